Source: an optimization exercise on an open RTL-to-GDS flow (aim: small area and a short achievable clock period). Production flows keep margins and buffers that such runs may drop.
Where RTL was checked, it was by simulation tests only, not by an equivalence proof against the original.
The runs stand in the order in which they began. Some may have run side by side, so a run need not build on the results above it, and the first need not be the original design.
The series may have gaps, and a smaller design here may also do less where the tests do not look.
Function not checked in runs 1 to 6, 22, 25, 26, 29, 30 and 34: the RTL went through the layout flow alone.

File: flow/design.v
`timescale 1ns/1ps
module mul_pipe_single #(
  parameter XLEN    = 32,
  parameter RD_BITS = 5,
  parameter TAG_W   = 4   
) (
  input  wire                 clk,
  input  wire                 rst,
  input  wire                 EX_mul,
  input  wire [XLEN-1:0]      EX_mul_a,
  input  wire [XLEN-1:0]      EX_mul_b,
  input  wire [RD_BITS-1:0]   EX_mul_rd,
  input  wire [TAG_W-1:0]     EX_mul_tag,     
  input  wire                 MEM_we,     
  input  wire                 MEM_jlx,    
  output wire                 mul_result_valid,
  output wire [XLEN-1:0]      mul_result,
  output wire [RD_BITS-1:0]   mul_rd,           
  output wire [TAG_W-1:0]     mul_result_tag,   
  output wire                 mul_busy,
  output wire [RD_BITS-1:0]   mul_busy_rd,
  output wire [TAG_W-1:0]     mul_busy_tag,    
  output wire                 mul_wb_conflict_stall,
  output wire                 mul_issue_stall
);
  reg v1, v2, v3, v4, v5;
  reg [XLEN-1:0] p1, p2, p3, p4, p5;
  reg [RD_BITS-1:0] rd1, rd2, rd3, rd4, rd5;
  reg [TAG_W-1:0]   t1,  t2,  t3,  t4,  t5;
  assign mul_busy    = v1 | v2 | v3 | v4 | v5;
  assign mul_busy_rd = rd5;         
  assign mul_busy_tag= t5;
  assign mul_result_valid = v5;
  assign mul_result       = p5;
  assign mul_rd           = rd5;
  assign mul_result_tag   = t5;
  assign mul_wb_conflict_stall = v5 && (MEM_we || MEM_jlx);
  assign mul_issue_stall = EX_mul && mul_busy;
  wire accept_new = EX_mul && !mul_busy;
  always @(posedge clk) begin
    if (rst) begin
      v1 <= 1'b0; v2 <= 1'b0; v3 <= 1'b0; v4 <= 1'b0; v5 <= 1'b0;
      p1 <= {XLEN{1'b0}}; p2 <= {XLEN{1'b0}};
      p3 <= {XLEN{1'b0}}; p4 <= {XLEN{1'b0}}; p5 <= {XLEN{1'b0}};
      rd1 <= {RD_BITS{1'b0}}; rd2 <= {RD_BITS{1'b0}}; rd3 <= {RD_BITS{1'b0}};
      rd4 <= {RD_BITS{1'b0}}; rd5 <= {RD_BITS{1'b0}};
      t1  <= {TAG_W{1'b0}}; t2  <= {TAG_W{1'b0}}; t3  <= {TAG_W{1'b0}};
      t4  <= {TAG_W{1'b0}}; t5  <= {TAG_W{1'b0}};
    end else begin
      v5 <= v4;  p5 <= p4;  rd5 <= rd4;  t5 <= t4;
      v4 <= v3;  p4 <= p3;  rd4 <= rd3;  t4 <= t3;
      v3 <= v2;  p3 <= p2;  rd3 <= rd2;  t3 <= t2;
      v2 <= v1;  p2 <= p1;  rd2 <= rd1;  t2 <= t1;
      if (accept_new) begin
        v1  <= 1'b1;
        p1  <= EX_mul_a * EX_mul_b;
        rd1 <= EX_mul_rd;
        t1  <= EX_mul_tag;
      end else begin
        v1  <= 1'b0;
        p1  <= {XLEN{1'b0}};
        rd1 <= {RD_BITS{1'b0}};
        t1  <= {TAG_W{1'b0}};
      end
    end
  end
endmodule
File: flow/constraint.sdc
create_clock -name core_clock -period 10.0 [get_ports {clk}]
set_input_delay 2.0000 -clock core_clock [delete_from_list [all_inputs] [get_ports {clk}]]
set_output_delay 2.0000 -clock core_clock [all_outputs]
set_load 0.01 [all_outputs]
File: flow/run.sh
#!/bin/bash
# synth_recipe.tcl (not shown) runs the flow's synth.tcl, then flattens the netlist and writes it again
# the make line also repeats each setting of config.mk as NAME=value (left out here)
make -C /OpenROAD-flow-scripts/flow DESIGN_CONFIG=/design/flow/config.mk WORK_HOME=/design/flow/orfs CLKGATE_MAP_FILE= SYNTH_SCRIPT=/design/flow/synth_recipe.tcl finish
File: flow/config.mk
export PLATFORM = sky130hd
export DESIGN_NAME = mul_pipe_single
export DESIGN_NICKNAME = mul_pipe_single
export VERILOG_FILES = /design/flow/design.v
export SDC_FILE = /design/flow/constraint.sdc
export NUM_CORES = 4
export LEC_CHECK = 0
export CAP_MARGIN = 20
export CORE_MARGIN = 2
export CORE_UTILIZATION = 40
export SLEW_MARGIN = 20
==> summary.md, run 1 <==
| Metric | Value |
|---|---|
| CTS hold repair buffers | `0` |
| Vias per cell | `approximately 4.7` |
| Gr usage total | `between 10% and 20%` |
| Share of layout cells above drive strength 1 | `4.01%` |
| H-tree depth | `1` |
| Initial antenna violation count | `1` |
| First-pass GRT wire length | `81500 um` |
| Post-DP HPWL | `about 40000 um` |
| Final period util | `around nine tenths` |
| Worst Path Max Fanout | `14` |
| Iteration-0 DRC Markers | `around 670` |
| Core area | `0.0527 mm^2` |
| Port Buf Inserts | `approximately 130` |
| Area Overhead vs Synth | `12.6%` |
| Critical setup path kind | `in -> reg` |
| Largest net degree at the start of global routing | `91` |
| Detailed Route WL | `49900 um` |
| Startpoint types | `input port` |
| Status | `complete, no violations` |
| Drc violations | `0` |
| Multi-input gate area | `0.0153 mm^2` |
| First-pass DRT Iterations | `5` |
| Die ar. | `between 0.05 and 0.06 mm^2` |
| Max Cap Violations | `0` |
| Synthesis Warnings | `1` |
| Setup violators final | `0` |
| Min-Delay Path Class | `reg -> reg` |
| RSZ-0062 raised after global routing | `false` |
| Worst Path Arrival | `9510 ps` |
| Pre-CTS setup slack | `approximately 370 ps` |
| Synth Register Bits | `210` |
| Register area share after synthesis | `19.7%` |
| Top FF cell, synth | `dfxtp_1` |
| Mapped Area | `0.0213 mm^2` |
| Final setup TNS | `0 ps` |
| Postcts setup bufs | `0` |
| Ports | `132` |
| Final Hold Violating Endpoints | `0` |
| FF+latch area | `0.00420 mm^2` |
| # rows | `84` |
| Clk latency of the worst-skew pair | `470 ps` |
| Synthesized Nets | `roughly 2800` |
| Overflow after GRT | `0` |
| Worst setup EP type | `register` |
| CTS Buffer Depth | `3` |
| Final clock skew | `14.4 ps` |
| Post-DRT Antenna Nets | `0` |
| Routability congestion estimate | `slightly below 0.9` |
| Post-synth EDFFs | `0` |
| Vias in the first global route | `15000` |
| Worst Slack Setup Final | `846 ps` |
| CTS tree | `built` |
| Library cells used by synthesis | `42` |
| Clock sink count | `210` |
| Mapped Cells | `2146` |
| Clock Pin Slew Worst Setup and Hold Paths | `70 ps` |
| Fraction of registers with async set/reset | `0%` |
| Post-CTS Resized | `0` |
| Most frequent cells in the layout | `fa_1, and2_1, inv_1, dfxtp_1, nand2_1` |
| Final Util | `between 40% and 50%` |
| Commonest non-fill, non-tap cell in the layout | `fa_1` |
| Max Slew Vio Count | `0` |
| Slew @ Worst Pin | `991 ps` |
| Fillers | `4940` |
| WL/cell | `about 17 um` |
| Nets | `2843` |
| Total CTS buffers | `19` |
| Die Y | `approximately 230 um` |
| Post-synth top area cell | `fa_1` |
| Worst endpoint required time | `between 10000 and 15000 ps` |
| Relative slew slack | `33.7%` |
| Crit path time final | `9150 ps` |
| Starting Density | `40.5%` |
| Die X | `235 um` |
| Mean Syn Cell Area | `slightly below 10 um^2` |
| Clk root buf | `clkbuf_16` |
| Top cell type's share of synthesized area | `38.3%` |
| FMAX | `109 MHz` |
| Routed vias | `around 14000` |
| Area contributors post-synth | `fa_1, dfxtp_1, and2_1` |
metal layers:
layer | GRT usage [%] | wire length [um]
met1 | 25.3 | 22100
met2 | 30.7 | 23200
met3 | 3.31 | 3590
met4 | 4.10 | 1020
met5 | 0 | 0
logic make-up (layout without fill, tap and decap cells):
family | count (synthesis) | in the layout | share of synthesized area, %
AOI/OAI and AO/OA | 70 | 70 | 2.49
xor gates and xnor gates | 83 | 83 | 3.41
adders and majority gates | 531 | 531 | 45.5
buffers and inverters | 468 | 569 | 8.40
DFF | 210 | 210 | 19.7
other | 0 | 1 | 0
and+or+nand+nor | 784 | 784 | 20.5
path summary, 6_finish.rpt:
path	from	endpoint	slack, ps	cells past startpoint
worst max-delay path	EX_mul_b[8]	p1[29]$_SDFF_PP0_	850	24
worst min-delay path	p1[21]$_SDFF_PP0_	p2[21]$_SDFF_PP0_	420	1
worst max register to register	v2$_SDFF_PP0_	p1[0]$_SDFF_PP0_	8180	5
worst min register to register	p1[21]$_SDFF_PP0_	p2[21]$_SDFF_PP0_	420	1
sequential cells by signal (all words and copies together), names as in the netlist, 5 cells and up:
signal  count
p5         32
rd2         5
p3         32
p1         32
rd1         5
p2         32
rd4         5
rd3         5
rd5         5
p4         32
Yosys cell counts (all sizes together) (2+ instances only):
library cell,number
nand2,173
o21ai,15
nor2b,169
a211oi,6
a21o,10
nand3,3
clkbuf,100
o21a,5
inv,358
a21oi,17
o21bai,4
nand2b,2
xnor2,60
o31ai,3
nor3,9
buf,10
xor2,23
nand4,4
and3,2
dfxtp,210
and2,380
fa,408
ha,123
nor2,40
worst max-delay path, stage by stage:
cell,delay [ps]
clkdlybuf4s50_1,810
buf_4,410
and2_1,180
fa_1,540
inv_1,60
fa_1,550
fa_1,580
inv_1,70
fa_1,500
inv_1,50
fa_1,540
inv_1,60
fa_1,450
fa_1,520
fa_1,420
ha_1,350
a21oi_1,270
a21boi_0,250
o21ai_0,160
nor3_1,190
a211o_1,220
o21ai_1,110
xnor2_1,140
nor2_1,50
metrics by stage:
step	cell area, um^2	hold slack [ps]	cells
after floorplan	21300	414	2146
final	24000	421	2936
after detailed placement	23400	420	2901
after global placement	23400	416	2901
after CTS	24000	422	2935
after global routing	24000	439	2935
area by class of cell:
class / instances / area share [%]
diodes: 1 / 0.0104
well taps: 688 / 3.59
multi-input cells: 1468 / 63.8
repair buffers: 177 / 6.89
inverters: 358 / 5.60
clock inverters: 6 / 0.193
flip-flops and latches: 210 / 17.5
clock buffers: 28 / 2.37
Power of run 1 is left out: the tool's default activity adds up to more than one toggle a clock period on the data nets, which glitch-free logic cannot reach.
==> run 2, diff against run 1 <==
==> flow/design.v (replaced) <==
`timescale 1ns/1ps
module mul_pipe_single #(
  parameter XLEN    = 32,
  parameter RD_BITS = 5,
  parameter TAG_W   = 4
) (
  input  wire                 clk,
  input  wire                 rst,
  input  wire                 EX_mul,
  input  wire [XLEN-1:0]      EX_mul_a,
  input  wire [XLEN-1:0]      EX_mul_b,
  input  wire [RD_BITS-1:0]   EX_mul_rd,
  input  wire [TAG_W-1:0]     EX_mul_tag,
  input  wire                 MEM_we,     
  input  wire                 MEM_jlx,    
  output wire                 mul_result_valid,
  output wire [XLEN-1:0]      mul_result,
  output wire [RD_BITS-1:0]   mul_rd,           
  output wire [TAG_W-1:0]     mul_result_tag,   
  output wire                 mul_busy,
  output wire [RD_BITS-1:0]   mul_busy_rd,
  output wire [TAG_W-1:0]     mul_busy_tag,
  output wire                 mul_wb_conflict_stall,
  output wire                 mul_issue_stall
);
  reg  [2:0]         cnt;
  reg  [31:0]        a;
  reg  [31:0]        pb;      
  reg                bprev;   
  reg  [23:0]        acc;
  reg  [RD_BITS-1:0] rd;
  reg  [TAG_W-1:0]   tag;
  wire idle  = (cnt == 3'd0);
  wire valid = (cnt == 3'd5);
  assign mul_busy         = !idle;
  assign mul_result_valid = valid;
  assign mul_result       = valid ? pb  : 32'd0;
  assign mul_rd           = valid ? rd  : {RD_BITS{1'b0}};
  assign mul_result_tag   = valid ? tag : {TAG_W{1'b0}};
  assign mul_busy_rd      = mul_rd;
  assign mul_busy_tag     = mul_result_tag;
  assign mul_wb_conflict_stall = valid && (MEM_we || MEM_jlx);
  assign mul_issue_stall       = EX_mul && !idle;
  wire [8:0]  bw = {pb[7:0], bprev};
  wire [31:0] sa, sb, x;
  wire one1;
  wire two2;
  wire neg3;
  wire one4;
  wire two5;
  wire neg6;
  wire one7;
  wire two8;
  wire neg9;
  wire one10;
  wire two11;
  wire neg12;
  wire pp13;
  wire pp14;
  wire pp15;
  wire pp16;
  wire pp17;
  wire pp18;
  wire pp19;
  wire pp20;
  wire pp21;
  wire pp22;
  wire pp23;
  wire pp24;
  wire pp25;
  wire pp26;
  wire pp27;
  wire pp28;
  wire pp29;
  wire pp30;
  wire pp31;
  wire pp32;
  wire pp33;
  wire pp34;
  wire pp35;
  wire pp36;
  wire pp37;
  wire pp38;
  wire pp39;
  wire pp40;
  wire pp41;
  wire pp42;
  wire pp43;
  wire pp44;
  wire pp45;
  wire pp46;
  wire pp47;
  wire pp48;
  wire pp49;
  wire pp50;
  wire pp51;
  wire pp52;
  wire pp53;
  wire pp54;
  wire pp55;
  wire pp56;
  wire pp57;
  wire pp58;
  wire pp59;
  wire pp60;
  wire pp61;
  wire pp62;
  wire pp63;
  wire pp64;
  wire pp65;
  wire pp66;
  wire pp67;
  wire pp68;
  wire pp69;
  wire pp70;
  wire pp71;
  wire pp72;
  wire pp73;
  wire pp74;
  wire pp75;
  wire pp76;
  wire pp77;
  wire pp78;
  wire pp79;
  wire pp80;
  wire pp81;
  wire pp82;
  wire pp83;
  wire pp84;
  wire pp85;
  wire pp86;
  wire pp87;
  wire pp88;
  wire pp89;
  wire pp90;
  wire pp91;
  wire pp92;
  wire pp93;
  wire pp94;
  wire pp95;
  wire pp96;
  wire pp97;
  wire pp98;
  wire pp99;
  wire pp100;
  wire pp101;
  wire pp102;
  wire pp103;
  wire pp104;
  wire pp105;
  wire pp106;
  wire pp107;
  wire pp108;
  wire pp109;
  wire pp110;
  wire pp111;
  wire pp112;
  wire pp113;
  wire pp114;
  wire pp115;
  wire pp116;
  wire pp117;
  wire pp118;
  wire pp119;
  wire pp120;
  wire pp121;
  wire pp122;
  wire pp123;
  wire pp124;
  wire pp125;
  wire pp126;
  wire pp127;
  wire pp128;
  wire s129;
  wire c130;
  wire s131;
  wire c132;
  wire s133;
  wire c134;
  wire s135;
  wire c136;
  wire s137;
  wire c138;
  wire s139;
  wire c140;
  wire s141;
  wire c142;
  wire s143;
  wire c144;
  wire s145;
  wire c146;
  wire s147;
  wire c148;
  wire s149;
  wire c150;
  wire s151;
  wire c152;
  wire s153;
  wire c154;
  wire s155;
  wire c156;
  wire s157;
  wire c158;
  wire s159;
  wire c160;
  wire s161;
  wire c162;
  wire s163;
  wire c164;
  wire s165;
  wire c166;
  wire s167;
  wire c168;
  wire s169;
  wire c170;
  wire s171;
  wire c172;
  wire s173;
  wire c174;
  wire s175;
  wire c176;
  wire s177;
  wire c178;
  wire s179;
  wire c180;
  wire s181;
  wire c182;
  wire s183;
  wire c184;
  wire s185;
  wire c186;
  wire s187;
  wire c188;
  wire s189;
  wire c190;
  wire s191;
  wire c192;
  wire s193;
  wire c194;
  wire s195;
  wire c196;
  wire s197;
  wire c198;
  wire s199;
  wire c200;
  wire s201;
  wire c202;
  wire s203;
  wire c204;
  wire s205;
  wire c206;
  wire s207;
  wire c208;
  wire s209;
  wire c210;
  wire s211;
  wire c212;
  wire s213;
  wire c214;
  wire s215;
  wire c216;
  wire s217;
  wire c218;
  wire s219;
  wire c220;
  wire s221;
  wire c222;
  wire s223;
  wire c224;
  wire s225;
  wire c226;
  wire s227;
  wire c228;
  wire s229;
  wire c230;
  wire s231;
  wire c232;
  wire s233;
  wire c234;
  wire s235;
  wire c236;
  wire s237;
  wire c238;
  wire s239;
  wire c240;
  wire s241;
  wire c242;
  wire s243;
  wire c244;
  wire s245;
  wire c246;
  wire s247;
  wire c248;
  wire s249;
  wire c250;
  wire s251;
  wire c252;
  wire s253;
  wire c254;
  wire s255;
  wire c256;
  wire s257;
  wire c258;
  wire s259;
  wire c260;
  wire s261;
  wire c262;
  wire s263;
  wire c264;
  wire s265;
  wire c266;
  wire s267;
  wire c268;
  wire s269;
  wire c270;
  wire s271;
  wire c272;
  wire s273;
  wire c274;
  wire s275;
  wire c276;
  wire s277;
  wire c278;
  wire s279;
  wire c280;
  wire s281;
  wire c282;
  wire s283;
  wire c284;
  wire s285;
  wire c286;
  wire s287;
  wire c288;
  wire s289;
  wire c290;
  wire s291;
  wire c292;
  wire s293;
  wire c294;
  wire s295;
  wire c296;
  wire s297;
  wire c298;
  wire s299;
  wire c300;
  wire s301;
  wire c302;
  wire s303;
  wire c304;
  wire s305;
  wire c306;
  wire s307;
  wire c308;
  wire s309;
  wire c310;
  wire s311;
  wire c312;
  wire s313;
  wire c314;
  wire s315;
  wire c316;
  wire s317;
  wire c318;
  wire s319;
  wire c320;
  wire s321;
  wire c322;
  wire s323;
  wire c324;
  wire s325;
  wire c326;
  wire s327;
  wire c328;
  wire s329;
  wire c330;
  wire s331;
  wire c332;
  wire s333;
  wire c334;
  wire s335;
  wire c336;
  wire s337;
  wire c338;
  wire s339;
  wire c340;
  wire s341;
  wire c342;
  wire s343;
  wire c344;
  wire g345;
  wire p346;
  wire g347;
  wire p348;
  wire g349;
  wire p350;
  wire g351;
  wire p352;
  wire g353;
  wire p354;
  wire g355;
  wire p356;
  wire g357;
  wire p358;
  wire g359;
  wire p360;
  wire g361;
  wire p362;
  wire g363;
  wire p364;
  wire g365;
  wire p366;
  wire g367;
  wire p368;
  wire g369;
  wire p370;
  wire g371;
  wire p372;
  wire g373;
  wire p374;
  wire g375;
  wire p376;
  wire g377;
  wire p378;
  wire g379;
  wire p380;
  wire g381;
  wire p382;
  wire g383;
  wire p384;
  wire g385;
  wire p386;
  wire g387;
  wire p388;
  wire g389;
  wire p390;
  wire g391;
  wire p392;
  wire g393;
  wire p394;
  wire g395;
  wire p396;
  wire g397;
  wire p398;
  wire g399;
  wire p400;
  wire g401;
  wire p402;
  wire g403;
  wire p404;
  wire g405;
  wire p406;
  wire g407;
  wire p408;
  wire g409;
  wire p410;
  wire g411;
  wire p412;
  wire g413;
  wire p414;
  wire g415;
  wire p416;
  wire g417;
  wire p418;
  wire g419;
  wire p420;
  wire g421;
  wire p422;
  wire g423;
  wire p424;
  wire g425;
  wire p426;
  wire g427;
  wire p428;
  wire g429;
  wire p430;
  wire g431;
  wire p432;
  wire g433;
  wire p434;
  wire g435;
  wire p436;
  wire g437;
  wire p438;
  wire g439;
  wire p440;
  wire g441;
  wire p442;
  wire g443;
  wire p444;
  wire g445;
  wire p446;
  wire g447;
  wire p448;
  wire g449;
  wire p450;
  wire g451;
  wire p452;
  wire g453;
  wire p454;
  wire g455;
  wire p456;
  wire g457;
  wire p458;
  wire g459;
  wire p460;
  wire g461;
  wire p462;
  wire g463;
  wire p464;
  wire g465;
  wire p466;
  wire g467;
  wire p468;
  wire g469;
  wire p470;
  wire g471;
  wire p472;
  wire g473;
  wire p474;
  wire g475;
  wire p476;
  wire g477;
  wire p478;
  wire g479;
  wire p480;
  wire g481;
  wire p482;
  wire g483;
  wire p484;
  wire g485;
  wire p486;
  wire g487;
  wire p488;
  wire g489;
  wire p490;
  wire g491;
  wire p492;
  wire g493;
  wire p494;
  wire g495;
  wire p496;
  wire g497;
  wire p498;
  wire g499;
  wire p500;
  wire g501;
  wire p502;
  wire g503;
  wire p504;
  wire g505;
  wire p506;
  wire g507;
  wire p508;
  wire g509;
  wire p510;
  wire g511;
  wire p512;
  wire g513;
  wire p514;
  wire g515;
  wire p516;
  wire g517;
  wire p518;
  wire g519;
  wire p520;
  wire g521;
  wire p522;
  wire g523;
  wire p524;
  wire g525;
  wire p526;
  wire g527;
  wire p528;
  wire g529;
  wire p530;
  wire g531;
  wire p532;
  wire g533;
  wire p534;
  wire g535;
  wire p536;
  wire g537;
  wire p538;
  wire g539;
  wire p540;
  wire g541;
  wire p542;
  wire g543;
  wire p544;
  wire g545;
  wire p546;
  wire g547;
  wire p548;
  wire g549;
  wire p550;
  wire g551;
  wire p552;
  wire g553;
  wire p554;
  wire g555;
  wire p556;
  wire g557;
  wire p558;
  wire g559;
  wire p560;
  wire g561;
  wire p562;
  wire g563;
  wire p564;
  wire g565;
  wire p566;
  wire g567;
  wire p568;
  assign one1 = bw[0] ^ bw[1];
  assign two2 = (bw[2] & ~bw[1] & ~bw[0]) | (~bw[2] & bw[1] & bw[0]);
  assign neg3 = bw[2];
  assign one4 = bw[2] ^ bw[3];
  assign two5 = (bw[4] & ~bw[3] & ~bw[2]) | (~bw[4] & bw[3] & bw[2]);
  assign neg6 = bw[4];
  assign one7 = bw[4] ^ bw[5];
  assign two8 = (bw[6] & ~bw[5] & ~bw[4]) | (~bw[6] & bw[5] & bw[4]);
  assign neg9 = bw[6];
  assign one10 = bw[6] ^ bw[7];
  assign two11 = (bw[8] & ~bw[7] & ~bw[6]) | (~bw[8] & bw[7] & bw[6]);
  assign neg12 = bw[8];
  assign pp13 = (one1 & a[0]) ^ neg3;
  assign pp14 = ((one1 & a[1]) | (two2 & a[0])) ^ neg3;
  assign pp15 = ((one1 & a[2]) | (two2 & a[1])) ^ neg3;
  assign pp16 = ((one1 & a[3]) | (two2 & a[2])) ^ neg3;
  assign pp17 = ((one1 & a[4]) | (two2 & a[3])) ^ neg3;
  assign pp18 = ((one1 & a[5]) | (two2 & a[4])) ^ neg3;
  assign pp19 = ((one1 & a[6]) | (two2 & a[5])) ^ neg3;
  assign pp20 = ((one1 & a[7]) | (two2 & a[6])) ^ neg3;
  assign pp21 = ((one1 & a[8]) | (two2 & a[7])) ^ neg3;
  assign pp22 = ((one1 & a[9]) | (two2 & a[8])) ^ neg3;
  assign pp23 = ((one1 & a[10]) | (two2 & a[9])) ^ neg3;
  assign pp24 = ((one1 & a[11]) | (two2 & a[10])) ^ neg3;
  assign pp25 = ((one1 & a[12]) | (two2 & a[11])) ^ neg3;
  assign pp26 = ((one1 & a[13]) | (two2 & a[12])) ^ neg3;
  assign pp27 = ((one1 & a[14]) | (two2 & a[13])) ^ neg3;
  assign pp28 = ((one1 & a[15]) | (two2 & a[14])) ^ neg3;
  assign pp29 = ((one1 & a[16]) | (two2 & a[15])) ^ neg3;
  assign pp30 = ((one1 & a[17]) | (two2 & a[16])) ^ neg3;
  assign pp31 = ((one1 & a[18]) | (two2 & a[17])) ^ neg3;
  assign pp32 = ((one1 & a[19]) | (two2 & a[18])) ^ neg3;
  assign pp33 = ((one1 & a[20]) | (two2 & a[19])) ^ neg3;
  assign pp34 = ((one1 & a[21]) | (two2 & a[20])) ^ neg3;
  assign pp35 = ((one1 & a[22]) | (two2 & a[21])) ^ neg3;
  assign pp36 = ((one1 & a[23]) | (two2 & a[22])) ^ neg3;
  assign pp37 = ((one1 & a[24]) | (two2 & a[23])) ^ neg3;
  assign pp38 = ((one1 & a[25]) | (two2 & a[24])) ^ neg3;
  assign pp39 = ((one1 & a[26]) | (two2 & a[25])) ^ neg3;
  assign pp40 = ((one1 & a[27]) | (two2 & a[26])) ^ neg3;
  assign pp41 = ((one1 & a[28]) | (two2 & a[27])) ^ neg3;
  assign pp42 = ((one1 & a[29]) | (two2 & a[28])) ^ neg3;
  assign pp43 = ((one1 & a[30]) | (two2 & a[29])) ^ neg3;
  assign pp44 = ((one1 & a[31]) | (two2 & a[30])) ^ neg3;
  assign pp45 = (one4 & a[0]) ^ neg6;
  assign pp46 = ((one4 & a[1]) | (two5 & a[0])) ^ neg6;
  assign pp47 = ((one4 & a[2]) | (two5 & a[1])) ^ neg6;
  assign pp48 = ((one4 & a[3]) | (two5 & a[2])) ^ neg6;
  assign pp49 = ((one4 & a[4]) | (two5 & a[3])) ^ neg6;
  assign pp50 = ((one4 & a[5]) | (two5 & a[4])) ^ neg6;
  assign pp51 = ((one4 & a[6]) | (two5 & a[5])) ^ neg6;
  assign pp52 = ((one4 & a[7]) | (two5 & a[6])) ^ neg6;
  assign pp53 = ((one4 & a[8]) | (two5 & a[7])) ^ neg6;
  assign pp54 = ((one4 & a[9]) | (two5 & a[8])) ^ neg6;
  assign pp55 = ((one4 & a[10]) | (two5 & a[9])) ^ neg6;
  assign pp56 = ((one4 & a[11]) | (two5 & a[10])) ^ neg6;
  assign pp57 = ((one4 & a[12]) | (two5 & a[11])) ^ neg6;
  assign pp58 = ((one4 & a[13]) | (two5 & a[12])) ^ neg6;
  assign pp59 = ((one4 & a[14]) | (two5 & a[13])) ^ neg6;
  assign pp60 = ((one4 & a[15]) | (two5 & a[14])) ^ neg6;
  assign pp61 = ((one4 & a[16]) | (two5 & a[15])) ^ neg6;
  assign pp62 = ((one4 & a[17]) | (two5 & a[16])) ^ neg6;
  assign pp63 = ((one4 & a[18]) | (two5 & a[17])) ^ neg6;
  assign pp64 = ((one4 & a[19]) | (two5 & a[18])) ^ neg6;
  assign pp65 = ((one4 & a[20]) | (two5 & a[19])) ^ neg6;
  assign pp66 = ((one4 & a[21]) | (two5 & a[20])) ^ neg6;
  assign pp67 = ((one4 & a[22]) | (two5 & a[21])) ^ neg6;
  assign pp68 = ((one4 & a[23]) | (two5 & a[22])) ^ neg6;
  assign pp69 = ((one4 & a[24]) | (two5 & a[23])) ^ neg6;
  assign pp70 = ((one4 & a[25]) | (two5 & a[24])) ^ neg6;
  assign pp71 = ((one4 & a[26]) | (two5 & a[25])) ^ neg6;
  assign pp72 = ((one4 & a[27]) | (two5 & a[26])) ^ neg6;
  assign pp73 = ((one4 & a[28]) | (two5 & a[27])) ^ neg6;
  assign pp74 = ((one4 & a[29]) | (two5 & a[28])) ^ neg6;
  assign pp75 = (one7 & a[0]) ^ neg9;
  assign pp76 = ((one7 & a[1]) | (two8 & a[0])) ^ neg9;
  assign pp77 = ((one7 & a[2]) | (two8 & a[1])) ^ neg9;
  assign pp78 = ((one7 & a[3]) | (two8 & a[2])) ^ neg9;
  assign pp79 = ((one7 & a[4]) | (two8 & a[3])) ^ neg9;
  assign pp80 = ((one7 & a[5]) | (two8 & a[4])) ^ neg9;
  assign pp81 = ((one7 & a[6]) | (two8 & a[5])) ^ neg9;
  assign pp82 = ((one7 & a[7]) | (two8 & a[6])) ^ neg9;
  assign pp83 = ((one7 & a[8]) | (two8 & a[7])) ^ neg9;
  assign pp84 = ((one7 & a[9]) | (two8 & a[8])) ^ neg9;
  assign pp85 = ((one7 & a[10]) | (two8 & a[9])) ^ neg9;
  assign pp86 = ((one7 & a[11]) | (two8 & a[10])) ^ neg9;
  assign pp87 = ((one7 & a[12]) | (two8 & a[11])) ^ neg9;
  assign pp88 = ((one7 & a[13]) | (two8 & a[12])) ^ neg9;
  assign pp89 = ((one7 & a[14]) | (two8 & a[13])) ^ neg9;
  assign pp90 = ((one7 & a[15]) | (two8 & a[14])) ^ neg9;
  assign pp91 = ((one7 & a[16]) | (two8 & a[15])) ^ neg9;
  assign pp92 = ((one7 & a[17]) | (two8 & a[16])) ^ neg9;
  assign pp93 = ((one7 & a[18]) | (two8 & a[17])) ^ neg9;
  assign pp94 = ((one7 & a[19]) | (two8 & a[18])) ^ neg9;
  assign pp95 = ((one7 & a[20]) | (two8 & a[19])) ^ neg9;
  assign pp96 = ((one7 & a[21]) | (two8 & a[20])) ^ neg9;
  assign pp97 = ((one7 & a[22]) | (two8 & a[21])) ^ neg9;
  assign pp98 = ((one7 & a[23]) | (two8 & a[22])) ^ neg9;
  assign pp99 = ((one7 & a[24]) | (two8 & a[23])) ^ neg9;
  assign pp100 = ((one7 & a[25]) | (two8 & a[24])) ^ neg9;
  assign pp101 = ((one7 & a[26]) | (two8 & a[25])) ^ neg9;
  assign pp102 = ((one7 & a[27]) | (two8 & a[26])) ^ neg9;
  assign pp103 = (one10 & a[0]) ^ neg12;
  assign pp104 = ((one10 & a[1]) | (two11 & a[0])) ^ neg12;
  assign pp105 = ((one10 & a[2]) | (two11 & a[1])) ^ neg12;
  assign pp106 = ((one10 & a[3]) | (two11 & a[2])) ^ neg12;
  assign pp107 = ((one10 & a[4]) | (two11 & a[3])) ^ neg12;
  assign pp108 = ((one10 & a[5]) | (two11 & a[4])) ^ neg12;
  assign pp109 = ((one10 & a[6]) | (two11 & a[5])) ^ neg12;
  assign pp110 = ((one10 & a[7]) | (two11 & a[6])) ^ neg12;
  assign pp111 = ((one10 & a[8]) | (two11 & a[7])) ^ neg12;
  assign pp112 = ((one10 & a[9]) | (two11 & a[8])) ^ neg12;
  assign pp113 = ((one10 & a[10]) | (two11 & a[9])) ^ neg12;
  assign pp114 = ((one10 & a[11]) | (two11 & a[10])) ^ neg12;
  assign pp115 = ((one10 & a[12]) | (two11 & a[11])) ^ neg12;
  assign pp116 = ((one10 & a[13]) | (two11 & a[12])) ^ neg12;
  assign pp117 = ((one10 & a[14]) | (two11 & a[13])) ^ neg12;
  assign pp118 = ((one10 & a[15]) | (two11 & a[14])) ^ neg12;
  assign pp119 = ((one10 & a[16]) | (two11 & a[15])) ^ neg12;
  assign pp120 = ((one10 & a[17]) | (two11 & a[16])) ^ neg12;
  assign pp121 = ((one10 & a[18]) | (two11 & a[17])) ^ neg12;
  assign pp122 = ((one10 & a[19]) | (two11 & a[18])) ^ neg12;
  assign pp123 = ((one10 & a[20]) | (two11 & a[19])) ^ neg12;
  assign pp124 = ((one10 & a[21]) | (two11 & a[20])) ^ neg12;
  assign pp125 = ((one10 & a[22]) | (two11 & a[21])) ^ neg12;
  assign pp126 = ((one10 & a[23]) | (two11 & a[22])) ^ neg12;
  assign pp127 = ((one10 & a[24]) | (two11 & a[23])) ^ neg12;
  assign pp128 = ((one10 & a[25]) | (two11 & a[24])) ^ neg12;
  assign s129 = acc[4] ^ pp17;
  assign c130 = acc[4] & pp17;
  assign s131 = acc[5] ^ pp18;
  assign c132 = acc[5] & pp18;
  assign s133 = acc[6] ^ pp19 ^ pp49;
  assign c134 = (acc[6] & pp19) | (acc[6] & pp49) | (pp19 & pp49);
  assign s135 = pp77 ^ pp103;
  assign c136 = pp77 & pp103;
  assign s137 = acc[7] ^ pp20 ^ pp50;
  assign c138 = (acc[7] & pp20) | (acc[7] & pp50) | (pp20 & pp50);
  assign s139 = pp78 ^ pp104;
  assign c140 = pp78 & pp104;
  assign s141 = acc[8] ^ pp21 ^ pp51;
  assign c142 = (acc[8] & pp21) | (acc[8] & pp51) | (pp21 & pp51);
  assign s143 = pp79 ^ pp105;
  assign c144 = pp79 & pp105;
  assign s145 = acc[9] ^ pp22 ^ pp52;
  assign c146 = (acc[9] & pp22) | (acc[9] & pp52) | (pp22 & pp52);
  assign s147 = pp80 ^ pp106;
  assign c148 = pp80 & pp106;
  assign s149 = acc[10] ^ pp23 ^ pp53;
  assign c150 = (acc[10] & pp23) | (acc[10] & pp53) | (pp23 & pp53);
  assign s151 = pp81 ^ pp107;
  assign c152 = pp81 & pp107;
  assign s153 = acc[11] ^ pp24 ^ pp54;
  assign c154 = (acc[11] & pp24) | (acc[11] & pp54) | (pp24 & pp54);
  assign s155 = pp82 ^ pp108;
  assign c156 = pp82 & pp108;
  assign s157 = acc[12] ^ pp25 ^ pp55;
  assign c158 = (acc[12] & pp25) | (acc[12] & pp55) | (pp25 & pp55);
  assign s159 = pp83 ^ pp109;
  assign c160 = pp83 & pp109;
  assign s161 = acc[13] ^ pp26 ^ pp56;
  assign c162 = (acc[13] & pp26) | (acc[13] & pp56) | (pp26 & pp56);
  assign s163 = pp84 ^ pp110;
  assign c164 = pp84 & pp110;
  assign s165 = acc[14] ^ pp27 ^ pp57;
  assign c166 = (acc[14] & pp27) | (acc[14] & pp57) | (pp27 & pp57);
  assign s167 = pp85 ^ pp111;
  assign c168 = pp85 & pp111;
  assign s169 = acc[15] ^ pp28 ^ pp58;
  assign c170 = (acc[15] & pp28) | (acc[15] & pp58) | (pp28 & pp58);
  assign s171 = pp86 ^ pp112;
  assign c172 = pp86 & pp112;
  assign s173 = acc[16] ^ pp29 ^ pp59;
  assign c174 = (acc[16] & pp29) | (acc[16] & pp59) | (pp29 & pp59);
  assign s175 = pp87 ^ pp113;
  assign c176 = pp87 & pp113;
  assign s177 = acc[17] ^ pp30 ^ pp60;
  assign c178 = (acc[17] & pp30) | (acc[17] & pp60) | (pp30 & pp60);
  assign s179 = pp88 ^ pp114;
  assign c180 = pp88 & pp114;
  assign s181 = acc[18] ^ pp31 ^ pp61;
  assign c182 = (acc[18] & pp31) | (acc[18] & pp61) | (pp31 & pp61);
  assign s183 = pp89 ^ pp115;
  assign c184 = pp89 & pp115;
  assign s185 = acc[19] ^ pp32 ^ pp62;
  assign c186 = (acc[19] & pp32) | (acc[19] & pp62) | (pp32 & pp62);
  assign s187 = pp90 ^ pp116;
  assign c188 = pp90 & pp116;
  assign s189 = acc[20] ^ pp33 ^ pp63;
  assign c190 = (acc[20] & pp33) | (acc[20] & pp63) | (pp33 & pp63);
  assign s191 = pp91 ^ pp117;
  assign c192 = pp91 & pp117;
  assign s193 = acc[21] ^ pp34 ^ pp64;
  assign c194 = (acc[21] & pp34) | (acc[21] & pp64) | (pp34 & pp64);
  assign s195 = pp92 ^ pp118;
  assign c196 = pp92 & pp118;
  assign s197 = acc[22] ^ pp35 ^ pp65;
  assign c198 = (acc[22] & pp35) | (acc[22] & pp65) | (pp35 & pp65);
  assign s199 = pp93 ^ pp119;
  assign c200 = pp93 & pp119;
  assign s201 = acc[23] ^ pp36 ^ pp66;
  assign c202 = (acc[23] & pp36) | (acc[23] & pp66) | (pp36 & pp66);
  assign s203 = pp94 ^ pp120;
  assign c204 = pp94 & pp120;
  assign s205 = pp37 ^ pp67 ^ pp95;
  assign c206 = (pp37 & pp67) | (pp37 & pp95) | (pp67 & pp95);
  assign s207 = pp38 ^ pp68;
  assign c208 = pp38 & pp68;
  assign s209 = pp39 ^ pp69;
  assign c210 = pp39 & pp69;
  assign s211 = pp40 ^ pp70;
  assign c212 = pp40 & pp70;
  assign s213 = pp41 ^ pp71;
  assign c214 = pp41 & pp71;
  assign s215 = pp42 ^ pp72;
  assign c216 = pp42 & pp72;
  assign s217 = pp43 ^ pp73;
  assign c218 = pp43 & pp73;
  assign s219 = pp44 ^ pp74;
  assign c220 = pp44 & pp74;
  assign s221 = acc[2] ^ pp15;
  assign c222 = acc[2] & pp15;
  assign s223 = acc[3] ^ pp16;
  assign c224 = acc[3] & pp16;
  assign s225 = pp47 ^ pp75 ^ neg9;
  assign c226 = (pp47 & pp75) | (pp47 & neg9) | (pp75 & neg9);
  assign s227 = pp48 ^ pp76 ^ s131;
  assign c228 = (pp48 & pp76) | (pp48 & s131) | (pp76 & s131);
  assign s229 = neg12 ^ s133 ^ s135;
  assign c230 = (neg12 & s133) | (neg12 & s135) | (s133 & s135);
  assign s231 = s137 ^ s139 ^ c134;
  assign c232 = (s137 & s139) | (s137 & c134) | (s139 & c134);
  assign s233 = s141 ^ s143 ^ c138;
  assign c234 = (s141 & s143) | (s141 & c138) | (s143 & c138);
  assign s235 = s145 ^ s147 ^ c142;
  assign c236 = (s145 & s147) | (s145 & c142) | (s147 & c142);
  assign s237 = s149 ^ s151 ^ c146;
  assign c238 = (s149 & s151) | (s149 & c146) | (s151 & c146);
  assign s239 = s153 ^ s155 ^ c150;
  assign c240 = (s153 & s155) | (s153 & c150) | (s155 & c150);
  assign s241 = s157 ^ s159 ^ c154;
  assign c242 = (s157 & s159) | (s157 & c154) | (s159 & c154);
  assign s243 = s161 ^ s163 ^ c158;
  assign c244 = (s161 & s163) | (s161 & c158) | (s163 & c158);
  assign s245 = s165 ^ s167 ^ c162;
  assign c246 = (s165 & s167) | (s165 & c162) | (s167 & c162);
  assign s247 = s169 ^ s171 ^ c166;
  assign c248 = (s169 & s171) | (s169 & c166) | (s171 & c166);
  assign s249 = s173 ^ s175 ^ c170;
  assign c250 = (s173 & s175) | (s173 & c170) | (s175 & c170);
  assign s251 = s177 ^ s179 ^ c174;
  assign c252 = (s177 & s179) | (s177 & c174) | (s179 & c174);
  assign s253 = s181 ^ s183 ^ c178;
  assign c254 = (s181 & s183) | (s181 & c178) | (s183 & c178);
  assign s255 = s185 ^ s187 ^ c182;
  assign c256 = (s185 & s187) | (s185 & c182) | (s187 & c182);
  assign s257 = s189 ^ s191 ^ c186;
  assign c258 = (s189 & s191) | (s189 & c186) | (s191 & c186);
  assign s259 = s193 ^ s195 ^ c190;
  assign c260 = (s193 & s195) | (s193 & c190) | (s195 & c190);
  assign s261 = s197 ^ s199 ^ c194;
  assign c262 = (s197 & s199) | (s197 & c194) | (s199 & c194);
  assign s263 = s201 ^ s203 ^ c198;
  assign c264 = (s201 & s203) | (s201 & c198) | (s203 & c198);
  assign s265 = pp121 ^ s205 ^ c202;
  assign c266 = (pp121 & s205) | (pp121 & c202) | (s205 & c202);
  assign s267 = pp96 ^ pp122 ^ s207;
  assign c268 = (pp96 & pp122) | (pp96 & s207) | (pp122 & s207);
  assign s269 = pp97 ^ pp123 ^ s209;
  assign c270 = (pp97 & pp123) | (pp97 & s209) | (pp123 & s209);
  assign s271 = pp98 ^ pp124 ^ s211;
  assign c272 = (pp98 & pp124) | (pp98 & s211) | (pp124 & s211);
  assign s273 = pp99 ^ pp125 ^ s213;
  assign c274 = (pp99 & pp125) | (pp99 & s213) | (pp125 & s213);
  assign s275 = pp100 ^ pp126 ^ s215;
  assign c276 = (pp100 & pp126) | (pp100 & s215) | (pp126 & s215);
  assign s277 = pp101 ^ pp127 ^ s217;
  assign c278 = (pp101 & pp127) | (pp101 & s217) | (pp127 & s217);
  assign s279 = pp102 ^ pp128 ^ s219;
  assign c280 = (pp102 & pp128) | (pp102 & s219) | (pp128 & s219);
  assign s281 = acc[0] ^ pp13;
  assign c282 = acc[0] & pp13;
  assign s283 = acc[1] ^ pp14;
  assign c284 = acc[1] & pp14;
  assign s285 = pp45 ^ neg6 ^ s221;
  assign c286 = (pp45 & neg6) | (pp45 & s221) | (neg6 & s221);
  assign s287 = pp46 ^ s223 ^ c222;
  assign c288 = (pp46 & s223) | (pp46 & c222) | (s223 & c222);
  assign s289 = s129 ^ s225 ^ c224;
  assign c290 = (s129 & s225) | (s129 & c224) | (s225 & c224);
  assign s291 = c130 ^ s227 ^ c226;
  assign c292 = (c130 & s227) | (c130 & c226) | (s227 & c226);
  assign s293 = c132 ^ s229 ^ c228;
  assign c294 = (c132 & s229) | (c132 & c228) | (s229 & c228);
  assign s295 = c136 ^ s231 ^ c230;
  assign c296 = (c136 & s231) | (c136 & c230) | (s231 & c230);
  assign s297 = c140 ^ s233 ^ c232;
  assign c298 = (c140 & s233) | (c140 & c232) | (s233 & c232);
  assign s299 = c144 ^ s235 ^ c234;
  assign c300 = (c144 & s235) | (c144 & c234) | (s235 & c234);
  assign s301 = c148 ^ s237 ^ c236;
  assign c302 = (c148 & s237) | (c148 & c236) | (s237 & c236);
  assign s303 = c152 ^ s239 ^ c238;
  assign c304 = (c152 & s239) | (c152 & c238) | (s239 & c238);
  assign s305 = c156 ^ s241 ^ c240;
  assign c306 = (c156 & s241) | (c156 & c240) | (s241 & c240);
  assign s307 = c160 ^ s243 ^ c242;
  assign c308 = (c160 & s243) | (c160 & c242) | (s243 & c242);
  assign s309 = c164 ^ s245 ^ c244;
  assign c310 = (c164 & s245) | (c164 & c244) | (s245 & c244);
  assign s311 = c168 ^ s247 ^ c246;
  assign c312 = (c168 & s247) | (c168 & c246) | (s247 & c246);
  assign s313 = c172 ^ s249 ^ c248;
  assign c314 = (c172 & s249) | (c172 & c248) | (s249 & c248);
  assign s315 = c176 ^ s251 ^ c250;
  assign c316 = (c176 & s251) | (c176 & c250) | (s251 & c250);
  assign s317 = c180 ^ s253 ^ c252;
  assign c318 = (c180 & s253) | (c180 & c252) | (s253 & c252);
  assign s319 = c184 ^ s255 ^ c254;
  assign c320 = (c184 & s255) | (c184 & c254) | (s255 & c254);
  assign s321 = c188 ^ s257 ^ c256;
  assign c322 = (c188 & s257) | (c188 & c256) | (s257 & c256);
  assign s323 = c192 ^ s259 ^ c258;
  assign c324 = (c192 & s259) | (c192 & c258) | (s259 & c258);
  assign s325 = c196 ^ s261 ^ c260;
  assign c326 = (c196 & s261) | (c196 & c260) | (s261 & c260);
  assign s327 = c200 ^ s263 ^ c262;
  assign c328 = (c200 & s263) | (c200 & c262) | (s263 & c262);
  assign s329 = c204 ^ s265 ^ c264;
  assign c330 = (c204 & s265) | (c204 & c264) | (s265 & c264);
  assign s331 = c206 ^ s267 ^ c266;
  assign c332 = (c206 & s267) | (c206 & c266) | (s267 & c266);
  assign s333 = c208 ^ s269 ^ c268;
  assign c334 = (c208 & s269) | (c208 & c268) | (s269 & c268);
  assign s335 = c210 ^ s271 ^ c270;
  assign c336 = (c210 & s271) | (c210 & c270) | (s271 & c270);
  assign s337 = c212 ^ s273 ^ c272;
  assign c338 = (c212 & s273) | (c212 & c272) | (s273 & c272);
  assign s339 = c214 ^ s275 ^ c274;
  assign c340 = (c214 & s275) | (c214 & c274) | (s275 & c274);
  assign s341 = c216 ^ s277 ^ c276;
  assign c342 = (c216 & s277) | (c216 & c276) | (s277 & c276);
  assign s343 = c218 ^ s279 ^ c278;
  assign c344 = (c218 & s279) | (c218 & c278) | (s279 & c278);
  assign sa = {s343, s341, s339, s337, s335, s333, s331, s329, s327, s325, s323, s321, s319, s317, s315, s313, s311, s309, s307, s305, s303, s301, s299, s297, s295, s293, s291, s289, s287, s285, s283, neg3};
  assign sb = {c342, c340, c338, c336, c334, c332, c330, c328, c326, c324, c322, c320, c318, c316, c314, c312, c310, c308, c306, c304, c302, c300, c298, c296, c294, c292, c290, c288, c286, c284, c282, s281};
  assign g345 = (sa[0] & sb[0]);
  assign p346 = (sa[0] ^ sb[0]);
  assign g347 = (sa[1] & sb[1]);
  assign p348 = (sa[1] ^ sb[1]);
  assign g349 = (sa[2] & sb[2]);
  assign p350 = (sa[2] ^ sb[2]);
  assign g351 = (sa[3] & sb[3]);
  assign p352 = (sa[3] ^ sb[3]);
  assign g353 = (sa[4] & sb[4]);
  assign p354 = (sa[4] ^ sb[4]);
  assign g355 = (sa[5] & sb[5]);
  assign p356 = (sa[5] ^ sb[5]);
  assign g357 = (sa[6] & sb[6]);
  assign p358 = (sa[6] ^ sb[6]);
  assign g359 = (sa[7] & sb[7]);
  assign p360 = (sa[7] ^ sb[7]);
  assign g361 = (sa[8] & sb[8]);
  assign p362 = (sa[8] ^ sb[8]);
  assign g363 = (sa[9] & sb[9]);
  assign p364 = (sa[9] ^ sb[9]);
  assign g365 = (sa[10] & sb[10]);
  assign p366 = (sa[10] ^ sb[10]);
  assign g367 = (sa[11] & sb[11]);
  assign p368 = (sa[11] ^ sb[11]);
  assign g369 = (sa[12] & sb[12]);
  assign p370 = (sa[12] ^ sb[12]);
  assign g371 = (sa[13] & sb[13]);
  assign p372 = (sa[13] ^ sb[13]);
  assign g373 = (sa[14] & sb[14]);
  assign p374 = (sa[14] ^ sb[14]);
  assign g375 = (sa[15] & sb[15]);
  assign p376 = (sa[15] ^ sb[15]);
  assign g377 = (sa[16] & sb[16]);
  assign p378 = (sa[16] ^ sb[16]);
  assign g379 = (sa[17] & sb[17]);
  assign p380 = (sa[17] ^ sb[17]);
  assign g381 = (sa[18] & sb[18]);
  assign p382 = (sa[18] ^ sb[18]);
  assign g383 = (sa[19] & sb[19]);
  assign p384 = (sa[19] ^ sb[19]);
  assign g385 = (sa[20] & sb[20]);
  assign p386 = (sa[20] ^ sb[20]);
  assign g387 = (sa[21] & sb[21]);
  assign p388 = (sa[21] ^ sb[21]);
  assign g389 = (sa[22] & sb[22]);
  assign p390 = (sa[22] ^ sb[22]);
  assign g391 = (sa[23] & sb[23]);
  assign p392 = (sa[23] ^ sb[23]);
  assign g393 = (sa[24] & sb[24]);
  assign p394 = (sa[24] ^ sb[24]);
  assign g395 = (sa[25] & sb[25]);
  assign p396 = (sa[25] ^ sb[25]);
  assign g397 = (sa[26] & sb[26]);
  assign p398 = (sa[26] ^ sb[26]);
  assign g399 = (sa[27] & sb[27]);
  assign p400 = (sa[27] ^ sb[27]);
  assign g401 = (sa[28] & sb[28]);
  assign p402 = (sa[28] ^ sb[28]);
  assign g403 = (sa[29] & sb[29]);
  assign p404 = (sa[29] ^ sb[29]);
  assign g405 = (sa[30] & sb[30]);
  assign p406 = (sa[30] ^ sb[30]);
  assign g407 = (sa[31] & sb[31]);
  assign p408 = (sa[31] ^ sb[31]);
  assign g409 = g347 | (p348 & g345);
  assign p410 = p348 & p346;
  assign g411 = g351 | (p352 & g349);
  assign p412 = p352 & p350;
  assign g413 = g355 | (p356 & g353);
  assign p414 = p356 & p354;
  assign g415 = g359 | (p360 & g357);
  assign p416 = p360 & p358;
  assign g417 = g363 | (p364 & g361);
  assign p418 = p364 & p362;
  assign g419 = g367 | (p368 & g365);
  assign p420 = p368 & p366;
  assign g421 = g371 | (p372 & g369);
  assign p422 = p372 & p370;
  assign g423 = g375 | (p376 & g373);
  assign p424 = p376 & p374;
  assign g425 = g379 | (p380 & g377);
  assign p426 = p380 & p378;
  assign g427 = g383 | (p384 & g381);
  assign p428 = p384 & p382;
  assign g429 = g387 | (p388 & g385);
  assign p430 = p388 & p386;
  assign g431 = g391 | (p392 & g389);
  assign p432 = p392 & p390;
  assign g433 = g395 | (p396 & g393);
  assign p434 = p396 & p394;
  assign g435 = g399 | (p400 & g397);
  assign p436 = p400 & p398;
  assign g437 = g403 | (p404 & g401);
  assign p438 = p404 & p402;
  assign g439 = g407 | (p408 & g405);
  assign p440 = p408 & p406;
  assign g441 = g349 | (p350 & g409);
  assign p442 = p350 & p410;
  assign g443 = g411 | (p412 & g409);
  assign p444 = p412 & p410;
  assign g445 = g357 | (p358 & g413);
  assign p446 = p358 & p414;
  assign g447 = g415 | (p416 & g413);
  assign p448 = p416 & p414;
  assign g449 = g365 | (p366 & g417);
  assign p450 = p366 & p418;
  assign g451 = g419 | (p420 & g417);
  assign p452 = p420 & p418;
  assign g453 = g373 | (p374 & g421);
  assign p454 = p374 & p422;
  assign g455 = g423 | (p424 & g421);
  assign p456 = p424 & p422;
  assign g457 = g381 | (p382 & g425);
  assign p458 = p382 & p426;
  assign g459 = g427 | (p428 & g425);
  assign p460 = p428 & p426;
  assign g461 = g389 | (p390 & g429);
  assign p462 = p390 & p430;
  assign g463 = g431 | (p432 & g429);
  assign p464 = p432 & p430;
  assign g465 = g397 | (p398 & g433);
  assign p466 = p398 & p434;
  assign g467 = g435 | (p436 & g433);
  assign p468 = p436 & p434;
  assign g469 = g405 | (p406 & g437);
  assign p470 = p406 & p438;
  assign g471 = g439 | (p440 & g437);
  assign p472 = p440 & p438;
  assign g473 = g353 | (p354 & g443);
  assign p474 = p354 & p444;
  assign g475 = g413 | (p414 & g443);
  assign p476 = p414 & p444;
  assign g477 = g445 | (p446 & g443);
  assign p478 = p446 & p444;
  assign g479 = g447 | (p448 & g443);
  assign p480 = p448 & p444;
  assign g481 = g369 | (p370 & g451);
  assign p482 = p370 & p452;
  assign g483 = g421 | (p422 & g451);
  assign p484 = p422 & p452;
  assign g485 = g453 | (p454 & g451);
  assign p486 = p454 & p452;
  assign g487 = g455 | (p456 & g451);
  assign p488 = p456 & p452;
  assign g489 = g385 | (p386 & g459);
  assign p490 = p386 & p460;
  assign g491 = g429 | (p430 & g459);
  assign p492 = p430 & p460;
  assign g493 = g461 | (p462 & g459);
  assign p494 = p462 & p460;
  assign g495 = g463 | (p464 & g459);
  assign p496 = p464 & p460;
  assign g497 = g401 | (p402 & g467);
  assign p498 = p402 & p468;
  assign g499 = g437 | (p438 & g467);
  assign p500 = p438 & p468;
  assign g501 = g469 | (p470 & g467);
  assign p502 = p470 & p468;
  assign g503 = g471 | (p472 & g467);
  assign p504 = p472 & p468;
  assign g505 = g361 | (p362 & g479);
  assign p506 = p362 & p480;
  assign g507 = g417 | (p418 & g479);
  assign p508 = p418 & p480;
  assign g509 = g449 | (p450 & g479);
  assign p510 = p450 & p480;
  assign g511 = g451 | (p452 & g479);
  assign p512 = p452 & p480;
  assign g513 = g481 | (p482 & g479);
  assign p514 = p482 & p480;
  assign g515 = g483 | (p484 & g479);
  assign p516 = p484 & p480;
  assign g517 = g485 | (p486 & g479);
  assign p518 = p486 & p480;
  assign g519 = g487 | (p488 & g479);
  assign p520 = p488 & p480;
  assign g521 = g393 | (p394 & g495);
  assign p522 = p394 & p496;
  assign g523 = g433 | (p434 & g495);
  assign p524 = p434 & p496;
  assign g525 = g465 | (p466 & g495);
  assign p526 = p466 & p496;
  assign g527 = g467 | (p468 & g495);
  assign p528 = p468 & p496;
  assign g529 = g497 | (p498 & g495);
  assign p530 = p498 & p496;
  assign g531 = g499 | (p500 & g495);
  assign p532 = p500 & p496;
  assign g533 = g501 | (p502 & g495);
  assign p534 = p502 & p496;
  assign g535 = g503 | (p504 & g495);
  assign p536 = p504 & p496;
  assign g537 = g377 | (p378 & g519);
  assign p538 = p378 & p520;
  assign g539 = g425 | (p426 & g519);
  assign p540 = p426 & p520;
  assign g541 = g457 | (p458 & g519);
  assign p542 = p458 & p520;
  assign g543 = g459 | (p460 & g519);
  assign p544 = p460 & p520;
  assign g545 = g489 | (p490 & g519);
  assign p546 = p490 & p520;
  assign g547 = g491 | (p492 & g519);
  assign p548 = p492 & p520;
  assign g549 = g493 | (p494 & g519);
  assign p550 = p494 & p520;
  assign g551 = g495 | (p496 & g519);
  assign p552 = p496 & p520;
  assign g553 = g521 | (p522 & g519);
  assign p554 = p522 & p520;
  assign g555 = g523 | (p524 & g519);
  assign p556 = p524 & p520;
  assign g557 = g525 | (p526 & g519);
  assign p558 = p526 & p520;
  assign g559 = g527 | (p528 & g519);
  assign p560 = p528 & p520;
  assign g561 = g529 | (p530 & g519);
  assign p562 = p530 & p520;
  assign g563 = g531 | (p532 & g519);
  assign p564 = p532 & p520;
  assign g565 = g533 | (p534 & g519);
  assign p566 = p534 & p520;
  assign g567 = g535 | (p536 & g519);
  assign p568 = p536 & p520;
  assign x[0] = p346 ^ 1'b0;
  assign x[1] = p348 ^ g345;
  assign x[2] = p350 ^ g409;
  assign x[3] = p352 ^ g441;
  assign x[4] = p354 ^ g443;
  assign x[5] = p356 ^ g473;
  assign x[6] = p358 ^ g475;
  assign x[7] = p360 ^ g477;
  assign x[8] = p362 ^ g479;
  assign x[9] = p364 ^ g505;
  assign x[10] = p366 ^ g507;
  assign x[11] = p368 ^ g509;
  assign x[12] = p370 ^ g511;
  assign x[13] = p372 ^ g513;
  assign x[14] = p374 ^ g515;
  assign x[15] = p376 ^ g517;
  assign x[16] = p378 ^ g519;
  assign x[17] = p380 ^ g537;
  assign x[18] = p382 ^ g539;
  assign x[19] = p384 ^ g541;
  assign x[20] = p386 ^ g543;
  assign x[21] = p388 ^ g545;
  assign x[22] = p390 ^ g547;
  assign x[23] = p392 ^ g549;
  assign x[24] = p394 ^ g551;
  assign x[25] = p396 ^ g553;
  assign x[26] = p398 ^ g555;
  assign x[27] = p400 ^ g557;
  assign x[28] = p402 ^ g559;
  assign x[29] = p404 ^ g561;
  assign x[30] = p406 ^ g563;
  assign x[31] = p408 ^ g565;
  always @(posedge clk) begin
    if (rst) cnt <= 3'd0;
    else if (idle) cnt <= EX_mul ? 3'd1 : 3'd0;
    else if (valid) cnt <= 3'd0;
    else cnt <= cnt + 3'd1;
    if (idle) begin
      a     <= EX_mul_a;
      pb    <= EX_mul_b;
      rd    <= EX_mul_rd;
      tag   <= EX_mul_tag;
      bprev <= 1'b0;
      acc   <= 24'd0;
    end else begin
      pb    <= {x[7:0], pb[31:8]};
      bprev <= pb[7];
      acc   <= x[31:8];
    end
  end
endmodule
==> run 2 against run 1 <==
Compared with the run above: routed wire length fell by 30%; global-route usage rose by 4.2 points; non-clock buffer count fell by 26; synthesized cell count fell by 28%; first-iteration DRC count rose by 31%; flip-flop and latch count fell by 109; design area fell by 45%; die area fell by 44%; clock skew rose by 3.4 ps; utilization rose by 0.65 points; critical path type is now reg -> reg; largest cell class unchanged; highest routed layer unchanged.
==> summary.md, run 2 <==
| Metric | Value |
|---|---|
| Status | `complete, no violations` |
| Die Y | `175 um (-25%)` |
| Nets | `1747 (-39%)` |
| Min-Delay Path Class | `reg -> reg` |
| Hold Startpoint | `pb[26]$_DFF_P_` |
| Overflow after GRT | `0 (unchanged)` |
| Starting Density | `40.8% (+0.31 points)` |
| Max Cap Violations | `0 (unchanged)` |
| WL/cell | `18.1 um (+6.6%)` |
| Synthesized Nets | `1765 (-36%)` |
| Fraction of registers with async set/reset | `0% (unchanged)` |
| Gr usage total | `22.7% (+4.2 points)` |
| Clock sink count | `101 (-52%)` |
| CTS hold repair buffers | `0 (unchanged)` |
| Terminus of the critical flop-to-flop path | `acc[23]$_SDFF_PP0_` |
| Mapped Cells | `1546 (-28%)` |
| Most common cell in the synthesized netlist | `nand2_1` |
| Synth top cells by count | `nand2_1, a21oi_1, clkbuf_1, inv_1, nor2_1` |
| Drc violations | `0 (unchanged)` |
| Iteration-0 DRC Markers | `877 (+31%)` |
| Die ar. | `0.0307 mm^2 (-44%)` |
| Clk root buf | `clkbuf_16` |
| Slew @ Worst Pin | `1050 ps (+57.2 ps)` |
| Critical setup path kind | `reg -> reg` |
| Ports | `132 (unchanged)` |
| Detailed Route WL | `34700 um (-30%)` |
| Total CTS buffers | `9 (-10)` |
| Post-Route M1 WL | `15900 um (-28%)` |
| Final setup TNS | `0 ps (unchanged)` |
| Worst Path Arrival | `6410 ps (-3100 ps)` |
| Area contributors post-synth | `fa_1, edfxtp_1, dfxtp_1` |
| Area Overhead vs Synth | `13.3%` |
| Worst setup EP type | `register` |
| Post-synth top area cell | `fa_1` |
| CTS tree | `built` |
| Most frequent cells in the layout | `nand2_1, a21oi_1, inv_1, clkdlybuf4s50_1, nor2_1` |
| Top flop regs | `a (32), pb (32), acc (24)` |
| Startpoint types | `register` |
| RSZ-0062 raised after global routing | `false` |
| Relative slew slack | `30.0% (-3.8 points)` |
| Routability congestion estimate | `0.878 (-1.4%)` |
| Share of layout cells above drive strength 1 | `3.26% (-0.74 points)` |
| Worst Path Max Fanout | `72 (+58)` |
| Clock Pin Slew Worst Setup and Hold Paths | `90 ps (+20 ps)` |
| Pre-CTS setup slack | `4020 ps (+3640 ps)` |
| Postcts setup bufs | `0 (unchanged)` |
| Routed vias | `11000 (-21%)` |
| Max Slew Vio Count | `0 (unchanged)` |
| Synth Register Bits | `101 (-52%)` |
| Mapped Area | `0.0117 mm^2 (-45%)` |
| Final period util | `61.4% (-30 points)` |
| CTS Buffer Depth | `2 (-1)` |
| Crit path time final | `6140 ps (-3020 ps)` |
| Max layer used | `met4` |
| Commonest non-fill, non-tap cell in the layout | `nand2_1` |
| Core area | `0.0288 mm^2 (-45%)` |
| Met2 WL | `15600 um (-33%)` |
| Diode count | `0 (-1)` |
| Worst endpoint required time | `10270 ps (-90 ps)` |
| Post-DP HPWL | `23600 um (-42%)` |
| Register area share after synthesis | `20.7% (+0.99 points)` |
| Initial antenna violation count | `0 (-1)` |
| Met3 routed WL | `2510 um (-30%)` |
| Top FF cell, synth | `dfxtp_1` |
| Hold endpoint | `pb[18]$_DFF_P_` |
| Post-DRT Antenna Nets | `0 (unchanged)` |
| Post-synth EDFFs | `41 (+41)` |
| Vias in the first global route | `10300 (-32%)` |
| Mean Syn Cell Area | `7.60 um^2 (-24%)` |
| Largest net degree at the start of global routing | `77 (-15%)` |
| # rows | `62 (-26%)` |
| First-pass DRT Iterations | `5 (unchanged)` |
| Post-CTS Resized | `0 (unchanged)` |
| Register-to-Register Path Depth | `17 (+12)` |
| Crit path from | `pb[1]$_DFF_P_` |
| Clk latency of the worst-skew pair | `380 ps (-90 ps)` |
| Hold depth | `2 (+1)` |
| H-tree depth | `3 (+2)` |
| Final Hold Violating Endpoints | `0 (unchanged)` |
| R2R Setup Slk | `3860 ps (-4320 ps)` |
| Vias per cell | `5.75 (+21%)` |
| First-pass GRT wire length | `56300 um (-31%)` |
| RR Startpoint | `pb[1]$_DFF_P_` |
| FMAX | `163 MHz (+49%)` |
| Synthesis Warnings | `1 (unchanged)` |
| Setup violators final | `0 (unchanged)` |
| Die X | `175 um (-25%)` |
| Library cells used by synthesis | `60 (+43%)` |
| Worst Slack Setup Final | `3860 ps (+3020 ps)` |
| Port Buf Inserts | `131 (unchanged)` |
| Top cell type's share of synthesized area | `13.3% (-25 points)` |
| Final clock skew | `17.8 ps (+3.44 ps)` |
-- run 2: cell types whose count changed in the layout (fill, tap and decap cells not counted), moves of 54 or more --
| cell | previous run | this run |
|---|---|---|
| o22ai_1 | 1 | 77 |
| nor2_1 | 39 | 124 |
| dfxtp_1 | 210 | 55 |
| nor2b_1 | 169 | 45 |
| a21oi_1 | 17 | 147 |
| and2_1 | 380 | 12 |
| inv_1 | 358 | 133 |
| fa_1 | 408 | 78 |
| ha_1 | 123 | 63 |
| a221oi_1 | 0 | 54 |
-- run 2: how the worst max path moves through the flow --
| stage | cells past startpoint | slack (ps) | endpoint |
|---|---|---|---|
| 2_1_floorplan | 18 | 4940 | acc[23]$_SDFF_PP0_ |
| 5_1_grt | 17 | 3480 | acc[23]$_SDFF_PP0_ |
| 6_report | 17 | 3860 | acc[23]$_SDFF_PP0_ |
| 3_3_place_gp | 17 | 4080 | acc[23]$_SDFF_PP0_ |
| 4_1_cts | 17 | 3960 | acc[23]$_SDFF_PP0_ |
| 3_5_place_dp | 17 | 4020 | acc[23]$_SDFF_PP0_ |
-- run 2: area by class of cell --
| class | count | area, um^2 |
|---|---|---|
| clock buffer | 9 | 225 |
| clock inverter | 7 | 81.3 |
| fill | 2879 | 15500 |
| inverter | 134 | 505 |
| multi-input combinational | 1131 | 8110 |
| sequential | 101 | 2450 |
| tap | 384 | 480 |
| timing repair buffer | 151 | 1460 |
-- run 2: logic make-up after synthesis --
logic type / synth area share [%]
AND/OR/NAND/NOR: 18.2
AO/OA/AOI/OAI: 24.1
buffers and inverters: 10.4
adder cells (fa/ha/maj): 23.9
flip-flops: 20.7
XOR/XNOR: 2.34
multiplexers: 0.362
-- run 2: metrics by stage --
stage	hold WS (ps)	cell area, um^2	cells	util [%]
after global routing	443	13300	1917	46.2
after floorplan	414	11700	1546	-
after detailed placement	429	13000	1901	45.2
final	436	13300	1917	46.2
after global placement	427	13000	1901	45.2
after CTS	440	13300	1917	46.2
-- run 2: layer usage --
metal	global-route usage, %	up-vias
li1	-	5332
met1	31.7	5221
met2	35.9	420
met3	4.37	43
met4	6.15	0
met5	0	-
-- run 2: critical path, cell delays in order, from the launching register on --
cell and delay [ps]:
dfxtp_4 830, buf_4 560, and2_1 200, buf_4 340, a221oi_1 180, fa_1 530
inv_1 50, fa_1 480, inv_1 50, fa_1 480, ha_1 370, a21o_1 210
a21oi_1 240, o211ai_1 390, a21o_1 320, nor3_1 360, nor4b_1 120, nor4_2 280
Power of run 2 is not shown: the default activity estimate is doubtful for this run.
==> run 3, diff against run 2 <==
--- a/flow/config.mk
+++ b/flow/config.mk
@@ -8,4 +8,5 @@
 export CAP_MARGIN = 20
 export CORE_MARGIN = 2
 export CORE_UTILIZATION = 40
+export SETUP_SLACK_MARGIN = 5
 export SLEW_MARGIN = 20
==> run 3 against run 2 <==
Compared with the run above: die area unchanged; register-to-register slack gained 1300 ps; clock skew is 0.58 ps higher; sequential share of layout area down 1.8 points; area after synthesis did not move; first-iteration DRC count is 30% higher.
==> summary.md, run 3 <==
| Metric | Value |
|---|---|
| Status | `complete, no violations` |
| Ports | `132 (unchanged)` |
| Synthesis Warnings | `1 (unchanged)` |
| Mapped Cells | `1546 (unchanged)` |
| Most frequent cells in the layout | `nand2_1, a21oi_1, inv_1, clkdlybuf4s50_1, nor2_1` |
| Multi-input gate area | `0.00851 mm^2 (+5.0%)` |
| Post-synth top area cell | `fa_1` |
| Worst endpoint required time | `8000 ps (-2270 ps)` |
| CP max stage cell | `clkdlybuf4s50_1` |
| Top FF cell, synth | `dfxtp_1` |
| Max Slew Vio Count | `0 (unchanged)` |
| FMAX | `205 MHz (+26%)` |
| Worst Setup EP | `mul_issue_stall` |
| Top cell type's share of synthesized area | `13.3% (unchanged)` |
| Hold Startpoint | `pb[11]$_DFF_P_` |
| Clk latency of the worst-skew pair | `380 ps (about the same)` |
| CTS hold repair buffers | `0 (unchanged)` |
| Port Buf Inserts | `131 (unchanged)` |
| Final Hold Violating Endpoints | `0 (unchanged)` |
| Mapped Area | `0.0117 mm^2 (unchanged)` |
| Fraction of registers with async set/reset | `0% (unchanged)` |
| Commonest non-fill, non-tap cell in the layout | `nand2_1` |
| Largest family of logic cells by synthesized area | `compound AO/OA/AOI/OAI gates` |
| Simple-Gate Fraction of Synth Area | `18.2% (unchanged)` |
| Most common cell in the synthesized netlist | `nand2_1` |
| Worst Path Arrival | `2880 ps (-3530 ps)` |
| Fillers | `2691 (-6.5%)` |
| Overflow after GRT | `0 (unchanged)` |
| Min-Delay Path Class | `reg -> reg` |
| Final setup TNS | `0 ps (unchanged)` |
| Die X | `175 um (unchanged)` |
| Starting Density | `40.8% (unchanged)` |
| Mux contribution to synthesized area | `0.362% (unchanged)` |
| Startpoint types | `input port` |
| Post-synth EDFFs | `41 (unchanged)` |
| Initial antenna violation count | `0 (unchanged)` |
| Post-DP Area | `0.0130 mm^2 (unchanged)` |
| Diode count | `0 (unchanged)` |
| Clock Pin Slew Worst Setup and Hold Paths | `80 ps (about the same)` |
| Design area | `0.0149 mm^2 (+12%)` |
| Clk root buf | `clkbuf_16` |
| Worst setup EP type | `primary output` |
| Routed vias | `11700 (+6.4%)` |
| Largest net degree at the start of global routing | `94 (+22%)` |
| CTS Buffer Depth | `2 (unchanged)` |
| Post-synthesis compound-gate area fraction | `24.1% (unchanged)` |
| Clock sink count | `101 (unchanged)` |
| Iteration-0 DRC Markers | `1141 (+30%)` |
| Terminus of the critical flop-to-flop path | `acc[9]$_SDFF_PP0_` |
| Final period util | `48.8% (-13 points)` |
| Post-DRT Antenna Nets | `0 (unchanged)` |
| RSZ-0062 raised after global routing | `true` |
| CP peak stage delay | `470 ps (-360 ps)` |
| Fin Hold WS | `435 ps (-1.23 ps)` |
| Adder-cell area share of the yosys netlist | `23.9% (unchanged)` |
| Die Y | `175 um (unchanged)` |
| Total CTS buffers | `9 (unchanged)` |
| Buffers plus inverters on the worst setup path | `2 (-2)` |
| Register area share after synthesis | `20.7% (unchanged)` |
| # rows | `62 (unchanged)` |
| Relative slew slack | `41.8% (+12 points)` |
| Max Cap Violations | `0 (unchanged)` |
| Area contributors post-synth | `fa_1, edfxtp_1, dfxtp_1` |
| RR Startpoint | `bprev$_SDFF_PP0_` |
| Share of layout cells above drive strength 1 | `12.3% (+9.0 points)` |
| Family with the most delay on the worst path | `buffers and inverters` |
| Register-to-Register Path Depth | `19 (+2)` |
| Crit path cell chain | `clkdlybuf4s50_1 > and2_1 > dlygate4sd2_1` |
| Drc violations | `0 (unchanged)` |
| Synth Register Bits | `101 (unchanged)` |
| Synthesized Nets | `1765 (unchanged)` |
| Post-DP HPWL | `23700 um (+0.33%)` |
| FF+latch area | `0.00246 mm^2 (+0.41%)` |
| Final Util | `51.6% (+5.4 points)` |
| Detailed Route WL | `39800 um (+15%)` |
| Synth top cells by count | `nand2_1, a21oi_1, clkbuf_1, inv_1, nor2_1` |
| Critical setup path kind | `in -> out` |
| Routability congestion estimate | `0.877 (-0.11%)` |
| Vias in the first global route | `10600 (+3.5%)` |
| Mean Syn Cell Area | `7.60 um^2 (unchanged)` |
| Gr usage total | `24.4% (+1.7 points)` |
| Worst Path Max Fanout | `2 (-97%)` |
| Core area | `0.0288 mm^2 (unchanged)` |
| H-tree depth | `3 (unchanged)` |
| Nets | `1836 (+5.1%)` |
| Die ar. | `0.0307 mm^2 (unchanged)` |
| Slew @ Worst Pin | `873 ps (-175 ps)` |
| Crit path from | `EX_mul` |
| Area Overhead vs Synth | `26.5%` |
| Setup violators final | `0 (unchanged)` |
| Top flop regs | `a (32), pb (32), acc (24)` |
| Final clock skew | `18.4 ps (+0.576 ps)` |
| First-pass DRT Iterations | `6 (+1)` |
| First-pass GRT wire length | `58900 um (+4.7%)` |
| Cell count along the critical path | `3 (-14)` |
| XOR/XNOR share of the synthesized area | `2.34% (unchanged)` |
| WL/cell | `19.8 um (+9.6%)` |
| CTS tree | `built` |
| Library cells used by synthesis | `60 (unchanged)` |
| Vias per cell | `5.84 (+1.7%)` |
| R2R Setup Slk | `5140 ps (+1280 ps)` |
| Crit path time final | `4880 ps (-1260 ps)` |
-- run 3: cell counts after synthesis --
Identical to the previous run, type by type.
-- run 3: cell type report --
type	count	share of cell area (%)
Sequential cell	101	16.6
Tap cell	384	3.23
Clock buffer	10	1.68
Multi-Input combinational cell	1135	57.3
Clock inverter	6	0.430
Timing Repair Buffer	236	17.4
Inverter	134	3.42
-- run 3: worst min-delay path by stage --
| stage | to | slack, ps | cells after the start |
|---|---|---|---|
| 2_1_floorplan | pb[0]$_DFF_P_ | 410 | 2 |
| 3_3_place_gp | pb[1]$_DFF_P_ | 420 | 2 |
| 3_5_place_dp | pb[1]$_DFF_P_ | 420 | 2 |
| 4_1_cts | pb[3]$_DFF_P_ | 440 | 2 |
| 5_1_grt | pb[9]$_DFF_P_ | 460 | 2 |
| 6_report | pb[3]$_DFF_P_ | 430 | 2 |
-- run 3: worst reg2reg max path, cell delays in order (launching register included) --
cell      delay (ps)
dfxtp_4          380
buf_12           160
xor2_4           190
and2_4           190
buf_4            170
a221oi_2         260
fa_1             460
inv_1             80
fa_1             430
fa_1             510
inv_1             40
ha_1             330
nand4_1          180
buf_4            190
o22ai_4          170
o21ai_1          140
and3_1           200
fa_1             430
xor2_1           150
nor2_1            50
-- run 3: metal layers --
layer  part of all wire (%)  GRT usage (%)
met5                      0              0
met1                     43           33.1
met4                    1.8           6.94
met3                     10           5.95
met2                     45           38.6
-- run 3: cell families after synthesis --
group | after synthesis
multiplexers | 4
flip-flops | 101
adder cells (fa/ha/maj) | 187
buffers and inverters | 314
XOR/XNOR | 29
AO/OA/AOI/OAI | 444
AND/OR/NAND/NOR | 467
-- run 3: metrics by stage --
step | worst slack (ps) | instances
6_report | 5120 | 2006
3_5_place_dp | 3690 | 1901
2_1_floorplan | 5020 | 1546
4_1_cts | 4980 | 1951
5_1_grt | 4960 | 2006
3_3_place_gp | 3810 | 1901
-- run 3: what timing repair did --
action                     4_1_cts  5_1_grt
pin swaps                        4       13
setup endpoints to repair       28       20
buffers inserted                30       49
cloned                           4        6
gates resized for setup         53       68
Power of run 3 is not shown: the default activity estimate is doubtful for this run.
## Run 4: large edit since run 3, in outline
flow/design.v: 1234 -> 1220 lines; modules unchanged: 0
  mul_pipe_single: edited, 1233 -> 1219 lines, shown in part
==> module mul_pipe_single, changes in run 4, first 89 of 1323 lines <==
@@ -25,7 +25,7 @@
   reg  [2:0]         cnt;
   reg  [31:0]        a;
   reg  [31:0]        pb;      
-  reg                bprev;   
+  reg  [3:0]         bo, bt, bn;   
   reg  [23:0]        acc;
   reg  [RD_BITS-1:0] rd;
   reg  [TAG_W-1:0]   tag;
@@ -40,20 +40,29 @@
   assign mul_busy_tag     = mul_result_tag;
   assign mul_wb_conflict_stall = valid && (MEM_we || MEM_jlx);
   assign mul_issue_stall       = EX_mul && !idle;
-  wire [8:0]  bw = {pb[7:0], bprev};
+  wire [8:0] nw = idle ? {EX_mul_b[7:0], 1'b0} : pb[15:7];
+  wire [3:0] no, nt, nn;
+  genvar gj;
+  generate
+    for (gj = 0; gj < 4; gj = gj + 1) begin : g_booth
+      assign no[gj] = nw[2*gj] ^ nw[2*gj+1];
+      assign nt[gj] = (nw[2*gj+2] & ~nw[2*gj+1] & ~nw[2*gj]) | (~nw[2*gj+2] & nw[2*gj+1] & nw[2*gj]);
+      assign nn[gj] = nw[2*gj+2];
+    end
+  endgenerate
   wire [31:0] sa, sb, x;
-  wire one1;
-  wire two2;
-  wire neg3;
-  wire one4;
-  wire two5;
-  wire neg6;
-  wire one7;
-  wire two8;
-  wire neg9;
-  wire one10;
-  wire two11;
-  wire neg12;
+  wire pp1;
+  wire pp2;
+  wire pp3;
+  wire pp4;
+  wire pp5;
+  wire pp6;
+  wire pp7;
+  wire pp8;
+  wire pp9;
+  wire pp10;
+  wire pp11;
+  wire pp12;
   wire pp13;
   wire pp14;
   wire pp15;
@@ -158,18 +167,18 @@
   wire pp114;
   wire pp115;
   wire pp116;
-  wire pp117;
-  wire pp118;
-  wire pp119;
-  wire pp120;
-  wire pp121;
-  wire pp122;
-  wire pp123;
-  wire pp124;
-  wire pp125;
-  wire pp126;
-  wire pp127;
-  wire pp128;
+  wire s117;
+  wire c118;
+  wire s119;
+  wire c120;
+  wire s121;
+  wire c122;
+  wire s123;
+  wire c124;
+  wire s125;
+  wire c126;
+  wire s127;
+  wire c128;
   wire s129;
   wire c130;
   wire s131;
@@ -374,18 +383,18 @@
   wire c330;
   wire s331;
   wire c332;
-  wire s333;
-  wire c334;
removed: flow/run.sh
==> flow/flow/run.sh (new file) <==
#!/bin/bash
# Layout flow: the standard ORFS flow (standard.sh, unchanged synthesis), with
#  - port buffers made of plain buffers instead of the delay cells buffer_ports picks by default
set -euo pipefail
cd "$(dirname "$0")/.."
source flow/params.sh
export BUFFER_PORTS_ARGS
export SETUP_SLACK_MARGIN
bash standard.sh > standard.log 2>&1
==> flow/flow/params.sh (new file) <==
BUFFER_PORTS_ARGS="-buffer_cell sky130_fd_sc_hd__buf_2"
SETUP_SLACK_MARGIN=5.6
==> flow/standard.sh (new file) <==
#!/bin/bash
# synth_recipe.tcl (not shown) runs the flow's synth.tcl, then flattens the netlist and writes it again
# the make line also repeats each setting of config.mk as NAME=value (left out here)
make -C /OpenROAD-flow-scripts/flow DESIGN_CONFIG=/design/flow/config.mk WORK_HOME=/design/flow/orfs CLKGATE_MAP_FILE= SYNTH_SCRIPT=/design/flow/synth_recipe.tcl "${@:-finish}"
--- a/flow/config.mk
+++ b/flow/config.mk
@@ -8,5 +8,4 @@
 export CAP_MARGIN = 20
 export CORE_MARGIN = 2
 export CORE_UTILIZATION = 40
-export SETUP_SLACK_MARGIN = 5
 export SLEW_MARGIN = 20
==> run 4 against run 3 <==
Compared with the run above: clock skew down 10 ps; hold slack gained 2.3 ps; synthesized cell count down 35%; first-iteration DRC count down 59%; clock-buffer cell count is 2 higher; design area fell by 25%.
==> summary.md, run 4 <==
| Metric | Value |
|---|---|
| Status | `complete, no violations` |
| Worst Path Arrival | `4930 ps (+2050 ps)` |
| Iteration-0 DRC Markers | `464 (-59%)` |
| Clock Pin Slew Worst Setup and Hold Paths | `80 ps (about the same)` |
| Max Cap Violations | `0 (unchanged)` |
| Hold depth | `2 (unchanged)` |
| # rows | `56 (-9.7%)` |
| R2R Setup Slk | `5290 ps (+150 ps)` |
| Die Y | `158 um (-10%)` |
| First-pass GRT wire length | `39400 um (-33%)` |
| Detailed Route WL | `25100 um (-37%)` |
| Top FF cell, synth | `dfxtp_1` |
| CTS Buffer Depth | `2 (unchanged)` |
| Critical setup path kind | `reg -> reg` |
| Clk root buf | `clkbuf_16` |
| Vias in the first global route | `7441 (-30%)` |
| Share of layout cells above drive strength 1 | `23.2% (+11 points)` |
| Top cell type's share of synthesized area | `16.6% (+3.3 points)` |
| Top flop regs | `a (32), pb (32), acc (24)` |
| Post-DP HPWL | `17800 um (-25%)` |
| Worst endpoint required time | `10220 ps (+2220 ps)` |
| Die X | `158 um (-10%)` |
| Synthesis Warnings | `1 (unchanged)` |
| Core area | `0.0233 mm^2 (-19%)` |
| CTS hold repair buffers | `0 (unchanged)` |
| Startpoint types | `register` |
| Most frequent cells in the layout | `buf_2, inv_1, xnor2_1, a22oi_1, nand2_1` |
| Crit path time final | `4710 ps (-162 ps)` |
| Mapped Cells | `1011 (-35%)` |
| Ports | `132 (unchanged)` |
| CTS tree | `built` |
| Slew @ Worst Pin | `860 ps (-13.2 ps)` |
| Vias per cell | `5.21 (-11%)` |
| Routed vias | `7471 (-36%)` |
| RSZ-0062 raised after global routing | `true` |
| Final clock skew | `8.32 ps (-10.1 ps)` |
| Final setup TNS | `0 ps (unchanged)` |
| FF+latch area | `0.00261 mm^2 (+6.2%)` |
| Library cells used by synthesis | `49 (-18%)` |
| Synthesized Nets | `1230 (-30%)` |
| Fillers | `2213 (-18%)` |
| Clk latency of the worst-skew pair | `360 ps (-20 ps)` |
| Area Overhead vs Synth | `18.6%` |
| Hold Startpoint | `pb[16]$_DFF_P_` |
| Register area share after synthesis | `27.3% (+6.6 points)` |
| Total CTS buffers | `9 (unchanged)` |
| Most common cell in the synthesized netlist | `inv_1` |
| Port Buf Inserts | `131 (unchanged)` |
| Area contributors post-synth | `fa_1, dfxtp_1, edfxtp_1` |
| Commonest non-fill, non-tap cell in the layout | `buf_2` |
| Final Hold Violating Endpoints | `0 (unchanged)` |
| Mapped Area | `0.00943 mm^2 (-20%)` |
| Pre-CTS setup slack | `4760 ps (+1070 ps)` |
| Synth Register Bits | `108 (+6.9%)` |
| Largest net degree at the start of global routing | `68 (-28%)` |
| Post-synth top area cell | `fa_1` |
| Relative slew slack | `42.7% (+0.88 points)` |
| WL/cell | `17.5 um (-12%)` |
| Worst setup EP type | `register` |
| Fraction of registers with async set/reset | `0% (unchanged)` |
| RR Startpoint | `a[7]$_DFFE_PP_` |
| First-pass DRT Iterations | `5 (-1)` |
| Drc violations | `0 (unchanged)` |
| Post-synth EDFFs | `41 (unchanged)` |
| Final period util | `47.1% (-1.6 points)` |
| H-tree depth | `3 (unchanged)` |
| Routability congestion estimate | `0.836 (-4.6%)` |
| Initial antenna violation count | `0 (unchanged)` |
| Diode count | `0 (unchanged)` |
| Final Util | `48.0% (-3.7 points)` |
| Hold endpoint | `pb[8]$_DFF_P_` |
| Setup violators final | `0 (unchanged)` |
| Multi-input gate area | `0.00626 mm^2 (-27%)` |
| Synth top cells by count | `inv_1, a22oi_1, xnor2_1, nand2_1, fa_1` |
| Max Slew Vio Count | `0 (unchanged)` |
| Starting Density | `40.4% (-0.39 points)` |
| Register-to-Register Path Depth | `16 (-3)` |
| FMAX | `212 MHz (+3.4%)` |
| Min-Delay Path Class | `reg -> reg` |
| Post-DRT Antenna Nets | `0 (unchanged)` |
| Nets | `1329 (-28%)` |
| Die ar. | `0.0248 mm^2 (-19%)` |
| Worst Path Max Fanout | `4 (+2)` |
| Overflow after GRT | `0 (unchanged)` |
| Gr usage total | `20.3% (-4.1 points)` |
| Worst Slack Setup Final | `5290 ps (+162 ps)` |
| Clock sink count | `108 (+6.9%)` |
| Mean Syn Cell Area | `9.33 um^2 (+23%)` |
| Terminus of the critical flop-to-flop path | `acc[18]$_SDFF_PP0_` |
## run 4: cell count changes in the layout (fill, tap and decap cells not counted), sizes merged, moves of 18 or more
cell           previous run  this run
a22oi                    11       112
nor2b                    45         0
xnor2                    13       107
a21oi                   147        17
buf                      98       177
clkdlybuf4s50           129         0
nor2                    127        32
o31ai                    22         4
o21ai                    43        11
a221oi                   54         1
a31oi                    26         3
maj3                     46         0
o22ai                    77         0
nand2                   181        90
## run 4: metrics by stage
| stage | cell area (um^2) | std cells | hold slack [ps] |
|---|---|---|---|
| 6_report | 11200 | 1434 | 437 |
| 5_1_grt | 11200 | 1434 | 473 |
| 4_1_cts | 10900 | 1417 | 437 |
| 3_5_place_dp | 10300 | 1384 | 424 |
| 3_3_place_gp | 10300 | 1384 | 427 |
| 2_1_floorplan | 9580 | 1011 | 414 |
## run 4: routing by layer
| metal | routed length, um | global-route usage, % | part of all wire, % | up-vias |
|---|---|---|---|---|
| met4 | 295 | 5.15 | 1.2 | 0 |
| met2 | 11800 | 33.4 | 47 | 273 |
| met1 | 11400 | 27.7 | 45 | 3632 |
| met3 | 1610 | 3.36 | 6.4 | 20 |
| li1 | - | - | - | 3546 |
| met5 | 0 | 0 | 0 | - |
## run 4: layout make-up
cell class                      instances  area share (%)
Multi-Input combinational cell        681            55.9
Tap cell                              319            3.57
Inverter                              132            4.44
Clock inverter                          4           0.481
Sequential cell                       108            23.3
Timing Repair Buffer                  178            9.87
Clock buffer                           12            2.39
## run 4: kinds of logic (layout without fill, tap and decap cells)
kind of cell | after synthesis | after routing | synth area share, %
buffers and inverters | 222 | 326 | 9.43
and+or+nand+nor | 210 | 210 | 10.5
AOI/OAI and AO/OA | 188 | 188 | 14.6
adders and majority gates | 141 | 141 | 24.9
xor gates and xnor gates | 135 | 135 | 12.5
DFF | 108 | 108 | 27.3
muxes | 7 | 7 | 0.756
## run 4: worst max path at each step
stage,cells after the start,end,start,slack (ps)
5_1_grt,18,acc[18]$_SDFF_PP0_,a[7]$_DFFE_PP_,5180
3_5_place_dp,14,acc[19]$_SDFF_PP0_,pb[3]$_DFF_P_,4760
6_report,16,acc[18]$_SDFF_PP0_,a[7]$_DFFE_PP_,5290
2_1_floorplan,17,acc[21]$_SDFF_PP0_,bt[1]$_DFF_P_,5550
3_3_place_gp,14,acc[20]$_SDFF_PP0_,pb[3]$_DFF_P_,4800
4_1_cts,15,acc[21]$_SDFF_PP0_,a[7]$_DFFE_PP_,5280
## run 4: critical path: stages, from the launching register on
cell and delay (ps):
edfxtp_1 510, a22oi_2 280, xnor2_2 110, fa_1 550, inv_1 50, fa_1 500, inv_2 40, fa_1 480
ha_4 280, a2111oi_4 280, o21ai_1 130, a311o_1 350, or4_4 490, buf_4 170, a31oi_2 140, xor2_1 160
nor2_1 50
## run 4: repair_timing
action	CTS	global route
resized for setup	42	40
setup endpoints to repair	27	24
pin swaps	8	21
cloned	0	1
buffers inserted	17	16
Power of run 4 is not shown: default switching activity piles up to over one toggle a cycle in this logic, so the estimate is an artifact.
==> run 5, diff against run 4 <==
==> flow/run.sh (new file) <==
#!/bin/bash
# synth_recipe.tcl (not shown) runs the flow's synth.tcl, then flattens the netlist and writes it again
# the make line also repeats each setting of config.mk as NAME=value (left out here)
make -C /OpenROAD-flow-scripts/flow DESIGN_CONFIG=/design/flow/config.mk WORK_HOME=/design/flow/orfs CLKGATE_MAP_FILE= SYNTH_SCRIPT=/design/flow/synth_recipe.tcl finish
--- a/flow/config.mk
+++ b/flow/config.mk
@@ -8,4 +8,5 @@
 export CAP_MARGIN = 20
 export CORE_MARGIN = 2
 export CORE_UTILIZATION = 40
+export SETUP_SLACK_MARGIN = 5
 export SLEW_MARGIN = 20
removed: flow/flow/run.sh
removed: flow/flow/params.sh
removed: flow/standard.sh
==> run 5 against run 4 <==
Compared with the run above: area after synthesis unchanged; clock-buffer cell count down 3; cell count down 0.84%; clock skew up 4.0 ps; flip-flop and latch count unchanged.
==> summary.md, run 5 <==
| Metric | Value |
|---|---|
| Commonest non-fill, non-tap cell in the layout | `inv_1` |
| Die Y | `158 um (unchanged)` |
| Slew @ Worst Pin | `920 ps (+60.1 ps)` |
| CP max stage cell | `clkdlybuf4s50_1` |
| Critical setup path kind | `in -> out` |
| Met2 WL | `11500 um (-2.4%)` |
| Share of layout cells above drive strength 1 | `6.62% (-17 points)` |
| Nets | `1317 (-0.90%)` |
| Area contributors post-synth | `fa_1, dfxtp_1, edfxtp_1` |
| Relative slew slack | `38.7% (-4.0 points)` |
| Post-DP HPWL | `17900 um (+0.86%)` |
| Buffers plus inverters on the worst setup path | `2 (-1)` |
| Most common cell in the synthesized netlist | `inv_1` |
| Final period util | `48.8% (+1.7 points)` |
| Mapped Area | `0.00943 mm^2 (unchanged)` |
| First-pass GRT wire length | `39100 um (-0.73%)` |
| Final clock skew | `12.4 ps (+4.05 ps)` |
| Post-synth top area cell | `fa_1` |
| Die ar. | `0.0248 mm^2 (unchanged)` |
| Synthesized Nets | `1230 (unchanged)` |
| Overflow after GRT | `0 (unchanged)` |
| Vias in the first global route | `7364 (-1.0%)` |
| Clk latency of the worst-skew pair | `370 ps (about the same)` |
| Synth Register Bits | `108 (unchanged)` |
| Min-Delay Path Class | `reg -> reg` |
| Most frequent cells in the layout | `inv_1, clkdlybuf4s50_1, a22oi_1, xnor2_1, nand2_1` |
| Final Hold Violating Endpoints | `0 (unchanged)` |
| Register area share after synthesis | `27.3% (unchanged)` |
| Crit path time final | `4880 ps (+170 ps)` |
| # rows | `56 (unchanged)` |
| Post-synth EDFFs | `41 (unchanged)` |
| WL/cell | `17.2 um (-1.5%)` |
| Clk root buf | `clkbuf_16` |
| Area Overhead vs Synth | `21.5%` |
| CTS hold repair buffers | `0 (unchanged)` |
| Library cells used by synthesis | `49 (unchanged)` |
| First-pass DRT Iterations | `5 (unchanged)` |
| RSZ-0062 raised after global routing | `false` |
| Iteration-0 DRC Markers | `412 (-11%)` |
| Largest net degree at the start of global routing | `54 (-21%)` |
| CP peak stage delay | `490 ps (-60 ps)` |
| Clock Pin Slew Worst Setup and Hold Paths | `80 ps (about the same)` |
| Max Slew Vio Count | `0 (unchanged)` |
| Total CTS buffers | `9 (unchanged)` |
| Die X | `158 um (unchanged)` |
| Starting Density | `40.4% (unchanged)` |
| Top FF cell, synth | `dfxtp_1` |
| Post-Route M1 WL | `11200 um (-1.1%)` |
| Post-DRT Antenna Nets | `0 (unchanged)` |
| Diode count | `0 (unchanged)` |
| Routed vias | `7315 (-2.1%)` |
| Met3 routed WL | `1460 um (-9.1%)` |
| Top cell type's share of synthesized area | `16.6% (unchanged)` |
| Fraction of registers with async set/reset | `0% (unchanged)` |
| CTS tree | `built` |
| Routability congestion estimate | `0.836 (about the same)` |
| Max layer used | `met4` |
| Core area | `0.0233 mm^2 (unchanged)` |
| CTS Buffer Depth | `2 (unchanged)` |
| Worst Path Max Fanout | `2 (-2)` |
| Gr usage total | `20.4% (+0.10 points)` |
| Worst endpoint required time | `8000 ps (-2220 ps)` |
| Synthesis Warnings | `1 (unchanged)` |
| Ports | `132 (unchanged)` |
| Synth top cells by count | `inv_1, a22oi_1, xnor2_1, nand2_1, fa_1` |
| Worst setup EP type | `primary output` |
| Max Cap Violations | `0 (unchanged)` |
| Mapped Cells | `1011 (unchanged)` |
| Startpoint types | `input port` |
| Status | `complete, no violations` |
| Final setup TNS | `0 ps (unchanged)` |
| Top flop regs | `a (32), pb (32), acc (24)` |
| Detailed Route WL | `24500 um (-2.3%)` |
| H-tree depth | `3 (unchanged)` |
| Clock sink count | `108 (unchanged)` |
| Setup violators final | `0 (unchanged)` |
| Port Buf Inserts | `131 (unchanged)` |
| Drc violations | `0 (unchanged)` |
| Mean Syn Cell Area | `9.33 um^2 (unchanged)` |
| FMAX | `205 MHz (-3.5%)` |
| Vias per cell | `5.14 (-1.3%)` |
| Family with the most delay on the worst path | `buffers and inverters` |
| Crit path cell chain | `clkdlybuf4s50_1 > and2_1 > dlygate4sd2_1` |
| Initial antenna violation count | `0 (unchanged)` |
| Worst Path Arrival | `2880 ps (-2050 ps)` |
## run 5: cell counts after synthesis
No cell type changed its count.
## run 5: tightest hold or removal path, delay by kind of cell, from the launching register on
family,cells,cell delay (ps)
flip-flops,1,310
AND/OR/NAND/NOR,2,100
## run 5: worst paths after layout
kind,endpoint,from,slack (ps),cells past startpoint
setup / recovery,mul_issue_stall,EX_mul,5120,3
hold / removal,pb[9]$_DFF_P_,pb[17]$_DFF_P_,450,2
setup reg to reg,acc[21]$_SDFF_PP0_,a[5]$_DFFE_PP_,5190,16
hold reg to reg,pb[9]$_DFF_P_,pb[17]$_DFF_P_,450,2
## run 5: cell families (layout without fill, tap and decap cells)
group,Yosys count,in the layout,share of synthesized area (%)
compound gates,188,188,14.6
fa+ha+maj,141,141,24.9
mux,7,7,0.756
buf+inv,222,314,9.43
simple gates,210,210,10.5
xor+xnor,135,135,12.5
flops,108,108,27.3
## run 5: timing repair
action	CTS	global route
cloned	0	1
buffers inserted	0	18
resized for setup	10	24
pin swaps	0	3
setup endpoints to repair	20	14
## run 5: metrics by stage
stage          setup WS, ps  util, %  instances  hold slack, ps  area [um^2]
2_1_floorplan          5030        -       1011             414         9430
3_3_place_gp           4790     46.6       1387             433        10900
3_5_place_dp           4690     46.6       1387             434        10900
4_1_cts                5020     47.9       1403             450        11200
5_1_grt                4980     49.1       1422             471        11500
6_report               5120     49.1       1422             447        11500
## run 5: per-layer routing
layer | track usage [%] | vias to the layer above
met5 | 0 | -
met4 | 5.89 | 0
met3 | 4.32 | 18
met2 | 33.4 | 210
met1 | 27.2 | 3561
li1 | - | 3526
## run 5: final cells by class
class / count / area, um^2
timing repair buffer: 166 / 1650
inverter: 132 / 497
tap: 319 / 399
clock inverter: 7 / 65.1
sequential: 108 / 2590
multi-input combinational: 681 / 6030
clock buffer: 9 / 225
fill: 2201 / 11900
Power of run 5 is left out for the same reason.
==> run 6, diff against run 5 <==
==> flow/design.v (replaced) <==
`timescale 1ns/1ps
module mul_pipe_single #(
  parameter XLEN    = 32,
  parameter RD_BITS = 5,
  parameter TAG_W   = 4
) (
  input  wire                 clk,
  input  wire                 rst,
  input  wire                 EX_mul,
  input  wire [XLEN-1:0]      EX_mul_a,
  input  wire [XLEN-1:0]      EX_mul_b,
  input  wire [RD_BITS-1:0]   EX_mul_rd,
  input  wire [TAG_W-1:0]     EX_mul_tag,
  input  wire                 MEM_we,     
  input  wire                 MEM_jlx,    
  output wire                 mul_result_valid,
  output wire [XLEN-1:0]      mul_result,
  output wire [RD_BITS-1:0]   mul_rd,           
  output wire [TAG_W-1:0]     mul_result_tag,   
  output wire                 mul_busy,
  output wire [RD_BITS-1:0]   mul_busy_rd,
  output wire [TAG_W-1:0]     mul_busy_tag,
  output wire                 mul_wb_conflict_stall,
  output wire                 mul_issue_stall
);
  reg  [2:0]         cnt;
  reg  [31:0]        a;
  reg  [31:0]        pb;      
  reg  [3:0]         bo, bt, bn;   
  reg  [23:0]        acc;
  reg  [RD_BITS-1:0] rd;
  reg  [TAG_W-1:0]   tag;
  wire idle  = (cnt == 3'd0);
  wire valid = (cnt == 3'd5);
  assign mul_busy         = !idle;
  assign mul_result_valid = valid;
  assign mul_result       = valid ? pb  : 32'd0;
  assign mul_rd           = valid ? rd  : {RD_BITS{1'b0}};
  assign mul_result_tag   = valid ? tag : {TAG_W{1'b0}};
  assign mul_busy_rd      = mul_rd;
  assign mul_busy_tag     = mul_result_tag;
  assign mul_wb_conflict_stall = valid && (MEM_we || MEM_jlx);
  assign mul_issue_stall       = EX_mul && !idle;
  wire [8:0] nw = idle ? {EX_mul_b[7:0], 1'b0} : pb[15:7];
  wire [3:0] no, nt, nn;
  genvar gj;
  generate
    for (gj = 0; gj < 4; gj = gj + 1) begin : g_booth
      assign no[gj] = nw[2*gj] ^ nw[2*gj+1];
      assign nt[gj] = (nw[2*gj+2] & ~nw[2*gj+1] & ~nw[2*gj]) | (~nw[2*gj+2] & nw[2*gj+1] & nw[2*gj]);
      assign nn[gj] = nw[2*gj+2];
    end
  endgenerate
  wire [31:0] sa, sb, x;
  wire pp1;
  wire pp2;
  wire pp3;
  wire pp4;
  wire pp5;
  wire pp6;
  wire pp7;
  wire pp8;
  wire pp9;
  wire pp10;
  wire pp11;
  wire pp12;
  wire pp13;
  wire pp14;
  wire pp15;
  wire pp16;
  wire pp17;
  wire pp18;
  wire pp19;
  wire pp20;
  wire pp21;
  wire pp22;
  wire pp23;
  wire pp24;
  wire pp25;
  wire pp26;
  wire pp27;
  wire pp28;
  wire pp29;
  wire pp30;
  wire pp31;
  wire pp32;
  wire pp33;
  wire pp34;
  wire pp35;
  wire pp36;
  wire pp37;
  wire pp38;
  wire pp39;
  wire pp40;
  wire pp41;
  wire pp42;
  wire pp43;
  wire pp44;
  wire pp45;
  wire pp46;
  wire pp47;
  wire pp48;
  wire pp49;
  wire pp50;
  wire pp51;
  wire pp52;
  wire pp53;
  wire pp54;
  wire pp55;
  wire pp56;
  wire pp57;
  wire pp58;
  wire pp59;
  wire pp60;
  wire pp61;
  wire pp62;
  wire pp63;
  wire pp64;
  wire pp65;
  wire pp66;
  wire pp67;
  wire pp68;
  wire pp69;
  wire pp70;
  wire pp71;
  wire pp72;
  wire pp73;
  wire pp74;
  wire pp75;
  wire pp76;
  wire pp77;
  wire pp78;
  wire pp79;
  wire pp80;
  wire pp81;
  wire pp82;
  wire pp83;
  wire pp84;
  wire pp85;
  wire pp86;
  wire pp87;
  wire pp88;
  wire pp89;
  wire pp90;
  wire pp91;
  wire pp92;
  wire pp93;
  wire pp94;
  wire pp95;
  wire pp96;
  wire pp97;
  wire pp98;
  wire pp99;
  wire pp100;
  wire pp101;
  wire pp102;
  wire pp103;
  wire pp104;
  wire pp105;
  wire pp106;
  wire pp107;
  wire pp108;
  wire pp109;
  wire pp110;
  wire pp111;
  wire pp112;
  wire pp113;
  wire pp114;
  wire pp115;
  wire pp116;
  wire s117;
  wire c118;
  wire s119;
  wire c120;
  wire s121;
  wire c122;
  wire s123;
  wire c124;
  wire s125;
  wire c126;
  wire s127;
  wire c128;
  wire s129;
  wire c130;
  wire s131;
  wire c132;
  wire s133;
  wire c134;
  wire s135;
  wire c136;
  wire s137;
  wire c138;
  wire s139;
  wire c140;
  wire s141;
  wire c142;
  wire s143;
  wire c144;
  wire s145;
  wire c146;
  wire s147;
  wire c148;
  wire s149;
  wire c150;
  wire s151;
  wire c152;
  wire s153;
  wire c154;
  wire s155;
  wire c156;
  wire s157;
  wire c158;
  wire s159;
  wire c160;
  wire s161;
  wire c162;
  wire s163;
  wire c164;
  wire s165;
  wire c166;
  wire s167;
  wire c168;
  wire s169;
  wire c170;
  wire s171;
  wire c172;
  wire s173;
  wire c174;
  wire s175;
  wire c176;
  wire s177;
  wire c178;
  wire s179;
  wire c180;
  wire s181;
  wire c182;
  wire s183;
  wire c184;
  wire s185;
  wire c186;
  wire s187;
  wire c188;
  wire s189;
  wire c190;
  wire s191;
  wire c192;
  wire s193;
  wire c194;
  wire s195;
  wire c196;
  wire s197;
  wire c198;
  wire s199;
  wire c200;
  wire s201;
  wire c202;
  wire s203;
  wire c204;
  wire s205;
  wire c206;
  wire s207;
  wire c208;
  wire s209;
  wire c210;
  wire s211;
  wire c212;
  wire s213;
  wire c214;
  wire s215;
  wire c216;
  wire s217;
  wire c218;
  wire s219;
  wire c220;
  wire s221;
  wire c222;
  wire s223;
  wire c224;
  wire s225;
  wire c226;
  wire s227;
  wire c228;
  wire s229;
  wire c230;
  wire s231;
  wire c232;
  wire s233;
  wire c234;
  wire s235;
  wire c236;
  wire s237;
  wire c238;
  wire s239;
  wire c240;
  wire s241;
  wire c242;
  wire s243;
  wire c244;
  wire s245;
  wire c246;
  wire s247;
  wire c248;
  wire s249;
  wire c250;
  wire s251;
  wire c252;
  wire s253;
  wire c254;
  wire s255;
  wire c256;
  wire s257;
  wire c258;
  wire s259;
  wire c260;
  wire s261;
  wire c262;
  wire s263;
  wire c264;
  wire s265;
  wire c266;
  wire s267;
  wire c268;
  wire s269;
  wire c270;
  wire s271;
  wire c272;
  wire s273;
  wire c274;
  wire s275;
  wire c276;
  wire s277;
  wire c278;
  wire s279;
  wire c280;
  wire s281;
  wire c282;
  wire s283;
  wire c284;
  wire g285;
  wire p286;
  wire g287;
  wire p288;
  wire g289;
  wire p290;
  wire g291;
  wire p292;
  wire g293;
  wire p294;
  wire g295;
  wire p296;
  wire g297;
  wire p298;
  wire g299;
  wire p300;
  wire g301;
  wire p302;
  wire g303;
  wire p304;
  wire g305;
  wire p306;
  wire g307;
  wire p308;
  wire g309;
  wire p310;
  wire g311;
  wire p312;
  wire g313;
  wire p314;
  wire g315;
  wire p316;
  wire g317;
  wire p318;
  wire g319;
  wire p320;
  wire g321;
  wire p322;
  wire g323;
  wire p324;
  wire g325;
  wire p326;
  wire g327;
  wire p328;
  wire g329;
  wire p330;
  wire g331;
  wire p332;
  wire g333;
  wire p334;
  wire g335;
  wire p336;
  wire g337;
  wire p338;
  wire g339;
  wire p340;
  wire g341;
  wire p342;
  wire g343;
  wire p344;
  wire g345;
  wire p346;
  wire g347;
  wire p348;
  wire g349;
  wire g350;
  wire p351;
  wire g352;
  wire p353;
  wire g354;
  wire p355;
  wire g356;
  wire p357;
  wire g358;
  wire p359;
  wire g360;
  wire p361;
  wire g362;
  wire p363;
  wire g364;
  wire p365;
  wire g366;
  wire p367;
  wire g368;
  wire p369;
  wire g370;
  wire p371;
  wire g372;
  wire p373;
  wire g374;
  wire p375;
  wire g376;
  wire p377;
  wire g378;
  wire p379;
  wire g380;
  wire p381;
  wire g382;
  wire p383;
  wire g384;
  wire p385;
  wire g386;
  wire p387;
  wire g388;
  wire p389;
  wire g390;
  wire p391;
  wire g392;
  wire p393;
  wire g394;
  wire p395;
  wire g396;
  wire p397;
  wire g398;
  wire p399;
  wire g400;
  wire p401;
  wire g402;
  wire p403;
  wire g404;
  wire p405;
  wire g406;
  wire p407;
  wire g408;
  wire p409;
  wire g410;
  wire p411;
  wire g412;
  wire p413;
  wire g414;
  wire p415;
  wire g416;
  wire p417;
  wire g418;
  wire p419;
  wire g420;
  wire p421;
  wire g422;
  wire p423;
  wire g424;
  wire p425;
  wire g426;
  wire p427;
  wire g428;
  wire p429;
  wire g430;
  wire p431;
  wire g432;
  wire p433;
  wire g434;
  wire p435;
  wire g436;
  wire p437;
  wire g438;
  wire p439;
  wire g440;
  wire p441;
  wire g442;
  wire p443;
  wire g444;
  wire p445;
  wire g446;
  wire p447;
  wire g448;
  wire p449;
  wire g450;
  wire p451;
  wire g452;
  wire p453;
  wire g454;
  wire p455;
  wire g456;
  wire p457;
  wire g458;
  wire p459;
  wire g460;
  wire p461;
  wire g462;
  wire p463;
  assign pp1 = (bo[0] & a[0]) ^ bn[0];
  assign pp2 = ((bo[0] & a[1]) | (bt[0] & a[0])) ^ bn[0];
  assign pp3 = ((bo[0] & a[2]) | (bt[0] & a[1])) ^ bn[0];
  assign pp4 = ((bo[0] & a[3]) | (bt[0] & a[2])) ^ bn[0];
  assign pp5 = ((bo[0] & a[4]) | (bt[0] & a[3])) ^ bn[0];
  assign pp6 = ((bo[0] & a[5]) | (bt[0] & a[4])) ^ bn[0];
  assign pp7 = ((bo[0] & a[6]) | (bt[0] & a[5])) ^ bn[0];
  assign pp8 = ((bo[0] & a[7]) | (bt[0] & a[6])) ^ bn[0];
  assign pp9 = ((bo[0] & a[8]) | (bt[0] & a[7])) ^ bn[0];
  assign pp10 = ((bo[0] & a[9]) | (bt[0] & a[8])) ^ bn[0];
  assign pp11 = ((bo[0] & a[10]) | (bt[0] & a[9])) ^ bn[0];
  assign pp12 = ((bo[0] & a[11]) | (bt[0] & a[10])) ^ bn[0];
  assign pp13 = ((bo[0] & a[12]) | (bt[0] & a[11])) ^ bn[0];
  assign pp14 = ((bo[0] & a[13]) | (bt[0] & a[12])) ^ bn[0];
  assign pp15 = ((bo[0] & a[14]) | (bt[0] & a[13])) ^ bn[0];
  assign pp16 = ((bo[0] & a[15]) | (bt[0] & a[14])) ^ bn[0];
  assign pp17 = ((bo[0] & a[16]) | (bt[0] & a[15])) ^ bn[0];
  assign pp18 = ((bo[0] & a[17]) | (bt[0] & a[16])) ^ bn[0];
  assign pp19 = ((bo[0] & a[18]) | (bt[0] & a[17])) ^ bn[0];
  assign pp20 = ((bo[0] & a[19]) | (bt[0] & a[18])) ^ bn[0];
  assign pp21 = ((bo[0] & a[20]) | (bt[0] & a[19])) ^ bn[0];
  assign pp22 = ((bo[0] & a[21]) | (bt[0] & a[20])) ^ bn[0];
  assign pp23 = ((bo[0] & a[22]) | (bt[0] & a[21])) ^ bn[0];
  assign pp24 = ((bo[0] & a[23]) | (bt[0] & a[22])) ^ bn[0];
  assign pp25 = ((bo[0] & a[24]) | (bt[0] & a[23])) ^ bn[0];
  assign pp26 = ((bo[0] & a[25]) | (bt[0] & a[24])) ^ bn[0];
  assign pp27 = ((bo[0] & a[26]) | (bt[0] & a[25])) ^ bn[0];
  assign pp28 = ((bo[0] & a[27]) | (bt[0] & a[26])) ^ bn[0];
  assign pp29 = ((bo[0] & a[28]) | (bt[0] & a[27])) ^ bn[0];
  assign pp30 = ((bo[0] & a[29]) | (bt[0] & a[28])) ^ bn[0];
  assign pp31 = ((bo[0] & a[30]) | (bt[0] & a[29])) ^ bn[0];
  assign pp32 = ((bo[0] & a[31]) | (bt[0] & a[30])) ^ bn[0];
  assign pp33 = (bo[1] & a[0]) ^ bn[1];
  assign pp34 = ((bo[1] & a[1]) | (bt[1] & a[0])) ^ bn[1];
  assign pp35 = ((bo[1] & a[2]) | (bt[1] & a[1])) ^ bn[1];
  assign pp36 = ((bo[1] & a[3]) | (bt[1] & a[2])) ^ bn[1];
  assign pp37 = ((bo[1] & a[4]) | (bt[1] & a[3])) ^ bn[1];
  assign pp38 = ((bo[1] & a[5]) | (bt[1] & a[4])) ^ bn[1];
  assign pp39 = ((bo[1] & a[6]) | (bt[1] & a[5])) ^ bn[1];
  assign pp40 = ((bo[1] & a[7]) | (bt[1] & a[6])) ^ bn[1];
  assign pp41 = ((bo[1] & a[8]) | (bt[1] & a[7])) ^ bn[1];
  assign pp42 = ((bo[1] & a[9]) | (bt[1] & a[8])) ^ bn[1];
  assign pp43 = ((bo[1] & a[10]) | (bt[1] & a[9])) ^ bn[1];
  assign pp44 = ((bo[1] & a[11]) | (bt[1] & a[10])) ^ bn[1];
  assign pp45 = ((bo[1] & a[12]) | (bt[1] & a[11])) ^ bn[1];
  assign pp46 = ((bo[1] & a[13]) | (bt[1] & a[12])) ^ bn[1];
  assign pp47 = ((bo[1] & a[14]) | (bt[1] & a[13])) ^ bn[1];
  assign pp48 = ((bo[1] & a[15]) | (bt[1] & a[14])) ^ bn[1];
  assign pp49 = ((bo[1] & a[16]) | (bt[1] & a[15])) ^ bn[1];
  assign pp50 = ((bo[1] & a[17]) | (bt[1] & a[16])) ^ bn[1];
  assign pp51 = ((bo[1] & a[18]) | (bt[1] & a[17])) ^ bn[1];
  assign pp52 = ((bo[1] & a[19]) | (bt[1] & a[18])) ^ bn[1];
  assign pp53 = ((bo[1] & a[20]) | (bt[1] & a[19])) ^ bn[1];
  assign pp54 = ((bo[1] & a[21]) | (bt[1] & a[20])) ^ bn[1];
  assign pp55 = ((bo[1] & a[22]) | (bt[1] & a[21])) ^ bn[1];
  assign pp56 = ((bo[1] & a[23]) | (bt[1] & a[22])) ^ bn[1];
  assign pp57 = ((bo[1] & a[24]) | (bt[1] & a[23])) ^ bn[1];
  assign pp58 = ((bo[1] & a[25]) | (bt[1] & a[24])) ^ bn[1];
  assign pp59 = ((bo[1] & a[26]) | (bt[1] & a[25])) ^ bn[1];
  assign pp60 = ((bo[1] & a[27]) | (bt[1] & a[26])) ^ bn[1];
  assign pp61 = ((bo[1] & a[28]) | (bt[1] & a[27])) ^ bn[1];
  assign pp62 = ((bo[1] & a[29]) | (bt[1] & a[28])) ^ bn[1];
  assign pp63 = (bo[2] & a[0]) ^ bn[2];
  assign pp64 = ((bo[2] & a[1]) | (bt[2] & a[0])) ^ bn[2];
  assign pp65 = ((bo[2] & a[2]) | (bt[2] & a[1])) ^ bn[2];
  assign pp66 = ((bo[2] & a[3]) | (bt[2] & a[2])) ^ bn[2];
  assign pp67 = ((bo[2] & a[4]) | (bt[2] & a[3])) ^ bn[2];
  assign pp68 = ((bo[2] & a[5]) | (bt[2] & a[4])) ^ bn[2];
  assign pp69 = ((bo[2] & a[6]) | (bt[2] & a[5])) ^ bn[2];
  assign pp70 = ((bo[2] & a[7]) | (bt[2] & a[6])) ^ bn[2];
  assign pp71 = ((bo[2] & a[8]) | (bt[2] & a[7])) ^ bn[2];
  assign pp72 = ((bo[2] & a[9]) | (bt[2] & a[8])) ^ bn[2];
  assign pp73 = ((bo[2] & a[10]) | (bt[2] & a[9])) ^ bn[2];
  assign pp74 = ((bo[2] & a[11]) | (bt[2] & a[10])) ^ bn[2];
  assign pp75 = ((bo[2] & a[12]) | (bt[2] & a[11])) ^ bn[2];
  assign pp76 = ((bo[2] & a[13]) | (bt[2] & a[12])) ^ bn[2];
  assign pp77 = ((bo[2] & a[14]) | (bt[2] & a[13])) ^ bn[2];
  assign pp78 = ((bo[2] & a[15]) | (bt[2] & a[14])) ^ bn[2];
  assign pp79 = ((bo[2] & a[16]) | (bt[2] & a[15])) ^ bn[2];
  assign pp80 = ((bo[2] & a[17]) | (bt[2] & a[16])) ^ bn[2];
  assign pp81 = ((bo[2] & a[18]) | (bt[2] & a[17])) ^ bn[2];
  assign pp82 = ((bo[2] & a[19]) | (bt[2] & a[18])) ^ bn[2];
  assign pp83 = ((bo[2] & a[20]) | (bt[2] & a[19])) ^ bn[2];
  assign pp84 = ((bo[2] & a[21]) | (bt[2] & a[20])) ^ bn[2];
  assign pp85 = ((bo[2] & a[22]) | (bt[2] & a[21])) ^ bn[2];
  assign pp86 = ((bo[2] & a[23]) | (bt[2] & a[22])) ^ bn[2];
  assign pp87 = ((bo[2] & a[24]) | (bt[2] & a[23])) ^ bn[2];
  assign pp88 = ((bo[2] & a[25]) | (bt[2] & a[24])) ^ bn[2];
  assign pp89 = ((bo[2] & a[26]) | (bt[2] & a[25])) ^ bn[2];
  assign pp90 = ((bo[2] & a[27]) | (bt[2] & a[26])) ^ bn[2];
  assign pp91 = (bo[3] & a[0]) ^ bn[3];
  assign pp92 = ((bo[3] & a[1]) | (bt[3] & a[0])) ^ bn[3];
  assign pp93 = ((bo[3] & a[2]) | (bt[3] & a[1])) ^ bn[3];
  assign pp94 = ((bo[3] & a[3]) | (bt[3] & a[2])) ^ bn[3];
  assign pp95 = ((bo[3] & a[4]) | (bt[3] & a[3])) ^ bn[3];
  assign pp96 = ((bo[3] & a[5]) | (bt[3] & a[4])) ^ bn[3];
  assign pp97 = ((bo[3] & a[6]) | (bt[3] & a[5])) ^ bn[3];
  assign pp98 = ((bo[3] & a[7]) | (bt[3] & a[6])) ^ bn[3];
  assign pp99 = ((bo[3] & a[8]) | (bt[3] & a[7])) ^ bn[3];
  assign pp100 = ((bo[3] & a[9]) | (bt[3] & a[8])) ^ bn[3];
  assign pp101 = ((bo[3] & a[10]) | (bt[3] & a[9])) ^ bn[3];
  assign pp102 = ((bo[3] & a[11]) | (bt[3] & a[10])) ^ bn[3];
  assign pp103 = ((bo[3] & a[12]) | (bt[3] & a[11])) ^ bn[3];
  assign pp104 = ((bo[3] & a[13]) | (bt[3] & a[12])) ^ bn[3];
  assign pp105 = ((bo[3] & a[14]) | (bt[3] & a[13])) ^ bn[3];
  assign pp106 = ((bo[3] & a[15]) | (bt[3] & a[14])) ^ bn[3];
  assign pp107 = ((bo[3] & a[16]) | (bt[3] & a[15])) ^ bn[3];
  assign pp108 = ((bo[3] & a[17]) | (bt[3] & a[16])) ^ bn[3];
  assign pp109 = ((bo[3] & a[18]) | (bt[3] & a[17])) ^ bn[3];
  assign pp110 = ((bo[3] & a[19]) | (bt[3] & a[18])) ^ bn[3];
  assign pp111 = ((bo[3] & a[20]) | (bt[3] & a[19])) ^ bn[3];
  assign pp112 = ((bo[3] & a[21]) | (bt[3] & a[20])) ^ bn[3];
  assign pp113 = ((bo[3] & a[22]) | (bt[3] & a[21])) ^ bn[3];
  assign pp114 = ((bo[3] & a[23]) | (bt[3] & a[22])) ^ bn[3];
  assign pp115 = ((bo[3] & a[24]) | (bt[3] & a[23])) ^ bn[3];
  assign pp116 = ((bo[3] & a[25]) | (bt[3] & a[24])) ^ bn[3];
  assign s117 = acc[4] ^ pp5 ^ pp35;
  assign c118 = (acc[4] & pp5) | (acc[4] & pp35) | (pp5 & pp35);
  assign s119 = acc[5] ^ pp6 ^ pp36;
  assign c120 = (acc[5] & pp6) | (acc[5] & pp36) | (pp6 & pp36);
  assign s121 = acc[6] ^ pp7 ^ pp37;
  assign c122 = (acc[6] & pp7) | (acc[6] & pp37) | (pp7 & pp37);
  assign s123 = pp65 ^ pp91 ^ bn[3];
  assign c124 = (pp65 & pp91) | (pp65 & bn[3]) | (pp91 & bn[3]);
  assign s125 = acc[7] ^ pp8 ^ pp38;
  assign c126 = (acc[7] & pp8) | (acc[7] & pp38) | (pp8 & pp38);
  assign s127 = pp66 ^ pp92 ^ s125;
  assign c128 = (pp66 & pp92) | (pp66 & s125) | (pp92 & s125);
  assign s129 = acc[8] ^ pp9 ^ pp39;
  assign c130 = (acc[8] & pp9) | (acc[8] & pp39) | (pp9 & pp39);
  assign s131 = pp67 ^ pp93 ^ s129;
  assign c132 = (pp67 & pp93) | (pp67 & s129) | (pp93 & s129);
  assign s133 = acc[9] ^ pp10 ^ pp40;
  assign c134 = (acc[9] & pp10) | (acc[9] & pp40) | (pp10 & pp40);
  assign s135 = pp68 ^ pp94 ^ s133;
  assign c136 = (pp68 & pp94) | (pp68 & s133) | (pp94 & s133);
  assign s137 = acc[10] ^ pp11 ^ pp41;
  assign c138 = (acc[10] & pp11) | (acc[10] & pp41) | (pp11 & pp41);
  assign s139 = pp69 ^ pp95 ^ s137;
  assign c140 = (pp69 & pp95) | (pp69 & s137) | (pp95 & s137);
  assign s141 = acc[11] ^ pp12 ^ pp42;
  assign c142 = (acc[11] & pp12) | (acc[11] & pp42) | (pp12 & pp42);
  assign s143 = pp70 ^ pp96 ^ s141;
  assign c144 = (pp70 & pp96) | (pp70 & s141) | (pp96 & s141);
  assign s145 = acc[12] ^ pp13 ^ pp43;
  assign c146 = (acc[12] & pp13) | (acc[12] & pp43) | (pp13 & pp43);
  assign s147 = pp71 ^ pp97 ^ s145;
  assign c148 = (pp71 & pp97) | (pp71 & s145) | (pp97 & s145);
  assign s149 = acc[13] ^ pp14 ^ pp44;
  assign c150 = (acc[13] & pp14) | (acc[13] & pp44) | (pp14 & pp44);
  assign s151 = pp72 ^ pp98 ^ s149;
  assign c152 = (pp72 & pp98) | (pp72 & s149) | (pp98 & s149);
  assign s153 = acc[14] ^ pp15 ^ pp45;
  assign c154 = (acc[14] & pp15) | (acc[14] & pp45) | (pp15 & pp45);
  assign s155 = pp73 ^ pp99 ^ s153;
  assign c156 = (pp73 & pp99) | (pp73 & s153) | (pp99 & s153);
  assign s157 = acc[15] ^ pp16 ^ pp46;
  assign c158 = (acc[15] & pp16) | (acc[15] & pp46) | (pp16 & pp46);
  assign s159 = pp74 ^ pp100 ^ s157;
  assign c160 = (pp74 & pp100) | (pp74 & s157) | (pp100 & s157);
  assign s161 = acc[16] ^ pp17 ^ pp47;
  assign c162 = (acc[16] & pp17) | (acc[16] & pp47) | (pp17 & pp47);
  assign s163 = pp75 ^ pp101 ^ s161;
  assign c164 = (pp75 & pp101) | (pp75 & s161) | (pp101 & s161);
  assign s165 = acc[17] ^ pp18 ^ pp48;
  assign c166 = (acc[17] & pp18) | (acc[17] & pp48) | (pp18 & pp48);
  assign s167 = pp76 ^ pp102 ^ s165;
  assign c168 = (pp76 & pp102) | (pp76 & s165) | (pp102 & s165);
  assign s169 = acc[18] ^ pp19 ^ pp49;
  assign c170 = (acc[18] & pp19) | (acc[18] & pp49) | (pp19 & pp49);
  assign s171 = pp77 ^ pp103 ^ s169;
  assign c172 = (pp77 & pp103) | (pp77 & s169) | (pp103 & s169);
  assign s173 = acc[19] ^ pp20 ^ pp50;
  assign c174 = (acc[19] & pp20) | (acc[19] & pp50) | (pp20 & pp50);
  assign s175 = pp78 ^ pp104 ^ s173;
  assign c176 = (pp78 & pp104) | (pp78 & s173) | (pp104 & s173);
  assign s177 = acc[20] ^ pp21 ^ pp51;
  assign c178 = (acc[20] & pp21) | (acc[20] & pp51) | (pp21 & pp51);
  assign s179 = pp79 ^ pp105 ^ s177;
  assign c180 = (pp79 & pp105) | (pp79 & s177) | (pp105 & s177);
  assign s181 = acc[21] ^ pp22 ^ pp52;
  assign c182 = (acc[21] & pp22) | (acc[21] & pp52) | (pp22 & pp52);
  assign s183 = pp80 ^ pp106 ^ s181;
  assign c184 = (pp80 & pp106) | (pp80 & s181) | (pp106 & s181);
  assign s185 = acc[22] ^ pp23 ^ pp53;
  assign c186 = (acc[22] & pp23) | (acc[22] & pp53) | (pp23 & pp53);
  assign s187 = pp81 ^ pp107 ^ s185;
  assign c188 = (pp81 & pp107) | (pp81 & s185) | (pp107 & s185);
  assign s189 = acc[23] ^ pp24 ^ pp54;
  assign c190 = (acc[23] & pp24) | (acc[23] & pp54) | (pp24 & pp54);
  assign s191 = pp82 ^ pp108 ^ s189;
  assign c192 = (pp82 & pp108) | (pp82 & s189) | (pp108 & s189);
  assign s193 = pp25 ^ pp55 ^ pp83;
  assign c194 = (pp25 & pp55) | (pp25 & pp83) | (pp55 & pp83);
  assign s195 = pp26 ^ pp56 ^ pp84;
  assign c196 = (pp26 & pp56) | (pp26 & pp84) | (pp56 & pp84);
  assign s197 = pp27 ^ pp57 ^ pp85;
  assign c198 = (pp27 & pp57) | (pp27 & pp85) | (pp57 & pp85);
  assign s199 = pp28 ^ pp58 ^ pp86;
  assign c200 = (pp28 & pp58) | (pp28 & pp86) | (pp58 & pp86);
  assign s201 = pp29 ^ pp59 ^ pp87;
  assign c202 = (pp29 & pp59) | (pp29 & pp87) | (pp59 & pp87);
  assign s203 = pp30 ^ pp60 ^ pp88;
  assign c204 = (pp30 & pp60) | (pp30 & pp88) | (pp60 & pp88);
  assign s205 = pp31 ^ pp61 ^ pp89;
  assign c206 = (pp31 & pp61) | (pp31 & pp89) | (pp61 & pp89);
  assign s207 = pp32 ^ pp62 ^ pp90;
  assign c208 = (pp32 & pp62) | (pp32 & pp90) | (pp62 & pp90);
  assign s209 = acc[2] ^ pp3 ^ pp33;
  assign c210 = (acc[2] & pp3) | (acc[2] & pp33) | (pp3 & pp33);
  assign s211 = acc[3] ^ pp4 ^ pp34;
  assign c212 = (acc[3] & pp4) | (acc[3] & pp34) | (pp4 & pp34);
  assign s213 = pp63 ^ bn[2] ^ s117;
  assign c214 = (pp63 & bn[2]) | (pp63 & s117) | (bn[2] & s117);
  assign s215 = pp64 ^ s119 ^ c118;
  assign c216 = (pp64 & s119) | (pp64 & c118) | (s119 & c118);
  assign s217 = s121 ^ s123 ^ c120;
  assign c218 = (s121 & s123) | (s121 & c120) | (s123 & c120);
  assign s219 = s127 ^ c122 ^ c124;
  assign c220 = (s127 & c122) | (s127 & c124) | (c122 & c124);
  assign s221 = s131 ^ c126 ^ c128;
  assign c222 = (s131 & c126) | (s131 & c128) | (c126 & c128);
  assign s223 = s135 ^ c130 ^ c132;
  assign c224 = (s135 & c130) | (s135 & c132) | (c130 & c132);
  assign s225 = s139 ^ c134 ^ c136;
  assign c226 = (s139 & c134) | (s139 & c136) | (c134 & c136);
  assign s227 = s143 ^ c138 ^ c140;
  assign c228 = (s143 & c138) | (s143 & c140) | (c138 & c140);
  assign s229 = s147 ^ c142 ^ c144;
  assign c230 = (s147 & c142) | (s147 & c144) | (c142 & c144);
  assign s231 = s151 ^ c146 ^ c148;
  assign c232 = (s151 & c146) | (s151 & c148) | (c146 & c148);
  assign s233 = s155 ^ c150 ^ c152;
  assign c234 = (s155 & c150) | (s155 & c152) | (c150 & c152);
  assign s235 = s159 ^ c154 ^ c156;
  assign c236 = (s159 & c154) | (s159 & c156) | (c154 & c156);
  assign s237 = s163 ^ c158 ^ c160;
  assign c238 = (s163 & c158) | (s163 & c160) | (c158 & c160);
  assign s239 = s167 ^ c162 ^ c164;
  assign c240 = (s167 & c162) | (s167 & c164) | (c162 & c164);
  assign s241 = s171 ^ c166 ^ c168;
  assign c242 = (s171 & c166) | (s171 & c168) | (c166 & c168);
  assign s243 = s175 ^ c170 ^ c172;
  assign c244 = (s175 & c170) | (s175 & c172) | (c170 & c172);
  assign s245 = s179 ^ c174 ^ c176;
  assign c246 = (s179 & c174) | (s179 & c176) | (c174 & c176);
  assign s247 = s183 ^ c178 ^ c180;
  assign c248 = (s183 & c178) | (s183 & c180) | (c178 & c180);
  assign s249 = s187 ^ c182 ^ c184;
  assign c250 = (s187 & c182) | (s187 & c184) | (c182 & c184);
  assign s251 = s191 ^ c186 ^ c188;
  assign c252 = (s191 & c186) | (s191 & c188) | (c186 & c188);
  assign s253 = pp109 ^ s193 ^ c190;
  assign c254 = (pp109 & s193) | (pp109 & c190) | (s193 & c190);
  assign s255 = pp110 ^ s195 ^ c194;
  assign c256 = (pp110 & s195) | (pp110 & c194) | (s195 & c194);
  assign s257 = pp111 ^ s197 ^ c196;
  assign c258 = (pp111 & s197) | (pp111 & c196) | (s197 & c196);
  assign s259 = pp112 ^ s199 ^ c198;
  assign c260 = (pp112 & s199) | (pp112 & c198) | (s199 & c198);
  assign s261 = pp113 ^ s201 ^ c200;
  assign c262 = (pp113 & s201) | (pp113 & c200) | (s201 & c200);
  assign s263 = pp114 ^ s203 ^ c202;
  assign c264 = (pp114 & s203) | (pp114 & c202) | (s203 & c202);
  assign s265 = pp115 ^ s205 ^ c204;
  assign c266 = (pp115 & s205) | (pp115 & c204) | (s205 & c204);
  assign s267 = pp116 ^ s207 ^ c206;
  assign c268 = (pp116 & s207) | (pp116 & c206) | (s207 & c206);
  assign s269 = c192 ^ s253 ^ c252;
  assign c270 = (c192 & s253) | (c192 & c252) | (s253 & c252);
  assign s271 = s255 ^ c254;
  assign c272 = s255 & c254;
  assign s273 = s257 ^ c256;
  assign c274 = s257 & c256;
  assign s275 = s259 ^ c258;
  assign c276 = s259 & c258;
  assign s277 = s261 ^ c260;
  assign c278 = s261 & c260;
  assign s279 = s263 ^ c262;
  assign c280 = s263 & c262;
  assign s281 = s265 ^ c264;
  assign c282 = s265 & c264;
  assign s283 = s267 ^ c266;
  assign c284 = s267 & c266;
  assign sa = {s283, s281, s279, s277, s275, s273, s271, s269, s251, s249, s247, s245, s243, s241, s239, s237, s235, s233, s231, s229, s227, s225, s223, s221, s219, s217, s215, s213, s211, bn[1], acc[1], acc[0]};
  assign sb = {c282, c280, c278, c276, c274, c272, c270, 1'b0, c250, c248, c246, c244, c242, c240, c238, c236, c234, c232, c230, c228, c226, c224, c222, c220, c218, c216, c214, c212, c210, s209, pp2, pp1};
  assign g285 = (sa[0] & sb[0]);
  assign p286 = (sa[0] ^ sb[0]);
  assign g287 = (sa[1] & sb[1]);
  assign p288 = (sa[1] ^ sb[1]);
  assign g289 = (sa[2] & sb[2]);
  assign p290 = (sa[2] ^ sb[2]);
  assign g291 = (sa[3] & sb[3]);
  assign p292 = (sa[3] ^ sb[3]);
  assign g293 = (sa[4] & sb[4]);
  assign p294 = (sa[4] ^ sb[4]);
  assign g295 = (sa[5] & sb[5]);
  assign p296 = (sa[5] ^ sb[5]);
  assign g297 = (sa[6] & sb[6]);
  assign p298 = (sa[6] ^ sb[6]);
  assign g299 = (sa[7] & sb[7]);
  assign p300 = (sa[7] ^ sb[7]);
  assign g301 = (sa[8] & sb[8]);
  assign p302 = (sa[8] ^ sb[8]);
  assign g303 = (sa[9] & sb[9]);
  assign p304 = (sa[9] ^ sb[9]);
  assign g305 = (sa[10] & sb[10]);
  assign p306 = (sa[10] ^ sb[10]);
  assign g307 = (sa[11] & sb[11]);
  assign p308 = (sa[11] ^ sb[11]);
  assign g309 = (sa[12] & sb[12]);
  assign p310 = (sa[12] ^ sb[12]);
  assign g311 = (sa[13] & sb[13]);
  assign p312 = (sa[13] ^ sb[13]);
  assign g313 = (sa[14] & sb[14]);
  assign p314 = (sa[14] ^ sb[14]);
  assign g315 = (sa[15] & sb[15]);
  assign p316 = (sa[15] ^ sb[15]);
  assign g317 = (sa[16] & sb[16]);
  assign p318 = (sa[16] ^ sb[16]);
  assign g319 = (sa[17] & sb[17]);
  assign p320 = (sa[17] ^ sb[17]);
  assign g321 = (sa[18] & sb[18]);
  assign p322 = (sa[18] ^ sb[18]);
  assign g323 = (sa[19] & sb[19]);
  assign p324 = (sa[19] ^ sb[19]);
  assign g325 = (sa[20] & sb[20]);
  assign p326 = (sa[20] ^ sb[20]);
  assign g327 = (sa[21] & sb[21]);
  assign p328 = (sa[21] ^ sb[21]);
  assign g329 = (sa[22] & sb[22]);
  assign p330 = (sa[22] ^ sb[22]);
  assign g331 = (sa[23] & sb[23]);
  assign p332 = (sa[23] ^ sb[23]);
  assign g333 = (sa[24] & sb[24]);
  assign p334 = (sa[24] ^ sb[24]);
  assign g335 = (sa[25] & sb[25]);
  assign p336 = (sa[25] ^ sb[25]);
  assign g337 = (sa[26] & sb[26]);
  assign p338 = (sa[26] ^ sb[26]);
  assign g339 = (sa[27] & sb[27]);
  assign p340 = (sa[27] ^ sb[27]);
  assign g341 = (sa[28] & sb[28]);
  assign p342 = (sa[28] ^ sb[28]);
  assign g343 = (sa[29] & sb[29]);
  assign p344 = (sa[29] ^ sb[29]);
  assign g345 = (sa[30] & sb[30]);
  assign p346 = (sa[30] ^ sb[30]);
  assign g347 = (sa[31] & sb[31]);
  assign p348 = (sa[31] ^ sb[31]);
  assign g349 = g285 | (p286 & bn[0]);
  assign g350 = g287 | (p288 & g349);
  assign p351 = p288 & p286;
  assign g352 = g291 | (p292 & g289);
  assign p353 = p292 & p290;
  assign g354 = g295 | (p296 & g293);
  assign p355 = p296 & p294;
  assign g356 = g299 | (p300 & g297);
  assign p357 = p300 & p298;
  assign g358 = g303 | (p304 & g301);
  assign p359 = p304 & p302;
  assign g360 = g307 | (p308 & g305);
  assign p361 = p308 & p306;
  assign g362 = g311 | (p312 & g309);
  assign p363 = p312 & p310;
  assign g364 = g315 | (p316 & g313);
  assign p365 = p316 & p314;
  assign g366 = g319 | (p320 & g317);
  assign p367 = p320 & p318;
  assign g368 = g323 | (p324 & g321);
  assign p369 = p324 & p322;
  assign g370 = g327 | (p328 & g325);
  assign p371 = p328 & p326;
  assign g372 = g331 | (p332 & g329);
  assign p373 = p332 & p330;
  assign g374 = g335 | (p336 & g333);
  assign p375 = p336 & p334;
  assign g376 = g339 | (p340 & g337);
  assign p377 = p340 & p338;
  assign g378 = g343 | (p344 & g341);
  assign p379 = p344 & p342;
  assign g380 = g347 | (p348 & g345);
  assign p381 = p348 & p346;
  assign g382 = g352 | (p353 & g350);
  assign p383 = p353 & p351;
  assign g384 = g356 | (p357 & g354);
  assign p385 = p357 & p355;
  assign g386 = g360 | (p361 & g358);
  assign p387 = p361 & p359;
  assign g388 = g364 | (p365 & g362);
  assign p389 = p365 & p363;
  assign g390 = g368 | (p369 & g366);
  assign p391 = p369 & p367;
  assign g392 = g372 | (p373 & g370);
  assign p393 = p373 & p371;
  assign g394 = g376 | (p377 & g374);
  assign p395 = p377 & p375;
  assign g396 = g380 | (p381 & g378);
  assign p397 = p381 & p379;
  assign g398 = g384 | (p385 & g382);
  assign p399 = p385 & p383;
  assign g400 = g388 | (p389 & g386);
  assign p401 = p389 & p387;
  assign g402 = g392 | (p393 & g390);
  assign p403 = p393 & p391;
  assign g404 = g396 | (p397 & g394);
  assign p405 = p397 & p395;
  assign g406 = g400 | (p401 & g398);
  assign p407 = p401 & p399;
  assign g408 = g404 | (p405 & g402);
  assign p409 = p405 & p403;
  assign g410 = g408 | (p409 & g406);
  assign p411 = p409 & p407;
  assign g412 = g402 | (p403 & g406);
  assign p413 = p403 & p407;
  assign g414 = g386 | (p387 & g398);
  assign p415 = p387 & p399;
  assign g416 = g390 | (p391 & g406);
  assign p417 = p391 & p407;
  assign g418 = g394 | (p395 & g412);
  assign p419 = p395 & p413;
  assign g420 = g354 | (p355 & g382);
  assign p421 = p355 & p383;
  assign g422 = g358 | (p359 & g398);
  assign p423 = p359 & p399;
  assign g424 = g362 | (p363 & g414);
  assign p425 = p363 & p415;
  assign g426 = g366 | (p367 & g406);
  assign p427 = p367 & p407;
  assign g428 = g370 | (p371 & g416);
  assign p429 = p371 & p417;
  assign g430 = g374 | (p375 & g412);
  assign p431 = p375 & p413;
  assign g432 = g378 | (p379 & g418);
  assign p433 = p379 & p419;
  assign g434 = g289 | (p290 & g350);
  assign p435 = p290 & p351;
  assign g436 = g293 | (p294 & g382);
  assign p437 = p294 & p383;
  assign g438 = g297 | (p298 & g420);
  assign p439 = p298 & p421;
  assign g440 = g301 | (p302 & g398);
  assign p441 = p302 & p399;
  assign g442 = g305 | (p306 & g422);
  assign p443 = p306 & p423;
  assign g444 = g309 | (p310 & g414);
  assign p445 = p310 & p415;
  assign g446 = g313 | (p314 & g424);
  assign p447 = p314 & p425;
  assign g448 = g317 | (p318 & g406);
  assign p449 = p318 & p407;
  assign g450 = g321 | (p322 & g426);
  assign p451 = p322 & p427;
  assign g452 = g325 | (p326 & g416);
  assign p453 = p326 & p417;
  assign g454 = g329 | (p330 & g428);
  assign p455 = p330 & p429;
  assign g456 = g333 | (p334 & g412);
  assign p457 = p334 & p413;
  assign g458 = g337 | (p338 & g430);
  assign p459 = p338 & p431;
  assign g460 = g341 | (p342 & g418);
  assign p461 = p342 & p419;
  assign g462 = g345 | (p346 & g432);
  assign p463 = p346 & p433;
  assign x[0] = p286 ^ bn[0];
  assign x[1] = p288 ^ g349;
  assign x[2] = p290 ^ g350;
  assign x[3] = p292 ^ g434;
  assign x[4] = p294 ^ g382;
  assign x[5] = p296 ^ g436;
  assign x[6] = p298 ^ g420;
  assign x[7] = p300 ^ g438;
  assign x[8] = p302 ^ g398;
  assign x[9] = p304 ^ g440;
  assign x[10] = p306 ^ g422;
  assign x[11] = p308 ^ g442;
  assign x[12] = p310 ^ g414;
  assign x[13] = p312 ^ g444;
  assign x[14] = p314 ^ g424;
  assign x[15] = p316 ^ g446;
  assign x[16] = p318 ^ g406;
  assign x[17] = p320 ^ g448;
  assign x[18] = p322 ^ g426;
  assign x[19] = p324 ^ g450;
  assign x[20] = p326 ^ g416;
  assign x[21] = p328 ^ g452;
  assign x[22] = p330 ^ g428;
  assign x[23] = p332 ^ g454;
  assign x[24] = p334 ^ g412;
  assign x[25] = p336 ^ g456;
  assign x[26] = p338 ^ g430;
  assign x[27] = p340 ^ g458;
  assign x[28] = p342 ^ g418;
  assign x[29] = p344 ^ g460;
  assign x[30] = p346 ^ g432;
  assign x[31] = p348 ^ g462;
  always @(posedge clk) begin
    if (rst) cnt <= 3'd0;
    else if (idle) cnt <= EX_mul ? 3'd1 : 3'd0;
    else if (valid) cnt <= 3'd0;
    else cnt <= cnt + 3'd1;
    bo <= no;
    bt <= nt;
    bn <= nn;
    if (idle) begin
      a     <= EX_mul_a;
      pb    <= EX_mul_b;
      rd    <= EX_mul_rd;
      tag   <= EX_mul_tag;
      acc   <= 24'd0;
    end else begin
      pb    <= {x[7:0], pb[31:8]};
      acc   <= x[31:8];
    end
  end
endmodule
==> flow/flow/run.sh (new file) <==
#!/bin/bash
# Layout flow: the standard ORFS flow (standard.sh, unchanged synthesis), with
#  - port buffers made of plain buffers instead of the delay cells buffer_ports picks by default
set -euo pipefail
cd "$(dirname "$0")/.."
source flow/params.sh
export BUFFER_PORTS_ARGS
export SETUP_SLACK_MARGIN
bash standard.sh > standard.log 2>&1
==> flow/flow/params.sh (new file) <==
BUFFER_PORTS_ARGS="-buffer_cell sky130_fd_sc_hd__buf_2"
SETUP_SLACK_MARGIN=5.6
==> flow/standard.sh (new file) <==
#!/bin/bash
# synth_recipe.tcl (not shown) runs the flow's synth.tcl, then flattens the netlist and writes it again
# the make line also repeats each setting of config.mk as NAME=value (left out here)
make -C /OpenROAD-flow-scripts/flow DESIGN_CONFIG=/design/flow/config.mk WORK_HOME=/design/flow/orfs CLKGATE_MAP_FILE= SYNTH_SCRIPT=/design/flow/synth_recipe.tcl "${@:-finish}"
--- a/flow/config.mk
+++ b/flow/config.mk
@@ -8,5 +8,4 @@
 export CAP_MARGIN = 20
 export CORE_MARGIN = 2
 export CORE_UTILIZATION = 40
-export SETUP_SLACK_MARGIN = 5
 export SLEW_MARGIN = 20
removed: flow/run.sh
==> run 6 against run 5 <==
Compared with the run above: flip-flop and latch count is the same; still clean on timing, DRC and antenna; fmax shrank 7.5%; global-route usage shrank 0.31 points; design area shrank 8.7%; area after synthesis shrank 5.5%; largest cell class unchanged; critical endpoint is now acc[23]$_SDFF_PP0_; cell count shrank 8.2%; worst setup slack lost 390 ps; routed wire length shrank 4.7%; clock skew is essentially flat; clock-buffer cell count is the same; sequential share of layout area grew 2.1 points; utilization shrank 1.2 points.
==> summary.md, run 6 <==
| Metric | Value |
|---|---|
| Status | `complete, no violations` |
| Synthesized Nets | `1128 (-8.3%)` |
| Clock sink count | `108 (unchanged)` |
| Starting Density | `40.8% (+0.42 points)` |
| Library cells used by synthesis | `42 (-14%)` |
| Die ar. | `0.0235 mm^2 (-5.4%)` |
| Total CTS buffers | `9 (unchanged)` |
| Mean Syn Cell Area | `9.63 um^2 (+3.3%)` |
| Buffers plus inverters on the worst setup path | `2 (unchanged)` |
| Nets | `1223 (-7.1%)` |
| Family with the most delay on the worst path | `adder cells` |
| Share of layout cells above drive strength 1 | `22.6% (+16 points)` |
| Most common cell in the synthesized netlist | `a22oi_1` |
| Worst endpoint required time | `10250 ps (+2250 ps)` |
| H-tree depth | `3 (unchanged)` |
| Clk latency of the worst-skew pair | `370 ps (about the same)` |
| CTS tree | `built` |
| Final clock skew | `12.0 ps (-0.341 ps)` |
| Die Y | `153 um (-2.7%)` |
| Register area share after synthesis | `28.9% (+1.6 points)` |
| Gr usage total | `20.1% (-0.31 points)` |
| Post-synth top area cell | `fa_1` |
| Min-Delay Path Class | `reg -> reg` |
| Port Buf Inserts | `131 (unchanged)` |
| Max Cap Violations | `0 (unchanged)` |
| Most frequent cells in the layout | `buf_2, inv_1, a22oi_1, fa_1, nand2_1` |
| Final period util | `52.8% (+3.9 points)` |
| CP max stage cell | `fa_1` |
| Top cell type's share of synthesized area | `19.8% (+3.2 points)` |
| Synth top cells by count | `a22oi_1, inv_1, fa_1, nand2_1, xnor2_1` |
| Final Hold Violating Endpoints | `0 (unchanged)` |
| Core area | `0.0218 mm^2 (-6.5%)` |
| Setup violators final | `0 (unchanged)` |
| Die X | `153 um (-2.7%)` |
| First-pass DRT Iterations | `4 (-1)` |
| Drc violations | `0 (unchanged)` |
| Synth Register Bits | `108 (unchanged)` |
| RSZ-0062 raised after global routing | `true` |
| FMAX | `189 MHz (-7.5%)` |
| Post-synth EDFFs | `41 (unchanged)` |
| CTS Buffer Depth | `2 (unchanged)` |
| CP peak stage delay | `530 ps (+40 ps)` |
| Fin Hold WS | `444 ps (-2.89 ps)` |
| Synthesis Warnings | `1 (unchanged)` |
| Startpoint types | `register` |
| Max Slew Vio Count | `0 (unchanged)` |
| Vias in the first global route | `6855 (-6.9%)` |
| Overflow after GRT | `0 (unchanged)` |
| Routed vias | `6810 (-6.9%)` |
| Slew @ Worst Pin | `825 ps (-94.4 ps)` |
| Area Overhead vs Synth | `17.3%` |
| Routability congestion estimate | `0.827 (-1.0%)` |
| RR Startpoint | `a[5]$_DFFE_PP_` |
| WL/cell | `17.9 um (+3.7%)` |
| Area contributors post-synth | `fa_1, dfxtp_1, edfxtp_1` |
| # rows | `54 (-3.6%)` |
| Post-DP HPWL | `16400 um (-8.2%)` |
| Worst Path Arrival | `5520 ps (+2640 ps)` |
| Crit path time final | `5280 ps (+395 ps)` |
| Relative slew slack | `45.0% (+6.3 points)` |
| Initial antenna violation count | `1 (+1)` |
| Mapped Area | `0.00891 mm^2 (-5.5%)` |
| Crit path from | `a[5]$_DFFE_PP_` |
| Post-DRT Antenna Nets | `0 (unchanged)` |
| Final setup TNS | `0 ps (unchanged)` |
| First-pass GRT wire length | `37300 um (-4.5%)` |
| Top flop regs | `a (32), pb (32), acc (24)` |
| Crit path cell chain | `a22oi_2 > xnor2_2 > fa_1 > inv_1 > fa_1 > fa_1 > inv_2 > ha_4 > a21o_1 > or3b_4 > a31o_4 > a211o_4 > a41o_1 > o41ai_4 > fa_2 > xnor2_2 > xnor2_1 > xnor2_1 > xnor2_1 > nor2_1` |
| Clock Pin Slew Worst Setup and Hold Paths | `90 ps (about the same)` |
| Mapped Cells | `925 (-8.5%)` |
| Critical setup path kind | `reg -> reg` |
| Ports | `132 (unchanged)` |
| Iteration-0 DRC Markers | `330 (-20%)` |
| Fraction of registers with async set/reset | `0% (unchanged)` |
| Commonest non-fill, non-tap cell in the layout | `buf_2` |
| Worst setup EP type | `register` |
| Top FF cell, synth | `dfxtp_1` |
| Clk root buf | `clkbuf_16` |
| Fillers | `2090 (-5.0%)` |
| Detailed Route WL | `23300 um (-4.7%)` |
| Vias per cell | `5.21 (+1.4%)` |
| Hold Startpoint | `pb[20]$_DFF_P_` |
| Largest net degree at the start of global routing | `52 (-3.7%)` |
| Worst Path Max Fanout | `4 (+2)` |
==> run 6: changes by cell type after synthesis, sizes merged, moves of 6 or more <==
cell,change
a21o,-6
buf,-8
clkbuf,+7
fa,+10
ha,-26
inv,-23
nand2,-10
nor3,-13
o21a,-9
xnor2,-33
xor2,+39
==> run 6: metrics by stage <==
stage / cell area, um^2 / util (%) / instances / setup WS (ps)
detailed placement: 9660 / 44.3 / 1259 / 3950
CTS: 10200 / 46.7 / 1290 / 4750
floorplan: 9000 / - / 925 / 4850
global placement: 9660 / 44.3 / 1259 / 4040
global route: 10500 / 47.9 / 1305 / 4510
finish: 10500 / 47.9 / 1306 / 4720
==> run 6: area by class of cell <==
class	count	area (um^2)	share of cell area [%]
Clock inverter	7	83.8	0.802
Multi-Input combinational cell	619	5750	55.0
Antenna cell	1	2.50	0.0239
Clock buffer	9	225	2.15
Timing Repair Buffer	173	1040	9.97
Inverter	109	415	3.97
Sequential cell	108	2590	24.7
Tap cell	280	350	3.35
==> run 6: worst paths after layout <==
kind | endpoint | slack [ps] | depth (start not counted)
worst max-delay path | acc[23]$_SDFF_PP0_ | 4720 | 20
worst min-delay path | pb[12]$_DFF_P_ | 440 | 2
worst max register to register | acc[23]$_SDFF_PP0_ | 4720 | 20
worst min register to register | pb[12]$_DFF_P_ | 440 | 2
==> run 6: cell families (layout without fill, tap and decap cells) <==
family	count (synthesis)	count (layout)	synth area share (%)
other	0	1	0
buffers and inverters	198	298	8.91
flip-flops	108	108	28.9
AND/OR/NAND/NOR	184	184	9.69
multiplexers	6	6	0.674
AO/OA/AOI/OAI	163	163	13.0
XOR/XNOR	141	141	13.9
adder cells (fa/ha/maj)	125	125	25.0
==> run 6: worst min-delay path, delay by kind of cell, from the launching register on <==
kind,cells,cell delay [ps]
DFF,1,310
and+or+nand+nor,2,90
==> run 6: routing by layer <==
layer,up-vias,wire length (um),global-route usage (%)
met3,19,1490,4.34
met4,0,264,4.67
li1,3211,-,-
met5,-,0,0
met2,228,11100,31.9
met1,3352,10500,28.1
==> run 6: repair_timing <==
| item | CTS | global route |
|---|---|---|
| endpoints found under the hold margin | 0 | 0 |
| hold buffers | 0 | 0 |
| setup endpoints to repair | 23 | 20 |
| buffers inserted | 15 | 15 |
| pin swaps | 5 | 9 |
| gates resized for setup | 22 | 30 |
Power of run 6 is left out for the same reason.
==> run 7, diff against run 6 <==
--- a/flow/design.v
+++ b/flow/design.v
@@ -515,6 +515,52 @@
   wire p461;
   wire g462;
   wire p463;
+  wire g464;
+  wire p465;
+  wire g466;
+  wire p467;
+  wire g468;
+  wire p469;
+  wire g470;
+  wire p471;
+  wire g472;
+  wire p473;
+  wire g474;
+  wire p475;
+  wire g476;
+  wire p477;
+  wire g478;
+  wire p479;
+  wire g480;
+  wire p481;
+  wire g482;
+  wire p483;
+  wire g484;
+  wire p485;
+  wire g486;
+  wire p487;
+  wire g488;
+  wire p489;
+  wire g490;
+  wire p491;
+  wire g492;
+  wire p493;
+  wire g494;
+  wire p495;
+  wire g496;
+  wire p497;
+  wire g498;
+  wire p499;
+  wire g500;
+  wire p501;
+  wire g502;
+  wire p503;
+  wire g504;
+  wire p505;
+  wire g506;
+  wire p507;
+  wire g508;
+  wire p509;
   assign pp1 = (bo[0] & a[0]) ^ bn[0];
   assign pp2 = ((bo[0] & a[1]) | (bt[0] & a[0])) ^ bn[0];
   assign pp3 = ((bo[0] & a[2]) | (bt[0] & a[1])) ^ bn[0];
@@ -898,120 +944,166 @@
   assign p379 = p344 & p342;
   assign g380 = g347 | (p348 & g345);
   assign p381 = p348 & p346;
-  assign g382 = g352 | (p353 & g350);
-  assign p383 = p353 & p351;
-  assign g384 = g356 | (p357 & g354);
-  assign p385 = p357 & p355;
-  assign g386 = g360 | (p361 & g358);
-  assign p387 = p361 & p359;
-  assign g388 = g364 | (p365 & g362);
-  assign p389 = p365 & p363;
-  assign g390 = g368 | (p369 & g366);
-  assign p391 = p369 & p367;
-  assign g392 = g372 | (p373 & g370);
-  assign p393 = p373 & p371;
-  assign g394 = g376 | (p377 & g374);
-  assign p395 = p377 & p375;
-  assign g396 = g380 | (p381 & g378);
-  assign p397 = p381 & p379;
-  assign g398 = g384 | (p385 & g382);
-  assign p399 = p385 & p383;
-  assign g400 = g388 | (p389 & g386);
-  assign p401 = p389 & p387;
-  assign g402 = g392 | (p393 & g390);
-  assign p403 = p393 & p391;
-  assign g404 = g396 | (p397 & g394);
-  assign p405 = p397 & p395;
-  assign g406 = g400 | (p401 & g398);
-  assign p407 = p401 & p399;
-  assign g408 = g404 | (p405 & g402);
-  assign p409 = p405 & p403;
-  assign g410 = g408 | (p409 & g406);
-  assign p411 = p409 & p407;
-  assign g412 = g402 | (p403 & g406);
-  assign p413 = p403 & p407;
-  assign g414 = g386 | (p387 & g398);
-  assign p415 = p387 & p399;
-  assign g416 = g390 | (p391 & g406);
-  assign p417 = p391 & p407;
-  assign g418 = g394 | (p395 & g412);
-  assign p419 = p395 & p413;
-  assign g420 = g354 | (p355 & g382);
-  assign p421 = p355 & p383;
-  assign g422 = g358 | (p359 & g398);
-  assign p423 = p359 & p399;
-  assign g424 = g362 | (p363 & g414);
-  assign p425 = p363 & p415;
-  assign g426 = g366 | (p367 & g406);
-  assign p427 = p367 & p407;
-  assign g428 = g370 | (p371 & g416);
-  assign p429 = p371 & p417;
-  assign g430 = g374 | (p375 & g412);
-  assign p431 = p375 & p413;
-  assign g432 = g378 | (p379 & g418);
-  assign p433 = p379 & p419;
-  assign g434 = g289 | (p290 & g350);
-  assign p435 = p290 & p351;
-  assign g436 = g293 | (p294 & g382);
-  assign p437 = p294 & p383;
-  assign g438 = g297 | (p298 & g420);
-  assign p439 = p298 & p421;
-  assign g440 = g301 | (p302 & g398);
-  assign p441 = p302 & p399;
-  assign g442 = g305 | (p306 & g422);
-  assign p443 = p306 & p423;
-  assign g444 = g309 | (p310 & g414);
-  assign p445 = p310 & p415;
-  assign g446 = g313 | (p314 & g424);
-  assign p447 = p314 & p425;
-  assign g448 = g317 | (p318 & g406);
-  assign p449 = p318 & p407;
-  assign g450 = g321 | (p322 & g426);
-  assign p451 = p322 & p427;
-  assign g452 = g325 | (p326 & g416);
-  assign p453 = p326 & p417;
-  assign g454 = g329 | (p330 & g428);
-  assign p455 = p330 & p429;
-  assign g456 = g333 | (p334 & g412);
-  assign p457 = p334 & p413;
-  assign g458 = g337 | (p338 & g430);
-  assign p459 = p338 & p431;
-  assign g460 = g341 | (p342 & g418);
-  assign p461 = p342 & p419;
-  assign g462 = g345 | (p346 & g432);
-  assign p463 = p346 & p433;
+  assign g382 = g289 | (p290 & g350);
+  assign p383 = p290 & p351;
+  assign g384 = g352 | (p353 & g350);
+  assign p385 = p353 & p351;
+  assign g386 = g297 | (p298 & g354);
+  assign p387 = p298 & p355;
+  assign g388 = g356 | (p357 & g354);
+  assign p389 = p357 & p355;
+  assign g390 = g305 | (p306 & g358);
+  assign p391 = p306 & p359;
+  assign g392 = g360 | (p361 & g358);
+  assign p393 = p361 & p359;
+  assign g394 = g313 | (p314 & g362);
+  assign p395 = p314 & p363;
+  assign g396 = g364 | (p365 & g362);
+  assign p397 = p365 & p363;
+  assign g398 = g321 | (p322 & g366);
+  assign p399 = p322 & p367;
+  assign g400 = g368 | (p369 & g366);
+  assign p401 = p369 & p367;
+  assign g402 = g329 | (p330 & g370);
+  assign p403 = p330 & p371;
+  assign g404 = g372 | (p373 & g370);
+  assign p405 = p373 & p371;
+  assign g406 = g337 | (p338 & g374);
+  assign p407 = p338 & p375;
+  assign g408 = g376 | (p377 & g374);
+  assign p409 = p377 & p375;
+  assign g410 = g345 | (p346 & g378);
+  assign p411 = p346 & p379;
+  assign g412 = g380 | (p381 & g378);
+  assign p413 = p381 & p379;
+  assign g414 = g293 | (p294 & g384);
+  assign p415 = p294 & p385;
+  assign g416 = g354 | (p355 & g384);
+  assign p417 = p355 & p385;
+  assign g418 = g386 | (p387 & g384);
+  assign p419 = p387 & p385;
+  assign g420 = g388 | (p389 & g384);
+  assign p421 = p389 & p385;
+  assign g422 = g309 | (p310 & g392);
+  assign p423 = p310 & p393;
+  assign g424 = g362 | (p363 & g392);
+  assign p425 = p363 & p393;
+  assign g426 = g394 | (p395 & g392);
+  assign p427 = p395 & p393;
+  assign g428 = g396 | (p397 & g392);
+  assign p429 = p397 & p393;
+  assign g430 = g325 | (p326 & g400);
+  assign p431 = p326 & p401;
+  assign g432 = g370 | (p371 & g400);
+  assign p433 = p371 & p401;
+  assign g434 = g402 | (p403 & g400);
+  assign p435 = p403 & p401;
+  assign g436 = g404 | (p405 & g400);
+  assign p437 = p405 & p401;
+  assign g438 = g341 | (p342 & g408);
+  assign p439 = p342 & p409;
+  assign g440 = g378 | (p379 & g408);
+  assign p441 = p379 & p409;
+  assign g442 = g410 | (p411 & g408);
+  assign p443 = p411 & p409;
+  assign g444 = g412 | (p413 & g408);
+  assign p445 = p413 & p409;
+  assign g446 = g301 | (p302 & g420);
+  assign p447 = p302 & p421;
+  assign g448 = g358 | (p359 & g420);
+  assign p449 = p359 & p421;
+  assign g450 = g390 | (p391 & g420);
+  assign p451 = p391 & p421;
+  assign g452 = g392 | (p393 & g420);
+  assign p453 = p393 & p421;
+  assign g454 = g422 | (p423 & g420);
+  assign p455 = p423 & p421;
+  assign g456 = g424 | (p425 & g420);
+  assign p457 = p425 & p421;
+  assign g458 = g426 | (p427 & g420);
+  assign p459 = p427 & p421;
+  assign g460 = g428 | (p429 & g420);
+  assign p461 = p429 & p421;
+  assign g462 = g333 | (p334 & g436);
+  assign p463 = p334 & p437;
+  assign g464 = g374 | (p375 & g436);
+  assign p465 = p375 & p437;
+  assign g466 = g406 | (p407 & g436);
+  assign p467 = p407 & p437;
+  assign g468 = g408 | (p409 & g436);
+  assign p469 = p409 & p437;
+  assign g470 = g438 | (p439 & g436);
+  assign p471 = p439 & p437;
+  assign g472 = g440 | (p441 & g436);
+  assign p473 = p441 & p437;
+  assign g474 = g442 | (p443 & g436);
+  assign p475 = p443 & p437;
+  assign g476 = g444 | (p445 & g436);
+  assign p477 = p445 & p437;
+  assign g478 = g317 | (p318 & g460);
+  assign p479 = p318 & p461;
+  assign g480 = g366 | (p367 & g460);
+  assign p481 = p367 & p461;
+  assign g482 = g398 | (p399 & g460);
+  assign p483 = p399 & p461;
+  assign g484 = g400 | (p401 & g460);
+  assign p485 = p401 & p461;
+  assign g486 = g430 | (p431 & g460);
+  assign p487 = p431 & p461;
+  assign g488 = g432 | (p433 & g460);
+  assign p489 = p433 & p461;
+  assign g490 = g434 | (p435 & g460);
+  assign p491 = p435 & p461;
+  assign g492 = g436 | (p437 & g460);
+  assign p493 = p437 & p461;
+  assign g494 = g462 | (p463 & g460);
+  assign p495 = p463 & p461;
+  assign g496 = g464 | (p465 & g460);
+  assign p497 = p465 & p461;
+  assign g498 = g466 | (p467 & g460);
+  assign p499 = p467 & p461;
+  assign g500 = g468 | (p469 & g460);
+  assign p501 = p469 & p461;
+  assign g502 = g470 | (p471 & g460);
+  assign p503 = p471 & p461;
+  assign g504 = g472 | (p473 & g460);
+  assign p505 = p473 & p461;
+  assign g506 = g474 | (p475 & g460);
+  assign p507 = p475 & p461;
+  assign g508 = g476 | (p477 & g460);
+  assign p509 = p477 & p461;
   assign x[0] = p286 ^ bn[0];
   assign x[1] = p288 ^ g349;
   assign x[2] = p290 ^ g350;
-  assign x[3] = p292 ^ g434;
-  assign x[4] = p294 ^ g382;
-  assign x[5] = p296 ^ g436;
-  assign x[6] = p298 ^ g420;
-  assign x[7] = p300 ^ g438;
-  assign x[8] = p302 ^ g398;
-  assign x[9] = p304 ^ g440;
-  assign x[10] = p306 ^ g422;
-  assign x[11] = p308 ^ g442;
-  assign x[12] = p310 ^ g414;
-  assign x[13] = p312 ^ g444;
-  assign x[14] = p314 ^ g424;
-  assign x[15] = p316 ^ g446;
-  assign x[16] = p318 ^ g406;
-  assign x[17] = p320 ^ g448;
-  assign x[18] = p322 ^ g426;
-  assign x[19] = p324 ^ g450;
-  assign x[20] = p326 ^ g416;
-  assign x[21] = p328 ^ g452;
-  assign x[22] = p330 ^ g428;
-  assign x[23] = p332 ^ g454;
-  assign x[24] = p334 ^ g412;
-  assign x[25] = p336 ^ g456;
-  assign x[26] = p338 ^ g430;
-  assign x[27] = p340 ^ g458;
-  assign x[28] = p342 ^ g418;
-  assign x[29] = p344 ^ g460;
-  assign x[30] = p346 ^ g432;
-  assign x[31] = p348 ^ g462;
+  assign x[3] = p292 ^ g382;
+  assign x[4] = p294 ^ g384;
+  assign x[5] = p296 ^ g414;
+  assign x[6] = p298 ^ g416;
+  assign x[7] = p300 ^ g418;
+  assign x[8] = p302 ^ g420;
+  assign x[9] = p304 ^ g446;
+  assign x[10] = p306 ^ g448;
+  assign x[11] = p308 ^ g450;
+  assign x[12] = p310 ^ g452;
+  assign x[13] = p312 ^ g454;
+  assign x[14] = p314 ^ g456;
+  assign x[15] = p316 ^ g458;
+  assign x[16] = p318 ^ g460;
+  assign x[17] = p320 ^ g478;
+  assign x[18] = p322 ^ g480;
+  assign x[19] = p324 ^ g482;
+  assign x[20] = p326 ^ g484;
+  assign x[21] = p328 ^ g486;
+  assign x[22] = p330 ^ g488;
+  assign x[23] = p332 ^ g490;
+  assign x[24] = p334 ^ g492;
+  assign x[25] = p336 ^ g494;
+  assign x[26] = p338 ^ g496;
+  assign x[27] = p340 ^ g498;
+  assign x[28] = p342 ^ g500;
+  assign x[29] = p344 ^ g502;
+  assign x[30] = p346 ^ g504;
+  assign x[31] = p348 ^ g506;
   always @(posedge clk) begin
     if (rst) cnt <= 3'd0;
     else if (idle) cnt <= EX_mul ? 3'd1 : 3'd0;
==> run 7 against run 6 <==
Compared with the run above: design area increased by 5.5%; register-to-register slack improved by 700 ps; global-route usage is 0.82 points higher; non-clock buffer count increased by 33; clock-buffer cell count increased by 1; via count grew 5.2%; fmax is 15% higher; area after synthesis shrank 0.17%; hold slack lost 8.3 ps; flip-flop and latch count unchanged; clock skew barely moved; highest routed layer unchanged.
==> summary.md, run 7 <==
| Metric | Value |
|---|---|
| Clock Pin Slew Worst Setup and Hold Paths | `80 ps (about the same)` |
| CTS tree | `built` |
| Fraction of registers with async set/reset | `0% (unchanged)` |
| Pre-CTS setup slack | `5150 ps (+1200 ps)` |
| Slew @ Worst Pin | `716 ps (-110 ps)` |
| Worst endpoint required time | `10230 ps (-20 ps)` |
| FMAX | `218 MHz (+15%)` |
| Die Y | `153 um (about the same)` |
| CP max stage cell | `fa_2` |
| Clock sink count | `108 (unchanged)` |
| H-tree depth | `3 (unchanged)` |
| Most frequent cells in the layout | `buf_2, a22oi_1, inv_1, nand2_1, fa_1` |
| Diode count | `0 (-1)` |
| Drc violations | `0 (unchanged)` |
| Final setup TNS | `0 ps (unchanged)` |
| Routed vias | `7166 (+5.2%)` |
| Clk latency of the worst-skew pair | `370 ps (about the same)` |
| CP peak stage delay | `530 ps (about the same)` |
| Initial antenna violation count | `0 (-1)` |
| Die X | `153 um (about the same)` |
| Share of layout cells above drive strength 1 | `28.5% (+5.9 points)` |
| Iteration-0 DRC Markers | `575 (+74%)` |
| Core area | `0.0218 mm^2 (unchanged)` |
| Worst setup EP type | `register` |
| Startpoint types | `register` |
| Setup violators final | `0 (unchanged)` |
| Final period util | `45.8% (-7.0 points)` |
| CTS hold repair buffers | `0 (unchanged)` |
| Mapped Area | `0.00890 mm^2 (-0.17%)` |
| Post-DP HPWL | `16100 um (-2.2%)` |
| # rows | `54 (unchanged)` |
| Worst Path Arrival | `4810 ps (-710 ps)` |
| Clk root buf | `clkbuf_16` |
| WL/cell | `18.4 um (+2.8%)` |
| Starting Density | `40.8% (-0.069 points)` |
| Buffers plus inverters on the worst setup path | `6 (+4)` |
| Post-DRT Antenna Nets | `0 (unchanged)` |
| Worst path most repeated cell | `buf_4` |
| Synth Register Bits | `108 (unchanged)` |
| Area contributors post-synth | `fa_1, dfxtp_1, edfxtp_1` |
| First-pass DRT Iterations | `5 (+1)` |
| Commonest non-fill, non-tap cell in the layout | `buf_2` |
| Mapped Cells | `938 (+1.4%)` |
| Relative slew slack | `52.3% (+7.3 points)` |
| Max Cap Violations | `0 (unchanged)` |
| Top FF cell, synth | `dfxtp_1` |
| Crit path cell chain | `buf_4 > a22oi_2 > xnor2_2 > fa_1 > fa_1 > inv_2 > fa_2 > inv_2 > ha_4 > nand4_1 > buf_4 > nor4_4 > o211ai_2 > nand3_4 > buf_4 > buf_6 > a21bo_4 > a21oi_2 > xnor2_2 > nor2_1` |
| Synthesized Nets | `1131 (+0.27%)` |
| Top flop regs | `a (32), pb (32), acc (24)` |
| Final clock skew | `12.1 ps (+0.119 ps)` |
| Largest net degree at the start of global routing | `54 (+3.8%)` |
| Port Buf Inserts | `131 (unchanged)` |
| Die ar. | `0.0235 mm^2 (-0.16%)` |
| Most common cell in the synthesized netlist | `a22oi_1` |
| Total CTS buffers | `9 (unchanged)` |
| Worst Slack Setup Final | `5420 ps (+695 ps)` |
| Max Slew Vio Count | `0 (unchanged)` |
| Gr usage total | `20.9% (+0.82 points)` |
| Library cells used by synthesis | `48 (+14%)` |
| Family with the most delay on the worst path | `adder cells` |
| Min-Delay Path Class | `reg -> reg` |
| Status | `complete, no violations` |
| Detailed Route WL | `24800 um (+6.2%)` |
| Post-synth EDFFs | `41 (unchanged)` |
| Synth top cells by count | `a22oi_1, inv_1, xnor2_1, fa_1, nand2_1` |
| Area Overhead vs Synth | `24.0%` |
| Overflow after GRT | `0 (unchanged)` |
| Ports | `132 (unchanged)` |
| Vias per cell | `5.31 (+1.8%)` |
| Top cell type's share of synthesized area | `17.6% (-2.2 points)` |
| CTS Buffer Depth | `2 (unchanged)` |
| RSZ-0062 raised after global routing | `true` |
| Worst Path Max Fanout | `6 (+2)` |
| Mean Syn Cell Area | `9.49 um^2 (-1.6%)` |
| Crit path time final | `4580 ps (-695 ps)` |
| Critical setup path kind | `reg -> reg` |
| First-pass GRT wire length | `38800 um (+3.9%)` |
| Final Hold Violating Endpoints | `0 (unchanged)` |
| Vias in the first global route | `7103 (+3.6%)` |
| Register area share after synthesis | `28.9% (+0.049 points)` |
| Nets | `1258 (+2.9%)` |
| Synthesis Warnings | `1 (unchanged)` |
| Routability congestion estimate | `0.826 (-0.22%)` |
| Post-synth top area cell | `fa_1` |
==> run 7: cell count changes after synthesis, moves of 4 or more <==
| cell | before | now |
|---|---|---|
| inv_1 | 108 | 104 |
| nand3_1 | 0 | 7 |
| o21ai_0 | 11 | 7 |
| fa_1 | 88 | 78 |
| buf_1 | 15 | 22 |
| a21oi_1 | 21 | 25 |
| nand2_1 | 80 | 76 |
| and2_1 | 7 | 2 |
| clkbuf_1 | 51 | 45 |
| xnor2_1 | 74 | 79 |
==> run 7: timing repair <==
item	4_1_cts	5_1_grt
gates cloned	3	1
endpoints found under the setup margin	15	17
resized for setup	70	26
setup buffers	49	8
pin swaps	48	25
==> run 7: routing by layer <==
| layer | global-route usage (%) | part of all wire (%) |
|---|---|---|
| met2 | 34.6 | 48 |
| met1 | 27.8 | 44 |
| met3 | 3.54 | 5.9 |
| met5 | 0 | 0 |
| met4 | 7.01 | 2.8 |
==> run 7: final cells by class <==
class                   instances  area [um^2]
fillers                      2036        10800
clock buffers                  10          250
multi-input cells             636         5970
well taps                     280          350
flip-flops and latches        108         2590
clock inverters                 6         70.1
repair buffers                206         1410
inverters                     104          395
==> run 7: path summary, 6_finish.rpt <==
kind | from | endpoint | slack, ps | cells after the start
setup / recovery | a[12]$_DFFE_PP_ | acc[16]$_SDFF_PP0_ | 5420 | 20
hold / removal | pb[25]$_DFF_P_ | pb[17]$_DFF_P_ | 440 | 2
setup reg to reg | a[12]$_DFFE_PP_ | acc[16]$_SDFF_PP0_ | 5420 | 20
hold reg to reg | pb[25]$_DFF_P_ | pb[17]$_DFF_P_ | 440 | 2
==> run 7: logic make-up after synthesis <==
kind of cell | after synthesis | share of synthesized area (%)
and+or+nand+nor | 192 | 10.2
buffers and inverters | 194 | 8.76
adders and majority gates | 115 | 22.8
DFF | 108 | 28.9
xor gates and xnor gates | 146 | 14.4
AOI/OAI and AO/OA | 176 | 14.2
muxes | 7 | 0.802
==> run 7: tightest hold or removal path: stages, from the launching register on <==
cell	delay, ps
dfxtp_1	310
nand2_1	50
nand2_1	40
==> run 7: stage by stage <==
| step | cells | area [um^2] | hold WS, ps | util [%] |
|---|---|---|---|---|
| after global routing | 1350 | 11000 | 447 | 50.6 |
| after CTS | 1341 | 10800 | 440 | 49.5 |
| final | 1350 | 11000 | 435 | 50.6 |
| after detailed placement | 1273 | 9680 | 428 | 44.4 |
| after floorplan | 938 | 8990 | 414 | - |
| after global placement | 1273 | 9680 | 422 | 44.3 |
Power of run 7 is left out for the same reason.
==> run 8, diff against run 7 <==
==> flow/flow/run.sh (replaced) <==
#!/bin/bash
# Layout flow: the standard ORFS flow (standard.sh, unchanged synthesis), with
#  - after synthesis, flow/polarity.py flips full-adder cells (FA(~a,~b,~c) = ~FA(a,b,c))
#    so that fewer inverters are needed around them; registers are untouched
#  - port buffers made of plain buffers instead of the delay cells buffer_ports picks
set -euo pipefail
cd "$(dirname "$0")/.."
source flow/params.sh
export BUFFER_PORTS_ARGS
export SETUP_SLACK_MARGIN
R=orfs/results/sky130hd/mul_pipe_single/base
bash standard.sh synth > synth.log 2>&1
if [[ "${POLARITY:-1}" == 1 ]]; then
  cp $R/1_2_yosys.v $R/1_2_yosys.std.v
  python3 flow/polarity.py $R/1_2_yosys.std.v $R/1_2_yosys.v > polarity.log 2>&1
  rm -f $R/1_synth.odb
fi
bash standard.sh > standard.log 2>&1
==> flow/flow/params.sh (replaced) <==
BUFFER_PORTS_ARGS="-buffer_cell sky130_fd_sc_hd__buf_1"
SETUP_SLACK_MARGIN=5.6
POLARITY=1
==> flow/flow/polarity.py (new file) <==
#!/usr/bin/env python3
"""Remove inverters around full adders in a flat gate-level netlist.

A full adder is self-dual: FA(~a, ~b, ~c) = (~cout, ~sum). So a full-adder cell can be
"flipped" (fed the complements of its inputs, its outputs then carry the complements of
their old values) without changing the circuit's function. This script chooses which
full adders to flip so that as few inverters as possible are needed, then rewrites the
netlist: inverters that only feed cell pins are removed and re-created where needed.
Registers, ports and all other cells are untouched.

usage: polarity.py IN.v OUT.v
"""
import re
import sys
from collections import defaultdict

INV = re.compile(r'sky130_fd_sc_hd__(clk)?inv_\d+$')
FA = re.compile(r'sky130_fd_sc_hd__fa_\d+$')
OUTPINS = {'X', 'Y', 'Q', 'Q_N', 'SUM', 'COUT', 'HI', 'LO'}

src = open(sys.argv[1]).read()
m = re.search(r'\bmodule\b.*?;', src, re.S)
endm = src.rindex('endmodule')
body = src[m.end():endm]

# statements of the module body
stmts = [s for s in re.split(r';', body)]
cells = []    # dict(type, name, pins: [(pin, net)], idx)
other = []    # (idx, text)
ports = set()
for i, s in enumerate(stmts):
    t = s.strip()
    if not t:
        continue
    cm = re.match(r'(sky130_fd_sc_hd__\w+)\s+(\S+)\s*\((.*)\)\s*$', t, re.S)
    if cm:
        pins = [(p, n.strip()) for p, n in re.findall(r'\.(\w+)\(([^()]*)\)', cm.group(3))]
        cells.append({'type': cm.group(1), 'name': cm.group(2), 'pins': pins})
        continue
    pm = re.match(r'(input|output|inout)\s+(\[[^\]]*\]\s*)?(\S+)', t)
    if pm:
        ports.add(pm.group(3))
    other.append(t)

def base_name(net):
    return re.sub(r'\s*\[\d+\]$', '', net.strip())

driver = {}
loads = defaultdict(list)   # net -> [(cell index, pin index)]
for ci, c in enumerate(cells):
    for pi, (p, n) in enumerate(c['pins']):
        if p in OUTPINS:
            driver[n] = ci
        else:
            loads[n].append((ci, pi))
# nets read by assign statements or ports count as fixed loads
assign_rhs = set()
for t in other:
    am = re.match(r'assign\s+(.*?)\s*=\s*(.*)$', t, re.S)
    if am:
        for tok in re.findall(r'\\\S+|[A-Za-z_][\w$]*(?:\s*\[\d+\])?', am.group(2)):
            assign_rhs.add(tok.strip())

def is_port_net(n):
    return base_name(n) in ports

# removable inverters: output feeds only cell input pins, is no port, no assign source
removable = set()
for ci, c in enumerate(cells):
    if INV.match(c['type']):
        y = dict(c['pins'])['Y']
        if not is_port_net(y) and y not in assign_rhs and y in loads:
            removable.add(ci)

def resolve(net):
    """logical source of a net: (base net, polarity) through removable inverters"""
    pol = 0
    seen = 0
    while net in driver and driver[net] in removable and seen < 100:
        net = dict(cells[driver[net]]['pins'])['A']
        pol ^= 1
        seen += 1
    return net, pol

fas = [ci for ci, c in enumerate(cells) if FA.match(c['type'])]
flip = defaultdict(int)

# load requirements: list of (cell index, pin index, base, pol)
reqs = []
for ci, c in enumerate(cells):
    if ci in removable:
        continue
    for pi, (p, n) in enumerate(c['pins']):
        if p in OUTPINS:
            continue
        b, pol = resolve(n)
        reqs.append((ci, pi, b, pol))
by_base = defaultdict(list)
by_cell = defaultdict(list)
for r in reqs:
    by_base[r[2]].append(r)
    by_cell[r[0]].append(r)

def phys(b):
    d = driver.get(b)
    return flip[d] if d is not None and FA.match(cells[d]['type']) else 0

def need(r):
    ci, pi, b, pol = r
    want = pol ^ (flip[ci] if FA.match(cells[ci]['type']) else 0)
    return want ^ phys(b)

def base_cost(b):
    return 1 if any(need(r) for r in by_base[b]) else 0

def fa_bases(ci):
    bs = {r[2] for r in by_cell[ci]}
    for p, n in cells[ci]['pins']:
        if p in OUTPINS:
            bs.add(n)
    return bs

total0 = sum(base_cost(b) for b in by_base)
improved = True
passes = 0
while improved and passes < 50:
    improved = False
    passes += 1
    for ci in fas:
        bs = fa_bases(ci)
        before = sum(base_cost(b) for b in bs)
        flip[ci] ^= 1
        after = sum(base_cost(b) for b in bs)
        if after < before:
            improved = True
        else:
            flip[ci] ^= 1
total1 = sum(base_cost(b) for b in by_base)

# rewrite
def esc(n):
    return n + ' ' if n.startswith('\\') else n

comp = {}
newcells = []
k = 0
for b in by_base:
    if base_cost(b):
        k += 1
        nn = f'polinv_n{k}'
        comp[b] = nn
        newcells.append(f'  sky130_fd_sc_hd__inv_1 polinv_{k} (\n    .A({esc(b)}),\n    .Y({nn})\n  );')
for r in reqs:
    ci, pi, b, pol = r
    p, _ = cells[ci]['pins'][pi]
    cells[ci]['pins'][pi] = (p, comp[b] if need(r) else b)

out = [src[:m.end()], '\n']
for t in other:
    out.append('  ' + t + ' ;\n')
for nn in comp.values():
    out.append(f'  wire {nn};\n')
for ci, c in enumerate(cells):
    if ci in removable:
        continue
    pins = ',\n'.join(f'    .{p}({esc(n)})' for p, n in c['pins'])
    out.append(f'  {c["type"]} {c["name"]} (\n{pins}\n  );\n')
out.append('\n'.join(newcells) + '\n')
out.append(src[endm:])
open(sys.argv[2], 'w').write(''.join(out))
print(f'polarity: {len(fas)} full adders, {sum(flip[c] for c in fas)} flipped, '
      f'inverters {len(removable)} removable -> {len(comp)} needed '
      f'(cost before {total0}, after {total1})', file=sys.stderr)
==> run 8 against run 7 <==
Compared with the run above: first-iteration DRC count is 19% lower; hold slack better by 3.4 ps; fmax is 1.4% lower; clock-buffer cell count is 1 lower; design area is 4.1% lower; highest routed layer unchanged.
==> summary.md, run 8 <==
| Metric | Value |
|---|---|
| Min-Delay Path Class | `reg -> reg` |
| Final Hold Violating Endpoints | `0 (unchanged)` |
| Share of layout cells above drive strength 1 | `15.2% (-13 points)` |
| Clk root buf | `clkbuf_16` |
| Worst endpoint required time | `10310 ps (+80 ps)` |
| Relative slew slack | `48.6% (-3.7 points)` |
| FMAX | `215 MHz (-1.4%)` |
| Routability congestion estimate | `0.821 (-0.53%)` |
| Terminus of the critical flop-to-flop path | `acc[8]$_SDFF_PP0_` |
| Crit path from | `a[5]$_DFFE_PP_` |
| Setup violators final | `0 (unchanged)` |
| Final setup TNS | `0 ps (unchanged)` |
| Routed vias | `6923 (-3.4%)` |
| Core area | `0.0217 mm^2 (-0.62%)` |
| Register-to-Register Path Depth | `16 (-20%)` |
| Synthesis Warnings | `1 (unchanged)` |
| First-pass DRT Iterations | `5 (unchanged)` |
| RR Startpoint | `a[5]$_DFFE_PP_` |
| Vias per cell | `5.26 (-0.82%)` |
| Worst Setup EP | `acc[8]$_SDFF_PP0_` |
| CTS tree | `built` |
| Critical setup path kind | `reg -> reg` |
| Port Buf Inserts | `131 (unchanged)` |
| WL/cell | `18.3 um (-0.43%)` |
| Fillers | `2046 (+0.49%)` |
| Slew @ Worst Pin | `770 ps (+54.0 ps)` |
| Final clock skew | `7.89 ps (-4.25 ps)` |
| Nets | `1223 (-2.8%)` |
| Die X | `152 um (-0.64%)` |
| Worst path most repeated cell | `fa_1` |
| Detailed Route WL | `24000 um (-3.0%)` |
| Largest net degree at the start of global routing | `51 (-5.6%)` |
| Max Cap Violations | `0 (unchanged)` |
| Status | `complete, no violations` |
| Diode count | `0 (unchanged)` |
| R2R Setup Slk | `5350 ps (-70 ps)` |
| # rows | `54 (unchanged)` |
| Clock Pin Slew Worst Setup and Hold Paths | `80 ps (about the same)` |
| Most frequent cells in the layout | `buf_1, a22oi_1, fa_1, nand2_1, xnor2_1` |
| Mean Syn Cell Area | `9.68 um^2 (+2.1%)` |
| Iteration-0 DRC Markers | `467 (-19%)` |
| Gr usage total | `20.2% (-0.65 points)` |
| Ports | `132 (unchanged)` |
| Top flop regs | `a (32), pb (32), acc (24)` |
| CTS Buffer Depth | `2 (unchanged)` |
| Max Slew Vio Count | `0 (unchanged)` |
| CTS hold repair buffers | `0 (unchanged)` |
| Final period util | `46.5% (+0.66 points)` |
| Total CTS buffers | `9 (unchanged)` |
| Area Overhead vs Synth | `20.5%` |
| Vias in the first global route | `6814 (-4.1%)` |
| Post-DP HPWL | `15800 um (-1.7%)` |
| Worst Path Max Fanout | `3 (-3)` |
| Clock sink count | `108 (unchanged)` |
| RSZ-0062 raised after global routing | `true` |
| Commonest non-fill, non-tap cell in the layout | `buf_1` |
| Fin Hold WS | `439 ps (+3.35 ps)` |
| Worst setup EP type | `register` |
| Synthesized Nets | `1100 (-2.7%)` |
| Clk latency of the worst-skew pair | `380 ps (about the same)` |
| Crit path cell chain | `a22oi_2 > xnor2_1 > fa_1 > inv_1 > fa_1 > inv_2 > fa_1 > ha_2 > a2111o_1 > o211ai_1 > a31oi_4 > or2_1 > a21o_1 > a21oi_2 > fa_1 > nor2_1` |
| Crit path time final | `4650 ps (+65.9 ps)` |
| Die Y | `152 um (-0.64%)` |
| CP max stage cell | `fa_1` |
| Worst Path Arrival | `4960 ps (+150 ps)` |
| Overflow after GRT | `0 (unchanged)` |
| CP peak stage delay | `510 ps (-20 ps)` |
| Initial antenna violation count | `0 (unchanged)` |
| Post-DRT Antenna Nets | `0 (unchanged)` |
| Mapped Area | `0.00878 mm^2 (-1.3%)` |
| Starting Density | `40.5% (-0.28 points)` |
| First-pass GRT wire length | `37300 um (-3.9%)` |
| Mapped Cells | `907 (-3.3%)` |
| Drc violations | `0 (unchanged)` |
| Die ar. | `0.0232 mm^2 (-1.3%)` |
| Startpoint types | `register` |
| H-tree depth | `3 (unchanged)` |
## run 8: worst min path at each step
stage                   startpoint              to  depth (start not counted)
floorplan           pb[18]$_DFF_P_  pb[10]$_DFF_P_                          2
global placement    pb[30]$_DFF_P_  pb[22]$_DFF_P_                          2
detailed placement  pb[24]$_DFF_P_  pb[16]$_DFF_P_                          2
CTS                 pb[24]$_DFF_P_  pb[16]$_DFF_P_                          2
global route        pb[27]$_DFF_P_  pb[19]$_DFF_P_                          2
finish              pb[27]$_DFF_P_  pb[19]$_DFF_P_                          2
## run 8: metrics by stage
step	worst slack [ps]	std cells	util [%]	cell area (um^2)
6_report	5350	1315	48.8	10600
5_1_grt	5210	1315	48.8	10600
4_1_cts	5500	1299	47.1	10200
3_5_place_dp	5010	1242	43.2	9380
3_3_place_gp	5090	1242	43.2	9380
2_1_floorplan	5530	907	-	8840
## run 8: repair_timing
action | CTS | global route
resized for setup | 40 | 38
setup endpoints to repair | 20 | 20
hold endpoints to repair | 0 | 0
setup buffers | 39 | 15
cloned | 2 | 1
pin swaps | 35 | 32
## run 8: per-layer routing
layer	GRT usage (%)	vias to the layer above	routed length (um)	share of wire, %
met1	27.8	3378	11000	46
met4	4.67	0	378	1.6
met5	0	-	0	0
li1	-	3297	-	-
met2	33.2	221	11500	48
met3	4.07	27	1210	5.0
## run 8: final cells by class
class	count	area, um^2	share of cell area, %
flip-flops and latches	108	2590	24.4
repair buffers	202	1170	11.1
well taps	280	350	3.31
inverters	73	279	2.64
multi-input cells	636	5880	55.6
clock inverters	7	82.6	0.781
clock buffers	9	225	2.13
## run 8: worst max-delay path, delay by kind of cell (launching register included)
kind                       cells  cell delay [ps]
buffers and inverters          2               90
xor gates and xnor gates       1              120
AOI/OAI and AO/OA              6             1480
adders and majority gates      5             2050
and+or+nand+nor                2              360
DFF                            1              470
Power of run 8 is left out for the same reason.
==> run 9, diff against run 8 <==
==> flow/flow/params.sh (replaced) <==
BUFFER_PORTS_ARGS="-buffer_cell sky130_fd_sc_hd__buf_1"
SETUP_SLACK_MARGIN=6.0
POLARITY=1
==> run 9 against run 8 <==
Compared with the run above: via count hardly changed; design area increased by 0.72%; sequential share of layout area is 0.20 points lower; utilization is 0.35 points higher; cell count down 0.23%; hold slack is essentially flat; fmax rose by 1.4%; register-to-register slack better by 70 ps; synthesized cell count did not move; critical path depth increased by 1; clock skew rose by 4.9 ps; flip-flop and latch count is the same; critical path type unchanged.
==> summary.md, run 9 <==
| Metric | Value |
|---|---|
| Status | `complete, no violations` |
| CTS tree | `built` |
| Worst Path Arrival | `4880 ps (-80 ps)` |
| Vias in the first global route | `7026 (+3.1%)` |
| Vias per cell | `5.28 (+0.20%)` |
| Synthesis Warnings | `1 (unchanged)` |
| Ports | `132 (unchanged)` |
| Met3 routed WL | `1430 um (+19%)` |
| Drc violations | `0 (unchanged)` |
| Met2 WL | `11500 um (about the same)` |
| Final period util | `45.8% (-0.66 points)` |
| # rows | `54 (unchanged)` |
| Commonest non-fill, non-tap cell in the layout | `buf_1` |
| Top flop regs | `a (32), pb (32), acc (24)` |
| Clock sink count | `108 (unchanged)` |
| Final Hold Violating Endpoints | `0 (unchanged)` |
| Share of layout cells above drive strength 1 | `16.0% (+0.82 points)` |
| Worst endpoint required time | `10290 ps (-20 ps)` |
| Max layer used | `met4` |
| Die Y | `152 um (unchanged)` |
| Post-DRT Antenna Nets | `0 (unchanged)` |
| Routed vias | `6921 (-0.029%)` |
| Final setup TNS | `0 ps (unchanged)` |
| First-pass DRT Iterations | `5 (unchanged)` |
| Fillers | `2046 (unchanged)` |
| FF+latch area | `0.00258 mm^2 (about the same)` |
| Gr usage total | `20.2% (-0.043 points)` |
| Post-Route M1 WL | `10400 um (-5.5%)` |
| Crit path cell chain | `buf_12 > a22oi_2 > xnor2_2 > fa_1 > inv_1 > fa_1 > inv_1 > fa_1 > ha_2 > a2111o_1 > o211ai_1 > a31oi_2 > or2_1 > a21o_1 > a21oi_2 > fa_1 > nor2_1` |
| Port Buf Inserts | `131 (unchanged)` |
| Mapped Cells | `907 (unchanged)` |
| Final clock skew | `12.8 ps (+4.88 ps)` |
| Crit path time final | `4580 ps (-66.2 ps)` |
| Area Overhead vs Synth | `21.4%` |
| Worst Path Max Fanout | `11 (+8)` |
| Post-DP HPWL | `15700 um (-0.56%)` |
| Diode count | `0 (unchanged)` |
| Total CTS buffers | `9 (unchanged)` |
| Placed cell count | `1242 (unchanged)` |
| Worst setup EP type | `register` |
| CP max stage cell | `fa_1` |
| Startpoint types | `register` |
| Clock Pin Slew Worst Setup and Hold Paths | `80 ps (about the same)` |
| Critical setup path kind | `reg -> reg` |
| Overflow after GRT | `0 (unchanged)` |
| Final non-filler cell total | `1312 (-0.23%)` |
| Mapped Area | `0.00878 mm^2 (unchanged)` |
| Slew @ Worst Pin | `785 ps (+15.1 ps)` |
| H-tree depth | `3 (unchanged)` |
| Core area | `0.0217 mm^2 (unchanged)` |
| Max Slew Vio Count | `0 (unchanged)` |
| Clk root buf | `clkbuf_16` |
| Detailed Route WL | `23800 um (-1.2%)` |
| Largest net degree at the start of global routing | `64 (+25%)` |
| Die X | `152 um (unchanged)` |
| CP peak stage delay | `520 ps (about the same)` |
| CTS hold repair buffers | `0 (unchanged)` |
| Most frequent cells in the layout | `buf_1, a22oi_1, nand2_1, fa_1` |
| First-pass GRT wire length | `37400 um (+0.35%)` |
| Mean Syn Cell Area | `9.68 um^2 (unchanged)` |
| Starting Density | `40.5% (unchanged)` |
| CTS Buffer Depth | `2 (unchanged)` |
| Iteration-0 DRC Markers | `456 (-2.4%)` |
| Min-Delay Path Class | `reg -> reg` |
| Routability congestion estimate | `0.830 (+1.0%)` |
| Nets | `1220 (-0.25%)` |
| Worst path most repeated cell | `fa_1` |
| Multi-input gate area | `0.00596 mm^2 (+1.4%)` |
| FMAX | `218 MHz (+1.4%)` |
| Max Cap Violations | `0 (unchanged)` |
| WL/cell | `18.1 um (-0.97%)` |
| RSZ-0062 raised after global routing | `true` |
| Setup violators final | `0 (unchanged)` |
| Clk latency of the worst-skew pair | `360 ps (-20 ps)` |
| Synthesized Nets | `1100 (unchanged)` |
| Initial antenna violation count | `0 (unchanged)` |
| Relative slew slack | `47.7% (-0.95 points)` |
| Die ar. | `0.0232 mm^2 (unchanged)` |
-- run 9: worst max-delay path, delay by kind of cell, from the launching register on --
kind | cells | cell delay (ps)
DFF | 1 | 370
xor gates and xnor gates | 1 | 100
buffers and inverters | 3 | 260
and+or+nand+nor | 2 | 360
AOI/OAI and AO/OA | 6 | 1330
adders and majority gates | 5 | 2110
-- run 9: repair_timing --
action                                  in CTS  in global routing
endpoints found under the setup margin      24                 27
pin swaps                                   34                 18
setup buffers                               34                 17
resized for setup                           60                 25
gates cloned                                 2                  1
-- run 9: cell type report --
type	instances	area share (%)
flip-flops and latches	108	24.2
well taps	280	3.29
multi-input cells	636	55.9
repair buffers	199	11.0
inverters	73	2.63
clock buffers	9	2.11
clock inverters	7	0.740
-- run 9: through the flow --
| step | util [%] | setup WS, ps | area (um^2) | hold WS [ps] |
|---|---|---|---|---|
| after global placement | 43.6 | 5290 | 9460 | 424 |
| final | 49.1 | 5420 | 10700 | 438 |
| after CTS | 48.0 | 5500 | 10400 | 443 |
| after detailed placement | 43.6 | 5210 | 9460 | 435 |
| after floorplan | - | 5620 | 8940 | 414 |
| after global routing | 49.1 | 5260 | 10700 | 476 |
-- run 9: path summary, 6_finish.rpt --
kind | from | endpoint | slack, ps | depth (start not counted)
worst max-delay path | bo[1]$_DFF_P_ | acc[8]$_SDFF_PP0_ | 5420 | 17
worst min-delay path | pb[25]$_DFF_P_ | pb[17]$_DFF_P_ | 440 | 2
worst max register to register | bo[1]$_DFF_P_ | acc[8]$_SDFF_PP0_ | 5420 | 17
worst min register to register | pb[25]$_DFF_P_ | pb[17]$_DFF_P_ | 440 | 2
-- run 9: layer usage --
metal,vias up,global-route usage (%)
met3,42,3.87
li1,3282,-
met1,3327,27.0
met5,-,0
met2,270,33.0
met4,0,6.99
Power of run 9 is left out for the same reason.
==> run 10, diff against run 9 <==
--- a/flow/flow/polarity.py
+++ b/flow/flow/polarity.py
@@ -1,7 +1,7 @@
 #!/usr/bin/env python3
 """Remove inverters around full adders in a flat gate-level netlist.
 
-A full adder is self-dual: FA(~a, ~b, ~c) = (~cout, ~sum). So a full-adder cell can be
+An xor2/xnor2 cell can be swapped for the other to invert its output. A full adder is self-dual: FA(~a, ~b, ~c) = (~cout, ~sum). So a full-adder cell can be
 "flipped" (fed the complements of its inputs, its outputs then carry the complements of
 their old values) without changing the circuit's function. This script chooses which
 full adders to flip so that as few inverters as possible are needed, then rewrites the
@@ -10,12 +10,14 @@
 
 usage: polarity.py IN.v OUT.v
 """
+import random
 import re
 import sys
 from collections import defaultdict
 
 INV = re.compile(r'sky130_fd_sc_hd__(clk)?inv_\d+$')
 FA = re.compile(r'sky130_fd_sc_hd__fa_\d+$')
+XO = re.compile(r'sky130_fd_sc_hd__x(n?)or2_(\d+)$')
 OUTPINS = {'X', 'Y', 'Q', 'Q_N', 'SUM', 'COUT', 'HI', 'LO'}
 
 src = open(sys.argv[1]).read()
@@ -83,6 +85,7 @@
     return net, pol
 
 fas = [ci for ci, c in enumerate(cells) if FA.match(c['type'])]
+xos = [ci for ci, c in enumerate(cells) if XO.match(c['type'])]
 flip = defaultdict(int)
 
 # load requirements: list of (cell index, pin index, base, pol)
@@ -103,7 +106,7 @@
 
 def phys(b):
     d = driver.get(b)
-    return flip[d] if d is not None and FA.match(cells[d]['type']) else 0
+    return flip[d] if d is not None and (FA.match(cells[d]['type']) or XO.match(cells[d]['type'])) else 0
 
 def need(r):
     ci, pi, b, pol = r
@@ -121,20 +124,38 @@
     return bs
 
 total0 = sum(base_cost(b) for b in by_base)
-improved = True
-passes = 0
-while improved and passes < 50:
-    improved = False
-    passes += 1
-    for ci in fas:
-        bs = fa_bases(ci)
-        before = sum(base_cost(b) for b in bs)
-        flip[ci] ^= 1
-        after = sum(base_cost(b) for b in bs)
-        if after < before:
-            improved = True
-        else:
+movable = fas + xos
+rng = random.Random(1)
+best = None
+for trial in range(30):
+    if trial:
+        for ci in movable:
+            flip[ci] = best[ci]
+        # perturb the best solution a little, then descend again
+        for ci in rng.sample(movable, max(1, len(movable) // 10)):
             flip[ci] ^= 1
+    for sweep in range(200):
+        changed = False
+        order = list(movable)
+        rng.shuffle(order)
+        for ci in order:
+            bs = fa_bases(ci)
+            before = sum(base_cost(b) for b in bs)
+            flip[ci] ^= 1
+            after = sum(base_cost(b) for b in bs)
+            if after < before:
+                changed = True
+            elif after == before and rng.random() < 0.3 and sweep < 150:
+                pass
+            else:
+                flip[ci] ^= 1
+        if not changed and sweep >= 150:
+            break
+    cost = sum(base_cost(b) for b in by_base)
+    if best is None or cost < best_cost:
+        best, best_cost = {ci: flip[ci] for ci in movable}, cost
+for ci in movable:
+    flip[ci] = best[ci]
 total1 = sum(base_cost(b) for b in by_base)
 
 # rewrite
@@ -163,11 +184,16 @@
 for ci, c in enumerate(cells):
     if ci in removable:
         continue
+    xm = XO.match(c['type'])
+    if xm and flip[ci]:
+        c['type'] = f"sky130_fd_sc_hd__{'xor2' if xm.group(1) else 'xnor2'}_{xm.group(2)}"
+        # xor2 drives X, xnor2 drives Y
+        c['pins'] = [({'X': 'Y', 'Y': 'X'}.get(p, p), n) for p, n in c['pins']]
     pins = ',\n'.join(f'    .{p}({esc(n)})' for p, n in c['pins'])
     out.append(f'  {c["type"]} {c["name"]} (\n{pins}\n  );\n')
 out.append('\n'.join(newcells) + '\n')
 out.append(src[endm:])
 open(sys.argv[2], 'w').write(''.join(out))
 print(f'polarity: {len(fas)} full adders, {sum(flip[c] for c in fas)} flipped, '
-      f'inverters {len(removable)} removable -> {len(comp)} needed '
+      f'{sum(flip[c] for c in xos)} of {len(xos)} xor/xnor swapped, inverters {len(removable)} removable -> {len(comp)} needed '
       f'(cost before {total0}, after {total1})', file=sys.stderr)
--- a/flow/config.mk
+++ b/flow/config.mk
@@ -7,5 +7,6 @@
 export LEC_CHECK = 0
 export CAP_MARGIN = 20
 export CORE_MARGIN = 2
-export CORE_UTILIZATION = 40
+export CORE_UTILIZATION = 60
+export CTS_BUF_LIST = sky130_fd_sc_hd__clkbuf_4 sky130_fd_sc_hd__clkbuf_8
 export SLEW_MARGIN = 20
==> run 10 against run 9 <==
Compared with the run above: still clean; clock skew grew 7.5 ps; sequential share of layout area grew 0.52 points; clock-buffer cell count stayed put; area after synthesis down 1.8%; highest routed layer unchanged.
==> summary.md, run 10 <==
| Metric | Value |
|---|---|
| Status | `complete, no violations` |
| Clk latency of the worst-skew pair | `400 ps (+40 ps)` |
| Terminus of the critical flop-to-flop path | `acc[9]$_SDFF_PP0_` |
| Final clock skew | `20.3 ps (+7.54 ps)` |
| First-pass DRT Iterations | `5 (unchanged)` |
| Die ar. | `0.0153 mm^2 (-34%)` |
| Routability congestion estimate | `0.860 (+3.6%)` |
| R2R Setup Slk | `5370 ps (-40 ps)` |
| Mapped Cells | `865 (-4.6%)` |
| Worst Path Arrival | `4890 ps (about the same)` |
| Max Cap Violations | `0 (unchanged)` |
| Final period util | `46.3% (+0.44 points)` |
| Setup violators final | `0 (unchanged)` |
| Max Slew Vio Count | `0 (unchanged)` |
| Clk root buf | `clkbuf_8` |
| Initial antenna violation count | `0 (unchanged)` |
| Hold endpoint | `pb[17]$_DFF_P_` |
| Total CTS buffers | `9 (unchanged)` |
| Mapped Area | `0.00862 mm^2 (-1.8%)` |
| Fillers | `1006 (-51%)` |
| Vias in the first global route | `6983 (-0.61%)` |
| Gr usage total | `32.0% (+12 points)` |
| Port Buf Inserts | `131 (unchanged)` |
| Clock sink count | `108 (unchanged)` |
| Slew @ Worst Pin | `818 ps (+33.3 ps)` |
| Vias per cell | `6.05 (+15%)` |
| Die X | `124 um (-19%)` |
| Critical setup path kind | `reg -> reg` |
| Ports | `132 (unchanged)` |
| Register-to-Register Path Depth | `16 (-1)` |
| Synthesized Nets | `1058 (-3.8%)` |
| Worst endpoint required time | `10270 ps (-20 ps)` |
| Share of layout cells above drive strength 1 | `19.4% (+3.4 points)` |
| Mean Syn Cell Area | `9.97 um^2 (+3.0%)` |
| Worst setup EP type | `register` |
| Crit path time final | `4630 ps (+44.1 ps)` |
| Startpoint types | `register` |
| Nets | `1183 (-3.0%)` |
| CTS Buffer Depth | `2 (unchanged)` |
| Overflow after GRT | `0 (unchanged)` |
| Routed vias | `7103 (+2.6%)` |
| CTS tree | `built` |
| Iteration-0 DRC Markers | `557 (+22%)` |
| Post-DRT Antenna Nets | `0 (unchanged)` |
| # rows | `43 (-20%)` |
| Synthesis Warnings | `1 (unchanged)` |
| Final Hold Violating Endpoints | `0 (unchanged)` |
| RR Startpoint | `a[7]$_DFFE_PP_` |
| Core area | `0.0139 mm^2 (-36%)` |
| First-pass GRT wire length | `37200 um (-0.70%)` |
| Commonest non-fill, non-tap cell in the layout | `buf_1` |
| H-tree depth | `3 (unchanged)` |
| Multi-input gate area | `0.00611 mm^2 (+2.4%)` |
| Diode count | `0 (unchanged)` |
| Drc violations | `0 (unchanged)` |
| Hold depth | `2 (unchanged)` |
| Hold Startpoint | `pb[25]$_DFF_P_` |
| Starting Density | `61.9% (+21 points)` |
| Top flop regs | `a (32), pb (32), acc (24)` |
| Worst Path Max Fanout | `5 (-6)` |
| Most frequent cells in the layout | `buf_1, xnor2_1, a22oi_1, nand2_1, fa_1` |
| RSZ-0062 raised after global routing | `true` |
| Largest net degree at the start of global routing | `67 (+4.7%)` |
| Die Y | `124 um (-19%)` |
| Detailed Route WL | `24300 um (+2.1%)` |
| FF+latch area | `0.00259 mm^2 (+0.24%)` |
| Min-Delay Path Class | `reg -> reg` |
| Final setup TNS | `0 ps (unchanged)` |
| CTS hold repair buffers | `0 (unchanged)` |
| FMAX | `216 MHz (-0.95%)` |
| Clock Pin Slew Worst Setup and Hold Paths | `110 ps (+30 ps)` |
| Area Overhead vs Synth | `21.3% (about the same)` |
| Post-DP HPWL | `15900 um (+1.1%)` |
| WL/cell | `20.6 um (+14%)` |
| Relative slew slack | `45.5% (-2.2 points)` |
[run 10: stage by stage]
| stage | cells | hold WS, ps | setup WS [ps] | area [um^2] | utilization (%) |
|---|---|---|---|---|---|
| 2_1_floorplan | 865 | 414 | 5730 | 8850 | - |
| 3_3_place_gp | 1097 | 437 | 5190 | 9210 | 66.1 |
| 3_5_place_dp | 1098 | 431 | 5050 | 9220 | 66.2 |
| 4_1_cts | 1167 | 452 | 5590 | 10200 | 73.3 |
| 5_1_grt | 1175 | 468 | 5290 | 10500 | 75.1 |
| 6_report | 1175 | 452 | 5370 | 10500 | 75.1 |
[run 10: final cells by class]
| cell class | count | share of cell area (%) |
|---|---|---|
| timing repair buffer | 204 | 11.9 |
| tap | 180 | 2.15 |
| inverter | 31 | 1.16 |
| clock inverter | 7 | 0.478 |
| clock buffer | 9 | 1.18 |
| multi-input combinational | 636 | 58.4 |
| sequential | 108 | 24.8 |
[run 10: critical path, cell delays in order, from the launching register on]
cell      delay [ps]
edfxtp_1         560
a22oi_2          300
xnor2_2          150
fa_1             470
fa_2             560
fa_2             470
ha_4             340
a21oi_2           70
o21ai_2          210
nand2_2          130
a31oi_2          220
or2_1            170
a21o_1           150
a21oi_2           70
fa_1             380
xor2_1           180
nor2_1            60
[run 10: repair_timing]
action / 4_1_cts / 5_1_grt
gates cloned: 3 / 1
resized for setup: 72 / 32
pin swaps: 41 / 14
hold endpoints to repair: 0 / 0
buffers inserted: 50 / 7
setup endpoints to repair: 77 / 35
[run 10: per-layer routing]
metal	track usage (%)	vias up	routed length [um]
met4	8.10	0	432
met1	44.9	3502	10200
met2	51.8	360	11700
met5	0	-	0
met3	5.27	35	1890
li1	-	3206	-
[run 10: worst max-delay path by stage]
stage / start / slack (ps) / to
2_1_floorplan: bt[1]$_DFF_P_ / 5730 / acc[8]$_SDFF_PP0_
3_3_place_gp: pb[1]$_DFF_P_ / 5190 / acc[9]$_SDFF_PP0_
3_5_place_dp: pb[1]$_DFF_P_ / 5050 / acc[9]$_SDFF_PP0_
4_1_cts: a[5]$_DFFE_PP_ / 5590 / acc[8]$_SDFF_PP0_
5_1_grt: a[7]$_DFFE_PP_ / 5290 / acc[9]$_SDFF_PP0_
6_report: a[7]$_DFFE_PP_ / 5370 / acc[9]$_SDFF_PP0_
Power of run 10 is left out for the same reason.
==> run 11, diff against run 10 <==
--- a/flow/config.mk
+++ b/flow/config.mk
@@ -7,6 +7,5 @@
 export LEC_CHECK = 0
 export CAP_MARGIN = 20
 export CORE_MARGIN = 2
-export CORE_UTILIZATION = 60
-export CTS_BUF_LIST = sky130_fd_sc_hd__clkbuf_4 sky130_fd_sc_hd__clkbuf_8
+export CORE_UTILIZATION = 40
 export SLEW_MARGIN = 20
==> run 11 against run 10 <==
Compared with the run above: design area rose by 0.48%; cell count rose by 6.9%; hold slack got worse by 16 ps; fmax rose by 3.6%; area after synthesis did not move; utilization fell by 25 points; synthesized cell count did not move; largest cell class unchanged; clock-buffer cell count rose by 1; critical endpoint is now acc[8]$_SDFF_PP0_; first-iteration DRC count fell by 34%; still clean.
==> summary.md, run 11 <==
| Metric | Value |
|---|---|
| Crit path cell chain | `a22oi_2 > xnor2_2 > fa_1 > fa_1 > fa_1 > ha_2 > a2111o_1 > o211ai_1 > a31oi_2 > or2_1 > a21o_1 > a21oi_2 > fa_1 > nor2_1` |
| Mean Syn Cell Area | `9.97 um^2 (unchanged)` |
| Final Hold Violating Endpoints | `0 (unchanged)` |
| Diode count | `0 (unchanged)` |
| Worst Path Max Fanout | `4 (-1)` |
| Clock Pin Slew Worst Setup and Hold Paths | `80 ps (-30 ps)` |
| Routed vias | `6790 (-4.4%)` |
| CP peak stage delay | `560 ps (about the same)` |
| Setup violators final | `0 (unchanged)` |
| # rows | `53 (+23%)` |
| RSZ-0062 raised after global routing | `true` |
| Die X | `151 um (+22%)` |
| Largest net degree at the start of global routing | `64 (-4.5%)` |
| Crit path time final | `4470 ps (-159 ps)` |
| Clk root buf | `clkbuf_16` |
| Mapped Cells | `865 (unchanged)` |
| Share of layout cells above drive strength 1 | `17.6% (-1.8 points)` |
| Core area | `0.0211 mm^2 (+51%)` |
| Routability congestion estimate | `0.885 (+3.0%)` |
| Overflow after GRT | `0 (unchanged)` |
| H-tree depth | `3 (unchanged)` |
| Vias in the first global route | `6791 (-2.7%)` |
| Final clock skew | `10.0 ps (-10.3 ps)` |
| Worst endpoint required time | `10290 ps (+20 ps)` |
| Top flop regs | `a (32), pb (32), acc (24)` |
| Slew @ Worst Pin | `765 ps (-53.0 ps)` |
| Post-DP HPWL | `15500 um (-2.6%)` |
| Status | `complete, no violations` |
| Final setup TNS | `0 ps (unchanged)` |
| Min-Delay Path Class | `reg -> reg` |
| Most frequent cells in the layout | `buf_1, xnor2_1, a22oi_1, nand2_1, fa_1` |
| Iteration-0 DRC Markers | `369 (-34%)` |
| Worst setup EP type | `register` |
| Final period util | `44.7% (-1.6 points)` |
| Worst Path Arrival | `4760 ps (-130 ps)` |
| Max Slew Vio Count | `0 (unchanged)` |
| Die ar. | `0.0227 mm^2 (+48%)` |
| Clock sink count | `108 (unchanged)` |
| Clk latency of the worst-skew pair | `360 ps (-40 ps)` |
| Total CTS buffers | `9 (unchanged)` |
| Fillers | `1987 (+98%)` |
| Startpoint types | `register` |
| First-pass GRT wire length | `37200 um (about the same)` |
| Area Overhead vs Synth | `21.9%` |
| Starting Density | `40.9% (-21 points)` |
| First-pass DRT Iterations | `5 (unchanged)` |
| Worst path most repeated cell | `fa_1` |
| Max Cap Violations | `0 (unchanged)` |
| Commonest non-fill, non-tap cell in the layout | `buf_1` |
| Ports | `132 (unchanged)` |
| Post-DRT Antenna Nets | `0 (unchanged)` |
| Critical setup path kind | `reg -> reg` |
| Nets | `1169 (-1.2%)` |
| Detailed Route WL | `23300 um (-3.8%)` |
| Synthesis Warnings | `1 (unchanged)` |
| FMAX | `224 MHz (+3.6%)` |
| CTS Buffer Depth | `2 (unchanged)` |
| R2R Setup Slk | `5530 ps (+160 ps)` |
| Gr usage total | `21.1% (-11 points)` |
| Port Buf Inserts | `131 (unchanged)` |
| Initial antenna violation count | `0 (unchanged)` |
| WL/cell | `18.6 um (-10%)` |
| CP max stage cell | `fa_1` |
| Relative slew slack | `49.0% (+3.5 points)` |
| Drc violations | `0 (unchanged)` |
| Synthesized Nets | `1058 (unchanged)` |
| Mapped Area | `0.00862 mm^2 (unchanged)` |
| CTS tree | `built` |
| CTS hold repair buffers | `0 (unchanged)` |
| Die Y | `151 um (+22%)` |
| Vias per cell | `5.41 (-11%)` |
==> run 11: changes by cell type in the layout (fill, tap and decap cells not counted), sizes merged <==
cell	change
bufinv	+1
inv	-1
buf	-12
clkinv	-1
clkbuf	-1
==> run 11: repair_timing <==
action                                  in CTS  in global routing
cloned                                       3                  0
pin swaps                                   43                 24
resized for setup                           65                 22
buffers inserted                            40                  8
endpoints found under the setup margin      79                 24
==> run 11: final timing paths <==
| kind | cells after the start | startpoint | to |
|---|---|---|---|
| min reg2reg | 2 | pb[26]$_DFF_P_ | pb[18]$_DFF_P_ |
| max reg2reg | 14 | a[5]$_DFFE_PP_ | acc[8]$_SDFF_PP0_ |
| min | 2 | pb[26]$_DFF_P_ | pb[18]$_DFF_P_ |
| max | 14 | a[5]$_DFFE_PP_ | acc[8]$_SDFF_PP0_ |
==> run 11: cell type report <==
type | instances | area (um^2) | area share, %
Sequential cell | 108 | 2590 | 24.7
Multi-Input combinational cell | 636 | 6050 | 57.5
Clock buffer | 10 | 229 | 2.18
Inverter | 31 | 121 | 1.15
Timing Repair Buffer | 190 | 1100 | 10.5
Clock inverter | 6 | 73.8 | 0.702
Tap cell | 275 | 344 | 3.27
==> run 11: worst max-delay path: cells and delay by family (launching register included) <==
kind / cells / cell delay [ps]
fa+ha+maj: 5 / 2060
compound gates: 6 / 1340
flops: 1 / 520
simple gates: 2 / 350
xor+xnor: 1 / 110
==> run 11: per-stage QoR <==
stage	worst slack [ps]	hold WS [ps]	utilization (%)	cell area (um^2)	instances
detailed placement	4810	431	44.1	9300	1189
global placement	4960	426	44.1	9300	1189
finish	5530	435	49.8	10500	1256
CTS	5550	443	48.9	10300	1248
floorplan	5730	414	-	8850	865
global route	5330	467	49.8	10500	1256
==> run 11: metal layers <==
| metal | vias to the layer above | GRT usage [%] | wire, um |
|---|---|---|---|
| met5 | - | 0 | 0 |
| met4 | 0 | 6.59 | 478 |
| met3 | 29 | 3.31 | 1620 |
| met2 | 281 | 35.6 | 11200 |
| met1 | 3295 | 27.9 | 10000 |
| li1 | 3185 | - | - |
Power of run 11 is left out for the same reason.
==> run 12, diff against run 11 <==
--- a/flow/config.mk
+++ b/flow/config.mk
@@ -8,4 +8,5 @@
 export CAP_MARGIN = 20
 export CORE_MARGIN = 2
 export CORE_UTILIZATION = 40
+export CTS_BUF_LIST = sky130_fd_sc_hd__clkbuf_4 sky130_fd_sc_hd__clkbuf_8
 export SLEW_MARGIN = 20
==> run 12 against run 11 <==
Compared with the run above: still clean on timing, DRC and antenna; clock-buffer cell count did not move; largest cell class unchanged; cell count is 0.16% higher; design area is 1.6% lower; critical endpoint unchanged.
==> summary.md, run 12 <==
| Metric | Value |
|---|---|
| Die ar. | `0.0227 mm^2 (unchanged)` |
| Setup violators final | `0 (unchanged)` |
| Startpoint types | `register` |
| Routability congestion estimate | `0.885 (unchanged)` |
| Multi-input gate area | `0.00598 mm^2 (-1.2%)` |
| Crit path time final | `4480 ps (+8.27 ps)` |
| Synthesized Nets | `1058 (unchanged)` |
| Clk root buf | `clkbuf_8` |
| Total CTS buffers | `9 (unchanged)` |
| Worst Path Max Fanout | `4 (unchanged)` |
| Post-DP HPWL | `15500 um (unchanged)` |
| Port Buf Inserts | `131 (unchanged)` |
| Gr usage total | `20.7% (-0.35 points)` |
| Vias in the first global route | `6643 (-2.2%)` |
| Final setup TNS | `0 ps (unchanged)` |
| Slew @ Worst Pin | `765 ps (-0.448 ps)` |
| Starting Density | `40.9% (unchanged)` |
| Detailed Route WL | `23100 um (-1.0%)` |
| Largest net degree at the start of global routing | `64 (unchanged)` |
| Status | `complete, no violations` |
| Clock sink count | `108 (unchanged)` |
| # rows | `53 (unchanged)` |
| WL/cell | `18.4 um (-1.2%)` |
| Mapped Area | `0.00862 mm^2 (unchanged)` |
| Diode count | `0 (unchanged)` |
| H-tree depth | `3 (unchanged)` |
| CTS Buffer Depth | `2 (unchanged)` |
| Worst Path Arrival | `4810 ps (+50 ps)` |
| Clk latency of the worst-skew pair | `400 ps (+40 ps)` |
| Worst setup EP type | `register` |
| Iteration-0 DRC Markers | `394 (+6.8%)` |
| First-pass GRT wire length | `36400 um (-2.1%)` |
| RSZ-0062 raised after global routing | `true` |
| Top flop regs | `a (32), pb (32), acc (24)` |
| Clock Pin Slew Worst Setup and Hold Paths | `110 ps (+30 ps)` |
| Final Hold Violating Endpoints | `0 (unchanged)` |
| Worst endpoint required time | `10340 ps (+50 ps)` |
| Final period util | `44.8% (+0.083 points)` |
| Synthesis Warnings | `1 (unchanged)` |
| Initial antenna violation count | `0 (unchanged)` |
| Mapped Cells | `865 (unchanged)` |
| Vias per cell | `5.38 (-0.51%)` |
| Share of layout cells above drive strength 1 | `16.6% (-1.1 points)` |
| FF+latch area | `0.00259 mm^2 (unchanged)` |
| First-pass DRT Iterations | `5 (unchanged)` |
| Min-Delay Path Class | `reg -> reg` |
| Die Y | `151 um (unchanged)` |
| Post-DP Area | `0.00930 mm^2 (unchanged)` |
| CTS tree | `built` |
| Final clock skew | `17.2 ps (+7.21 ps)` |
| Mean Syn Cell Area | `9.97 um^2 (unchanged)` |
| Routed vias | `6766 (-0.35%)` |
| Commonest non-fill, non-tap cell in the layout | `buf_1` |
| Most frequent cells in the layout | `buf_1, xnor2_1, a22oi_1, nand2_1, fa_1` |
| Overflow after GRT | `0 (unchanged)` |
| Die X | `151 um (unchanged)` |
| FMAX | `223 MHz (-0.18%)` |
| Max Cap Violations | `0 (unchanged)` |
| Nets | `1171 (+0.17%)` |
| CTS hold repair buffers | `0 (unchanged)` |
| Post-DRT Antenna Nets | `0 (unchanged)` |
| Fillers | `2001 (+0.70%)` |
| Relative slew slack | `49.0% (about the same)` |
| Critical setup path kind | `reg -> reg` |
| Core area | `0.0211 mm^2 (unchanged)` |
| Area Overhead vs Synth | `19.9%` |
| Max Slew Vio Count | `0 (unchanged)` |
| Design area | `0.0103 mm^2 (-1.6%)` |
| Drc violations | `0 (unchanged)` |
| Ports | `132 (unchanged)` |
-- run 12: critical path, stage by stage (launching register included) --
cell      delay [ps]
edfxtp_1         540
a22oi_2          270
xnor2_2          110
fa_1             560
fa_1             440
fa_1             450
ha_2             190
a2111o_1         330
o211ai_1         290
a31oi_2          140
or2_1            250
a21o_1           180
a21oi_2          130
fa_1             420
nor2_1           100
-- run 12: worst paths after layout --
check | slack [ps] | to | cells after the start | from
min reg2reg | 440 | pb[21]$_DFF_P_ | 2 | pb[29]$_DFF_P_
max reg2reg | 5520 | acc[8]$_SDFF_PP0_ | 14 | a[5]$_DFFE_PP_
max | 5520 | acc[8]$_SDFF_PP0_ | 14 | a[5]$_DFFE_PP_
min | 440 | pb[21]$_DFF_P_ | 2 | pb[29]$_DFF_P_
-- run 12: layout make-up --
class                           instances  area share, %
Tap cell                              275           3.33
Inverter                               31           1.17
Clock inverter                          6          0.714
Multi-Input combinational cell        636           57.8
Clock buffer                           10           1.27
Timing Repair Buffer                  192           10.6
Sequential cell                       108           25.1
-- run 12: layer usage --
metal | GRT usage [%] | share of wire, % | vias to the layer above | wire length [um]
met5 | 0 | 0 | - | 0
met4 | 6.45 | 1.8 | 0 | 424
met3 | 2.62 | 6.2 | 27 | 1430
met2 | 34.8 | 48 | 241 | 11200
met1 | 28.0 | 44 | 3320 | 10100
li1 | - | - | 3178 | -
-- run 12: stage by stage --
step	utilization (%)	instances	setup slack [ps]	hold WS, ps
2_1_floorplan	-	865	5730	414
3_3_place_gp	44.1	1189	4960	426
3_5_place_dp	44.1	1189	4810	431
4_1_cts	48.1	1246	5510	442
5_1_grt	49.0	1258	5340	471
6_report	49.0	1258	5520	438
-- run 12: repair_timing --
item,4_1_cts,5_1_grt
gates cloned,2,0
setup endpoints to repair,79,29
pin swaps,39,11
resized for setup,58,15
setup buffers,39,12
Power of run 12 is left out for the same reason.
==> run 13, diff against run 12 <==
--- a/flow/config.mk
+++ b/flow/config.mk
@@ -7,6 +7,5 @@
 export LEC_CHECK = 0
 export CAP_MARGIN = 20
 export CORE_MARGIN = 2
-export CORE_UTILIZATION = 40
-export CTS_BUF_LIST = sky130_fd_sc_hd__clkbuf_4 sky130_fd_sc_hd__clkbuf_8
+export CORE_UTILIZATION = 50
 export SLEW_MARGIN = 20
==> run 13 against run 12 <==
Compared with the run above: largest cell class unchanged; non-clock buffer count stayed put; clock skew is 4.0 ps lower; area after synthesis stayed put; die area is 19% lower; synthesized cell count stayed put; global-route usage is 6.1 points higher; sequential share of layout area is 0.12 points lower; first-iteration DRC count is 20% higher; fmax is 0.75% lower; design area is 0.44% higher; register-to-register slack worse by 30 ps; utilization is 12 points higher.
==> summary.md, run 13 <==
| Metric | Value |
|---|---|
| Status | `complete, no violations` |
| Synthesized Nets | `1058 (unchanged)` |
| Most frequent cells in the layout | `buf_1, xnor2_1, a22oi_1, nand2_1, fa_1` |
| Top flop regs | `a (32), pb (32), acc (24)` |
| Die ar. | `0.0183 mm^2 (-19%)` |
| Register-to-Register Path Depth | `14 (unchanged)` |
| Mapped Cells | `865 (unchanged)` |
| Die X | `135 um (-10%)` |
| Ports | `132 (unchanged)` |
| Min-Delay Path Class | `reg -> reg` |
| Core area | `0.0171 mm^2 (-19%)` |
| Clock sink count | `108 (unchanged)` |
| WL/cell | `19.9 um (+8.2%)` |
| Max Cap Violations | `0 (unchanged)` |
| Largest net degree at the start of global routing | `54 (-16%)` |
| Clock Pin Slew Worst Setup and Hold Paths | `80 ps (-30 ps)` |
| Gr usage total | `26.9% (+6.1 points)` |
| Multi-input gate area | `0.00595 mm^2 (-0.54%)` |
| Share of layout cells above drive strength 1 | `16.5% (-0.10 points)` |
| Worst endpoint required time | `10300 ps (-40 ps)` |
| Max Slew Vio Count | `0 (unchanged)` |
| Starting Density | `50.6% (+9.7 points)` |
| Commonest non-fill, non-tap cell in the layout | `buf_1` |
| Crit path time final | `4510 ps (+33.6 ps)` |
| Hold endpoint | `pb[19]$_DFF_P_` |
| Post-DRT Antenna Nets | `0 (unchanged)` |
| Mean Syn Cell Area | `9.97 um^2 (unchanged)` |
| CTS Buffer Depth | `2 (unchanged)` |
| Startpoint types | `register` |
| Worst Path Max Fanout | `4 (unchanged)` |
| Busiest grt layer | `met2` |
| M1 GR Usage | `34.4% (+6.4 points)` |
| Routed vias | `6921 (+2.3%)` |
| Port Buf Inserts | `131 (unchanged)` |
| Nets | `1171 (unchanged)` |
| Placed cell count | `1143 (-3.9%)` |
| Met3 GRT Util | `4.75% (+2.1 points)` |
| Hold Startpoint | `pb[27]$_DFF_P_` |
| Die Y | `135 um (-10%)` |
| Clk latency of the worst-skew pair | `380 ps (-20 ps)` |
| Final setup TNS | `0 ps (unchanged)` |
| FF+latch area | `0.00259 mm^2 (about the same)` |
| Final period util | `45.1% (+0.34 points)` |
| R2R Setup Slk | `5490 ps (-30 ps)` |
| Worst setup EP type | `register` |
| RR Startpoint | `a[4]$_DFFE_PP_` |
| Vias in the first global route | `7042 (+6.0%)` |
| Relative slew slack | `51.8% (+2.7 points)` |
| Clk root buf | `clkbuf_16` |
| Synthesis Warnings | `1 (unchanged)` |
| Setup violators final | `0 (unchanged)` |
| Detailed Route WL | `24000 um (+3.9%)` |
| Overflow after GRT | `0 (unchanged)` |
| Routability congestion estimate | `0.932 (+5.2%)` |
| Worst Path Arrival | `4810 ps (about the same)` |
| H-tree depth | `3 (unchanged)` |
| Fillers | `1446 (-28%)` |
| First-pass DRT Iterations | `5 (unchanged)` |
| First-pass GRT wire length | `37900 um (+4.2%)` |
| Diode count | `0 (unchanged)` |
| Total CTS buffers | `9 (unchanged)` |
| Final clock skew | `13.2 ps (-4.03 ps)` |
| Final Hold Violating Endpoints | `0 (unchanged)` |
| Final non-filler cell total | `1208 (-4.0%)` |
| Hold depth | `2 (unchanged)` |
| FMAX | `222 MHz (-0.75%)` |
| CTS tree | `built` |
| Post-DP HPWL | `15900 um (+2.5%)` |
| Area Overhead vs Synth | `20.4%` |
| Critical setup path kind | `reg -> reg` |
| Drc violations | `0 (unchanged)` |
| Met2 Track Usage GR | `45.5% (+11 points)` |
| Slew @ Worst Pin | `724 ps (-41.1 ps)` |
| Terminus of the critical flop-to-flop path | `acc[8]$_SDFF_PP0_` |
| RSZ-0062 raised after global routing | `true` |
| Iteration-0 DRC Markers | `472 (+20%)` |
| # rows | `48 (-9.4%)` |
| Initial antenna violation count | `0 (unchanged)` |
| Vias per cell | `5.73 (+6.5%)` |
| Mapped Area | `0.00862 mm^2 (unchanged)` |
[run 13: worst max-delay path by stage]
| stage | startpoint | end | cells past startpoint | slack [ps] |
|---|---|---|---|---|
| global route | bo[1]$_DFF_P_ | acc[8]$_SDFF_PP0_ | 15 | 5340 |
| CTS | a[6]$_DFFE_PP_ | acc[9]$_SDFF_PP0_ | 15 | 5480 |
| detailed placement | bt[3]$_DFF_P_ | acc[9]$_SDFF_PP0_ | 15 | 5060 |
| finish | a[4]$_DFFE_PP_ | acc[8]$_SDFF_PP0_ | 14 | 5490 |
| floorplan | bt[1]$_DFF_P_ | acc[8]$_SDFF_PP0_ | 16 | 5730 |
| global placement | bt[2]$_DFF_P_ | acc[9]$_SDFF_PP0_ | 15 | 5100 |
[run 13: what timing repair did]
action	in CTS	in global routing
gates cloned	3	1
gates resized for setup	61	14
endpoints found under the setup margin	78	27
hold buffers	0	0
buffers inserted	41	4
pin swaps	31	15
[run 13: per-stage QoR]
step	setup slack, ps	instance area, um^2	utilization [%]	hold WS [ps]
after floorplan	5730	8850	-	414
after global placement	5100	9270	54.4	434
after detailed placement	5060	9270	54.4	432
after CTS	5480	10300	60.2	442
after global routing	5340	10400	60.9	459
final	5490	10400	60.9	441
[run 13: worst max-delay path, stage by stage (launching register included)]
cell and delay, ps:
edfxtp_1 520, buf_4 210, a22oi_1 210, xnor2_1 200, fa_1 480, fa_1 470, ha_1 350, a2111o_1 430
o211ai_1 270, a31oi_2 160, or2_1 240, a21o_1 180, a21oi_2 160, fa_2 440, nor2_1 120
[run 13: final cells by class]
class | instances | share of cell area (%)
Clock buffer | 9 | 2.17
Clock inverter | 7 | 0.771
Inverter | 31 | 1.18
Multi-Input combinational cell | 636 | 57.3
Sequential cell | 108 | 24.9
Tap cell | 225 | 2.71
Timing Repair Buffer | 192 | 11.0
[run 13: layer usage]
metal / wire, um / vias up / part of all wire, %
met3: 1790 / 53 / 7.4
met2: 11600 / 343 / 48
met1: 9800 / 3335 / 41
met4: 786 / 0 / 3.3
li1: - / 3190 / -
met5: 0 / - / 0
Power of run 13 is left out for the same reason.
==> run 14, diff against run 13 <==
--- a/flow/design.v
+++ b/flow/design.v
@@ -25,8 +25,8 @@
 );
   reg  [2:0]         cnt;
   reg  [31:0]        a;
-  reg  [31:0]        pb;      
-  reg  [3:0]         bo, bt, bn;   
+  reg  [31:0]        pbn;     
+  reg  [3:0]         bo, bt;   
   reg  [23:0]        acc;
   reg  [RD_BITS-1:0] rd;
   reg  [TAG_W-1:0]   tag;
@@ -34,21 +34,21 @@
   wire valid = (cnt == 3'd5);
   assign mul_busy         = !idle;
   assign mul_result_valid = valid;
-  assign mul_result       = valid ? pb  : 32'd0;
+  assign mul_result       = valid ? ~pbn : 32'd0;
   assign mul_rd           = valid ? rd  : {RD_BITS{1'b0}};
   assign mul_result_tag   = valid ? tag : {TAG_W{1'b0}};
   assign mul_busy_rd      = mul_rd;
   assign mul_busy_tag     = mul_result_tag;
   assign mul_wb_conflict_stall = valid && (MEM_we || MEM_jlx);
   assign mul_issue_stall       = EX_mul && !idle;
-  wire [8:0] nw = idle ? {EX_mul_b[7:0], 1'b0} : pb[15:7];
-  wire [3:0] no, nt, nn;
+  wire [8:0] nw = idle ? {EX_mul_b[7:0], 1'b0} : ~pbn[15:7];
+  wire [3:0] no, nt;
+  wire [3:0] bn = ~{pbn[7], pbn[5], pbn[3], pbn[1]};
   genvar gj;
   generate
     for (gj = 0; gj < 4; gj = gj + 1) begin : g_booth
       assign no[gj] = nw[2*gj] ^ nw[2*gj+1];
       assign nt[gj] = (nw[2*gj+2] & ~nw[2*gj+1] & ~nw[2*gj]) | (~nw[2*gj+2] & nw[2*gj+1] & nw[2*gj]);
-      assign nn[gj] = nw[2*gj+2];
     end
   endgenerate
   wire [31:0] sa, sb, x;
@@ -1111,15 +1111,14 @@
     else cnt <= cnt + 3'd1;
     bo <= no;
     bt <= nt;
-    bn <= nn;
     if (idle) begin
       a     <= EX_mul_a;
-      pb    <= EX_mul_b;
+      pbn   <= ~EX_mul_b;
       rd    <= EX_mul_rd;
       tag   <= EX_mul_tag;
       acc   <= 24'd0;
     end else begin
-      pb    <= {x[7:0], pb[31:8]};
+      pbn   <= {~x[7:0], pbn[31:8]};
       acc   <= x[31:8];
     end
   end
--- a/flow/config.mk
+++ b/flow/config.mk
@@ -7,5 +7,6 @@
 export LEC_CHECK = 0
 export CAP_MARGIN = 20
 export CORE_MARGIN = 2
-export CORE_UTILIZATION = 50
+export CORE_UTILIZATION = 40
+export CTS_BUF_LIST = sky130_fd_sc_hd__clkbuf_4 sky130_fd_sc_hd__clkbuf_8
 export SLEW_MARGIN = 20
==> run 14 against run 13 <==
Compared with the run above: hold slack gained 36 ps; routed wire length fell by 7.3%; sequential share of layout area up 0.14 points; critical path depth is the same; via count shrank 4.5%; highest routed layer unchanged.
==> summary.md, run 14 <==
| Metric | Value |
|---|---|
| Status | `complete, no violations` |
| Vias per cell | `5.32 (-7.2%)` |
| Final Hold Violating Endpoints | `0 (unchanged)` |
| R2R Setup Slk | `5490 ps (about the same)` |
| Overflow after GRT | `0 (unchanged)` |
| Routed vias | `6612 (-4.5%)` |
| RSZ-0062 raised after global routing | `true` |
| Total CTS buffers | `9 (unchanged)` |
| Final period util | `45.1% (about the same)` |
| Clk latency of the worst-skew pair | `400 ps (+20 ps)` |
| Hold Startpoint | `pbn[25]$_DFF_P_` |
| Worst Path Arrival | `4760 ps (-50 ps)` |
| Final clock skew | `18.2 ps (+5.04 ps)` |
| Mean Syn Cell Area | `10.1 um^2 (+1.5%)` |
| Iteration-0 DRC Markers | `624 (+32%)` |
| Max Slew Vio Count | `0 (unchanged)` |
| Post-DP HPWL | `14900 um (-5.7%)` |
| Vias in the first global route | `6409 (-9.0%)` |
| Terminus of the critical flop-to-flop path | `acc[21]$_SDFF_PP0_` |
| Diode count | `0 (unchanged)` |
| CTS hold repair buffers | `0 (unchanged)` |
| Worst endpoint required time | `10250 ps (-50 ps)` |
| Fillers | `1995 (+38%)` |
| Detailed Route WL | `22200 um (-7.3%)` |
| Starting Density | `40.7% (-9.8 points)` |
| Clock sink count | `108 (unchanged)` |
| Max Cap Violations | `0 (unchanged)` |
| Die Y | `150 um (+11%)` |
| Mapped Cells | `844 (-2.4%)` |
| Die X | `150 um (+11%)` |
| Initial antenna violation count | `0 (unchanged)` |
| Routability congestion estimate | `0.834 (-10%)` |
| Drc violations | `0 (unchanged)` |
| Clock Pin Slew Worst Setup and Hold Paths | `120 ps (+40 ps)` |
| Synthesis Warnings | `1 (unchanged)` |
| Die ar. | `0.0225 mm^2 (+23%)` |
| Gr usage total | `19.9% (-7.0 points)` |
| Hold depth | `2 (unchanged)` |
| Nets | `1157 (-1.2%)` |
| H-tree depth | `3 (unchanged)` |
| Hold endpoint | `pbn[17]$_DFF_P_` |
| CTS tree | `built` |
| CTS Buffer Depth | `2 (unchanged)` |
| Slew @ Worst Pin | `855 ps (+132 ps)` |
| CP peak stage delay | `560 ps (+40 ps)` |
| Worst path most repeated cell | `fa_1` |
| RR Startpoint | `a[14]$_DFFE_PP_` |
| Setup violators final | `0 (unchanged)` |
| CP max stage cell | `edfxtp_1` |
| Core area | `0.0210 mm^2 (+23%)` |
| Crit path time final | `4510 ps (-1.68 ps)` |
| Top flop regs | `a (32), pbn (32), acc (24)` |
| Area Overhead vs Synth | `20.6%` |
| Share of layout cells above drive strength 1 | `17.8% (+1.3 points)` |
| Ports | `132 (unchanged)` |
| WL/cell | `17.9 um (-10%)` |
| Register-to-Register Path Depth | `14 (unchanged)` |
| First-pass GRT wire length | `34700 um (-8.5%)` |
| Mapped Area | `0.00854 mm^2 (-0.99%)` |
| Post-DRT Antenna Nets | `0 (unchanged)` |
| Critical setup path kind | `reg -> reg` |
| Relative slew slack | `43.0% (-8.8 points)` |
| # rows | `53 (+10%)` |
| Port Buf Inserts | `131 (unchanged)` |
| First-pass DRT Iterations | `5 (unchanged)` |
| Final setup TNS | `0 ps (unchanged)` |
| Most frequent cells in the layout | `buf_1, xor2_1, a22oi_1, fa_1, dfxtp_1` |
| Startpoint types | `register` |
| Crit path cell chain | `a22oi_1 > xor2_1 > fa_1 > fa_1 > fa_1 > ha_2 > a21o_1 > a31oi_2 > o22ai_4 > a2111oi_4 > buf_4 > o31ai_4 > a211oi_2 > nor3_1` |
| Worst setup EP type | `register` |
| Commonest non-fill, non-tap cell in the layout | `buf_1` |
| Min-Delay Path Class | `reg -> reg` |
| Clk root buf | `clkbuf_8` |
| Worst Path Max Fanout | `8 (+4)` |
| Synthesized Nets | `1037 (-2.0%)` |
| FMAX | `222 MHz (about the same)` |
| Largest net degree at the start of global routing | `78 (+44%)` |
[run 14: final cells by class]
type | instances | area, um^2 | area share (%)
sequential | 108 | 2580 | 25.1
inverter | 26 | 101 | 0.984
multi-input combinational | 623 | 5970 | 58.0
timing repair buffer | 196 | 1090 | 10.6
clock buffer | 10 | 138 | 1.34
clock inverter | 6 | 67.6 | 0.656
tap | 275 | 344 | 3.34
[run 14: worst max-delay path by stage]
stage / start / to / cells after the start
final: a[14]$_DFFE_PP_ / acc[21]$_SDFF_PP0_ / 14
after global routing: pbn[3]$_DFF_P_ / acc[21]$_SDFF_PP0_ / 15
after CTS: a[7]$_DFFE_PP_ / acc[21]$_SDFF_PP0_ / 14
after detailed placement: pbn[3]$_DFF_P_ / acc[22]$_SDFF_PP0_ / 14
after global placement: pbn[3]$_DFF_P_ / acc[22]$_SDFF_PP0_ / 14
after floorplan: bo[1]$_DFF_P_ / acc[22]$_SDFF_PP0_ / 15
[run 14: per-layer routing]
metal  wire length (um)  part of all wire, %  global-route usage (%)
met5                  0                    0                       0
met4                316                  1.4                    4.43
met3               1040                  4.7                    2.64
met2              10900                   49                    33.5
met1              10000                   45                    27.5
[run 14: through the flow]
stage	setup slack (ps)	hold slack, ps	instance area (um^2)	utilization, %	std cells
finish	5490	477	10300	49.1	1244
global route	5330	504	10300	49.1	1244
CTS	5400	483	9800	46.8	1223
detailed placement	4840	452	9210	44.0	1176
global placement	4890	447	9210	44.0	1176
floorplan	5680	426	8720	-	844
[run 14: worst max-delay path, delay by kind of cell (launching register included)]
kind / cells / cell delay (ps)
compound gates: 7 / 1430
xor+xnor: 1 / 230
fa+ha+maj: 4 / 1870
buf+inv: 1 / 200
flops: 1 / 560
simple gates: 1 / 70
[run 14: what timing repair did]
item,CTS,global route
setup buffers,31,21
pin swaps,25,33
resized for setup,32,58
gates cloned,0,0
endpoints found under the setup margin,58,33
Power of run 14 is left out for the same reason.
==> run 15, diff against run 14 <==
--- a/flow/config.mk
+++ b/flow/config.mk
@@ -5,6 +5,7 @@
 export SDC_FILE = /design/flow/constraint.sdc
 export NUM_CORES = 4
 export LEC_CHECK = 0
+export ABC_CLOCK_PERIOD_IN_PS = 4000
 export CAP_MARGIN = 20
 export CORE_MARGIN = 2
 export CORE_UTILIZATION = 40
==> run 15 against run 14 <==
Compared with the run above: still clean on timing, DRC and antenna; flip-flop and latch count is the same; first-iteration DRC count is the same; largest cell class unchanged; highest routed layer unchanged; synthesized cell count unchanged; critical endpoint unchanged; worst setup slack did not move; utilization unchanged.
==> summary.md, run 15 <==
| Metric | Value |
|---|---|
| Status | `complete, no violations` |
| Synthesis Warnings | `1 (unchanged)` |
| Crit path time final | `4510 ps (unchanged)` |
| Share of layout cells above drive strength 1 | `17.8% (unchanged)` |
| FF+latch area | `0.00258 mm^2 (unchanged)` |
| Final period util | `45.1% (unchanged)` |
| Max Cap Violations | `0 (unchanged)` |
| Post-DRT Antenna Nets | `0 (unchanged)` |
| Nets | `1157 (unchanged)` |
| Iteration-0 DRC Markers | `624 (unchanged)` |
| Die ar. | `0.0225 mm^2 (unchanged)` |
| Post-DP Area | `0.00921 mm^2 (unchanged)` |
| Routed vias | `6612 (unchanged)` |
| Gr usage total | `19.9% (unchanged)` |
| Mapped Cells | `844 (unchanged)` |
| Synthesized Nets | `1037 (unchanged)` |
| FMAX | `222 MHz (unchanged)` |
| Detailed Route WL | `22200 um (unchanged)` |
| Mean Syn Cell Area | `10.1 um^2 (unchanged)` |
| Worst Slack Setup Final | `5490 ps (unchanged)` |
| Diode count | `0 (unchanged)` |
| Max Slew Vio Count | `0 (unchanged)` |
| Commonest non-fill, non-tap cell in the layout | `buf_1` |
| WL/cell | `17.9 um (unchanged)` |
| Core area | `0.0210 mm^2 (unchanged)` |
| Worst endpoint required time | `10250 ps (about the same)` |
| Slew @ Worst Pin | `855 ps (unchanged)` |
| # rows | `53 (unchanged)` |
| Setup violators final | `0 (unchanged)` |
| Vias per cell | `5.32 (unchanged)` |
| Largest net degree at the start of global routing | `78 (unchanged)` |
| Ports | `132 (unchanged)` |
| Area Overhead vs Synth | `20.6% (unchanged)` |
| Most frequent cells in the layout | `buf_1, xor2_1, a22oi_1, fa_1, dfxtp_1` |
| CTS tree | `built` |
| Top flop regs | `a (32), pbn (32), acc (24)` |
| Final clock skew | `18.2 ps (unchanged)` |
| First-pass GRT wire length | `34700 um (unchanged)` |
| Starting Density | `40.7% (unchanged)` |
| Overflow after GRT | `0 (unchanged)` |
| H-tree depth | `3 (unchanged)` |
| Design area | `0.0103 mm^2 (unchanged)` |
| Drc violations | `0 (unchanged)` |
| Die X | `150 um (unchanged)` |
| Final setup TNS | `0 ps (unchanged)` |
| Clock Pin Slew Worst Setup and Hold Paths | `120 ps (about the same)` |
| Startpoint types | `register` |
| Fillers | `1995 (unchanged)` |
| First-pass DRT Iterations | `5 (unchanged)` |
| Critical setup path kind | `reg -> reg` |
| Clk latency of the worst-skew pair | `400 ps (about the same)` |
| Mapped Area | `0.00854 mm^2 (unchanged)` |
| Die Y | `150 um (unchanged)` |
| Total CTS buffers | `9 (unchanged)` |
| Post-DP HPWL | `14900 um (unchanged)` |
| Routability congestion estimate | `0.834 (unchanged)` |
| Port Buf Inserts | `131 (unchanged)` |
| Min-Delay Path Class | `reg -> reg` |
| Clk root buf | `clkbuf_8` |
| Pre-CTS setup slack | `4840 ps (unchanged)` |
| CTS Buffer Depth | `2 (unchanged)` |
| Clock sink count | `108 (unchanged)` |
| RSZ-0062 raised after global routing | `true` |
| Relative slew slack | `43.0% (unchanged)` |
| Initial antenna violation count | `0 (unchanged)` |
| Worst setup EP type | `register` |
| Worst Path Arrival | `4760 ps (about the same)` |
| Final Hold Violating Endpoints | `0 (unchanged)` |
| Worst Path Max Fanout | `8 (unchanged)` |
| Multi-input gate area | `0.00597 mm^2 (unchanged)` |
| Vias in the first global route | `6409 (unchanged)` |
| CTS hold repair buffers | `0 (unchanged)` |
run 15: per-stage QoR:
step           hold WS, ps  utilization (%)  std cells
6_report               477             49.1       1244
3_5_place_dp           452             44.0       1176
3_3_place_gp           447             44.0       1176
4_1_cts                483             46.8       1223
5_1_grt                504             49.1       1244
2_1_floorplan          426                -        844
run 15: critical path: stages, from the launching register on:
cell       delay [ps]
edfxtp_1          560
a22oi_1           280
xor2_1            230
fa_1              470
fa_1              510
fa_1              550
ha_2              340
a21o_1            190
a31oi_2           250
o22ai_4           130
a2111oi_4         310
buf_4             200
o31ai_4            80
a211oi_2          190
nor3_1             70
run 15: cell type report:
| cell class | instances | share of cell area (%) |
|---|---|---|
| Tap cell | 275 | 3.34 |
| Timing Repair Buffer | 196 | 10.6 |
| Sequential cell | 108 | 25.1 |
| Inverter | 26 | 0.984 |
| Clock inverter | 6 | 0.656 |
| Multi-Input combinational cell | 623 | 58.0 |
| Clock buffer | 10 | 1.34 |
run 15: worst paths after layout:
check	startpoint	to	slack, ps	cells after the start
max reg2reg	a[14]$_DFFE_PP_	acc[21]$_SDFF_PP0_	5490	14
max	a[14]$_DFFE_PP_	acc[21]$_SDFF_PP0_	5490	14
min reg2reg	pbn[25]$_DFF_P_	pbn[17]$_DFF_P_	480	2
min	pbn[25]$_DFF_P_	pbn[17]$_DFF_P_	480	2
run 15: timing repair:
action,in CTS,in global routing
cloned,0,0
resized for setup,32,58
endpoints found under the setup margin,58,33
buffers inserted,31,21
pin swaps,25,33
run 15: metal layers:
metal	GRT usage, %	routed length [um]	share of wire [%]
met1	27.5	10000	45
met2	33.5	10900	49
met3	2.64	1040	4.7
met4	4.43	316	1.4
met5	0	0	0
Power of run 15 is left out for the same reason.
==> run 16, diff against run 15 <==
==> flow/config.mk (replaced) <==
export PLATFORM = sky130hd
export DESIGN_NAME = mul_pipe_single
export DESIGN_NICKNAME = mul_pipe_single
export VERILOG_FILES = /design/flow/design.v
export SDC_FILE = /design/flow/constraint.sdc
export NUM_CORES = 4
export LEC_CHECK = 0
export CAP_MARGIN = 20
export CORE_MARGIN = 2
export CORE_UTILIZATION = 40
export SLEW_MARGIN = 20
==> run 16 against run 15 <==
Compared with the run above: design area rose by 0.56%; hold slack worse by 9.4 ps; still clean on timing, DRC and antenna; synthesized cell count stayed put; global-route usage increased by 0.16 points; clock-buffer cell count is the same; flip-flop and latch count stayed put; die area stayed put; sequential share of layout area is 0.14 points lower; clock skew fell by 7.3 ps; fmax down 0.57%.
==> summary.md, run 16 <==
| Metric | Value |
|---|---|
| Diode count | `0 (unchanged)` |
| Clock sink count | `108 (unchanged)` |
| Final period util | `45.3% (+0.26 points)` |
| H-tree depth | `3 (unchanged)` |
| Gr usage total | `20.1% (+0.16 points)` |
| Top flop regs | `a (32), pbn (32), acc (24)` |
| Routability congestion estimate | `0.834 (unchanged)` |
| RSZ-0062 raised after global routing | `true` |
| First-pass GRT wire length | `34900 um (+0.44%)` |
| FMAX | `221 MHz (-0.57%)` |
| Max Slew Vio Count | `0 (unchanged)` |
| Detailed Route WL | `22400 um (+0.85%)` |
| Slew @ Worst Pin | `861 ps (+5.22 ps)` |
| Routed vias | `6631 (+0.29%)` |
| Drc violations | `0 (unchanged)` |
| Overflow after GRT | `0 (unchanged)` |
| # rows | `53 (unchanged)` |
| Clock Pin Slew Worst Setup and Hold Paths | `80 ps (-40 ps)` |
| Placed cell count | `1176 (unchanged)` |
| Worst setup EP type | `register` |
| Vias in the first global route | `6476 (+1.0%)` |
| Nets | `1157 (unchanged)` |
| Commonest non-fill, non-tap cell in the layout | `buf_1` |
| Final setup TNS | `0 ps (unchanged)` |
| Buffers plus inverters on the worst setup path | `1 (unchanged)` |
| Min-Delay Path Class | `reg -> reg` |
| Relative slew slack | `42.6% (-0.35 points)` |
| Critical setup path kind | `reg -> reg` |
| Mapped Cells | `844 (unchanged)` |
| Worst endpoint required time | `10220 ps (-30 ps)` |
| CTS Buffer Depth | `2 (unchanged)` |
| Post-DRT Antenna Nets | `0 (unchanged)` |
| Initial antenna violation count | `0 (unchanged)` |
| Crit path cell chain | `a22oi_2 > xor2_1 > fa_1 > fa_1 > fa_1 > ha_4 > and2_1 > a221o_1 > a22o_4 > a2111oi_4 > buf_4 > o31ai_4 > a211oi_2 > nor3_1` |
| Die X | `150 um (unchanged)` |
| Share of layout cells above drive strength 1 | `16.9% (-0.83 points)` |
| Ports | `132 (unchanged)` |
| Port Buf Inserts | `131 (unchanged)` |
| Iteration-0 DRC Markers | `590 (-5.4%)` |
| Area Overhead vs Synth | `21.2%` |
| Largest net degree at the start of global routing | `78 (unchanged)` |
| Most frequent cells in the layout | `buf_1, xor2_1, a22oi_1, fa_1, dfxtp_1` |
| First-pass DRT Iterations | `6 (+1)` |
| Die Y | `150 um (unchanged)` |
| Total CTS buffers | `9 (unchanged)` |
| Final clock skew | `10.9 ps (-7.31 ps)` |
| Status | `complete, no violations` |
| Mean Syn Cell Area | `10.1 um^2 (unchanged)` |
| Max Cap Violations | `0 (unchanged)` |
| CP max stage cell | `fa_1` |
| Starting Density | `40.7% (unchanged)` |
| Vias per cell | `5.33 (+0.29%)` |
| Post-DP HPWL | `14900 um (unchanged)` |
| CP peak stage delay | `600 ps (+40 ps)` |
| Die ar. | `0.0225 mm^2 (unchanged)` |
| Synthesis Warnings | `1 (unchanged)` |
| Fillers | `1993 (-0.10%)` |
| Synthesized Nets | `1037 (unchanged)` |
| Setup violators final | `0 (unchanged)` |
| Worst Path Max Fanout | `6 (-2)` |
| Clk latency of the worst-skew pair | `370 ps (-30 ps)` |
| Core area | `0.0210 mm^2 (unchanged)` |
| Startpoint types | `register` |
| WL/cell | `18.0 um (+0.85%)` |
| Clk root buf | `clkbuf_16` |
| Final non-filler cell total | `1244 (unchanged)` |
| Worst Path Arrival | `4750 ps (about the same)` |
| Multi-input gate area | `0.00593 mm^2 (-0.73%)` |
| Final Hold Violating Endpoints | `0 (unchanged)` |
| FF+latch area | `0.00258 mm^2 (unchanged)` |
| Worst path most repeated cell | `fa_1` |
| CTS hold repair buffers | `0 (unchanged)` |
| CTS tree | `built` |
| Crit path time final | `4530 ps (+25.9 ps)` |
| Family with the most delay on the worst path | `adder cells` |
| Mapped Area | `0.00854 mm^2 (unchanged)` |
==> run 16: cell types whose count changed in the layout (fill, tap and decap cells not counted), moves of 2 or more <==
cell and change:
ha_2 -2, a22oi_1 +2, a22oi_2 -2, xnor2_1 +3, ha_1 +3, clkbuf_16 +9
xnor2_2 -3, clkbuf_8 -9
==> run 16: per-stage QoR <==
step	setup WS (ps)	utilization, %	hold WS, ps	instance area (um^2)
5_1_grt	5330	49.4	496	10400
6_report	5470	49.4	468	10400
3_5_place_dp	4840	44.0	452	9210
2_1_floorplan	5680	-	426	8720
4_1_cts	5410	47.3	473	9920
3_3_place_gp	4890	44.0	447	9210
==> run 16: path summary, 6_finish.rpt <==
path              depth (start not counted)                 end  slack (ps)             from
hold / removal                            2     pbn[17]$_DFF_P_         470  pbn[25]$_DFF_P_
setup reg to reg                         14  acc[21]$_SDFF_PP0_        5470  a[10]$_DFFE_PP_
hold reg to reg                           2     pbn[17]$_DFF_P_         470  pbn[25]$_DFF_P_
setup / recovery                         14  acc[21]$_SDFF_PP0_        5470  a[10]$_DFFE_PP_
==> run 16: final cells by class <==
type                    instances  area share, %
multi-input cells             623           57.3
flip-flops and latches        108           24.9
repair buffers                196           10.5
well taps                     275           3.32
clock buffers                  10           2.31
inverters                      26          0.979
clock inverters                 6          0.653
==> run 16: timing repair <==
action	CTS	global route
gates resized for setup	32	50
pin swaps	25	24
setup endpoints to repair	58	25
cloned	0	0
buffers inserted	33	19
==> run 16: worst reg2reg max path: stages (launching register included) <==
cell	delay [ps]
edfxtp_1	530
a22oi_2	250
xor2_1	190
fa_1	460
fa_1	470
fa_1	600
ha_4	240
and2_1	150
a221o_1	330
a22o_4	300
a2111oi_4	300
buf_4	210
o31ai_4	90
a211oi_2	190
nor3_1	70
==> run 16: per-layer routing <==
layer	wire, um	GRT usage (%)
met2	11000	33.8
met5	0	0
met3	1180	3.09
met1	9910	27.3
met4	304	4.76
Power of run 16 is left out for the same reason.
==> run 17, diff against run 16 <==
--- a/flow/config.mk
+++ b/flow/config.mk
@@ -8,4 +8,5 @@
 export CAP_MARGIN = 20
 export CORE_MARGIN = 2
 export CORE_UTILIZATION = 40
+export CTS_BUF_LIST = sky130_fd_sc_hd__clkbuf_8
 export SLEW_MARGIN = 20
==> run 17 against run 16 <==
Compared with the run above: flip-flop and latch count unchanged; fmax increased by 0.57%; synthesized cell count unchanged; critical path depth unchanged; hold slack improved by 9.4 ps; global-route usage decreased by 0.16 points; clock skew increased by 7.3 ps; register-to-register slack improved by 30 ps; cell count unchanged; clock-buffer cell count unchanged; still clean on timing, DRC and antenna; utilization decreased by 0.27 points.
==> summary.md, run 17 <==
| Metric | Value |
|---|---|
| Status | `complete, no violations` |
| Worst Path Arrival | `4760 ps (about the same)` |
| Clock sink count | `108 (unchanged)` |
| FF+latch area | `0.00258 mm^2 (unchanged)` |
| Core area | `0.0210 mm^2 (unchanged)` |
| Initial antenna violation count | `0 (unchanged)` |
| Area Overhead vs Synth | `20.6%` |
| R2R Setup Slk | `5490 ps (+30 ps)` |
| Mapped Area | `0.00854 mm^2 (unchanged)` |
| Clk latency of the worst-skew pair | `400 ps (+30 ps)` |
| Ports | `132 (unchanged)` |
| First-pass GRT wire length | `34700 um (-0.43%)` |
| Synthesis Warnings | `1 (unchanged)` |
| Die X | `150 um (unchanged)` |
| Starting Density | `40.7% (unchanged)` |
| Routed vias | `6612 (-0.29%)` |
| Top flop regs | `a (32), pbn (32), acc (24)` |
| Final setup TNS | `0 ps (unchanged)` |
| Port Buf Inserts | `131 (unchanged)` |
| Fillers | `1995 (+0.10%)` |
| Post-DP Area | `0.00921 mm^2 (unchanged)` |
| Worst endpoint required time | `10250 ps (+30 ps)` |
| Post-DP HPWL | `14900 um (unchanged)` |
| Crit path from | `a[14]$_DFFE_PP_` |
| Mapped Cells | `844 (unchanged)` |
| Most frequent cells in the layout | `buf_1, xor2_1, a22oi_1, fa_1, dfxtp_1` |
| Post-DRT Antenna Nets | `0 (unchanged)` |
| Clock Pin Slew Worst Setup and Hold Paths | `120 ps (+40 ps)` |
| Crit path cell chain | `a22oi_1 > xor2_1 > fa_1 > fa_1 > fa_1 > ha_2 > a21o_1 > a31oi_2 > o22ai_4 > a2111oi_4 > buf_4 > o31ai_4 > a211oi_2 > nor3_1` |
| WL/cell | `17.9 um (-0.84%)` |
| CTS hold repair buffers | `0 (unchanged)` |
| Max Cap Violations | `0 (unchanged)` |
| Nets | `1157 (unchanged)` |
| Family with the most delay on the worst path | `adder cells` |
| First-pass DRT Iterations | `5 (-1)` |
| FMAX | `222 MHz (+0.57%)` |
| Share of layout cells above drive strength 1 | `17.8% (+0.83 points)` |
| Clk root buf | `clkbuf_8` |
| Multi-input gate area | `0.00597 mm^2 (+0.74%)` |
| # rows | `53 (unchanged)` |
| Worst setup EP type | `register` |
| Register-to-Register Path Depth | `14 (unchanged)` |
| Relative slew slack | `43.0% (+0.35 points)` |
| Total CTS buffers | `9 (unchanged)` |
| Diode count | `0 (unchanged)` |
| Critical setup path kind | `reg -> reg` |
| Terminus of the critical flop-to-flop path | `acc[21]$_SDFF_PP0_` |
| Mean Syn Cell Area | `10.1 um^2 (unchanged)` |
| Worst path most repeated cell | `fa_1` |
| Pre-CTS setup slack | `4840 ps (unchanged)` |
| Die ar. | `0.0225 mm^2 (unchanged)` |
| Gr usage total | `19.9% (-0.16 points)` |
| CP peak stage delay | `560 ps (-40 ps)` |
| Min-Delay Path Class | `reg -> reg` |
| Routability congestion estimate | `0.834 (unchanged)` |
| Detailed Route WL | `22200 um (-0.84%)` |
| CP max stage cell | `edfxtp_1` |
| Commonest non-fill, non-tap cell in the layout | `buf_1` |
| Crit path time final | `4510 ps (-25.9 ps)` |
| Drc violations | `0 (unchanged)` |
| Vias in the first global route | `6409 (-1.0%)` |
| RR Startpoint | `a[14]$_DFFE_PP_` |
| CTS tree | `built` |
| Startpoint types | `register` |
| Final Util | `49.1% (-0.27 points)` |
| Worst Path Max Fanout | `8 (+2)` |
| Worst Setup EP | `acc[21]$_SDFF_PP0_` |
| Cell count along the critical path | `14 (unchanged)` |
| Worst Slack Setup Final | `5490 ps (+25.9 ps)` |
| CTS Buffer Depth | `2 (unchanged)` |
| Buffers plus inverters on the worst setup path | `1 (unchanged)` |
| RSZ-0062 raised after global routing | `true` |
| Overflow after GRT | `0 (unchanged)` |
| Design area | `0.0103 mm^2 (-0.56%)` |
| Iteration-0 DRC Markers | `624 (+5.8%)` |
| Final clock skew | `18.2 ps (+7.31 ps)` |
| H-tree depth | `3 (unchanged)` |
| Synthesized Nets | `1037 (unchanged)` |
| Largest net degree at the start of global routing | `78 (unchanged)` |
| Setup violators final | `0 (unchanged)` |
| Final period util | `45.1% (-0.26 points)` |
| Die Y | `150 um (unchanged)` |
| Final Hold Violating Endpoints | `0 (unchanged)` |
| Slew @ Worst Pin | `855 ps (-5.22 ps)` |
| Vias per cell | `5.32 (-0.29%)` |
| Max Slew Vio Count | `0 (unchanged)` |
[run 17: metrics by stage]
step                      hold slack [ps]  cells
after CTS                             483   1223
after floorplan                       426    844
after detailed placement              452   1176
after global placement                447   1176
after global routing                  504   1244
final                                 477   1244
[run 17: worst min path at each step]
| stage | to | startpoint | slack [ps] | cells past startpoint |
|---|---|---|---|---|
| 6_report | pbn[17]$_DFF_P_ | pbn[25]$_DFF_P_ | 480 | 2 |
| 5_1_grt | pbn[17]$_DFF_P_ | pbn[25]$_DFF_P_ | 500 | 2 |
| 4_1_cts | pbn[17]$_DFF_P_ | pbn[25]$_DFF_P_ | 480 | 2 |
| 3_5_place_dp | pbn[17]$_DFF_P_ | pbn[25]$_DFF_P_ | 450 | 2 |
| 3_3_place_gp | pbn[22]$_DFF_P_ | pbn[30]$_DFF_P_ | 450 | 2 |
| 2_1_floorplan | pbn[10]$_DFF_P_ | pbn[18]$_DFF_P_ | 430 | 2 |
[run 17: cell type report]
type | instances | area share [%]
Tap cell | 275 | 3.34
Multi-Input combinational cell | 623 | 58.0
Sequential cell | 108 | 25.1
Clock buffer | 10 | 1.34
Clock inverter | 6 | 0.656
Timing Repair Buffer | 196 | 10.6
Inverter | 26 | 0.984
[run 17: worst reg2reg max path, cell delays in order, from the launching register on]
cell and delay [ps]:
edfxtp_1 560, a22oi_1 290, xor2_1 230, fa_1 470, fa_1 510, fa_1 550, ha_2 340, a21o_1 190
a31oi_2 250, o22ai_4 130, a2111oi_4 310, buf_4 200, o31ai_4 90, a211oi_2 190, nor3_1 70
[run 17: repair_timing]
action | 4_1_cts | 5_1_grt
resized for setup | 32 | 58
endpoints found under the setup margin | 58 | 33
buffers inserted | 31 | 21
pin swaps | 25 | 33
[run 17: per-layer routing]
metal	GRT usage [%]	share of wire, %	up-vias
met1	27.5	45	3255
met4	4.43	1.4	0
met5	0	0	-
met3	2.64	4.7	28
li1	-	-	3146
met2	33.5	49	183
Power of run 17 is left out for the same reason.
==> run 18, diff against run 17 <==
==> flow/flow/params.sh (replaced) <==
BUFFER_PORTS_ARGS="-buffer_cell sky130_fd_sc_hd__buf_1"
SETUP_SLACK_MARGIN=7.0
POLARITY=1
--- a/flow/config.mk
+++ b/flow/config.mk
@@ -8,5 +8,4 @@
 export CAP_MARGIN = 20
 export CORE_MARGIN = 2
 export CORE_UTILIZATION = 40
-export CTS_BUF_LIST = sky130_fd_sc_hd__clkbuf_8
 export SLEW_MARGIN = 20
==> run 18 against run 17 <==
Compared with the run above: still clean; fmax grew 0.84%; critical path depth grew 1; worst setup slack gained 37 ps; via count grew 5.3%; flip-flop and latch count is the same; utilization grew 5.4 points; register-to-register slack gained 40 ps; die area is the same; synthesized cell count is the same; area after synthesis is the same; design area grew 11%; critical path type unchanged; critical endpoint is now acc[18]$_SDFF_PP0_.
==> summary.md, run 18 <==
| Metric | Value |
|---|---|
| Status | `complete, no violations` |
| Clock Pin Slew Worst Setup and Hold Paths | `80 ps (-40 ps)` |
| Area Overhead vs Synth | `33.8%` |
| Mean Syn Cell Area | `10.1 um^2 (unchanged)` |
| Max Cap Violations | `0 (unchanged)` |
| Critical setup path kind | `reg -> reg` |
| Overflow after GRT | `0 (unchanged)` |
| Nets | `1185 (+2.4%)` |
| Vias per cell | `5.47 (+3.0%)` |
| Commonest non-fill, non-tap cell in the layout | `xor2_1` |
| Die ar. | `0.0225 mm^2 (unchanged)` |
| Gr usage total | `23.1% (+3.1 points)` |
| Port Buf Inserts | `131 (unchanged)` |
| First-pass DRT Iterations | `7 (+2)` |
| Relative slew slack | `44.7% (+1.7 points)` |
| Ports | `132 (unchanged)` |
| First-pass GRT wire length | `39400 um (+13%)` |
| Final clock skew | `9.31 ps (-8.91 ps)` |
| Placed cell count | `1175 (-0.085%)` |
| Family with the most delay on the worst path | `adder cells` |
| Iteration-0 DRC Markers | `654 (+4.8%)` |
| Fin Hold WS | `484 ps (+7.07 ps)` |
| Worst endpoint required time | `10240 ps (about the same)` |
| Slew @ Worst Pin | `829 ps (-26.1 ps)` |
| Crit path cell chain | `a22oi_2 > xnor2_2 > fa_1 > fa_2 > fa_1 > ha_1 > and2_1 > a221o_1 > a22o_4 > buf_4 > buf_6 > a211oi_4 > o31ai_2 > xnor2_1 > nor2_1` |
| Buffers plus inverters on the worst setup path | `2 (+1)` |
| RSZ-0062 raised after global routing | `true` |
| Final period util | `44.7% (-0.37 points)` |
| Share of layout cells above drive strength 1 | `30.3% (+13 points)` |
| Core area | `0.0210 mm^2 (unchanged)` |
| Final Util | `54.5% (+5.4 points)` |
| H-tree depth | `3 (unchanged)` |
| Startpoint types | `register` |
| Crit path time final | `4470 ps (-37.5 ps)` |
| Clk root buf | `clkbuf_16` |
| Most frequent cells in the layout | `xor2_1, a22oi_1, buf_1, fa_1, buf_4` |
| Worst path most repeated cell | `fa_1` |
| Largest net degree at the start of global routing | `41 (-47%)` |
| FMAX | `224 MHz (+0.84%)` |
| Total CTS buffers | `9 (unchanged)` |
| Post-DP HPWL | `15200 um (+1.6%)` |
| Final Hold Violating Endpoints | `0 (unchanged)` |
| Starting Density | `40.7% (unchanged)` |
| Setup violators final | `0 (unchanged)` |
| Final setup TNS | `0 ps (unchanged)` |
| Clk latency of the worst-skew pair | `360 ps (-40 ps)` |
| Mapped Area | `0.00854 mm^2 (unchanged)` |
| Die X | `150 um (unchanged)` |
| Detailed Route WL | `25600 um (+15%)` |
| CP peak stage delay | `540 ps (-20 ps)` |
| CTS tree | `built` |
| Post-DRT Antenna Nets | `0 (unchanged)` |
| Diode count | `0 (unchanged)` |
| Synthesis Warnings | `1 (unchanged)` |
| # rows | `53 (unchanged)` |
| Drc violations | `0 (unchanged)` |
| Min-Delay Path Class | `reg -> reg` |
| Synthesized Nets | `1037 (unchanged)` |
| Final non-filler cell total | `1272 (+2.3%)` |
| Routability congestion estimate | `0.810 (-2.9%)` |
| Initial antenna violation count | `0 (unchanged)` |
| WL/cell | `20.2 um (+13%)` |
| CP max stage cell | `fa_2` |
| CTS hold repair buffers | `0 (unchanged)` |
| Top flop regs | `a (32), pbn (32), acc (24)` |
| R2R Setup Slk | `5530 ps (+40 ps)` |
| Max Slew Vio Count | `0 (unchanged)` |
| Routed vias | `6961 (+5.3%)` |
| Mapped Cells | `844 (unchanged)` |
| Die Y | `150 um (unchanged)` |
| Worst Path Arrival | `4710 ps (-50 ps)` |
| Worst Path Max Fanout | `6 (-2)` |
| Clock sink count | `108 (unchanged)` |
| Worst setup EP type | `register` |
| CTS Buffer Depth | `2 (unchanged)` |
| Vias in the first global route | `7052 (+10%)` |
[run 18: cell types whose count changed in the layout (fill, tap and decap cells not counted), sizes merged]
cell	change
clkdlybuf4s18	+1
nand2b	+3
nand2	+5
clkinvlp	-1
inv	+3
clkbuf	+3
buf	+17
clkinv	-3
[run 18: timing repair]
| action | 4_1_cts | 5_1_grt |
|---|---|---|
| buffers inserted | 56 | 15 |
| gates resized for setup | 159 | 91 |
| gates cloned | 8 | 2 |
| setup endpoints to repair | 82 | 82 |
| pin swaps | 42 | 44 |
| hold endpoints to repair | 0 | 0 |
[run 18: worst paths after layout]
kind	end	start	depth (start not counted)
worst min register to register	pbn[16]$_DFF_P_	pbn[24]$_DFF_P_	2
worst min-delay path	pbn[16]$_DFF_P_	pbn[24]$_DFF_P_	2
worst max register to register	acc[18]$_SDFF_PP0_	a[8]$_DFFE_PP_	15
worst max-delay path	acc[18]$_SDFF_PP0_	a[8]$_DFFE_PP_	15
[run 18: worst reg2reg max path, stage by stage, from the launching register on]
cell and delay [ps]:
edfxtp_1 530, a22oi_2 270, xnor2_2 100, fa_1 510, fa_2 540, fa_1 410
ha_1 340, and2_1 160, a221o_1 330, a22o_4 300, buf_4 150, buf_6 110
a211oi_4 300, o31ai_2 100, xnor2_1 150, nor2_1 50
[run 18: routing by layer]
layer / routed length (um) / share of wire, % / global-route usage (%) / vias to the layer above
met5: 0 / 0 / 0 / -
met4: 1010 / 3.9 / 10.0 / 0
met2: 12400 / 48 / 36.9 / 251
met3: 1340 / 5.2 / 3.18 / 63
met1: 10900 / 42 / 31.3 / 3431
li1: - / - / - / 3216
[run 18: cell type report]
| class | count | area [um^2] |
|---|---|---|
| clock buffers | 11 | 275 |
| clock inverters | 5 | 43.8 |
| fillers | 1848 | 9530 |
| inverters | 26 | 100 |
| multi-input cells | 631 | 6410 |
| flip-flops and latches | 108 | 2590 |
| well taps | 275 | 344 |
| repair buffers | 216 | 1650 |
[run 18: through the flow]
step / cell area [um^2] / setup slack, ps
after floorplan: 8870 / 5690
after global placement: 9300 / 5180
after detailed placement: 9300 / 5120
after CTS: 10900 / 5530
after global routing: 11400 / 5340
final: 11400 / 5530
Power of run 18 is left out for the same reason.
==> run 19, diff against run 18 <==
==> flow/flow/params.sh (replaced) <==
BUFFER_PORTS_ARGS="-buffer_cell sky130_fd_sc_hd__buf_1"
SETUP_SLACK_MARGIN=4.5
POLARITY=1
==> run 19 against run 18 <==
Compared with the run above: first-iteration DRC count decreased by 31%; area after synthesis stayed put; critical path depth down 2; non-clock buffer count fell by 72; sequential share of layout area increased by 4.6 points; global-route usage fell by 3.3 points; hold slack worse by 19 ps; register-to-register slack lost 590 ps; utilization shrank 9.6 points; design area is 18% lower; routed wire length is 16% lower; via count shrank 7.7%.
==> summary.md, run 19 <==
| Metric | Value |
|---|---|
| Postcts setup bufs | `0 (-100%)` |
| # rows | `53 (unchanged)` |
| Nets | `1105 (-6.8%)` |
| First-pass DRT Iterations | `6 (-1)` |
| Final clock skew | `16.3 ps (+7.00 ps)` |
| Status | `complete, no violations` |
| Synthesized Nets | `1037 (unchanged)` |
| Synthesis Warnings | `1 (unchanged)` |
| R2R Setup Slk | `4940 ps (-590 ps)` |
| Iteration-0 DRC Markers | `451 (-31%)` |
| Ports | `132 (unchanged)` |
| Cell count along the critical path | `13 (-2)` |
| Total CTS buffers | `9 (unchanged)` |
| Clock Pin Slew Worst Setup and Hold Paths | `90 ps (about the same)` |
| Mean Syn Cell Area | `10.1 um^2 (unchanged)` |
| Worst path most repeated cell | `fa_1` |
| Die Y | `150 um (unchanged)` |
| Worst endpoint required time | `10240 ps (about the same)` |
| Largest net degree at the start of global routing | `64 (+56%)` |
| Vias per cell | `5.39 (-1.6%)` |
| CTS hold repair buffers | `0 (unchanged)` |
| Fillers | `2083 (+13%)` |
| Relative slew slack | `51.3% (+6.5 points)` |
| Clk root buf | `clkbuf_16` |
| H-tree depth | `3 (unchanged)` |
| CTS Buffer Depth | `2 (unchanged)` |
| Post-CTS Resized | `0 (-100%)` |
| Mapped Area | `0.00854 mm^2 (unchanged)` |
| CTS tree | `built` |
| Terminus of the critical flop-to-flop path | `acc[21]$_SDFF_PP0_` |
| Post-Route M1 WL | `9750 um (-11%)` |
| Drc violations | `0 (unchanged)` |
| Crit path from | `pbn[3]$_DFF_P_` |
| Mapped Cells | `844 (unchanged)` |
| Share of layout cells above drive strength 1 | `4.80% (-25 points)` |
| CP max stage cell | `dfxtp_2` |
| Commonest non-fill, non-tap cell in the layout | `buf_1` |
| Met2 WL | `10500 um (-15%)` |
| Diode count | `0 (unchanged)` |
| Initial antenna violation count | `0 (unchanged)` |
| Post-DRT Antenna Nets | `0 (unchanged)` |
| Met3 routed WL | `932 um (-30%)` |
| Clock sink count | `108 (unchanged)` |
| Worst Slack Setup Final | `4940 ps (-590 ps)` |
| Max Cap Violations | `0 (unchanged)` |
| Crit path cell chain | `inv_2 > xnor2_1 > fa_1 > fa_1 > fa_1 > ha_1 > a21o_1 > a221o_1 > a22o_4 > a2111oi_4 > o31ai_1 > a211oi_1 > nor3_1` |
| FMAX | `198 MHz (-12%)` |
| Startpoint types | `register` |
| Worst Setup EP | `acc[21]$_SDFF_PP0_` |
| Pre-CTS setup slack | `4610 ps (-504 ps)` |
| Buffers plus inverters on the worst setup path | `1 (-1)` |
| Worst setup EP type | `register` |
| Vias in the first global route | `6455 (-8.5%)` |
| Die ar. | `0.0225 mm^2 (unchanged)` |
| Routed vias | `6422 (-7.7%)` |
| Max layer used | `met4` |
| Slew @ Worst Pin | `730 ps (-99.1 ps)` |
| RSZ-0062 raised after global routing | `false` |
| First-pass GRT wire length | `34700 um (-12%)` |
| CP peak stage delay | `600 ps (+60 ps)` |
| Routability congestion estimate | `0.799 (-1.3%)` |
| Gr usage total | `19.8% (-3.3 points)` |
| Setup violators final | `0 (unchanged)` |
| Critical setup path kind | `reg -> reg` |
| Top flop regs | `a (32), pbn (32), acc (24)` |
| RR Startpoint | `pbn[3]$_DFF_P_` |
| Overflow after GRT | `0 (unchanged)` |
| Core area | `0.0210 mm^2 (unchanged)` |
| Worst Path Max Fanout | `20 (+14)` |
| Final setup TNS | `0 ps (unchanged)` |
| Detailed Route WL | `21500 um (-16%)` |
| Max Slew Vio Count | `0 (unchanged)` |
| Area Overhead vs Synth | `10.3%` |
| Clk latency of the worst-skew pair | `370 ps (about the same)` |
| Port Buf Inserts | `131 (unchanged)` |
| Post-DP HPWL | `15200 um (+0.38%)` |
| Family with the most delay on the worst path | `adder cells` |
| Final period util | `50.6% (+5.9 points)` |
| Register-to-Register Path Depth | `13 (-2)` |
| Starting Density | `40.7% (unchanged)` |
| Crit path time final | `5060 ps (+590 ps)` |
| Min-Delay Path Class | `reg -> reg` |
| Die X | `150 um (unchanged)` |
| Most frequent cells in the layout | `buf_1, a22oi_1, xor2_1, fa_1, dfxtp_1` |
| Worst Path Arrival | `5300 ps (+590 ps)` |
| WL/cell | `18.0 um (-11%)` |
| Final Hold Violating Endpoints | `0 (unchanged)` |
-- run 19: changes by cell type in the layout (fill, tap and decap cells not counted), sizes merged --
cell           change
nand2b             -3
buf               -69
nand2              -5
clkinv             +1
clkbuf             -4
inv                +1
clkdlybuf4s18      -1
-- run 19: per-stage QoR --
| stage | hold slack (ps) | utilization [%] | area, um^2 | instances |
|---|---|---|---|---|
| final | 465 | 44.9 | 9420 | 1192 |
| after global routing | 507 | 44.9 | 9420 | 1192 |
| after CTS | 471 | 44.9 | 9410 | 1192 |
| after detailed placement | 447 | 43.4 | 9090 | 1176 |
| after global placement | 441 | 43.4 | 9090 | 1176 |
| after floorplan | 426 | - | 8540 | 844 |
-- run 19: worst min path at each step --
stage / start / endpoint / depth (start not counted)
global placement: pbn[24]$_DFF_P_ / pbn[16]$_DFF_P_ / 2
global route: pbn[24]$_DFF_P_ / pbn[16]$_DFF_P_ / 2
detailed placement: pbn[24]$_DFF_P_ / pbn[16]$_DFF_P_ / 2
finish: pbn[26]$_DFF_P_ / pbn[18]$_DFF_P_ / 2
CTS: pbn[26]$_DFF_P_ / pbn[18]$_DFF_P_ / 2
floorplan: pbn[18]$_DFF_P_ / pbn[10]$_DFF_P_ / 2
-- run 19: metal layers --
metal | global-route usage [%] | vias up
li1 | - | 3041
met5 | 0 | -
met3 | 3.03 | 20
met2 | 32.9 | 181
met1 | 27.0 | 3180
met4 | 5.28 | 0
-- run 19: final cells by class --
| class | count | area, um^2 | share of cell area [%] |
|---|---|---|---|
| clock inverters | 7 | 96.3 | 1.02 |
| inverters | 26 | 97.6 | 1.04 |
| flip-flops and latches | 108 | 2570 | 27.3 |
| repair buffers | 144 | 589 | 6.26 |
| well taps | 275 | 344 | 3.65 |
| clock buffers | 9 | 225 | 2.39 |
| multi-input cells | 623 | 5490 | 58.3 |
-- run 19: worst reg2reg max path: cells and delay by family, from the launching register on --
family                     cells  cell delay, ps
and+or+nand+nor                1              70
xor gates and xnor gates       1             350
AOI/OAI and AO/OA              6            1720
buffers and inverters          1             400
DFF                            1             600
adders and majority gates      4            1800
Power of run 19 is left out for the same reason.
==> run 20, diff against run 19 <==
==> flow/flow/params.sh (replaced) <==
BUFFER_PORTS_ARGS="-buffer_cell sky130_fd_sc_hd__buf_1"
SETUP_SLACK_MARGIN=4.0
POLARITY=1
==> run 20 against run 19 <==
Compared with the run above: first-iteration DRC count is the same; area after synthesis unchanged; utilization about the same; design area is essentially flat; worst setup slack lost 380 ps; synthesized cell count stayed put; clock-buffer cell count unchanged; clock skew is essentially flat; flip-flop and latch count unchanged; hold slack did not move.
==> summary.md, run 20 <==
| Metric | Value |
|---|---|
| Status | `complete, no violations` |
| CP max stage cell | `dfxtp_1` |
| Max Cap Violations | `0 (unchanged)` |
| Top flop regs | `a (32), pbn (32), acc (24)` |
| Ports | `132 (unchanged)` |
| Detailed Route WL | `21500 um (unchanged)` |
| Max Slew Vio Count | `0 (unchanged)` |
| Nets | `1105 (unchanged)` |
| Synthesis Warnings | `1 (unchanged)` |
| Clock Pin Slew Worst Setup and Hold Paths | `90 ps (about the same)` |
| WL/cell | `18.0 um (unchanged)` |
| Largest net degree at the start of global routing | `64 (unchanged)` |
| Post-DP HPWL | `15200 um (unchanged)` |
| Routed vias | `6419 (-0.047%)` |
| Placed cell count | `1176 (unchanged)` |
| Die ar. | `0.0225 mm^2 (unchanged)` |
| Worst Path Max Fanout | `20 (unchanged)` |
| Routability congestion estimate | `0.799 (unchanged)` |
| Post-DRT Antenna Nets | `0 (unchanged)` |
| RSZ-0062 raised after global routing | `false` |
| Post-CTS Resized | `0 (unchanged)` |
| Vias in the first global route | `6455 (unchanged)` |
| Min-Delay Path Class | `reg -> reg` |
| Die Y | `150 um (unchanged)` |
| CTS tree | `built` |
| Vias per cell | `5.39 (about the same)` |
| CTS Buffer Depth | `2 (unchanged)` |
| Setup violators final | `0 (unchanged)` |
| Synthesized Nets | `1037 (unchanged)` |
| First-pass GRT wire length | `34700 um (unchanged)` |
| Final setup TNS | `0 ps (unchanged)` |
| FMAX | `184 MHz (-7.0%)` |
| Drc violations | `0 (unchanged)` |
| Overflow after GRT | `0 (unchanged)` |
| Starting Density | `40.7% (unchanged)` |
| H-tree depth | `3 (unchanged)` |
| Fin Hold WS | `465 ps (unchanged)` |
| # rows | `53 (unchanged)` |
| First-pass DRT Iterations | `5 (-1)` |
| Die X | `150 um (unchanged)` |
| Worst Path Arrival | `5680 ps (+380 ps)` |
| Most frequent cells in the layout | `buf_1, a22oi_1, xor2_1, fa_1, dfxtp_1` |
| Core area | `0.0210 mm^2 (unchanged)` |
| Worst setup EP type | `register` |
| Final clock skew | `16.3 ps (+0.000100 ps)` |
| Crit path cell chain | `inv_2 > xnor2_1 > fa_1 > fa_1 > fa_1 > ha_1 > a21o_1 > a221o_1 > a22o_4 > a2111oi_4 > o31ai_1 > a211oi_1 > nor3_1` |
| Total CTS buffers | `9 (unchanged)` |
| Mapped Cells | `844 (unchanged)` |
| Startpoint types | `register` |
| Initial antenna violation count | `0 (unchanged)` |
| Clk latency of the worst-skew pair | `370 ps (about the same)` |
| Clock sink count | `108 (unchanged)` |
| CP peak stage delay | `850 ps (+250 ps)` |
| CTS hold repair buffers | `0 (unchanged)` |
| Iteration-0 DRC Markers | `451 (unchanged)` |
| Final period util | `54.4% (+3.8 points)` |
| Worst endpoint required time | `10240 ps (about the same)` |
| R2R Setup Slk | `4560 ps (-380 ps)` |
| Family with the most delay on the worst path | `adder cells` |
| Critical setup path kind | `reg -> reg` |
| Relative slew slack | `46.3% (-5.0 points)` |
| Mapped Area | `0.00854 mm^2 (unchanged)` |
| Area Overhead vs Synth | `10.3% (about the same)` |
| Crit path time final | `5440 ps (+384 ps)` |
| Final Hold Violating Endpoints | `0 (unchanged)` |
| Postcts setup bufs | `0 (unchanged)` |
| Diode count | `0 (unchanged)` |
| Port Buf Inserts | `131 (unchanged)` |
| Gr usage total | `19.8% (unchanged)` |
| Worst path most repeated cell | `fa_1` |
| Mean Syn Cell Area | `10.1 um^2 (unchanged)` |
| Commonest non-fill, non-tap cell in the layout | `buf_1` |
| Share of layout cells above drive strength 1 | `4.69% (-0.11 points)` |
| Clk root buf | `clkbuf_16` |
| Slew @ Worst Pin | `804 ps (+74.4 ps)` |
| Buffers plus inverters on the worst setup path | `1 (unchanged)` |
| Final non-filler cell total | `1192 (unchanged)` |
[run 20: tightest hold or removal path: cells and delay by family (launching register included)]
kind,cells,cell delay [ps]
compound gates,1,50
flops,1,340
simple gates,1,40
[run 20: area by class of cell]
type / count / area, um^2
clock buffer: 9 / 225
clock inverter: 7 / 96.3
fill: 2084 / 11500
inverter: 26 / 97.6
multi-input combinational: 623 / 5490
sequential: 108 / 2570
tap: 275 / 344
timing repair buffer: 144 / 589
[run 20: metrics by stage]
stage | area [um^2] | utilization, % | worst slack (ps)
floorplan | 8540 | - | 5320
global placement | 9090 | 43.4 | 4360
detailed placement | 9090 | 43.4 | 4610
CTS | 9410 | 44.9 | 4560
global route | 9420 | 44.9 | 4250
finish | 9420 | 44.9 | 4560
[run 20: worst paths after layout]
check | from | end | cells past startpoint
worst min-delay path | pbn[26]$_DFF_P_ | pbn[18]$_DFF_P_ | 2
worst min register to register | pbn[26]$_DFF_P_ | pbn[18]$_DFF_P_ | 2
worst max-delay path | pbn[3]$_DFF_P_ | acc[21]$_SDFF_PP0_ | 13
worst max register to register | pbn[3]$_DFF_P_ | acc[21]$_SDFF_PP0_ | 13
[run 20: per-layer routing]
layer  up-vias  share of wire [%]  track usage, %  wire length (um)
li1       3041                  -               -                 -
met1      3175                 45            27.0              9750
met2       183                 49            32.9             10500
met3        20                4.3            3.03               934
met4         0                1.4            5.28               292
met5         -                  0               0                 0
Power of run 20 is left out for the same reason.
==> run 21, diff against run 20 <==
==> flow/flow/params.sh (replaced) <==
BUFFER_PORTS_ARGS="-buffer_cell sky130_fd_sc_hd__buf_1"
SETUP_SLACK_MARGIN=5.0
POLARITY=1
--- a/flow/config.mk
+++ b/flow/config.mk
@@ -5,6 +5,7 @@
 export SDC_FILE = /design/flow/constraint.sdc
 export NUM_CORES = 4
 export LEC_CHECK = 0
+export ABC_AREA = 1
 export CAP_MARGIN = 20
 export CORE_MARGIN = 2
 export CORE_UTILIZATION = 40
==> run 21 against run 20 <==
Compared with the run above: critical path type unchanged; sequential share of layout area decreased by 1.3 points; worst setup slack improved by 700 ps; clock-buffer cell count unchanged.
==> summary.md, run 21 <==
| Metric | Value |
|---|---|
| Drc violations | `0 (unchanged)` |
| Synthesized Nets | `1227 (+18%)` |
| Overflow after GRT | `0 (unchanged)` |
| Final setup TNS | `0 ps (unchanged)` |
| Fillers | `2179 (+4.6%)` |
| Commonest non-fill, non-tap cell in the layout | `nand2_1` |
| Mapped Cells | `1034 (+23%)` |
| Worst Path Max Fanout | `16 (-20%)` |
| Routed vias | `7307 (+14%)` |
| Core area | `0.0218 mm^2 (+4.1%)` |
| CTS hold repair buffers | `0 (unchanged)` |
| H-tree depth | `3 (unchanged)` |
| Max Cap Violations | `0 (unchanged)` |
| Min-Delay Path Class | `reg -> reg` |
| Worst Path Arrival | `4990 ps (-690 ps)` |
| CTS tree | `built` |
| Placed cell count | `1396 (+19%)` |
| R2R Setup Slk | `5250 ps (+700 ps)` |
| Post-DRT Antenna Nets | `0 (unchanged)` |
| Critical setup path kind | `reg -> reg` |
| Slew @ Worst Pin | `934 ps (+129 ps)` |
| Clk root buf | `clkbuf_16` |
| Diode count | `0 (unchanged)` |
| Crit path time final | `4750 ps (-699 ps)` |
| Clock Pin Slew Worst Setup and Hold Paths | `90 ps (about the same)` |
| # rows | `54 (+1.9%)` |
| Crit path cell chain | `clkinvlp_4 > xor2_1 > fa_1 > fa_1 > fa_1 > ha_1 > nand2_1 > nand2_1 > nand2_1 > nand2_1 > a21oi_2 > nand2_4 > fa_1 > inv_1 > xor2_1 > nor2_1` |
| FMAX | `211 MHz (+15%)` |
| Final clock skew | `17.8 ps (+1.50 ps)` |
| WL/cell | `17.0 um (-5.6%)` |
| Top flop regs | `a (32), pbn (32), acc (24)` |
| Ports | `132 (unchanged)` |
| Port Buf Inserts | `131 (unchanged)` |
| Status | `complete, no violations` |
| Most frequent cells in the layout | `nand2_1, buf_1, inv_1, o22ai_1, nor2_1` |
| RSZ-0062 raised after global routing | `true` |
| Total CTS buffers | `9 (unchanged)` |
| Clock sink count | `108 (unchanged)` |
| Share of layout cells above drive strength 1 | `5.96% (+1.3 points)` |
| Largest net degree at the start of global routing | `63 (-1.6%)` |
| Starting Density | `40.8% (+0.059 points)` |
| First-pass DRT Iterations | `7 (+2)` |
| Die ar. | `0.0235 mm^2 (+4.2%)` |
| Clk latency of the worst-skew pair | `370 ps (about the same)` |
| CTS Buffer Depth | `2 (unchanged)` |
| Final non-filler cell total | `1420 (+19%)` |
| First-pass GRT wire length | `38200 um (+10%)` |
| Worst endpoint required time | `10240 ps (about the same)` |
| CP max stage cell | `dfxtp_2` |
| Mapped Area | `0.00890 mm^2 (+4.3%)` |
| Initial antenna violation count | `0 (unchanged)` |
| Vias in the first global route | `7166 (+11%)` |
| Synthesis Warnings | `1 (unchanged)` |
| Final period util | `47.5% (-7.0 points)` |
| Post-DP HPWL | `17800 um (+17%)` |
| Setup violators final | `0 (unchanged)` |
| Mean Syn Cell Area | `8.61 um^2 (-15%)` |
| Final Util | `45.3% (+0.32 points)` |
| Worst setup EP type | `register` |
| Nets | `1328 (+20%)` |
| Die X | `153 um (+2.1%)` |
| Iteration-0 DRC Markers | `650 (+44%)` |
| Die Y | `153 um (+2.1%)` |
| Final Hold Violating Endpoints | `0 (unchanged)` |
| Detailed Route WL | `24200 um (+13%)` |
| Max Slew Vio Count | `0 (unchanged)` |
| Startpoint types | `register` |
| CP peak stage delay | `650 ps (-200 ps)` |
| Vias per cell | `5.15 (-4.4%)` |
| Relative slew slack | `37.7% (-8.6 points)` |
| Gr usage total | `20.6% (+0.80 points)` |
| Routability congestion estimate | `0.856 (+7.1%)` |
| Area Overhead vs Synth | `10.9%` |
run 21: critical path, delay by kind of cell (launching register included):
kind / cells / cell delay, ps
fa+ha+maj: 5 / 2220
flops: 1 / 650
simple gates: 6 / 570
buf+inv: 2 / 540
xor+xnor: 2 / 440
compound gates: 1 / 200
run 21: area by class of cell:
type	count	area (um^2)	area share [%]
clock buffer	9	225	2.28
sequential	108	2570	26.1
tap	280	350	3.55
timing repair buffer	139	552	5.59
multi-input combinational	734	5530	56.0
inverter	137	537	5.43
clock inverter	7	68.8	0.697
timing repair inverter	6	37.5	0.380
run 21: per-stage QoR:
| step | hold WS (ps) | cell area, um^2 | setup slack (ps) |
|---|---|---|---|
| finish | 481 | 9880 | 5250 |
| global route | 503 | 9880 | 4990 |
| detailed placement | 456 | 9510 | 4750 |
| floorplan | 429 | 8900 | 5640 |
| CTS | 481 | 9820 | 5160 |
| global placement | 446 | 9510 | 4870 |
run 21: final timing paths:
kind                                           to  cells past startpoint            start
worst min register to register    pbn[13]$_DFF_P_                      2  pbn[21]$_DFF_P_
worst max register to register  acc[9]$_SDFF_PP0_                     16   pbn[1]$_DFF_P_
worst max-delay path            acc[9]$_SDFF_PP0_                     16   pbn[1]$_DFF_P_
worst min-delay path              pbn[13]$_DFF_P_                      2  pbn[21]$_DFF_P_
run 21: timing repair:
item | CTS | global route
endpoints found under the setup margin | 8 | 10
resized for setup | 5 | 6
setup buffers | 0 | 2
gates cloned | 2 | 4
run 21: metal layers:
| metal | wire length (um) | global-route usage (%) | vias up | part of all wire, % |
|---|---|---|---|---|
| met5 | 0 | 0 | - | 0 |
| met4 | 340 | 5.16 | 0 | 1.4 |
| met3 | 1680 | 4.28 | 21 | 7.0 |
| met2 | 11300 | 33.9 | 288 | 47 |
| met1 | 10800 | 27.9 | 3445 | 45 |
| li1 | - | - | 3553 | - |
Power of run 21 is left out for the same reason.
==> run 22, diff against run 21 <==
--- a/flow/design.v
+++ b/flow/design.v
@@ -26,7 +26,7 @@
   reg  [2:0]         cnt;
   reg  [31:0]        a;
   reg  [31:0]        pbn;     
-  reg  [3:0]         bo, bt;   
+  reg                bprev;    
   reg  [23:0]        acc;
   reg  [RD_BITS-1:0] rd;
   reg  [TAG_W-1:0]   tag;
@@ -41,14 +41,14 @@
   assign mul_busy_tag     = mul_result_tag;
   assign mul_wb_conflict_stall = valid && (MEM_we || MEM_jlx);
   assign mul_issue_stall       = EX_mul && !idle;
-  wire [8:0] nw = idle ? {EX_mul_b[7:0], 1'b0} : ~pbn[15:7];
-  wire [3:0] no, nt;
+  wire [8:0] nw = {~pbn[7:0], bprev};
+  wire [3:0] bo, bt;
   wire [3:0] bn = ~{pbn[7], pbn[5], pbn[3], pbn[1]};
   genvar gj;
   generate
     for (gj = 0; gj < 4; gj = gj + 1) begin : g_booth
-      assign no[gj] = nw[2*gj] ^ nw[2*gj+1];
-      assign nt[gj] = (nw[2*gj+2] & ~nw[2*gj+1] & ~nw[2*gj]) | (~nw[2*gj+2] & nw[2*gj+1] & nw[2*gj]);
+      assign bo[gj] = nw[2*gj] ^ nw[2*gj+1];
+      assign bt[gj] = (nw[2*gj+2] & ~nw[2*gj+1] & ~nw[2*gj]) | (~nw[2*gj+2] & nw[2*gj+1] & nw[2*gj]);
     end
   endgenerate
   wire [31:0] sa, sb, x;
@@ -1109,17 +1109,17 @@
     else if (idle) cnt <= EX_mul ? 3'd1 : 3'd0;
     else if (valid) cnt <= 3'd0;
     else cnt <= cnt + 3'd1;
-    bo <= no;
-    bt <= nt;
     if (idle) begin
       a     <= EX_mul_a;
       pbn   <= ~EX_mul_b;
       rd    <= EX_mul_rd;
       tag   <= EX_mul_tag;
       acc   <= 24'd0;
+      bprev <= 1'b0;
     end else begin
       pbn   <= {~x[7:0], pbn[31:8]};
       acc   <= x[31:8];
+      bprev <= ~pbn[7];
     end
   end
 endmodule
--- a/flow/config.mk
+++ b/flow/config.mk
@@ -5,7 +5,6 @@
 export SDC_FILE = /design/flow/constraint.sdc
 export NUM_CORES = 4
 export LEC_CHECK = 0
-export ABC_AREA = 1
 export CAP_MARGIN = 20
 export CORE_MARGIN = 2
 export CORE_UTILIZATION = 40
==> run 22 against run 21 <==
Compared with the run above: critical endpoint unchanged; hold slack worse by 15 ps; first-iteration DRC count grew 60%; design area grew 21%; clock-buffer cell count unchanged; fmax shrank 2.1%; cell count is 22% higher.
==> summary.md, run 22 <==
| Metric | Value |
|---|---|
| Die X | `164 um (+7.1%)` |
| Worst Path Max Fanout | `15 (-1)` |
| Starting Density | `40.7% (-0.070 points)` |
| Startpoint types | `register` |
| Clock Pin Slew Worst Setup and Hold Paths | `80 ps (about the same)` |
| Min-Delay Path Class | `reg -> reg` |
| First-pass GRT wire length | `49700 um (+30%)` |
| CTS Buffer Depth | `2 (unchanged)` |
| Family with the most delay on the worst path | `adder cells` |
| Worst Slack Setup Final | `5150 ps (-100 ps)` |
| Vias per cell | `5.74 (+12%)` |
| Status | `complete, no violations` |
| CTS hold repair buffers | `0 (unchanged)` |
| Worst setup EP type | `register` |
| Clk latency of the worst-skew pair | `380 ps (about the same)` |
| Worst endpoint required time | `10230 ps (about the same)` |
| Share of layout cells above drive strength 1 | `10.4% (+4.5 points)` |
| Mapped Area | `0.0103 mm^2 (+15%)` |
| Clock sink count | `101 (-6.5%)` |
| Commonest non-fill, non-tap cell in the layout | `nand2_1` |
| Crit path time final | `4850 ps (+100 ps)` |
| Worst Path Arrival | `5080 ps (+90 ps)` |
| R2R Setup Slk | `5150 ps (-100 ps)` |
| Overflow after GRT | `0 (unchanged)` |
| Final Hold Violating Endpoints | `0 (unchanged)` |
| WL/cell | `18.9 um (+11%)` |
| Largest net degree at the start of global routing | `69 (+9.5%)` |
| Nets | `1589 (+20%)` |
| Post-DP HPWL | `21200 um (+19%)` |
| Synthesized Nets | `1514 (+23%)` |
| Critical setup path kind | `reg -> reg` |
| RSZ-0062 raised after global routing | `true` |
| FMAX | `206 MHz (-2.1%)` |
| Pre-CTS setup slack | `4090 ps (-663 ps)` |
| # rows | `58 (+7.4%)` |
| Top flop regs | `a (32), pbn (32), acc (24)` |
| Setup violators final | `0 (unchanged)` |
| Initial antenna violation count | `0 (unchanged)` |
| Design area | `0.0119 mm^2 (+21%)` |
| Clk root buf | `clkbuf_16` |
| Final clock skew | `17.7 ps (-0.121 ps)` |
| CTS tree | `built` |
| Drc violations | `0 (unchanged)` |
| Max Slew Vio Count | `0 (unchanged)` |
| Final setup TNS | `0 ps (unchanged)` |
| Mean Syn Cell Area | `7.76 um^2 (-9.8%)` |
| Most frequent cells in the layout | `nand2_1, nor2_1, buf_1, a21oi_1, fa_1` |
| Diode count | `0 (unchanged)` |
| Slew @ Worst Pin | `652 ps (-281 ps)` |
| Ports | `132 (unchanged)` |
| H-tree depth | `3 (unchanged)` |
| Iteration-0 DRC Markers | `1041 (+60%)` |
| Area Overhead vs Synth | `16.5%` |
| Buffers plus inverters on the worst setup path | `3 (+1)` |
| Gr usage total | `23.6% (+3.0 points)` |
| Synthesis Warnings | `1 (unchanged)` |
| CP peak stage delay | `570 ps (-80 ps)` |
| Post-DRT Antenna Nets | `0 (unchanged)` |
| Die ar. | `0.0269 mm^2 (+15%)` |
| Crit path cell chain | `buf_4 > nor2b_4 > nor3_4 > buf_4 > a22o_1 > a21oi_1 > fa_1 > fa_1 > fa_1 > ha_1 > and4_1 > and3_2 > and3_1 > or2_1 > fa_1 > inv_1 > xor2_1 > nor2_1` |
| Vias in the first global route | `8864 (+24%)` |
| Routed vias | `9940 (+36%)` |
| Worst path most repeated cell | `fa_1` |
| Routability congestion estimate | `0.919 (+7.4%)` |
| Core area | `0.0252 mm^2 (+15%)` |
| Max Cap Violations | `0 (unchanged)` |
| Die Y | `164 um (+7.1%)` |
| Final non-filler cell total | `1731 (+22%)` |
| Port Buf Inserts | `131 (unchanged)` |
| Final period util | `48.5% (+1.0 points)` |
| Relative slew slack | `56.5% (+19 points)` |
| Placed cell count | `1648 (+18%)` |
| Mapped Cells | `1321 (+28%)` |
| First-pass DRT Iterations | `6 (-1)` |
| CP max stage cell | `fa_1` |
| Total CTS buffers | `9 (unchanged)` |
| Post-DP Area | `0.0107 mm^2 (+13%)` |
| Detailed Route WL | `32700 um (+35%)` |
## run 22: changes by cell type in the layout (fill, tap and decap cells not counted), moves of 16 or more
cell	change
nor2_1	+74
a21oi_1	+69
o22ai_1	-63
inv_1	-62
buf_4	+55
xnor2_1	-50
a221oi_1	+46
o21ai_0	+44
a22oi_1	+36
xor2_1	-33
nand2_1	+27
nand3_1	-23
o221ai_1	+20
maj3_1	+16
## run 22: final timing paths
kind	startpoint	to	cells after the start
max reg2reg	bprev$_SDFF_PP0_	acc[9]$_SDFF_PP0_	18
min reg2reg	pbn[16]$_DFF_P_	pbn[8]$_DFF_P_	2
max	bprev$_SDFF_PP0_	acc[9]$_SDFF_PP0_	18
min	pbn[16]$_DFF_P_	pbn[8]$_DFF_P_	2
## run 22: worst register-to-register path: cells and delay by family, from the launching register on
family | cells | cell delay [ps]
simple gates | 7 | 1180
flops | 1 | 390
compound gates | 2 | 340
fa+ha+maj | 5 | 2230
xor+xnor | 1 | 130
buf+inv | 3 | 450
## run 22: stage by stage
stage	util (%)	hold WS [ps]
2_1_floorplan	-	426
3_3_place_gp	42.5	437
3_5_place_dp	42.6	450
4_1_cts	44.7	465
5_1_grt	47.4	495
6_report	47.4	466
## run 22: layout make-up
cell class                      count  area, um^2
Timing Repair inverter              1        7.51
Fill cell                        2516       13200
Tap cell                          330         413
Clock inverter                      7        91.3
Sequential cell                   101        2450
Timing Repair Buffer              216        1390
Inverter                           70         267
Clock buffer                        9         225
Multi-Input combinational cell    997        7100
## run 22: timing repair
action	CTS	global route
pin swaps	0	5
endpoints found under the setup margin	24	17
resized for setup	30	38
cloned	2	7
setup buffers	7	51
## run 22: metal layers
layer	GRT usage [%]	up-vias	wire, um
met1	32.1	4742	13900
met3	2.88	54	2170
met4	8.17	0	913
met5	0	-	0
li1	-	4751	-
met2	38.9	393	15700
Power of run 22 is not shown: the default activity estimate is doubtful for this run.
==> run 23, diff against run 22 <==
--- a/flow/design.v
+++ b/flow/design.v
@@ -26,7 +26,7 @@
   reg  [2:0]         cnt;
   reg  [31:0]        a;
   reg  [31:0]        pbn;     
-  reg                bprev;    
+  reg  [3:0]         bo, bt;   
   reg  [23:0]        acc;
   reg  [RD_BITS-1:0] rd;
   reg  [TAG_W-1:0]   tag;
@@ -41,14 +41,14 @@
   assign mul_busy_tag     = mul_result_tag;
   assign mul_wb_conflict_stall = valid && (MEM_we || MEM_jlx);
   assign mul_issue_stall       = EX_mul && !idle;
-  wire [8:0] nw = {~pbn[7:0], bprev};
-  wire [3:0] bo, bt;
+  wire [8:0] nw = idle ? {EX_mul_b[7:0], 1'b0} : ~pbn[15:7];
+  wire [3:0] no, nt;
   wire [3:0] bn = ~{pbn[7], pbn[5], pbn[3], pbn[1]};
   genvar gj;
   generate
     for (gj = 0; gj < 4; gj = gj + 1) begin : g_booth
-      assign bo[gj] = nw[2*gj] ^ nw[2*gj+1];
-      assign bt[gj] = (nw[2*gj+2] & ~nw[2*gj+1] & ~nw[2*gj]) | (~nw[2*gj+2] & nw[2*gj+1] & nw[2*gj]);
+      assign no[gj] = nw[2*gj] ^ nw[2*gj+1];
+      assign nt[gj] = (nw[2*gj+2] & ~nw[2*gj+1] & ~nw[2*gj]) | (~nw[2*gj+2] & nw[2*gj+1] & nw[2*gj]);
     end
   endgenerate
   wire [31:0] sa, sb, x;
@@ -1109,17 +1109,17 @@
     else if (idle) cnt <= EX_mul ? 3'd1 : 3'd0;
     else if (valid) cnt <= 3'd0;
     else cnt <= cnt + 3'd1;
+    bo <= no;
+    bt <= nt;
     if (idle) begin
       a     <= EX_mul_a;
       pbn   <= ~EX_mul_b;
       rd    <= EX_mul_rd;
       tag   <= EX_mul_tag;
       acc   <= 24'd0;
-      bprev <= 1'b0;
     end else begin
       pbn   <= {~x[7:0], pbn[31:8]};
       acc   <= x[31:8];
-      bprev <= ~pbn[7];
     end
   end
 endmodule
==> flow/flow/params.sh (replaced) <==
BUFFER_PORTS_ARGS="-buffer_cell sky130_fd_sc_hd__buf_1"
SETUP_SLACK_MARGIN=5.5
POLARITY=1
==> run 23 against run 22 <==
Compared with the run above: clock skew shrank 6.9 ps; critical path type unchanged; synthesized cell count is 36% lower; routed wire length is 31% lower; global-route usage down 3.2 points; utilization grew 0.79 points; first-iteration DRC count is 57% lower; design area is 15% lower; area after synthesis decreased by 17%; non-clock buffer count decreased by 29; critical path depth fell by 4.
==> summary.md, run 23 <==
| Metric | Value |
|---|---|
| Status | `complete, no violations` |
| Hold depth | `2 (unchanged)` |
| Mapped Cells | `844 (-36%)` |
| CP peak stage delay | `580 ps (about the same)` |
| Gr usage total | `20.4% (-3.2 points)` |
| Clk latency of the worst-skew pair | `370 ps (about the same)` |
| # rows | `53 (-8.6%)` |
| Worst Path Max Fanout | `6 (-9)` |
| Worst endpoint required time | `10220 ps (about the same)` |
| Detailed Route WL | `22500 um (-31%)` |
| Largest net degree at the start of global routing | `69 (unchanged)` |
| Max Slew Vio Count | `0 (unchanged)` |
| Max Cap Violations | `0 (unchanged)` |
| Final setup TNS | `0 ps (unchanged)` |
| Worst Slack Setup Final | `5430 ps (+280 ps)` |
| Final Util | `48.2% (+0.79 points)` |
| CP max stage cell | `fa_2` |
| First-pass DRT Iterations | `5 (-1)` |
| Terminus of the critical flop-to-flop path | `acc[21]$_SDFF_PP0_` |
| Relative slew slack | `49.1% (-7.4 points)` |
| CTS tree | `built` |
| Most frequent cells in the layout | `buf_1, a22oi_1, xor2_1, fa_1` |
| R2R Setup Slk | `5430 ps (+280 ps)` |
| Placed cell count | `1177 (-29%)` |
| Synthesized Nets | `1037 (-32%)` |
| Final period util | `45.7% (-2.8 points)` |
| Drc violations | `0 (unchanged)` |
| Final Hold Violating Endpoints | `0 (unchanged)` |
| H-tree depth | `3 (unchanged)` |
| Register-to-Register Path Depth | `14 (-4)` |
| Crit path time final | `4570 ps (-280 ps)` |
| Min-Delay Path Class | `reg -> reg` |
| FMAX | `219 MHz (+6.1%)` |
| Final clock skew | `10.8 ps (-6.88 ps)` |
| Nets | `1148 (-28%)` |
| Final non-filler cell total | `1235 (-29%)` |
| Worst path most repeated cell | `fa_1` |
| Total CTS buffers | `9 (unchanged)` |
| Clk root buf | `clkbuf_16` |
| Pre-CTS setup slack | `4330 ps (+241 ps)` |
| Diode count | `0 (unchanged)` |
| Post-DP HPWL | `14900 um (-30%)` |
| Vias in the first global route | `6572 (-26%)` |
| Share of layout cells above drive strength 1 | `13.4% (+3.0 points)` |
| Worst setup EP type | `register` |
| Hold endpoint | `pbn[20]$_DFF_P_` |
| RR Startpoint | `a[8]$_DFFE_PP_` |
| Clock sink count | `108 (+6.9%)` |
| Die X | `150 um (-8.6%)` |
| Routability congestion estimate | `0.850 (-7.5%)` |
| Critical setup path kind | `reg -> reg` |
| Crit path cell chain | `a22oi_2 > xor2_2 > fa_1 > fa_2 > fa_1 > ha_4 > a21o_1 > a221o_1 > a22o_4 > a2111oi_4 > buf_4 > o31ai_2 > a211oi_1 > nor3_1` |
| Area Overhead vs Synth | `18.4%` |
| Top flop regs | `a (32), pbn (32), acc (24)` |
| WL/cell | `18.2 um (-3.4%)` |
| Worst Path Arrival | `4790 ps (-290 ps)` |
| Port Buf Inserts | `131 (unchanged)` |
| Mapped Area | `0.00854 mm^2 (-17%)` |
| First-pass GRT wire length | `35500 um (-29%)` |
| Post-DRT Antenna Nets | `0 (unchanged)` |
| CTS Buffer Depth | `2 (unchanged)` |
| RSZ-0062 raised after global routing | `true` |
| Setup violators final | `0 (unchanged)` |
| Slew @ Worst Pin | `763 ps (+111 ps)` |
| Startpoint types | `register` |
| Mean Syn Cell Area | `10.1 um^2 (+30%)` |
| Hold Startpoint | `pbn[28]$_DFF_P_` |
| Clock Pin Slew Worst Setup and Hold Paths | `90 ps (about the same)` |
| Core area | `0.0210 mm^2 (-17%)` |
| Iteration-0 DRC Markers | `449 (-57%)` |
| Commonest non-fill, non-tap cell in the layout | `buf_1` |
| Overflow after GRT | `0 (unchanged)` |
| Routed vias | `6552 (-34%)` |
| Initial antenna violation count | `0 (unchanged)` |
| Vias per cell | `5.31 (-7.6%)` |
| Die ar. | `0.0225 mm^2 (-16%)` |
| Starting Density | `40.7% (about the same)` |
| Die Y | `150 um (-8.6%)` |
| Synthesis Warnings | `1 (unchanged)` |
| Ports | `132 (unchanged)` |
[run 23: per-stage QoR]
stage | hold WS (ps) | area, um^2
2_1_floorplan | 426 | 8570
3_3_place_gp | 438 | 9120
3_5_place_dp | 444 | 9120
4_1_cts | 468 | 9790
5_1_grt | 514 | 10100
6_report | 466 | 10100
[run 23: cell type report]
class	count	area, um^2
clock buffers	9	225
clock inverters	7	88.8
fillers	2003	10800
inverters	26	101
multi-input cells	623	5740
flip-flops and latches	108	2580
well taps	275	344
repair buffers	187	1020
[run 23: worst max-delay path: cells and delay by family (launching register included)]
family          cells  cell delay, ps
compound gates      7            1710
xor+xnor            1             190
fa+ha+maj           4            1730
buf+inv             1             180
flops               1             540
simple gates        1              70
[run 23: what timing repair did]
| action | in CTS | in global routing |
|---|---|---|
| endpoints found under the setup margin | 24 | 17 |
| hold buffers | 0 | 0 |
| resized for setup | 31 | 29 |
| cloned | 0 | 3 |
| setup buffers | 26 | 13 |
| pin swaps | 8 | 23 |
[run 23: worst max path at each step]
| stage | from | to | slack [ps] | cells after the start |
|---|---|---|---|---|
| final | a[8]$_DFFE_PP_ | acc[21]$_SDFF_PP0_ | 5430 | 14 |
| after global routing | a[10]$_DFFE_PP_ | acc[21]$_SDFF_PP0_ | 5310 | 15 |
| after CTS | a[9]$_DFFE_PP_ | acc[22]$_SDFF_PP0_ | 5420 | 14 |
| after detailed placement | pbn[3]$_DFF_P_ | acc[21]$_SDFF_PP0_ | 4330 | 14 |
| after global placement | pbn[3]$_DFF_P_ | acc[21]$_SDFF_PP0_ | 4410 | 14 |
| after floorplan | bo[1]$_DFF_P_ | acc[21]$_SDFF_PP0_ | 5520 | 15 |
[run 23: per-layer routing]
layer | routed length [um] | vias to the layer above | global-route usage (%)
li1 | - | 3129 | -
met1 | 9870 | 3189 | 28.2
met2 | 10900 | 198 | 33.3
met3 | 1220 | 36 | 3.09
met4 | 492 | 0 | 6.13
met5 | 0 | - | 0
Power of run 23 is left out: the tool's default activity adds up to more than one toggle a clock period on the data nets, which glitch-free logic cannot reach.
==> run 24, diff against run 23 <==
==> flow/flow/params.sh (replaced) <==
BUFFER_PORTS_ARGS="-buffer_cell sky130_fd_sc_hd__buf_1"
SETUP_SLACK_MARGIN=5.0
POLARITY=1
==> run 24 against run 23 <==
Compared with the run above: still clean; flip-flop and latch count unchanged; clock skew increased by 3.4 ps; via count is 1.1% lower; routed wire length down 4.4%; critical path depth stayed put; utilization is 2.9 points lower; register-to-register slack worse by 230 ps; first-iteration DRC count shrank 1.3%; synthesized cell count unchanged; clock-buffer cell count unchanged; non-clock buffer count is 36 lower; critical path type unchanged.
==> summary.md, run 24 <==
| Metric | Value |
|---|---|
| Share of layout cells above drive strength 1 | `5.52% (-7.9 points)` |
| Worst Slack Setup Final | `5210 ps (-227 ps)` |
| Synthesis Warnings | `1 (unchanged)` |
| Total CTS buffers | `9 (unchanged)` |
| WL/cell | `17.9 um (-1.5%)` |
| Diode count | `0 (unchanged)` |
| Most frequent cells in the layout | `buf_1, a22oi_1, xor2_1, fa_1, dfxtp_1` |
| Final period util | `47.9% (+2.3 points)` |
| Register-to-Register Path Depth | `14 (unchanged)` |
| First-pass DRT Iterations | `5 (unchanged)` |
| Post-DRT Antenna Nets | `0 (unchanged)` |
| Post-DP Area | `0.00909 mm^2 (-0.33%)` |
| FMAX | `209 MHz (-4.7%)` |
| Vias per cell | `5.40 (+1.8%)` |
| Final Util | `45.3% (-2.9 points)` |
| Crit path time final | `4790 ps (+227 ps)` |
| Largest net degree at the start of global routing | `64 (-7.2%)` |
| CTS Buffer Depth | `2 (unchanged)` |
| Mapped Cells | `844 (unchanged)` |
| Clk root buf | `clkbuf_16` |
| Critical setup path kind | `reg -> reg` |
| Design area | `0.00949 mm^2 (-6.1%)` |
| Worst Path Max Fanout | `30 (+24)` |
| Die Y | `150 um (unchanged)` |
| Overflow after GRT | `0 (unchanged)` |
| Iteration-0 DRC Markers | `443 (-1.3%)` |
| Core area | `0.0210 mm^2 (unchanged)` |
| Drc violations | `0 (unchanged)` |
| Multi-input gate area | `0.00549 mm^2 (-4.4%)` |
| CTS hold repair buffers | `0 (unchanged)` |
| FF+latch area | `0.00258 mm^2 (-0.19%)` |
| Mapped Area | `0.00854 mm^2 (unchanged)` |
| Top flop regs | `a (32), pbn (32), acc (24)` |
| Detailed Route WL | `21500 um (-4.4%)` |
| Status | `complete, no violations` |
| Max Slew Vio Count | `0 (unchanged)` |
| Ports | `132 (unchanged)` |
| RSZ-0062 raised after global routing | `false` |
| Starting Density | `40.7% (unchanged)` |
| Hold depth | `2 (unchanged)` |
| Worst setup EP type | `register` |
| Routed vias | `6477 (-1.1%)` |
| Worst endpoint required time | `10240 ps (+20 ps)` |
| Worst Path Arrival | `5030 ps (+240 ps)` |
| Relative slew slack | `51.8% (+2.7 points)` |
| Routability congestion estimate | `0.799 (-6.0%)` |
| Vias in the first global route | `6447 (-1.9%)` |
| Min-Delay Path Class | `reg -> reg` |
| Mean Syn Cell Area | `10.1 um^2 (unchanged)` |
| Nets | `1112 (-3.1%)` |
| Gr usage total | `19.8% (-0.57 points)` |
| Final setup TNS | `0 ps (unchanged)` |
| Fillers | `2080 (+3.8%)` |
| Initial antenna violation count | `0 (unchanged)` |
| Final Hold Violating Endpoints | `0 (unchanged)` |
| Final clock skew | `14.2 ps (+3.36 ps)` |
| R2R Setup Slk | `5210 ps (-230 ps)` |
| Commonest non-fill, non-tap cell in the layout | `buf_1` |
| Port Buf Inserts | `131 (unchanged)` |
| Clock Pin Slew Worst Setup and Hold Paths | `90 ps (about the same)` |
| Synthesized Nets | `1037 (unchanged)` |
| Die X | `150 um (unchanged)` |
| Area Overhead vs Synth | `11.2%` |
| Pre-CTS setup slack | `4610 ps (+285 ps)` |
| Clock sink count | `108 (unchanged)` |
| Clk latency of the worst-skew pair | `370 ps (about the same)` |
| Slew @ Worst Pin | `721 ps (-42.1 ps)` |
| CTS tree | `built` |
| H-tree depth | `3 (unchanged)` |
| Startpoint types | `register` |
| Die ar. | `0.0225 mm^2 (unchanged)` |
| # rows | `53 (unchanged)` |
| Max Cap Violations | `0 (unchanged)` |
| Setup violators final | `0 (unchanged)` |
| First-pass GRT wire length | `34700 um (-2.1%)` |
| Post-DP HPWL | `15200 um (+2.4%)` |
==> run 24: cell types whose count changed in the layout (fill, tap and decap cells not counted), sizes merged <==
cell	change
clkinvlp	-1
clkinv	-1
inv	+2
clkbuf	-3
buf	-33
==> run 24: worst max-delay path, stage by stage, from the launching register on <==
cell and delay [ps]:
dfxtp_1 330, buf_6 280, a22oi_1 150, xnor2_1 250
fa_1 490, fa_1 560, fa_1 420, ha_1 330
a21o_1 200, a221o_1 310, a22o_4 310, a2111oi_4 470
o31ai_1 190, a211oi_1 290, nor3_1 70
==> run 24: layout make-up <==
cell class | count | area share, %
clock buffers | 9 | 2.37
inverters | 26 | 1.05
multi-input cells | 623 | 57.8
well taps | 275 | 3.62
clock inverters | 7 | 1.01
flip-flops and latches | 108 | 27.1
repair buffers | 151 | 6.96
==> run 24: metrics by stage <==
stage | cells | hold WS [ps]
2_1_floorplan | 844 | 426
3_3_place_gp | 1176 | 441
3_5_place_dp | 1176 | 447
4_1_cts | 1192 | 471
5_1_grt | 1199 | 507
6_report | 1199 | 465
==> run 24: metal layers <==
metal  track usage, %  share of wire (%)  vias up
met5                0                  0        -
met4             5.09                1.3        0
met3             2.91                4.3       20
met2             33.0                 49      173
met1             27.2                 45     3226
li1                 -                  -     3058
==> run 24: path summary, 6_finish.rpt <==
check / from / endpoint
setup / recovery: bo[1]$_DFF_P_ / acc[21]$_SDFF_PP0_
hold / removal: pbn[26]$_DFF_P_ / pbn[18]$_DFF_P_
setup reg to reg: bo[1]$_DFF_P_ / acc[21]$_SDFF_PP0_
hold reg to reg: pbn[26]$_DFF_P_ / pbn[18]$_DFF_P_
==> run 24: repair_timing <==
| action | in CTS | in global routing |
|---|---|---|
| pin swaps | 0 | 1 |
| setup buffers | 0 | 7 |
| resized for setup | 2 | 6 |
| endpoints found under the setup margin | 16 | 8 |
| cloned | 0 | 0 |
Power of run 24 is left out for the same reason.
==> run 25, diff against run 24 <==
--- a/flow/design.v
+++ b/flow/design.v
@@ -515,52 +515,6 @@
   wire p461;
   wire g462;
   wire p463;
-  wire g464;
-  wire p465;
-  wire g466;
-  wire p467;
-  wire g468;
-  wire p469;
-  wire g470;
-  wire p471;
-  wire g472;
-  wire p473;
-  wire g474;
-  wire p475;
-  wire g476;
-  wire p477;
-  wire g478;
-  wire p479;
-  wire g480;
-  wire p481;
-  wire g482;
-  wire p483;
-  wire g484;
-  wire p485;
-  wire g486;
-  wire p487;
-  wire g488;
-  wire p489;
-  wire g490;
-  wire p491;
-  wire g492;
-  wire p493;
-  wire g494;
-  wire p495;
-  wire g496;
-  wire p497;
-  wire g498;
-  wire p499;
-  wire g500;
-  wire p501;
-  wire g502;
-  wire p503;
-  wire g504;
-  wire p505;
-  wire g506;
-  wire p507;
-  wire g508;
-  wire p509;
   assign pp1 = (bo[0] & a[0]) ^ bn[0];
   assign pp2 = ((bo[0] & a[1]) | (bt[0] & a[0])) ^ bn[0];
   assign pp3 = ((bo[0] & a[2]) | (bt[0] & a[1])) ^ bn[0];
@@ -944,166 +898,120 @@
   assign p379 = p344 & p342;
   assign g380 = g347 | (p348 & g345);
   assign p381 = p348 & p346;
-  assign g382 = g289 | (p290 & g350);
-  assign p383 = p290 & p351;
-  assign g384 = g352 | (p353 & g350);
-  assign p385 = p353 & p351;
-  assign g386 = g297 | (p298 & g354);
-  assign p387 = p298 & p355;
-  assign g388 = g356 | (p357 & g354);
-  assign p389 = p357 & p355;
-  assign g390 = g305 | (p306 & g358);
-  assign p391 = p306 & p359;
-  assign g392 = g360 | (p361 & g358);
-  assign p393 = p361 & p359;
-  assign g394 = g313 | (p314 & g362);
-  assign p395 = p314 & p363;
-  assign g396 = g364 | (p365 & g362);
-  assign p397 = p365 & p363;
-  assign g398 = g321 | (p322 & g366);
-  assign p399 = p322 & p367;
-  assign g400 = g368 | (p369 & g366);
-  assign p401 = p369 & p367;
-  assign g402 = g329 | (p330 & g370);
-  assign p403 = p330 & p371;
-  assign g404 = g372 | (p373 & g370);
-  assign p405 = p373 & p371;
-  assign g406 = g337 | (p338 & g374);
-  assign p407 = p338 & p375;
-  assign g408 = g376 | (p377 & g374);
-  assign p409 = p377 & p375;
-  assign g410 = g345 | (p346 & g378);
-  assign p411 = p346 & p379;
-  assign g412 = g380 | (p381 & g378);
-  assign p413 = p381 & p379;
-  assign g414 = g293 | (p294 & g384);
-  assign p415 = p294 & p385;
-  assign g416 = g354 | (p355 & g384);
-  assign p417 = p355 & p385;
-  assign g418 = g386 | (p387 & g384);
-  assign p419 = p387 & p385;
-  assign g420 = g388 | (p389 & g384);
-  assign p421 = p389 & p385;
-  assign g422 = g309 | (p310 & g392);
-  assign p423 = p310 & p393;
-  assign g424 = g362 | (p363 & g392);
-  assign p425 = p363 & p393;
-  assign g426 = g394 | (p395 & g392);
-  assign p427 = p395 & p393;
-  assign g428 = g396 | (p397 & g392);
-  assign p429 = p397 & p393;
-  assign g430 = g325 | (p326 & g400);
-  assign p431 = p326 & p401;
-  assign g432 = g370 | (p371 & g400);
-  assign p433 = p371 & p401;
-  assign g434 = g402 | (p403 & g400);
-  assign p435 = p403 & p401;
-  assign g436 = g404 | (p405 & g400);
-  assign p437 = p405 & p401;
-  assign g438 = g341 | (p342 & g408);
-  assign p439 = p342 & p409;
-  assign g440 = g378 | (p379 & g408);
-  assign p441 = p379 & p409;
-  assign g442 = g410 | (p411 & g408);
-  assign p443 = p411 & p409;
-  assign g444 = g412 | (p413 & g408);
-  assign p445 = p413 & p409;
-  assign g446 = g301 | (p302 & g420);
-  assign p447 = p302 & p421;
-  assign g448 = g358 | (p359 & g420);
-  assign p449 = p359 & p421;
-  assign g450 = g390 | (p391 & g420);
-  assign p451 = p391 & p421;
-  assign g452 = g392 | (p393 & g420);
-  assign p453 = p393 & p421;
-  assign g454 = g422 | (p423 & g420);
-  assign p455 = p423 & p421;
-  assign g456 = g424 | (p425 & g420);
-  assign p457 = p425 & p421;
-  assign g458 = g426 | (p427 & g420);
-  assign p459 = p427 & p421;
-  assign g460 = g428 | (p429 & g420);
-  assign p461 = p429 & p421;
-  assign g462 = g333 | (p334 & g436);
-  assign p463 = p334 & p437;
-  assign g464 = g374 | (p375 & g436);
-  assign p465 = p375 & p437;
-  assign g466 = g406 | (p407 & g436);
-  assign p467 = p407 & p437;
-  assign g468 = g408 | (p409 & g436);
-  assign p469 = p409 & p437;
-  assign g470 = g438 | (p439 & g436);
-  assign p471 = p439 & p437;
-  assign g472 = g440 | (p441 & g436);
-  assign p473 = p441 & p437;
-  assign g474 = g442 | (p443 & g436);
-  assign p475 = p443 & p437;
-  assign g476 = g444 | (p445 & g436);
-  assign p477 = p445 & p437;
-  assign g478 = g317 | (p318 & g460);
-  assign p479 = p318 & p461;
-  assign g480 = g366 | (p367 & g460);
-  assign p481 = p367 & p461;
-  assign g482 = g398 | (p399 & g460);
-  assign p483 = p399 & p461;
-  assign g484 = g400 | (p401 & g460);
-  assign p485 = p401 & p461;
-  assign g486 = g430 | (p431 & g460);
-  assign p487 = p431 & p461;
-  assign g488 = g432 | (p433 & g460);
-  assign p489 = p433 & p461;
-  assign g490 = g434 | (p435 & g460);
-  assign p491 = p435 & p461;
-  assign g492 = g436 | (p437 & g460);
-  assign p493 = p437 & p461;
-  assign g494 = g462 | (p463 & g460);
-  assign p495 = p463 & p461;
-  assign g496 = g464 | (p465 & g460);
-  assign p497 = p465 & p461;
-  assign g498 = g466 | (p467 & g460);
-  assign p499 = p467 & p461;
-  assign g500 = g468 | (p469 & g460);
-  assign p501 = p469 & p461;
-  assign g502 = g470 | (p471 & g460);
-  assign p503 = p471 & p461;
-  assign g504 = g472 | (p473 & g460);
-  assign p505 = p473 & p461;
-  assign g506 = g474 | (p475 & g460);
-  assign p507 = p475 & p461;
-  assign g508 = g476 | (p477 & g460);
-  assign p509 = p477 & p461;
+  assign g382 = g352 | (p353 & g350);
+  assign p383 = p353 & p351;
+  assign g384 = g356 | (p357 & g354);
+  assign p385 = p357 & p355;
+  assign g386 = g360 | (p361 & g358);
+  assign p387 = p361 & p359;
+  assign g388 = g364 | (p365 & g362);
+  assign p389 = p365 & p363;
+  assign g390 = g368 | (p369 & g366);
+  assign p391 = p369 & p367;
+  assign g392 = g372 | (p373 & g370);
+  assign p393 = p373 & p371;
+  assign g394 = g376 | (p377 & g374);
+  assign p395 = p377 & p375;
+  assign g396 = g380 | (p381 & g378);
+  assign p397 = p381 & p379;
+  assign g398 = g384 | (p385 & g382);
+  assign p399 = p385 & p383;
+  assign g400 = g388 | (p389 & g386);
+  assign p401 = p389 & p387;
+  assign g402 = g392 | (p393 & g390);
+  assign p403 = p393 & p391;
+  assign g404 = g396 | (p397 & g394);
+  assign p405 = p397 & p395;
+  assign g406 = g400 | (p401 & g398);
+  assign p407 = p401 & p399;
+  assign g408 = g404 | (p405 & g402);
+  assign p409 = p405 & p403;
+  assign g410 = g408 | (p409 & g406);
+  assign p411 = p409 & p407;
+  assign g412 = g402 | (p403 & g406);
+  assign p413 = p403 & p407;
+  assign g414 = g386 | (p387 & g398);
+  assign p415 = p387 & p399;
+  assign g416 = g390 | (p391 & g406);
+  assign p417 = p391 & p407;
+  assign g418 = g394 | (p395 & g412);
+  assign p419 = p395 & p413;
+  assign g420 = g354 | (p355 & g382);
+  assign p421 = p355 & p383;
+  assign g422 = g358 | (p359 & g398);
+  assign p423 = p359 & p399;
+  assign g424 = g362 | (p363 & g414);
+  assign p425 = p363 & p415;
+  assign g426 = g366 | (p367 & g406);
+  assign p427 = p367 & p407;
+  assign g428 = g370 | (p371 & g416);
+  assign p429 = p371 & p417;
+  assign g430 = g374 | (p375 & g412);
+  assign p431 = p375 & p413;
+  assign g432 = g378 | (p379 & g418);
+  assign p433 = p379 & p419;
+  assign g434 = g289 | (p290 & g350);
+  assign p435 = p290 & p351;
+  assign g436 = g293 | (p294 & g382);
+  assign p437 = p294 & p383;
+  assign g438 = g297 | (p298 & g420);
+  assign p439 = p298 & p421;
+  assign g440 = g301 | (p302 & g398);
+  assign p441 = p302 & p399;
+  assign g442 = g305 | (p306 & g422);
+  assign p443 = p306 & p423;
+  assign g444 = g309 | (p310 & g414);
+  assign p445 = p310 & p415;
+  assign g446 = g313 | (p314 & g424);
+  assign p447 = p314 & p425;
+  assign g448 = g317 | (p318 & g406);
+  assign p449 = p318 & p407;
+  assign g450 = g321 | (p322 & g426);
+  assign p451 = p322 & p427;
+  assign g452 = g325 | (p326 & g416);
+  assign p453 = p326 & p417;
+  assign g454 = g329 | (p330 & g428);
+  assign p455 = p330 & p429;
+  assign g456 = g333 | (p334 & g412);
+  assign p457 = p334 & p413;
+  assign g458 = g337 | (p338 & g430);
+  assign p459 = p338 & p431;
+  assign g460 = g341 | (p342 & g418);
+  assign p461 = p342 & p419;
+  assign g462 = g345 | (p346 & g432);
+  assign p463 = p346 & p433;
   assign x[0] = p286 ^ bn[0];
   assign x[1] = p288 ^ g349;
   assign x[2] = p290 ^ g350;
-  assign x[3] = p292 ^ g382;
-  assign x[4] = p294 ^ g384;
-  assign x[5] = p296 ^ g414;
-  assign x[6] = p298 ^ g416;
-  assign x[7] = p300 ^ g418;
-  assign x[8] = p302 ^ g420;
-  assign x[9] = p304 ^ g446;
-  assign x[10] = p306 ^ g448;
-  assign x[11] = p308 ^ g450;
-  assign x[12] = p310 ^ g452;
-  assign x[13] = p312 ^ g454;
-  assign x[14] = p314 ^ g456;
-  assign x[15] = p316 ^ g458;
-  assign x[16] = p318 ^ g460;
-  assign x[17] = p320 ^ g478;
-  assign x[18] = p322 ^ g480;
-  assign x[19] = p324 ^ g482;
-  assign x[20] = p326 ^ g484;
-  assign x[21] = p328 ^ g486;
-  assign x[22] = p330 ^ g488;
-  assign x[23] = p332 ^ g490;
-  assign x[24] = p334 ^ g492;
-  assign x[25] = p336 ^ g494;
-  assign x[26] = p338 ^ g496;
-  assign x[27] = p340 ^ g498;
-  assign x[28] = p342 ^ g500;
-  assign x[29] = p344 ^ g502;
-  assign x[30] = p346 ^ g504;
-  assign x[31] = p348 ^ g506;
+  assign x[3] = p292 ^ g434;
+  assign x[4] = p294 ^ g382;
+  assign x[5] = p296 ^ g436;
+  assign x[6] = p298 ^ g420;
+  assign x[7] = p300 ^ g438;
+  assign x[8] = p302 ^ g398;
+  assign x[9] = p304 ^ g440;
+  assign x[10] = p306 ^ g422;
+  assign x[11] = p308 ^ g442;
+  assign x[12] = p310 ^ g414;
+  assign x[13] = p312 ^ g444;
+  assign x[14] = p314 ^ g424;
+  assign x[15] = p316 ^ g446;
+  assign x[16] = p318 ^ g406;
+  assign x[17] = p320 ^ g448;
+  assign x[18] = p322 ^ g426;
+  assign x[19] = p324 ^ g450;
+  assign x[20] = p326 ^ g416;
+  assign x[21] = p328 ^ g452;
+  assign x[22] = p330 ^ g428;
+  assign x[23] = p332 ^ g454;
+  assign x[24] = p334 ^ g412;
+  assign x[25] = p336 ^ g456;
+  assign x[26] = p338 ^ g430;
+  assign x[27] = p340 ^ g458;
+  assign x[28] = p342 ^ g418;
+  assign x[29] = p344 ^ g460;
+  assign x[30] = p346 ^ g432;
+  assign x[31] = p348 ^ g462;
   always @(posedge clk) begin
     if (rst) cnt <= 3'd0;
     else if (idle) cnt <= EX_mul ? 3'd1 : 3'd0;
==> run 25 against run 24 <==
Compared with the run above: still clean; non-clock buffer count rose by 23; hold slack improved by 7.0 ps; sequential share of layout area down 1.2 points; design area up 5.1%; worst setup slack got worse by 420 ps; clock skew increased by 2.5 ps; global-route usage is 0.15 points lower; fmax down 8.1%; via count increased by 0.36%; critical endpoint is now acc[23]$_SDFF_PP0_; largest cell class unchanged; highest routed layer unchanged.
==> summary.md, run 25 <==
| Metric | Value |
|---|---|
| Slew @ Worst Pin | `640 ps (-81.1 ps)` |
| Drc violations | `0 (unchanged)` |
| Worst Setup EP | `acc[23]$_SDFF_PP0_` |
| Worst endpoint required time | `10230 ps (about the same)` |
| Min-Delay Path Class | `reg -> reg` |
| Register-to-Register Path Depth | `18 (+4)` |
| CP peak stage delay | `570 ps (about the same)` |
| Final clock skew | `16.7 ps (+2.50 ps)` |
| Fillers | `1940 (-6.7%)` |
| Iteration-0 DRC Markers | `519 (+17%)` |
| Crit path time final | `5220 ps (+424 ps)` |
| Routed vias | `6500 (+0.36%)` |
| Core area | `0.0210 mm^2 (+0.32%)` |
| Crit path from | `a[8]$_DFFE_PP_` |
| Fin Hold WS | `472 ps (+7.01 ps)` |
| Worst Path Max Fanout | `5 (-83%)` |
| Die X | `150 um (about the same)` |
| Top flop regs | `a (32), pbn (32), acc (24)` |
| WL/cell | `17.9 um (-0.25%)` |
| Post-DP HPWL | `14700 um (-3.7%)` |
| CTS tree | `built` |
| Worst Slack Setup Final | `4780 ps (-424 ps)` |
| Clock Pin Slew Worst Setup and Hold Paths | `90 ps (about the same)` |
| Vias per cell | `5.31 (-1.6%)` |
| Final period util | `52.2% (+4.2 points)` |
| RR Startpoint | `a[8]$_DFFE_PP_` |
| Final Util | `47.5% (+2.2 points)` |
| Most frequent cells in the layout | `buf_1, a22oi_1, xor2_1, fa_1, nor2_1` |
| Gr usage total | `19.7% (-0.15 points)` |
| Max Slew Vio Count | `0 (unchanged)` |
| Terminus of the critical flop-to-flop path | `acc[23]$_SDFF_PP0_` |
| Die ar. | `0.0226 mm^2 (+0.16%)` |
| Clk latency of the worst-skew pair | `370 ps (about the same)` |
| Routability congestion estimate | `0.867 (+8.5%)` |
| Clk root buf | `clkbuf_16` |
| Worst Path Arrival | `5450 ps (+420 ps)` |
| FF+latch area | `0.00259 mm^2 (+0.34%)` |
| Cell count along the critical path | `18 (+4)` |
| Max Cap Violations | `0 (unchanged)` |
| Multi-input gate area | `0.00572 mm^2 (+4.2%)` |
| Mapped Cells | `843 (-0.12%)` |
| Starting Density | `40.7% (-0.063 points)` |
| Final setup TNS | `0 ps (unchanged)` |
| Critical setup path kind | `reg -> reg` |
| Final Hold Violating Endpoints | `0 (unchanged)` |
| Setup violators final | `0 (unchanged)` |
| Initial antenna violation count | `0 (unchanged)` |
| Overflow after GRT | `0 (unchanged)` |
| Startpoint types | `register` |
| H-tree depth | `3 (unchanged)` |
| Ports | `132 (unchanged)` |
| Port Buf Inserts | `131 (unchanged)` |
| Largest net degree at the start of global routing | `70 (+9.4%)` |
| # rows | `53 (unchanged)` |
| Area Overhead vs Synth | `16.7%` |
| Status | `complete, no violations` |
| Crit path cell chain | `a22oi_1 > xor2_1 > fa_1 > fa_1 > fa_1 > ha_4 > nand2_1 > nor3_2 > a31oi_4 > a31oi_4 > a41oi_2 > a211o_1 > fa_1 > xnor2_1 > xnor2_1 > xnor2_1 > xnor2_1 > nor2_1` |
| Nets | `1146 (+3.1%)` |
| Post-DRT Antenna Nets | `0 (unchanged)` |
| First-pass GRT wire length | `34200 um (-1.6%)` |
| Synthesis Warnings | `1 (unchanged)` |
| Worst setup EP type | `register` |
| Commonest non-fill, non-tap cell in the layout | `buf_1` |
| CTS hold repair buffers | `0 (unchanged)` |
| R2R Setup Slk | `4780 ps (-420 ps)` |
| Diode count | `0 (unchanged)` |
| Buffers plus inverters on the worst setup path | `0 (-1)` |
| CTS Buffer Depth | `2 (unchanged)` |
| Pre-CTS setup slack | `4090 ps (-524 ps)` |
| Relative slew slack | `57.2% (+5.4 points)` |
| Die Y | `150 um (about the same)` |
| Clock sink count | `108 (unchanged)` |
| Share of layout cells above drive strength 1 | `11.7% (+6.2 points)` |
| First-pass DRT Iterations | `5 (unchanged)` |
| Family with the most delay on the worst path | `adder cells` |
| Synthesized Nets | `1046 (+0.87%)` |
| Detailed Route WL | `21900 um (+1.7%)` |
| FMAX | `192 MHz (-8.1%)` |
| Mean Syn Cell Area | `10.1 um^2 (+0.28%)` |
| CP max stage cell | `fa_1` |
| Mapped Area | `0.00855 mm^2 (+0.16%)` |
| RSZ-0062 raised after global routing | `true` |
| Total CTS buffers | `9 (unchanged)` |
| Vias in the first global route | `6306 (-2.2%)` |
==> run 25: cell types whose count changed in the layout (fill, tap and decap cells not counted), sizes merged, moves of 4 or more <==
cell	previous run	this run
inv	31	42
fa	78	88
nand2b	6	2
mux2i	7	2
buf	151	173
nor2	61	71
a211oi	5	1
a21o	9	2
==> run 25: worst min path at each step <==
stage,slack (ps),to,start,cells after the start
finish,470,pbn[22]$_DFF_P_,pbn[30]$_DFF_P_,2
global route,500,pbn[21]$_DFF_P_,pbn[29]$_DFF_P_,2
CTS,480,pbn[19]$_DFF_P_,pbn[27]$_DFF_P_,2
detailed placement,460,pbn[19]$_DFF_P_,pbn[27]$_DFF_P_,2
global placement,440,pbn[17]$_DFF_P_,pbn[25]$_DFF_P_,2
floorplan,430,pbn[10]$_DFF_P_,pbn[18]$_DFF_P_,2
==> run 25: layout make-up <==
class,count,area share [%]
multi-input combinational,612,57.3
sequential,108,25.9
timing repair buffer,174,8.66
tap,275,3.45
clock buffer,9,2.26
inverter,38,1.47
clock inverter,7,0.915
==> run 25: per-stage QoR <==
step | std cells | area [um^2]
global route | 1223 | 9980
floorplan | 843 | 8580
finish | 1223 | 9980
CTS | 1212 | 9750
detailed placement | 1175 | 9120
global placement | 1174 | 9100
==> run 25: timing repair <==
action	in CTS	in global routing
gates resized for setup	31	21
pin swaps	8	8
buffers inserted	21	11
gates cloned	0	0
endpoints found under the setup margin	16	3
==> run 25: worst reg2reg max path: cells and delay by family (launching register included) <==
kind	cells	cell delay, ps
AO/OA/AOI/OAI	5	1100
adder cells (fa/ha/maj)	5	2200
AND/OR/NAND/NOR	3	400
XOR/XNOR	5	840
flip-flops	1	540
==> run 25: metal layers <==
metal  up-vias  track usage [%]  part of all wire [%]
met1      3217             27.4                    43
met4         0             5.14                   1.7
met2       214             31.6                    49
met5         -                0                     0
li1       3036                -                     -
met3        33             3.64                   6.1
Power of run 25 is left out for the same reason.
==> run 26, diff against run 25 <==
--- a/flow/design.v
+++ b/flow/design.v
@@ -28,6 +28,7 @@
   reg  [31:0]        pbn;     
   reg  [3:0]         bo, bt;   
   reg  [23:0]        acc;
+  reg  [2:0]         kc;      
   reg  [RD_BITS-1:0] rd;
   reg  [TAG_W-1:0]   tag;
   wire idle  = (cnt == 3'd0);
@@ -52,6 +53,7 @@
     end
   endgenerate
   wire [31:0] sa, sb, x;
+  wire [2:0]  kco;     
   wire pp1;
   wire pp2;
   wire pp3;
@@ -336,54 +338,54 @@
   wire c282;
   wire s283;
   wire c284;
-  wire g285;
-  wire p286;
-  wire g287;
-  wire p288;
-  wire g289;
-  wire p290;
-  wire g291;
-  wire p292;
-  wire g293;
-  wire p294;
-  wire g295;
-  wire p296;
-  wire g297;
-  wire p298;
-  wire g299;
-  wire p300;
-  wire g301;
-  wire p302;
-  wire g303;
-  wire p304;
-  wire g305;
-  wire p306;
-  wire g307;
-  wire p308;
-  wire g309;
-  wire p310;
-  wire g311;
-  wire p312;
-  wire g313;
-  wire p314;
-  wire g315;
-  wire p316;
-  wire g317;
-  wire p318;
-  wire g319;
-  wire p320;
-  wire g321;
-  wire p322;
-  wire g323;
-  wire p324;
-  wire g325;
-  wire p326;
-  wire g327;
-  wire p328;
-  wire g329;
-  wire p330;
-  wire g331;
-  wire p332;
+  wire s285;
+  wire c286;
+  wire s287;
+  wire c288;
+  wire s289;
+  wire c290;
+  wire s291;
+  wire c292;
+  wire s293;
+  wire c294;
+  wire s295;
+  wire c296;
+  wire s297;
+  wire c298;
+  wire s299;
+  wire c300;
+  wire s301;
+  wire c302;
+  wire s303;
+  wire c304;
+  wire s305;
+  wire c306;
+  wire s307;
+  wire c308;
+  wire s309;
+  wire c310;
+  wire s311;
+  wire c312;
+  wire s313;
+  wire c314;
+  wire s315;
+  wire c316;
+  wire s317;
+  wire c318;
+  wire s319;
+  wire c320;
+  wire s321;
+  wire c322;
+  wire s323;
+  wire c324;
+  wire s325;
+  wire c326;
+  wire s327;
+  wire c328;
+  wire s329;
+  wire c330;
+  wire s331;
+  wire c332;
   wire g333;
   wire p334;
   wire g335;
@@ -401,56 +403,56 @@
   wire g347;
   wire p348;
   wire g349;
-  wire g350;
-  wire p351;
-  wire g352;
-  wire p353;
-  wire g354;
-  wire p355;
-  wire g356;
-  wire p357;
-  wire g358;
-  wire p359;
-  wire g360;
-  wire p361;
-  wire g362;
-  wire p363;
-  wire g364;
-  wire p365;
-  wire g366;
-  wire p367;
-  wire g368;
-  wire p369;
-  wire g370;
-  wire p371;
-  wire g372;
-  wire p373;
-  wire g374;
-  wire p375;
-  wire g376;
-  wire p377;
-  wire g378;
-  wire p379;
-  wire g380;
-  wire p381;
-  wire g382;
-  wire p383;
-  wire g384;
-  wire p385;
-  wire g386;
-  wire p387;
-  wire g388;
-  wire p389;
-  wire g390;
-  wire p391;
-  wire g392;
-  wire p393;
-  wire g394;
-  wire p395;
-  wire g396;
-  wire p397;
+  wire p350;
+  wire g351;
+  wire p352;
+  wire g353;
+  wire p354;
+  wire g355;
+  wire p356;
+  wire g357;
+  wire p358;
+  wire g359;
+  wire p360;
+  wire g361;
+  wire p362;
+  wire g363;
+  wire p364;
+  wire g365;
+  wire p366;
+  wire g367;
+  wire p368;
+  wire g369;
+  wire p370;
+  wire g371;
+  wire p372;
+  wire g373;
+  wire p374;
+  wire g375;
+  wire p376;
+  wire g377;
+  wire p378;
+  wire g379;
+  wire p380;
+  wire g381;
+  wire p382;
+  wire g383;
+  wire p384;
+  wire g385;
+  wire p386;
+  wire g387;
+  wire p388;
+  wire g389;
+  wire p390;
+  wire g391;
+  wire p392;
+  wire g393;
+  wire p394;
+  wire g395;
+  wire p396;
+  wire g397;
   wire g398;
-  wire p399;
+  wire g399;
   wire g400;
   wire p401;
   wire g402;
@@ -515,6 +517,38 @@
   wire p461;
   wire g462;
   wire p463;
+  wire g464;
+  wire p465;
+  wire g466;
+  wire p467;
+  wire g468;
+  wire p469;
+  wire g470;
+  wire p471;
+  wire g472;
+  wire p473;
+  wire g474;
+  wire p475;
+  wire g476;
+  wire p477;
+  wire g478;
+  wire p479;
+  wire g480;
+  wire p481;
+  wire g482;
+  wire p483;
+  wire g484;
+  wire p485;
+  wire g486;
+  wire p487;
+  wire g488;
+  wire p489;
+  wire g490;
+  wire p491;
+  wire g492;
+  wire p493;
+  wire g494;
+  wire p495;
   assign pp1 = (bo[0] & a[0]) ^ bn[0];
   assign pp2 = ((bo[0] & a[1]) | (bt[0] & a[0])) ^ bn[0];
   assign pp3 = ((bo[0] & a[2]) | (bt[0] & a[1])) ^ bn[0];
@@ -783,235 +817,270 @@
   assign c266 = (pp115 & s205) | (pp115 & c204) | (s205 & c204);
   assign s267 = pp116 ^ s207 ^ c206;
   assign c268 = (pp116 & s207) | (pp116 & c206) | (s207 & c206);
-  assign s269 = c192 ^ s253 ^ c252;
-  assign c270 = (c192 & s253) | (c192 & c252) | (s253 & c252);
-  assign s271 = s255 ^ c254;
-  assign c272 = s255 & c254;
-  assign s273 = s257 ^ c256;
-  assign c274 = s257 & c256;
-  assign s275 = s259 ^ c258;
-  assign c276 = s259 & c258;
-  assign s277 = s261 ^ c260;
-  assign c278 = s261 & c260;
-  assign s279 = s263 ^ c262;
-  assign c280 = s263 & c262;
-  assign s281 = s265 ^ c264;
-  assign c282 = s265 & c264;
-  assign s283 = s267 ^ c266;
-  assign c284 = s267 & c266;
-  assign sa = {s283, s281, s279, s277, s275, s273, s271, s269, s251, s249, s247, s245, s243, s241, s239, s237, s235, s233, s231, s229, s227, s225, s223, s221, s219, s217, s215, s213, s211, bn[1], acc[1], acc[0]};
-  assign sb = {c282, c280, c278, c276, c274, c272, c270, 1'b0, c250, c248, c246, c244, c242, c240, c238, c236, c234, c232, c230, c228, c226, c224, c222, c220, c218, c216, c214, c212, c210, s209, pp2, pp1};
-  assign g285 = (sa[0] & sb[0]);
-  assign p286 = (sa[0] ^ sb[0]);
-  assign g287 = (sa[1] & sb[1]);
-  assign p288 = (sa[1] ^ sb[1]);
-  assign g289 = (sa[2] & sb[2]);
-  assign p290 = (sa[2] ^ sb[2]);
-  assign g291 = (sa[3] & sb[3]);
-  assign p292 = (sa[3] ^ sb[3]);
-  assign g293 = (sa[4] & sb[4]);
-  assign p294 = (sa[4] ^ sb[4]);
-  assign g295 = (sa[5] & sb[5]);
-  assign p296 = (sa[5] ^ sb[5]);
-  assign g297 = (sa[6] & sb[6]);
-  assign p298 = (sa[6] ^ sb[6]);
-  assign g299 = (sa[7] & sb[7]);
-  assign p300 = (sa[7] ^ sb[7]);
-  assign g301 = (sa[8] & sb[8]);
-  assign p302 = (sa[8] ^ sb[8]);
-  assign g303 = (sa[9] & sb[9]);
-  assign p304 = (sa[9] ^ sb[9]);
-  assign g305 = (sa[10] & sb[10]);
-  assign p306 = (sa[10] ^ sb[10]);
-  assign g307 = (sa[11] & sb[11]);
-  assign p308 = (sa[11] ^ sb[11]);
-  assign g309 = (sa[12] & sb[12]);
-  assign p310 = (sa[12] ^ sb[12]);
-  assign g311 = (sa[13] & sb[13]);
-  assign p312 = (sa[13] ^ sb[13]);
-  assign g313 = (sa[14] & sb[14]);
-  assign p314 = (sa[14] ^ sb[14]);
-  assign g315 = (sa[15] & sb[15]);
-  assign p316 = (sa[15] ^ sb[15]);
-  assign g317 = (sa[16] & sb[16]);
-  assign p318 = (sa[16] ^ sb[16]);
-  assign g319 = (sa[17] & sb[17]);
-  assign p320 = (sa[17] ^ sb[17]);
-  assign g321 = (sa[18] & sb[18]);
-  assign p322 = (sa[18] ^ sb[18]);
-  assign g323 = (sa[19] & sb[19]);
-  assign p324 = (sa[19] ^ sb[19]);
-  assign g325 = (sa[20] & sb[20]);
-  assign p326 = (sa[20] ^ sb[20]);
-  assign g327 = (sa[21] & sb[21]);
-  assign p328 = (sa[21] ^ sb[21]);
-  assign g329 = (sa[22] & sb[22]);
-  assign p330 = (sa[22] ^ sb[22]);
-  assign g331 = (sa[23] & sb[23]);
-  assign p332 = (sa[23] ^ sb[23]);
-  assign g333 = (sa[24] & sb[24]);
-  assign p334 = (sa[24] ^ sb[24]);
-  assign g335 = (sa[25] & sb[25]);
-  assign p336 = (sa[25] ^ sb[25]);
-  assign g337 = (sa[26] & sb[26]);
-  assign p338 = (sa[26] ^ sb[26]);
-  assign g339 = (sa[27] & sb[27]);
-  assign p340 = (sa[27] ^ sb[27]);
-  assign g341 = (sa[28] & sb[28]);
-  assign p342 = (sa[28] ^ sb[28]);
-  assign g343 = (sa[29] & sb[29]);
-  assign p344 = (sa[29] ^ sb[29]);
-  assign g345 = (sa[30] & sb[30]);
-  assign p346 = (sa[30] ^ sb[30]);
-  assign g347 = (sa[31] & sb[31]);
-  assign p348 = (sa[31] ^ sb[31]);
-  assign g349 = g285 | (p286 & bn[0]);
-  assign g350 = g287 | (p288 & g349);
-  assign p351 = p288 & p286;
-  assign g352 = g291 | (p292 & g289);
-  assign p353 = p292 & p290;
-  assign g354 = g295 | (p296 & g293);
-  assign p355 = p296 & p294;
-  assign g356 = g299 | (p300 & g297);
-  assign p357 = p300 & p298;
-  assign g358 = g303 | (p304 & g301);
-  assign p359 = p304 & p302;
-  assign g360 = g307 | (p308 & g305);
-  assign p361 = p308 & p306;
-  assign g362 = g311 | (p312 & g309);
-  assign p363 = p312 & p310;
-  assign g364 = g315 | (p316 & g313);
-  assign p365 = p316 & p314;
-  assign g366 = g319 | (p320 & g317);
-  assign p367 = p320 & p318;
-  assign g368 = g323 | (p324 & g321);
-  assign p369 = p324 & p322;
-  assign g370 = g327 | (p328 & g325);
-  assign p371 = p328 & p326;
-  assign g372 = g331 | (p332 & g329);
-  assign p373 = p332 & p330;
-  assign g374 = g335 | (p336 & g333);
-  assign p375 = p336 & p334;
-  assign g376 = g339 | (p340 & g337);
-  assign p377 = p340 & p338;
-  assign g378 = g343 | (p344 & g341);
-  assign p379 = p344 & p342;
-  assign g380 = g347 | (p348 & g345);
-  assign p381 = p348 & p346;
-  assign g382 = g352 | (p353 & g350);
-  assign p383 = p353 & p351;
-  assign g384 = g356 | (p357 & g354);
-  assign p385 = p357 & p355;
-  assign g386 = g360 | (p361 & g358);
-  assign p387 = p361 & p359;
-  assign g388 = g364 | (p365 & g362);
-  assign p389 = p365 & p363;
-  assign g390 = g368 | (p369 & g366);
-  assign p391 = p369 & p367;
-  assign g392 = g372 | (p373 & g370);
-  assign p393 = p373 & p371;
-  assign g394 = g376 | (p377 & g374);
-  assign p395 = p377 & p375;
-  assign g396 = g380 | (p381 & g378);
-  assign p397 = p381 & p379;
-  assign g398 = g384 | (p385 & g382);
-  assign p399 = p385 & p383;
-  assign g400 = g388 | (p389 & g386);
-  assign p401 = p389 & p387;
-  assign g402 = g392 | (p393 & g390);
-  assign p403 = p393 & p391;
-  assign g404 = g396 | (p397 & g394);
-  assign p405 = p397 & p395;
-  assign g406 = g400 | (p401 & g398);
-  assign p407 = p401 & p399;
-  assign g408 = g404 | (p405 & g402);
-  assign p409 = p405 & p403;
-  assign g410 = g408 | (p409 & g406);
-  assign p411 = p409 & p407;
-  assign g412 = g402 | (p403 & g406);
-  assign p413 = p403 & p407;
-  assign g414 = g386 | (p387 & g398);
-  assign p415 = p387 & p399;
-  assign g416 = g390 | (p391 & g406);
-  assign p417 = p391 & p407;
-  assign g418 = g394 | (p395 & g412);
-  assign p419 = p395 & p413;
-  assign g420 = g354 | (p355 & g382);
-  assign p421 = p355 & p383;
-  assign g422 = g358 | (p359 & g398);
-  assign p423 = p359 & p399;
-  assign g424 = g362 | (p363 & g414);
-  assign p425 = p363 & p415;
-  assign g426 = g366 | (p367 & g406);
-  assign p427 = p367 & p407;
-  assign g428 = g370 | (p371 & g416);
-  assign p429 = p371 & p417;
-  assign g430 = g374 | (p375 & g412);
-  assign p431 = p375 & p413;
-  assign g432 = g378 | (p379 & g418);
-  assign p433 = p379 & p419;
-  assign g434 = g289 | (p290 & g350);
-  assign p435 = p290 & p351;
-  assign g436 = g293 | (p294 & g382);
-  assign p437 = p294 & p383;
-  assign g438 = g297 | (p298 & g420);
-  assign p439 = p298 & p421;
-  assign g440 = g301 | (p302 & g398);
-  assign p441 = p302 & p399;
-  assign g442 = g305 | (p306 & g422);
-  assign p443 = p306 & p423;
-  assign g444 = g309 | (p310 & g414);
-  assign p445 = p310 & p415;
-  assign g446 = g313 | (p314 & g424);
-  assign p447 = p314 & p425;
-  assign g448 = g317 | (p318 & g406);
-  assign p449 = p318 & p407;
-  assign g450 = g321 | (p322 & g426);
-  assign p451 = p322 & p427;
-  assign g452 = g325 | (p326 & g416);
-  assign p453 = p326 & p417;
-  assign g454 = g329 | (p330 & g428);
-  assign p455 = p330 & p429;
-  assign g456 = g333 | (p334 & g412);
-  assign p457 = p334 & p413;
-  assign g458 = g337 | (p338 & g430);
-  assign p459 = p338 & p431;
-  assign g460 = g341 | (p342 & g418);
-  assign p461 = p342 & p419;
-  assign g462 = g345 | (p346 & g432);
-  assign p463 = p346 & p433;
-  assign x[0] = p286 ^ bn[0];
-  assign x[1] = p288 ^ g349;
-  assign x[2] = p290 ^ g350;
-  assign x[3] = p292 ^ g434;
-  assign x[4] = p294 ^ g382;
-  assign x[5] = p296 ^ g436;
-  assign x[6] = p298 ^ g420;
-  assign x[7] = p300 ^ g438;
-  assign x[8] = p302 ^ g398;
-  assign x[9] = p304 ^ g440;
-  assign x[10] = p306 ^ g422;
-  assign x[11] = p308 ^ g442;
-  assign x[12] = p310 ^ g414;
-  assign x[13] = p312 ^ g444;
-  assign x[14] = p314 ^ g424;
-  assign x[15] = p316 ^ g446;
-  assign x[16] = p318 ^ g406;
-  assign x[17] = p320 ^ g448;
-  assign x[18] = p322 ^ g426;
-  assign x[19] = p324 ^ g450;
-  assign x[20] = p326 ^ g416;
-  assign x[21] = p328 ^ g452;
-  assign x[22] = p330 ^ g428;
-  assign x[23] = p332 ^ g454;
-  assign x[24] = p334 ^ g412;
-  assign x[25] = p336 ^ g456;
-  assign x[26] = p338 ^ g430;
-  assign x[27] = p340 ^ g458;
-  assign x[28] = p342 ^ g418;
-  assign x[29] = p344 ^ g460;
-  assign x[30] = p346 ^ g432;
-  assign x[31] = p348 ^ g462;
+  assign s269 = acc[0] ^ pp1 ^ kc[0];
+  assign c270 = (acc[0] & pp1) | (acc[0] & kc[0]) | (pp1 & kc[0]);
+  assign s271 = acc[1] ^ pp2;
+  assign c272 = acc[1] & pp2;
+  assign s273 = bn[1] ^ s209;
+  assign c274 = bn[1] & s209;
+  assign s275 = s211 ^ c210;
+  assign c276 = s211 & c210;
+  assign s277 = s213 ^ c212;
+  assign c278 = s213 & c212;
+  assign s279 = s215 ^ c214;
+  assign c280 = s215 & c214;
+  assign s281 = s217 ^ c216;
+  assign c282 = s217 & c216;
+  assign s283 = s219 ^ c218;
+  assign c284 = s219 & c218;
+  assign s285 = s221 ^ c220;
+  assign c286 = s221 & c220;
+  assign s287 = s223 ^ c222;
+  assign c288 = s223 & c222;
+  assign s289 = s225 ^ c224;
+  assign c290 = s225 & c224;
+  assign s291 = s227 ^ c226;
+  assign c292 = s227 & c226;
+  assign s293 = s229 ^ c228;
+  assign c294 = s229 & c228;
+  assign s295 = s231 ^ c230;
+  assign c296 = s231 & c230;
+  assign s297 = s233 ^ c232;
+  assign c298 = s233 & c232;
+  assign s299 = s235 ^ c234;
+  assign c300 = s235 & c234;
+  assign s301 = s237 ^ c236;
+  assign c302 = s237 & c236;
+  assign s303 = s239 ^ c238;
+  assign c304 = s239 & c238;
+  assign s305 = s241 ^ c240;
+  assign c306 = s241 & c240;
+  assign s307 = s243 ^ c242;
+  assign c308 = s243 & c242;
+  assign s309 = s245 ^ c244;
+  assign c310 = s245 & c244;
+  assign s311 = s247 ^ c246;
+  assign c312 = s247 & c246;
+  assign s313 = s249 ^ c248;
+  assign c314 = s249 & c248;
+  assign s315 = s251 ^ c250;
+  assign c316 = s251 & c250;
+  assign s317 = c192 ^ s253 ^ c252;
+  assign c318 = (c192 & s253) | (c192 & c252) | (s253 & c252);
+  assign s319 = s255 ^ c254;
+  assign c320 = s255 & c254;
+  assign s321 = s257 ^ c256;
+  assign c322 = s257 & c256;
+  assign s323 = s259 ^ c258;
+  assign c324 = s259 & c258;
+  assign s325 = s261 ^ c260;
+  assign c326 = s261 & c260;
+  assign s327 = s263 ^ c262;
+  assign c328 = s263 & c262;
+  assign s329 = s265 ^ c264;
+  assign c330 = s265 & c264;
+  assign s331 = s267 ^ c266;
+  assign c332 = s267 & c266;
+  assign sa = {s331, s329, s327, s325, s323, s321, s319, s317, s315, s313, s311, s309, s307, s305, s303, s301, s299, s297, s295, s293, s291, s289, s287, s285, s283, s281, s279, s277, s275, s273, s271, s269};
+  assign sb = {c330, c328, c326, c324, c322, c320, c318, c316, c314, c312, c310, c308, c306, c304, c302, c300, c298, c296, c294, c292, c290, c288, c286, c284, c282, c280, c278, c276, c274, c272, c270, 1'b0};
+  assign g333 = (sa[0] & sb[0]);
+  assign p334 = (sa[0] ^ sb[0]);
+  assign g335 = (sa[1] & sb[1]);
+  assign p336 = (sa[1] ^ sb[1]);
+  assign g337 = (sa[2] & sb[2]);
+  assign p338 = (sa[2] ^ sb[2]);
+  assign g339 = (sa[3] & sb[3]);
+  assign p340 = (sa[3] ^ sb[3]);
+  assign g341 = (sa[4] & sb[4]);
+  assign p342 = (sa[4] ^ sb[4]);
+  assign g343 = (sa[5] & sb[5]);
+  assign p344 = (sa[5] ^ sb[5]);
+  assign g345 = (sa[6] & sb[6]);
+  assign p346 = (sa[6] ^ sb[6]);
+  assign g347 = (sa[7] & sb[7]);
+  assign p348 = (sa[7] ^ sb[7]);
+  assign g349 = (sa[8] & sb[8]);
+  assign p350 = (sa[8] ^ sb[8]);
+  assign g351 = (sa[9] & sb[9]);
+  assign p352 = (sa[9] ^ sb[9]);
+  assign g353 = (sa[10] & sb[10]);
+  assign p354 = (sa[10] ^ sb[10]);
+  assign g355 = (sa[11] & sb[11]);
+  assign p356 = (sa[11] ^ sb[11]);
+  assign g357 = (sa[12] & sb[12]);
+  assign p358 = (sa[12] ^ sb[12]);
+  assign g359 = (sa[13] & sb[13]);
+  assign p360 = (sa[13] ^ sb[13]);
+  assign g361 = (sa[14] & sb[14]);
+  assign p362 = (sa[14] ^ sb[14]);
+  assign g363 = (sa[15] & sb[15]);
+  assign p364 = (sa[15] ^ sb[15]);
+  assign g365 = (sa[16] & sb[16]);
+  assign p366 = (sa[16] ^ sb[16]);
+  assign g367 = (sa[17] & sb[17]);
+  assign p368 = (sa[17] ^ sb[17]);
+  assign g369 = (sa[18] & sb[18]);
+  assign p370 = (sa[18] ^ sb[18]);
+  assign g371 = (sa[19] & sb[19]);
+  assign p372 = (sa[19] ^ sb[19]);
+  assign g373 = (sa[20] & sb[20]);
+  assign p374 = (sa[20] ^ sb[20]);
+  assign g375 = (sa[21] & sb[21]);
+  assign p376 = (sa[21] ^ sb[21]);
+  assign g377 = (sa[22] & sb[22]);
+  assign p378 = (sa[22] ^ sb[22]);
+  assign g379 = (sa[23] & sb[23]);
+  assign p380 = (sa[23] ^ sb[23]);
+  assign g381 = (sa[24] & sb[24]);
+  assign p382 = (sa[24] ^ sb[24]);
+  assign g383 = (sa[25] & sb[25]);
+  assign p384 = (sa[25] ^ sb[25]);
+  assign g385 = (sa[26] & sb[26]);
+  assign p386 = (sa[26] ^ sb[26]);
+  assign g387 = (sa[27] & sb[27]);
+  assign p388 = (sa[27] ^ sb[27]);
+  assign g389 = (sa[28] & sb[28]);
+  assign p390 = (sa[28] ^ sb[28]);
+  assign g391 = (sa[29] & sb[29]);
+  assign p392 = (sa[29] ^ sb[29]);
+  assign g393 = (sa[30] & sb[30]);
+  assign p394 = (sa[30] ^ sb[30]);
+  assign g395 = (sa[31] & sb[31]);
+  assign p396 = (sa[31] ^ sb[31]);
+  assign g397 = g333 | (p334 & bn[0]);
+  assign g398 = g349 | (p350 & kc[1]);
+  assign g399 = g365 | (p366 & kc[2]);
+  assign g400 = g335 | (p336 & g397);
+  assign p401 = p336 & p334;
+  assign g402 = g339 | (p340 & g337);
+  assign p403 = p340 & p338;
+  assign g404 = g343 | (p344 & g341);
+  assign p405 = p344 & p342;
+  assign g406 = g347 | (p348 & g345);
+  assign p407 = p348 & p346;
+  assign g408 = g351 | (p352 & g398);
+  assign p409 = p352 & p350;
+  assign g410 = g355 | (p356 & g353);
+  assign p411 = p356 & p354;
+  assign g412 = g359 | (p360 & g357);
+  assign p413 = p360 & p358;
+  assign g414 = g363 | (p364 & g361);
+  assign p415 = p364 & p362;
+  assign g416 = g367 | (p368 & g399);
+  assign p417 = p368 & p366;
+  assign g418 = g371 | (p372 & g369);
+  assign p419 = p372 & p370;
+  assign g420 = g375 | (p376 & g373);
+  assign p421 = p376 & p374;
+  assign g422 = g379 | (p380 & g377);
+  assign p423 = p380 & p378;
+  assign g424 = g383 | (p384 & g381);
+  assign p425 = p384 & p382;
+  assign g426 = g387 | (p388 & g385);
+  assign p427 = p388 & p386;
+  assign g428 = g391 | (p392 & g389);
+  assign p429 = p392 & p390;
+  assign g430 = g395 | (p396 & g393);
+  assign p431 = p396 & p394;
+  assign g432 = g337 | (p338 & g400);
+  assign p433 = p338 & p401;
+  assign g434 = g402 | (p403 & g400);
+  assign p435 = p403 & p401;
+  assign g436 = g345 | (p346 & g404);
+  assign p437 = p346 & p405;
+  assign g438 = g406 | (p407 & g404);
+  assign p439 = p407 & p405;
+  assign g440 = g353 | (p354 & g408);
+  assign p441 = p354 & p409;
+  assign g442 = g410 | (p411 & g408);
+  assign p443 = p411 & p409;
+  assign g444 = g361 | (p362 & g412);
+  assign p445 = p362 & p413;
+  assign g446 = g414 | (p415 & g412);
+  assign p447 = p415 & p413;
+  assign g448 = g369 | (p370 & g416);
+  assign p449 = p370 & p417;
+  assign g450 = g418 | (p419 & g416);
+  assign p451 = p419 & p417;
+  assign g452 = g377 | (p378 & g420);
+  assign p453 = p378 & p421;
+  assign g454 = g422 | (p423 & g420);
+  assign p455 = p423 & p421;
+  assign g456 = g385 | (p386 & g424);
+  assign p457 = p386 & p425;
+  assign g458 = g426 | (p427 & g424);
+  assign p459 = p427 & p425;
+  assign g460 = g393 | (p394 & g428);
+  assign p461 = p394 & p429;
+  assign g462 = g430 | (p431 & g428);
+  assign p463 = p431 & p429;
+  assign g464 = g341 | (p342 & g434);
+  assign p465 = p342 & p435;
+  assign g466 = g404 | (p405 & g434);
+  assign p467 = p405 & p435;
+  assign g468 = g436 | (p437 & g434);
+  assign p469 = p437 & p435;
+  assign g470 = g438 | (p439 & g434);
+  assign p471 = p439 & p435;
+  assign g472 = g357 | (p358 & g442);
+  assign p473 = p358 & p443;
+  assign g474 = g412 | (p413 & g442);
+  assign p475 = p413 & p443;
+  assign g476 = g444 | (p445 & g442);
+  assign p477 = p445 & p443;
+  assign g478 = g446 | (p447 & g442);
+  assign p479 = p447 & p443;
+  assign g480 = g373 | (p374 & g450);
+  assign p481 = p374 & p451;
+  assign g482 = g420 | (p421 & g450);
+  assign p483 = p421 & p451;
+  assign g484 = g452 | (p453 & g450);
+  assign p485 = p453 & p451;
+  assign g486 = g454 | (p455 & g450);
+  assign p487 = p455 & p451;
+  assign g488 = g389 | (p390 & g458);
+  assign p489 = p390 & p459;
+  assign g490 = g428 | (p429 & g458);
+  assign p491 = p429 & p459;
+  assign g492 = g460 | (p461 & g458);
+  assign p493 = p461 & p459;
+  assign g494 = g462 | (p463 & g458);
+  assign p495 = p463 & p459;
+  assign x[0] = p334 ^ bn[0];
+  assign x[1] = p336 ^ g397;
+  assign x[2] = p338 ^ g400;
+  assign x[3] = p340 ^ g432;
+  assign x[4] = p342 ^ g434;
+  assign x[5] = p344 ^ g464;
+  assign x[6] = p346 ^ g466;
+  assign x[7] = p348 ^ g468;
+  assign kco[0] = g470;
+  assign x[8] = p350 ^ kc[1];
+  assign x[9] = p352 ^ g398;
+  assign x[10] = p354 ^ g408;
+  assign x[11] = p356 ^ g440;
+  assign x[12] = p358 ^ g442;
+  assign x[13] = p360 ^ g472;
+  assign x[14] = p362 ^ g474;
+  assign x[15] = p364 ^ g476;
+  assign kco[1] = g478;
+  assign x[16] = p366 ^ kc[2];
+  assign x[17] = p368 ^ g399;
+  assign x[18] = p370 ^ g416;
+  assign x[19] = p372 ^ g448;
+  assign x[20] = p374 ^ g450;
+  assign x[21] = p376 ^ g480;
+  assign x[22] = p378 ^ g482;
+  assign x[23] = p380 ^ g484;
+  assign kco[2] = g486;
+  assign x[24] = p382;
+  assign x[25] = p384 ^ g381;
+  assign x[26] = p386 ^ g424;
+  assign x[27] = p388 ^ g456;
+  assign x[28] = p390 ^ g458;
+  assign x[29] = p392 ^ g488;
+  assign x[30] = p394 ^ g490;
+  assign x[31] = p396 ^ g492;
   always @(posedge clk) begin
     if (rst) cnt <= 3'd0;
     else if (idle) cnt <= EX_mul ? 3'd1 : 3'd0;
@@ -1025,9 +1094,11 @@
       rd    <= EX_mul_rd;
       tag   <= EX_mul_tag;
       acc   <= 24'd0;
+      kc    <= 3'd0;
     end else begin
       pbn   <= {~x[7:0], pbn[31:8]};
       acc   <= x[31:8];
+      kc    <= kco;
     end
   end
 endmodule
==> run 26 against run 25 <==
Compared with the run above: clock skew fell by 4.8 ps; hold slack got worse by 11 ps; via count fell by 4.1%; critical path depth fell by 6; cell count fell by 2.9%; fmax rose by 10%; register-to-register slack improved by 490 ps.
==> summary.md, run 26 <==
| Metric | Value |
|---|---|
| Crit path cell chain | `a22oi_1 > xor2_1 > fa_1 > fa_1 > fa_1 > ha_1 > fa_1 > fa_1 > a21o_1 > a21oi_1 > fa_1 > nor2_1` |
| Area Overhead vs Synth | `10.7%` |
| Clock sink count | `111 (+2.8%)` |
| Clock Pin Slew Worst Setup and Hold Paths | `80 ps (about the same)` |
| CTS hold repair buffers | `0 (unchanged)` |
| Nets | `1125 (-1.8%)` |
| First-pass GRT wire length | `33300 um (-2.6%)` |
| Gr usage total | `18.8% (-0.84 points)` |
| Buffers plus inverters on the worst setup path | `0 (unchanged)` |
| Most frequent cells in the layout | `buf_1, a22oi_1, xor2_1, fa_1, nor2_1` |
| Mapped Cells | `826 (-2.0%)` |
| Routability congestion estimate | `0.845 (-2.6%)` |
| Hold Startpoint | `pbn[28]$_DFF_P_` |
| Min-Delay Path Class | `reg -> reg` |
| Worst setup EP type | `register` |
| Die X | `152 um (+0.98%)` |
| FF+latch area | `0.00264 mm^2 (+2.0%)` |
| RSZ-0062 raised after global routing | `false` |
| CTS tree | `built` |
| Family with the most delay on the worst path | `adder cells` |
| Status | `complete, no violations` |
| Share of layout cells above drive strength 1 | `5.62% (-6.1 points)` |
| Clk latency of the worst-skew pair | `370 ps (about the same)` |
| H-tree depth | `3 (unchanged)` |
| Setup violators final | `0 (unchanged)` |
| Routed vias | `6236 (-4.1%)` |
| First-pass DRT Iterations | `5 (unchanged)` |
| Total CTS buffers | `9 (unchanged)` |
| FMAX | `212 MHz (+10%)` |
| Final clock skew | `11.8 ps (-4.83 ps)` |
| Final period util | `47.2% (-4.9 points)` |
| Commonest non-fill, non-tap cell in the layout | `buf_1` |
| Post-DRT Antenna Nets | `0 (unchanged)` |
| Starting Density | `40.4% (-0.33 points)` |
| Critical setup path kind | `reg -> reg` |
| CP max stage cell | `edfxtp_1` |
| Crit path from | `a[14]$_DFFE_PP_` |
| Mapped Area | `0.00872 mm^2 (+2.0%)` |
| # rows | `54 (+1.9%)` |
| CTS Buffer Depth | `2 (unchanged)` |
| Overflow after GRT | `0 (unchanged)` |
| Crit path time final | `4720 ps (-495 ps)` |
| Worst Path Arrival | `5020 ps (-430 ps)` |
| Drc violations | `0 (unchanged)` |
| Final setup TNS | `0 ps (unchanged)` |
| Port Buf Inserts | `131 (unchanged)` |
| Ports | `132 (unchanged)` |
| Relative slew slack | `49.6% (-7.6 points)` |
| Detailed Route WL | `20700 um (-5.4%)` |
| Worst endpoint required time | `10290 ps (+60 ps)` |
| Iteration-0 DRC Markers | `525 (+1.2%)` |
| Slew @ Worst Pin | `757 ps (+116 ps)` |
| Vias in the first global route | `6155 (-2.4%)` |
| Initial antenna violation count | `0 (unchanged)` |
| Max Cap Violations | `0 (unchanged)` |
| WL/cell | `17.4 um (-2.6%)` |
| CP peak stage delay | `530 ps (-40 ps)` |
| Die ar. | `0.0230 mm^2 (+2.0%)` |
| Vias per cell | `5.25 (-1.2%)` |
| Max Slew Vio Count | `0 (unchanged)` |
| Largest net degree at the start of global routing | `71 (+1.4%)` |
| Multi-input gate area | `0.00561 mm^2 (-1.9%)` |
| Synthesized Nets | `1049 (+0.29%)` |
| Post-DP HPWL | `14800 um (+0.60%)` |
| Die Y | `152 um (+0.98%)` |
| Clk root buf | `clkbuf_16` |
| Synthesis Warnings | `1 (unchanged)` |
| Final Hold Violating Endpoints | `0 (unchanged)` |
| Core area | `0.0216 mm^2 (+2.9%)` |
| Worst path most repeated cell | `fa_1` |
| Startpoint types | `register` |
| Worst Path Max Fanout | `8 (+3)` |
| Mean Syn Cell Area | `10.6 um^2 (+4.1%)` |
| Fillers | `2076 (+7.0%)` |
| Diode count | `0 (unchanged)` |
| Top flop regs | `a (32), pbn (32), acc (24)` |
| RR Startpoint | `a[14]$_DFFE_PP_` |
[run 26: repair_timing]
item | in CTS | in global routing
endpoints found under the setup margin | 10 | 14
resized for setup | 2 | 9
pin swaps | 0 | 0
setup buffers | 3 | 5
endpoints found under the hold margin | 0 | 0
[run 26: cell type report]
class	count	share of cell area, %
clock buffers	9	2.33
clock inverters	7	0.855
inverters	20	0.855
multi-input cells	608	58.1
flip-flops and latches	111	27.3
well taps	280	3.63
repair buffers	152	6.93
[run 26: worst paths after layout]
kind	to	slack, ps	cells after the start
worst max-delay path	acc[12]$_SDFF_PP0_	5280	12
worst min-delay path	pbn[20]$_DFF_P_	460	2
worst max register to register	acc[12]$_SDFF_PP0_	5280	12
worst min register to register	pbn[20]$_DFF_P_	460	2
[run 26: worst register-to-register path, stage by stage (launching register included)]
cell and delay (ps):
edfxtp_1 530, a22oi_1 260, xor2_1 220, fa_1 450, fa_1 470, fa_1 500
ha_1 330, fa_1 410, fa_1 420, a21o_1 200, a21oi_1 300, fa_1 450
nor2_1 110
[run 26: stage by stage]
stage / hold WS (ps) / utilization [%] / setup WS, ps / instances / cell area, um^2
after global routing: 489 / 44.7 / 5000 / 1187 / 9660
after global placement: 441 / 42.8 / 4950 / 1163 / 9260
final: 461 / 44.7 / 5280 / 1187 / 9660
after detailed placement: 451 / 42.8 / 4880 / 1163 / 9260
after CTS: 467 / 44.4 / 5040 / 1182 / 9590
after floorplan: 426 / - / 5210 / 826 / 8720
[run 26: per-layer routing]
layer,global-route usage [%],vias up,wire [um]
li1,-,2953,-
met1,26.4,3062,9370
met2,30.4,191,9900
met3,2.90,30,1030
met4,5.32,0,393
met5,0,-,0
Power of run 26 is left out for the same reason.
==> run 27, diff against run 26 <==
--- a/flow/design.v
+++ b/flow/design.v
@@ -452,7 +452,7 @@
   wire p396;
   wire g397;
   wire g398;
-  wire g399;
+  wire p399;
   wire g400;
   wire p401;
   wire g402;
@@ -547,8 +547,6 @@
   wire p491;
   wire g492;
   wire p493;
-  wire g494;
-  wire p495;
   assign pp1 = (bo[0] & a[0]) ^ bn[0];
   assign pp2 = ((bo[0] & a[1]) | (bt[0] & a[0])) ^ bn[0];
   assign pp3 = ((bo[0] & a[2]) | (bt[0] & a[1])) ^ bn[0];
@@ -679,8 +677,8 @@
   assign c128 = (pp66 & pp92) | (pp66 & s125) | (pp92 & s125);
   assign s129 = acc[8] ^ pp9 ^ pp39;
   assign c130 = (acc[8] & pp9) | (acc[8] & pp39) | (pp9 & pp39);
-  assign s131 = pp67 ^ pp93 ^ s129;
-  assign c132 = (pp67 & pp93) | (pp67 & s129) | (pp93 & s129);
+  assign s131 = pp67 ^ pp93 ^ kc[1];
+  assign c132 = (pp67 & pp93) | (pp67 & kc[1]) | (pp93 & kc[1]);
   assign s133 = acc[9] ^ pp10 ^ pp40;
   assign c134 = (acc[9] & pp10) | (acc[9] & pp40) | (pp10 & pp40);
   assign s135 = pp68 ^ pp94 ^ s133;
@@ -711,8 +709,8 @@
   assign c160 = (pp74 & pp100) | (pp74 & s157) | (pp100 & s157);
   assign s161 = acc[16] ^ pp17 ^ pp47;
   assign c162 = (acc[16] & pp17) | (acc[16] & pp47) | (pp17 & pp47);
-  assign s163 = pp75 ^ pp101 ^ s161;
-  assign c164 = (pp75 & pp101) | (pp75 & s161) | (pp101 & s161);
+  assign s163 = pp75 ^ pp101 ^ kc[2];
+  assign c164 = (pp75 & pp101) | (pp75 & kc[2]) | (pp101 & kc[2]);
   assign s165 = acc[17] ^ pp18 ^ pp48;
   assign c166 = (acc[17] & pp18) | (acc[17] & pp48) | (pp18 & pp48);
   assign s167 = pp76 ^ pp102 ^ s165;
@@ -769,8 +767,8 @@
   assign c218 = (s121 & s123) | (s121 & c120) | (s123 & c120);
   assign s219 = s127 ^ c122 ^ c124;
   assign c220 = (s127 & c122) | (s127 & c124) | (c122 & c124);
-  assign s221 = s131 ^ c126 ^ c128;
-  assign c222 = (s131 & c126) | (s131 & c128) | (c126 & c128);
+  assign s221 = s129 ^ s131 ^ c126;
+  assign c222 = (s129 & s131) | (s129 & c126) | (s131 & c126);
   assign s223 = s135 ^ c130 ^ c132;
   assign c224 = (s135 & c130) | (s135 & c132) | (c130 & c132);
   assign s225 = s139 ^ c134 ^ c136;
@@ -785,8 +783,8 @@
   assign c234 = (s155 & c150) | (s155 & c152) | (c150 & c152);
   assign s235 = s159 ^ c154 ^ c156;
   assign c236 = (s159 & c154) | (s159 & c156) | (c154 & c156);
-  assign s237 = s163 ^ c158 ^ c160;
-  assign c238 = (s163 & c158) | (s163 & c160) | (c158 & c160);
+  assign s237 = s161 ^ s163 ^ c158;
+  assign c238 = (s161 & s163) | (s161 & c158) | (s163 & c158);
   assign s239 = s167 ^ c162 ^ c164;
   assign c240 = (s167 & c162) | (s167 & c164) | (c162 & c164);
   assign s241 = s171 ^ c166 ^ c168;
@@ -833,8 +831,8 @@
   assign c282 = s217 & c216;
   assign s283 = s219 ^ c218;
   assign c284 = s219 & c218;
-  assign s285 = s221 ^ c220;
-  assign c286 = s221 & c220;
+  assign s285 = c128 ^ s221 ^ c220;
+  assign c286 = (c128 & s221) | (c128 & c220) | (s221 & c220);
   assign s287 = s223 ^ c222;
   assign c288 = s223 & c222;
   assign s289 = s225 ^ c224;
@@ -849,8 +847,8 @@
   assign c298 = s233 & c232;
   assign s299 = s235 ^ c234;
   assign c300 = s235 & c234;
-  assign s301 = s237 ^ c236;
-  assign c302 = s237 & c236;
+  assign s301 = c160 ^ s237 ^ c236;
+  assign c302 = (c160 & s237) | (c160 & c236) | (s237 & c236);
   assign s303 = s239 ^ c238;
   assign c304 = s239 & c238;
   assign s305 = s241 ^ c240;
@@ -948,139 +946,137 @@
   assign g395 = (sa[31] & sb[31]);
   assign p396 = (sa[31] ^ sb[31]);
   assign g397 = g333 | (p334 & bn[0]);
-  assign g398 = g349 | (p350 & kc[1]);
-  assign g399 = g365 | (p366 & kc[2]);
-  assign g400 = g335 | (p336 & g397);
-  assign p401 = p336 & p334;
-  assign g402 = g339 | (p340 & g337);
-  assign p403 = p340 & p338;
-  assign g404 = g343 | (p344 & g341);
-  assign p405 = p344 & p342;
-  assign g406 = g347 | (p348 & g345);
-  assign p407 = p348 & p346;
-  assign g408 = g351 | (p352 & g398);
-  assign p409 = p352 & p350;
-  assign g410 = g355 | (p356 & g353);
-  assign p411 = p356 & p354;
-  assign g412 = g359 | (p360 & g357);
-  assign p413 = p360 & p358;
-  assign g414 = g363 | (p364 & g361);
-  assign p415 = p364 & p362;
-  assign g416 = g367 | (p368 & g399);
-  assign p417 = p368 & p366;
-  assign g418 = g371 | (p372 & g369);
-  assign p419 = p372 & p370;
-  assign g420 = g375 | (p376 & g373);
-  assign p421 = p376 & p374;
-  assign g422 = g379 | (p380 & g377);
-  assign p423 = p380 & p378;
-  assign g424 = g383 | (p384 & g381);
-  assign p425 = p384 & p382;
-  assign g426 = g387 | (p388 & g385);
-  assign p427 = p388 & p386;
-  assign g428 = g391 | (p392 & g389);
-  assign p429 = p392 & p390;
-  assign g430 = g395 | (p396 & g393);
-  assign p431 = p396 & p394;
-  assign g432 = g337 | (p338 & g400);
-  assign p433 = p338 & p401;
-  assign g434 = g402 | (p403 & g400);
-  assign p435 = p403 & p401;
-  assign g436 = g345 | (p346 & g404);
-  assign p437 = p346 & p405;
-  assign g438 = g406 | (p407 & g404);
-  assign p439 = p407 & p405;
-  assign g440 = g353 | (p354 & g408);
-  assign p441 = p354 & p409;
-  assign g442 = g410 | (p411 & g408);
-  assign p443 = p411 & p409;
-  assign g444 = g361 | (p362 & g412);
-  assign p445 = p362 & p413;
-  assign g446 = g414 | (p415 & g412);
-  assign p447 = p415 & p413;
-  assign g448 = g369 | (p370 & g416);
-  assign p449 = p370 & p417;
-  assign g450 = g418 | (p419 & g416);
-  assign p451 = p419 & p417;
-  assign g452 = g377 | (p378 & g420);
-  assign p453 = p378 & p421;
-  assign g454 = g422 | (p423 & g420);
-  assign p455 = p423 & p421;
-  assign g456 = g385 | (p386 & g424);
-  assign p457 = p386 & p425;
-  assign g458 = g426 | (p427 & g424);
-  assign p459 = p427 & p425;
-  assign g460 = g393 | (p394 & g428);
-  assign p461 = p394 & p429;
-  assign g462 = g430 | (p431 & g428);
-  assign p463 = p431 & p429;
-  assign g464 = g341 | (p342 & g434);
-  assign p465 = p342 & p435;
-  assign g466 = g404 | (p405 & g434);
-  assign p467 = p405 & p435;
-  assign g468 = g436 | (p437 & g434);
-  assign p469 = p437 & p435;
-  assign g470 = g438 | (p439 & g434);
-  assign p471 = p439 & p435;
-  assign g472 = g357 | (p358 & g442);
-  assign p473 = p358 & p443;
-  assign g474 = g412 | (p413 & g442);
-  assign p475 = p413 & p443;
-  assign g476 = g444 | (p445 & g442);
-  assign p477 = p445 & p443;
-  assign g478 = g446 | (p447 & g442);
-  assign p479 = p447 & p443;
-  assign g480 = g373 | (p374 & g450);
-  assign p481 = p374 & p451;
-  assign g482 = g420 | (p421 & g450);
-  assign p483 = p421 & p451;
-  assign g484 = g452 | (p453 & g450);
-  assign p485 = p453 & p451;
-  assign g486 = g454 | (p455 & g450);
-  assign p487 = p455 & p451;
-  assign g488 = g389 | (p390 & g458);
-  assign p489 = p390 & p459;
-  assign g490 = g428 | (p429 & g458);
-  assign p491 = p429 & p459;
-  assign g492 = g460 | (p461 & g458);
-  assign p493 = p461 & p459;
-  assign g494 = g462 | (p463 & g458);
-  assign p495 = p463 & p459;
+  assign g398 = g335 | (p336 & g397);
+  assign p399 = p336 & p334;
+  assign g400 = g339 | (p340 & g337);
+  assign p401 = p340 & p338;
+  assign g402 = g343 | (p344 & g341);
+  assign p403 = p344 & p342;
+  assign g404 = g347 | (p348 & g345);
+  assign p405 = p348 & p346;
+  assign g406 = g351 | (p352 & g349);
+  assign p407 = p352 & p350;
+  assign g408 = g355 | (p356 & g353);
+  assign p409 = p356 & p354;
+  assign g410 = g359 | (p360 & g357);
+  assign p411 = p360 & p358;
+  assign g412 = g363 | (p364 & g361);
+  assign p413 = p364 & p362;
+  assign g414 = g367 | (p368 & g365);
+  assign p415 = p368 & p366;
+  assign g416 = g371 | (p372 & g369);
+  assign p417 = p372 & p370;
+  assign g418 = g375 | (p376 & g373);
+  assign p419 = p376 & p374;
+  assign g420 = g379 | (p380 & g377);
+  assign p421 = p380 & p378;
+  assign g422 = g383 | (p384 & g381);
+  assign p423 = p384 & p382;
+  assign g424 = g387 | (p388 & g385);
+  assign p425 = p388 & p386;
+  assign g426 = g391 | (p392 & g389);
+  assign p427 = p392 & p390;
+  assign g428 = g395 | (p396 & g393);
+  assign p429 = p396 & p394;
+  assign g430 = g337 | (p338 & g398);
+  assign p431 = p338 & p399;
+  assign g432 = g400 | (p401 & g398);
+  assign p433 = p401 & p399;
+  assign g434 = g345 | (p346 & g402);
+  assign p435 = p346 & p403;
+  assign g436 = g404 | (p405 & g402);
+  assign p437 = p405 & p403;
+  assign g438 = g353 | (p354 & g406);
+  assign p439 = p354 & p407;
+  assign g440 = g408 | (p409 & g406);
+  assign p441 = p409 & p407;
+  assign g442 = g361 | (p362 & g410);
+  assign p443 = p362 & p411;
+  assign g444 = g412 | (p413 & g410);
+  assign p445 = p413 & p411;
+  assign g446 = g369 | (p370 & g414);
+  assign p447 = p370 & p415;
+  assign g448 = g416 | (p417 & g414);
+  assign p449 = p417 & p415;
+  assign g450 = g377 | (p378 & g418);
+  assign p451 = p378 & p419;
+  assign g452 = g420 | (p421 & g418);
+  assign p453 = p421 & p419;
+  assign g454 = g385 | (p386 & g422);
+  assign p455 = p386 & p423;
+  assign g456 = g424 | (p425 & g422);
+  assign p457 = p425 & p423;
+  assign g458 = g393 | (p394 & g426);
+  assign p459 = p394 & p427;
+  assign g460 = g428 | (p429 & g426);
+  assign p461 = p429 & p427;
+  assign g462 = g341 | (p342 & g432);
+  assign p463 = p342 & p433;
+  assign g464 = g402 | (p403 & g432);
+  assign p465 = p403 & p433;
+  assign g466 = g434 | (p435 & g432);
+  assign p467 = p435 & p433;
+  assign g468 = g436 | (p437 & g432);
+  assign p469 = p437 & p433;
+  assign g470 = g357 | (p358 & g440);
+  assign p471 = p358 & p441;
+  assign g472 = g410 | (p411 & g440);
+  assign p473 = p411 & p441;
+  assign g474 = g442 | (p443 & g440);
+  assign p475 = p443 & p441;
+  assign g476 = g444 | (p445 & g440);
+  assign p477 = p445 & p441;
+  assign g478 = g373 | (p374 & g448);
+  assign p479 = p374 & p449;
+  assign g480 = g418 | (p419 & g448);
+  assign p481 = p419 & p449;
+  assign g482 = g450 | (p451 & g448);
+  assign p483 = p451 & p449;
+  assign g484 = g452 | (p453 & g448);
+  assign p485 = p453 & p449;
+  assign g486 = g389 | (p390 & g456);
+  assign p487 = p390 & p457;
+  assign g488 = g426 | (p427 & g456);
+  assign p489 = p427 & p457;
+  assign g490 = g458 | (p459 & g456);
+  assign p491 = p459 & p457;
+  assign g492 = g460 | (p461 & g456);
+  assign p493 = p461 & p457;
   assign x[0] = p334 ^ bn[0];
   assign x[1] = p336 ^ g397;
-  assign x[2] = p338 ^ g400;
-  assign x[3] = p340 ^ g432;
-  assign x[4] = p342 ^ g434;
-  assign x[5] = p344 ^ g464;
-  assign x[6] = p346 ^ g466;
-  assign x[7] = p348 ^ g468;
-  assign kco[0] = g470;
-  assign x[8] = p350 ^ kc[1];
-  assign x[9] = p352 ^ g398;
-  assign x[10] = p354 ^ g408;
-  assign x[11] = p356 ^ g440;
-  assign x[12] = p358 ^ g442;
-  assign x[13] = p360 ^ g472;
-  assign x[14] = p362 ^ g474;
-  assign x[15] = p364 ^ g476;
-  assign kco[1] = g478;
-  assign x[16] = p366 ^ kc[2];
-  assign x[17] = p368 ^ g399;
-  assign x[18] = p370 ^ g416;
-  assign x[19] = p372 ^ g448;
-  assign x[20] = p374 ^ g450;
-  assign x[21] = p376 ^ g480;
-  assign x[22] = p378 ^ g482;
-  assign x[23] = p380 ^ g484;
-  assign kco[2] = g486;
+  assign x[2] = p338 ^ g398;
+  assign x[3] = p340 ^ g430;
+  assign x[4] = p342 ^ g432;
+  assign x[5] = p344 ^ g462;
+  assign x[6] = p346 ^ g464;
+  assign x[7] = p348 ^ g466;
+  assign kco[0] = g468;
+  assign x[8] = p350;
+  assign x[9] = p352 ^ g349;
+  assign x[10] = p354 ^ g406;
+  assign x[11] = p356 ^ g438;
+  assign x[12] = p358 ^ g440;
+  assign x[13] = p360 ^ g470;
+  assign x[14] = p362 ^ g472;
+  assign x[15] = p364 ^ g474;
+  assign kco[1] = g476;
+  assign x[16] = p366;
+  assign x[17] = p368 ^ g365;
+  assign x[18] = p370 ^ g414;
+  assign x[19] = p372 ^ g446;
+  assign x[20] = p374 ^ g448;
+  assign x[21] = p376 ^ g478;
+  assign x[22] = p378 ^ g480;
+  assign x[23] = p380 ^ g482;
+  assign kco[2] = g484;
   assign x[24] = p382;
   assign x[25] = p384 ^ g381;
-  assign x[26] = p386 ^ g424;
-  assign x[27] = p388 ^ g456;
-  assign x[28] = p390 ^ g458;
-  assign x[29] = p392 ^ g488;
-  assign x[30] = p394 ^ g490;
-  assign x[31] = p396 ^ g492;
+  assign x[26] = p386 ^ g422;
+  assign x[27] = p388 ^ g454;
+  assign x[28] = p390 ^ g456;
+  assign x[29] = p392 ^ g486;
+  assign x[30] = p394 ^ g488;
+  assign x[31] = p396 ^ g490;
   always @(posedge clk) begin
     if (rst) cnt <= 3'd0;
     else if (idle) cnt <= EX_mul ? 3'd1 : 3'd0;
==> run 27 against run 26 <==
Compared with the run above: design area is essentially flat; first-iteration DRC count is 10% lower; cell count down 0.42%; still clean on timing, DRC and antenna; register-to-register slack gained 60 ps; synthesized cell count decreased by 0.97%.
==> summary.md, run 27 <==
| Metric | Value |
|---|---|
| Status | `complete, no violations` |
| Detailed Route WL | `20200 um (-2.5%)` |
| Setup violators final | `0 (unchanged)` |
| Nets | `1124 (-0.089%)` |
| First-pass GRT wire length | `33100 um (-0.44%)` |
| Port Buf Inserts | `131 (unchanged)` |
| Die ar. | `0.0230 mm^2 (-0.16%)` |
| Crit path cell chain | `a22oi_1 > xor2_1 > fa_1 > fa_1 > fa_1 > fa_1 > ha_1 > fa_1 > inv_1 > nor2b_1 > o21ai_0 > a21boi_0 > o41ai_1 > xnor2_1 > nor2_1` |
| # rows | `53 (-1.9%)` |
| Area Overhead vs Synth | `10.8% (about the same)` |
| FMAX | `214 MHz (+1.3%)` |
| Vias in the first global route | `6076 (-1.3%)` |
| Final clock skew | `16.0 ps (+4.13 ps)` |
| Critical setup path kind | `reg -> reg` |
| Synthesized Nets | `1041 (-0.76%)` |
| CTS hold repair buffers | `0 (unchanged)` |
| RR Startpoint | `a[19]$_DFFE_PP_` |
| First-pass DRT Iterations | `5 (unchanged)` |
| Die X | `152 um (about the same)` |
| Most frequent cells in the layout | `buf_1, a22oi_1, fa_1, xor2_1, dfxtp_1` |
| CTS tree | `built` |
| Clock Pin Slew Worst Setup and Hold Paths | `80 ps (about the same)` |
| Hold endpoint | `pbn[22]$_DFF_P_` |
| Hold Startpoint | `pbn[30]$_DFF_P_` |
| Register-to-Register Path Depth | `15 (+3)` |
| Final Hold Violating Endpoints | `0 (unchanged)` |
| Terminus of the critical flop-to-flop path | `acc[23]$_SDFF_PP0_` |
| Worst Path Max Fanout | `8 (unchanged)` |
| Ports | `132 (unchanged)` |
| Routability congestion estimate | `0.803 (-5.0%)` |
| Worst Path Arrival | `4910 ps (-110 ps)` |
| RSZ-0062 raised after global routing | `false` |
| Clock sink count | `111 (unchanged)` |
| Largest net degree at the start of global routing | `71 (unchanged)` |
| Clk latency of the worst-skew pair | `370 ps (about the same)` |
| H-tree depth | `3 (unchanged)` |
| Mapped Cells | `818 (-0.97%)` |
| Max Slew Vio Count | `0 (unchanged)` |
| Overflow after GRT | `0 (unchanged)` |
| Crit path time final | `4660 ps (-60.0 ps)` |
| Max Cap Violations | `0 (unchanged)` |
| Total CTS buffers | `9 (unchanged)` |
| Relative slew slack | `50.1% (+0.54 points)` |
| Worst setup EP type | `register` |
| Final setup TNS | `0 ps (unchanged)` |
| Post-DRT Antenna Nets | `0 (unchanged)` |
| Hold depth | `2 (unchanged)` |
| Min-Delay Path Class | `reg -> reg` |
| CP max stage cell | `edfxtp_1` |
| Slew @ Worst Pin | `747 ps (-9.12 ps)` |
| Vias per cell | `5.20 (-0.96%)` |
| Worst path most repeated cell | `fa_1` |
| Mean Syn Cell Area | `10.6 um^2 (+0.80%)` |
| Startpoint types | `register` |
| Starting Density | `41.0% (+0.69 points)` |
| Drc violations | `0 (unchanged)` |
| Share of layout cells above drive strength 1 | `5.63% (+0.0062 points)` |
| Top flop regs | `a (32), pbn (32), acc (24)` |
| Family with the most delay on the worst path | `adder cells` |
| CP peak stage delay | `540 ps (about the same)` |
| Iteration-0 DRC Markers | `472 (-10%)` |
| Gr usage total | `18.7% (-0.10 points)` |
| Initial antenna violation count | `1 (+1)` |
| Die Y | `152 um (about the same)` |
| Mapped Area | `0.00871 mm^2 (-0.17%)` |
| Core area | `0.0212 mm^2 (-1.9%)` |
| Cell count along the critical path | `15 (+3)` |
| Commonest non-fill, non-tap cell in the layout | `buf_1` |
| Routed vias | `6150 (-1.4%)` |
| Final period util | `46.6% (-0.60 points)` |
| R2R Setup Slk | `5340 ps (+60 ps)` |
| Buffers plus inverters on the worst setup path | `1 (+1)` |
| Worst endpoint required time | `10240 ps (-50 ps)` |
| WL/cell | `17.1 um (-2.1%)` |
| CTS Buffer Depth | `2 (unchanged)` |
| Post-DP HPWL | `15000 um (+1.2%)` |
| Synthesis Warnings | `1 (unchanged)` |
| Clk root buf | `clkbuf_16` |
-- run 27: tightest hold or removal path, delay by kind of cell (launching register included) --
kind	cells	cell delay (ps)
flops	1	340
compound gates	1	60
simple gates	1	50
-- run 27: worst max path at each step --
stage / start / end / slack [ps]
6_report: a[19]$_DFFE_PP_ / acc[23]$_SDFF_PP0_ / 5340
5_1_grt: a[19]$_DFFE_PP_ / acc[23]$_SDFF_PP0_ / 5020
4_1_cts: pbn[1]$_DFF_P_ / acc[6]$_SDFF_PP0_ / 5050
3_5_place_dp: pbn[1]$_DFF_P_ / acc[6]$_SDFF_PP0_ / 4300
3_3_place_gp: pbn[1]$_DFF_P_ / acc[6]$_SDFF_PP0_ / 4390
2_1_floorplan: bt[1]$_DFF_P_ / acc[4]$_SDFF_PP0_ / 5270
-- run 27: area by class of cell --
| cell class | count | area, um^2 |
|---|---|---|
| Tap cell | 275 | 344 |
| Inverter | 20 | 82.6 |
| Clock inverter | 7 | 92.6 |
| Sequential cell | 111 | 2640 |
| Antenna cell | 1 | 2.50 |
| Clock buffer | 9 | 225 |
| Timing Repair Buffer | 157 | 687 |
| Fill cell | 2052 | 11600 |
| Multi-Input combinational cell | 602 | 5580 |
-- run 27: layer usage --
layer	vias up	track usage [%]	routed length, um
met5	-	0	0
li1	2943	-	-
met3	22	2.90	1070
met4	0	4.68	342
met2	188	30.3	9550
met1	2997	26.4	9220
-- run 27: what timing repair did --
action	CTS	global route
pin swaps	0	0
setup endpoints to repair	20	14
gates cloned	0	0
setup buffers	3	9
gates resized for setup	2	3
-- run 27: stage by stage --
step / util, % / hold WS (ps) / area [um^2] / setup WS, ps / instances
2_1_floorplan: - / 426 / 8710 / 5270 / 818
3_3_place_gp: 43.5 / 442 / 9230 / 4390 / 1153
3_5_place_dp: 43.5 / 453 / 9230 / 4300 / 1153
4_1_cts: 45.1 / 474 / 9570 / 5050 / 1172
5_1_grt: 45.5 / 481 / 9650 / 5020 / 1182
6_report: 45.5 / 471 / 9650 / 5340 / 1182
Power of run 27 is left out for the same reason.
==> run 28, diff against run 27 <==
--- a/flow/config.mk
+++ b/flow/config.mk
@@ -8,4 +8,5 @@
 export CAP_MARGIN = 20
 export CORE_MARGIN = 2
 export CORE_UTILIZATION = 40
+export CTS_BUF_LIST = sky130_fd_sc_hd__clkbuf_8 sky130_fd_sc_hd__clkbuf_16
 export SLEW_MARGIN = 20
==> run 28 against run 27 <==
Compared with the run above: still clean on timing, DRC and antenna; area after synthesis did not move; fmax unchanged; hold slack is the same; sequential share of layout area is the same; non-clock buffer count unchanged; flip-flop and latch count is the same; critical path type unchanged; largest cell class unchanged.
==> summary.md, run 28 <==
| Metric | Value |
|---|---|
| Status | `complete, no violations` |
| Die Y | `152 um (unchanged)` |
| Starting Density | `41.0% (unchanged)` |
| Final setup TNS | `0 ps (unchanged)` |
| # rows | `53 (unchanged)` |
| Min-Delay Path Class | `reg -> reg` |
| Worst setup EP type | `register` |
| Clock sink count | `111 (unchanged)` |
| Mapped Area | `0.00871 mm^2 (unchanged)` |
| Startpoint types | `register` |
| Setup violators final | `0 (unchanged)` |
| CTS hold repair buffers | `0 (unchanged)` |
| Synthesized Nets | `1041 (unchanged)` |
| Max Slew Vio Count | `0 (unchanged)` |
| Fillers | `2052 (unchanged)` |
| Vias in the first global route | `6076 (unchanged)` |
| Most frequent cells in the layout | `buf_1, a22oi_1, fa_1, xor2_1, dfxtp_1` |
| Final clock skew | `16.0 ps (unchanged)` |
| Total CTS buffers | `9 (unchanged)` |
| Nets | `1124 (unchanged)` |
| Worst endpoint required time | `10240 ps (about the same)` |
| Area Overhead vs Synth | `10.8% (unchanged)` |
| Slew @ Worst Pin | `747 ps (unchanged)` |
| FF+latch area | `0.00264 mm^2 (unchanged)` |
| Critical setup path kind | `reg -> reg` |
| Die ar. | `0.0230 mm^2 (unchanged)` |
| Mean Syn Cell Area | `10.6 um^2 (unchanged)` |
| Largest net degree at the start of global routing | `71 (unchanged)` |
| First-pass GRT wire length | `33100 um (unchanged)` |
| Ports | `132 (unchanged)` |
| Synthesis Warnings | `1 (unchanged)` |
| Worst Path Max Fanout | `8 (unchanged)` |
| Post-DRT Antenna Nets | `0 (unchanged)` |
| CTS tree | `built` |
| Final non-filler cell total | `1182 (unchanged)` |
| Top flop regs | `a (32), pbn (32), acc (24)` |
| Drc violations | `0 (unchanged)` |
| Worst Path Arrival | `4910 ps (about the same)` |
| Max Cap Violations | `0 (unchanged)` |
| Core area | `0.0212 mm^2 (unchanged)` |
| Die X | `152 um (unchanged)` |
| Detailed Route WL | `20200 um (unchanged)` |
| Final Hold Violating Endpoints | `0 (unchanged)` |
| Multi-input gate area | `0.00558 mm^2 (unchanged)` |
| Final period util | `46.6% (unchanged)` |
| WL/cell | `17.1 um (unchanged)` |
| Placed cell count | `1153 (unchanged)` |
| Crit path time final | `4660 ps (unchanged)` |
| H-tree depth | `3 (unchanged)` |
| Clk latency of the worst-skew pair | `370 ps (about the same)` |
| Share of layout cells above drive strength 1 | `5.63% (unchanged)` |
| Initial antenna violation count | `1 (unchanged)` |
| Routability congestion estimate | `0.803 (unchanged)` |
| Relative slew slack | `50.1% (unchanged)` |
| Clk root buf | `clkbuf_16` |
| Gr usage total | `18.7% (unchanged)` |
| Overflow after GRT | `0 (unchanged)` |
| Commonest non-fill, non-tap cell in the layout | `buf_1` |
| Iteration-0 DRC Markers | `472 (unchanged)` |
| FMAX | `214 MHz (unchanged)` |
| Clock Pin Slew Worst Setup and Hold Paths | `80 ps (about the same)` |
| RSZ-0062 raised after global routing | `false` |
| Post-DP HPWL | `15000 um (unchanged)` |
| Port Buf Inserts | `131 (unchanged)` |
| CTS Buffer Depth | `2 (unchanged)` |
| Mapped Cells | `818 (unchanged)` |
| Routed vias | `6150 (unchanged)` |
| Vias per cell | `5.20 (unchanged)` |
| First-pass DRT Iterations | `5 (unchanged)` |
run 28: final timing paths:
check	from	to	slack [ps]	cells after the start
worst max register to register	a[19]$_DFFE_PP_	acc[23]$_SDFF_PP0_	5340	15
worst min-delay path	pbn[30]$_DFF_P_	pbn[22]$_DFF_P_	470	2
worst min register to register	pbn[30]$_DFF_P_	pbn[22]$_DFF_P_	470	2
worst max-delay path	a[19]$_DFFE_PP_	acc[23]$_SDFF_PP0_	5340	15
run 28: stage by stage:
step / instance area [um^2] / util [%] / setup slack, ps / hold slack, ps
4_1_cts: 9570 / 45.1 / 5050 / 474
5_1_grt: 9650 / 45.5 / 5020 / 481
6_report: 9650 / 45.5 / 5340 / 471
2_1_floorplan: 8710 / - / 5270 / 426
3_3_place_gp: 9230 / 43.5 / 4390 / 442
3_5_place_dp: 9230 / 43.5 / 4300 / 453
run 28: repair_timing:
item                                    in CTS  in global routing
hold endpoints to repair                     0                  0
setup buffers                                3                  9
endpoints found under the setup margin      20                 14
resized for setup                            2                  3
run 28: worst max-delay path, stage by stage (launching register included):
cell,delay [ps]
edfxtp_1,540
a22oi_1,260
xor2_1,220
fa_1,480
fa_1,480
fa_1,450
fa_1,440
ha_1,240
fa_1,400
inv_1,80
nor2b_1,40
o21ai_0,210
a21boi_0,160
o41ai_1,330
xnor2_1,170
nor2_1,60
run 28: cell type report:
class / count / share of cell area [%]
multi-input cells: 602 / 57.8
flip-flops and latches: 111 / 27.3
repair buffers: 157 / 7.12
well taps: 275 / 3.56
clock buffers: 9 / 2.33
clock inverters: 7 / 0.959
inverters: 20 / 0.855
diodes: 1 / 0.0259
run 28: routing by layer:
layer | wire length (um) | global-route usage (%) | vias up
li1 | - | - | 2943
met4 | 342 | 4.68 | 0
met1 | 9220 | 26.4 | 2997
met3 | 1070 | 2.90 | 22
met2 | 9550 | 30.3 | 188
met5 | 0 | 0 | -
Power of run 28 is left out for the same reason.
==> run 29, diff against run 28 <==
--- a/flow/design.v
+++ b/flow/design.v
@@ -26,7 +26,7 @@
   reg  [2:0]         cnt;
   reg  [31:0]        a;
   reg  [31:0]        pbn;     
-  reg  [3:0]         bo, bt;   
+  reg  [3:0]         bo, bt, bn;   
   reg  [23:0]        acc;
   reg  [2:0]         kc;      
   reg  [RD_BITS-1:0] rd;
@@ -43,13 +43,13 @@
   assign mul_wb_conflict_stall = valid && (MEM_we || MEM_jlx);
   assign mul_issue_stall       = EX_mul && !idle;
   wire [8:0] nw = idle ? {EX_mul_b[7:0], 1'b0} : ~pbn[15:7];
-  wire [3:0] no, nt;
-  wire [3:0] bn = ~{pbn[7], pbn[5], pbn[3], pbn[1]};
+  wire [3:0] no, nt, nn;
   genvar gj;
   generate
     for (gj = 0; gj < 4; gj = gj + 1) begin : g_booth
       assign no[gj] = nw[2*gj] ^ nw[2*gj+1];
       assign nt[gj] = (nw[2*gj+2] & ~nw[2*gj+1] & ~nw[2*gj]) | (~nw[2*gj+2] & nw[2*gj+1] & nw[2*gj]);
+      assign nn[gj] = nw[2*gj+2];
     end
   endgenerate
   wire [31:0] sa, sb, x;
@@ -1084,6 +1084,7 @@
     else cnt <= cnt + 3'd1;
     bo <= no;
     bt <= nt;
+    bn <= nn;   
     if (idle) begin
       a     <= EX_mul_a;
       pbn   <= ~EX_mul_b;
--- a/flow/config.mk
+++ b/flow/config.mk
@@ -8,5 +8,4 @@
 export CAP_MARGIN = 20
 export CORE_MARGIN = 2
 export CORE_UTILIZATION = 40
-export CTS_BUF_LIST = sky130_fd_sc_hd__clkbuf_8 sky130_fd_sc_hd__clkbuf_16
 export SLEW_MARGIN = 20
==> run 29 against run 28 <==
Compared with the run above: routed wire length is 2.9% higher; utilization is 0.065 points higher; clock skew hardly changed; flip-flop and latch count is 4 higher; die area is 1.2% higher; synthesized cell count is 0.61% higher; area after synthesis is 1.3% higher; design area is 2.7% higher; register-to-register slack worse by 70 ps.
==> summary.md, run 29 <==
| Metric | Value |
|---|---|
| Status | `complete, no violations` |
| Starting Density | `40.5% (-0.50 points)` |
| Total CTS buffers | `17 (+8)` |
| Detailed Route WL | `20800 um (+2.9%)` |
| Post-DP HPWL | `14600 um (-2.4%)` |
| Met2 WL | `10000 um (+4.7%)` |
| Die ar. | `0.0233 mm^2 (+1.2%)` |
| Vias per cell | `5.21 (+0.14%)` |
| Synthesis Warnings | `1 (unchanged)` |
| Initial antenna violation count | `0 (-1)` |
| Met3 routed WL | `1130 um (+5.4%)` |
| Largest net degree at the start of global routing | `71 (unchanged)` |
| First-pass DRT Iterations | `5 (unchanged)` |
| Commonest non-fill, non-tap cell in the layout | `buf_1` |
| Top flop regs | `a (32), pbn (32), acc (24)` |
| Worst Setup EP | `acc[12]$_SDFF_PP0_` |
| Share of layout cells above drive strength 1 | `5.92% (+0.29 points)` |
| Worst Path Arrival | `5090 ps (+180 ps)` |
| Post-Route M1 WL | `9250 um (+0.31%)` |
| WL/cell | `17.4 um (+2.0%)` |
| FMAX | `211 MHz (-1.6%)` |
| CTS Buffer Depth | `2 (unchanged)` |
| Worst setup EP type | `register` |
| CTS hold repair buffers | `0 (unchanged)` |
| Crit path from | `bn[0]$_DFF_P_` |
| Post-CTS Resized | `0 (-2)` |
| R2R Setup Slk | `5260 ps (-70 ps)` |
| Max Cap Violations | `0 (unchanged)` |
| Min-Delay Path Class | `reg -> reg` |
| RSZ-0062 raised after global routing | `false` |
| Die Y | `152 um (+0.61%)` |
| Routability congestion estimate | `0.820 (+2.2%)` |
| Routed vias | `6211 (+0.99%)` |
| Worst endpoint required time | `10360 ps (+120 ps)` |
| Clk root buf | `clkbuf_16` |
| Diode count | `0 (-1)` |
| Max layer used | `met4` |
| Nets | `1122 (-0.18%)` |
| Final clock skew | `15.5 ps (-0.479 ps)` |
| Most frequent cells in the layout | `buf_1, xnor2_1, a22oi_1, fa_1, dfxtp_1` |
| Setup violators final | `0 (unchanged)` |
| # rows | `54 (+1.9%)` |
| RR Startpoint | `bn[0]$_DFF_P_` |
| Post-DRT Antenna Nets | `0 (unchanged)` |
| Terminus of the critical flop-to-flop path | `acc[12]$_SDFF_PP0_` |
| Overflow after GRT | `0 (unchanged)` |
| Hold Startpoint | `pbn[28]$_DFF_P_` |
| Mapped Cells | `823 (+0.61%)` |
| Startpoint types | `register` |
| Mean Syn Cell Area | `10.7 um^2 (+0.65%)` |
| Critical setup path kind | `reg -> reg` |
| Core area | `0.0218 mm^2 (+2.5%)` |
| Relative slew slack | `51.8% (+1.7 points)` |
| Port Buf Inserts | `131 (unchanged)` |
| Area Overhead vs Synth | `12.4%` |
| Fillers | `2071 (+0.93%)` |
| Worst Path Max Fanout | `20 (+12)` |
| First-pass GRT wire length | `33300 um (+0.42%)` |
| Gr usage total | `18.2% (-0.58 points)` |
| Clk latency of the worst-skew pair | `430 ps (+60 ps)` |
| Clock Pin Slew Worst Setup and Hold Paths | `60 ps (-20 ps)` |
| Final setup TNS | `0 ps (unchanged)` |
| Iteration-0 DRC Markers | `456 (-3.4%)` |
| Max Slew Vio Count | `0 (unchanged)` |
| Final period util | `47.4% (+0.74 points)` |
| Clock sink count | `115 (+3.6%)` |
| Register-to-Register Path Depth | `12 (-3)` |
| Ports | `132 (unchanged)` |
| Die X | `152 um (+0.61%)` |
| Synthesized Nets | `1046 (+0.48%)` |
| Vias in the first global route | `6207 (+2.2%)` |
| Drc violations | `0 (unchanged)` |
| Final Hold Violating Endpoints | `0 (unchanged)` |
| Crit path time final | `4740 ps (+73.8 ps)` |
| CTS tree | `built` |
| Postcts setup bufs | `0 (-3)` |
| Mapped Area | `0.00882 mm^2 (+1.3%)` |
| H-tree depth | `4 (+1)` |
| Slew @ Worst Pin | `723 ps (-24.3 ps)` |
-- run 29: worst min path at each step --
| stage | slack [ps] | cells after the start | endpoint |
|---|---|---|---|
| after floorplan | 430 | 2 | pbn[10]$_DFF_P_ |
| after global placement | 450 | 2 | pbn[20]$_DFF_P_ |
| after detailed placement | 450 | 2 | pbn[17]$_DFF_P_ |
| after CTS | 460 | 2 | pbn[20]$_DFF_P_ |
| after global routing | 500 | 2 | pbn[19]$_DFF_P_ |
| final | 460 | 2 | pbn[20]$_DFF_P_ |
-- run 29: layout make-up --
class                   instances  area (um^2)  share of cell area, %
flip-flops and latches        115         2720                   27.4
inverters                      22         82.6                  0.833
multi-input cells             600         5610                   56.6
well taps                     280          350                   3.53
repair buffers                143          582                   5.87
clock buffers                  19          454                   4.58
clock inverters                13          111                   1.12
-- run 29: layer usage --
| layer | vias up | GRT usage (%) |
|---|---|---|
| met4 | 0 | 5.78 |
| met3 | 30 | 4.38 |
| met1 | 3031 | 24.2 |
| li1 | 2955 | - |
| met2 | 195 | 29.3 |
| met5 | - | 0 |
-- run 29: stage by stage --
step / worst slack (ps) / hold slack [ps] / instances / util (%) / cell area [um^2]
final: 5260 / 460 / 1192 / 45.6 / 9910
after floorplan: 5260 / 426 / 823 / - / 8820
after global routing: 5030 / 499 / 1192 / 45.6 / 9910
after detailed placement: 5140 / 452 / 1160 / 42.9 / 9340
after CTS: 5110 / 463 / 1192 / 45.5 / 9900
after global placement: 5210 / 448 / 1160 / 42.9 / 9340
-- run 29: worst max-delay path, stage by stage, from the launching register on --
cell and delay, ps:
dfxtp_2 590, buf_4 420, xnor2_1 190, fa_1 470, fa_1 460, fa_1 440
fa_1 450, ha_1 220, fa_1 400, a21o_1 190, a21oi_1 280, fa_1 450
nor2_1 100
Power of run 29 is left out for the same reason.
==> run 30, diff against run 29 <==
==> flow/flow/params.sh (replaced) <==
BUFFER_PORTS_ARGS="-buffer_cell sky130_fd_sc_hd__buf_1"
SETUP_SLACK_MARGIN=5.5
POLARITY=1
==> run 30 against run 29 <==
Compared with the run above: fmax is 8.6% higher; global-route usage is 0.52 points higher; area after synthesis is the same; synthesized cell count stayed put; die area did not move; cell count increased by 2.3%; utilization up 2.2 points; critical path type unchanged; flip-flop and latch count did not move; design area increased by 4.8%; hold slack better by 8.3 ps; critical path depth increased by 3.
==> summary.md, run 30 <==
| Metric | Value |
|---|---|
| Starting Density | `40.5% (unchanged)` |
| Commonest non-fill, non-tap cell in the layout | `buf_1` |
| Clock Pin Slew Worst Setup and Hold Paths | `60 ps (about the same)` |
| Relative slew slack | `45.6% (-6.2 points)` |
| Synthesis Warnings | `1 (unchanged)` |
| Most frequent cells in the layout | `buf_1, xnor2_1, a22oi_1, fa_1, dfxtp_1` |
| Mapped Cells | `823 (unchanged)` |
| Critical setup path kind | `reg -> reg` |
| Max Slew Vio Count | `0 (unchanged)` |
| Vias in the first global route | `6265 (+0.93%)` |
| Top flop regs | `a (32), pbn (32), acc (24)` |
| Met2 WL | `10700 um (+7.0%)` |
| Routed vias | `6380 (+2.7%)` |
| Final setup TNS | `0 ps (unchanged)` |
| Largest net degree at the start of global routing | `71 (unchanged)` |
| Register-to-Register Path Depth | `15 (+3)` |
| CTS hold repair buffers | `0 (unchanged)` |
| H-tree depth | `4 (unchanged)` |
| CTS Buffer Depth | `2 (unchanged)` |
| Max Cap Violations | `0 (unchanged)` |
| Final clock skew | `11.2 ps (-4.33 ps)` |
| Max layer used | `met4` |
| First-pass DRT Iterations | `5 (unchanged)` |
| Share of layout cells above drive strength 1 | `11.0% (+5.0 points)` |
| Routability congestion estimate | `0.821 (about the same)` |
| Core area | `0.0218 mm^2 (unchanged)` |
| Total CTS buffers | `17 (unchanged)` |
| Final period util | `43.6% (-3.8 points)` |
| Worst Path Max Fanout | `16 (-20%)` |
| Setup violators final | `0 (unchanged)` |
| Iteration-0 DRC Markers | `448 (-1.8%)` |
| Post-Route M1 WL | `9890 um (+7.0%)` |
| Post-DP HPWL | `14700 um (+0.80%)` |
| Startpoint types | `register` |
| Hold depth | `2 (unchanged)` |
| Vias per cell | `5.23 (+0.45%)` |
| Die ar. | `0.0233 mm^2 (unchanged)` |
| Min-Delay Path Class | `reg -> reg` |
| Slew @ Worst Pin | `816 ps (+93.3 ps)` |
| Synthesized Nets | `1046 (unchanged)` |
| Pre-CTS setup slack | `5160 ps (+21.5 ps)` |
| Post-DRT Antenna Nets | `0 (unchanged)` |
| Initial antenna violation count | `0 (unchanged)` |
| Worst Path Arrival | `4650 ps (-440 ps)` |
| Gr usage total | `18.7% (+0.52 points)` |
| Nets | `1149 (+2.4%)` |
| FMAX | `229 MHz (+8.6%)` |
| Worst endpoint required time | `10290 ps (-70 ps)` |
| Ports | `132 (unchanged)` |
| Clock sink count | `115 (unchanged)` |
| Mapped Area | `0.00882 mm^2 (unchanged)` |
| Met3 routed WL | `988 um (-13%)` |
| R2R Setup Slk | `5640 ps (+380 ps)` |
| WL/cell | `18.1 um (+3.6%)` |
| First-pass GRT wire length | `34300 um (+3.2%)` |
| Crit path time final | `4360 ps (-376 ps)` |
| Clk root buf | `clkbuf_16` |
| Final Hold Violating Endpoints | `0 (unchanged)` |
| Fillers | `2070 (-0.048%)` |
| CTS tree | `built` |
| Hold Startpoint | `pbn[19]$_DFF_P_` |
| Die X | `152 um (unchanged)` |
| # rows | `54 (unchanged)` |
| Area Overhead vs Synth | `17.8%` |
| Status | `complete, no violations` |
| Worst Slack Setup Final | `5640 ps (+376 ps)` |
| Drc violations | `0 (unchanged)` |
| Overflow after GRT | `0 (unchanged)` |
| Diode count | `0 (unchanged)` |
| Worst setup EP type | `register` |
| Mean Syn Cell Area | `10.7 um^2 (unchanged)` |
| Detailed Route WL | `22000 um (+6.0%)` |
| Die Y | `152 um (unchanged)` |
| RSZ-0062 raised after global routing | `true` |
| Crit path from | `bo[0]$_DFF_P_` |
| Clk latency of the worst-skew pair | `430 ps (about the same)` |
| RR Startpoint | `bo[0]$_DFF_P_` |
| Port Buf Inserts | `131 (unchanged)` |
run 30: worst max-delay path, stage by stage, from the launching register on:
cell and delay (ps):
dfxtp_2 350, buf_12 160, a22oi_1 240, xnor2_1 180
fa_1 470, fa_1 460, fa_2 420, fa_1 490
ha_1 250, fa_2 360, a21o_1 210, a21oi_4 160
o21bai_1 80, a21oi_1 170, xor2_1 160, nor2_1 50
run 30: worst paths after layout:
check	endpoint
hold reg to reg	pbn[11]$_DFF_P_
setup reg to reg	acc[14]$_SDFF_PP0_
hold / removal	pbn[11]$_DFF_P_
setup / recovery	acc[14]$_SDFF_PP0_
run 30: timing repair:
item,4_1_cts,5_1_grt
gates cloned,0,4
resized for setup,16,25
endpoints found under the setup margin,20,14
buffers inserted,18,4
pin swaps,1,14
run 30: stage by stage:
stage	cells	area [um^2]	util [%]	hold WS [ps]
after floorplan	823	8840	-	426
after global placement	1161	9350	43.0	444
after detailed placement	1161	9350	43.0	454
after CTS	1211	10200	46.7	471
after global routing	1219	10400	47.8	501
final	1219	10400	47.8	468
run 30: routing by layer:
| layer | global-route usage [%] | vias to the layer above |
|---|---|---|
| li1 | - | 3018 |
| met3 | 3.47 | 34 |
| met2 | 30.2 | 194 |
| met1 | 25.5 | 3134 |
| met4 | 6.13 | 0 |
| met5 | 0 | - |
run 30: area by class of cell:
class | count | area (um^2) | share of cell area [%]
multi-input combinational | 600 | 5700 | 54.9
sequential | 115 | 2730 | 26.3
timing repair buffer | 170 | 925 | 8.90
clock buffer | 17 | 425 | 4.09
tap | 280 | 350 | 3.37
clock inverter | 15 | 174 | 1.67
inverter | 22 | 82.6 | 0.795
Power of run 30 is left out for the same reason.
==> run 31, diff against run 30 <==
--- a/flow/design.v
+++ b/flow/design.v
@@ -26,7 +26,7 @@
   reg  [2:0]         cnt;
   reg  [31:0]        a;
   reg  [31:0]        pbn;     
-  reg  [3:0]         bo, bt, bn;   
+  reg  [3:0]         bo, bt;   
   reg  [23:0]        acc;
   reg  [2:0]         kc;      
   reg  [RD_BITS-1:0] rd;
@@ -43,13 +43,13 @@
   assign mul_wb_conflict_stall = valid && (MEM_we || MEM_jlx);
   assign mul_issue_stall       = EX_mul && !idle;
   wire [8:0] nw = idle ? {EX_mul_b[7:0], 1'b0} : ~pbn[15:7];
-  wire [3:0] no, nt, nn;
+  wire [3:0] no, nt;
+  wire [3:0] bn = ~{pbn[7], pbn[5], pbn[3], pbn[1]};
   genvar gj;
   generate
     for (gj = 0; gj < 4; gj = gj + 1) begin : g_booth
       assign no[gj] = nw[2*gj] ^ nw[2*gj+1];
       assign nt[gj] = (nw[2*gj+2] & ~nw[2*gj+1] & ~nw[2*gj]) | (~nw[2*gj+2] & nw[2*gj+1] & nw[2*gj]);
-      assign nn[gj] = nw[2*gj+2];
     end
   endgenerate
   wire [31:0] sa, sb, x;
@@ -1084,7 +1084,6 @@
     else cnt <= cnt + 3'd1;
     bo <= no;
     bt <= nt;
-    bn <= nn;   
     if (idle) begin
       a     <= EX_mul_a;
       pbn   <= ~EX_mul_b;
==> flow/flow/params.sh (replaced) <==
BUFFER_PORTS_ARGS="-buffer_cell sky130_fd_sc_hd__buf_1"
SETUP_SLACK_MARGIN=4.8
POLARITY=1
==> run 31 against run 30 <==
Compared with the run above: critical path depth decreased by 1; fmax decreased by 9.5%; area after synthesis decreased by 1.2%; cell count decreased by 3.8%; clock-buffer cell count decreased by 8; hold slack improved by 2.0 ps; clock skew increased by 4.7 ps; critical path type unchanged; largest cell class unchanged.
==> summary.md, run 31 <==
| Metric | Value |
|---|---|
| Port Buf Inserts | `131 (unchanged)` |
| R2R Setup Slk | `5180 ps (-460 ps)` |
| Worst setup EP type | `register` |
| Die ar. | `0.0230 mm^2 (-1.2%)` |
| Startpoint types | `register` |
| Ports | `132 (unchanged)` |
| Final Hold Violating Endpoints | `0 (unchanged)` |
| Hold depth | `2 (unchanged)` |
| Worst Setup EP | `acc[7]$_SDFF_PP0_` |
| Final period util | `48.2% (+4.6 points)` |
| Clock Pin Slew Worst Setup and Hold Paths | `90 ps (+30 ps)` |
| Mapped Cells | `818 (-0.61%)` |
| Terminus of the critical flop-to-flop path | `acc[7]$_SDFF_PP0_` |
| Area Overhead vs Synth | `9.97%` |
| Max Slew Vio Count | `0 (unchanged)` |
| Worst Path Arrival | `5040 ps (+390 ps)` |
| First-pass GRT wire length | `33100 um (-3.5%)` |
| Clock sink count | `111 (-3.5%)` |
| Slew @ Worst Pin | `759 ps (-57.2 ps)` |
| Final setup TNS | `0 ps (unchanged)` |
| First-pass DRT Iterations | `5 (unchanged)` |
| Post-DP HPWL | `15000 um (+1.6%)` |
| Setup violators final | `0 (unchanged)` |
| Top flop regs | `a (32), pbn (32), acc (24)` |
| CTS tree | `built` |
| Mean Syn Cell Area | `10.6 um^2 (-0.64%)` |
| Worst Path Max Fanout | `14 (-2)` |
| RR Startpoint | `pbn[3]$_DFF_P_` |
| Register-to-Register Path Depth | `14 (-1)` |
| Iteration-0 DRC Markers | `452 (+0.89%)` |
| Crit path from | `pbn[3]$_DFF_P_` |
| Nets | `1115 (-3.0%)` |
| Commonest non-fill, non-tap cell in the layout | `buf_1` |
| Detailed Route WL | `20200 um (-8.4%)` |
| # rows | `53 (-1.9%)` |
| Core area | `0.0212 mm^2 (-2.5%)` |
| H-tree depth | `3 (-1)` |
| Overflow after GRT | `0 (unchanged)` |
| Synthesized Nets | `1041 (-0.48%)` |
| Min-Delay Path Class | `reg -> reg` |
| Fin Hold WS | `470 ps (+1.98 ps)` |
| Vias in the first global route | `6076 (-3.0%)` |
| Worst Slack Setup Final | `5180 ps (-457 ps)` |
| Gr usage total | `18.7% (+0.056 points)` |
| WL/cell | `17.2 um (-4.8%)` |
| Die X | `152 um (-0.61%)` |
| Relative slew slack | `49.3% (+3.7 points)` |
| Post-DRT Antenna Nets | `0 (unchanged)` |
| Starting Density | `41.0% (+0.50 points)` |
| Most frequent cells in the layout | `buf_1, a22oi_1, fa_1, xor2_1, dfxtp_1` |
| Drc violations | `0 (unchanged)` |
| Mapped Area | `0.00871 mm^2 (-1.2%)` |
| CTS hold repair buffers | `0 (unchanged)` |
| Worst endpoint required time | `10230 ps (-60 ps)` |
| FMAX | `208 MHz (-9.5%)` |
| Clk latency of the worst-skew pair | `370 ps (-60 ps)` |
| Final Util | `45.1% (-2.6 points)` |
| Share of layout cells above drive strength 1 | `4.46% (-6.5 points)` |
| Routed vias | `6084 (-4.6%)` |
| Crit path time final | `4820 ps (+457 ps)` |
| Critical setup path kind | `reg -> reg` |
| Pre-CTS setup slack | `4300 ps (-868 ps)` |
| Largest net degree at the start of global routing | `71 (unchanged)` |
| CTS Buffer Depth | `2 (unchanged)` |
| Status | `complete, no violations` |
| Max Cap Violations | `0 (unchanged)` |
| Initial antenna violation count | `1 (+1)` |
| Routability congestion estimate | `0.803 (-2.2%)` |
| RSZ-0062 raised after global routing | `false` |
| Total CTS buffers | `9 (-8)` |
| Vias per cell | `5.19 (-0.90%)` |
| Synthesis Warnings | `1 (unchanged)` |
| Clk root buf | `clkbuf_16` |
| Die Y | `152 um (-0.61%)` |
| Final clock skew | `15.9 ps (+4.73 ps)` |
[run 31: cell types whose count changed in the layout (fill, tap and decap cells not counted), moves of 4 or more]
cell	previous run	this run
xor2_1	16	87
clkbuf_16	21	9
inv_8	8	1
buf_12	5	0
fa_2	6	0
nand2_1	34	38
fa_1	82	88
buf_4	28	17
a22oi_1	104	110
xnor2_1	120	54
a22oi_2	6	1
[run 31: routing by layer]
layer  vias to the layer above  wire, um  global-route usage [%]
met2                       171      9530                    30.3
met4                         0       350                    4.68
met5                         -         0                       0
li1                       2925         -                       -
met1                      2965      9340                    26.4
met3                        23       945                    2.90
[run 31: area by class of cell]
| class | instances | area, um^2 |
|---|---|---|
| diodes | 1 | 2.50 |
| clock inverters | 7 | 92.6 |
| fillers | 2062 | 11600 |
| repair buffers | 148 | 619 |
| flip-flops and latches | 111 | 2640 |
| well taps | 275 | 344 |
| inverters | 20 | 78.8 |
| multi-input cells | 602 | 5580 |
| clock buffers | 9 | 225 |
[run 31: critical path, stage by stage (launching register included)]
cell and delay (ps):
dfxtp_1 320, inv_1 550, xnor2_1 210, fa_1 520, fa_1 500, fa_1 410
fa_1 490, ha_1 210, fa_1 480, a21o_1 200, a21oi_1 290, o21ai_0 140
o211a_1 160, xnor2_1 140, nor2_1 50
[run 31: stage by stage]
stage	area (um^2)	std cells
2_1_floorplan	8710	818
3_3_place_gp	9230	1153
3_5_place_dp	9230	1153
4_1_cts	9570	1172
5_1_grt	9580	1173
6_report	9580	1173
[run 31: how the worst min path moves through the flow]
| stage | from | to | slack [ps] |
|---|---|---|---|
| 2_1_floorplan | pbn[18]$_DFF_P_ | pbn[10]$_DFF_P_ | 430 |
| 3_3_place_gp | pbn[27]$_DFF_P_ | pbn[19]$_DFF_P_ | 440 |
| 3_5_place_dp | pbn[27]$_DFF_P_ | pbn[19]$_DFF_P_ | 450 |
| 4_1_cts | pbn[27]$_DFF_P_ | pbn[19]$_DFF_P_ | 470 |
| 5_1_grt | pbn[27]$_DFF_P_ | pbn[19]$_DFF_P_ | 480 |
| 6_report | pbn[30]$_DFF_P_ | pbn[22]$_DFF_P_ | 470 |
[run 31: what timing repair did]
action / 4_1_cts / 5_1_grt
setup buffers: 3 / 0
endpoints found under the setup margin: 19 / 7
gates resized for setup: 2 / 1
Power of run 31 is left out for the same reason.
==> run 32, diff against run 31 <==
==> flow/flow/params.sh (replaced) <==
BUFFER_PORTS_ARGS="-buffer_cell sky130_fd_sc_hd__buf_1"
SETUP_SLACK_MARGIN=5.2
POLARITY=1
==> run 32 against run 31 <==
Compared with the run above: design area increased by 1.7%; global-route usage increased by 0.058 points; routed wire length increased by 0.59%; fmax increased by 5.6%; synthesized cell count unchanged; hold slack about the same; flip-flop and latch count unchanged; clock-buffer cell count unchanged; critical endpoint unchanged.
==> summary.md, run 32 <==
| Metric | Value |
|---|---|
| Hold endpoint | `pbn[22]$_DFF_P_` |
| Mapped Area | `0.00871 mm^2 (unchanged)` |
| Terminus of the critical flop-to-flop path | `acc[7]$_SDFF_PP0_` |
| RR Startpoint | `a[7]$_DFFE_PP_` |
| First-pass GRT wire length | `33200 um (+0.31%)` |
| Routed vias | `6167 (+1.4%)` |
| Post-DP HPWL | `15000 um (unchanged)` |
| Final Util | `45.9% (+0.75 points)` |
| Die Y | `152 um (unchanged)` |
| Hold Startpoint | `pbn[30]$_DFF_P_` |
| RSZ-0062 raised after global routing | `false` |
| Vias in the first global route | `6090 (+0.23%)` |
| Overflow after GRT | `0 (unchanged)` |
| Top flop regs | `a (32), pbn (32), acc (24)` |
| Gr usage total | `18.8% (+0.058 points)` |
| # rows | `53 (unchanged)` |
| Nets | `1132 (+1.5%)` |
| Final clock skew | `15.9 ps (+0.0156 ps)` |
| WL/cell | `17.0 um (-0.85%)` |
| FMAX | `219 MHz (+5.6%)` |
| Busiest grt layer | `met2` |
| Die X | `152 um (unchanged)` |
| Clk latency of the worst-skew pair | `370 ps (about the same)` |
| M1 GR Usage | `26.5% (+0.096 points)` |
| Port Buf Inserts | `131 (unchanged)` |
| Clock sink count | `111 (unchanged)` |
| Core area | `0.0212 mm^2 (unchanged)` |
| Starting Density | `41.0% (unchanged)` |
| Vias per cell | `5.18 (about the same)` |
| Max Slew Vio Count | `0 (unchanged)` |
| H-tree depth | `3 (unchanged)` |
| Min-Delay Path Class | `reg -> reg` |
| Slew @ Worst Pin | `693 ps (-66.1 ps)` |
| Hold depth | `2 (unchanged)` |
| Final setup TNS | `0 ps (unchanged)` |
| Die ar. | `0.0230 mm^2 (unchanged)` |
| Register-to-Register Path Depth | `14 (unchanged)` |
| R2R Setup Slk | `5440 ps (+260 ps)` |
| Fillers | `2058 (-0.19%)` |
| Post-DRT Antenna Nets | `0 (unchanged)` |
| CTS hold repair buffers | `0 (unchanged)` |
| Relative slew slack | `53.8% (+4.5 points)` |
| Worst Path Max Fanout | `8 (-6)` |
| Startpoint types | `register` |
| CTS Buffer Depth | `2 (unchanged)` |
| Synthesis Warnings | `1 (unchanged)` |
| Final period util | `45.6% (-2.6 points)` |
| Commonest non-fill, non-tap cell in the layout | `buf_1` |
| First-pass DRT Iterations | `5 (unchanged)` |
| CTS tree | `built` |
| Share of layout cells above drive strength 1 | `6.78% (+2.3 points)` |
| Worst setup EP type | `register` |
| Detailed Route WL | `20300 um (+0.59%)` |
| Setup violators final | `0 (unchanged)` |
| Met2 Track Usage GR | `30.3% (unchanged)` |
| Total CTS buffers | `9 (unchanged)` |
| Max Cap Violations | `0 (unchanged)` |
| Clock Pin Slew Worst Setup and Hold Paths | `80 ps (about the same)` |
| Clk root buf | `clkbuf_16` |
| Most frequent cells in the layout | `buf_1, a22oi_1, fa_1, xor2_1, dfxtp_1` |
| Mean Syn Cell Area | `10.6 um^2 (unchanged)` |
| Mapped Cells | `818 (unchanged)` |
| Met3 GRT Util | `2.93% (+0.030 points)` |
| Final Hold Violating Endpoints | `0 (unchanged)` |
| Worst endpoint required time | `10230 ps (about the same)` |
| Routability congestion estimate | `0.803 (unchanged)` |
| Area Overhead vs Synth | `11.8%` |
| Critical setup path kind | `reg -> reg` |
| Worst Path Arrival | `4790 ps (-250 ps)` |
| Initial antenna violation count | `1 (unchanged)` |
| Drc violations | `0 (unchanged)` |
| Crit path time final | `4560 ps (-257 ps)` |
| Synthesized Nets | `1041 (unchanged)` |
| Crit path from | `a[7]$_DFFE_PP_` |
| Iteration-0 DRC Markers | `442 (-2.2%)` |
| Fin Hold WS | `470 ps (-0.0220 ps)` |
| Ports | `132 (unchanged)` |
| Status | `complete, no violations` |
| Largest net degree at the start of global routing | `71 (unchanged)` |
==> run 32: cell type report <==
type	instances	area, um^2	area share, %
clock inverters	7	92.6	0.951
well taps	275	344	3.53
multi-input cells	602	5590	57.4
repair buffers	165	758	7.79
inverters	20	82.6	0.848
diodes	1	2.50	0.0257
flip-flops and latches	111	2640	27.1
clock buffers	9	225	2.31
==> run 32: worst max-delay path by stage <==
stage	endpoint	slack, ps	cells after the start
floorplan	acc[4]$_SDFF_PP0_	5270	14
global placement	acc[6]$_SDFF_PP0_	4390	14
detailed placement	acc[6]$_SDFF_PP0_	4300	14
CTS	acc[6]$_SDFF_PP0_	5260	15
global route	acc[7]$_SDFF_PP0_	5220	14
finish	acc[7]$_SDFF_PP0_	5440	14
==> run 32: layer usage <==
layer | up-vias | share of wire [%] | wire [um]
li1 | 2958 | - | -
met1 | 3005 | 46 | 9310
met2 | 180 | 47 | 9570
met3 | 24 | 5.1 | 1040
met4 | 0 | 1.8 | 360
met5 | - | 0 | 0
==> run 32: per-stage QoR <==
stage / worst slack (ps) / cell area (um^2) / std cells
6_report: 5440 / 9740 / 1190
5_1_grt: 5220 / 9740 / 1190
4_1_cts: 5260 / 9610 / 1176
3_5_place_dp: 4300 / 9230 / 1153
3_3_place_gp: 4390 / 9230 / 1153
2_1_floorplan: 5270 / 8710 / 818
==> run 32: worst max-delay path, cell delays in order (launching register included) <==
cell and delay, ps:
edfxtp_1 560, a22oi_1 270, xnor2_1 170, fa_1 460, fa_1 500, fa_1 410, fa_1 490, ha_1 210
fa_1 480, a21o_1 210, a21oi_2 200, o21ai_0 120, o211a_1 160, xnor2_1 140, nor2_1 50
==> run 32: timing repair <==
action / 4_1_cts / 5_1_grt
buffers inserted: 7 / 13
gates resized for setup: 4 / 8
pin swaps: 0 / 0
setup endpoints to repair: 21 / 14
Power of run 32 is left out for the same reason.
==> run 33, diff against run 32 <==
==> flow/flow/params.sh (replaced) <==
BUFFER_PORTS_ARGS="-buffer_cell sky130_fd_sc_hd__buf_1"
SETUP_SLACK_MARGIN=5.4
POLARITY=1
==> run 33 against run 32 <==
Compared with the run above: first-iteration DRC count up 20%; hold slack better by 5.5 ps; clock skew up 1.1 ps; via count up 1.9%.
==> summary.md, run 33 <==
| Metric | Value |
|---|---|
| Final setup TNS | `0 ps (unchanged)` |
| Hold Startpoint | `pbn[23]$_DFF_P_` |
| Initial antenna violation count | `0 (-1)` |
| Min-Delay Path Class | `reg -> reg` |
| # rows | `53 (unchanged)` |
| Die X | `152 um (unchanged)` |
| First-pass GRT wire length | `34400 um (+3.4%)` |
| Setup violators final | `0 (unchanged)` |
| Status | `complete, no violations` |
| Final Hold Violating Endpoints | `0 (unchanged)` |
| Most frequent cells in the layout | `buf_1, a22oi_1, xor2_1, fa_1, dfxtp_1` |
| Die ar. | `0.0230 mm^2 (unchanged)` |
| Crit path time final | `4460 ps (-103 ps)` |
| Critical setup path kind | `reg -> reg` |
| Die Y | `152 um (unchanged)` |
| Share of layout cells above drive strength 1 | `9.27% (+2.5 points)` |
| RSZ-0062 raised after global routing | `true` |
| First-pass DRT Iterations | `5 (unchanged)` |
| Mapped Cells | `818 (unchanged)` |
| R2R Setup Slk | `5540 ps (+100 ps)` |
| Clk root buf | `clkbuf_16` |
| Core area | `0.0212 mm^2 (unchanged)` |
| Total CTS buffers | `9 (unchanged)` |
| Vias per cell | `5.22 (+0.81%)` |
| Vias in the first global route | `6315 (+3.7%)` |
| Iteration-0 DRC Markers | `532 (+20%)` |
| Top flop regs | `a (32), pbn (32), acc (24)` |
| Mapped Area | `0.00871 mm^2 (unchanged)` |
| Post-DP HPWL | `14900 um (-0.34%)` |
| Diode count | `0 (-1)` |
| Slew @ Worst Pin | `1020 ps (+322 ps)` |
| Mean Syn Cell Area | `10.6 um^2 (unchanged)` |
| Worst Path Max Fanout | `16 (+8)` |
| Placed cell count | `1153 (unchanged)` |
| Final non-filler cell total | `1203 (+1.1%)` |
| Overflow after GRT | `0 (unchanged)` |
| Routability congestion estimate | `0.816 (+1.6%)` |
| Area Overhead vs Synth | `14.8%` |
| Nets | `1146 (+1.2%)` |
| Max Cap Violations | `0 (unchanged)` |
| Final period util | `44.6% (-1.0 points)` |
| Worst endpoint required time | `10300 ps (+70 ps)` |
| Worst Path Arrival | `4750 ps (-40 ps)` |
| RR Startpoint | `bo[0]$_DFF_P_` |
| CTS tree | `built` |
| Clk latency of the worst-skew pair | `380 ps (about the same)` |
| Fin Hold WS | `476 ps (+5.45 ps)` |
| Startpoint types | `register` |
| WL/cell | `18.0 um (+5.5%)` |
| Relative slew slack | `32.3% (-21 points)` |
| Synthesis Warnings | `1 (unchanged)` |
| Post-DRT Antenna Nets | `0 (unchanged)` |
| Max Slew Vio Count | `0 (unchanged)` |
| Drc violations | `0 (unchanged)` |
| Largest net degree at the start of global routing | `71 (unchanged)` |
| Gr usage total | `19.6% (+0.76 points)` |
| Final clock skew | `17.0 ps (+1.12 ps)` |
| Commonest non-fill, non-tap cell in the layout | `buf_1` |
| Ports | `132 (unchanged)` |
| CTS Buffer Depth | `2 (unchanged)` |
| Port Buf Inserts | `131 (unchanged)` |
| Routed vias | `6285 (+1.9%)` |
| Starting Density | `41.0% (unchanged)` |
| Worst setup EP type | `register` |
| FMAX | `224 MHz (+2.3%)` |
| H-tree depth | `3 (unchanged)` |
| Clock Pin Slew Worst Setup and Hold Paths | `90 ps (about the same)` |
| Detailed Route WL | `21600 um (+6.6%)` |
| Synthesized Nets | `1041 (unchanged)` |
| Clock sink count | `111 (unchanged)` |
| Crit path from | `bo[0]$_DFF_P_` |
-- run 33: final cells by class --
| type | count | area [um^2] |
|---|---|---|
| Clock inverter | 7 | 96.3 |
| Fill cell | 1997 | 11200 |
| Inverter | 20 | 78.8 |
| Sequential cell | 111 | 2640 |
| Multi-Input combinational cell | 602 | 5660 |
| Clock buffer | 9 | 225 |
| Timing Repair Buffer | 179 | 952 |
| Tap cell | 275 | 344 |
-- run 33: path summary, 6_finish.rpt --
check | to | cells past startpoint
setup / recovery | acc[4]$_SDFF_PP0_ | 13
hold / removal | pbn[15]$_DFF_P_ | 2
setup reg to reg | acc[4]$_SDFF_PP0_ | 13
hold reg to reg | pbn[15]$_DFF_P_ | 2
-- run 33: routing by layer --
metal	routed length (um)	GRT usage, %	part of all wire, %	up-vias
li1	-	-	-	2990
met1	9970	28.7	46	3060
met2	10200	30.6	47	217
met3	1220	2.90	5.6	18
met4	287	4.63	1.3	0
met5	0	0	0	-
-- run 33: repair_timing --
action | CTS | global route
hold endpoints to repair | 0 | 0
pin swaps | 3 | 9
gates resized for setup | 15 | 20
hold buffers | 0 | 0
setup endpoints to repair | 20 | 14
cloned | 0 | 2
buffers inserted | 22 | 10
-- run 33: critical path: stages (launching register included) --
cell and delay [ps]:
dfxtp_2 390, buf_12 170, a22oi_1 100, xnor2_1 260, fa_1 480, fa_1 500
fa_1 400, fa_1 500, ha_1 220, fa_2 420, a21o_1 220, a21oi_4 190
fa_1 410, nor2_1 100
-- run 33: per-stage QoR --
stage	area, um^2	worst slack, ps	utilization, %
finish	10000	5540	47.1
global route	10000	5340	47.1
CTS	9780	5410	46.1
detailed placement	9240	4830	43.5
global placement	9220	4950	43.4
floorplan	8720	5350	-
Power of run 33 is left out for the same reason.
==> run 34, diff against run 33 <==
--- a/flow/design.v
+++ b/flow/design.v
@@ -28,7 +28,7 @@
   reg  [31:0]        pbn;     
   reg  [3:0]         bo, bt;   
   reg  [23:0]        acc;
-  reg  [2:0]         kc;      
+  reg  [0:0]         kc;      
   reg  [RD_BITS-1:0] rd;
   reg  [TAG_W-1:0]   tag;
   wire idle  = (cnt == 3'd0);
@@ -53,7 +53,7 @@
     end
   endgenerate
   wire [31:0] sa, sb, x;
-  wire [2:0]  kco;     
+  wire [0:0]  kco;     
   wire pp1;
   wire pp2;
   wire pp3;
@@ -370,22 +370,22 @@
   wire c314;
   wire s315;
   wire c316;
-  wire s317;
-  wire c318;
-  wire s319;
-  wire c320;
-  wire s321;
-  wire c322;
-  wire s323;
-  wire c324;
-  wire s325;
-  wire c326;
-  wire s327;
-  wire c328;
-  wire s329;
-  wire c330;
-  wire s331;
-  wire c332;
+  wire g317;
+  wire p318;
+  wire g319;
+  wire p320;
+  wire g321;
+  wire p322;
+  wire g323;
+  wire p324;
+  wire g325;
+  wire p326;
+  wire g327;
+  wire p328;
+  wire g329;
+  wire p330;
+  wire g331;
+  wire p332;
   wire g333;
   wire p334;
   wire g335;
@@ -435,22 +435,22 @@
   wire g379;
   wire p380;
   wire g381;
-  wire p382;
-  wire g383;
-  wire p384;
-  wire g385;
-  wire p386;
-  wire g387;
-  wire p388;
-  wire g389;
-  wire p390;
-  wire g391;
-  wire p392;
-  wire g393;
-  wire p394;
-  wire g395;
-  wire p396;
-  wire g397;
+  wire g382;
+  wire p383;
+  wire g384;
+  wire p385;
+  wire g386;
+  wire p387;
+  wire g388;
+  wire p389;
+  wire g390;
+  wire p391;
+  wire g392;
+  wire p393;
+  wire g394;
+  wire p395;
+  wire g396;
+  wire p397;
   wire g398;
   wire p399;
   wire g400;
@@ -547,6 +547,22 @@
   wire p491;
   wire g492;
   wire p493;
+  wire g494;
+  wire p495;
+  wire g496;
+  wire p497;
+  wire g498;
+  wire p499;
+  wire g500;
+  wire p501;
+  wire g502;
+  wire p503;
+  wire g504;
+  wire p505;
+  wire g506;
+  wire p507;
+  wire g508;
+  wire p509;
   assign pp1 = (bo[0] & a[0]) ^ bn[0];
   assign pp2 = ((bo[0] & a[1]) | (bt[0] & a[0])) ^ bn[0];
   assign pp3 = ((bo[0] & a[2]) | (bt[0] & a[1])) ^ bn[0];
@@ -677,8 +693,8 @@
   assign c128 = (pp66 & pp92) | (pp66 & s125) | (pp92 & s125);
   assign s129 = acc[8] ^ pp9 ^ pp39;
   assign c130 = (acc[8] & pp9) | (acc[8] & pp39) | (pp9 & pp39);
-  assign s131 = pp67 ^ pp93 ^ kc[1];
-  assign c132 = (pp67 & pp93) | (pp67 & kc[1]) | (pp93 & kc[1]);
+  assign s131 = pp67 ^ pp93 ^ kc[0];
+  assign c132 = (pp67 & pp93) | (pp67 & kc[0]) | (pp93 & kc[0]);
   assign s133 = acc[9] ^ pp10 ^ pp40;
   assign c134 = (acc[9] & pp10) | (acc[9] & pp40) | (pp10 & pp40);
   assign s135 = pp68 ^ pp94 ^ s133;
@@ -709,8 +725,8 @@
   assign c160 = (pp74 & pp100) | (pp74 & s157) | (pp100 & s157);
   assign s161 = acc[16] ^ pp17 ^ pp47;
   assign c162 = (acc[16] & pp17) | (acc[16] & pp47) | (pp17 & pp47);
-  assign s163 = pp75 ^ pp101 ^ kc[2];
-  assign c164 = (pp75 & pp101) | (pp75 & kc[2]) | (pp101 & kc[2]);
+  assign s163 = pp75 ^ pp101 ^ s161;
+  assign c164 = (pp75 & pp101) | (pp75 & s161) | (pp101 & s161);
   assign s165 = acc[17] ^ pp18 ^ pp48;
   assign c166 = (acc[17] & pp18) | (acc[17] & pp48) | (pp18 & pp48);
   assign s167 = pp76 ^ pp102 ^ s165;
@@ -783,8 +799,8 @@
   assign c234 = (s155 & c150) | (s155 & c152) | (c150 & c152);
   assign s235 = s159 ^ c154 ^ c156;
   assign c236 = (s159 & c154) | (s159 & c156) | (c154 & c156);
-  assign s237 = s161 ^ s163 ^ c158;
-  assign c238 = (s161 & s163) | (s161 & c158) | (s163 & c158);
+  assign s237 = s163 ^ c158 ^ c160;
+  assign c238 = (s163 & c158) | (s163 & c160) | (c158 & c160);
   assign s239 = s167 ^ c162 ^ c164;
   assign c240 = (s167 & c162) | (s167 & c164) | (c162 & c164);
   assign s241 = s171 ^ c166 ^ c168;
@@ -815,268 +831,282 @@
   assign c266 = (pp115 & s205) | (pp115 & c204) | (s205 & c204);
   assign s267 = pp116 ^ s207 ^ c206;
   assign c268 = (pp116 & s207) | (pp116 & c206) | (s207 & c206);
-  assign s269 = acc[0] ^ pp1 ^ kc[0];
-  assign c270 = (acc[0] & pp1) | (acc[0] & kc[0]) | (pp1 & kc[0]);
-  assign s271 = acc[1] ^ pp2;
-  assign c272 = acc[1] & pp2;
-  assign s273 = bn[1] ^ s209;
-  assign c274 = bn[1] & s209;
-  assign s275 = s211 ^ c210;
-  assign c276 = s211 & c210;
-  assign s277 = s213 ^ c212;
-  assign c278 = s213 & c212;
-  assign s279 = s215 ^ c214;
-  assign c280 = s215 & c214;
-  assign s281 = s217 ^ c216;
-  assign c282 = s217 & c216;
-  assign s283 = s219 ^ c218;
-  assign c284 = s219 & c218;
-  assign s285 = c128 ^ s221 ^ c220;
-  assign c286 = (c128 & s221) | (c128 & c220) | (s221 & c220);
-  assign s287 = s223 ^ c222;
-  assign c288 = s223 & c222;
-  assign s289 = s225 ^ c224;
-  assign c290 = s225 & c224;
-  assign s291 = s227 ^ c226;
-  assign c292 = s227 & c226;
-  assign s293 = s229 ^ c228;
-  assign c294 = s229 & c228;
-  assign s295 = s231 ^ c230;
-  assign c296 = s231 & c230;
-  assign s297 = s233 ^ c232;
-  assign c298 = s233 & c232;
-  assign s299 = s235 ^ c234;
-  assign c300 = s235 & c234;
-  assign s301 = c160 ^ s237 ^ c236;
-  assign c302 = (c160 & s237) | (c160 & c236) | (s237 & c236);
-  assign s303 = s239 ^ c238;
-  assign c304 = s239 & c238;
-  assign s305 = s241 ^ c240;
-  assign c306 = s241 & c240;
-  assign s307 = s243 ^ c242;
-  assign c308 = s243 & c242;
-  assign s309 = s245 ^ c244;
-  assign c310 = s245 & c244;
-  assign s311 = s247 ^ c246;
-  assign c312 = s247 & c246;
-  assign s313 = s249 ^ c248;
-  assign c314 = s249 & c248;
-  assign s315 = s251 ^ c250;
-  assign c316 = s251 & c250;
-  assign s317 = c192 ^ s253 ^ c252;
-  assign c318 = (c192 & s253) | (c192 & c252) | (s253 & c252);
-  assign s319 = s255 ^ c254;
-  assign c320 = s255 & c254;
-  assign s321 = s257 ^ c256;
-  assign c322 = s257 & c256;
-  assign s323 = s259 ^ c258;
-  assign c324 = s259 & c258;
-  assign s325 = s261 ^ c260;
-  assign c326 = s261 & c260;
-  assign s327 = s263 ^ c262;
-  assign c328 = s263 & c262;
-  assign s329 = s265 ^ c264;
-  assign c330 = s265 & c264;
-  assign s331 = s267 ^ c266;
-  assign c332 = s267 & c266;
-  assign sa = {s331, s329, s327, s325, s323, s321, s319, s317, s315, s313, s311, s309, s307, s305, s303, s301, s299, s297, s295, s293, s291, s289, s287, s285, s283, s281, s279, s277, s275, s273, s271, s269};
-  assign sb = {c330, c328, c326, c324, c322, c320, c318, c316, c314, c312, c310, c308, c306, c304, c302, c300, c298, c296, c294, c292, c290, c288, c286, c284, c282, c280, c278, c276, c274, c272, c270, 1'b0};
-  assign g333 = (sa[0] & sb[0]);
-  assign p334 = (sa[0] ^ sb[0]);
-  assign g335 = (sa[1] & sb[1]);
-  assign p336 = (sa[1] ^ sb[1]);
-  assign g337 = (sa[2] & sb[2]);
-  assign p338 = (sa[2] ^ sb[2]);
-  assign g339 = (sa[3] & sb[3]);
-  assign p340 = (sa[3] ^ sb[3]);
-  assign g341 = (sa[4] & sb[4]);
-  assign p342 = (sa[4] ^ sb[4]);
-  assign g343 = (sa[5] & sb[5]);
-  assign p344 = (sa[5] ^ sb[5]);
-  assign g345 = (sa[6] & sb[6]);
-  assign p346 = (sa[6] ^ sb[6]);
-  assign g347 = (sa[7] & sb[7]);
-  assign p348 = (sa[7] ^ sb[7]);
-  assign g349 = (sa[8] & sb[8]);
-  assign p350 = (sa[8] ^ sb[8]);
-  assign g351 = (sa[9] & sb[9]);
-  assign p352 = (sa[9] ^ sb[9]);
-  assign g353 = (sa[10] & sb[10]);
-  assign p354 = (sa[10] ^ sb[10]);
-  assign g355 = (sa[11] & sb[11]);
-  assign p356 = (sa[11] ^ sb[11]);
-  assign g357 = (sa[12] & sb[12]);
-  assign p358 = (sa[12] ^ sb[12]);
-  assign g359 = (sa[13] & sb[13]);
-  assign p360 = (sa[13] ^ sb[13]);
-  assign g361 = (sa[14] & sb[14]);
-  assign p362 = (sa[14] ^ sb[14]);
-  assign g363 = (sa[15] & sb[15]);
-  assign p364 = (sa[15] ^ sb[15]);
-  assign g365 = (sa[16] & sb[16]);
-  assign p366 = (sa[16] ^ sb[16]);
-  assign g367 = (sa[17] & sb[17]);
-  assign p368 = (sa[17] ^ sb[17]);
-  assign g369 = (sa[18] & sb[18]);
-  assign p370 = (sa[18] ^ sb[18]);
-  assign g371 = (sa[19] & sb[19]);
-  assign p372 = (sa[19] ^ sb[19]);
-  assign g373 = (sa[20] & sb[20]);
-  assign p374 = (sa[20] ^ sb[20]);
-  assign g375 = (sa[21] & sb[21]);
-  assign p376 = (sa[21] ^ sb[21]);
-  assign g377 = (sa[22] & sb[22]);
-  assign p378 = (sa[22] ^ sb[22]);
-  assign g379 = (sa[23] & sb[23]);
-  assign p380 = (sa[23] ^ sb[23]);
-  assign g381 = (sa[24] & sb[24]);
-  assign p382 = (sa[24] ^ sb[24]);
-  assign g383 = (sa[25] & sb[25]);
-  assign p384 = (sa[25] ^ sb[25]);
-  assign g385 = (sa[26] & sb[26]);
-  assign p386 = (sa[26] ^ sb[26]);
-  assign g387 = (sa[27] & sb[27]);
-  assign p388 = (sa[27] ^ sb[27]);
-  assign g389 = (sa[28] & sb[28]);
-  assign p390 = (sa[28] ^ sb[28]);
-  assign g391 = (sa[29] & sb[29]);
-  assign p392 = (sa[29] ^ sb[29]);
-  assign g393 = (sa[30] & sb[30]);
-  assign p394 = (sa[30] ^ sb[30]);
-  assign g395 = (sa[31] & sb[31]);
-  assign p396 = (sa[31] ^ sb[31]);
-  assign g397 = g333 | (p334 & bn[0]);
-  assign g398 = g335 | (p336 & g397);
-  assign p399 = p336 & p334;
-  assign g400 = g339 | (p340 & g337);
-  assign p401 = p340 & p338;
-  assign g402 = g343 | (p344 & g341);
-  assign p403 = p344 & p342;
-  assign g404 = g347 | (p348 & g345);
-  assign p405 = p348 & p346;
-  assign g406 = g351 | (p352 & g349);
-  assign p407 = p352 & p350;
-  assign g408 = g355 | (p356 & g353);
-  assign p409 = p356 & p354;
-  assign g410 = g359 | (p360 & g357);
-  assign p411 = p360 & p358;
-  assign g412 = g363 | (p364 & g361);
-  assign p413 = p364 & p362;
-  assign g414 = g367 | (p368 & g365);
-  assign p415 = p368 & p366;
-  assign g416 = g371 | (p372 & g369);
-  assign p417 = p372 & p370;
-  assign g418 = g375 | (p376 & g373);
-  assign p419 = p376 & p374;
-  assign g420 = g379 | (p380 & g377);
-  assign p421 = p380 & p378;
-  assign g422 = g383 | (p384 & g381);
-  assign p423 = p384 & p382;
-  assign g424 = g387 | (p388 & g385);
-  assign p425 = p388 & p386;
-  assign g426 = g391 | (p392 & g389);
-  assign p427 = p392 & p390;
-  assign g428 = g395 | (p396 & g393);
-  assign p429 = p396 & p394;
-  assign g430 = g337 | (p338 & g398);
-  assign p431 = p338 & p399;
+  assign s269 = c128 ^ s221 ^ c220;
+  assign c270 = (c128 & s221) | (c128 & c220) | (s221 & c220);
+  assign s271 = s223 ^ c222;
+  assign c272 = s223 & c222;
+  assign s273 = s225 ^ c224;
+  assign c274 = s225 & c224;
+  assign s275 = s227 ^ c226;
+  assign c276 = s227 & c226;
+  assign s277 = s229 ^ c228;
+  assign c278 = s229 & c228;
+  assign s279 = s231 ^ c230;
+  assign c280 = s231 & c230;
+  assign s281 = s233 ^ c232;
+  assign c282 = s233 & c232;
+  assign s283 = s235 ^ c234;
+  assign c284 = s235 & c234;
+  assign s285 = s237 ^ c236;
+  assign c286 = s237 & c236;
+  assign s287 = s239 ^ c238;
+  assign c288 = s239 & c238;
+  assign s289 = s241 ^ c240;
+  assign c290 = s241 & c240;
+  assign s291 = s243 ^ c242;
+  assign c292 = s243 & c242;
+  assign s293 = s245 ^ c244;
+  assign c294 = s245 & c244;
+  assign s295 = s247 ^ c246;
+  assign c296 = s247 & c246;
+  assign s297 = s249 ^ c248;
+  assign c298 = s249 & c248;
+  assign s299 = s251 ^ c250;
+  assign c300 = s251 & c250;
+  assign s301 = c192 ^ s253 ^ c252;
+  assign c302 = (c192 & s253) | (c192 & c252) | (s253 & c252);
+  assign s303 = s255 ^ c254;
+  assign c304 = s255 & c254;
+  assign s305 = s257 ^ c256;
+  assign c306 = s257 & c256;
+  assign s307 = s259 ^ c258;
+  assign c308 = s259 & c258;
+  assign s309 = s261 ^ c260;
+  assign c310 = s261 & c260;
+  assign s311 = s263 ^ c262;
+  assign c312 = s263 & c262;
+  assign s313 = s265 ^ c264;
+  assign c314 = s265 & c264;
+  assign s315 = s267 ^ c266;
+  assign c316 = s267 & c266;
+  assign sa = {s315, s313, s311, s309, s307, s305, s303, s301, s299, s297, s295, s293, s291, s289, s287, s285, s283, s281, s279, s277, s275, s273, s271, s269, s219, s217, s215, s213, s211, bn[1], acc[1], acc[0]};
+  assign sb = {c314, c312, c310, c308, c306, c304, c302, c300, c298, c296, c294, c292, c290, c288, c286, c284, c282, c280, c278, c276, c274, c272, c270, 1'b0, c218, c216, c214, c212, c210, s209, pp2, pp1};
+  assign g317 = (sa[0] & sb[0]);
+  assign p318 = (sa[0] ^ sb[0]);
+  assign g319 = (sa[1] & sb[1]);
+  assign p320 = (sa[1] ^ sb[1]);
+  assign g321 = (sa[2] & sb[2]);
+  assign p322 = (sa[2] ^ sb[2]);
+  assign g323 = (sa[3] & sb[3]);
+  assign p324 = (sa[3] ^ sb[3]);
+  assign g325 = (sa[4] & sb[4]);
+  assign p326 = (sa[4] ^ sb[4]);
+  assign g327 = (sa[5] & sb[5]);
+  assign p328 = (sa[5] ^ sb[5]);
+  assign g329 = (sa[6] & sb[6]);
+  assign p330 = (sa[6] ^ sb[6]);
+  assign g331 = (sa[7] & sb[7]);
+  assign p332 = (sa[7] ^ sb[7]);
+  assign g333 = (sa[8] & sb[8]);
+  assign p334 = (sa[8] ^ sb[8]);
+  assign g335 = (sa[9] & sb[9]);
+  assign p336 = (sa[9] ^ sb[9]);
+  assign g337 = (sa[10] & sb[10]);
+  assign p338 = (sa[10] ^ sb[10]);
+  assign g339 = (sa[11] & sb[11]);
+  assign p340 = (sa[11] ^ sb[11]);
+  assign g341 = (sa[12] & sb[12]);
+  assign p342 = (sa[12] ^ sb[12]);
+  assign g343 = (sa[13] & sb[13]);
+  assign p344 = (sa[13] ^ sb[13]);
+  assign g345 = (sa[14] & sb[14]);
+  assign p346 = (sa[14] ^ sb[14]);
+  assign g347 = (sa[15] & sb[15]);
+  assign p348 = (sa[15] ^ sb[15]);
+  assign g349 = (sa[16] & sb[16]);
+  assign p350 = (sa[16] ^ sb[16]);
+  assign g351 = (sa[17] & sb[17]);
+  assign p352 = (sa[17] ^ sb[17]);
+  assign g353 = (sa[18] & sb[18]);
+  assign p354 = (sa[18] ^ sb[18]);
+  assign g355 = (sa[19] & sb[19]);
+  assign p356 = (sa[19] ^ sb[19]);
+  assign g357 = (sa[20] & sb[20]);
+  assign p358 = (sa[20] ^ sb[20]);
+  assign g359 = (sa[21] & sb[21]);
+  assign p360 = (sa[21] ^ sb[21]);
+  assign g361 = (sa[22] & sb[22]);
+  assign p362 = (sa[22] ^ sb[22]);
+  assign g363 = (sa[23] & sb[23]);
+  assign p364 = (sa[23] ^ sb[23]);
+  assign g365 = (sa[24] & sb[24]);
+  assign p366 = (sa[24] ^ sb[24]);
+  assign g367 = (sa[25] & sb[25]);
+  assign p368 = (sa[25] ^ sb[25]);
+  assign g369 = (sa[26] & sb[26]);
+  assign p370 = (sa[26] ^ sb[26]);
+  assign g371 = (sa[27] & sb[27]);
+  assign p372 = (sa[27] ^ sb[27]);
+  assign g373 = (sa[28] & sb[28]);
+  assign p374 = (sa[28] ^ sb[28]);
+  assign g375 = (sa[29] & sb[29]);
+  assign p376 = (sa[29] ^ sb[29]);
+  assign g377 = (sa[30] & sb[30]);
+  assign p378 = (sa[30] ^ sb[30]);
+  assign g379 = (sa[31] & sb[31]);
+  assign p380 = (sa[31] ^ sb[31]);
+  assign g381 = g317 | (p318 & bn[0]);
+  assign g382 = g319 | (p320 & g381);
+  assign p383 = p320 & p318;
+  assign g384 = g323 | (p324 & g321);
+  assign p385 = p324 & p322;
+  assign g386 = g327 | (p328 & g325);
+  assign p387 = p328 & p326;
+  assign g388 = g331 | (p332 & g329);
+  assign p389 = p332 & p330;
+  assign g390 = g335 | (p336 & g333);
+  assign p391 = p336 & p334;
+  assign g392 = g339 | (p340 & g337);
+  assign p393 = p340 & p338;
+  assign g394 = g343 | (p344 & g341);
+  assign p395 = p344 & p342;
+  assign g396 = g347 | (p348 & g345);
+  assign p397 = p348 & p346;
+  assign g398 = g351 | (p352 & g349);
+  assign p399 = p352 & p350;
+  assign g400 = g355 | (p356 & g353);
+  assign p401 = p356 & p354;
+  assign g402 = g359 | (p360 & g357);
+  assign p403 = p360 & p358;
+  assign g404 = g363 | (p364 & g361);
+  assign p405 = p364 & p362;
+  assign g406 = g367 | (p368 & g365);
+  assign p407 = p368 & p366;
+  assign g408 = g371 | (p372 & g369);
+  assign p409 = p372 & p370;
+  assign g410 = g375 | (p376 & g373);
+  assign p411 = p376 & p374;
+  assign g412 = g379 | (p380 & g377);
+  assign p413 = p380 & p378;
+  assign g414 = g321 | (p322 & g382);
+  assign p415 = p322 & p383;
+  assign g416 = g384 | (p385 & g382);
+  assign p417 = p385 & p383;
+  assign g418 = g329 | (p330 & g386);
+  assign p419 = p330 & p387;
+  assign g420 = g388 | (p389 & g386);
+  assign p421 = p389 & p387;
+  assign g422 = g337 | (p338 & g390);
+  assign p423 = p338 & p391;
+  assign g424 = g392 | (p393 & g390);
+  assign p425 = p393 & p391;
+  assign g426 = g345 | (p346 & g394);
+  assign p427 = p346 & p395;
+  assign g428 = g396 | (p397 & g394);
+  assign p429 = p397 & p395;
+  assign g430 = g353 | (p354 & g398);
+  assign p431 = p354 & p399;
   assign g432 = g400 | (p401 & g398);
   assign p433 = p401 & p399;
-  assign g434 = g345 | (p346 & g402);
-  assign p435 = p346 & p403;
+  assign g434 = g361 | (p362 & g402);
+  assign p435 = p362 & p403;
   assign g436 = g404 | (p405 & g402);
   assign p437 = p405 & p403;
-  assign g438 = g353 | (p354 & g406);
-  assign p439 = p354 & p407;
+  assign g438 = g369 | (p370 & g406);
+  assign p439 = p370 & p407;
   assign g440 = g408 | (p409 & g406);
   assign p441 = p409 & p407;
-  assign g442 = g361 | (p362 & g410);
-  assign p443 = p362 & p411;
+  assign g442 = g377 | (p378 & g410);
+  assign p443 = p378 & p411;
   assign g444 = g412 | (p413 & g410);
   assign p445 = p413 & p411;
-  assign g446 = g369 | (p370 & g414);
-  assign p447 = p370 & p415;
-  assign g448 = g416 | (p417 & g414);
-  assign p449 = p417 & p415;
-  assign g450 = g377 | (p378 & g418);
-  assign p451 = p378 & p419;
-  assign g452 = g420 | (p421 & g418);
-  assign p453 = p421 & p419;
-  assign g454 = g385 | (p386 & g422);
-  assign p455 = p386 & p423;
-  assign g456 = g424 | (p425 & g422);
-  assign p457 = p425 & p423;
-  assign g458 = g393 | (p394 & g426);
-  assign p459 = p394 & p427;
-  assign g460 = g428 | (p429 & g426);
-  assign p461 = p429 & p427;
-  assign g462 = g341 | (p342 & g432);
-  assign p463 = p342 & p433;
+  assign g446 = g325 | (p326 & g416);
+  assign p447 = p326 & p417;
+  assign g448 = g386 | (p387 & g416);
+  assign p449 = p387 & p417;
+  assign g450 = g418 | (p419 & g416);
+  assign p451 = p419 & p417;
+  assign g452 = g420 | (p421 & g416);
+  assign p453 = p421 & p417;
+  assign g454 = g341 | (p342 & g424);
+  assign p455 = p342 & p425;
+  assign g456 = g394 | (p395 & g424);
+  assign p457 = p395 & p425;
+  assign g458 = g426 | (p427 & g424);
+  assign p459 = p427 & p425;
+  assign g460 = g428 | (p429 & g424);
+  assign p461 = p429 & p425;
+  assign g462 = g357 | (p358 & g432);
+  assign p463 = p358 & p433;
   assign g464 = g402 | (p403 & g432);
   assign p465 = p403 & p433;
   assign g466 = g434 | (p435 & g432);
   assign p467 = p435 & p433;
   assign g468 = g436 | (p437 & g432);
   assign p469 = p437 & p433;
-  assign g470 = g357 | (p358 & g440);
-  assign p471 = p358 & p441;
+  assign g470 = g373 | (p374 & g440);
+  assign p471 = p374 & p441;
   assign g472 = g410 | (p411 & g440);
   assign p473 = p411 & p441;
   assign g474 = g442 | (p443 & g440);
   assign p475 = p443 & p441;
   assign g476 = g444 | (p445 & g440);
   assign p477 = p445 & p441;
-  assign g478 = g373 | (p374 & g448);
-  assign p479 = p374 & p449;
-  assign g480 = g418 | (p419 & g448);
-  assign p481 = p419 & p449;
-  assign g482 = g450 | (p451 & g448);
-  assign p483 = p451 & p449;
-  assign g484 = g452 | (p453 & g448);
-  assign p485 = p453 & p449;
-  assign g486 = g389 | (p390 & g456);
-  assign p487 = p390 & p457;
-  assign g488 = g426 | (p427 & g456);
-  assign p489 = p427 & p457;
-  assign g490 = g458 | (p459 & g456);
-  assign p491 = p459 & p457;
-  assign g492 = g460 | (p461 & g456);
-  assign p493 = p461 & p457;
-  assign x[0] = p334 ^ bn[0];
-  assign x[1] = p336 ^ g397;
-  assign x[2] = p338 ^ g398;
-  assign x[3] = p340 ^ g430;
-  assign x[4] = p342 ^ g432;
-  assign x[5] = p344 ^ g462;
-  assign x[6] = p346 ^ g464;
-  assign x[7] = p348 ^ g466;
-  assign kco[0] = g468;
-  assign x[8] = p350;
-  assign x[9] = p352 ^ g349;
-  assign x[10] = p354 ^ g406;
-  assign x[11] = p356 ^ g438;
-  assign x[12] = p358 ^ g440;
-  assign x[13] = p360 ^ g470;
-  assign x[14] = p362 ^ g472;
-  assign x[15] = p364 ^ g474;
-  assign kco[1] = g476;
-  assign x[16] = p366;
-  assign x[17] = p368 ^ g365;
-  assign x[18] = p370 ^ g414;
-  assign x[19] = p372 ^ g446;
-  assign x[20] = p374 ^ g448;
-  assign x[21] = p376 ^ g478;
-  assign x[22] = p378 ^ g480;
-  assign x[23] = p380 ^ g482;
-  assign kco[2] = g484;
-  assign x[24] = p382;
-  assign x[25] = p384 ^ g381;
-  assign x[26] = p386 ^ g422;
-  assign x[27] = p388 ^ g454;
-  assign x[28] = p390 ^ g456;
-  assign x[29] = p392 ^ g486;
-  assign x[30] = p394 ^ g488;
-  assign x[31] = p396 ^ g490;
+  assign g478 = g333 | (p334 & g452);
+  assign p479 = p334 & p453;
+  assign g480 = g390 | (p391 & g452);
+  assign p481 = p391 & p453;
+  assign g482 = g422 | (p423 & g452);
+  assign p483 = p423 & p453;
+  assign g484 = g424 | (p425 & g452);
+  assign p485 = p425 & p453;
+  assign g486 = g454 | (p455 & g452);
+  assign p487 = p455 & p453;
+  assign g488 = g456 | (p457 & g452);
+  assign p489 = p457 & p453;
+  assign g490 = g458 | (p459 & g452);
+  assign p491 = p459 & p453;
+  assign g492 = g460 | (p461 & g452);
+  assign p493 = p461 & p453;
+  assign g494 = g365 | (p366 & g468);
+  assign p495 = p366 & p469;
+  assign g496 = g406 | (p407 & g468);
+  assign p497 = p407 & p469;
+  assign g498 = g438 | (p439 & g468);
+  assign p499 = p439 & p469;
+  assign g500 = g440 | (p441 & g468);
+  assign p501 = p441 & p469;
+  assign g502 = g470 | (p471 & g468);
+  assign p503 = p471 & p469;
+  assign g504 = g472 | (p473 & g468);
+  assign p505 = p473 & p469;
+  assign g506 = g474 | (p475 & g468);
+  assign p507 = p475 & p469;
+  assign g508 = g476 | (p477 & g468);
+  assign p509 = p477 & p469;
+  assign x[0] = p318 ^ bn[0];
+  assign x[1] = p320 ^ g381;
+  assign x[2] = p322 ^ g382;
+  assign x[3] = p324 ^ g414;
+  assign x[4] = p326 ^ g416;
+  assign x[5] = p328 ^ g446;
+  assign x[6] = p330 ^ g448;
+  assign x[7] = p332 ^ g450;
+  assign x[8] = p334 ^ g452;
+  assign x[9] = p336 ^ g478;
+  assign x[10] = p338 ^ g480;
+  assign x[11] = p340 ^ g482;
+  assign x[12] = p342 ^ g484;
+  assign x[13] = p344 ^ g486;
+  assign x[14] = p346 ^ g488;
+  assign x[15] = p348 ^ g490;
+  assign kco[0] = g492;
+  assign x[16] = p350;
+  assign x[17] = p352 ^ g349;
+  assign x[18] = p354 ^ g398;
+  assign x[19] = p356 ^ g430;
+  assign x[20] = p358 ^ g432;
+  assign x[21] = p360 ^ g462;
+  assign x[22] = p362 ^ g464;
+  assign x[23] = p364 ^ g466;
+  assign x[24] = p366 ^ g468;
+  assign x[25] = p368 ^ g494;
+  assign x[26] = p370 ^ g496;
+  assign x[27] = p372 ^ g498;
+  assign x[28] = p374 ^ g500;
+  assign x[29] = p376 ^ g502;
+  assign x[30] = p378 ^ g504;
+  assign x[31] = p380 ^ g506;
   always @(posedge clk) begin
     if (rst) cnt <= 3'd0;
     else if (idle) cnt <= EX_mul ? 3'd1 : 3'd0;
@@ -1090,7 +1120,7 @@
       rd    <= EX_mul_rd;
       tag   <= EX_mul_tag;
       acc   <= 24'd0;
-      kc    <= 3'd0;
+      kc    <= 1'd0;
     end else begin
       pbn   <= {~x[7:0], pbn[31:8]};
       acc   <= x[31:8];
==> flow/flow/params.sh (replaced) <==
BUFFER_PORTS_ARGS="-buffer_cell sky130_fd_sc_hd__buf_1"
SETUP_SLACK_MARGIN=5.2
POLARITY=1
==> run 34 against run 33 <==
Compared with the run above: fmax decreased by 4.2%; clock-buffer cell count increased by 1; global-route usage increased by 0.37 points; clock skew about the same; die area decreased by 0.52%; utilization decreased by 0.38 points; synthesized cell count increased by 3.7%; still clean; critical path depth increased by 3; worst setup slack got worse by 200 ps; routed wire length increased by 0.25%.
==> summary.md, run 34 <==
| Metric | Value |
|---|---|
| Placed cell count | `1180 (+2.3%)` |
| Worst endpoint required time | `10280 ps (-20 ps)` |
| R2R Setup Slk | `5350 ps (-200 ps)` |
| Iteration-0 DRC Markers | `505 (-5.1%)` |
| Routed vias | `6517 (+3.7%)` |
| First-pass GRT wire length | `35200 um (+2.3%)` |
| WL/cell | `17.8 um (-1.2%)` |
| Post-DRT Antenna Nets | `0 (unchanged)` |
| Post-DP HPWL | `15100 um (+1.0%)` |
| # rows | `53 (unchanged)` |
| Final Hold Violating Endpoints | `0 (unchanged)` |
| Crit path time final | `4650 ps (+195 ps)` |
| Routability congestion estimate | `0.843 (+3.4%)` |
| Max Cap Violations | `0 (unchanged)` |
| Die Y | `151 um (-0.26%)` |
| RR Startpoint | `a[12]$_DFFE_PP_` |
| CP max stage cell | `fa_2` |
| Drc violations | `0 (unchanged)` |
| H-tree depth | `3 (unchanged)` |
| Starting Density | `41.0% (-0.090 points)` |
| FF+latch area | `0.00261 mm^2 (-1.3%)` |
| Clk root buf | `clkbuf_16` |
| Initial antenna violation count | `0 (unchanged)` |
| Overflow after GRT | `0 (unchanged)` |
| CP peak stage delay | `530 ps (+30 ps)` |
| Multi-input gate area | `0.00568 mm^2 (+0.24%)` |
| Die X | `151 um (-0.26%)` |
| Min-Delay Path Class | `reg -> reg` |
| Mapped Area | `0.00866 mm^2 (-0.53%)` |
| Ports | `132 (unchanged)` |
| Hold endpoint | `pbn[16]$_DFF_P_` |
| First-pass DRT Iterations | `5 (unchanged)` |
| Slew @ Worst Pin | `654 ps (-362 ps)` |
| Status | `complete, no violations` |
| Top flop regs | `a (32), pbn (32), acc (24)` |
| FMAX | `215 MHz (-4.2%)` |
| Core area | `0.0212 mm^2 (-0.31%)` |
| Setup violators final | `0 (unchanged)` |
| Worst setup EP type | `register` |
| Final period util | `46.5% (+2.0 points)` |
| Relative slew slack | `56.2% (+24 points)` |
| Largest net degree at the start of global routing | `68 (-4.2%)` |
| Diode count | `0 (unchanged)` |
| Startpoint types | `register` |
| Final non-filler cell total | `1221 (+1.5%)` |
| Final clock skew | `16.5 ps (-0.489 ps)` |
| Mean Syn Cell Area | `10.2 um^2 (-4.1%)` |
| Nets | `1152 (+0.52%)` |
| Total CTS buffers | `9 (unchanged)` |
| Area Overhead vs Synth | `14.1%` |
| Hold depth | `2 (unchanged)` |
| Fillers | `1958 (-2.0%)` |
| Max Slew Vio Count | `0 (unchanged)` |
| RSZ-0062 raised after global routing | `false` |
| Crit path cell chain | `buf_6 > a22oi_2 > xor2_2 > fa_1 > fa_2 > fa_1 > ha_1 > ha_2 > fa_2 > a211oi_2 > o21bai_1 > a21oi_2 > o21ai_1 > fa_2 > inv_1 > nor2_1` |
| Family with the most delay on the worst path | `adder cells` |
| Detailed Route WL | `21700 um (+0.25%)` |
| Terminus of the critical flop-to-flop path | `acc[16]$_SDFF_PP0_` |
| Die ar. | `0.0229 mm^2 (-0.52%)` |
| CTS Buffer Depth | `2 (unchanged)` |
| Worst path most repeated cell | `fa_2` |
| Clock sink count | `109 (-1.8%)` |
| Most frequent cells in the layout | `buf_1, a22oi_1, xor2_1, fa_1, nor2_1` |
| Gr usage total | `19.9% (+0.37 points)` |
| Clk latency of the worst-skew pair | `370 ps (about the same)` |
| Critical setup path kind | `reg -> reg` |
| Worst Path Max Fanout | `3 (-13)` |
| Final Util | `46.7% (-0.38 points)` |
| Synthesized Nets | `1059 (+1.7%)` |
| Synthesis Warnings | `1 (unchanged)` |
| Register-to-Register Path Depth | `16 (+3)` |
| Buffers plus inverters on the worst setup path | `2 (+1)` |
| Hold Startpoint | `pbn[24]$_DFF_P_` |
| Vias per cell | `5.34 (+2.2%)` |
| Worst Path Arrival | `4940 ps (+190 ps)` |
| Clock Pin Slew Worst Setup and Hold Paths | `80 ps (about the same)` |
| Vias in the first global route | `6698 (+6.1%)` |
| Final setup TNS | `0 ps (unchanged)` |
| Commonest non-fill, non-tap cell in the layout | `buf_1` |
| CTS hold repair buffers | `0 (unchanged)` |
| Mapped Cells | `848 (+3.7%)` |
| Port Buf Inserts | `131 (unchanged)` |
| CTS tree | `built` |
| Share of layout cells above drive strength 1 | `8.67% (-0.60 points)` |
run 34: through the flow:
stage	setup WS [ps]	hold WS (ps)	area [um^2]
6_report	5350	469	9890
3_3_place_gp	4040	451	9230
3_5_place_dp	3930	442	9230
4_1_cts	5210	471	9710
2_1_floorplan	5210	426	8700
5_1_grt	5180	506	9890
run 34: worst max-delay path by stage:
stage	from	endpoint	slack, ps	depth (start not counted)
2_1_floorplan	pbn[3]$_DFF_P_	acc[17]$_SDFF_PP0_	5210	17
3_3_place_gp	pbn[3]$_DFF_P_	acc[17]$_SDFF_PP0_	4040	16
3_5_place_dp	pbn[3]$_DFF_P_	acc[17]$_SDFF_PP0_	3930	16
4_1_cts	bt[0]$_DFF_P_	acc[17]$_SDFF_PP0_	5210	17
5_1_grt	a[12]$_DFFE_PP_	acc[16]$_SDFF_PP0_	5180	16
6_report	a[12]$_DFFE_PP_	acc[16]$_SDFF_PP0_	5350	16
run 34: worst min-delay path, stage by stage (launching register included):
cell,delay [ps]
dfxtp_1,330
nand2_1,40
o21ai_0,60
run 34: metal layers:
metal	part of all wire (%)	GRT usage (%)	up-vias
li1	-	-	3100
met1	46	27.7	3230
met2	48	32.3	164
met3	4.5	3.28	23
met4	1.6	5.37	0
met5	0	0	-
run 34: timing repair:
item | CTS | global route
pin swaps | 6 | 18
cloned | 0 | 1
endpoints found under the setup margin | 24 | 3
resized for setup | 15 | 20
setup buffers | 13 | 11
run 34: area by class of cell:
cell class	instances	area share (%)
clock buffers	10	2.42
repair buffers	169	8.70
multi-input cells	632	57.4
clock inverters	6	0.848
flip-flops and latches	109	26.4
inverters	20	0.797
well taps	275	3.48
Power of run 34 is left out for the same reason.

## static timing again, ports no longer ideal
The results above use ideal ports. As a check the final layouts listed here were re-extracted and re-timed, cells and wires unchanged.
Step 1 assumes that a clkbuf_16 drives the clock port and a buf_2 every other input.
Step 2 times the ports against the registers' clock, not the clock port: input delays grow and output delays shrink by t, the midpoint of the rising clock arrivals with the driver on.
Three values: ideal ports, drivers, drivers and shift; two values: the first two.
run | shift t [ns] | setup slack, ns | hold slack, ns | pins driven straight from the clock port
run 1 | 0.506 | 0.846 / 0.860 / 0.353 | 0.421 / 0.421 / 0.421 | 1
run 2 | 0.422 | 3.864 / 3.864 / 3.864 | 0.436 / 0.436 / 0.436 | 1
run 3 | 0.429 | 5.124 / 5.101 / 5.101 | 0.435 / 0.435 / 0.435 | 1
run 4 | 0.401 | 5.286 / 5.286 / 5.286 | 0.437 / 0.437 / 0.437 | 1
run 5 | 0.407 | 5.117 / 5.094 / 5.094 | 0.447 / 0.447 / 0.447 | 1
run 6 | 0.409 | 4.722 / 4.722 / 4.722 | 0.444 / 0.444 / 0.444 | 1
run 7 | 0.409 | 5.417 / 5.417 / 5.417 | 0.435 / 0.435 / 0.435 | 1
run 8 | 0.412 | 5.351 / 5.351 / 5.351 | 0.439 / 0.439 / 0.439 | 1
run 9 | 0.398 | 5.417 / 5.417 / 5.417 | 0.438 / 0.438 / 0.438 | 1
run 10 | 0.428 | 5.373 / 5.373 / 5.373 | 0.452 / 0.452 / 0.452 | 1
run 11 | 0.399 | 5.532 / 5.532 / 5.532 | 0.435 / 0.435 / 0.435 | 1
run 12 | 0.431 | 5.524 / 5.524 / 5.524 | 0.438 / 0.438 / 0.438 | 1
run 13 | 0.411 | 5.490 / 5.490 / 5.490 | 0.441 / 0.441 / 0.441 | 1
run 14 | 0.432 | 5.492 / 5.492 / 5.492 | 0.477 / 0.477 / 0.477 | 1
run 15 | 0.432 | 5.492 / 5.492 / 5.492 | 0.477 / 0.477 / 0.477 | 1
run 16 | 0.404 | 5.466 / 5.466 / 5.466 | 0.468 / 0.468 / 0.468 | 1
run 17 | 0.432 | 5.492 / 5.492 / 5.492 | 0.477 / 0.477 / 0.477 | 1
run 18 | 0.399 | 5.529 / 5.529 / 5.529 | 0.484 / 0.484 / 0.484 | 1
run 19 | 0.406 | 4.939 / 4.939 / 4.939 | 0.465 / 0.465 / 0.465 | 1
run 20 | 0.406 | 4.555 / 4.555 / 4.555 | 0.465 / 0.465 / 0.465 | 1
run 21 | 0.406 | 5.255 / 5.255 / 5.255 | 0.481 / 0.481 / 0.481 | 1
run 22 | 0.415 | 5.154 / 5.154 / 5.154 | 0.466 / 0.466 / 0.466 | 1
run 23 | 0.410 | 5.434 / 5.434 / 5.434 | 0.466 / 0.466 / 0.466 | 1
run 24 | 0.404 | 5.207 / 5.207 / 5.207 | 0.465 / 0.465 / 0.465 | 1
run 25 | 0.404 | 4.783 / 4.783 / 4.783 | 0.472 / 0.472 / 0.472 | 1
run 26 | 0.412 | 5.277 / 5.277 / 5.277 | 0.461 / 0.461 / 0.461 | 1
run 27 | 0.409 | 5.337 / 5.337 / 5.337 | 0.471 / 0.471 / 0.471 | 1
run 28 | 0.409 | 5.337 / 5.337 / 5.337 | 0.471 / 0.471 / 0.471 | 1
run 29 | 0.468 | 5.264 / 5.264 / 5.264 | 0.460 / 0.460 / 0.460 | 1
run 30 | 0.471 | 5.640 / 5.623 / 5.623 | 0.468 / 0.468 / 0.468 | 1
run 31 | 0.408 | 5.183 / 5.183 / 5.183 | 0.470 / 0.470 / 0.470 | 1
run 32 | 0.407 | 5.440 / 5.440 / 5.440 | 0.470 / 0.470 / 0.470 | 1
run 33 | 0.416 | 5.543 / 5.543 / 5.543 | 0.476 / 0.476 / 0.476 | 1
run 34 | 0.402 | 5.348 / 5.348 / 5.348 | 0.469 / 0.469 / 0.469 | 1
After both steps every run listed still meets setup and hold. The setup slack of run 1, which loses most, moves by +0.014 ns with the drivers and by -0.493 ns with both steps.
